What follows belongs to an exercise in optimizing a design on an open flow for small area, a short achievable clock period and few clock cycles; a production flow would make more cautious choices.
At most, simulation tests tie the RTL to the original design; equivalence was not proved.
Order is by start time. A run may have started before the one above it ended, and the first run may already hold edits.
Not every run is shown, and edits may drop behaviour that the tests do not exercise.
The RTL of runs 2 to 8 and 11 was laid out without a check of its function.

### flow/config.mk
export PLATFORM = sky130hd
export DESIGN_NAME = milestone1
export DESIGN_NICKNAME = milestone1
export VERILOG_FILES = /design/flow/design.v
export SDC_FILE = /design/flow/constraint.sdc
export NUM_CORES = 4
export LEC_CHECK = 0
export CAP_MARGIN = 20
export CORE_MARGIN = 2
export CORE_UTILIZATION = 40
export SLEW_MARGIN = 20
### flow/constraint.sdc
create_clock -name core_clock -period 12.0 [get_ports {CLOCK_50_I}]
set_input_delay 2.4000 -clock core_clock [delete_from_list [all_inputs] [get_ports {CLOCK_50_I}]]
set_output_delay 2.4000 -clock core_clock [all_outputs]
set_load 0.01 [all_outputs]
### flow/design.v
module milestone1 (
		input logic CLOCK_50_I,                    
		input logic resetn,                        
		input logic ena,                           
		output logic done,
		output logic [17:0] SRAM_address,
		output logic [15:0] SRAM_write_data,
		output logic SRAM_we_n,
		input  logic [15:0] SRAM_read_data
);
parameter [17:0] U_OFFSET = 18'd38400;
parameter [17:0] V_OFFSET = 18'd57600;
parameter [17:0] RGB_OFFSET = 18'd146944;
logic [17:0] even_pixel_counter;
logic [7:0] col_counter;
logic [17:0] write_address_counter;
logic [15:0] SRAM_Y;
logic [15:0] SRAM_U [1:0];
logic [15:0] SRAM_V [1:0];
logic [7:0] FIR_U [5:0];
logic [7:0] FIR_V [5:0];
logic [31:0] U_prime;
logic [31:0] V_prime;
logic [31:0] Y_CSC [1:0];
logic [31:0] red [1:0];
logic [31:0] green [1:0];
logic [31:0] blue [1:0];
logic [31:0] op1 [1:0];
logic [31:0] op2 [1:0];
logic [31:0] op3 [1:0];
logic [31:0] result1;
logic [31:0] result2;
logic [31:0] result3;
logic toggle; 
typedef enum logic [4:0] {
	S_IDLE,
	S_LI1,
	S_LI2, 
	S_LI3, 
	S_LI4, 
	S_LI5, 
	S_LI6, 
	S_LI7, 
	S_LI8, 
	S_LI9, 
	S_LI10, 
	S_LI11, 
	S_LI12, 
	S_LI13,
	S_LI14, 
	S_LI15,
	S_CC1, 
	S_CC2, 
	S_CC3, 
	S_CC4, 
	S_CC5, 
	S_CC6, 
	S_LO1,
	S_LO2, 
	S_LO3, 
	S_LO4, 
	S_LO5,
	S_LO6, 
	S_LO7, 
	S_LO8, 
	S_LO9,
	S_DONE
} state_type;
state_type state;
always_ff @ (posedge CLOCK_50_I or negedge resetn) begin
	if (~resetn) begin 
        state <= S_IDLE;                           
        even_pixel_counter <= 18'd0;                
		  col_counter <= 8'd0;
		  write_address_counter <= 18'd0;
        SRAM_address <= 18'd0;                      
        SRAM_write_data <= 16'd0;                   
        SRAM_we_n <= 1'b1;                          
        SRAM_Y <= 16'd0;
        SRAM_U[0] <= 16'd0;                        
        SRAM_U[1] <= 16'd0;                        
        SRAM_V[0] <= 16'd0;                        
        SRAM_V[1] <= 16'd0;                        
        FIR_U[0] <= 8'd0;
        FIR_U[1] <= 8'd0;
        FIR_U[2] <= 8'd0;
        FIR_U[3] <= 8'd0;
        FIR_U[4] <= 8'd0;
        FIR_U[5] <= 8'd0;
        FIR_V[0] <= 8'd0;
        FIR_V[1] <= 8'd0;
        FIR_V[2] <= 8'd0;
        FIR_V[3] <= 8'd0;
        FIR_V[4] <= 8'd0;
        FIR_V[5] <= 8'd0;
        U_prime <= 32'd0;
        V_prime <= 32'd0;
        Y_CSC[0] <= 32'd0;                         
        Y_CSC[1] <= 32'd0;                         
        red[0] <= 32'd0;                           
        red[1] <= 32'd0;                           
        green[0] <= 32'd0;                         
        green[1] <= 32'd0;                         
        blue[0] <= 32'd0;                          
        blue[1] <= 32'd0;                          
        op1[0] <= 32'd0;
        op1[1] <= 32'd0;
        op2[0] <= 32'd0;
        op2[1] <= 32'd0;
        op3[0] <= 32'd0;
        op3[1] <= 32'd0;
		  toggle <= 1'b0;
		  done <= 1'b0;
    end else begin
		SRAM_we_n <= 1'b1;  
		case(state) 
			S_IDLE: begin
				done <= 1'b0;
				state <= S_IDLE;
				if(ena == 1'b1) begin 
					state <= S_LI1;
				end
         end
			S_LI1: begin 
				state <= S_LI2;
				SRAM_address <= {1'b0, even_pixel_counter[17:1]};
				SRAM_we_n <= 1'b1;
			end
			S_LI2: begin 
				state <= S_LI3;
				SRAM_address <= {2'b00, even_pixel_counter[17:2]} + U_OFFSET;
				SRAM_we_n <= 1'b1;
			end
			S_LI3: begin 
				state <= S_LI4;
				SRAM_address <= {2'b00, even_pixel_counter[17:2]} + V_OFFSET;
				SRAM_we_n <= 1'b1;
			end
			S_LI4: begin
				state <= S_LI5;	
				SRAM_address <= {2'b00, even_pixel_counter[17:2]} + U_OFFSET + 18'd1;
				SRAM_we_n <= 1'b1;
				SRAM_Y <= SRAM_read_data;
			end
			S_LI5: begin 
				state <= S_LI6;
				SRAM_address <= {2'b00, even_pixel_counter[17:2]} + V_OFFSET + 18'd1;
				SRAM_we_n <= 1'b1;
				SRAM_U[0] <= SRAM_read_data;
			end
			S_LI6: begin
				state <= S_LI7;
				SRAM_V [0] <= SRAM_read_data;
			end
			S_LI7: begin 
				state <= S_LI8;
				SRAM_U [1] <= SRAM_read_data;
			end
			S_LI8: begin 
				state <= S_LI9;
				SRAM_V [1] <= SRAM_read_data;
			end
			S_LI9: begin
				state <= S_LI10;
				SRAM_address <= (even_pixel_counter + 18'd2) >> 1;
				SRAM_we_n <= 1'b1;
				FIR_U[0] <= SRAM_U[1][7:0];
				FIR_U[1] <= SRAM_U[1][15:8];
				FIR_U[2] <= SRAM_U[0][7:0];
				FIR_U[3] <= SRAM_U[0][15:8];
				FIR_U[4] <= SRAM_U[0][15:8];
				FIR_U[5] <= SRAM_U[0][15:8];
				FIR_V[0] <= SRAM_V[1][7:0];
				FIR_V[1] <= SRAM_V[1][15:8];
				FIR_V[2] <= SRAM_V[0][7:0];
				FIR_V[3] <= SRAM_V[0][15:8];
				FIR_V[4] <= SRAM_V[0][15:8];
				FIR_V[5] <= SRAM_V[0][15:8];
				op1[0] <= {{24{1'b0}}, SRAM_Y[15:8]} - 32'd16; 
				op1[1] <= 32'd76284;
			end
			S_LI10: begin 
				state <= S_LI11;
				if(toggle == 1'b0) begin 
					SRAM_address <= ((even_pixel_counter + 18'd8) >> 2) + U_OFFSET;
					SRAM_we_n <= 1'b1;
				end else begin 
					SRAM_address <= ((even_pixel_counter + 18'd2) >> 2) + U_OFFSET;
					SRAM_we_n <= 1'b1;
				end
				Y_CSC[0] <= result1; 
				op1[0] <= {{24{1'b0}}, SRAM_Y[7:0]} - 32'd16; 
				op1[1] <= 23'd76284;
				green[1] <= green[1] - result2; 
				op2[0] <= {{23{1'b0}}, {1'b0, FIR_U[0]} + {1'b0, FIR_U[5]}};  
				op2[1] <= 32'd21;
				op3[0] <= {{23{1'b0}}, {1'b0, FIR_V[0]} + {1'b0, FIR_V[5]}};  
				op3[1] <= 32'd21;
			end
			S_LI11: begin 
				state <= S_LI12;
				if(toggle == 1'b0) begin 
					SRAM_address <= ((even_pixel_counter + 18'd8) >> 2) + V_OFFSET;
					SRAM_we_n <= 1'b1;
				end else begin 
					SRAM_address <=  ((even_pixel_counter + 18'd2) >> 2) + V_OFFSET;
					SRAM_we_n <= 1'b1;
				end
				op1[0] <= {{24{1'b0}}, SRAM_V[0][15:8]} - 32'd128;
				op1[1] <= 32'd104595;
				Y_CSC[1] <= result1; 
				op2[0] <= {{23{1'b0}}, {1'b0, FIR_U[1]} + {1'b0, FIR_U[4]}};  
				op2[1] <= 32'd52;
				U_prime <= 32'd128 + result2;
				op3[0] <= {{23{1'b0}}, {1'b0, FIR_V[1]} + {1'b0, FIR_V[4]}};  
				op3[1] <= 32'd52;
				V_prime <= 32'd128 + result3;
			end
			S_LI12: begin 
				state <= S_LI13;
				SRAM_Y <= SRAM_read_data;
				op1[0] <= {{24{1'b0}}, {SRAM_U[0][15:8]}} - 32'd128;
				op1[1] <= 32'd25624;
				red[0] <= Y_CSC[0] + result1;
				op2[0] <= {{23{1'b0}}, {1'b0, FIR_U[2]} + {1'b0, FIR_U[3]}};  
				op2[1] <= 32'd159;
				U_prime <= U_prime - result2;
				op3[0] <= {{23{1'b0}}, {1'b0, FIR_V[2]} + {1'b0, FIR_V[3]}};  
				op3[1] <= 32'd159;
				V_prime <= V_prime - result3;
			end
			S_LI13: begin
				state <= S_LI14;
				if(toggle == 1'b0) begin 
					SRAM_U[1] <= SRAM_read_data;
				end else begin 
					SRAM_U[0] <= SRAM_read_data;
				end
				op1[0] <= {{24{1'b0}}, SRAM_V[0][15:8]} - 32'd128;
				op1[1] <= 32'd53281;
				op2[0] <= {{24{1'b0}}, SRAM_U[0][15:8]} - 32'd128;
				op2[1] <= 32'd132251;
				green[0] <= Y_CSC[0] - result1;
				U_prime <= U_prime + result2;
				V_prime <= V_prime + result3;
			end
			S_LI14: begin
				state <= S_LI15;
				if(toggle == 1'b0) begin 
					SRAM_V[1] <= SRAM_read_data;
				end else begin 
					SRAM_V[0] <= SRAM_read_data;
				end
				green[0] <= green[0] - result1;
				blue[0] <= Y_CSC[0] + result2;
				op1[0] <= {{8{V_prime[31]}}, V_prime[31:8]} - 32'd128;
				op1[1] <= 32'd104595;
				op2[0] <= {{8{U_prime[31]}}, U_prime[31:8]} - 32'd128;
				op2[1] <= 32'd25624;
				op3[0] <= {{8{U_prime[31]}}, U_prime[31:8]} - 32'd128;
				op3[1] <= 32'd132251;
				if(toggle == 1'b0) begin 
					SRAM_U[0] <= {SRAM_U[0][7:0], 8'b0};
					SRAM_V[0] <= {SRAM_V[0][7:0], 8'b0};
				end else begin 
					SRAM_U[1] <= {SRAM_U[1][7:0], 8'b0};
					SRAM_V[1] <= {SRAM_V[1][7:0], 8'b0};
				end
			end
			S_LI15: begin 
				state <= S_CC1;
				SRAM_address <= (even_pixel_counter + 18'd4) >> 1;
				SRAM_we_n <= 1'b1;
				op1[0] <= {{24{1'b0}}, SRAM_Y[15:8]} - 32'd16; 
				op1[1] <= 32'd76284;
				op2[0] <= {{8{V_prime[31]}}, V_prime[31:8]} - 32'd128;
				op2[1] <= 32'd53281;
				red[1] <= Y_CSC[1] +  result1;
				green [1] <= Y_CSC[1] - result2;
				blue[1] <= Y_CSC[1] + result3;
				FIR_U[0] <= SRAM_U[1][15:8];     
           	FIR_U[1] <= FIR_U[0];        
   			FIR_U[2] <= FIR_U[1];        
				FIR_U[3] <= FIR_U[2];        
				FIR_U[4] <= FIR_U[3];        
            FIR_U[5] <= FIR_U[4];        
				FIR_V[0] <= SRAM_V[1][15:8];     
            FIR_V[1] <= FIR_V[0];        
            FIR_V[2] <= FIR_V[1];        
            FIR_V[3] <= FIR_V[2];        
         	FIR_V[4] <= FIR_V[3];        
         	FIR_V[5] <= FIR_V[4];        
				toggle <= ~toggle;
				even_pixel_counter <= even_pixel_counter + 18'd2;
				col_counter <= col_counter + 8'd1;
			end
			S_CC1: begin 
				state <= S_CC2;
				if(toggle == 1'b0) begin 
					SRAM_address <= ((even_pixel_counter + 18'd8) >> 2) + U_OFFSET;
					SRAM_we_n <= 1'b1;
				end else begin 
					SRAM_address <= ((even_pixel_counter + 18'd2) >> 2) + U_OFFSET;
					SRAM_we_n <= 1'b1;
				end
				Y_CSC[0] <= result1;  
				op1[0] <= {{24{1'b0}}, SRAM_Y[7:0]} - 32'd16;  
				op1[1] <= 23'd76284;
				green[1] <= green[1] - result2;  
				op2[0] <= {{23{1'b0}}, {1'b0, FIR_U[0]} + {1'b0, FIR_U[5]}};  
				op2[1] <= 32'd21;
				op3[0] <= {{23{1'b0}}, {1'b0, FIR_V[0]} + {1'b0, FIR_V[5]}};  
				op3[1] <= 32'd21;
			end
			S_CC2: begin 
				state <= S_CC3;
				if(toggle == 1'b0) begin 
					SRAM_address <= ((even_pixel_counter + 18'd8) >> 2) + V_OFFSET;
					SRAM_we_n <= 1'b1;
				end else begin 
					SRAM_address <=  ((even_pixel_counter + 18'd2) >> 2) + V_OFFSET;
					SRAM_we_n <= 1'b1;
				end
				op1[0] <= {{24{1'b0}}, SRAM_V[0][15:8]} - 32'd128;
				op1[1] <= 32'd104595;
				Y_CSC[1] <= result1;  
				op2[0] <= {{23{1'b0}}, {1'b0, FIR_U[1]} + {1'b0, FIR_U[4]}};  
				op2[1] <= 32'd52;
				U_prime <= 32'd128 + result2;
				op3[0] <= {{23{1'b0}}, {1'b0, FIR_V[1]} + {1'b0, FIR_V[4]}};  
				op3[1] <= 32'd52;
				V_prime <= 32'd128 + result3;
			end
			S_CC3: begin 
				state <= S_CC4;
				SRAM_address <= write_address_counter + RGB_OFFSET;
				SRAM_write_data <= { 
					 (red[0][31] == 1) ? 8'd0 :             
					 (red[0][31:24] != 8'd0) ? 8'd255 :     
					  red[0][23:16],                        
					 (green[0][31] == 1) ? 8'd0 :              
					 (green[0][31:24] != 8'd0) ? 8'd255 :      
					  green[0][23:16]                          
				};
				SRAM_we_n <= 1'b0;
				SRAM_Y <= SRAM_read_data;
				op1[0] <= {{24{1'b0}}, {SRAM_U[0][15:8]}} - 32'd128;
				op1[1] <= 32'd25624;
				red[0] <= Y_CSC[0] + result1;
				op2[0] <= {{23{1'b0}}, {1'b0, FIR_U[2]} + {1'b0, FIR_U[3]}};  
				op2[1] <= 32'd159;
				U_prime <= U_prime - result2;
				op3[0] <= {{23{1'b0}}, {1'b0, FIR_V[2]} + {1'b0, FIR_V[3]}};  
				op3[1] <= 32'd159;
				V_prime <= V_prime - result3;
			end
			S_CC4: begin
				state <= S_CC5;
				SRAM_address <= write_address_counter + RGB_OFFSET + 18'd1;
				SRAM_write_data <= { 
					 (blue[0][31] == 1) ? 8'd0 :            
					 (blue[0][31:24] != 8'd0) ? 8'd255 :    
					  blue[0][23:16],                       
					 (red[1][31] == 1) ? 8'd0 :             
					 (red[1][31:24] != 8'd0) ? 8'd255 :     
					  red[1][23:16]                         
				};
				SRAM_we_n <= 1'b0;
				if(toggle == 1'b0) begin 
					SRAM_U[1] <= SRAM_read_data;
				end else begin 
					SRAM_U[0] <= SRAM_read_data;
				end
				op1[0] <= {{24{1'b0}}, SRAM_V[0][15:8]} - 32'd128;
				op1[1] <= 32'd53281;
				op2[0] <= {{24{1'b0}}, SRAM_U[0][15:8]} - 32'd128;
				op2[1] <= 32'd132251;
				green[0] <= Y_CSC[0] - result1;
				U_prime <= U_prime + result2;
				V_prime <= V_prime + result3;
			end
			S_CC5: begin
				state <= S_CC6;
				SRAM_address <= write_address_counter + RGB_OFFSET + 18'd2;
				SRAM_write_data <= { 
					(green[1][31] == 1) ? 8'd0 :            
					(green[1][31:24] != 8'b0) ? 8'd255 :    
					 green[1][23:16],                       
					(blue[1][31] == 1) ? 8'd0 :             
					(blue[1][31:24] != 8'b0) ? 8'd255 :     
					 blue[1][23:16]                         
				};
				SRAM_we_n <= 1'b0;
				if(toggle == 1'b0) begin 
					SRAM_V[1] <= SRAM_read_data;
				end else begin 
					SRAM_V[0] <= SRAM_read_data;
				end
				green[0] <= green[0] - result1;
				blue[0] <= Y_CSC[0] + result2;
				op1[0] <= {{8{V_prime[31]}}, V_prime[31:8]} - 32'd128;
				op1[1] <= 32'd104595;
				op2[0] <= {{8{U_prime[31]}}, U_prime[31:8]} - 32'd128;
				op2[1] <= 32'd25624;
				op3[0] <= {{8{U_prime[31]}}, U_prime[31:8]} - 32'd128;
				op3[1] <= 32'd132251;
				if(toggle == 1'b0) begin 
					SRAM_U[0] <= {SRAM_U[0][7:0], 8'b0};
					SRAM_V[0] <= {SRAM_V[0][7:0], 8'b0};
				end else begin 
					SRAM_U[1] <= {SRAM_U[1][7:0], 8'b0};
					SRAM_V[1] <= {SRAM_V[1][7:0], 8'b0};
				end
			end
			S_CC6: begin 
				state <= S_CC1;
				col_counter <= col_counter + 8'd1;
				SRAM_address <= (even_pixel_counter + 18'd4) >> 1;
				SRAM_we_n <= 1'b1;
				op1[0] <= {{24{1'b0}}, SRAM_Y[15:8]} - 32'd16; 
				op1[1] <= 32'd76284;
				op2[0] <= {{8{V_prime[31]}}, V_prime[31:8]} - 32'd128;
				op2[1] <= 32'd53281;
				red[1] <= Y_CSC[1] +  result1;
				green [1] <= Y_CSC[1] - result2;
				blue[1] <= Y_CSC[1] + result3;
				FIR_U[0] <= SRAM_U[1][15:8];     
           	FIR_U[1] <= FIR_U[0];        
   			FIR_U[2] <= FIR_U[1];        
				FIR_U[3] <= FIR_U[2];        
				FIR_U[4] <= FIR_U[3];        
            FIR_U[5] <= FIR_U[4];        
				FIR_V[0] <= SRAM_V[1][15:8];     
            FIR_V[1] <= FIR_V[0];        
            FIR_V[2] <= FIR_V[1];        
            FIR_V[3] <= FIR_V[2];        
         	FIR_V[4] <= FIR_V[3];        
         	FIR_V[5] <= FIR_V[4];        
				toggle <= ~toggle;
				write_address_counter <= write_address_counter + 18'd3;
				if(col_counter == 8'd155) begin 
					state <= S_LO1; 
				end
				if(even_pixel_counter == 74240) begin 
					state <= S_DONE;
				end else begin
					even_pixel_counter <= even_pixel_counter + 18'd2;
				end
			end
			S_LO1: begin 
				state <= S_LO2;
				if(toggle == 1'b0) begin 
					SRAM_address <= ((even_pixel_counter + 18'd8) >> 2) + U_OFFSET;
					SRAM_we_n <= 1'b1;
				end else begin 
					SRAM_address <= ((even_pixel_counter + 18'd2) >> 2) + U_OFFSET;
					SRAM_we_n <= 1'b1;
				end
				Y_CSC[0] <= result1;  
				op1[0] <= {{24{1'b0}}, SRAM_Y[7:0]} - 32'd16;  
				op1[1] <= 23'd76284;
				green[1] <= green[1] - result2;  
				op2[0] <= {{23{1'b0}}, {1'b0, FIR_U[0]} + {1'b0, FIR_U[5]}};  
				op2[1] <= 32'd21;
				op3[0] <= {{23{1'b0}}, {1'b0, FIR_V[0]} + {1'b0, FIR_V[5]}};  
				op3[1] <= 32'd21;
			end
			S_LO2: begin 
				state <= S_LO3;
				if(toggle == 1'b0) begin 
					SRAM_address <= ((even_pixel_counter + 18'd8) >> 2) + V_OFFSET;
					SRAM_we_n <= 1'b1;
				end else begin 
					SRAM_address <=  ((even_pixel_counter + 18'd2) >> 2) + V_OFFSET;
					SRAM_we_n <= 1'b1;
				end
				op1[0] <= {{24{1'b0}}, SRAM_V[0][15:8]} - 32'd128;
				op1[1] <= 32'd104595;
				Y_CSC[1] <= result1;  
				op2[0] <= {{23{1'b0}}, {1'b0, FIR_U[1]} + {1'b0, FIR_U[4]}};  
				op2[1] <= 32'd52;
				U_prime <= 32'd128 + result2;
				op3[0] <= {{23{1'b0}}, {1'b0, FIR_V[1]} + {1'b0, FIR_V[4]}};  
				op3[1] <= 32'd52;
				V_prime <= 32'd128 + result3;
			end
			S_LO3: begin 
				state <= S_LO4;
				SRAM_address <= write_address_counter + RGB_OFFSET;
				SRAM_write_data <= { 
					 (red[0][31] == 1) ? 8'd0 :             
					 (red[0][31:24] != 8'd0) ? 8'd255 :     
					  red[0][23:16],                        
					 (green[0][31] == 1) ? 8'd0 :              
					 (green[0][31:24] != 8'd0) ? 8'd255 :      
					  green[0][23:16]                          
				};
				SRAM_we_n <= 1'b0;
				SRAM_Y <= SRAM_read_data;
				op1[0] <= {{24{1'b0}}, {SRAM_U[0][15:8]}} - 32'd128;
				op1[1] <= 32'd25624;
				red[0] <= Y_CSC[0] + result1;
				op2[0] <= {{23{1'b0}}, {1'b0, FIR_U[2]} + {1'b0, FIR_U[3]}};  
				op2[1] <= 32'd159;
				U_prime <= U_prime - result2;
				op3[0] <= {{23{1'b0}}, {1'b0, FIR_V[2]} + {1'b0, FIR_V[3]}};  
				op3[1] <= 32'd159;
				V_prime <= V_prime - result3;
			end
			S_LO4: begin
				state <= S_LO5;
				SRAM_address <= write_address_counter + RGB_OFFSET + 18'd1;
				SRAM_write_data <= { 
					 (blue[0][31] == 1) ? 8'd0 :            
					 (blue[0][31:24] != 8'd0) ? 8'd255 :    
					  blue[0][23:16],                       
					 (red[1][31] == 1) ? 8'd0 :             
					 (red[1][31:24] != 8'd0) ? 8'd255 :     
					  red[1][23:16]                         
				};
				SRAM_we_n <= 1'b0;
				if(toggle == 1'b0) begin 
					SRAM_U[1] <= SRAM_read_data;
				end else begin 
					SRAM_U[0] <= SRAM_read_data;
				end
				op1[0] <= {{24{1'b0}}, SRAM_V[0][15:8]} - 32'd128;
				op1[1] <= 32'd53281;
				op2[0] <= {{24{1'b0}}, SRAM_U[0][15:8]} - 32'd128;
				op2[1] <= 32'd132251;
				green[0] <= Y_CSC[0] - result1;
				U_prime <= U_prime + result2;
				V_prime <= V_prime + result3;
			end
			S_LO5: begin
				state <= S_LO6;
				SRAM_address <= write_address_counter + RGB_OFFSET + 18'd2;
				SRAM_write_data <= { 
					(green[1][31] == 1) ? 8'd0 :            
					(green[1][31:24] != 8'b0) ? 8'd255 :    
					 green[1][23:16],                       
					(blue[1][31] == 1) ? 8'd0 :             
					(blue[1][31:24] != 8'b0) ? 8'd255 :     
					 blue[1][23:16]                         
				};
				SRAM_we_n <= 1'b0;
				if(toggle == 1'b0) begin 
					SRAM_V[1] <= SRAM_read_data;
				end else begin 
					SRAM_V[0] <= SRAM_read_data;
				end
				green[0] <= green[0] - result1;
				blue[0] <= Y_CSC[0] + result2;
				op1[0] <= {{8{V_prime[31]}}, V_prime[31:8]} - 32'd128;
				op1[1] <= 32'd104595;
				op2[0] <= {{8{U_prime[31]}}, U_prime[31:8]} - 32'd128;
				op2[1] <= 32'd25624;
				op3[0] <= {{8{U_prime[31]}}, U_prime[31:8]} - 32'd128;
				op3[1] <= 32'd132251;
				if(toggle == 1'b0) begin 
					SRAM_U[0] <= {SRAM_U[0][7:0], 8'b0};
					SRAM_V[0] <= {SRAM_V[0][7:0], 8'b0};
				end else begin 
					SRAM_U[1] <= {SRAM_U[1][7:0], 8'b0};
					SRAM_V[1] <= {SRAM_V[1][7:0], 8'b0};
				end
			end
			S_LO6: begin 
				state <= S_LO1;
				SRAM_address <= (even_pixel_counter + 18'd4) >> 1;
				SRAM_we_n <= 1'b1;
				op1[0] <= {{24{1'b0}}, SRAM_Y[15:8]} - 32'd16; 
				op1[1] <= 32'd76284;
				op2[0] <= {{8{V_prime[31]}}, V_prime[31:8]} - 32'd128;
				op2[1] <= 32'd53281;
				red[1] <= Y_CSC[1] +  result1;
				green [1] <= Y_CSC[1] - result2;
				blue[1] <= Y_CSC[1] + result3;
				FIR_U[0] <= FIR_U[0];        
           	FIR_U[1] <= FIR_U[0];        
   			FIR_U[2] <= FIR_U[1];        
				FIR_U[3] <= FIR_U[2];        
				FIR_U[4] <= FIR_U[3];        
            FIR_U[5] <= FIR_U[4];        
				FIR_V[0] <= FIR_V[0];     
            FIR_V[1] <= FIR_V[0];        
            FIR_V[2] <= FIR_V[1];        
            FIR_V[3] <= FIR_V[2];        
         	FIR_V[4] <= FIR_V[3];        
         	FIR_V[5] <= FIR_V[4];        
				toggle <= ~toggle;
				write_address_counter <= write_address_counter + 18'd3;
				if(col_counter == 8'd159) begin 
					state <= S_LO7;
					col_counter <= 8'd0;
				end else begin 
					col_counter <= col_counter + 8'd1;
				end
				if(even_pixel_counter < 18'd76798) begin 
					even_pixel_counter <= even_pixel_counter + 18'd2;
				end
			end
			S_LO7: begin 
				state  <= S_LO8;
				SRAM_address <= write_address_counter + RGB_OFFSET;
				SRAM_write_data <= { 
					 (red[0][31] == 1) ? 8'd0 :             
					 (red[0][31:24] != 8'd0) ? 8'd255 :     
					  red[0][23:16],                        
					 (green[0][31] == 1) ? 8'd0 :              
					 (green[0][31:24] != 8'd0) ? 8'd255 :      
					  green[0][23:16]                          
				};
				SRAM_we_n <= 1'b0;
				green [1] <= green[1] - result2;
			end
			S_LO8: begin 
				state  <= S_LO9;
				SRAM_address <= write_address_counter + RGB_OFFSET + 18'd1;
				SRAM_write_data <= { 
					 (blue[0][31] == 1) ? 8'd0 :            
					 (blue[0][31:24] != 8'd0) ? 8'd255 :    
					  blue[0][23:16],                       
					 (red[1][31] == 1) ? 8'd0 :             
					 (red[1][31:24] != 8'd0) ? 8'd255 :     
					  red[1][23:16]                         
				};
				SRAM_we_n <= 1'b0;
			end
			S_LO9: begin 
				state  <= S_LI1;
				write_address_counter <= write_address_counter + 18'd3;
				SRAM_address <= write_address_counter + RGB_OFFSET + 18'd2;
				SRAM_write_data <= { 
					(green[1][31] == 1) ? 8'd0 :            
					(green[1][31:24] != 8'b0) ? 8'd255 :    
					 green[1][23:16],                       
					(blue[1][31] == 1) ? 8'd0 :             
					(blue[1][31:24] != 8'b0) ? 8'd255 :     
					 blue[1][23:16]                         
				};
				SRAM_we_n <= 1'b0;
				if(even_pixel_counter == 18'd76798) begin 
					state <= S_DONE;
				end
			end
			S_DONE: begin 
				done <= 1'b1;
				if(ena == 1'b0) begin 
					state <= S_IDLE;
				end
			end
		endcase 
	end
end
logic [63:0] temp_result1;
logic [63:0] temp_result2;
logic [63:0] temp_result3;
always_comb begin
	temp_result1 = 64'd0;
	temp_result2 = 64'd0;
	temp_result3 = 64'd0;
	result1 = 32'd0;	
	result2 = 32'd0;	
	result3 = 32'd0;	
	if (~resetn) begin 
      result1 = 32'd0;
      result2 = 32'd0;
      result3 = 32'd0;
   end else if (state != S_IDLE) begin 
      temp_result1 = op1[0] * op1[1];
      temp_result2 = op2[0] * op2[1];
      temp_result3 = op3[0] * op3[1];
      result1 = temp_result1[31:0];
      result2 = temp_result2[31:0];
      result3 = temp_result3[31:0];
   end
end
endmodule
### flow/run.sh
#!/bin/bash
# synth_recipe.tcl (not shown) runs the flow's synth.tcl, then flattens the netlist and writes it again
# the make line also repeats each setting of config.mk as NAME=value (left out here)
make -C /OpenROAD-flow-scripts/flow DESIGN_CONFIG=/design/flow/config.mk WORK_HOME=/design/flow/orfs CLKGATE_MAP_FILE= SYNTH_SCRIPT=/design/flow/synth_recipe.tcl finish
==> results of run 1 <==
synth_stat cells (145+ instances only):
library cell | number | area, sq um
sky130_fd_sc_hd__nand2_1 | 1050 | 3940
sky130_fd_sc_hd__a21o_1 | 145 | 1090
sky130_fd_sc_hd__fa_1 | 677 | 13600
sky130_fd_sc_hd__xor2_1 | 175 | 1530
sky130_fd_sc_hd__and2_1 | 428 | 2680
sky130_fd_sc_hd__ha_1 | 842 | 10500
sky130_fd_sc_hd__a21oi_1 | 368 | 1840
sky130_fd_sc_hd__inv_1 | 1040 | 3900
sky130_fd_sc_hd__clkbuf_1 | 307 | 1150
sky130_fd_sc_hd__nor2_1 | 467 | 1750
sky130_fd_sc_hd__xnor2_1 | 353 | 3090
sky130_fd_sc_hd__nand3_1 | 150 | 751
sky130_fd_sc_hd__o21ai_0 | 462 | 2310
sky130_fd_sc_hd__dfrtp_1 | 617 | 15400
cell type report:
class	instances	area share (%)
diodes	6	0.0187
clock buffers	107	2.76
clock inverters	31	0.714
inverters	1045	4.88
multi-input cells	6486	66.8
flip-flops and latches	618	19.2
well taps	2480	3.86
repair buffers	157	1.72
worst max path at each step:
stage	endpoint	startpoint
2_1_floorplan	V_prime[30]$_DFFE_PN0P_	op3[1][7]$_DFFE_PN0P_
3_3_place_gp	V_prime[31]$_DFFE_PN0P_	op3[1][7]$_DFFE_PN0P_
3_5_place_dp	V_prime[31]$_DFFE_PN0P_	op3[1][7]$_DFFE_PN0P_
4_1_cts	V_prime[31]$_DFFE_PN0P_	op3[1][7]$_DFFE_PN0P_
5_1_grt	V_prime[31]$_DFFE_PN0P_	op3[1][7]$_DFFE_PN0P_
6_report	V_prime[31]$_DFFE_PN0P_	op3[1][7]$_DFFE_PN0P_
routing by layer:
metal	vias up	GRT usage (%)	wire length (um)
li1	28400	-	-
met1	30300	34.1	105000
met2	1976	40.7	111000
met3	395	3.66	14800
met4	10	8.90	9180
met5	-	0	69
worst max-delay path: cells and delay by family (launching register included):
kind	cells	cell delay, ns
AOI/OAI and AO/OA	13	2.90
xor gates and xnor gates	3	0.51
and+or+nand+nor	7	1.70
adders and majority gates	10	4.01
buffers and inverters	5	0.44
DFF	1	0.85
cells by family (layout without fill, tap and decap cells):
| family | after synthesis | count (layout) | synth area share, % |
|---|---|---|---|
| compound gates | 1751 | 1751 | 15.5 |
| xor+xnor | 528 | 528 | 6.22 |
| fa+ha+maj | 1519 | 1519 | 32.4 |
| buf+inv | 1410 | 1340 | 7.17 |
| flops | 618 | 618 | 20.8 |
| mux | 88 | 88 | 1.30 |
| other cells | 0 | 6 | 0 |
| simple gates | 2600 | 2600 | 16.7 |
flip-flops by register name (all words and copies together), names as in the netlist, 17 cells and up:
| name | cells |
|---|---|
| Y_CSC | 64 |
| green | 64 |
| FIR_U | 48 |
| FIR_V | 48 |
| op2 | 36 |
| op1 | 34 |
| SRAM_U | 32 |
| SRAM_V | 32 |
| U_prime | 32 |
| V_prime | 32 |
| blue | 32 |
| red | 32 |
| op3 | 31 |
| SRAM_address | 18 |
| write_address_counter | 18 |
| even_pixel_counter | 17 |
through the flow:
step | std cells | area (sq um)
global placement | 10800 | 77600
detailed placement | 10800 | 77600
floorplan | 8514 | 74300
finish | 10900 | 80500
global route | 10900 | 80400
CTS | 10900 | 80400
==> metrics.log, run 1 <==
[metrics] H-tree depth: 3
[metrics] maximum frequency from static timing analysis: 0.0950 GHz
[metrics] worst hold slack after final layout: between 0.4 and 0.5 ns
[metrics] post-synth net total: about 10,000
[metrics] number of global-route vias before repair: 61,400
[metrics] Slowest Stage Delay on Critical Path: 0.85 ns
[metrics] number of I/O pins: 55
[metrics] Layout area overhead: 8.22%
[metrics] width of the die: 435 um
[metrics] die span in y: 435 um
[metrics] category of the worst setup path launch point: flop
[metrics] FF+latch area: 15,500 sq um
[metrics] Total Routed Length: 240,000 um
[metrics] relative slew slack: 22.5%
[metrics] share of cells above drive strength 1: 4.61%
[metrics] TritonRoute pass-1 iters: 6
[metrics] final clock period utilization by the worst path: 87.7%
[metrics] Clock Tree Root: sky130_fd_sc_hd__clkbuf_16
[metrics] flip-flop and latch count after synthesis: approximately 600
[metrics] RSZ-0062 raised after global routing: false
[metrics] worst setup margin: 1.48 ns
[metrics] global-route wire length before repair: 372,000 um
[metrics] post-synthesis sequential area ratio: a little over a fifth
[metrics] logic depth of the worst register-to-register path: 38
[metrics] routed wire length per instance: 22.0 um
[metrics] Setup Skew: 0.0584 ns
[metrics] most frequent cells in the layout: sky130_fd_sc_hd__nand2_1, sky130_fd_sc_hd__inv_1, sky130_fd_sc_hd__ha_1
[metrics] Slew @ Worst Pin: 1.15 ns
[metrics] nature of the critical path endpoint: flop
[metrics] Syn Std Cell Area: 74,300 sq um
[metrics] number of max-capacitance violations reported: 0
[metrics] count of final setup violators: 0
[metrics] worst skew pair latency: 0.71 ns
[metrics] Crit Reg-Reg Endpoint: V_prime[31]$_DFFE_PN0P_
[metrics] proportion of register bits with asynchronous set or reset after synthesis: 100%
[metrics] post-synthesis cell type count: 117
[metrics] post_cts resized: 0
[metrics] Post-CTS Setup Repair Bufs: 0
[metrics] count of input and output buffers: 54
[metrics] CTS Hold Bufs: 0
[metrics] FP Rows: 158
[metrics] accumulated negative setup slack: 0 ns
[metrics] vias per std cell: 5.59
[metrics] combined area of the multi-input logic cells: 53,800 sq um
[metrics] pre-CTS setup slack: 1.72 ns
[metrics] clock tree from TritonCTS: yes
[metrics] library cell contributing the largest single delay on the critical path: sky130_fd_sc_hd__dfrtp_1
[metrics] clock period minus final worst setup slack: 10.52 ns
[metrics] area of the core: ~190,000 sq um
[metrics] critical path fanouts, max: 27
[metrics] initial antenna violation count: 12
[metrics] DRC violations left: 0
[metrics] start point of the worst min-delay path: blue[0][18]$_DFFE_PN0N_
[metrics] count of mapped cells out of synthesis: 8,514
[metrics] count of flip-flops with a built-in enable after synthesis: 0
[metrics] final net count: approximately 9,900
[metrics] buffers from clock root to sink, at most: 3
[metrics] TritonCTS sink count: a little over 600
[metrics] required arrival time at the worst endpoint: between 10 and 15 ns
[metrics] worst setup path class: flop to flop
[metrics] DP HPWL: 191,000 um
[metrics] final standard cell utilization of the core: 43.5%
[metrics] placer congestion estimate: 0.932
[metrics] number of vias in the routed layout: 61,100
[metrics] Worst EP arrival: roughly 11 ns
[metrics] register clock-pin slew on the reported worst setup and hold paths: ~0.070 ns
[metrics] most common library cell in the layout ignoring fill and taps: sky130_fd_sc_hd__nand2_1
[metrics] run status: no timing/DRC/antenna violations
[metrics] worst reg2reg startpoint: op3[1][7]$_DFFE_PN0P_
[metrics] syn avg cell area: 8.73 sq um
[metrics] depth of the worst hold-timing path: 2
[metrics] max-slew violation count: 0
[metrics] Remaining Overflow, GRT: 0
[metrics] number of nets with antenna violations after detailed routing: 0
[metrics] clock buffer count from CTS: 77
[metrics] iteration-0 DRC count of the detailed router: 5,143
[metrics] Filler Cells Inserted: 18,300
[metrics] terminating pin of the worst hold path: blue[0][18]$_DFFE_PN0N_
[metrics] Primary FF master, synth: sky130_fd_sc_hd__dfrtp_1
[metrics] Yosys warning count: 12
[metrics] total die area: 189,000 sq um
[metrics] hold violation count in the final report: 0
[metrics] gr usage total: 25.1%
[metrics] slack of the worst reg-to-reg path: 1.48 ns
[metrics] starting density of the core: 40.2%
[metrics] worst hold path type: flop to flop
[metrics] pin count of the biggest net entering global routing: approximately 160
Testbench counts, summed over its fixed seeds: cycles 933,132.
Power of run 1 is left out: the tool's default activity adds up to more than one toggle a clock period on the data nets, which glitch-free logic cannot reach.
==> inputs of run 2 (changes only) <==
==> flow/design.v (replaced) <==
module milestone1 (
	input  logic        CLOCK_50_I,
	input  logic        resetn,
	input  logic        ena,
	output logic        done,
	output logic [17:0] SRAM_address,
	output logic [15:0] SRAM_write_data,
	output logic        SRAM_we_n,
	input  logic [15:0] SRAM_read_data
);
logic        run;          
logic        wen;          
logic [3:0]  c;            
logic [15:0] n;            
logic [6:0]  q;            
logic [16:0] waddr;        
logic start, act, finish;
assign start  = ena & ~run & ~done;
assign act    = run | start;
assign finish = run & (c == 4'd9) & (n == 16'd19200);
logic c0, c1, c2, c3, c4, c5, c6, c7, c8, c9;
assign c0 = (c == 4'd0);
assign c1 = (c == 4'd1);
assign c2 = (c == 4'd2);
assign c3 = (c == 4'd3);
assign c4 = (c == 4'd4);
assign c5 = (c == 4'd5);
assign c6 = (c == 4'd6);
assign c7 = (c == 4'd7);
assign c8 = (c == 4'd8);
assign c9 = (c == 4'd9);
logic wslot;               
assign wslot = c2 | c3 | c4 | c6 | c7 | c8;
logic [7:0]  sr [0:11];    
logic [7:0]  pend_u, pend_v;
logic signed [8:0] ureg, vreg;    
logic [15:0] yword;
logic [7:0]  pr, pg, pb;   
logic [7:0]  b0;           
logic p1, p2, k0, k1, k157, k158, k159;
assign p1   = c3 | c4;
assign p2   = c8 | c9;
assign k157 = p1 & (q == 7'd0);
assign k159 = p1 & (q == 7'd1);
assign k1   = p1 & (q == 7'd2);
assign k158 = p2 & (q == 7'd0);
assign k0   = p2 & (q == 7'd1);
logic [7:0] t0, t1, t2, t3, t4, t5;
always_comb begin
	t5 = k157 ? sr[2] : k158 ? sr[4] : k159 ? sr[6] : sr[0];
	t4 = k158 ? sr[4] : k159 ? sr[6] : sr[2];
	t3 = k159 ? sr[6] : sr[4];
	t2 = sr[6];
	t1 = k0 ? sr[6] : sr[8];
	t0 = k0 ? sr[6] : k1 ? sr[8] : sr[10];
end
logic [8:0] fa, fb, fc;
assign fa = {1'b0, t0} + {1'b0, t5};
assign fb = {1'b0, t1} + {1'b0, t4};
assign fc = {1'b0, t2} + {1'b0, t3};
logic ft_w1;
logic ft_w2;
logic ft_w3;
logic ft_w4;
logic ft_w5;
logic ft_w6;
logic ft_w7;
logic ft_w8;
logic ft_w9;
logic ft_w10;
logic ft_w11;
logic ft_w12;
logic ft_w13;
logic ft_w14;
logic ft_w15;
logic ft_w16;
logic ft_w17;
logic ft_w18;
logic ft_w19;
logic ft_w20;
logic ft_w21;
logic ft_w22;
logic ft_w23;
logic ft_w24;
logic ft_w25;
logic ft_w26;
logic ft_w27;
logic ft_w28;
logic ft_w29;
logic ft_w30;
logic ft_w31;
logic ft_w32;
logic ft_w33;
logic ft_w34;
logic ft_w35;
logic ft_w36;
logic ft_w37;
logic ft_w38;
logic ft_w39;
logic ft_w40;
logic ft_w41;
logic ft_w42;
logic ft_w43;
logic ft_w44;
logic ft_w45;
logic ft_w46;
logic ft_w47;
logic ft_w48;
logic ft_w49;
logic ft_w50;
logic ft_w51;
logic ft_w52;
logic ft_w53;
logic ft_w54;
logic ft_w55;
logic ft_w56;
logic ft_w57;
logic ft_w58;
logic ft_w59;
logic ft_w60;
logic ft_w61;
logic ft_w62;
logic ft_w63;
logic ft_w64;
logic ft_w65;
logic ft_w66;
logic ft_w67;
logic ft_w68;
logic ft_w69;
logic ft_w70;
logic ft_w71;
logic ft_w72;
logic ft_w73;
logic ft_w74;
logic ft_w75;
logic ft_w76;
logic ft_w77;
logic ft_w78;
logic ft_w79;
logic ft_w80;
logic ft_w81;
logic ft_w82;
logic ft_w83;
logic ft_w84;
logic ft_w85;
logic ft_w86;
logic ft_w87;
logic ft_w88;
logic ft_w89;
logic ft_w90;
logic ft_w91;
logic ft_w92;
logic ft_w93;
logic ft_w94;
logic ft_w95;
logic ft_w96;
logic ft_w97;
logic ft_w98;
logic ft_w99;
logic ft_w100;
logic ft_w101;
logic ft_w102;
logic ft_w103;
logic ft_w104;
logic ft_w105;
logic ft_w106;
logic ft_w107;
logic ft_w108;
logic ft_w109;
logic ft_w110;
logic ft_w111;
logic ft_w112;
logic ft_w113;
logic ft_w114;
logic ft_w115;
logic ft_w116;
logic ft_w117;
logic ft_w118;
logic ft_w119;
logic ft_w120;
logic ft_w121;
logic ft_w122;
logic ft_w123;
logic ft_w124;
logic ft_w125;
logic ft_w126;
logic ft_w127;
logic ft_w128;
logic ft_w129;
logic ft_w130;
logic ft_w131;
logic ft_w132;
logic ft_w133;
logic ft_w134;
logic ft_w135;
logic ft_w136;
logic ft_w137;
logic ft_w138;
logic ft_w139;
logic ft_w140;
logic ft_w141;
logic ft_w142;
logic ft_w143;
logic ft_w144;
assign ft_w1 = fa[7] ^ fa[5];
assign ft_w2 = fa[7] & fa[5];
assign ft_w3 = fa[8] ^ fa[6];
assign ft_w4 = fa[8] & fa[6];
assign ft_w5 = fa[5] ^ fa[3];
assign ft_w6 = fa[5] & fa[3];
assign ft_w7 = fa[6] ^ fa[4] ^ fa[2];
assign ft_w8 = (fa[6] & fa[4]) | (fa[6] & fa[2]) | (fa[4] & fa[2]);
assign ft_w9 = ~fb[4] ^ fb[2] ^ ~fb[0];
assign ft_w10 = (~fb[4] & fb[2]) | (~fb[4] & ~fb[0]) | (fb[2] & ~fb[0]);
assign ft_w11 = fa[3] ^ ~fb[5] ^ fb[3];
assign ft_w12 = (fa[3] & ~fb[5]) | (fa[3] & fb[3]) | (~fb[5] & fb[3]);
assign ft_w13 = ~fb[1] ^ ~fc[7] ^ fc[2];
assign ft_w14 = (~fb[1] & ~fc[7]) | (~fb[1] & fc[2]) | (~fc[7] & fc[2]);
assign ft_w15 = fc[0] ^ 1'b1;
assign ft_w16 = fc[0] & 1'b1;
assign ft_w17 = fa[4] ^ ~fb[6] ^ fb[4];
assign ft_w18 = (fa[4] & ~fb[6]) | (fa[4] & fb[4]) | (~fb[6] & fb[4]);
assign ft_w19 = ~fb[2] ^ ~fc[8] ^ fc[3];
assign ft_w20 = (~fb[2] & ~fc[8]) | (~fb[2] & fc[3]) | (~fc[8] & fc[3]);
assign ft_w21 = fc[1] ^ ft_w2 ^ ft_w3;
assign ft_w22 = (fc[1] & ft_w2) | (fc[1] & ft_w3) | (ft_w2 & ft_w3);
assign ft_w23 = fa[7] ^ fa[5] ^ ~fb[7];
assign ft_w24 = (fa[7] & fa[5]) | (fa[7] & ~fb[7]) | (fa[5] & ~fb[7]);
assign ft_w25 = fb[5] ^ ~fb[3] ^ fc[4];
assign ft_w26 = (fb[5] & ~fb[3]) | (fb[5] & fc[4]) | (~fb[3] & fc[4]);
assign ft_w27 = fc[2] ^ 1'b1 ^ ft_w4;
assign ft_w28 = (fc[2] & 1'b1) | (fc[2] & ft_w4) | (1'b1 & ft_w4);
assign ft_w29 = fa[8] ^ fa[6] ^ ~fb[8];
assign ft_w30 = (fa[8] & fa[6]) | (fa[8] & ~fb[8]) | (fa[6] & ~fb[8]);
assign ft_w31 = fb[6] ^ ~fb[4] ^ fc[5];
assign ft_w32 = (fb[6] & ~fb[4]) | (fb[6] & fc[5]) | (~fb[4] & fc[5]);
assign ft_w33 = fc[3] ^ 1'b1;
assign ft_w34 = fc[3] & 1'b1;
assign ft_w35 = fa[7] ^ fb[7] ^ ~fb[5];
assign ft_w36 = (fa[7] & fb[7]) | (fa[7] & ~fb[5]) | (fb[7] & ~fb[5]);
assign ft_w37 = fa[8] ^ fb[8];
assign ft_w38 = fa[8] & fb[8];
assign ft_w39 = fa[2] ^ fa[0];
assign ft_w40 = fa[2] & fa[0];
assign ft_w41 = fa[3] ^ fa[1];
assign ft_w42 = fa[3] & fa[1];
assign ft_w43 = fa[4] ^ fa[2] ^ fa[0];
assign ft_w44 = (fa[4] & fa[2]) | (fa[4] & fa[0]) | (fa[2] & fa[0]);
assign ft_w45 = ~fb[2] ^ fb[0];
assign ft_w46 = ~fb[2] & fb[0];
assign ft_w47 = fa[1] ^ ~fb[3] ^ fb[1];
assign ft_w48 = (fa[1] & ~fb[3]) | (fa[1] & fb[1]) | (~fb[3] & fb[1]);
assign ft_w49 = ~fc[5] ^ fc[0] ^ ft_w5;
assign ft_w50 = (~fc[5] & fc[0]) | (~fc[5] & ft_w5) | (fc[0] & ft_w5);
assign ft_w51 = ~fc[6] ^ fc[1] ^ 1'b1;
assign ft_w52 = (~fc[6] & fc[1]) | (~fc[6] & 1'b1) | (fc[1] & 1'b1);
assign ft_w53 = ft_w6 ^ ft_w7 ^ ft_w9;
assign ft_w54 = (ft_w6 & ft_w7) | (ft_w6 & ft_w9) | (ft_w7 & ft_w9);
assign ft_w55 = ft_w1 ^ ft_w8 ^ ft_w10;
assign ft_w56 = (ft_w1 & ft_w8) | (ft_w1 & ft_w10) | (ft_w8 & ft_w10);
assign ft_w57 = ft_w11 ^ ft_w13 ^ ft_w15;
assign ft_w58 = (ft_w11 & ft_w13) | (ft_w11 & ft_w15) | (ft_w13 & ft_w15);
assign ft_w59 = ft_w12 ^ ft_w14 ^ ft_w16;
assign ft_w60 = (ft_w12 & ft_w14) | (ft_w12 & ft_w16) | (ft_w14 & ft_w16);
assign ft_w61 = ft_w17 ^ ft_w19 ^ ft_w21;
assign ft_w62 = (ft_w17 & ft_w19) | (ft_w17 & ft_w21) | (ft_w19 & ft_w21);
assign ft_w63 = ft_w18 ^ ft_w20 ^ ft_w22;
assign ft_w64 = (ft_w18 & ft_w20) | (ft_w18 & ft_w22) | (ft_w20 & ft_w22);
assign ft_w65 = ft_w23 ^ ft_w25 ^ ft_w27;
assign ft_w66 = (ft_w23 & ft_w25) | (ft_w23 & ft_w27) | (ft_w25 & ft_w27);
assign ft_w67 = ft_w24 ^ ft_w26 ^ ft_w28;
assign ft_w68 = (ft_w24 & ft_w26) | (ft_w24 & ft_w28) | (ft_w26 & ft_w28);
assign ft_w69 = ft_w29 ^ ft_w31 ^ ft_w33;
assign ft_w70 = (ft_w29 & ft_w31) | (ft_w29 & ft_w33) | (ft_w31 & ft_w33);
assign ft_w71 = fc[6] ^ fc[4] ^ ft_w30;
assign ft_w72 = (fc[6] & fc[4]) | (fc[6] & ft_w30) | (fc[4] & ft_w30);
assign ft_w73 = ft_w32 ^ ft_w34 ^ ft_w35;
assign ft_w74 = (ft_w32 & ft_w34) | (ft_w32 & ft_w35) | (ft_w34 & ft_w35);
assign ft_w75 = ~fb[6] ^ fc[7] ^ fc[5];
assign ft_w76 = (~fb[6] & fc[7]) | (~fb[6] & fc[5]) | (fc[7] & fc[5]);
assign ft_w77 = 1'b1 ^ ft_w36 ^ ft_w37;
assign ft_w78 = (1'b1 & ft_w36) | (1'b1 & ft_w37) | (ft_w36 & ft_w37);
assign ft_w79 = ~fb[7] ^ fc[8] ^ fc[6];
assign ft_w80 = (~fb[7] & fc[8]) | (~fb[7] & fc[6]) | (fc[8] & fc[6]);
assign ft_w81 = 1'b1 ^ ft_w38;
assign ft_w82 = 1'b1 & ft_w38;
assign ft_w83 = ~fb[8] ^ fc[7];
assign ft_w84 = ~fb[8] & fc[7];
assign ft_w85 = ~fb[0] ^ ~fc[2];
assign ft_w86 = ~fb[0] & ~fc[2];
assign ft_w87 = ~fb[1] ^ ~fc[3] ^ ft_w40;
assign ft_w88 = (~fb[1] & ~fc[3]) | (~fb[1] & ft_w40) | (~fc[3] & ft_w40);
assign ft_w89 = ~fc[4] ^ ft_w42 ^ ft_w43;
assign ft_w90 = (~fc[4] & ft_w42) | (~fc[4] & ft_w43) | (ft_w42 & ft_w43);
assign ft_w91 = ft_w44 ^ ft_w46 ^ ft_w47;
assign ft_w92 = (ft_w44 & ft_w46) | (ft_w44 & ft_w47) | (ft_w46 & ft_w47);
assign ft_w93 = ft_w48 ^ ft_w50 ^ ft_w51;
assign ft_w94 = (ft_w48 & ft_w50) | (ft_w48 & ft_w51) | (ft_w50 & ft_w51);
assign ft_w95 = ft_w52 ^ ft_w54 ^ ft_w55;
assign ft_w96 = (ft_w52 & ft_w54) | (ft_w52 & ft_w55) | (ft_w54 & ft_w55);
assign ft_w97 = ft_w56 ^ ft_w58 ^ ft_w59;
assign ft_w98 = (ft_w56 & ft_w58) | (ft_w56 & ft_w59) | (ft_w58 & ft_w59);
assign ft_w99 = ft_w60 ^ ft_w62 ^ ft_w63;
assign ft_w100 = (ft_w60 & ft_w62) | (ft_w60 & ft_w63) | (ft_w62 & ft_w63);
assign ft_w101 = ft_w64 ^ ft_w66 ^ ft_w67;
assign ft_w102 = (ft_w64 & ft_w66) | (ft_w64 & ft_w67) | (ft_w66 & ft_w67);
assign ft_w103 = ft_w68 ^ ft_w70 ^ ft_w71;
assign ft_w104 = (ft_w68 & ft_w70) | (ft_w68 & ft_w71) | (ft_w70 & ft_w71);
assign ft_w105 = ft_w72 ^ ft_w74 ^ ft_w75;
assign ft_w106 = (ft_w72 & ft_w74) | (ft_w72 & ft_w75) | (ft_w74 & ft_w75);
assign ft_w107 = ft_w76 ^ ft_w78 ^ ft_w79;
assign ft_w108 = (ft_w76 & ft_w78) | (ft_w76 & ft_w79) | (ft_w78 & ft_w79);
assign ft_w109 = 1'b1 ^ ft_w80 ^ ft_w82;
assign ft_w110 = (1'b1 & ft_w80) | (1'b1 & ft_w82) | (ft_w80 & ft_w82);
assign ft_w111 = fc[8] ^ 1'b1;
assign ft_w112 = fc[8] & 1'b1;
assign ft_w113 = fa[0] ^ ~fc[0];
assign ft_w114 = fa[0] & ~fc[0];
assign ft_w115 = fa[1] ^ ~fc[1];
assign ft_w116 = fa[1] & ~fc[1];
assign ft_w117 = 1'b1 ^ ft_w39 ^ ft_w85;
assign ft_w118 = (1'b1 & ft_w39) | (1'b1 & ft_w85) | (ft_w39 & ft_w85);
assign ft_w119 = ft_w41 ^ ft_w86 ^ ft_w87;
assign ft_w120 = (ft_w41 & ft_w86) | (ft_w41 & ft_w87) | (ft_w86 & ft_w87);
assign ft_w121 = ft_w45 ^ ft_w88 ^ ft_w89;
assign ft_w122 = (ft_w45 & ft_w88) | (ft_w45 & ft_w89) | (ft_w88 & ft_w89);
assign ft_w123 = ft_w49 ^ ft_w90 ^ ft_w91;
assign ft_w124 = (ft_w49 & ft_w90) | (ft_w49 & ft_w91) | (ft_w90 & ft_w91);
assign ft_w125 = ft_w53 ^ ft_w92 ^ ft_w93;
assign ft_w126 = (ft_w53 & ft_w92) | (ft_w53 & ft_w93) | (ft_w92 & ft_w93);
assign ft_w127 = ft_w57 ^ ft_w94 ^ ft_w95;
assign ft_w128 = (ft_w57 & ft_w94) | (ft_w57 & ft_w95) | (ft_w94 & ft_w95);
assign ft_w129 = ft_w61 ^ ft_w96 ^ ft_w97;
assign ft_w130 = (ft_w61 & ft_w96) | (ft_w61 & ft_w97) | (ft_w96 & ft_w97);
assign ft_w131 = ft_w65 ^ ft_w98 ^ ft_w99;
assign ft_w132 = (ft_w65 & ft_w98) | (ft_w65 & ft_w99) | (ft_w98 & ft_w99);
assign ft_w133 = ft_w69 ^ ft_w100 ^ ft_w101;
assign ft_w134 = (ft_w69 & ft_w100) | (ft_w69 & ft_w101) | (ft_w100 & ft_w101);
assign ft_w135 = ft_w73 ^ ft_w102 ^ ft_w103;
assign ft_w136 = (ft_w73 & ft_w102) | (ft_w73 & ft_w103) | (ft_w102 & ft_w103);
assign ft_w137 = ft_w77 ^ ft_w104 ^ ft_w105;
assign ft_w138 = (ft_w77 & ft_w104) | (ft_w77 & ft_w105) | (ft_w104 & ft_w105);
assign ft_w139 = ft_w81 ^ ft_w106 ^ ft_w107;
assign ft_w140 = (ft_w81 & ft_w106) | (ft_w81 & ft_w107) | (ft_w106 & ft_w107);
assign ft_w141 = ft_w83 ^ ft_w108 ^ ft_w109;
assign ft_w142 = (ft_w83 & ft_w108) | (ft_w83 & ft_w109) | (ft_w108 & ft_w109);
assign ft_w143 = ft_w84 ^ ft_w110 ^ ft_w111;
assign ft_w144 = (ft_w84 & ft_w110) | (ft_w84 & ft_w111) | (ft_w110 & ft_w111);
logic [17:0] ft_a, ft_b;
assign ft_a = {1'b1, ft_w112, ft_w142, ft_w140, ft_w138, ft_w136, ft_w134, ft_w132, ft_w130, ft_w128, ft_w126, ft_w124, ft_w122, ft_w120, ft_w118, ft_w116, ft_w114, 1'b1};
assign ft_b = {1'b0, ft_w144, ft_w143, ft_w141, ft_w139, ft_w137, ft_w135, ft_w133, ft_w131, ft_w129, ft_w127, ft_w125, ft_w123, ft_w121, ft_w119, ft_w117, ft_w115, ft_w113};
logic [17:0] ff;
assign ff = ft_a + ft_b;
logic signed [8:0] fir;
assign fir = ff[16:8];
logic odd;
assign odd = ~(c1 | c5);
logic [7:0] yy;
logic signed [8:0] cu, cv;
assign yy = odd ? yword[7:0] : yword[15:8];
assign cu = odd ? ureg : $signed({~sr[7][7], ~sr[7][7], sr[7][6:0]});
assign cv = odd ? vreg : $signed({~sr[6][7], ~sr[6][7], sr[6][6:0]});
logic tr_w1;
logic tr_w2;
logic tr_w3;
logic tr_w4;
logic tr_w5;
logic tr_w6;
logic tr_w7;
logic tr_w8;
logic tr_w9;
logic tr_w10;
logic tr_w11;
logic tr_w12;
logic tr_w13;
logic tr_w14;
logic tr_w15;
logic tr_w16;
logic tr_w17;
logic tr_w18;
logic tr_w19;
logic tr_w20;
logic tr_w21;
logic tr_w22;
logic tr_w23;
logic tr_w24;
logic tr_w25;
logic tr_w26;
logic tr_w27;
logic tr_w28;
logic tr_w29;
logic tr_w30;
logic tr_w31;
logic tr_w32;
logic tr_w33;
logic tr_w34;
logic tr_w35;
logic tr_w36;
logic tr_w37;
logic tr_w38;
logic tr_w39;
logic tr_w40;
logic tr_w41;
logic tr_w42;
logic tr_w43;
logic tr_w44;
logic tr_w45;
logic tr_w46;
logic tr_w47;
logic tr_w48;
logic tr_w49;
logic tr_w50;
logic tr_w51;
logic tr_w52;
logic tr_w53;
logic tr_w54;
logic tr_w55;
logic tr_w56;
logic tr_w57;
logic tr_w58;
logic tr_w59;
logic tr_w60;
logic tr_w61;
logic tr_w62;
logic tr_w63;
logic tr_w64;
logic tr_w65;
logic tr_w66;
logic tr_w67;
logic tr_w68;
logic tr_w69;
logic tr_w70;
logic tr_w71;
logic tr_w72;
logic tr_w73;
logic tr_w74;
logic tr_w75;
logic tr_w76;
logic tr_w77;
logic tr_w78;
logic tr_w79;
logic tr_w80;
logic tr_w81;
logic tr_w82;
logic tr_w83;
logic tr_w84;
logic tr_w85;
logic tr_w86;
logic tr_w87;
logic tr_w88;
logic tr_w89;
logic tr_w90;
logic tr_w91;
logic tr_w92;
logic tr_w93;
logic tr_w94;
logic tr_w95;
logic tr_w96;
logic tr_w97;
logic tr_w98;
logic tr_w99;
logic tr_w100;
logic tr_w101;
logic tr_w102;
logic tr_w103;
logic tr_w104;
logic tr_w105;
logic tr_w106;
logic tr_w107;
logic tr_w108;
logic tr_w109;
logic tr_w110;
logic tr_w111;
logic tr_w112;
logic tr_w113;
logic tr_w114;
logic tr_w115;
logic tr_w116;
logic tr_w117;
logic tr_w118;
logic tr_w119;
logic tr_w120;
logic tr_w121;
logic tr_w122;
logic tr_w123;
logic tr_w124;
logic tr_w125;
logic tr_w126;
logic tr_w127;
logic tr_w128;
logic tr_w129;
logic tr_w130;
logic tr_w131;
logic tr_w132;
logic tr_w133;
logic tr_w134;
logic tr_w135;
logic tr_w136;
logic tr_w137;
logic tr_w138;
logic tr_w139;
logic tr_w140;
logic tr_w141;
logic tr_w142;
logic tr_w143;
logic tr_w144;
logic tr_w145;
logic tr_w146;
logic tr_w147;
logic tr_w148;
logic tr_w149;
logic tr_w150;
logic tr_w151;
logic tr_w152;
logic tr_w153;
logic tr_w154;
logic tr_w155;
logic tr_w156;
logic tr_w157;
logic tr_w158;
logic tr_w159;
logic tr_w160;
logic tr_w161;
logic tr_w162;
logic tr_w163;
logic tr_w164;
logic tr_w165;
logic tr_w166;
logic tr_w167;
logic tr_w168;
assign tr_w1 = yy[5] ^ yy[3];
assign tr_w2 = yy[5] & yy[3];
assign tr_w3 = yy[6] ^ yy[4] ^ yy[2];
assign tr_w4 = (yy[6] & yy[4]) | (yy[6] & yy[2]) | (yy[4] & yy[2]);
assign tr_w5 = yy[7] ^ yy[5] ^ yy[3];
assign tr_w6 = (yy[7] & yy[5]) | (yy[7] & yy[3]) | (yy[5] & yy[3]);
assign tr_w7 = yy[0] ^ ~cv[5];
assign tr_w8 = yy[0] & ~cv[5];
assign tr_w9 = yy[6] ^ yy[4] ^ yy[1];
assign tr_w10 = (yy[6] & yy[4]) | (yy[6] & yy[1]) | (yy[4] & yy[1]);
assign tr_w11 = ~cv[6] ^ cv[4];
assign tr_w12 = ~cv[6] & cv[4];
assign tr_w13 = yy[7] ^ yy[5] ^ yy[2];
assign tr_w14 = (yy[7] & yy[5]) | (yy[7] & yy[2]) | (yy[5] & yy[2]);
assign tr_w15 = ~cv[7] ^ cv[5] ^ ~cv[3];
assign tr_w16 = (~cv[7] & cv[5]) | (~cv[7] & ~cv[3]) | (cv[5] & ~cv[3]);
assign tr_w17 = yy[6] ^ yy[3] ^ cv[8];
assign tr_w18 = (yy[6] & yy[3]) | (yy[6] & cv[8]) | (yy[3] & cv[8]);
assign tr_w19 = ~yy[4] ^ ~cv[6];
assign tr_w20 = ~yy[4] & ~cv[6];
assign tr_w21 = ~yy[5] ^ ~cv[7] ^ cv[5];
assign tr_w22 = (~yy[5] & ~cv[7]) | (~yy[5] & cv[5]) | (~cv[7] & cv[5]);
assign tr_w23 = ~yy[6] ^ cv[8] ^ cv[6];
assign tr_w24 = (~yy[6] & cv[8]) | (~yy[6] & cv[6]) | (cv[8] & cv[6]);
assign tr_w25 = cv[4] ^ cv[1];
assign tr_w26 = cv[4] & cv[1];
assign tr_w27 = ~yy[7] ^ yy[0] ^ cv[7];
assign tr_w28 = (~yy[7] & yy[0]) | (~yy[7] & cv[7]) | (yy[0] & cv[7]);
assign tr_w29 = cv[5] ^ cv[2] ^ 1'b1;
assign tr_w30 = (cv[5] & cv[2]) | (cv[5] & 1'b1) | (cv[2] & 1'b1);
assign tr_w31 = yy[1] ^ ~cv[8] ^ cv[6];
assign tr_w32 = (yy[1] & ~cv[8]) | (yy[1] & cv[6]) | (~cv[8] & cv[6]);
assign tr_w33 = cv[3] ^ 1'b1;
assign tr_w34 = cv[3] & 1'b1;
assign tr_w35 = yy[2] ^ yy[0] ^ cv[7];
assign tr_w36 = (yy[2] & yy[0]) | (yy[2] & cv[7]) | (yy[0] & cv[7]);
assign tr_w37 = cv[4] ^ ~cv[0] ^ 1'b1;
assign tr_w38 = (cv[4] & ~cv[0]) | (cv[4] & 1'b1) | (~cv[0] & 1'b1);
assign tr_w39 = yy[3] ^ yy[1] ^ ~cv[8];
assign tr_w40 = (yy[3] & yy[1]) | (yy[3] & ~cv[8]) | (yy[1] & ~cv[8]);
assign tr_w41 = cv[5] ^ ~cv[1];
assign tr_w42 = cv[5] & ~cv[1];
assign tr_w43 = yy[4] ^ yy[2] ^ yy[0];
assign tr_w44 = (yy[4] & yy[2]) | (yy[4] & yy[0]) | (yy[2] & yy[0]);
assign tr_w45 = cv[6] ^ ~cv[2] ^ cv[0];
assign tr_w46 = (cv[6] & ~cv[2]) | (cv[6] & cv[0]) | (~cv[2] & cv[0]);
assign tr_w47 = yy[1] ^ cv[7] ^ ~cv[3];
assign tr_w48 = (yy[1] & cv[7]) | (yy[1] & ~cv[3]) | (cv[7] & ~cv[3]);
assign tr_w49 = cv[1] ^ 1'b1 ^ tr_w1;
assign tr_w50 = (cv[1] & 1'b1) | (cv[1] & tr_w1) | (1'b1 & tr_w1);
assign tr_w51 = ~cv[8] ^ ~cv[4] ^ cv[2];
assign tr_w52 = (~cv[8] & ~cv[4]) | (~cv[8] & cv[2]) | (~cv[4] & cv[2]);
assign tr_w53 = ~cv[0] ^ tr_w2 ^ tr_w3;
assign tr_w54 = (~cv[0] & tr_w2) | (~cv[0] & tr_w3) | (tr_w2 & tr_w3);
assign tr_w55 = cv[3] ^ ~cv[1] ^ 1'b1;
assign tr_w56 = (cv[3] & ~cv[1]) | (cv[3] & 1'b1) | (~cv[1] & 1'b1);
assign tr_w57 = tr_w4 ^ tr_w5 ^ tr_w7;
assign tr_w58 = (tr_w4 & tr_w5) | (tr_w4 & tr_w7) | (tr_w5 & tr_w7);
assign tr_w59 = ~cv[2] ^ cv[0] ^ tr_w6;
assign tr_w60 = (~cv[2] & cv[0]) | (~cv[2] & tr_w6) | (cv[0] & tr_w6);
assign tr_w61 = tr_w8 ^ tr_w9 ^ tr_w11;
assign tr_w62 = (tr_w8 & tr_w9) | (tr_w8 & tr_w11) | (tr_w9 & tr_w11);
assign tr_w63 = cv[1] ^ 1'b1 ^ tr_w10;
assign tr_w64 = (cv[1] & 1'b1) | (cv[1] & tr_w10) | (1'b1 & tr_w10);
assign tr_w65 = tr_w12 ^ tr_w13 ^ tr_w15;
assign tr_w66 = (tr_w12 & tr_w13) | (tr_w12 & tr_w15) | (tr_w13 & tr_w15);
assign tr_w67 = cv[6] ^ ~cv[4] ^ cv[2];
assign tr_w68 = (cv[6] & ~cv[4]) | (cv[6] & cv[2]) | (~cv[4] & cv[2]);
assign tr_w69 = tr_w14 ^ tr_w16 ^ tr_w17;
assign tr_w70 = (tr_w14 & tr_w16) | (tr_w14 & tr_w17) | (tr_w16 & tr_w17);
assign tr_w71 = yy[7] ^ yy[4] ^ cv[7];
assign tr_w72 = (yy[7] & yy[4]) | (yy[7] & cv[7]) | (yy[4] & cv[7]);
assign tr_w73 = ~cv[5] ^ cv[3] ^ tr_w18;
assign tr_w74 = (~cv[5] & cv[3]) | (~cv[5] & tr_w18) | (cv[3] & tr_w18);
assign tr_w75 = yy[5] ^ ~cv[8] ^ ~cv[6];
assign tr_w76 = (yy[5] & ~cv[8]) | (yy[5] & ~cv[6]) | (~cv[8] & ~cv[6]);
assign tr_w77 = yy[6] ^ ~cv[7];
assign tr_w78 = yy[6] & ~cv[7];
assign tr_w79 = ~yy[0] ^ ~cv[2];
assign tr_w80 = ~yy[0] & ~cv[2];
assign tr_w81 = ~yy[1] ^ ~cv[3];
assign tr_w82 = ~yy[1] & ~cv[3];
assign tr_w83 = ~yy[2] ^ ~cv[4] ^ cv[2];
assign tr_w84 = (~yy[2] & ~cv[4]) | (~yy[2] & cv[2]) | (~cv[4] & cv[2]);
assign tr_w85 = ~yy[3] ^ ~cv[5] ^ cv[3];
assign tr_w86 = (~yy[3] & ~cv[5]) | (~yy[3] & cv[3]) | (~cv[5] & cv[3]);
assign tr_w87 = cv[4] ^ cv[2] ^ 1'b1;
assign tr_w88 = (cv[4] & cv[2]) | (cv[4] & 1'b1) | (cv[2] & 1'b1);
assign tr_w89 = cv[3] ^ cv[0] ^ tr_w20;
assign tr_w90 = (cv[3] & cv[0]) | (cv[3] & tr_w20) | (cv[0] & tr_w20);
assign tr_w91 = 1'b1 ^ tr_w22 ^ tr_w23;
assign tr_w92 = (1'b1 & tr_w22) | (1'b1 & tr_w23) | (tr_w22 & tr_w23);
assign tr_w93 = tr_w24 ^ tr_w26 ^ tr_w27;
assign tr_w94 = (tr_w24 & tr_w26) | (tr_w24 & tr_w27) | (tr_w26 & tr_w27);
assign tr_w95 = tr_w28 ^ tr_w30 ^ tr_w31;
assign tr_w96 = (tr_w28 & tr_w30) | (tr_w28 & tr_w31) | (tr_w30 & tr_w31);
assign tr_w97 = tr_w32 ^ tr_w34 ^ tr_w35;
assign tr_w98 = (tr_w32 & tr_w34) | (tr_w32 & tr_w35) | (tr_w34 & tr_w35);
assign tr_w99 = tr_w36 ^ tr_w38 ^ tr_w39;
assign tr_w100 = (tr_w36 & tr_w38) | (tr_w36 & tr_w39) | (tr_w38 & tr_w39);
assign tr_w101 = tr_w40 ^ tr_w42 ^ tr_w43;
assign tr_w102 = (tr_w40 & tr_w42) | (tr_w40 & tr_w43) | (tr_w42 & tr_w43);
assign tr_w103 = tr_w44 ^ tr_w46 ^ tr_w47;
assign tr_w104 = (tr_w44 & tr_w46) | (tr_w44 & tr_w47) | (tr_w46 & tr_w47);
assign tr_w105 = tr_w48 ^ tr_w50 ^ tr_w51;
assign tr_w106 = (tr_w48 & tr_w50) | (tr_w48 & tr_w51) | (tr_w50 & tr_w51);
assign tr_w107 = tr_w52 ^ tr_w54 ^ tr_w55;
assign tr_w108 = (tr_w52 & tr_w54) | (tr_w52 & tr_w55) | (tr_w54 & tr_w55);
assign tr_w109 = tr_w56 ^ tr_w58 ^ tr_w59;
assign tr_w110 = (tr_w56 & tr_w58) | (tr_w56 & tr_w59) | (tr_w58 & tr_w59);
assign tr_w111 = tr_w60 ^ tr_w62 ^ tr_w63;
assign tr_w112 = (tr_w60 & tr_w62) | (tr_w60 & tr_w63) | (tr_w62 & tr_w63);
assign tr_w113 = tr_w64 ^ tr_w66 ^ tr_w67;
assign tr_w114 = (tr_w64 & tr_w66) | (tr_w64 & tr_w67) | (tr_w66 & tr_w67);
assign tr_w115 = tr_w68 ^ tr_w70 ^ tr_w71;
assign tr_w116 = (tr_w68 & tr_w70) | (tr_w68 & tr_w71) | (tr_w70 & tr_w71);
assign tr_w117 = cv[4] ^ tr_w72 ^ tr_w74;
assign tr_w118 = (cv[4] & tr_w72) | (cv[4] & tr_w74) | (tr_w72 & tr_w74);
assign tr_w119 = cv[5] ^ 1'b1 ^ tr_w76;
assign tr_w120 = (cv[5] & 1'b1) | (cv[5] & tr_w76) | (1'b1 & tr_w76);
assign tr_w121 = yy[7] ^ cv[8] ^ cv[6];
assign tr_w122 = (yy[7] & cv[8]) | (yy[7] & cv[6]) | (cv[8] & cv[6]);
assign tr_w123 = cv[0] ^ 1'b1;
assign tr_w124 = cv[0] & 1'b1;
assign tr_w125 = cv[1] ^ tr_w80 ^ tr_w81;
assign tr_w126 = (cv[1] & tr_w80) | (cv[1] & tr_w81) | (tr_w80 & tr_w81);
assign tr_w127 = cv[0] ^ tr_w82 ^ tr_w83;
assign tr_w128 = (cv[0] & tr_w82) | (cv[0] & tr_w83) | (tr_w82 & tr_w83);
assign tr_w129 = cv[1] ^ tr_w84 ^ tr_w85;
assign tr_w130 = (cv[1] & tr_w84) | (cv[1] & tr_w85) | (tr_w84 & tr_w85);
assign tr_w131 = tr_w19 ^ tr_w86 ^ tr_w87;
assign tr_w132 = (tr_w19 & tr_w86) | (tr_w19 & tr_w87) | (tr_w86 & tr_w87);
assign tr_w133 = tr_w21 ^ tr_w88 ^ tr_w89;
assign tr_w134 = (tr_w21 & tr_w88) | (tr_w21 & tr_w89) | (tr_w88 & tr_w89);
assign tr_w135 = tr_w25 ^ tr_w90 ^ tr_w91;
assign tr_w136 = (tr_w25 & tr_w90) | (tr_w25 & tr_w91) | (tr_w90 & tr_w91);
assign tr_w137 = tr_w29 ^ tr_w92 ^ tr_w93;
assign tr_w138 = (tr_w29 & tr_w92) | (tr_w29 & tr_w93) | (tr_w92 & tr_w93);
assign tr_w139 = tr_w33 ^ tr_w94 ^ tr_w95;
assign tr_w140 = (tr_w33 & tr_w94) | (tr_w33 & tr_w95) | (tr_w94 & tr_w95);
assign tr_w141 = tr_w37 ^ tr_w96 ^ tr_w97;
assign tr_w142 = (tr_w37 & tr_w96) | (tr_w37 & tr_w97) | (tr_w96 & tr_w97);
assign tr_w143 = tr_w41 ^ tr_w98 ^ tr_w99;
assign tr_w144 = (tr_w41 & tr_w98) | (tr_w41 & tr_w99) | (tr_w98 & tr_w99);
assign tr_w145 = tr_w45 ^ tr_w100 ^ tr_w101;
assign tr_w146 = (tr_w45 & tr_w100) | (tr_w45 & tr_w101) | (tr_w100 & tr_w101);
assign tr_w147 = tr_w49 ^ tr_w102 ^ tr_w103;
assign tr_w148 = (tr_w49 & tr_w102) | (tr_w49 & tr_w103) | (tr_w102 & tr_w103);
assign tr_w149 = tr_w53 ^ tr_w104 ^ tr_w105;
assign tr_w150 = (tr_w53 & tr_w104) | (tr_w53 & tr_w105) | (tr_w104 & tr_w105);
assign tr_w151 = tr_w57 ^ tr_w106 ^ tr_w107;
assign tr_w152 = (tr_w57 & tr_w106) | (tr_w57 & tr_w107) | (tr_w106 & tr_w107);
assign tr_w153 = tr_w61 ^ tr_w108 ^ tr_w109;
assign tr_w154 = (tr_w61 & tr_w108) | (tr_w61 & tr_w109) | (tr_w108 & tr_w109);
assign tr_w155 = tr_w65 ^ tr_w110 ^ tr_w111;
assign tr_w156 = (tr_w65 & tr_w110) | (tr_w65 & tr_w111) | (tr_w110 & tr_w111);
assign tr_w157 = tr_w69 ^ tr_w112 ^ tr_w113;
assign tr_w158 = (tr_w69 & tr_w112) | (tr_w69 & tr_w113) | (tr_w112 & tr_w113);
assign tr_w159 = tr_w73 ^ tr_w114 ^ tr_w115;
assign tr_w160 = (tr_w73 & tr_w114) | (tr_w73 & tr_w115) | (tr_w114 & tr_w115);
assign tr_w161 = tr_w75 ^ tr_w116 ^ tr_w117;
assign tr_w162 = (tr_w75 & tr_w116) | (tr_w75 & tr_w117) | (tr_w116 & tr_w117);
assign tr_w163 = tr_w77 ^ tr_w118 ^ tr_w119;
assign tr_w164 = (tr_w77 & tr_w118) | (tr_w77 & tr_w119) | (tr_w118 & tr_w119);
assign tr_w165 = tr_w78 ^ tr_w120 ^ tr_w121;
assign tr_w166 = (tr_w78 & tr_w120) | (tr_w78 & tr_w121) | (tr_w120 & tr_w121);
assign tr_w167 = cv[7] ^ 1'b1 ^ tr_w122;
assign tr_w168 = (cv[7] & 1'b1) | (cv[7] & tr_w122) | (1'b1 & tr_w122);
logic [27:0] tr_a, tr_b;
assign tr_a = {1'b1, 1'b1, ~cv[8], tr_w166, tr_w164, tr_w162, tr_w160, tr_w158, tr_w156, tr_w154, tr_w152, tr_w150, tr_w148, tr_w146, tr_w144, tr_w142, tr_w140, tr_w138, tr_w136, tr_w134, tr_w132, tr_w130, tr_w128, tr_w126, tr_w124, tr_w79, ~cv[1], ~cv[0]};
assign tr_b = {1'b0, 1'b0, tr_w168, tr_w167, tr_w165, tr_w163, tr_w161, tr_w159, tr_w157, tr_w155, tr_w153, tr_w151, tr_w149, tr_w147, tr_w145, tr_w143, tr_w141, tr_w139, tr_w137, tr_w135, tr_w133, tr_w131, tr_w129, tr_w127, tr_w125, tr_w123, 1'b0, 1'b1};
logic tg_w1;
logic tg_w2;
logic tg_w3;
logic tg_w4;
logic tg_w5;
logic tg_w6;
logic tg_w7;
logic tg_w8;
logic tg_w9;
logic tg_w10;
logic tg_w11;
logic tg_w12;
logic tg_w13;
logic tg_w14;
logic tg_w15;
logic tg_w16;
logic tg_w17;
logic tg_w18;
logic tg_w19;
logic tg_w20;
logic tg_w21;
logic tg_w22;
logic tg_w23;
logic tg_w24;
logic tg_w25;
logic tg_w26;
logic tg_w27;
logic tg_w28;
logic tg_w29;
logic tg_w30;
logic tg_w31;
logic tg_w32;
logic tg_w33;
logic tg_w34;
logic tg_w35;
logic tg_w36;
logic tg_w37;
logic tg_w38;
logic tg_w39;
logic tg_w40;
logic tg_w41;
logic tg_w42;
logic tg_w43;
logic tg_w44;
logic tg_w45;
logic tg_w46;
logic tg_w47;
logic tg_w48;
logic tg_w49;
logic tg_w50;
logic tg_w51;
logic tg_w52;
logic tg_w53;
logic tg_w54;
logic tg_w55;
logic tg_w56;
logic tg_w57;
logic tg_w58;
logic tg_w59;
logic tg_w60;
logic tg_w61;
logic tg_w62;
logic tg_w63;
logic tg_w64;
logic tg_w65;
logic tg_w66;
logic tg_w67;
logic tg_w68;
logic tg_w69;
logic tg_w70;
logic tg_w71;
logic tg_w72;
logic tg_w73;
logic tg_w74;
logic tg_w75;
logic tg_w76;
logic tg_w77;
logic tg_w78;
logic tg_w79;
logic tg_w80;
logic tg_w81;
logic tg_w82;
logic tg_w83;
logic tg_w84;
logic tg_w85;
logic tg_w86;
logic tg_w87;
logic tg_w88;
logic tg_w89;
logic tg_w90;
logic tg_w91;
logic tg_w92;
logic tg_w93;
logic tg_w94;
logic tg_w95;
logic tg_w96;
logic tg_w97;
logic tg_w98;
logic tg_w99;
logic tg_w100;
logic tg_w101;
logic tg_w102;
logic tg_w103;
logic tg_w104;
logic tg_w105;
logic tg_w106;
logic tg_w107;
logic tg_w108;
logic tg_w109;
logic tg_w110;
logic tg_w111;
logic tg_w112;
logic tg_w113;
logic tg_w114;
logic tg_w115;
logic tg_w116;
logic tg_w117;
logic tg_w118;
logic tg_w119;
logic tg_w120;
logic tg_w121;
logic tg_w122;
logic tg_w123;
logic tg_w124;
logic tg_w125;
logic tg_w126;
logic tg_w127;
logic tg_w128;
logic tg_w129;
logic tg_w130;
logic tg_w131;
logic tg_w132;
logic tg_w133;
logic tg_w134;
logic tg_w135;
logic tg_w136;
logic tg_w137;
logic tg_w138;
logic tg_w139;
logic tg_w140;
logic tg_w141;
logic tg_w142;
logic tg_w143;
logic tg_w144;
logic tg_w145;
logic tg_w146;
logic tg_w147;
logic tg_w148;
logic tg_w149;
logic tg_w150;
logic tg_w151;
logic tg_w152;
logic tg_w153;
logic tg_w154;
logic tg_w155;
logic tg_w156;
logic tg_w157;
logic tg_w158;
logic tg_w159;
logic tg_w160;
logic tg_w161;
logic tg_w162;
logic tg_w163;
logic tg_w164;
logic tg_w165;
logic tg_w166;
logic tg_w167;
logic tg_w168;
logic tg_w169;
logic tg_w170;
logic tg_w171;
logic tg_w172;
logic tg_w173;
logic tg_w174;
logic tg_w175;
logic tg_w176;
logic tg_w177;
logic tg_w178;
logic tg_w179;
logic tg_w180;
logic tg_w181;
logic tg_w182;
logic tg_w183;
logic tg_w184;
logic tg_w185;
logic tg_w186;
logic tg_w187;
logic tg_w188;
logic tg_w189;
logic tg_w190;
logic tg_w191;
logic tg_w192;
logic tg_w193;
logic tg_w194;
logic tg_w195;
logic tg_w196;
logic tg_w197;
logic tg_w198;
logic tg_w199;
logic tg_w200;
logic tg_w201;
logic tg_w202;
logic tg_w203;
logic tg_w204;
logic tg_w205;
logic tg_w206;
logic tg_w207;
logic tg_w208;
logic tg_w209;
logic tg_w210;
logic tg_w211;
logic tg_w212;
logic tg_w213;
logic tg_w214;
assign tg_w1 = yy[7] ^ yy[5];
assign tg_w2 = yy[7] & yy[5];
assign tg_w3 = yy[6] ^ yy[4] ^ yy[1];
assign tg_w4 = (yy[6] & yy[4]) | (yy[6] & yy[1]) | (yy[4] & yy[1]);
assign tg_w5 = yy[7] ^ yy[5];
assign tg_w6 = yy[7] & yy[5];
assign tg_w7 = yy[4] ^ yy[2] ^ yy[0];
assign tg_w8 = (yy[4] & yy[2]) | (yy[4] & yy[0]) | (yy[2] & yy[0]);
assign tg_w9 = cu[8] ^ ~cu[3];
assign tg_w10 = cu[8] & ~cu[3];
assign tg_w11 = yy[5] ^ yy[3] ^ yy[1];
assign tg_w12 = (yy[5] & yy[3]) | (yy[5] & yy[1]) | (yy[3] & yy[1]);
assign tg_w13 = ~cu[4] ^ cu[1];
assign tg_w14 = ~cu[4] & cu[1];
assign tg_w15 = yy[6] ^ yy[4] ^ yy[2];
assign tg_w16 = (yy[6] & yy[4]) | (yy[6] & yy[2]) | (yy[4] & yy[2]);
assign tg_w17 = ~cu[5] ^ cu[2] ^ ~cu[0];
assign tg_w18 = (~cu[5] & cu[2]) | (~cu[5] & ~cu[0]) | (cu[2] & ~cu[0]);
assign tg_w19 = ~cv[3] ^ cv[1];
assign tg_w20 = ~cv[3] & cv[1];
assign tg_w21 = yy[3] ^ yy[0] ^ ~cu[6];
assign tg_w22 = (yy[3] & yy[0]) | (yy[3] & ~cu[6]) | (yy[0] & ~cu[6]);
assign tg_w23 = cu[3] ^ ~cu[1] ^ ~cv[4];
assign tg_w24 = (cu[3] & ~cu[1]) | (cu[3] & ~cv[4]) | (~cu[1] & ~cv[4]);
assign tg_w25 = cv[2] ^ ~cv[0] ^ tg_w1;
assign tg_w26 = (cv[2] & ~cv[0]) | (cv[2] & tg_w1) | (~cv[0] & tg_w1);
assign tg_w27 = ~cu[7] ^ cu[4] ^ ~cu[2];
assign tg_w28 = (~cu[7] & cu[4]) | (~cu[7] & ~cu[2]) | (cu[4] & ~cu[2]);
assign tg_w29 = ~cv[5] ^ cv[3] ^ ~cv[1];
assign tg_w30 = (~cv[5] & cv[3]) | (~cv[5] & ~cv[1]) | (cv[3] & ~cv[1]);
assign tg_w31 = 1'b1 ^ tg_w2 ^ tg_w3;
assign tg_w32 = (1'b1 & tg_w2) | (1'b1 & tg_w3) | (tg_w2 & tg_w3);
assign tg_w33 = yy[2] ^ cu[8] ^ cu[5];
assign tg_w34 = (yy[2] & cu[8]) | (yy[2] & cu[5]) | (cu[8] & cu[5]);
assign tg_w35 = ~cu[3] ^ ~cv[6] ^ cv[4];
assign tg_w36 = (~cu[3] & ~cv[6]) | (~cu[3] & cv[4]) | (~cv[6] & cv[4]);
assign tg_w37 = ~cv[2] ^ tg_w4 ^ tg_w5;
assign tg_w38 = (~cv[2] & tg_w4) | (~cv[2] & tg_w5) | (tg_w4 & tg_w5);
assign tg_w39 = yy[6] ^ yy[3] ^ cu[6];
assign tg_w40 = (yy[6] & yy[3]) | (yy[6] & cu[6]) | (yy[3] & cu[6]);
assign tg_w41 = ~cu[4] ^ ~cv[7] ^ cv[5];
assign tg_w42 = (~cu[4] & ~cv[7]) | (~cu[4] & cv[5]) | (~cv[7] & cv[5]);
assign tg_w43 = ~cv[3] ^ 1'b1 ^ tg_w6;
assign tg_w44 = (~cv[3] & 1'b1) | (~cv[3] & tg_w6) | (1'b1 & tg_w6);
assign tg_w45 = yy[7] ^ yy[4] ^ cu[7];
assign tg_w46 = (yy[7] & yy[4]) | (yy[7] & cu[7]) | (yy[4] & cu[7]);
assign tg_w47 = ~cu[5] ^ cv[8] ^ cv[6];
assign tg_w48 = (~cu[5] & cv[8]) | (~cu[5] & cv[6]) | (cv[8] & cv[6]);
assign tg_w49 = ~cv[4] ^ 1'b1;
assign tg_w50 = ~cv[4] & 1'b1;
assign tg_w51 = yy[5] ^ ~cu[8] ^ ~cu[6];
assign tg_w52 = (yy[5] & ~cu[8]) | (yy[5] & ~cu[6]) | (~cu[8] & ~cu[6]);
assign tg_w53 = cv[7] ^ ~cv[5];
assign tg_w54 = cv[7] & ~cv[5];
assign tg_w55 = yy[6] ^ ~cu[7];
assign tg_w56 = yy[6] & ~cu[7];
assign tg_w57 = ~yy[3] ^ cu[2];
assign tg_w58 = ~yy[3] & cu[2];
assign tg_w59 = ~yy[4] ^ cu[3] ^ ~cu[1];
assign tg_w60 = (~yy[4] & cu[3]) | (~yy[4] & ~cu[1]) | (cu[3] & ~cu[1]);
assign tg_w61 = ~yy[5] ^ cu[4] ^ ~cu[2];
assign tg_w62 = (~yy[5] & cu[4]) | (~yy[5] & ~cu[2]) | (cu[4] & ~cu[2]);
assign tg_w63 = ~cv[7] ^ ~cv[2];
assign tg_w64 = ~cv[7] & ~cv[2];
assign tg_w65 = ~yy[6] ^ cu[5] ^ ~cu[3];
assign tg_w66 = (~yy[6] & cu[5]) | (~yy[6] & ~cu[3]) | (cu[5] & ~cu[3]);
assign tg_w67 = cv[8] ^ ~cv[3] ^ 1'b1;
assign tg_w68 = (cv[8] & ~cv[3]) | (cv[8] & 1'b1) | (~cv[3] & 1'b1);
assign tg_w69 = ~yy[7] ^ yy[0] ^ cu[6];
assign tg_w70 = (~yy[7] & yy[0]) | (~yy[7] & cu[6]) | (yy[0] & cu[6]);
assign tg_w71 = ~cu[4] ^ ~cv[4] ^ 1'b1;
assign tg_w72 = (~cu[4] & ~cv[4]) | (~cu[4] & 1'b1) | (~cv[4] & 1'b1);
assign tg_w73 = yy[1] ^ cu[7] ^ ~cu[5];
assign tg_w74 = (yy[1] & cu[7]) | (yy[1] & ~cu[5]) | (cu[7] & ~cu[5]);
assign tg_w75 = ~cu[0] ^ ~cv[5] ^ 1'b1;
assign tg_w76 = (~cu[0] & ~cv[5]) | (~cu[0] & 1'b1) | (~cv[5] & 1'b1);
assign tg_w77 = yy[2] ^ yy[0] ^ ~cu[8];
assign tg_w78 = (yy[2] & yy[0]) | (yy[2] & ~cu[8]) | (yy[0] & ~cu[8]);
assign tg_w79 = ~cu[6] ^ ~cu[1] ^ ~cv[6];
assign tg_w80 = (~cu[6] & ~cu[1]) | (~cu[6] & ~cv[6]) | (~cu[1] & ~cv[6]);
assign tg_w81 = yy[3] ^ yy[1] ^ ~cu[7];
assign tg_w82 = (yy[3] & yy[1]) | (yy[3] & ~cu[7]) | (yy[1] & ~cu[7]);
assign tg_w83 = ~cu[2] ^ ~cv[7] ^ ~cv[0];
assign tg_w84 = (~cu[2] & ~cv[7]) | (~cu[2] & ~cv[0]) | (~cv[7] & ~cv[0]);
assign tg_w85 = cu[0] ^ cv[8] ^ ~cv[1];
assign tg_w86 = (cu[0] & cv[8]) | (cu[0] & ~cv[1]) | (cv[8] & ~cv[1]);
assign tg_w87 = 1'b1 ^ tg_w7 ^ tg_w9;
assign tg_w88 = (1'b1 & tg_w7) | (1'b1 & tg_w9) | (tg_w7 & tg_w9);
assign tg_w89 = ~cv[2] ^ cv[0] ^ tg_w8;
assign tg_w90 = (~cv[2] & cv[0]) | (~cv[2] & tg_w8) | (cv[0] & tg_w8);
assign tg_w91 = tg_w10 ^ tg_w11 ^ tg_w13;
assign tg_w92 = (tg_w10 & tg_w11) | (tg_w10 & tg_w13) | (tg_w11 & tg_w13);
assign tg_w93 = 1'b1 ^ tg_w12 ^ tg_w14;
assign tg_w94 = (1'b1 & tg_w12) | (1'b1 & tg_w14) | (tg_w12 & tg_w14);
assign tg_w95 = tg_w15 ^ tg_w17 ^ tg_w19;
assign tg_w96 = (tg_w15 & tg_w17) | (tg_w15 & tg_w19) | (tg_w17 & tg_w19);
assign tg_w97 = tg_w16 ^ tg_w18 ^ tg_w20;
assign tg_w98 = (tg_w16 & tg_w18) | (tg_w16 & tg_w20) | (tg_w18 & tg_w20);
assign tg_w99 = tg_w21 ^ tg_w23 ^ tg_w25;
assign tg_w100 = (tg_w21 & tg_w23) | (tg_w21 & tg_w25) | (tg_w23 & tg_w25);
assign tg_w101 = tg_w22 ^ tg_w24 ^ tg_w26;
assign tg_w102 = (tg_w22 & tg_w24) | (tg_w22 & tg_w26) | (tg_w24 & tg_w26);
assign tg_w103 = tg_w27 ^ tg_w29 ^ tg_w31;
assign tg_w104 = (tg_w27 & tg_w29) | (tg_w27 & tg_w31) | (tg_w29 & tg_w31);
assign tg_w105 = tg_w28 ^ tg_w30 ^ tg_w32;
assign tg_w106 = (tg_w28 & tg_w30) | (tg_w28 & tg_w32) | (tg_w30 & tg_w32);
assign tg_w107 = tg_w33 ^ tg_w35 ^ tg_w37;
assign tg_w108 = (tg_w33 & tg_w35) | (tg_w33 & tg_w37) | (tg_w35 & tg_w37);
assign tg_w109 = tg_w34 ^ tg_w36 ^ tg_w38;
assign tg_w110 = (tg_w34 & tg_w36) | (tg_w34 & tg_w38) | (tg_w36 & tg_w38);
assign tg_w111 = tg_w39 ^ tg_w41 ^ tg_w43;
assign tg_w112 = (tg_w39 & tg_w41) | (tg_w39 & tg_w43) | (tg_w41 & tg_w43);
assign tg_w113 = tg_w40 ^ tg_w42 ^ tg_w44;
assign tg_w114 = (tg_w40 & tg_w42) | (tg_w40 & tg_w44) | (tg_w42 & tg_w44);
assign tg_w115 = tg_w45 ^ tg_w47 ^ tg_w49;
assign tg_w116 = (tg_w45 & tg_w47) | (tg_w45 & tg_w49) | (tg_w47 & tg_w49);
assign tg_w117 = 1'b1 ^ tg_w46 ^ tg_w48;
assign tg_w118 = (1'b1 & tg_w46) | (1'b1 & tg_w48) | (tg_w46 & tg_w48);
assign tg_w119 = tg_w50 ^ tg_w51 ^ tg_w53;
assign tg_w120 = (tg_w50 & tg_w51) | (tg_w50 & tg_w53) | (tg_w51 & tg_w53);
assign tg_w121 = ~cv[8] ^ ~cv[6] ^ 1'b1;
assign tg_w122 = (~cv[8] & ~cv[6]) | (~cv[8] & 1'b1) | (~cv[6] & 1'b1);
assign tg_w123 = tg_w52 ^ tg_w54 ^ tg_w55;
assign tg_w124 = (tg_w52 & tg_w54) | (tg_w52 & tg_w55) | (tg_w54 & tg_w55);
assign tg_w125 = yy[7] ^ cu[8] ^ ~cv[7];
assign tg_w126 = (yy[7] & cu[8]) | (yy[7] & ~cv[7]) | (cu[8] & ~cv[7]);
assign tg_w127 = 1'b1 ^ tg_w56;
assign tg_w128 = 1'b1 & tg_w56;
assign tg_w129 = ~cu[0] ^ ~cv[5];
assign tg_w130 = ~cu[0] & ~cv[5];
assign tg_w131 = ~cv[6] ^ ~cv[1] ^ tg_w58;
assign tg_w132 = (~cv[6] & ~cv[1]) | (~cv[6] & tg_w58) | (~cv[1] & tg_w58);
assign tg_w133 = 1'b1 ^ tg_w60 ^ tg_w61;
assign tg_w134 = (1'b1 & tg_w60) | (1'b1 & tg_w61) | (tg_w60 & tg_w61);
assign tg_w135 = tg_w62 ^ tg_w64 ^ tg_w65;
assign tg_w136 = (tg_w62 & tg_w64) | (tg_w62 & tg_w65) | (tg_w64 & tg_w65);
assign tg_w137 = tg_w66 ^ tg_w68 ^ tg_w69;
assign tg_w138 = (tg_w66 & tg_w68) | (tg_w66 & tg_w69) | (tg_w68 & tg_w69);
assign tg_w139 = tg_w70 ^ tg_w72 ^ tg_w73;
assign tg_w140 = (tg_w70 & tg_w72) | (tg_w70 & tg_w73) | (tg_w72 & tg_w73);
assign tg_w141 = tg_w74 ^ tg_w76 ^ tg_w77;
assign tg_w142 = (tg_w74 & tg_w76) | (tg_w74 & tg_w77) | (tg_w76 & tg_w77);
assign tg_w143 = tg_w78 ^ tg_w80 ^ tg_w81;
assign tg_w144 = (tg_w78 & tg_w80) | (tg_w78 & tg_w81) | (tg_w80 & tg_w81);
assign tg_w145 = tg_w82 ^ tg_w84 ^ tg_w85;
assign tg_w146 = (tg_w82 & tg_w84) | (tg_w82 & tg_w85) | (tg_w84 & tg_w85);
assign tg_w147 = tg_w86 ^ tg_w88 ^ tg_w89;
assign tg_w148 = (tg_w86 & tg_w88) | (tg_w86 & tg_w89) | (tg_w88 & tg_w89);
assign tg_w149 = tg_w90 ^ tg_w92 ^ tg_w93;
assign tg_w150 = (tg_w90 & tg_w92) | (tg_w90 & tg_w93) | (tg_w92 & tg_w93);
assign tg_w151 = tg_w94 ^ tg_w96 ^ tg_w97;
assign tg_w152 = (tg_w94 & tg_w96) | (tg_w94 & tg_w97) | (tg_w96 & tg_w97);
assign tg_w153 = tg_w98 ^ tg_w100 ^ tg_w101;
assign tg_w154 = (tg_w98 & tg_w100) | (tg_w98 & tg_w101) | (tg_w100 & tg_w101);
assign tg_w155 = tg_w102 ^ tg_w104 ^ tg_w105;
assign tg_w156 = (tg_w102 & tg_w104) | (tg_w102 & tg_w105) | (tg_w104 & tg_w105);
assign tg_w157 = tg_w106 ^ tg_w108 ^ tg_w109;
assign tg_w158 = (tg_w106 & tg_w108) | (tg_w106 & tg_w109) | (tg_w108 & tg_w109);
assign tg_w159 = tg_w110 ^ tg_w112 ^ tg_w113;
assign tg_w160 = (tg_w110 & tg_w112) | (tg_w110 & tg_w113) | (tg_w112 & tg_w113);
assign tg_w161 = tg_w114 ^ tg_w116 ^ tg_w117;
assign tg_w162 = (tg_w114 & tg_w116) | (tg_w114 & tg_w117) | (tg_w116 & tg_w117);
assign tg_w163 = tg_w118 ^ tg_w120 ^ tg_w121;
assign tg_w164 = (tg_w118 & tg_w120) | (tg_w118 & tg_w121) | (tg_w120 & tg_w121);
assign tg_w165 = tg_w122 ^ tg_w124 ^ tg_w125;
assign tg_w166 = (tg_w122 & tg_w124) | (tg_w122 & tg_w125) | (tg_w124 & tg_w125);
assign tg_w167 = cv[8] ^ 1'b1 ^ tg_w126;
assign tg_w168 = (cv[8] & 1'b1) | (cv[8] & tg_w126) | (1'b1 & tg_w126);
assign tg_w169 = ~yy[0] ^ ~cv[2];
assign tg_w170 = ~yy[0] & ~cv[2];
assign tg_w171 = ~yy[1] ^ cu[0] ^ ~cv[3];
assign tg_w172 = (~yy[1] & cu[0]) | (~yy[1] & ~cv[3]) | (cu[0] & ~cv[3]);
assign tg_w173 = ~yy[2] ^ cu[1] ^ ~cv[4];
assign tg_w174 = (~yy[2] & cu[1]) | (~yy[2] & ~cv[4]) | (cu[1] & ~cv[4]);
assign tg_w175 = ~cv[0] ^ tg_w57 ^ tg_w129;
assign tg_w176 = (~cv[0] & tg_w57) | (~cv[0] & tg_w129) | (tg_w57 & tg_w129);
assign tg_w177 = tg_w59 ^ tg_w130 ^ tg_w131;
assign tg_w178 = (tg_w59 & tg_w130) | (tg_w59 & tg_w131) | (tg_w130 & tg_w131);
assign tg_w179 = tg_w63 ^ tg_w132 ^ tg_w133;
assign tg_w180 = (tg_w63 & tg_w132) | (tg_w63 & tg_w133) | (tg_w132 & tg_w133);
assign tg_w181 = tg_w67 ^ tg_w134 ^ tg_w135;
assign tg_w182 = (tg_w67 & tg_w134) | (tg_w67 & tg_w135) | (tg_w134 & tg_w135);
assign tg_w183 = tg_w71 ^ tg_w136 ^ tg_w137;
assign tg_w184 = (tg_w71 & tg_w136) | (tg_w71 & tg_w137) | (tg_w136 & tg_w137);
assign tg_w185 = tg_w75 ^ tg_w138 ^ tg_w139;
assign tg_w186 = (tg_w75 & tg_w138) | (tg_w75 & tg_w139) | (tg_w138 & tg_w139);
assign tg_w187 = tg_w79 ^ tg_w140 ^ tg_w141;
assign tg_w188 = (tg_w79 & tg_w140) | (tg_w79 & tg_w141) | (tg_w140 & tg_w141);
assign tg_w189 = tg_w83 ^ tg_w142 ^ tg_w143;
assign tg_w190 = (tg_w83 & tg_w142) | (tg_w83 & tg_w143) | (tg_w142 & tg_w143);
assign tg_w191 = tg_w87 ^ tg_w144 ^ tg_w145;
assign tg_w192 = (tg_w87 & tg_w144) | (tg_w87 & tg_w145) | (tg_w144 & tg_w145);
assign tg_w193 = tg_w91 ^ tg_w146 ^ tg_w147;
assign tg_w194 = (tg_w91 & tg_w146) | (tg_w91 & tg_w147) | (tg_w146 & tg_w147);
assign tg_w195 = tg_w95 ^ tg_w148 ^ tg_w149;
assign tg_w196 = (tg_w95 & tg_w148) | (tg_w95 & tg_w149) | (tg_w148 & tg_w149);
assign tg_w197 = tg_w99 ^ tg_w150 ^ tg_w151;
assign tg_w198 = (tg_w99 & tg_w150) | (tg_w99 & tg_w151) | (tg_w150 & tg_w151);
assign tg_w199 = tg_w103 ^ tg_w152 ^ tg_w153;
assign tg_w200 = (tg_w103 & tg_w152) | (tg_w103 & tg_w153) | (tg_w152 & tg_w153);
assign tg_w201 = tg_w107 ^ tg_w154 ^ tg_w155;
assign tg_w202 = (tg_w107 & tg_w154) | (tg_w107 & tg_w155) | (tg_w154 & tg_w155);
assign tg_w203 = tg_w111 ^ tg_w156 ^ tg_w157;
assign tg_w204 = (tg_w111 & tg_w156) | (tg_w111 & tg_w157) | (tg_w156 & tg_w157);
assign tg_w205 = tg_w115 ^ tg_w158 ^ tg_w159;
assign tg_w206 = (tg_w115 & tg_w158) | (tg_w115 & tg_w159) | (tg_w158 & tg_w159);
assign tg_w207 = tg_w119 ^ tg_w160 ^ tg_w161;
assign tg_w208 = (tg_w119 & tg_w160) | (tg_w119 & tg_w161) | (tg_w160 & tg_w161);
assign tg_w209 = tg_w123 ^ tg_w162 ^ tg_w163;
assign tg_w210 = (tg_w123 & tg_w162) | (tg_w123 & tg_w163) | (tg_w162 & tg_w163);
assign tg_w211 = tg_w127 ^ tg_w164 ^ tg_w165;
assign tg_w212 = (tg_w127 & tg_w164) | (tg_w127 & tg_w165) | (tg_w164 & tg_w165);
assign tg_w213 = tg_w128 ^ tg_w166 ^ tg_w167;
assign tg_w214 = (tg_w128 & tg_w166) | (tg_w128 & tg_w167) | (tg_w166 & tg_w167);
logic [27:0] tg_a, tg_b;
assign tg_a = {1'b1, 1'b1, tg_w168, tg_w212, tg_w210, tg_w208, tg_w206, tg_w204, tg_w202, tg_w200, tg_w198, tg_w196, tg_w194, tg_w192, tg_w190, tg_w188, tg_w186, tg_w184, tg_w182, tg_w180, tg_w178, tg_w176, tg_w174, tg_w172, tg_w170, 1'b1, ~cv[1], ~cv[0]};
assign tg_b = {1'b0, 1'b0, tg_w214, tg_w213, tg_w211, tg_w209, tg_w207, tg_w205, tg_w203, tg_w201, tg_w199, tg_w197, tg_w195, tg_w193, tg_w191, tg_w189, tg_w187, tg_w185, tg_w183, tg_w181, tg_w179, tg_w177, tg_w175, tg_w173, tg_w171, tg_w169, 1'b0, 1'b1};
logic tb_w1;
logic tb_w2;
logic tb_w3;
logic tb_w4;
logic tb_w5;
logic tb_w6;
logic tb_w7;
logic tb_w8;
logic tb_w9;
logic tb_w10;
logic tb_w11;
logic tb_w12;
logic tb_w13;
logic tb_w14;
logic tb_w15;
logic tb_w16;
logic tb_w17;
logic tb_w18;
logic tb_w19;
logic tb_w20;
logic tb_w21;
logic tb_w22;
logic tb_w23;
logic tb_w24;
logic tb_w25;
logic tb_w26;
logic tb_w27;
logic tb_w28;
logic tb_w29;
logic tb_w30;
logic tb_w31;
logic tb_w32;
logic tb_w33;
logic tb_w34;
logic tb_w35;
logic tb_w36;
logic tb_w37;
logic tb_w38;
logic tb_w39;
logic tb_w40;
logic tb_w41;
logic tb_w42;
logic tb_w43;
logic tb_w44;
logic tb_w45;
logic tb_w46;
logic tb_w47;
logic tb_w48;
logic tb_w49;
logic tb_w50;
logic tb_w51;
logic tb_w52;
logic tb_w53;
logic tb_w54;
logic tb_w55;
logic tb_w56;
logic tb_w57;
logic tb_w58;
logic tb_w59;
logic tb_w60;
logic tb_w61;
logic tb_w62;
logic tb_w63;
logic tb_w64;
logic tb_w65;
logic tb_w66;
logic tb_w67;
logic tb_w68;
logic tb_w69;
logic tb_w70;
logic tb_w71;
logic tb_w72;
logic tb_w73;
logic tb_w74;
logic tb_w75;
logic tb_w76;
logic tb_w77;
logic tb_w78;
logic tb_w79;
logic tb_w80;
logic tb_w81;
logic tb_w82;
logic tb_w83;
logic tb_w84;
logic tb_w85;
logic tb_w86;
logic tb_w87;
logic tb_w88;
logic tb_w89;
logic tb_w90;
logic tb_w91;
logic tb_w92;
logic tb_w93;
logic tb_w94;
logic tb_w95;
logic tb_w96;
logic tb_w97;
logic tb_w98;
logic tb_w99;
logic tb_w100;
logic tb_w101;
logic tb_w102;
logic tb_w103;
logic tb_w104;
logic tb_w105;
logic tb_w106;
logic tb_w107;
logic tb_w108;
logic tb_w109;
logic tb_w110;
logic tb_w111;
logic tb_w112;
logic tb_w113;
logic tb_w114;
logic tb_w115;
logic tb_w116;
logic tb_w117;
logic tb_w118;
logic tb_w119;
logic tb_w120;
logic tb_w121;
logic tb_w122;
logic tb_w123;
logic tb_w124;
logic tb_w125;
logic tb_w126;
logic tb_w127;
logic tb_w128;
logic tb_w129;
logic tb_w130;
logic tb_w131;
logic tb_w132;
logic tb_w133;
logic tb_w134;
logic tb_w135;
logic tb_w136;
logic tb_w137;
logic tb_w138;
logic tb_w139;
logic tb_w140;
assign tb_w1 = yy[4] ^ yy[2];
assign tb_w2 = yy[4] & yy[2];
assign tb_w3 = ~yy[4] ^ ~cu[6];
assign tb_w4 = ~yy[4] & ~cu[6];
assign tb_w5 = ~yy[5] ^ ~cu[7] ^ ~cu[5];
assign tb_w6 = (~yy[5] & ~cu[7]) | (~yy[5] & ~cu[5]) | (~cu[7] & ~cu[5]);
assign tb_w7 = ~yy[6] ^ cu[8] ^ ~cu[6];
assign tb_w8 = (~yy[6] & cu[8]) | (~yy[6] & ~cu[6]) | (cu[8] & ~cu[6]);
assign tb_w9 = cu[3] ^ cu[1];
assign tb_w10 = cu[3] & cu[1];
assign tb_w11 = ~yy[7] ^ yy[0] ^ ~cu[7];
assign tb_w12 = (~yy[7] & yy[0]) | (~yy[7] & ~cu[7]) | (yy[0] & ~cu[7]);
assign tb_w13 = cu[4] ^ cu[2] ^ 1'b1;
assign tb_w14 = (cu[4] & cu[2]) | (cu[4] & 1'b1) | (cu[2] & 1'b1);
assign tb_w15 = yy[1] ^ cu[8] ^ cu[5];
assign tb_w16 = (yy[1] & cu[8]) | (yy[1] & cu[5]) | (cu[8] & cu[5]);
assign tb_w17 = cu[3] ^ cu[0] ^ 1'b1;
assign tb_w18 = (cu[3] & cu[0]) | (cu[3] & 1'b1) | (cu[0] & 1'b1);
assign tb_w19 = yy[2] ^ yy[0] ^ cu[6];
assign tb_w20 = (yy[2] & yy[0]) | (yy[2] & cu[6]) | (yy[0] & cu[6]);
assign tb_w21 = cu[4] ^ cu[1];
assign tb_w22 = cu[4] & cu[1];
assign tb_w23 = yy[3] ^ yy[1] ^ cu[7];
assign tb_w24 = (yy[3] & yy[1]) | (yy[3] & cu[7]) | (yy[1] & cu[7]);
assign tb_w25 = cu[5] ^ cu[2] ^ 1'b1;
assign tb_w26 = (cu[5] & cu[2]) | (cu[5] & 1'b1) | (cu[2] & 1'b1);
assign tb_w27 = yy[0] ^ ~cu[8] ^ cu[6];
assign tb_w28 = (yy[0] & ~cu[8]) | (yy[0] & cu[6]) | (~cu[8] & cu[6]);
assign tb_w29 = cu[3] ^ 1'b1 ^ tb_w1;
assign tb_w30 = (cu[3] & 1'b1) | (cu[3] & tb_w1) | (1'b1 & tb_w1);
assign tb_w31 = yy[5] ^ yy[3] ^ yy[1];
assign tb_w32 = (yy[5] & yy[3]) | (yy[5] & yy[1]) | (yy[3] & yy[1]);
assign tb_w33 = cu[7] ^ cu[4] ^ tb_w2;
assign tb_w34 = (cu[7] & cu[4]) | (cu[7] & tb_w2) | (cu[4] & tb_w2);
assign tb_w35 = yy[6] ^ yy[4] ^ yy[2];
assign tb_w36 = (yy[6] & yy[4]) | (yy[6] & yy[2]) | (yy[4] & yy[2]);
assign tb_w37 = ~cu[8] ^ cu[5] ^ 1'b1;
assign tb_w38 = (~cu[8] & cu[5]) | (~cu[8] & 1'b1) | (cu[5] & 1'b1);
assign tb_w39 = yy[7] ^ yy[5] ^ yy[3];
assign tb_w40 = (yy[7] & yy[5]) | (yy[7] & yy[3]) | (yy[5] & yy[3]);
assign tb_w41 = yy[0] ^ cu[6];
assign tb_w42 = yy[0] & cu[6];
assign tb_w43 = yy[6] ^ yy[4] ^ yy[1];
assign tb_w44 = (yy[6] & yy[4]) | (yy[6] & yy[1]) | (yy[4] & yy[1]);
assign tb_w45 = cu[7] ^ cu[0];
assign tb_w46 = cu[7] & cu[0];
assign tb_w47 = yy[7] ^ yy[5] ^ yy[2];
assign tb_w48 = (yy[7] & yy[5]) | (yy[7] & yy[2]) | (yy[5] & yy[2]);
assign tb_w49 = ~cu[8] ^ cu[1];
assign tb_w50 = ~cu[8] & cu[1];
assign tb_w51 = yy[6] ^ yy[3] ^ cu[2];
assign tb_w52 = (yy[6] & yy[3]) | (yy[6] & cu[2]) | (yy[3] & cu[2]);
assign tb_w53 = ~yy[1] ^ ~cu[3];
assign tb_w54 = ~yy[1] & ~cu[3];
assign tb_w55 = ~yy[2] ^ ~cu[4];
assign tb_w56 = ~yy[2] & ~cu[4];
assign tb_w57 = ~yy[3] ^ ~cu[5] ^ ~cu[3];
assign tb_w58 = (~yy[3] & ~cu[5]) | (~yy[3] & ~cu[3]) | (~cu[5] & ~cu[3]);
assign tb_w59 = ~cu[4] ^ cu[1] ^ 1'b1;
assign tb_w60 = (~cu[4] & cu[1]) | (~cu[4] & 1'b1) | (cu[1] & 1'b1);
assign tb_w61 = cu[2] ^ cu[0] ^ tb_w4;
assign tb_w62 = (cu[2] & cu[0]) | (cu[2] & tb_w4) | (cu[0] & tb_w4);
assign tb_w63 = 1'b1 ^ tb_w6 ^ tb_w7;
assign tb_w64 = (1'b1 & tb_w6) | (1'b1 & tb_w7) | (tb_w6 & tb_w7);
assign tb_w65 = tb_w8 ^ tb_w10 ^ tb_w11;
assign tb_w66 = (tb_w8 & tb_w10) | (tb_w8 & tb_w11) | (tb_w10 & tb_w11);
assign tb_w67 = tb_w12 ^ tb_w14 ^ tb_w15;
assign tb_w68 = (tb_w12 & tb_w14) | (tb_w12 & tb_w15) | (tb_w14 & tb_w15);
assign tb_w69 = tb_w16 ^ tb_w18 ^ tb_w19;
assign tb_w70 = (tb_w16 & tb_w18) | (tb_w16 & tb_w19) | (tb_w18 & tb_w19);
assign tb_w71 = tb_w20 ^ tb_w22 ^ tb_w23;
assign tb_w72 = (tb_w20 & tb_w22) | (tb_w20 & tb_w23) | (tb_w22 & tb_w23);
assign tb_w73 = tb_w24 ^ tb_w26 ^ tb_w27;
assign tb_w74 = (tb_w24 & tb_w26) | (tb_w24 & tb_w27) | (tb_w26 & tb_w27);
assign tb_w75 = tb_w28 ^ tb_w30 ^ tb_w31;
assign tb_w76 = (tb_w28 & tb_w30) | (tb_w28 & tb_w31) | (tb_w30 & tb_w31);
assign tb_w77 = tb_w32 ^ tb_w34 ^ tb_w35;
assign tb_w78 = (tb_w32 & tb_w34) | (tb_w32 & tb_w35) | (tb_w34 & tb_w35);
assign tb_w79 = tb_w36 ^ tb_w38 ^ tb_w39;
assign tb_w80 = (tb_w36 & tb_w38) | (tb_w36 & tb_w39) | (tb_w38 & tb_w39);
assign tb_w81 = tb_w40 ^ tb_w42 ^ tb_w43;
assign tb_w82 = (tb_w40 & tb_w42) | (tb_w40 & tb_w43) | (tb_w42 & tb_w43);
assign tb_w83 = tb_w44 ^ tb_w46 ^ tb_w47;
assign tb_w84 = (tb_w44 & tb_w46) | (tb_w44 & tb_w47) | (tb_w46 & tb_w47);
assign tb_w85 = 1'b1 ^ tb_w48 ^ tb_w50;
assign tb_w86 = (1'b1 & tb_w48) | (1'b1 & tb_w50) | (tb_w48 & tb_w50);
assign tb_w87 = yy[7] ^ yy[4] ^ cu[3];
assign tb_w88 = (yy[7] & yy[4]) | (yy[7] & cu[3]) | (yy[4] & cu[3]);
assign tb_w89 = yy[5] ^ cu[4];
assign tb_w90 = yy[5] & cu[4];
assign tb_w91 = yy[6] ^ cu[5];
assign tb_w92 = yy[6] & cu[5];
assign tb_w93 = yy[7] ^ cu[6];
assign tb_w94 = yy[7] & cu[6];
assign tb_w95 = ~yy[0] ^ ~cu[2];
assign tb_w96 = ~yy[0] & ~cu[2];
assign tb_w97 = ~cu[1] ^ 1'b1 ^ tb_w53;
assign tb_w98 = (~cu[1] & 1'b1) | (~cu[1] & tb_w53) | (1'b1 & tb_w53);
assign tb_w99 = ~cu[2] ^ tb_w54 ^ tb_w55;
assign tb_w100 = (~cu[2] & tb_w54) | (~cu[2] & tb_w55) | (tb_w54 & tb_w55);
assign tb_w101 = cu[0] ^ tb_w56 ^ tb_w57;
assign tb_w102 = (cu[0] & tb_w56) | (cu[0] & tb_w57) | (tb_w56 & tb_w57);
assign tb_w103 = tb_w3 ^ tb_w58 ^ tb_w59;
assign tb_w104 = (tb_w3 & tb_w58) | (tb_w3 & tb_w59) | (tb_w58 & tb_w59);
assign tb_w105 = tb_w5 ^ tb_w60 ^ tb_w61;
assign tb_w106 = (tb_w5 & tb_w60) | (tb_w5 & tb_w61) | (tb_w60 & tb_w61);
assign tb_w107 = tb_w9 ^ tb_w62 ^ tb_w63;
assign tb_w108 = (tb_w9 & tb_w62) | (tb_w9 & tb_w63) | (tb_w62 & tb_w63);
assign tb_w109 = tb_w13 ^ tb_w64 ^ tb_w65;
assign tb_w110 = (tb_w13 & tb_w64) | (tb_w13 & tb_w65) | (tb_w64 & tb_w65);
assign tb_w111 = tb_w17 ^ tb_w66 ^ tb_w67;
assign tb_w112 = (tb_w17 & tb_w66) | (tb_w17 & tb_w67) | (tb_w66 & tb_w67);
assign tb_w113 = tb_w21 ^ tb_w68 ^ tb_w69;
assign tb_w114 = (tb_w21 & tb_w68) | (tb_w21 & tb_w69) | (tb_w68 & tb_w69);
assign tb_w115 = tb_w25 ^ tb_w70 ^ tb_w71;
assign tb_w116 = (tb_w25 & tb_w70) | (tb_w25 & tb_w71) | (tb_w70 & tb_w71);
assign tb_w117 = tb_w29 ^ tb_w72 ^ tb_w73;
assign tb_w118 = (tb_w29 & tb_w72) | (tb_w29 & tb_w73) | (tb_w72 & tb_w73);
assign tb_w119 = tb_w33 ^ tb_w74 ^ tb_w75;
assign tb_w120 = (tb_w33 & tb_w74) | (tb_w33 & tb_w75) | (tb_w74 & tb_w75);
assign tb_w121 = tb_w37 ^ tb_w76 ^ tb_w77;
assign tb_w122 = (tb_w37 & tb_w76) | (tb_w37 & tb_w77) | (tb_w76 & tb_w77);
assign tb_w123 = tb_w41 ^ tb_w78 ^ tb_w79;
assign tb_w124 = (tb_w41 & tb_w78) | (tb_w41 & tb_w79) | (tb_w78 & tb_w79);
assign tb_w125 = tb_w45 ^ tb_w80 ^ tb_w81;
assign tb_w126 = (tb_w45 & tb_w80) | (tb_w45 & tb_w81) | (tb_w80 & tb_w81);
assign tb_w127 = tb_w49 ^ tb_w82 ^ tb_w83;
assign tb_w128 = (tb_w49 & tb_w82) | (tb_w49 & tb_w83) | (tb_w82 & tb_w83);
assign tb_w129 = tb_w51 ^ tb_w84 ^ tb_w85;
assign tb_w130 = (tb_w51 & tb_w84) | (tb_w51 & tb_w85) | (tb_w84 & tb_w85);
assign tb_w131 = tb_w52 ^ tb_w86 ^ tb_w87;
assign tb_w132 = (tb_w52 & tb_w86) | (tb_w52 & tb_w87) | (tb_w86 & tb_w87);
assign tb_w133 = 1'b1 ^ tb_w88 ^ tb_w89;
assign tb_w134 = (1'b1 & tb_w88) | (1'b1 & tb_w89) | (tb_w88 & tb_w89);
assign tb_w135 = 1'b1 ^ tb_w90 ^ tb_w91;
assign tb_w136 = (1'b1 & tb_w90) | (1'b1 & tb_w91) | (tb_w90 & tb_w91);
assign tb_w137 = 1'b1 ^ tb_w92 ^ tb_w93;
assign tb_w138 = (1'b1 & tb_w92) | (1'b1 & tb_w93) | (tb_w92 & tb_w93);
assign tb_w139 = cu[7] ^ 1'b1 ^ tb_w94;
assign tb_w140 = (cu[7] & 1'b1) | (cu[7] & tb_w94) | (1'b1 & tb_w94);
logic [27:0] tb_a, tb_b;
assign tb_a = {1'b1, 1'b1, ~cu[8], tb_w138, tb_w136, tb_w134, tb_w132, tb_w130, tb_w128, tb_w126, tb_w124, tb_w122, tb_w120, tb_w118, tb_w116, tb_w114, tb_w112, tb_w110, tb_w108, tb_w106, tb_w104, tb_w102, tb_w100, tb_w98, tb_w96, ~cu[0], ~cu[1], ~cu[0]};
assign tb_b = {1'b0, 1'b0, tb_w140, tb_w139, tb_w137, tb_w135, tb_w133, tb_w131, tb_w129, tb_w127, tb_w125, tb_w123, tb_w121, tb_w119, tb_w117, tb_w115, tb_w113, tb_w111, tb_w109, tb_w107, tb_w105, tb_w103, tb_w101, tb_w99, tb_w97, tb_w95, 1'b0, 1'b1};
logic signed [27:0] sr_r, sr_g, sr_b;
assign sr_r = tr_a + tr_b;
assign sr_g = tg_a + tg_b;
assign sr_b = tb_a + tb_b;
function automatic logic [7:0] clip(input logic signed [27:0] s);
	if (s[27])
		clip = 8'd0;
	else if (|s[26:24])
		clip = 8'd255;
	else
		clip = s[23:16];
endfunction
always_ff @(posedge CLOCK_50_I or negedge resetn) begin
	if (~resetn) begin
		run       <= 1'b0;
		wen       <= 1'b0;
		done      <= 1'b0;
		c         <= 4'd9;
		n         <= 16'hFFFE;
		q         <= 7'd79;
		waddr     <= 17'h03E00;
		SRAM_we_n <= 1'b1;
	end else if (act) begin
		c <= c9 ? 4'd0 : c + 4'd1;
		if (start)
			run <= 1'b1;
		if (c9)
			q <= (q == 7'd79) ? 7'd0 : q + 7'd1;
		if (c4)
			n <= n + 16'd1;
		if (c9 & ~n[15])
			wen <= 1'b1;
		SRAM_we_n <= ~(wen & wslot);
		if (wen & wslot)
			waddr <= waddr + 17'd1;
		if (finish) begin
			run  <= 1'b0;
			done <= 1'b1;
		end
	end
end
always_ff @(posedge CLOCK_50_I) begin
	if (act) begin
		if (c9)
			SRAM_address <= 18'd38402 + {{2{n[15]}}, n};
		else if (c0)
			SRAM_address <= 18'd57602 + {{2{n[15]}}, n};
		else if (c1)
			SRAM_address <= {1'b0, n, 1'b1};
		else if (c5)
			SRAM_address <= {1'b0, n, 1'b0};
		else
			SRAM_address <= {1'b1, waddr};
	end
	if (run & (c2 | c3 | c7 | c8)) begin
		sr[0] <= c2 | c3 ? SRAM_read_data[15:8] : c7 ? pend_u : pend_v;
		for (int i = 1; i < 12; i++)
			sr[i] <= sr[i-1];
	end
	if (c2)
		pend_u <= SRAM_read_data[7:0];
	if (c3)
		pend_v <= SRAM_read_data[7:0];
	if (c3 | c8)
		ureg <= fir;
	if (c4 | c9)
		vreg <= fir;
	if (c4 | c8)
		yword <= SRAM_read_data;
	pr <= clip(sr_r);
	pg <= clip(sr_g);
	pb <= clip(sr_b);
	if (c2 | c6)
		b0 <= pb;
	if (c2 | c6)
		SRAM_write_data <= {pr, pg};
	else if (c3 | c7)
		SRAM_write_data <= {b0, pr};
	else
		SRAM_write_data <= {pg, pb};
end
endmodule
==> run 2 against run 1 <==
Effect of this change:
- sequential cell count down 366
- first-iteration DRC count down 81%
- cell count fell by 75%
- fmax is 25% higher
- synthesized cell count down 76%
==> metrics.log, run 2 <==
[metrics] post-synth net total: 2,466 (-75%)
[metrics] Slowest Stage Delay on Critical Path: 1.10 ns (+0.25 ns)
[metrics] clock buffer count from CTS: 28 (-64%)
[metrics] most frequent cells in the layout: sky130_fd_sc_hd__inv_1, sky130_fd_sc_hd__fa_1, sky130_fd_sc_hd__ha_1
[metrics] final standard cell area without fillers: 23,800 sq um (-70%)
[metrics] final net count: 2,536 (-74%)
[metrics] maximum frequency from static timing analysis: 0.119 GHz (+25%)
[metrics] worst skew pair latency: 0.58 ns (-0.13 ns)
[metrics] leading cell type by number of instances after synthesis: sky130_fd_sc_hd__inv_1
[metrics] Clock Tree Root: sky130_fd_sc_hd__clkbuf_16
[metrics] accumulated negative setup slack: 0 ns (unchanged)
[metrics] synthesized-area fraction occupied by xor and xnor cells: 4.04% (-2.2 points)
[metrics] max-slew violation count: 0 (unchanged)
[metrics] post_cts resized: 0 (unchanged)
[metrics] total die area: 55,000 sq um (-71%)
[metrics] buffers from clock root to sink, at most: 3 (unchanged)
[metrics] number of buffers and inverters on the critical path: 2 (-3)
[metrics] Remaining Overflow, GRT: 0 (unchanged)
[metrics] number of nets with antenna violations after detailed routing: 0 (unchanged)
[metrics] number of vias in the routed layout: 14,100 (-77%)
[metrics] relative slew slack: 32.6% (+10 points)
[metrics] syn avg cell area: 10.6 sq um (+22%)
[metrics] DRC violations left: 0 (unchanged)
[metrics] clock tree from TritonCTS: yes
[metrics] Most common cell on crit path: sky130_fd_sc_hd__a21oi_1
[metrics] Post-CTS Setup Repair Bufs: 0 (unchanged)
[metrics] worst setup path class: flop to flop
[metrics] DP HPWL: 40,300 um (-79%)
[metrics] final clock period utilization by the worst path: 70.3% (-17 points)
[metrics] Worst EP arrival: 8.74 ns (-2.37 ns)
[metrics] register clock-pin slew on the reported worst setup and hold paths: 0.07 ns (about the same)
[metrics] width of the die: 235 um (-46%)
[metrics] TritonCTS sink count: 252 (-59%)
[metrics] run status: no timing/DRC/antenna violations
[metrics] hold violation count in the final report: 0 (unchanged)
[metrics] placed cell count: 2,730 (-75%)
[metrics] share of cells above drive strength 1: 6.64% (+2.0 points)
[metrics] total inserted antenna cells: 0 (-6)
[metrics] synthesized-area fraction occupied by adder cells: 34.5% (+2.1 points)
[metrics] count of non-filler cells in the finished layout: 2,782 (-75%)
[metrics] largest family of logic cells by synthesized area: adder cells
[metrics] worst setup margin: 3.57 ns (+2.09 ns)
[metrics] count of flip-flops with a built-in enable after synthesis: 164 (+164)
[metrics] critical path fanouts, max: 38 (+41%)
[metrics] post-synthesis sequential area ratio: 32.7% (+12 points)
[metrics] routed wire length per instance: 18.1 um (-18%)
[metrics] area of the core: 52,600 sq um (-72%)
[metrics] Layout area overhead: 12.0%
[metrics] count of final setup violators: 0 (unchanged)
[metrics] largest register by flop count: sr
[metrics] pre-CTS setup slack: 3.60 ns (+1.88 ns)
[metrics] die span in y: 235 um (-46%)
[metrics] post-synth top area cell: sky130_fd_sc_hd__edfxtp_1
[metrics] Syn Std Cell Area: 21,300 sq um (-71%)
[metrics] gr usage total: 18.8% (-6.3 points)
[metrics] vias per std cell: 5.07 (-9.3%)
[metrics] H-tree depth: 1 (-2)
[metrics] pin count of the biggest net entering global routing: 83 (-49%)
[metrics] clock period minus final worst setup slack: 8.43 ns (-2.09 ns)
[metrics] post-synthesis cell type count: 71 (-39%)
[metrics] Setup Skew: 0.0282 ns (-0.0302 ns)
[metrics] initial antenna violation count: 2 (-10)
[metrics] nature of the critical path endpoint: flop
[metrics] starting density of the core: 40.5% (+0.28 points)
[metrics] global-route wire length before repair: 79,500 um (-79%)
[metrics] CTS Hold Bufs: 0 (unchanged)
[metrics] Total Routed Length: 50,300 um (-79%)
[metrics] library cell contributing the largest single delay on the critical path: sky130_fd_sc_hd__dfstp_2
[metrics] count of mapped cells out of synthesis: 2,002 (-76%)
[metrics] Slew @ Worst Pin: 1.01 ns (-0.144 ns)
[metrics] fraction of synthesized area in multiplexers: 3.84% (+2.5 points)
[metrics] most common library cell in the layout ignoring fill and taps: sky130_fd_sc_hd__inv_1
[metrics] TritonRoute pass-1 iters: 5 (-1)
[metrics] FP Rows: 84 (-47%)
[metrics] iteration-0 DRC count of the detailed router: 986 (-81%)
[metrics] most frequent cells after synthesis: sky130_fd_sc_hd__inv_1, sky130_fd_sc_hd__fa_1, sky130_fd_sc_hd__ha_1, sky130_fd_sc_hd__edfxtp_1, sky130_fd_sc_hd__nand2_1
[metrics] Yosys warning count: 2 (-10)
[metrics] Primary FF master, synth: sky130_fd_sc_hd__edfxtp_1
[metrics] max reg flops: 88
[metrics] share of the synthesized area in compound gates (AO/OA/AOI/OAI): 8.58% (-6.9 points)
[metrics] number of global-route vias before repair: 14,500 (-76%)
[metrics] cell area reported after detailed placement: 22,700 sq um (-71%)
[metrics] number of I/O pins: 55 (unchanged)
[metrics] category of the worst setup path launch point: flop
[metrics] area share of and/or/nand/nor cells after synthesis: 8.04% (-8.6 points)
[metrics] number of max-capacitance violations reported: 0 (unchanged)
[metrics] Regs by FF count: sr x88, SRAM_address x18, waddr x17
[metrics] proportion of register bits with asynchronous set or reset after synthesis: 19.0% (-81 points)
[metrics] required arrival time at the worst endpoint: 12.30 ns (-0.29 ns)
[metrics] worst hold path type: flop to flop
[metrics] area share of the largest cell type after synthesis: 23.2% (+2.4 points)
[metrics] count of input and output buffers: 54 (unchanged)
[metrics] crit-path leading delay family: adder cells
[metrics] flip-flop and latch count after synthesis: 252 (-59%)
[metrics] synth top area cells: sky130_fd_sc_hd__edfxtp_1, sky130_fd_sc_hd__fa_1, sky130_fd_sc_hd__ha_1
[metrics] RSZ-0062 raised after global routing: false
[metrics] placer congestion estimate: 0.927 (-0.52%)
==> run 2: cell count changes in the layout (fill, tap and decap cells not counted), sizes merged, moves of 139 or more <==
cell    delta
ha       -631
a21oi    -259
xor2     -139
nor2     -390
dfrtp    -597
edfxtp   +164
xnor2    -291
and2     -424
nand2    -905
inv      -623
fa       -443
o21ai    -419
==> run 2: worst register-to-register path: cells and delay by family, from the launching register on <==
kind,cells,cell delay [ns]
mux,1,0.27
compound gates,9,1.38
xor+xnor,3,0.45
simple gates,9,2.34
flops,1,1.10
buf+inv,2,0.19
fa+ha+maj,7,2.43
==> run 2: final cells by class <==
class	instances	area, sq um
tap	688	861
clock buffer	31	722
timing repair buffer	85	768
sequential	252	6960
inverter	422	1580
clock inverter	21	345
fill	4886	28700
multi-input combinational	1283	12600
==> run 2: per-layer routing <==
| layer | up-vias | GRT usage, % | routed length [um] |
|---|---|---|---|
| li1 | 6681 | - | - |
| met1 | 6998 | 26.4 | 23100 |
| met2 | 329 | 30.5 | 23400 |
| met3 | 83 | 2.54 | 2460 |
| met4 | 0 | 5.27 | 1400 |
| met5 | - | 0 | 0 |
==> run 2: cells by family after synthesis <==
kind of cell    after synthesis
simple gates                366
xor+xnor                     98
buf+inv                     467
mux                          79
fa+ha+maj                   446
compound gates              294
flops                       252
==> run 2: through the flow <==
step,hold WS [ns],util [%]
after floorplan,0.400,-
after CTS,0.381,45.3
after global routing,0.396,45.3
after detailed placement,0.405,43.3
after global placement,0.400,43.3
final,0.392,45.3
==> run 2: path summary, 6_finish.rpt <==
path / end / slack, ns / cells after the start / start
worst max-delay path: vreg[6]$_DFFE_PP_ / 3.57 / 31 / c[0]$_DFFE_PN1P_
max in group asynchronous: q[5]$_DFFE_PN0P_ / 9.65 / 2 / resetn
worst min-delay path: sr[10][1]$_DFFE_PP_ / 0.39 / 0 / sr[9][1]$_DFFE_PP_
worst max register to register: vreg[6]$_DFFE_PP_ / 3.57 / 31 / c[0]$_DFFE_PN1P_
min in group asynchronous: waddr[7]$_DFFE_PN0P_ / 1.93 / 2 / resetn
worst min register to register: sr[10][1]$_DFFE_PP_ / 0.39 / 0 / sr[9][1]$_DFFE_PP_
Power of run 2 is left out for the same reason.
--- run 3: outline of the changes from run 2 ---
flow/design.v: 1497 -> 1581 lines; modules unchanged: 0
  milestone1: edited, 1497 -> 1581 lines, shown in part
==> module milestone1, changes in run 3, first 59 of 2999 lines <==
@@ -10,41 +10,26 @@
 );
 logic        run;          
 logic        wen;          
-logic [3:0]  c;            
+logic [9:0]  ph;           
 logic [15:0] n;            
 logic [6:0]  q;            
+logic        q0, q1, q2;   
 logic [16:0] waddr;        
 logic start, act, finish;
 assign start  = ena & ~run & ~done;
 assign act    = run | start;
-assign finish = run & (c == 4'd9) & (n == 16'd19200);
-logic c0, c1, c2, c3, c4, c5, c6, c7, c8, c9;
-assign c0 = (c == 4'd0);
-assign c1 = (c == 4'd1);
-assign c2 = (c == 4'd2);
-assign c3 = (c == 4'd3);
-assign c4 = (c == 4'd4);
-assign c5 = (c == 4'd5);
-assign c6 = (c == 4'd6);
-assign c7 = (c == 4'd7);
-assign c8 = (c == 4'd8);
-assign c9 = (c == 4'd9);
-logic wslot;               
-assign wslot = c2 | c3 | c4 | c6 | c7 | c8;
+assign finish = run & ph[9] & (n == 16'd19200);
+logic k157, k159, k1;      
+logic k158, k0;            
+logic odd;                 
+logic sh;                  
+logic wsel_rg, wsel_br;    
 logic [7:0]  sr [0:11];    
 logic [7:0]  pend_u, pend_v;
-logic signed [8:0] ureg, vreg;    
+logic [8:0]  fa, fb, fc;   
+logic [8:0]  ureg, vreg;   
 logic [15:0] yword;
-logic [7:0]  pr, pg, pb;   
 logic [7:0]  b0;           
-logic p1, p2, k0, k1, k157, k158, k159;
-assign p1   = c3 | c4;
-assign p2   = c8 | c9;
-assign k157 = p1 & (q == 7'd0);
-assign k159 = p1 & (q == 7'd1);
-assign k1   = p1 & (q == 7'd2);
-assign k158 = p2 & (q == 7'd0);
-assign k0   = p2 & (q == 7'd1);
 logic [7:0] t0, t1, t2, t3, t4, t5;
 always_comb begin
 	t5 = k157 ? sr[2] : k158 ? sr[4] : k159 ? sr[6] : sr[0];
@@ -54,1399 +39,1404 @@
 	t1 = k0 ? sr[6] : sr[8];
 	t0 = k0 ? sr[6] : k1 ? sr[8] : sr[10];
 end
-logic [8:0] fa, fb, fc;
-assign fa = {1'b0, t0} + {1'b0, t5};
-assign fb = {1'b0, t1} + {1'b0, t4};
==> run 3 against run 2 <==
Effect of this change:
- die area grew 8.4%
- final area grew 9.6%
- non-clock buffer count down 3
- critical path depth fell by 14
- utilization grew 0.19 points
- area after synthesis rose by 8.5%
- synthesized cell count rose by 3.0%
- sequential cell count is 108 higher
- sequential share of layout area is 5.2 points higher
- clock skew grew 0.0032 ns
- worst setup slack better by 3.7 ns
- critical endpoint is now vreg[8]$_DFFE_PP_
==> metrics.log, run 3 <==
[metrics] FF+latch area: 8990 sq um (+29%)
[metrics] number of global-route vias before repair: 15,300 (+5.2%)
[metrics] Yosys warning count: 2 (unchanged)
[metrics] Filler Cells Inserted: 5,233 (+7.1%)
[metrics] worst setup path class: flop to flop
[metrics] accumulated negative setup slack: 0 ns (unchanged)
[metrics] clock period minus final worst setup slack: 4.74 ns (-3.70 ns)
[metrics] gr usage total: 18.3% (-0.48 points)
[metrics] critical path fanouts, max: 4 (-89%)
[metrics] TritonCTS sink count: 360 (+43%)
[metrics] TritonRoute pass-1 iters: 5 (unchanged)
[metrics] Total Routed Length: 53,000 um (+5.2%)
[metrics] H-tree depth: 2 (+1)
[metrics] required arrival time at the worst endpoint: 12.30 ns (about the same)
[metrics] proportion of register bits with asynchronous set or reset after synthesis: 15.8% (-3.2 points)
[metrics] worst hold path type: flop to flop
[metrics] post-synth net total: 2,523 (+2.3%)
[metrics] Slowest Stage Delay on Critical Path: 0.50 ns (-0.60 ns)
[metrics] number of vias in the routed layout: 14,400 (+2.2%)
[metrics] DRC violations left: 0 (unchanged)
[metrics] clock buffer count from CTS: 42 (+50%)
[metrics] area of the core: 57,400 sq um (+9.2%)
[metrics] FP Rows: 88 (+4.8%)
[metrics] nature of the critical path endpoint: flop
[metrics] hold violation count in the final report: 0 (unchanged)
[metrics] starting density of the core: 40.2% (-0.24 points)
[metrics] number of max-capacitance violations reported: 0 (unchanged)
[metrics] Slew @ Worst Pin: 1.01 ns (+0.00371 ns)
[metrics] post_cts resized: 0 (unchanged)
[metrics] clock tree from TritonCTS: yes
[metrics] Setup Skew: 0.0315 ns (+0.00324 ns)
[metrics] most frequent cells in the layout: sky130_fd_sc_hd__inv_1, sky130_fd_sc_hd__fa_1, sky130_fd_sc_hd__ha_1
[metrics] buffers from clock root to sink, at most: 3 (unchanged)
[metrics] post-synth top area cell: sky130_fd_sc_hd__fa_1
[metrics] RSZ-0062 raised after global routing: false
[metrics] final net count: 2,611 (+3.0%)
[metrics] width of the die: 244 um (+4.1%)
[metrics] number of nets with antenna violations after detailed routing: 0 (unchanged)
[metrics] Regs by FF count: sr x88, SRAM_address x18, waddr x17
[metrics] total inserted antenna cells: 0 (unchanged)
[metrics] die span in y: 244 um (+4.1%)
[metrics] category of the worst setup path launch point: flop
[metrics] library cell contributing the largest single delay on the critical path: sky130_fd_sc_hd__fa_1
[metrics] largest register by flop count: sr
[metrics] placer congestion estimate: 0.858 (-7.5%)
[metrics] CTS Hold Bufs: 0 (unchanged)
[metrics] CP Cell Sequence: inv_1 -> fa_1 -> inv_1 -> fa_1 -> fa_1 -> inv_1 -> fa_1 -> inv_1 -> ha_1 -> a2111oi_0 -> o21ai_1 -> o22ai_2 -> o21ai_1 -> a41o_1 -> o41a_1 -> a21oi_2 -> xnor2_1
[metrics] combined area of the multi-input logic cells: 12,300 sq um (-1.8%)
[metrics] share of cells above drive strength 1: 7.37% (+0.73 points)
[metrics] flip-flop and latch count after synthesis: 360 (+43%)
[metrics] maximum frequency from static timing analysis: 0.211 GHz (+78%)
[metrics] global-route wire length before repair: 84,700 um (+6.5%)
[metrics] leading cell type by number of instances after synthesis: sky130_fd_sc_hd__inv_1
[metrics] routed wire length per instance: 18.0 um (-0.75%)
[metrics] synth top area cells: sky130_fd_sc_hd__fa_1, sky130_fd_sc_hd__edfxtp_1, sky130_fd_sc_hd__dfxtp_1
[metrics] Syn Std Cell Area: 23,100 sq um (+8.5%)
[metrics] count of input and output buffers: 54 (unchanged)
[metrics] run status: no timing/DRC/antenna violations
[metrics] Clock Tree Root: sky130_fd_sc_hd__clkbuf_16
[metrics] number of I/O pins: 55 (unchanged)
[metrics] Remaining Overflow, GRT: 0 (unchanged)
[metrics] count of mapped cells out of synthesis: 2,063 (+3.0%)
[metrics] syn avg cell area: 11.2 sq um (+5.3%)
[metrics] Post-CTS Setup Repair Bufs: 0 (unchanged)
[metrics] DP HPWL: 40,900 um (+1.5%)
[metrics] count of flip-flops with a built-in enable after synthesis: 146 (-11%)
[metrics] iteration-0 DRC count of the detailed router: 743 (-25%)
[metrics] register clock-pin slew on the reported worst setup and hold paths: 0.06 ns (about the same)
[metrics] worst skew pair latency: 0.58 ns (about the same)
[metrics] post-synthesis cell type count: 73 (+2.8%)
[metrics] post-synthesis sequential area ratio: 39.0% (+6.2 points)
[metrics] final clock period utilization by the worst path: 39.5% (-31 points)
[metrics] Layout area overhead: 13.1%
[metrics] initial antenna violation count: 1 (-1)
[metrics] total die area: 59,600 sq um (+8.4%)
[metrics] Primary FF master, synth: sky130_fd_sc_hd__dfxtp_1
[metrics] vias per std cell: 4.88 (-3.7%)
[metrics] area share of the largest cell type after synthesis: 20.7% (-2.5 points)
[metrics] Worst EP arrival: 5.04 ns (-3.70 ns)
[metrics] max-slew violation count: 0 (unchanged)
[metrics] pin count of the biggest net entering global routing: 84 (+1.2%)
[metrics] relative slew slack: 31.0% (-1.6 points)
[metrics] max reg flops: 88 (unchanged)
[metrics] count of final setup violators: 0 (unchanged)
[metrics] most frequent cells after synthesis: sky130_fd_sc_hd__inv_1, sky130_fd_sc_hd__fa_1, sky130_fd_sc_hd__ha_1, sky130_fd_sc_hd__dfxtp_1, sky130_fd_sc_hd__edfxtp_1
[metrics] most common library cell in the layout ignoring fill and taps: sky130_fd_sc_hd__inv_1
-- run 3: changes by cell type in the layout (fill, tap and decap cells not counted), moves of 13 or more --
cell | before | now
sky130_fd_sc_hd__nor3_1 | 15 | 33
sky130_fd_sc_hd__clkbuf_16 | 28 | 44
sky130_fd_sc_hd__nor2_1 | 79 | 103
sky130_fd_sc_hd__a21oi_1 | 113 | 100
sky130_fd_sc_hd__dfxtp_1 | 40 | 156
sky130_fd_sc_hd__edfxtp_1 | 164 | 146
sky130_fd_sc_hd__nand2_1 | 145 | 100
sky130_fd_sc_hd__nand3_1 | 32 | 19
-- run 3: worst max-delay path, delay by kind of cell (launching register included) --
family,cells,cell delay [ns]
AOI/OAI and AO/OA,7,1.70
adders and majority gates,5,2.03
buffers and inverters,4,0.26
DFF,1,0.38
xor gates and xnor gates,1,0.09
-- run 3: worst paths after layout --
path | start | depth (start not counted) | end | slack (ns)
setup / recovery | fa[2]$_DFF_P_ | 17 | vreg[8]$_DFFE_PP_ | 7.26
hold / removal | sr[5][7]$_DFFE_PP_ | 0 | sr[6][7]$_DFFE_PP_ | 0.42
setup reg to reg | fa[2]$_DFF_P_ | 17 | vreg[8]$_DFFE_PP_ | 7.26
hold reg to reg | sr[5][7]$_DFFE_PP_ | 0 | sr[6][7]$_DFFE_PP_ | 0.42
max in group asynchronous | resetn | 2 | waddr[7]$_DFFE_PN0P_ | 9.51
min in group asynchronous | resetn | 2 | ph[3]$_DFFE_PN0P_ | 1.96
-- run 3: metrics by stage --
stage | cell area, sq um | hold WS, ns | cells | utilization, % | worst slack [ns]
after floorplan | 23100 | 0.400 | 2063 | - | 7.28
after global placement | 24600 | 0.400 | 2872 | 42.9 | 7.35
after detailed placement | 24600 | 0.405 | 2872 | 42.9 | 7.27
after CTS | 26100 | 0.419 | 2950 | 45.5 | 7.26
after global routing | 26100 | 0.423 | 2950 | 45.5 | 6.92
final | 26100 | 0.418 | 2950 | 45.5 | 7.26
-- run 3: final cells by class --
class | instances | area share, %
inverter | 422 | 6.07
tap | 765 | 3.67
clock inverter | 22 | 1.17
timing repair buffer | 82 | 2.86
sequential | 360 | 34.4
clock buffer | 56 | 4.51
multi-input combinational | 1243 | 47.3
-- run 3: layer usage --
layer,track usage [%],part of all wire (%),wire length (um)
met1,24.9,46,24400
met2,30.3,47,25100
met3,2.93,4.1,2160
met4,5.33,2.5,1350
met5,0,0,0
-- run 3: cells by family (layout without fill, tap and decap cells) --
logic type	Yosys count	in the layout	synth area share [%]
buf+inv	460	582	7.58
fa+ha+maj	441	441	31.7
flops	360	360	39.0
simple gates	340	340	6.92
compound gates	298	298	8.25
xor+xnor	100	100	3.80
mux	64	64	2.84
Power of run 3 is not shown: the default activity estimate is doubtful for this run.
==> inputs of run 4 (changes only) <==
--- a/flow/config.mk
+++ b/flow/config.mk
@@ -5,6 +5,7 @@
 export SDC_FILE = /design/flow/constraint.sdc
 export NUM_CORES = 4
 export LEC_CHECK = 0
+export ABC_CLOCK_PERIOD_IN_PS = 3500
 export CAP_MARGIN = 20
 export CORE_MARGIN = 2
 export CORE_UTILIZATION = 40
==> run 4 against run 3 <==
Effect of this change:
- worst setup slack stayed put
- non-clock buffer count did not move
- global-route usage unchanged
- critical endpoint unchanged
==> metrics.log, run 4 <==
[metrics] clock tree from TritonCTS: yes
[metrics] share of the synthesized area in compound gates (AO/OA/AOI/OAI): 8.25% (unchanged)
[metrics] largest register by flop count: sr
[metrics] critical path fanouts, max: 4 (unchanged)
[metrics] starting density of the core: 40.2% (unchanged)
[metrics] Syn Std Cell Area: 23,100 sq um (unchanged)
[metrics] count of mapped cells out of synthesis: 2,063 (unchanged)
[metrics] post-synthesis sequential area ratio: 39.0% (unchanged)
[metrics] nature of the critical path endpoint: flop
[metrics] final clock period utilization by the worst path: 39.5% (unchanged)
[metrics] post-synth top area cell: sky130_fd_sc_hd__fa_1
[metrics] post-synthesis cell type count: 73 (unchanged)
[metrics] maximum frequency from static timing analysis: 0.211 GHz (unchanged)
[metrics] largest family of logic cells by synthesized area: adder cells
[metrics] buffers from clock root to sink, at most: 3 (unchanged)
[metrics] flip-flop and latch count after synthesis: 360 (unchanged)
[metrics] initial antenna violation count: 1 (unchanged)
[metrics] H-tree depth: 2 (unchanged)
[metrics] Regs by FF count: sr x88, SRAM_address x18, waddr x17
[metrics] vias per std cell: 4.88 (unchanged)
[metrics] iteration-0 DRC count of the detailed router: 743 (unchanged)
[metrics] share of cells above drive strength 1: 7.37% (unchanged)
[metrics] Layout area overhead: 13.1% (unchanged)
[metrics] worst setup path class: flop to flop
[metrics] routed wire length per instance: 18.0 um (unchanged)
[metrics] synth top area cells: sky130_fd_sc_hd__fa_1, sky130_fd_sc_hd__edfxtp_1, sky130_fd_sc_hd__dfxtp_1
[metrics] CTS Hold Bufs: 0 (unchanged)
[metrics] RSZ-0062 raised after global routing: false
[metrics] count of final setup violators: 0 (unchanged)
[metrics] number of max-capacitance violations reported: 0 (unchanged)
[metrics] Post-CTS Setup Repair Bufs: 0 (unchanged)
[metrics] count of flip-flops with a built-in enable after synthesis: 146 (unchanged)
[metrics] area share of the largest cell type after synthesis: 20.7% (unchanged)
[metrics] Total Routed Length: 53,000 um (unchanged)
[metrics] gr usage total: 18.3% (unchanged)
[metrics] FP Rows: 88 (unchanged)
[metrics] max-slew violation count: 0 (unchanged)
[metrics] register clock-pin slew on the reported worst setup and hold paths: 0.06 ns (about the same)
[metrics] fraction of synthesized area in multiplexers: 2.84% (unchanged)
[metrics] DP HPWL: 40,900 um (unchanged)
[metrics] number of global-route vias before repair: 15,300 (unchanged)
[metrics] total die area: 59,600 sq um (unchanged)
[metrics] most common library cell in the layout ignoring fill and taps: sky130_fd_sc_hd__inv_1
[metrics] clock period minus final worst setup slack: 4.74 ns (unchanged)
[metrics] number of nets with antenna violations after detailed routing: 0 (unchanged)
[metrics] Yosys warning count: 2 (unchanged)
[metrics] die span in y: 244 um (unchanged)
[metrics] leading cell type by number of instances after synthesis: sky130_fd_sc_hd__inv_1
[metrics] Setup Skew: 0.0315 ns (unchanged)
[metrics] Clock Tree Root: sky130_fd_sc_hd__clkbuf_16
[metrics] number of I/O pins: 55 (unchanged)
[metrics] relative slew slack: 31.0% (unchanged)
[metrics] final net count: 2,611 (unchanged)
[metrics] worst hold path type: flop to flop
[metrics] post-synth net total: 2,523 (unchanged)
[metrics] max reg flops: 88 (unchanged)
[metrics] count of input and output buffers: 54 (unchanged)
[metrics] pin count of the biggest net entering global routing: 84 (unchanged)
[metrics] width of the die: 244 um (unchanged)
[metrics] run status: no timing/DRC/antenna violations
[metrics] required arrival time at the worst endpoint: 12.30 ns (about the same)
[metrics] post_cts resized: 0 (unchanged)
[metrics] category of the worst setup path launch point: flop
[metrics] placer congestion estimate: 0.858 (unchanged)
[metrics] synthesized-area fraction occupied by adder cells: 31.7% (unchanged)
[metrics] TritonRoute pass-1 iters: 5 (unchanged)
[metrics] proportion of register bits with asynchronous set or reset after synthesis: 15.8% (unchanged)
[metrics] hold violation count in the final report: 0 (unchanged)
[metrics] syn avg cell area: 11.2 sq um (unchanged)
[metrics] Slew @ Worst Pin: 1.01 ns (unchanged)
[metrics] synthesized-area fraction occupied by xor and xnor cells: 3.80% (unchanged)
[metrics] total inserted antenna cells: 0 (unchanged)
[metrics] DRC violations left: 0 (unchanged)
[metrics] final standard cell utilization of the core: 45.5% (unchanged)
[metrics] area share of and/or/nand/nor cells after synthesis: 6.92% (unchanged)
[metrics] Remaining Overflow, GRT: 0 (unchanged)
[metrics] most frequent cells after synthesis: sky130_fd_sc_hd__inv_1, sky130_fd_sc_hd__fa_1, sky130_fd_sc_hd__ha_1, sky130_fd_sc_hd__dfxtp_1, sky130_fd_sc_hd__edfxtp_1
[metrics] number of vias in the routed layout: 14,400 (unchanged)
[metrics] most frequent cells in the layout: sky130_fd_sc_hd__inv_1, sky130_fd_sc_hd__fa_1, sky130_fd_sc_hd__ha_1
[metrics] clock buffer count from CTS: 42 (unchanged)
[metrics] accumulated negative setup slack: 0 ns (unchanged)
[metrics] global-route wire length before repair: 84,700 um (unchanged)
[metrics] area of the core: 57,400 sq um (unchanged)
[metrics] worst skew pair latency: 0.58 ns (about the same)
[metrics] TritonCTS sink count: 360 (unchanged)
[metrics] Worst EP arrival: 5.04 ns (about the same)
[metrics] Primary FF master, synth: sky130_fd_sc_hd__dfxtp_1
run 4: logic make-up (layout without fill, tap and decap cells):
kind of cell / after synthesis / count (layout)
buf+inv: 460 / 582
fa+ha+maj: 441 / 441
flops: 360 / 360
simple gates: 340 / 340
compound gates: 298 / 298
xor+xnor: 100 / 100
mux: 64 / 64
run 4: critical path, cell delays in order (launching register included):
cell and delay (ns):
sky130_fd_sc_hd__dfxtp_1 0.38, sky130_fd_sc_hd__inv_1 0.08, sky130_fd_sc_hd__fa_1 0.42, sky130_fd_sc_hd__inv_1 0.09, sky130_fd_sc_hd__fa_1 0.44, sky130_fd_sc_hd__fa_1 0.50, sky130_fd_sc_hd__inv_1 0.05, sky130_fd_sc_hd__fa_1 0.47
sky130_fd_sc_hd__inv_1 0.04, sky130_fd_sc_hd__ha_1 0.20, sky130_fd_sc_hd__a2111oi_0 0.33, sky130_fd_sc_hd__o21ai_1 0.15, sky130_fd_sc_hd__o22ai_2 0.19, sky130_fd_sc_hd__o21ai_1 0.19, sky130_fd_sc_hd__a41o_1 0.32, sky130_fd_sc_hd__o41a_1 0.36
sky130_fd_sc_hd__a21oi_2 0.16, sky130_fd_sc_hd__xnor2_1 0.09
run 4: per-layer routing:
| metal | global-route usage (%) | wire (um) | vias up | part of all wire [%] |
|---|---|---|---|---|
| met5 | 0 | 0 | - | 0 |
| met4 | 5.33 | 1350 | 0 | 2.5 |
| met3 | 2.93 | 2160 | 79 | 4.1 |
| met2 | 30.3 | 25100 | 272 | 47 |
| met1 | 24.9 | 24400 | 7171 | 46 |
| li1 | - | - | 6872 | - |
run 4: final cells by class:
cell class	count	area, sq um
clock inverters	22	307
clock buffers	56	1180
repair buffers	82	746
multi-input cells	1243	12300
fillers	5233	31300
flip-flops and latches	360	8990
inverters	422	1580
well taps	765	957
run 4: worst paths after layout:
| path | startpoint | depth (start not counted) | slack (ns) | to |
|---|---|---|---|---|
| max | fa[2]$_DFF_P_ | 17 | 7.26 | vreg[8]$_DFFE_PP_ |
| max in group asynchronous | resetn | 2 | 9.51 | waddr[7]$_DFFE_PN0P_ |
| min | sr[5][7]$_DFFE_PP_ | 0 | 0.42 | sr[6][7]$_DFFE_PP_ |
| max reg2reg | fa[2]$_DFF_P_ | 17 | 7.26 | vreg[8]$_DFFE_PP_ |
| min reg2reg | sr[5][7]$_DFFE_PP_ | 0 | 0.42 | sr[6][7]$_DFFE_PP_ |
| min in group asynchronous | resetn | 2 | 1.96 | ph[3]$_DFFE_PN0P_ |
run 4: stage by stage:
stage          worst slack, ns  hold WS [ns]  std cells  area [sq um]
2_1_floorplan             7.28         0.400       2063         23100
3_3_place_gp              7.35         0.400       2872         24600
3_5_place_dp              7.27         0.405       2872         24600
4_1_cts                   7.26         0.419       2950         26100
5_1_grt                   6.92         0.423       2950         26100
6_report                  7.26         0.418       2950         26100
Power of run 4 is not shown: the default activity estimate is doubtful for this run.
==> run 5: too many edits to list; what changed since run 4 <==
flow/design.v: 1581 -> 1587 lines; modules unchanged: 0
  milestone1: edited, 1581 -> 1587 lines, shown in part
==> module milestone1, changes in run 5, first 105 of 2953 lines <==
@@ -21,14 +21,15 @@
 assign finish = run & ph[9] & (n == 16'd19200);
 logic k157, k159, k1;      
 logic k158, k0;            
-logic odd;                 
 logic sh;                  
 logic wsel_rg, wsel_br;    
 logic [7:0]  sr [0:11];    
 logic [7:0]  pend_u, pend_v;
 logic [8:0]  fa, fb, fc;   
-logic [8:0]  ureg, vreg;   
-logic [15:0] yword;
+logic [8:0]  ureg;         
+logic [7:0]  ylo;          
+logic [7:0]  cy;           
+logic [8:0]  cu, cv;       
 logic [7:0]  b0;           
 logic [7:0] t0, t1, t2, t3, t4, t5;
 always_comb begin
@@ -39,1370 +40,1377 @@
 	t1 = k0 ? sr[6] : sr[8];
 	t0 = k0 ? sr[6] : k1 ? sr[8] : sr[10];
 end
-logic ft_0;
-logic ft_1;
-logic ft_2;
-logic ft_3;
-logic ft_4;
-logic ft_5;
-logic ft_6;
-logic ft_7;
-logic ft_8;
-logic ft_9;
-logic ft_10;
-logic ft_11;
-logic ft_12;
-logic ft_13;
-logic ft_14;
-logic ft_15;
-logic ft_16;
-logic ft_17;
-logic ft_18;
-logic ft_19;
-logic ft_20;
-logic ft_21;
-logic ft_22;
-logic ft_23;
-logic ft_24;
-logic ft_25;
-logic ft_26;
-logic ft_27;
-logic ft_28;
-logic ft_29;
-logic ft_30;
-logic ft_31;
-logic ft_32;
-logic ft_33;
-logic ft_34;
-logic ft_35;
-logic ft_36;
-logic ft_37;
-logic ft_38;
-logic ft_39;
-logic ft_40;
-logic ft_41;
-logic ft_42;
-logic ft_43;
-logic ft_44;
-logic ft_45;
-logic ft_46;
-logic ft_47;
-logic ft_48;
-logic ft_49;
-logic ft_50;
-logic ft_51;
-logic ft_52;
-logic ft_53;
-logic ft_54;
-logic ft_55;
-logic ft_56;
-logic ft_57;
-logic ft_58;
-logic ft_59;
-logic ft_60;
-logic ft_61;
-logic ft_62;
-logic ft_63;
-logic ft_64;
-logic ft_65;
-logic ft_66;
-logic ft_67;
-logic ft_68;
-logic ft_69;
-logic ft_70;
-logic ft_71;
-logic ft_72;
-logic ft_73;
-logic ft_74;
-logic ft_75;
-logic ft_76;
-logic ft_77;
-logic ft_78;
-logic ft_79;
-logic ft_80;
-logic ft_81;
--- a/flow/config.mk
+++ b/flow/config.mk
@@ -5,7 +5,6 @@
 export SDC_FILE = /design/flow/constraint.sdc
 export NUM_CORES = 4
 export LEC_CHECK = 0
-export ABC_CLOCK_PERIOD_IN_PS = 3500
 export CAP_MARGIN = 20
 export CORE_MARGIN = 2
 export CORE_UTILIZATION = 40
==> run 5 against run 4 <==
Effect of this change:
- register-to-register slack worse by 0.06 ns
- via count shrank 0.79%
- synthesized cell count down 0.97%
- worst hold slack lost 0.029 ns
- wire length down 2.8%
- worst setup slack got worse by 0.059 ns
- area after synthesis down 0.20%
- clock skew grew 0.017 ns
- final area down 1.3%
- largest cell class unchanged
- critical path depth unchanged
- sequential cell count fell by 2
==> metrics.log, run 5 <==
[metrics] Regs by FF count: sr x88, SRAM_address x18, waddr x17
[metrics] number of I/O pins: 55 (unchanged)
[metrics] pre-CTS setup slack: 7.19 ns (-0.0786 ns)
[metrics] share of cells above drive strength 1: 7.01% (-0.36 points)
[metrics] nature of the critical path endpoint: flop
[metrics] initial antenna violation count: 0 (-1)
[metrics] number of vias in the routed layout: 14,300 (-0.79%)
[metrics] run status: no timing/DRC/antenna violations
[metrics] leading cell type by number of instances after synthesis: sky130_fd_sc_hd__inv_1
[metrics] clock tree from TritonCTS: yes
[metrics] RSZ-0062 raised after global routing: false
[metrics] CTS Hold Bufs: 0 (unchanged)
[metrics] worst skew pair latency: 0.59 ns (about the same)
[metrics] Slew @ Worst Pin: 1.01 ns (-0.00920 ns)
[metrics] category of the worst setup path launch point: flop
[metrics] number of global-route vias before repair: 14,900 (-2.1%)
[metrics] count of mapped cells out of synthesis: 2,043 (-0.97%)
[metrics] worst hold path type: flop to flop
[metrics] pin count of the biggest net entering global routing: 89 (+6.0%)
[metrics] worst hold slack after final layout: 0.389 ns (-0.0294 ns)
[metrics] required arrival time at the worst endpoint: 12.33 ns (+0.03 ns)
[metrics] met2 WL post-DR: 24,300 um (-3.1%)
[metrics] synth top area cells: sky130_fd_sc_hd__fa_1, sky130_fd_sc_hd__edfxtp_1, sky130_fd_sc_hd__dfxtp_1
[metrics] final net count: 2,574 (-1.4%)
[metrics] clock buffer count from CTS: 40 (-4.8%)
[metrics] vias per std cell: 4.93 (+1.0%)
[metrics] most frequent cells after synthesis: sky130_fd_sc_hd__inv_1, sky130_fd_sc_hd__fa_1, sky130_fd_sc_hd__ha_1, sky130_fd_sc_hd__edfxtp_1, sky130_fd_sc_hd__dfxtp_1
[metrics] largest register by flop count: sr
[metrics] count of final setup violators: 0 (unchanged)
[metrics] hold violation count in the final report: 0 (unchanged)
[metrics] clock period minus final worst setup slack: 4.79 ns (+0.0587 ns)
[metrics] sum of met3 wire segment lengths after detailed routing: 2320 um (+7.6%)
[metrics] maximum frequency from static timing analysis: 0.209 GHz (-1.2%)
[metrics] starting density of the core: 40.7% (+0.46 points)
[metrics] relative slew slack: 31.1% (+0.034 points)
[metrics] Primary FF master, synth: sky130_fd_sc_hd__edfxtp_1
[metrics] Total Routed Length: 51,500 um (-2.8%)
[metrics] count of input and output buffers: 54 (unchanged)
[metrics] width of the die: 244 um (about the same)
[metrics] Worst EP arrival: 5.12 ns (+0.08 ns)
[metrics] max-slew violation count: 0 (unchanged)
[metrics] Syn Std Cell Area: 23,000 sq um (-0.20%)
[metrics] DP HPWL: 40,000 um (-2.3%)
[metrics] syn avg cell area: 11.3 sq um (+0.78%)
[metrics] buffers from clock root to sink, at most: 3 (unchanged)
[metrics] DRC violations left: 0 (unchanged)
[metrics] final standard cell utilization of the core: 45.5% (about the same)
[metrics] TritonRoute pass-1 iters: 5 (unchanged)
[metrics] iteration-0 DRC count of the detailed router: 915 (+23%)
[metrics] post-synthesis cell type count: 70 (-4.1%)
[metrics] accumulated negative setup slack: 0 ns (unchanged)
[metrics] proportion of register bits with asynchronous set or reset after synthesis: 15.9% (+0.088 points)
[metrics] flip-flop and latch count after synthesis: 358 (-0.56%)
[metrics] most common library cell in the layout ignoring fill and taps: sky130_fd_sc_hd__inv_1
[metrics] area share of the largest cell type after synthesis: 20.3% (-0.39 points)
[metrics] routed wire length per instance: 17.8 um (-1.0%)
[metrics] number of max-capacitance violations reported: 0 (unchanged)
[metrics] number of nets with antenna violations after detailed routing: 0 (unchanged)
[metrics] critical path fanouts, max: 4 (unchanged)
[metrics] placer congestion estimate: 0.871 (+1.5%)
[metrics] post-synth net total: 2,508 (-0.59%)
[metrics] post-synth top area cell: sky130_fd_sc_hd__fa_1
[metrics] die span in y: 244 um (about the same)
[metrics] Clock Tree Root: sky130_fd_sc_hd__clkbuf_16
[metrics] most frequent cells in the layout: sky130_fd_sc_hd__inv_1, sky130_fd_sc_hd__fa_1, sky130_fd_sc_hd__ha_1
[metrics] count of flip-flops with a built-in enable after synthesis: 155 (+6.2%)
[metrics] worst setup path class: flop to flop
[metrics] worst setup margin: 7.21 ns (-0.0587 ns)
[metrics] post-synthesis sequential area ratio: 39.3% (+0.29 points)
[metrics] area of the core: 56,600 sq um (-1.3%)
[metrics] max reg flops: 88 (unchanged)
[metrics] total inserted antenna cells: 0 (unchanged)
[metrics] Layout area overhead: 11.9%
[metrics] gr usage total: 17.8% (-0.51 points)
[metrics] Yosys warning count: 2 (unchanged)
[metrics] Filler Cells Inserted: 5,243 (+0.19%)
[metrics] global-route wire length before repair: 82,900 um (-2.2%)
[metrics] TritonCTS sink count: 358 (-0.56%)
[metrics] met1 layer wirelength in the final routing: 23,700 um (-2.9%)
[metrics] register clock-pin slew on the reported worst setup and hold paths: 0.06 ns (about the same)
[metrics] final clock period utilization by the worst path: 40.0% (+0.49 points)
[metrics] H-tree depth: 2 (unchanged)
[metrics] Post-CTS Setup Repair Bufs: 0 (unchanged)
[metrics] highest signal layer in the routed design: met4
[metrics] FP Rows: 87 (-1.1%)
[metrics] total die area: 59,500 sq um (-0.19%)
[metrics] Setup Skew: 0.0482 ns (+0.0167 ns)
[metrics] Remaining Overflow, GRT: 0 (unchanged)
[metrics] post_cts resized: 0 (unchanged)
-- run 5: stage by stage --
stage	instance area [sq um]	cells
after floorplan	23000	2043
after global placement	24400	2823
after detailed placement	24400	2823
after CTS	25800	2897
after global routing	25800	2897
final	25800	2897
-- run 5: final timing paths --
| path | slack, ns | cells past startpoint | to | startpoint |
|---|---|---|---|---|
| worst min-delay path | 0.39 | 0 | sr[10][1]$_DFFE_PP_ | sr[9][1]$_DFFE_PP_ |
| max in group asynchronous | 9.57 | 2 | q1$_DFFE_PN0P_ | resetn |
| worst min register to register | 0.39 | 0 | sr[10][1]$_DFFE_PP_ | sr[9][1]$_DFFE_PP_ |
| worst max-delay path | 7.21 | 17 | cv[7]$_DFFE_PP_ | fb[1]$_DFF_P_ |
| worst max register to register | 7.21 | 17 | cv[7]$_DFFE_PP_ | fb[1]$_DFF_P_ |
| min in group asynchronous | 1.96 | 2 | ph[2]$_DFFE_PN0P_ | resetn |
-- run 5: layer usage --
layer  global-route usage, %  vias up
li1                        -     6843
met1                    24.5     7064
met2                    29.2      302
met3                    2.73       72
met4                    5.25        0
met5                       0        -
-- run 5: worst max-delay path: stages, from the launching register on --
cell	delay, ns
sky130_fd_sc_hd__dfxtp_1	0.35
sky130_fd_sc_hd__inv_1	0.09
sky130_fd_sc_hd__fa_1	0.46
sky130_fd_sc_hd__fa_1	0.54
sky130_fd_sc_hd__inv_1	0.05
sky130_fd_sc_hd__fa_1	0.46
sky130_fd_sc_hd__fa_1	0.42
sky130_fd_sc_hd__inv_1	0.06
sky130_fd_sc_hd__ha_1	0.22
sky130_fd_sc_hd__ha_1	0.33
sky130_fd_sc_hd__nand3_1	0.16
sky130_fd_sc_hd__a21o_1	0.16
sky130_fd_sc_hd__o311ai_4	0.14
sky130_fd_sc_hd__o41ai_4	0.39
sky130_fd_sc_hd__o21ai_2	0.17
sky130_fd_sc_hd__a21oi_4	0.20
sky130_fd_sc_hd__xnor2_1	0.10
sky130_fd_sc_hd__o31a_1	0.25
-- run 5: final cells by class --
| type | instances | area, sq um | area share, % |
|---|---|---|---|
| multi-input combinational | 1258 | 12400 | 48.1 |
| tap | 756 | 946 | 3.67 |
| sequential | 358 | 9040 | 35.1 |
| timing repair buffer | 62 | 599 | 2.33 |
| clock inverter | 13 | 193 | 0.748 |
| clock buffer | 61 | 1140 | 4.42 |
| inverter | 389 | 1460 | 5.67 |
-- run 5: kinds of logic after synthesis --
| logic type | synth area share (%) |
|---|---|
| simple gates | 7.50 |
| fa+ha+maj | 31.8 |
| mux | 2.52 |
| compound gates | 8.54 |
| flops | 39.3 |
| xor+xnor | 3.38 |
| buf+inv | 6.98 |
Power of run 5 is not shown: default switching activity piles up to over one toggle a cycle in this logic, so the estimate is an artifact.
==> inputs of run 6 (changes only) <==
--- a/flow/design.v
+++ b/flow/design.v
@@ -8,6 +8,8 @@
 	output logic        SRAM_we_n,
 	input  logic [15:0] SRAM_read_data
 );
+logic        ena_q;        
+logic        we;           
 logic        run;          
 logic        wen;          
 logic [9:0]  ph;           
@@ -16,7 +18,8 @@
 logic        q0, q1, q2;   
 logic [16:0] waddr;        
 logic start, act, finish;
-assign start  = ena & ~run & ~done;
+assign start  = ena_q & ~run & ~done;
+assign SRAM_we_n = ~we;
 assign act    = run | start;
 assign finish = run & ph[9] & (n == 16'd19200);
 logic k157, k159, k1;      
@@ -25,7 +28,8 @@
 logic wsel_rg, wsel_br;    
 logic [7:0]  sr [0:11];    
 logic [7:0]  pend_u, pend_v;
-logic [8:0]  fa, fb, fc;   
+logic [9:0]  w1, w2, w3;   
+logic [12:0] w4;
 logic [8:0]  ureg;         
 logic [7:0]  ylo;          
 logic [7:0]  cy;           
@@ -40,6 +44,314 @@
 	t1 = k0 ? sr[6] : sr[8];
 	t0 = k0 ? sr[6] : k1 ? sr[8] : sr[10];
 end
+logic w1_s1;
+logic w1_c2;
+logic w1_s3;
+logic w1_c4;
+logic w1_s5;
+logic w1_c6;
+logic w1_s7;
+logic w1_c8;
+logic w1_s9;
+logic w1_c10;
+logic w1_s11;
+logic w1_c12;
+logic w1_s13;
+logic w1_c14;
+logic w1_s15;
+logic w1_c16;
+logic w1_s17;
+logic w1_c18;
+logic w1_s19;
+logic w1_c20;
+logic w1_s21;
+logic w1_c22;
+logic w1_s23;
+logic w1_c24;
+logic w1_s25;
+logic w1_c26;
+logic w1_s27;
+logic w1_c28;
+logic w1_s29;
+logic w1_c30;
+logic w2_s31;
+logic w2_c32;
+logic w2_s33;
+logic w2_c34;
+logic w2_s35;
+logic w2_c36;
+logic w2_s37;
+logic w2_c38;
+logic w2_s39;
+logic w2_c40;
+logic w2_s41;
+logic w2_c42;
+logic w2_s43;
+logic w2_c44;
+logic w2_s45;
+logic w2_c46;
+logic w2_s47;
+logic w2_c48;
+logic w2_s49;
+logic w2_c50;
+logic w2_s51;
+logic w2_c52;
+logic w2_s53;
+logic w2_c54;
+logic w2_s55;
+logic w2_c56;
+logic w2_s57;
+logic w2_c58;
+logic w2_s59;
+logic w2_c60;
+logic w3_s61;
+logic w3_c62;
+logic w3_s63;
+logic w3_c64;
+logic w3_s65;
+logic w3_c66;
+logic w3_s67;
+logic w3_c68;
+logic w3_s69;
+logic w3_c70;
+logic w3_s71;
+logic w3_c72;
+logic w3_s73;
+logic w3_c74;
+logic w3_s75;
+logic w3_c76;
+logic w3_s77;
+logic w3_c78;
+logic w3_s79;
+logic w3_c80;
+logic w3_s81;
+logic w3_c82;
+logic w3_s83;
+logic w3_c84;
+logic w3_s85;
+logic w3_c86;
+logic w3_s87;
+logic w3_c88;
+logic w3_s89;
+logic w3_c90;
+logic w4_s91;
+logic w4_c92;
+logic w4_s93;
+logic w4_c94;
+logic w4_s95;
+logic w4_c96;
+logic w4_s97;
+logic w4_c98;
+logic w4_s99;
+logic w4_c100;
+logic w4_s101;
+logic w4_c102;
+logic w4_s103;
+logic w4_c104;
+logic w4_s105;
+logic w4_c106;
+logic w4_s107;
+logic w4_c108;
+logic w4_s109;
+logic w4_c110;
+logic w4_s111;
+logic w4_c112;
+logic w4_s113;
+logic w4_c114;
+logic w4_s115;
+logic w4_c116;
+logic w4_s117;
+logic w4_c118;
+logic w4_s119;
+logic w4_c120;
+logic w4_s121;
+logic w4_c122;
+logic w4_s123;
+logic w4_c124;
+logic w4_s125;
+logic w4_c126;
+logic w4_s127;
+logic w4_c128;
+logic w4_s129;
+logic w4_c130;
+logic w4_s131;
+logic w4_c132;
+logic w4_s133;
+logic w4_c134;
+logic w4_s135;
+logic w4_c136;
+logic w4_s137;
+logic w4_c138;
+logic w4_s139;
+logic w4_c140;
+logic w4_s141;
+logic w4_c142;
+logic w4_s143;
+logic w4_c144;
+logic w4_s145;
+logic w4_c146;
+logic w4_s147;
+logic w4_c148;
+logic w4_s149;
+logic w4_c150;
+assign w1_s1 = t0[0] ^ t5[0] ^ ~t2[0];
+assign w1_c2 = (t0[0] & t5[0]) | (t0[0] & ~t2[0]) | (t5[0] & ~t2[0]);
+assign w1_s3 = 1'b1 ^ t0[1] ^ t5[1];
+assign w1_c4 = (1'b1 & t0[1]) | (1'b1 & t5[1]) | (t0[1] & t5[1]);
+assign w1_s5 = ~t2[1] ^ ~t3[1] ^ w1_c2;
+assign w1_c6 = (~t2[1] & ~t3[1]) | (~t2[1] & w1_c2) | (~t3[1] & w1_c2);
+assign w1_s7 = t0[2] ^ t5[2] ^ ~t2[2];
+assign w1_c8 = (t0[2] & t5[2]) | (t0[2] & ~t2[2]) | (t5[2] & ~t2[2]);
+assign w1_s9 = ~t3[2] ^ w1_c4 ^ w1_s7;
+assign w1_c10 = (~t3[2] & w1_c4) | (~t3[2] & w1_s7) | (w1_c4 & w1_s7);
+assign w1_s11 = t0[3] ^ t5[3] ^ ~t2[3];
+assign w1_c12 = (t0[3] & t5[3]) | (t0[3] & ~t2[3]) | (t5[3] & ~t2[3]);
+assign w1_s13 = ~t3[3] ^ w1_c8 ^ w1_s11;
+assign w1_c14 = (~t3[3] & w1_c8) | (~t3[3] & w1_s11) | (w1_c8 & w1_s11);
+assign w1_s15 = t0[4] ^ t5[4] ^ ~t2[4];
+assign w1_c16 = (t0[4] & t5[4]) | (t0[4] & ~t2[4]) | (t5[4] & ~t2[4]);
+assign w1_s17 = ~t3[4] ^ w1_c12 ^ w1_s15;
+assign w1_c18 = (~t3[4] & w1_c12) | (~t3[4] & w1_s15) | (w1_c12 & w1_s15);
+assign w1_s19 = t0[5] ^ t5[5] ^ ~t2[5];
+assign w1_c20 = (t0[5] & t5[5]) | (t0[5] & ~t2[5]) | (t5[5] & ~t2[5]);
+assign w1_s21 = ~t3[5] ^ w1_c16 ^ w1_s19;
+assign w1_c22 = (~t3[5] & w1_c16) | (~t3[5] & w1_s19) | (w1_c16 & w1_s19);
+assign w1_s23 = t0[6] ^ t5[6] ^ ~t2[6];
+assign w1_c24 = (t0[6] & t5[6]) | (t0[6] & ~t2[6]) | (t5[6] & ~t2[6]);
+assign w1_s25 = ~t3[6] ^ w1_c20 ^ w1_s23;
+assign w1_c26 = (~t3[6] & w1_c20) | (~t3[6] & w1_s23) | (w1_c20 & w1_s23);
+assign w1_s27 = t0[7] ^ t5[7] ^ ~t2[7];
+assign w1_c28 = (t0[7] & t5[7]) | (t0[7] & ~t2[7]) | (t5[7] & ~t2[7]);
+assign w1_s29 = ~t3[7] ^ w1_c24 ^ w1_s27;
+assign w1_c30 = (~t3[7] & w1_c24) | (~t3[7] & w1_s27) | (w1_c24 & w1_s27);
+logic [9:0] w1_n;
+assign w1_n = {1'b1, w1_c28, w1_c26, w1_c22, w1_c18, w1_c14, w1_c10, w1_c6, w1_s3, ~t3[0]} + {1'b0, w1_c30, w1_s29, w1_s25, w1_s21, w1_s17, w1_s13, w1_s9, w1_s5, w1_s1};
+assign w2_s31 = t0[0] ^ t5[0] ^ ~t1[0];
+assign w2_c32 = (t0[0] & t5[0]) | (t0[0] & ~t1[0]) | (t5[0] & ~t1[0]);
+assign w2_s33 = 1'b1 ^ t0[1] ^ t5[1];
+assign w2_c34 = (1'b1 & t0[1]) | (1'b1 & t5[1]) | (t0[1] & t5[1]);
+assign w2_s35 = ~t1[1] ^ ~t4[1] ^ w2_c32;
+assign w2_c36 = (~t1[1] & ~t4[1]) | (~t1[1] & w2_c32) | (~t4[1] & w2_c32);
+assign w2_s37 = t0[2] ^ t5[2] ^ ~t1[2];
+assign w2_c38 = (t0[2] & t5[2]) | (t0[2] & ~t1[2]) | (t5[2] & ~t1[2]);
+assign w2_s39 = ~t4[2] ^ w2_c34 ^ w2_s37;
+assign w2_c40 = (~t4[2] & w2_c34) | (~t4[2] & w2_s37) | (w2_c34 & w2_s37);
+assign w2_s41 = t0[3] ^ t5[3] ^ ~t1[3];
+assign w2_c42 = (t0[3] & t5[3]) | (t0[3] & ~t1[3]) | (t5[3] & ~t1[3]);
+assign w2_s43 = ~t4[3] ^ w2_c38 ^ w2_s41;
+assign w2_c44 = (~t4[3] & w2_c38) | (~t4[3] & w2_s41) | (w2_c38 & w2_s41);
+assign w2_s45 = t0[4] ^ t5[4] ^ ~t1[4];
+assign w2_c46 = (t0[4] & t5[4]) | (t0[4] & ~t1[4]) | (t5[4] & ~t1[4]);
+assign w2_s47 = ~t4[4] ^ w2_c42 ^ w2_s45;
+assign w2_c48 = (~t4[4] & w2_c42) | (~t4[4] & w2_s45) | (w2_c42 & w2_s45);
+assign w2_s49 = t0[5] ^ t5[5] ^ ~t1[5];
+assign w2_c50 = (t0[5] & t5[5]) | (t0[5] & ~t1[5]) | (t5[5] & ~t1[5]);
+assign w2_s51 = ~t4[5] ^ w2_c46 ^ w2_s49;
+assign w2_c52 = (~t4[5] & w2_c46) | (~t4[5] & w2_s49) | (w2_c46 & w2_s49);
+assign w2_s53 = t0[6] ^ t5[6] ^ ~t1[6];
+assign w2_c54 = (t0[6] & t5[6]) | (t0[6] & ~t1[6]) | (t5[6] & ~t1[6]);
+assign w2_s55 = ~t4[6] ^ w2_c50 ^ w2_s53;
+assign w2_c56 = (~t4[6] & w2_c50) | (~t4[6] & w2_s53) | (w2_c50 & w2_s53);
+assign w2_s57 = t0[7] ^ t5[7] ^ ~t1[7];
+assign w2_c58 = (t0[7] & t5[7]) | (t0[7] & ~t1[7]) | (t5[7] & ~t1[7]);
+assign w2_s59 = ~t4[7] ^ w2_c54 ^ w2_s57;
+assign w2_c60 = (~t4[7] & w2_c54) | (~t4[7] & w2_s57) | (w2_c54 & w2_s57);
+logic [9:0] w2_n;
+assign w2_n = {1'b1, w2_c58, w2_c56, w2_c52, w2_c48, w2_c44, w2_c40, w2_c36, w2_s33, ~t4[0]} + {1'b0, w2_c60, w2_s59, w2_s55, w2_s51, w2_s47, w2_s43, w2_s39, w2_s35, w2_s31};
+assign w3_s61 = t0[0] ^ t5[0] ^ t1[0];
+assign w3_c62 = (t0[0] & t5[0]) | (t0[0] & t1[0]) | (t5[0] & t1[0]);
+assign w3_s63 = t0[1] ^ t5[1] ^ t1[1];
+assign w3_c64 = (t0[1] & t5[1]) | (t0[1] & t1[1]) | (t5[1] & t1[1]);
+assign w3_s65 = t4[1] ^ w3_c62;
+assign w3_c66 = t4[1] & w3_c62;
+assign w3_s67 = t0[2] ^ t5[2] ^ t1[2];
+assign w3_c68 = (t0[2] & t5[2]) | (t0[2] & t1[2]) | (t5[2] & t1[2]);
+assign w3_s69 = t4[2] ^ w3_c64 ^ w3_s67;
+assign w3_c70 = (t4[2] & w3_c64) | (t4[2] & w3_s67) | (w3_c64 & w3_s67);
+assign w3_s71 = t0[3] ^ t5[3] ^ t1[3];
+assign w3_c72 = (t0[3] & t5[3]) | (t0[3] & t1[3]) | (t5[3] & t1[3]);
+assign w3_s73 = t4[3] ^ w3_c68 ^ w3_s71;
+assign w3_c74 = (t4[3] & w3_c68) | (t4[3] & w3_s71) | (w3_c68 & w3_s71);
+assign w3_s75 = t0[4] ^ t5[4] ^ t1[4];
+assign w3_c76 = (t0[4] & t5[4]) | (t0[4] & t1[4]) | (t5[4] & t1[4]);
+assign w3_s77 = t4[4] ^ w3_c72 ^ w3_s75;
+assign w3_c78 = (t4[4] & w3_c72) | (t4[4] & w3_s75) | (w3_c72 & w3_s75);
+assign w3_s79 = t0[5] ^ t5[5] ^ t1[5];
+assign w3_c80 = (t0[5] & t5[5]) | (t0[5] & t1[5]) | (t5[5] & t1[5]);
+assign w3_s81 = t4[5] ^ w3_c76 ^ w3_s79;
+assign w3_c82 = (t4[5] & w3_c76) | (t4[5] & w3_s79) | (w3_c76 & w3_s79);
+assign w3_s83 = t0[6] ^ t5[6] ^ t1[6];
+assign w3_c84 = (t0[6] & t5[6]) | (t0[6] & t1[6]) | (t5[6] & t1[6]);
+assign w3_s85 = t4[6] ^ w3_c80 ^ w3_s83;
+assign w3_c86 = (t4[6] & w3_c80) | (t4[6] & w3_s83) | (w3_c80 & w3_s83);
+assign w3_s87 = t0[7] ^ t5[7] ^ t1[7];
+assign w3_c88 = (t0[7] & t5[7]) | (t0[7] & t1[7]) | (t5[7] & t1[7]);
+assign w3_s89 = t4[7] ^ w3_c84 ^ w3_s87;
+assign w3_c90 = (t4[7] & w3_c84) | (t4[7] & w3_s87) | (w3_c84 & w3_s87);
+logic [9:0] w3_n;
+assign w3_n = {1'b0, w3_c88, w3_c86, w3_c82, w3_c78, w3_c74, w3_c70, w3_c66, w3_s63, t4[0]} + {1'b0, w3_c90, w3_s89, w3_s85, w3_s81, w3_s77, w3_s73, w3_s69, w3_s65, w3_s61};
+assign w4_s91 = t2[1] ^ t3[1] ^ ~t1[0];
+assign w4_c92 = (t2[1] & t3[1]) | (t2[1] & ~t1[0]) | (t3[1] & ~t1[0]);
+assign w4_s93 = 1'b1 ^ t2[2] ^ t2[0];
+assign w4_c94 = (1'b1 & t2[2]) | (1'b1 & t2[0]) | (t2[2] & t2[0]);
+assign w4_s95 = t3[2] ^ t3[0] ^ ~t1[1];
+assign w4_c96 = (t3[2] & t3[0]) | (t3[2] & ~t1[1]) | (t3[0] & ~t1[1]);
+assign w4_s97 = ~t4[1] ^ w4_c92 ^ w4_s93;
+assign w4_c98 = (~t4[1] & w4_c92) | (~t4[1] & w4_s93) | (w4_c92 & w4_s93);
+assign w4_s99 = t2[3] ^ t2[1] ^ t3[3];
+assign w4_c100 = (t2[3] & t2[1]) | (t2[3] & t3[3]) | (t2[1] & t3[3]);
+assign w4_s101 = t3[1] ^ ~t1[2] ^ ~t4[2];
+assign w4_c102 = (t3[1] & ~t1[2]) | (t3[1] & ~t4[2]) | (~t1[2] & ~t4[2]);
+assign w4_s103 = w4_c94 ^ w4_c96 ^ w4_s99;
+assign w4_c104 = (w4_c94 & w4_c96) | (w4_c94 & w4_s99) | (w4_c96 & w4_s99);
+assign w4_s105 = w4_s101 ^ w4_c98;
+assign w4_c106 = w4_s101 & w4_c98;
+assign w4_s107 = t2[4] ^ t2[2] ^ t3[4];
+assign w4_c108 = (t2[4] & t2[2]) | (t2[4] & t3[4]) | (t2[2] & t3[4]);
+assign w4_s109 = t3[2] ^ ~t1[3] ^ ~t4[3];
+assign w4_c110 = (t3[2] & ~t1[3]) | (t3[2] & ~t4[3]) | (~t1[3] & ~t4[3]);
+assign w4_s111 = w4_c100 ^ w4_c102 ^ w4_s107;
+assign w4_c112 = (w4_c100 & w4_c102) | (w4_c100 & w4_s107) | (w4_c102 & w4_s107);
+assign w4_s113 = w4_s109 ^ w4_c104 ^ w4_s111;
+assign w4_c114 = (w4_s109 & w4_c104) | (w4_s109 & w4_s111) | (w4_c104 & w4_s111);
+assign w4_s115 = t2[5] ^ t2[3] ^ t3[5];
+assign w4_c116 = (t2[5] & t2[3]) | (t2[5] & t3[5]) | (t2[3] & t3[5]);
+assign w4_s117 = t3[3] ^ ~t1[4] ^ ~t4[4];
+assign w4_c118 = (t3[3] & ~t1[4]) | (t3[3] & ~t4[4]) | (~t1[4] & ~t4[4]);
+assign w4_s119 = w4_c108 ^ w4_c110 ^ w4_s115;
+assign w4_c120 = (w4_c108 & w4_c110) | (w4_c108 & w4_s115) | (w4_c110 & w4_s115);
+assign w4_s121 = w4_s117 ^ w4_c112 ^ w4_s119;
+assign w4_c122 = (w4_s117 & w4_c112) | (w4_s117 & w4_s119) | (w4_c112 & w4_s119);
+assign w4_s123 = t2[6] ^ t2[4] ^ t3[6];
+assign w4_c124 = (t2[6] & t2[4]) | (t2[6] & t3[6]) | (t2[4] & t3[6]);
+assign w4_s125 = t3[4] ^ ~t1[5] ^ ~t4[5];
+assign w4_c126 = (t3[4] & ~t1[5]) | (t3[4] & ~t4[5]) | (~t1[5] & ~t4[5]);
+assign w4_s127 = w4_c116 ^ w4_c118 ^ w4_s123;
+assign w4_c128 = (w4_c116 & w4_c118) | (w4_c116 & w4_s123) | (w4_c118 & w4_s123);
+assign w4_s129 = w4_s125 ^ w4_c120 ^ w4_s127;
+assign w4_c130 = (w4_s125 & w4_c120) | (w4_s125 & w4_s127) | (w4_c120 & w4_s127);
+assign w4_s131 = t2[7] ^ t2[5] ^ t3[7];
+assign w4_c132 = (t2[7] & t2[5]) | (t2[7] & t3[7]) | (t2[5] & t3[7]);
+assign w4_s133 = t3[5] ^ ~t1[6] ^ ~t4[6];
+assign w4_c134 = (t3[5] & ~t1[6]) | (t3[5] & ~t4[6]) | (~t1[6] & ~t4[6]);
+assign w4_s135 = w4_c124 ^ w4_c126 ^ w4_s131;
+assign w4_c136 = (w4_c124 & w4_c126) | (w4_c124 & w4_s131) | (w4_c126 & w4_s131);
+assign w4_s137 = w4_s133 ^ w4_c128 ^ w4_s135;
+assign w4_c138 = (w4_s133 & w4_c128) | (w4_s133 & w4_s135) | (w4_c128 & w4_s135);
+assign w4_s139 = t2[6] ^ t3[6] ^ ~t1[7];
+assign w4_c140 = (t2[6] & t3[6]) | (t2[6] & ~t1[7]) | (t3[6] & ~t1[7]);
+assign w4_s141 = ~t4[7] ^ w4_c132 ^ w4_c134;
+assign w4_c142 = (~t4[7] & w4_c132) | (~t4[7] & w4_c134) | (w4_c132 & w4_c134);
+assign w4_s143 = w4_s139 ^ w4_c136 ^ w4_s141;
+assign w4_c144 = (w4_s139 & w4_c136) | (w4_s139 & w4_s141) | (w4_c136 & w4_s141);
+assign w4_s145 = t2[7] ^ t3[7] ^ w4_c140;
+assign w4_c146 = (t2[7] & t3[7]) | (t2[7] & w4_c140) | (t3[7] & w4_c140);
+assign w4_s147 = w4_c142 ^ w4_s145;
+assign w4_c148 = w4_c142 & w4_s145;
+assign w4_s149 = 1'b1 ^ w4_c146;
+assign w4_c150 = 1'b1 & w4_c146;
+logic [12:0] w4_n;
+assign w4_n = {1'b1, 1'b1, w4_s149, w4_s147, w4_c138, w4_c130, w4_c122, w4_c114, w4_c106, w4_s103, w4_s95, ~t4[0], t2[0]} + {1'b0, w4_c150, w4_c148, w4_c144, w4_s143, w4_s137, w4_s129, w4_s121, w4_s113, w4_s105, w4_s97, w4_s91, t3[0]};
 logic fs1;
 logic fc2;
 logic fs3;
@@ -88,224 +400,56 @@
 logic fc46;
 logic fs47;
 logic fc48;
-logic fs49;
-logic fc50;
-logic fs51;
-logic fc52;
-logic fs53;
-logic fc54;
-logic fs55;
-logic fc56;
-logic fs57;
-logic fc58;
-logic fs59;
-logic fc60;
-logic fs61;
-logic fc62;
-logic fs63;
-logic fc64;
-logic fs65;
-logic fc66;
-logic fs67;
-logic fc68;
-logic fs69;
-logic fc70;
-logic fs71;
-logic fc72;
-logic fs73;
-logic fc74;
-logic fs75;
-logic fc76;
-logic fs77;
-logic fc78;
-logic fs79;
-logic fc80;
-logic fs81;
-logic fc82;
-logic fs83;
-logic fc84;
-logic fs85;
-logic fc86;
-logic fs87;
-logic fc88;
-logic fs89;
-logic fc90;
-logic fs91;
-logic fc92;
-logic fs93;
-logic fc94;
-logic fs95;
-logic fc96;
-logic fs97;
-logic fc98;
-logic fs99;
-logic fc100;
-logic fs101;
-logic fc102;
-logic fs103;
-logic fc104;
-logic fs105;
-logic fc106;
-logic fs107;
-logic fc108;
-logic fs109;
-logic fc110;
-logic fs111;
-logic fc112;
-logic fs113;
-logic fc114;
-logic fs115;
-logic fc116;
-logic fs117;
-logic fc118;
-logic fs119;
-logic fc120;
-logic fs121;
-logic fc122;
-logic fs123;
-logic fc124;
-logic fs125;
-logic fc126;
-logic fs127;
-logic fc128;
-logic fs129;
-logic fc130;
-logic fs131;
-logic fc132;
-assign fs1 = 1'b1 ^ fa[0];
-assign fc2 = 1'b1 & fa[0];
-assign fs3 = fa[1] ^ ~fc[1];
-assign fc4 = fa[1] & ~fc[1];
-assign fs5 = 1'b1 ^ fa[2] ^ fa[0];
-assign fc6 = (1'b1 & fa[2]) | (1'b1 & fa[0]) | (fa[2] & fa[0]);
-assign fs7 = ~fb[0] ^ ~fc[2] ^ fc4;
-assign fc8 = (~fb[0] & ~fc[2]) | (~fb[0] & fc4) | (~fc[2] & fc4);
-assign fs9 = fa[3] ^ fa[1] ^ ~fb[1];
-assign fc10 = (fa[3] & fa[1]) | (fa[3] & ~fb[1]) | (fa[1] & ~fb[1]);
-assign fs11 = ~fc[3] ^ fc6 ^ fs9;
-assign fc12 = (~fc[3] & fc6) | (~fc[3] & fs9) | (fc6 & fs9);
-assign fs13 = fa[4] ^ fa[2] ^ fa[0];
-assign fc14 = (fa[4] & fa[2]) | (fa[4] & fa[0]) | (fa[2] & fa[0]);
-assign fs15 = ~fb[2] ^ fb[0] ^ ~fc[4];
-assign fc16 = (~fb[2] & fb[0]) | (~fb[2] & ~fc[4]) | (fb[0] & ~fc[4]);
-assign fs17 = fc10 ^ fs13 ^ fs15;
-assign fc18 = (fc10 & fs13) | (fc10 & fs15) | (fs13 & fs15);
-assign fs19 = fa[5] ^ fa[3] ^ fa[1];
-assign fc20 = (fa[5] & fa[3]) | (fa[5] & fa[1]) | (fa[3] & fa[1]);
-assign fs21 = ~fb[3] ^ fb[1] ^ ~fc[5];
-assign fc22 = (~fb[3] & fb[1]) | (~fb[3] & ~fc[5]) | (fb[1] & ~fc[5]);
-assign fs23 = fc[0] ^ fc14 ^ fc16;
-assign fc24 = (fc[0] & fc14) | (fc[0] & fc16) | (fc14 & fc16);
-assign fs25 = fs19 ^ fs21 ^ fc18;
-assign fc26 = (fs19 & fs21) | (fs19 & fc18) | (fs21 & fc18);
-assign fs27 = 1'b1 ^ fa[6] ^ fa[4];
-assign fc28 = (1'b1 & fa[6]) | (1'b1 & fa[4]) | (fa[6] & fa[4]);
-assign fs29 = fa[2] ^ ~fb[4] ^ fb[2];
-assign fc30 = (fa[2] & ~fb[4]) | (fa[2] & fb[2]) | (~fb[4] & fb[2]);
-assign fs31 = ~fb[0] ^ ~fc[6] ^ fc[1];
-assign fc32 = (~fb[0] & ~fc[6]) | (~fb[0] & fc[1]) | (~fc[6] & fc[1]);
-assign fs33 = fc20 ^ fc22 ^ fs27;
-assign fc34 = (fc20 & fc22) | (fc20 & fs27) | (fc22 & fs27);
-assign fs35 = fs29 ^ fs31 ^ fc24;
-assign fc36 = (fs29 & fs31) | (fs29 & fc24) | (fs31 & fc24);
-assign fs37 = fs33 ^ fc26;
-assign fc38 = fs33 & fc26;
-assign fs39 = 1'b1 ^ fa[7] ^ fa[5];
-assign fc40 = (1'b1 & fa[7]) | (1'b1 & fa[5]) | (fa[7] & fa[5]);
-assign fs41 = fa[3] ^ ~fb[5] ^ fb[3];
-assign fc42 = (fa[3] & ~fb[5]) | (fa[3] & fb[3]) | (~fb[5] & fb[3]);
-assign fs43 = ~fb[1] ^ ~fc[7] ^ fc[2];
-assign fc44 = (~fb[1] & ~fc[7]) | (~fb[1] & fc[2]) | (~fc[7] & fc[2]);
-assign fs45 = fc[0] ^ fc28 ^ fc30;
-assign fc46 = (fc[0] & fc28) | (fc[0] & fc30) | (fc28 & fc30);
-assign fs47 = fc32 ^ fs39 ^ fs41;
-assign fc48 = (fc32 & fs39) | (fc32 & fs41) | (fs39 & fs41);
-assign fs49 = fs43 ^ fc34 ^ fs45;
-assign fc50 = (fs43 & fc34) | (fs43 & fs45) | (fc34 & fs45);
-assign fs51 = fs47 ^ fc36 ^ fs49;
-assign fc52 = (fs47 & fc36) | (fs47 & fs49) | (fc36 & fs49);
-assign fs53 = fa[8] ^ fa[6] ^ fa[4];
-assign fc54 = (fa[8] & fa[6]) | (fa[8] & fa[4]) | (fa[6] & fa[4]);
-assign fs55 = ~fb[6] ^ fb[4] ^ ~fb[2];
-assign fc56 = (~fb[6] & fb[4]) | (~fb[6] & ~fb[2]) | (fb[4] & ~fb[2]);
-assign fs57 = ~fc[8] ^ fc[3] ^ fc[1];
-assign fc58 = (~fc[8] & fc[3]) | (~fc[8] & fc[1]) | (fc[3] & fc[1]);
-assign fs59 = fc40 ^ fc42 ^ fc44;
-assign fc60 = (fc40 & fc42) | (fc40 & fc44) | (fc42 & fc44);
-assign fs61 = fs53 ^ fs55 ^ fs57;
-assign fc62 = (fs53 & fs55) | (fs53 & fs57) | (fs55 & fs57);
-assign fs63 = fc46 ^ fc48 ^ fs59;
-assign fc64 = (fc46 & fc48) | (fc46 & fs59) | (fc48 & fs59);
-assign fs65 = fs61 ^ fc50 ^ fs63;
-assign fc66 = (fs61 & fc50) | (fs61 & fs63) | (fc50 & fs63);
-assign fs67 = 1'b1 ^ fa[7] ^ fa[5];
-assign fc68 = (1'b1 & fa[7]) | (1'b1 & fa[5]) | (fa[7] & fa[5]);
-assign fs69 = ~fb[7] ^ fb[5] ^ ~fb[3];
-assign fc70 = (~fb[7] & fb[5]) | (~fb[7] & ~fb[3]) | (fb[5] & ~fb[3]);
-assign fs71 = fc[4] ^ fc[2] ^ fc54;
-assign fc72 = (fc[4] & fc[2]) | (fc[4] & fc54) | (fc[2] & fc54);
-assign fs73 = fc56 ^ fc58 ^ fs67;
-assign fc74 = (fc56 & fc58) | (fc56 & fs67) | (fc58 & fs67);
-assign fs75 = fs69 ^ fc60 ^ fc62;
-assign fc76 = (fs69 & fc60) | (fs69 & fc62) | (fc60 & fc62);
-assign fs77 = fs71 ^ fs73 ^ fc64;
-assign fc78 = (fs71 & fs73) | (fs71 & fc64) | (fs73 & fc64);
-assign fs79 = fs75 ^ fc66;
-assign fc80 = fs75 & fc66;
-assign fs81 = 1'b1 ^ fa[8] ^ fa[6];
-assign fc82 = (1'b1 & fa[8]) | (1'b1 & fa[6]) | (fa[8] & fa[6]);
-assign fs83 = ~fb[8] ^ fb[6] ^ ~fb[4];
-assign fc84 = (~fb[8] & fb[6]) | (~fb[8] & ~fb[4]) | (fb[6] & ~fb[4]);
-assign fs85 = fc[5] ^ fc[3] ^ fc68;
-assign fc86 = (fc[5] & fc[3]) | (fc[5] & fc68) | (fc[3] & fc68);
-assign fs87 = fc70 ^ fs81 ^ fs83;
-assign fc88 = (fc70 & fs81) | (fc70 & fs83) | (fs81 & fs83);
-assign fs89 = fc72 ^ fc74 ^ fs85;
-assign fc90 = (fc72 & fc74) | (fc72 & fs85) | (fc74 & fs85);
-assign fs91 = fs87 ^ fc76 ^ fs89;
-assign fc92 = (fs87 & fc76) | (fs87 & fs89) | (fc76 & fs89);
-assign fs93 = fc78 ^ fs91;
-assign fc94 = fc78 & fs91;
-assign fs95 = fa[7] ^ fb[7] ^ ~fb[5];
-assign fc96 = (fa[7] & fb[7]) | (fa[7] & ~fb[5]) | (fb[7] & ~fb[5]);
-assign fs97 = fc[6] ^ fc[4] ^ fc82;
-assign fc98 = (fc[6] & fc[4]) | (fc[6] & fc82) | (fc[4] & fc82);
-assign fs99 = fc84 ^ fs95 ^ fc86;
-assign fc100 = (fc84 & fs95) | (fc84 & fc86) | (fs95 & fc86);
-assign fs101 = fc88 ^ fs97 ^ fc90;
-assign fc102 = (fc88 & fs97) | (fc88 & fc90) | (fs97 & fc90);
-assign fs103 = fs99 ^ fc92 ^ fs101;
-assign fc104 = (fs99 & fc92) | (fs99 & fs101) | (fc92 & fs101);
-assign fs105 = 1'b1 ^ fa[8] ^ fb[8];
-assign fc106 = (1'b1 & fa[8]) | (1'b1 & fb[8]) | (fa[8] & fb[8]);
-assign fs107 = ~fb[6] ^ fc[7] ^ fc[5];
-assign fc108 = (~fb[6] & fc[7]) | (~fb[6] & fc[5]) | (fc[7] & fc[5]);
-assign fs109 = fc96 ^ fs105 ^ fs107;
-assign fc110 = (fc96 & fs105) | (fc96 & fs107) | (fs105 & fs107);
-assign fs111 = fc98 ^ fs109 ^ fc100;
-assign fc112 = (fc98 & fs109) | (fc98 & fc100) | (fs109 & fc100);
-assign fs113 = fs111 ^ fc102;
-assign fc114 = fs111 & fc102;
-assign fs115 = 1'b1 ^ ~fb[7] ^ fc[8];
-assign fc116 = (1'b1 & ~fb[7]) | (1'b1 & fc[8]) | (~fb[7] & fc[8]);
-assign fs117 = fc[6] ^ fc106 ^ fc108;
-assign fc118 = (fc[6] & fc106) | (fc[6] & fc108) | (fc106 & fc108);
-assign fs119 = fs115 ^ fc110 ^ fs117;
-assign fc120 = (fs115 & fc110) | (fs115 & fs117) | (fc110 & fs117);
-assign fs121 = fs119 ^ fc112;
-assign fc122 = fs119 & fc112;
-assign fs123 = 1'b1 ^ ~fb[8] ^ fc[7];
-assign fc124 = (1'b1 & ~fb[8]) | (1'b1 & fc[7]) | (~fb[8] & fc[7]);
-assign fs125 = fc116 ^ fs123 ^ fc118;
-assign fc126 = (fc116 & fs123) | (fc116 & fc118) | (fs123 & fc118);
-assign fs127 = fc120 ^ fs125;
-assign fc128 = fc120 & fs125;
-assign fs129 = 1'b1 ^ fc[8] ^ fc124;
-assign fc130 = (1'b1 & fc[8]) | (1'b1 & fc124) | (fc[8] & fc124);
-assign fs131 = fs129 ^ fc126;
-assign fc132 = fs129 & fc126;
+assign fs1 = w1[4] ^ w2[2];
+assign fc2 = w1[4] & w2[2];
+assign fs3 = w1[5] ^ w2[3] ^ w3[1];
+assign fc4 = (w1[5] & w2[3]) | (w1[5] & w3[1]) | (w2[3] & w3[1]);
+assign fs5 = w4[0] ^ fc2;
+assign fc6 = w4[0] & fc2;
+assign fs7 = w1[6] ^ w2[4] ^ w3[2];
+assign fc8 = (w1[6] & w2[4]) | (w1[6] & w3[2]) | (w2[4] & w3[2]);
+assign fs9 = w4[1] ^ fc4 ^ fc6;
+assign fc10 = (w4[1] & fc4) | (w4[1] & fc6) | (fc4 & fc6);
+assign fs11 = 1'b1 ^ w1[7] ^ w2[5];
+assign fc12 = (1'b1 & w1[7]) | (1'b1 & w2[5]) | (w1[7] & w2[5]);
+assign fs13 = w3[3] ^ w4[2] ^ fc8;
+assign fc14 = (w3[3] & w4[2]) | (w3[3] & fc8) | (w4[2] & fc8);
+assign fs15 = fs11 ^ fc10;
+assign fc16 = fs11 & fc10;
+assign fs17 = w1[8] ^ w2[6] ^ w3[4];
+assign fc18 = (w1[8] & w2[6]) | (w1[8] & w3[4]) | (w2[6] & w3[4]);
+assign fs19 = w4[3] ^ fc12 ^ fs17;
+assign fc20 = (w4[3] & fc12) | (w4[3] & fs17) | (fc12 & fs17);
+assign fs21 = fc14 ^ fs19;
+assign fc22 = fc14 & fs19;
+assign fs23 = 1'b1 ^ ~w1[9] ^ w2[7];
+assign fc24 = (1'b1 & ~w1[9]) | (1'b1 & w2[7]) | (~w1[9] & w2[7]);
+assign fs25 = w3[5] ^ w4[4] ^ fc18;
+assign fc26 = (w3[5] & w4[4]) | (w3[5] & fc18) | (w4[4] & fc18);
+assign fs27 = fs23 ^ fc20 ^ fs25;
+assign fc28 = (fs23 & fc20) | (fs23 & fs25) | (fc20 & fs25);
+assign fs29 = 1'b1 ^ w2[8] ^ w3[6];
+assign fc30 = (1'b1 & w2[8]) | (1'b1 & w3[6]) | (w2[8] & w3[6]);
+assign fs31 = w4[5] ^ fc24 ^ fs29;
+assign fc32 = (w4[5] & fc24) | (w4[5] & fs29) | (fc24 & fs29);
+assign fs33 = fc26 ^ fs31;
+assign fc34 = fc26 & fs31;
+assign fs35 = ~w2[9] ^ w3[7] ^ w4[6];
+assign fc36 = (~w2[9] & w3[7]) | (~w2[9] & w4[6]) | (w3[7] & w4[6]);
+assign fs37 = fc30 ^ fs35 ^ fc32;
+assign fc38 = (fc30 & fs35) | (fc30 & fc32) | (fs35 & fc32);
+assign fs39 = 1'b1 ^ w3[8] ^ w4[7];
+assign fc40 = (1'b1 & w3[8]) | (1'b1 & w4[7]) | (w3[8] & w4[7]);
+assign fs41 = fc36 ^ fs39;
+assign fc42 = fc36 & fs39;
+assign fs43 = 1'b1 ^ w3[9] ^ w4[8];
+assign fc44 = (1'b1 & w3[9]) | (1'b1 & w4[8]) | (w3[9] & w4[8]);
+assign fs45 = fc40 ^ fs43;
+assign fc46 = fc40 & fs43;
+assign fs47 = 1'b1 ^ w4[9] ^ fc44;
+assign fc48 = (1'b1 & w4[9]) | (1'b1 & fc44) | (w4[9] & fc44);
 logic [16:0] fsum;
-assign fsum = {fc130, fs131, fs127, fs121, fs113, fc94, fc80, fs77, fc52, fc38, fs35, fs23, fc12, fc8, fs5, fc2, ~fc[0]} + {fc132, fc128, fc122, fc114, fc104, fs103, fs93, fs79, fs65, fs51, fs37, fs25, fs17, fs11, fs7, fs3, fs1};
+assign fsum = {1'b1, w4[10], fc46, fc42, fs41, fc34, fs33, fc22, fc16, fs13, fs7, fs3, w3[0], w1[3], w1[2], w1[1], w1[0]} + {w4[11], fc48, fs47, fs45, fc38, fs37, fc28, fs27, fs21, fs15, fs9, fs5, fs1, w2[1], w2[0], 1'b0, 1'b0};
 logic ys1;
 logic yc2;
 logic ys3;
@@ -1428,8 +1572,11 @@
 		q1        <= 1'b0;
 		q2        <= 1'b0;
 		waddr     <= 17'h03E00;
-		SRAM_we_n <= 1'b1;
-	end else if (act) begin
+		we        <= 1'b0;
+		ena_q     <= 1'b0;
+	end else begin
+		ena_q <= ena;
+		if (act) begin
 		ph <= {ph[8:0], ph[9]};
 		if (start)
 			run <= 1'b1;
@@ -1443,13 +1590,14 @@
 			n <= n + 16'd1;
 		if (ph[9] & ~n[15])
 			wen <= 1'b1;
-		SRAM_we_n <= ~(wen & (ph[2] | ph[3] | ph[4] | ph[6] | ph[7] | ph[8]));
+		we <= wen & (ph[2] | ph[3] | ph[4] | ph[6] | ph[7] | ph[8]);
 		if (wen & (ph[2] | ph[3] | ph[4] | ph[6] | ph[7] | ph[8]))
 			waddr <= waddr + 17'd1;
 		if (finish) begin
 			run  <= 1'b0;
 			done <= 1'b1;
 		end
+		end
 	end
 end
 always_ff @(posedge CLOCK_50_I) begin
@@ -1480,9 +1628,10 @@
 		pend_u <= SRAM_read_data[7:0];
 	if (ph[3])
 		pend_v <= SRAM_read_data[7:0];
-	fa <= {1'b0, t0} + {1'b0, t5};
-	fb <= {1'b0, t1} + {1'b0, t4};
-	fc <= {1'b0, t2} + {1'b0, t3};
+	w1 <= w1_n;
+	w2 <= w2_n;
+	w3 <= w3_n;
+	w4 <= w4_n;
 	if (ph[4] | ph[9])
 		ureg <= fsum[16:8];
 	if (ph[4] | ph[8])
==> run 6 against run 5 <==
Effect of this change:
- still clean on timing, DRC and antenna
- synthesized cell count rose by 10%
- final area rose by 8.1%
- via count rose by 8.9%
- die area rose by 7.9%
- register-to-register slack improved by 0.49 ns
- sequential share of layout area fell by 1.6 points
- area after synthesis rose by 8.0%
- critical path type unchanged
- critical endpoint is now w4[10]$_DFF_P_
==> metrics.log, run 6 <==
[metrics] Setup Skew: 0.0216 ns (-0.0266 ns)
[metrics] post-synthesis sequential area ratio: 37.5% (-1.8 points)
[metrics] placer congestion estimate: 0.899 (+3.2%)
[metrics] most frequent cells in the layout: sky130_fd_sc_hd__inv_1, sky130_fd_sc_hd__fa_1, sky130_fd_sc_hd__ha_1
[metrics] clock tree from TritonCTS: yes
[metrics] post_cts resized: 0 (unchanged)
[metrics] largest register by flop count: sr
[metrics] area of the core: 61,600 sq um (+8.8%)
[metrics] area share of the largest cell type after synthesis: 21.7% (+1.5 points)
[metrics] max reg flops: 88 (unchanged)
[metrics] gr usage total: 18.1% (+0.24 points)
[metrics] H-tree depth: 2 (unchanged)
[metrics] total inserted antenna cells: 0 (unchanged)
[metrics] share of the synthesized area in compound gates (AO/OA/AOI/OAI): 8.55% (+0.013 points)
[metrics] proportion of register bits with asynchronous set or reset after synthesis: 15.6% (-0.33 points)
[metrics] DP HPWL: 44,400 um (+11%)
[metrics] count of input and output buffers: 54 (unchanged)
[metrics] max-slew violation count: 0 (unchanged)
[metrics] buffers from clock root to sink, at most: 3 (unchanged)
[metrics] DRC violations left: 0 (unchanged)
[metrics] clock buffer count from CTS: 44 (+10%)
[metrics] iteration-0 DRC count of the detailed router: 856 (-6.4%)
[metrics] starting density of the core: 40.4% (-0.31 points)
[metrics] synthesized-area fraction occupied by adder cells: 33.1% (+1.3 points)
[metrics] number of max-capacitance violations reported: 0 (unchanged)
[metrics] Syn Std Cell Area: 24,900 sq um (+8.0%)
[metrics] Worst EP arrival: 4.73 ns (-0.39 ns)
[metrics] final clock period utilization by the worst path: 35.9% (-4.0 points)
[metrics] accumulated negative setup slack: 0 ns (unchanged)
[metrics] TritonRoute pass-1 iters: 5 (unchanged)
[metrics] flip-flop and latch count after synthesis: 372 (+3.9%)
[metrics] Layout area overhead: 12.0%
[metrics] run status: no timing/DRC/antenna violations
[metrics] largest family of logic cells by synthesized area: adder cells
[metrics] global-route wire length before repair: 89,700 um (+8.3%)
[metrics] area share of and/or/nand/nor cells after synthesis: 7.50% (about the same)
[metrics] RSZ-0062 raised after global routing: false
[metrics] number of I/O pins: 55 (unchanged)
[metrics] number of nets with antenna violations after detailed routing: 0 (unchanged)
[metrics] relative slew slack: 30.1% (-1.0 points)
[metrics] share of cells above drive strength 1: 7.02% (+0.0092 points)
[metrics] total die area: 64,200 sq um (+7.9%)
[metrics] count of final setup violators: 0 (unchanged)
[metrics] post-synthesis cell type count: 71 (+1.4%)
[metrics] CTS Hold Bufs: 0 (unchanged)
[metrics] most frequent cells after synthesis: sky130_fd_sc_hd__inv_1, sky130_fd_sc_hd__fa_1, sky130_fd_sc_hd__ha_1, sky130_fd_sc_hd__dfxtp_1, sky130_fd_sc_hd__edfxtp_1
[metrics] routed wire length per instance: 17.5 um (-1.5%)
[metrics] Total Routed Length: 55,900 um (+8.5%)
[metrics] most common library cell in the layout ignoring fill and taps: sky130_fd_sc_hd__inv_1
[metrics] pin count of the biggest net entering global routing: 89 (unchanged)
[metrics] count of flip-flops with a built-in enable after synthesis: 155 (unchanged)
[metrics] Regs by FF count: sr x88, SRAM_address x18, waddr x17
[metrics] worst hold path type: flop to flop
[metrics] width of the die: 253 um (+3.9%)
[metrics] synthesized-area fraction occupied by xor and xnor cells: 3.17% (-0.21 points)
[metrics] Remaining Overflow, GRT: 0 (unchanged)
[metrics] Yosys warning count: 2 (unchanged)
[metrics] worst skew pair latency: 0.57 ns (-0.02 ns)
[metrics] Post-CTS Setup Repair Bufs: 0 (unchanged)
[metrics] final net count: 2,831 (+10%)
[metrics] vias per std cell: 4.88 (-1.1%)
[metrics] maximum frequency from static timing analysis: 0.232 GHz (+11%)
[metrics] category of the worst setup path launch point: flop
[metrics] nature of the critical path endpoint: flop
[metrics] critical path fanouts, max: 24 (+20)
[metrics] worst setup path class: flop to flop
[metrics] number of global-route vias before repair: 16,500 (+10%)
[metrics] clock period minus final worst setup slack: 4.31 ns (-0.485 ns)
[metrics] post-synth net total: 2,766 (+10%)
[metrics] hold violation count in the final report: 0 (unchanged)
[metrics] leading cell type by number of instances after synthesis: sky130_fd_sc_hd__inv_1
[metrics] register clock-pin slew on the reported worst setup and hold paths: 0.06 ns (about the same)
[metrics] syn avg cell area: 11.0 sq um (-2.0%)
[metrics] die span in y: 253 um (+3.9%)
[metrics] fraction of synthesized area in multiplexers: 2.44% (-0.075 points)
[metrics] post-synth top area cell: sky130_fd_sc_hd__fa_1
[metrics] Slew @ Worst Pin: 1.05 ns (+0.0426 ns)
[metrics] Clock Tree Root: sky130_fd_sc_hd__clkbuf_16
[metrics] count of mapped cells out of synthesis: 2,251 (+10%)
[metrics] TritonCTS sink count: 372 (+3.9%)
[metrics] FP Rows: 91 (+4.6%)
[metrics] initial antenna violation count: 0 (unchanged)
[metrics] Filler Cells Inserted: 5,696 (+8.6%)
[metrics] number of vias in the routed layout: 15,500 (+8.9%)
[metrics] required arrival time at the worst endpoint: 12.42 ns (+0.09 ns)
[metrics] synth top area cells: sky130_fd_sc_hd__fa_1, sky130_fd_sc_hd__edfxtp_1, sky130_fd_sc_hd__dfxtp_1
[metrics] Primary FF master, synth: sky130_fd_sc_hd__dfxtp_1
[run 6: changes by cell type in the layout (fill, tap and decap cells not counted), sizes merged, moves of 8 or more]
cell,before,now
dfxtp,146,159
o221ai,13,5
o21ai,83,95
nor2,117,127
nor2b,12,22
o211ai,9,21
inv,391,476
ha,213,226
fa,233,270
[run 6: cell families (layout without fill, tap and decap cells)]
family          after synthesis  count (layout)
compound gates              328             328
xor+xnor                     90              90
fa+ha+maj                   496             496
buf+inv                     511             612
flops                       372             372
mux                          57              57
simple gates                397             397
[run 6: critical path, cell delays in order (launching register included)]
cell                       delay (ns)
sky130_fd_sc_hd__dfxtp_1         0.82
sky130_fd_sc_hd__mux2i_1         0.35
sky130_fd_sc_hd__inv_1           0.14
sky130_fd_sc_hd__fa_1            0.47
sky130_fd_sc_hd__fa_1            0.41
sky130_fd_sc_hd__inv_1           0.08
sky130_fd_sc_hd__fa_1            0.46
sky130_fd_sc_hd__ha_1            0.34
sky130_fd_sc_hd__a21boi_1        0.14
sky130_fd_sc_hd__o21ai_0         0.24
sky130_fd_sc_hd__a21boi_1        0.12
sky130_fd_sc_hd__o21ai_0         0.23
sky130_fd_sc_hd__nor2b_1         0.24
sky130_fd_sc_hd__o311ai_1        0.12
[run 6: per-stage QoR]
step           setup WS (ns)  instance area (sq um)  hold slack, ns  cells  utilization [%]
2_1_floorplan           7.92                  24900           0.400   2251                -
4_1_cts                 7.36                  27800           0.418   3188             45.2
6_report                7.69                  27900           0.417   3189             45.2
3_3_place_gp            7.36                  26300           0.402   3106             42.7
5_1_grt                 7.28                  27900           0.427   3189             45.2
3_5_place_dp            7.39                  26300           0.405   3106             42.7
[run 6: worst paths after layout]
kind | from | to | slack, ns | depth (start not counted)
worst max register to register | k0$_DFF_P_ | w4[10]$_DFF_P_ | 7.69 | 13
min in group asynchronous | resetn | q1$_DFFE_PN0P_ | 1.97 | 2
worst min register to register | sr[3][5]$_DFFE_PP_ | sr[4][5]$_DFFE_PP_ | 0.42 | 0
worst min-delay path | sr[3][5]$_DFFE_PP_ | sr[4][5]$_DFFE_PP_ | 0.42 | 0
worst max-delay path | k0$_DFF_P_ | w4[10]$_DFF_P_ | 7.69 | 13
max in group asynchronous | resetn | ph[4]$_DFFE_PN0N_ | 9.51 | 2
[run 6: final cells by class]
type,instances,area [sq um],area share [%]
clock buffer,61,1290,4.62
clock inverter,21,206,0.741
inverter,471,1770,6.35
multi-input combinational,1368,13600,48.9
sequential,372,9330,33.5
tap,837,1050,3.76
timing repair buffer,59,593,2.13
[run 6: layer usage]
layer / share of wire, % / track usage [%] / vias up
li1: - / - / 7427
met1: 45 / 23.9 / 7752
met2: 48 / 30.4 / 296
met3: 4.6 / 3.10 / 74
met4: 2.4 / 5.24 / 0
met5: 0 / 0 / -
Power of run 6 is not shown: the default activity estimate is doubtful for this run.
==> inputs of run 7 (changes only) <==
==> flow/design.v (replaced) <==
module milestone1 (
	input  logic        CLOCK_50_I,
	input  logic        resetn,
	input  logic        ena,
	output logic        done,
	output logic [17:0] SRAM_address,
	output logic [15:0] SRAM_write_data,
	output logic        SRAM_we_n,
	input  logic [15:0] SRAM_read_data
);
logic        run;          
logic        wen;          
logic [9:0]  ph;           
logic [15:0] n;            
logic [6:0]  q;            
logic        q0, q1, q2;   
logic [16:0] waddr;        
logic start, act, finish;
assign start  = ena & ~run & ~done;
assign act    = run | start;
assign finish = run & ph[9] & (n == 16'd19200);
logic k157, k159, k1;      
logic k158, k0;            
logic sh;                  
logic wsel_rg, wsel_br;    
logic [7:0]  sr [0:11];    
logic [7:0]  pend_u, pend_v;
logic [8:0]  fa, fb, fc;   
logic [8:0]  ureg;         
logic [7:0]  ylo;          
logic [7:0]  cy;           
logic [8:0]  cu, cv;       
logic [7:0]  b0;           
logic [7:0] ins;           
logic [7:0] win [0:10];
assign ins = (ph[2] | ph[3]) ? SRAM_read_data[15:8] : ph[8] ? pend_u : pend_v;
always_comb begin
	win[0] = ins;
	for (int i = 1; i < 11; i++)
		win[i] = sr[i-1];
end
logic [7:0] t0, t1, t2, t3, t4, t5;
always_comb begin
	t5 = k157 ? win[2] : k158 ? win[4] : k159 ? win[6] : win[0];
	t4 = k158 ? win[4] : k159 ? win[6] : win[2];
	t3 = k159 ? win[6] : win[4];
	t2 = win[6];
	t1 = k0 ? win[6] : win[8];
	t0 = k0 ? win[6] : k1 ? win[8] : win[10];
end
logic fs1;
logic fc2;
logic fs3;
logic fc4;
logic fs5;
logic fc6;
logic fs7;
logic fc8;
logic fs9;
logic fc10;
logic fs11;
logic fc12;
logic fs13;
logic fc14;
logic fs15;
logic fc16;
logic fs17;
logic fc18;
logic fs19;
logic fc20;
logic fs21;
logic fc22;
logic fs23;
logic fc24;
logic fs25;
logic fc26;
logic fs27;
logic fc28;
logic fs29;
logic fc30;
logic fs31;
logic fc32;
logic fs33;
logic fc34;
logic fs35;
logic fc36;
logic fs37;
logic fc38;
logic fs39;
logic fc40;
logic fs41;
logic fc42;
logic fs43;
logic fc44;
logic fs45;
logic fc46;
logic fs47;
logic fc48;
logic fs49;
logic fc50;
logic fs51;
logic fc52;
logic fs53;
logic fc54;
logic fs55;
logic fc56;
logic fs57;
logic fc58;
logic fs59;
logic fc60;
logic fs61;
logic fc62;
logic fs63;
logic fc64;
logic fs65;
logic fc66;
logic fs67;
logic fc68;
logic fs69;
logic fc70;
logic fs71;
logic fc72;
logic fs73;
logic fc74;
logic fs75;
logic fc76;
logic fs77;
logic fc78;
logic fs79;
logic fc80;
logic fs81;
logic fc82;
logic fs83;
logic fc84;
logic fs85;
logic fc86;
logic fs87;
logic fc88;
logic fs89;
logic fc90;
logic fs91;
logic fc92;
logic fs93;
logic fc94;
logic fs95;
logic fc96;
logic fs97;
logic fc98;
logic fs99;
logic fc100;
logic fs101;
logic fc102;
logic fs103;
logic fc104;
logic fs105;
logic fc106;
logic fs107;
logic fc108;
logic fs109;
logic fc110;
logic fs111;
logic fc112;
logic fs113;
logic fc114;
logic fs115;
logic fc116;
logic fs117;
logic fc118;
logic fs119;
logic fc120;
logic fs121;
logic fc122;
logic fs123;
logic fc124;
logic fs125;
logic fc126;
logic fs127;
logic fc128;
logic fs129;
logic fc130;
logic fs131;
logic fc132;
assign fs1 = ~fa[0];
assign fc2 = fa[0];
ha_cell u_fs3 (.a(fa[1]), .b(~fc[1]), .s(fs3), .co(fc4));
assign fs5 = ~(fa[2] ^ fa[0]);
assign fc6 = fa[2] | fa[0];
fa_cell u_fs7 (.a(~fb[0]), .b(~fc[2]), .c(fc4), .s(fs7), .co(fc8));
fa_cell u_fs9 (.a(fa[3]), .b(fa[1]), .c(~fb[1]), .s(fs9), .co(fc10));
fa_cell u_fs11 (.a(~fc[3]), .b(fc6), .c(fs9), .s(fs11), .co(fc12));
fa_cell u_fs13 (.a(fa[4]), .b(fa[2]), .c(fa[0]), .s(fs13), .co(fc14));
fa_cell u_fs15 (.a(~fb[2]), .b(fb[0]), .c(~fc[4]), .s(fs15), .co(fc16));
fa_cell u_fs17 (.a(fc10), .b(fs13), .c(fs15), .s(fs17), .co(fc18));
fa_cell u_fs19 (.a(fa[5]), .b(fa[3]), .c(fa[1]), .s(fs19), .co(fc20));
fa_cell u_fs21 (.a(~fb[3]), .b(fb[1]), .c(~fc[5]), .s(fs21), .co(fc22));
fa_cell u_fs23 (.a(fc[0]), .b(fc14), .c(fc16), .s(fs23), .co(fc24));
fa_cell u_fs25 (.a(fs19), .b(fs21), .c(fc18), .s(fs25), .co(fc26));
assign fs27 = ~(fa[6] ^ fa[4]);
assign fc28 = fa[6] | fa[4];
fa_cell u_fs29 (.a(fa[2]), .b(~fb[4]), .c(fb[2]), .s(fs29), .co(fc30));
fa_cell u_fs31 (.a(~fb[0]), .b(~fc[6]), .c(fc[1]), .s(fs31), .co(fc32));
fa_cell u_fs33 (.a(fc20), .b(fc22), .c(fs27), .s(fs33), .co(fc34));
fa_cell u_fs35 (.a(fs29), .b(fs31), .c(fc24), .s(fs35), .co(fc36));
ha_cell u_fs37 (.a(fs33), .b(fc26), .s(fs37), .co(fc38));
assign fs39 = ~(fa[7] ^ fa[5]);
assign fc40 = fa[7] | fa[5];
fa_cell u_fs41 (.a(fa[3]), .b(~fb[5]), .c(fb[3]), .s(fs41), .co(fc42));
fa_cell u_fs43 (.a(~fb[1]), .b(~fc[7]), .c(fc[2]), .s(fs43), .co(fc44));
fa_cell u_fs45 (.a(fc[0]), .b(fc28), .c(fc30), .s(fs45), .co(fc46));
fa_cell u_fs47 (.a(fc32), .b(fs39), .c(fs41), .s(fs47), .co(fc48));
fa_cell u_fs49 (.a(fs43), .b(fc34), .c(fs45), .s(fs49), .co(fc50));
fa_cell u_fs51 (.a(fs47), .b(fc36), .c(fs49), .s(fs51), .co(fc52));
fa_cell u_fs53 (.a(fa[8]), .b(fa[6]), .c(fa[4]), .s(fs53), .co(fc54));
fa_cell u_fs55 (.a(~fb[6]), .b(fb[4]), .c(~fb[2]), .s(fs55), .co(fc56));
fa_cell u_fs57 (.a(~fc[8]), .b(fc[3]), .c(fc[1]), .s(fs57), .co(fc58));
fa_cell u_fs59 (.a(fc40), .b(fc42), .c(fc44), .s(fs59), .co(fc60));
fa_cell u_fs61 (.a(fs53), .b(fs55), .c(fs57), .s(fs61), .co(fc62));
fa_cell u_fs63 (.a(fc46), .b(fc48), .c(fs59), .s(fs63), .co(fc64));
fa_cell u_fs65 (.a(fs61), .b(fc50), .c(fs63), .s(fs65), .co(fc66));
assign fs67 = ~(fa[7] ^ fa[5]);
assign fc68 = fa[7] | fa[5];
fa_cell u_fs69 (.a(~fb[7]), .b(fb[5]), .c(~fb[3]), .s(fs69), .co(fc70));
fa_cell u_fs71 (.a(fc[4]), .b(fc[2]), .c(fc54), .s(fs71), .co(fc72));
fa_cell u_fs73 (.a(fc56), .b(fc58), .c(fs67), .s(fs73), .co(fc74));
fa_cell u_fs75 (.a(fs69), .b(fc60), .c(fc62), .s(fs75), .co(fc76));
fa_cell u_fs77 (.a(fs71), .b(fs73), .c(fc64), .s(fs77), .co(fc78));
ha_cell u_fs79 (.a(fs75), .b(fc66), .s(fs79), .co(fc80));
assign fs81 = ~(fa[8] ^ fa[6]);
assign fc82 = fa[8] | fa[6];
fa_cell u_fs83 (.a(~fb[8]), .b(fb[6]), .c(~fb[4]), .s(fs83), .co(fc84));
fa_cell u_fs85 (.a(fc[5]), .b(fc[3]), .c(fc68), .s(fs85), .co(fc86));
fa_cell u_fs87 (.a(fc70), .b(fs81), .c(fs83), .s(fs87), .co(fc88));
fa_cell u_fs89 (.a(fc72), .b(fc74), .c(fs85), .s(fs89), .co(fc90));
fa_cell u_fs91 (.a(fs87), .b(fc76), .c(fs89), .s(fs91), .co(fc92));
ha_cell u_fs93 (.a(fc78), .b(fs91), .s(fs93), .co(fc94));
fa_cell u_fs95 (.a(fa[7]), .b(fb[7]), .c(~fb[5]), .s(fs95), .co(fc96));
fa_cell u_fs97 (.a(fc[6]), .b(fc[4]), .c(fc82), .s(fs97), .co(fc98));
fa_cell u_fs99 (.a(fc84), .b(fs95), .c(fc86), .s(fs99), .co(fc100));
fa_cell u_fs101 (.a(fc88), .b(fs97), .c(fc90), .s(fs101), .co(fc102));
fa_cell u_fs103 (.a(fs99), .b(fc92), .c(fs101), .s(fs103), .co(fc104));
assign fs105 = ~(fa[8] ^ fb[8]);
assign fc106 = fa[8] | fb[8];
fa_cell u_fs107 (.a(~fb[6]), .b(fc[7]), .c(fc[5]), .s(fs107), .co(fc108));
fa_cell u_fs109 (.a(fc96), .b(fs105), .c(fs107), .s(fs109), .co(fc110));
fa_cell u_fs111 (.a(fc98), .b(fs109), .c(fc100), .s(fs111), .co(fc112));
ha_cell u_fs113 (.a(fs111), .b(fc102), .s(fs113), .co(fc114));
assign fs115 = ~(~fb[7] ^ fc[8]);
assign fc116 = ~fb[7] | fc[8];
fa_cell u_fs117 (.a(fc[6]), .b(fc106), .c(fc108), .s(fs117), .co(fc118));
fa_cell u_fs119 (.a(fs115), .b(fc110), .c(fs117), .s(fs119), .co(fc120));
ha_cell u_fs121 (.a(fs119), .b(fc112), .s(fs121), .co(fc122));
assign fs123 = ~(~fb[8] ^ fc[7]);
assign fc124 = ~fb[8] | fc[7];
fa_cell u_fs125 (.a(fc116), .b(fs123), .c(fc118), .s(fs125), .co(fc126));
ha_cell u_fs127 (.a(fc120), .b(fs125), .s(fs127), .co(fc128));
assign fs129 = ~(fc[8] ^ fc124);
assign fc130 = fc[8] | fc124;
ha_cell u_fs131 (.a(fs129), .b(fc126), .s(fs131), .co(fc132));
logic [8:0] f_lo;
assign f_lo = {fc38, fs35, fs23, fc12, fc8, fs5, fc2, ~fc[0]} + {fs51, fs37, fs25, fs17, fs11, fs7, fs3, fs1};
logic [8:0] fra, frb;
logic frc;
logic [8:0] fsum;
assign fsum = {fra[8], fra[7], fra[6], fra[5], fra[4], fra[3], fra[2], fra[1], fra[0]} + {frb[8], frb[7], frb[6], frb[5], frb[4], frb[3], frb[2], frb[1], frb[0]} + {8'd0, frc};
logic ys1;
logic yc2;
logic ys3;
logic yc4;
logic ys5;
logic yc6;
logic ys7;
logic yc8;
logic ys9;
logic yc10;
logic ys11;
logic yc12;
logic ys13;
logic yc14;
logic ys15;
logic yc16;
logic ys17;
logic yc18;
logic ys19;
logic yc20;
logic ys21;
logic yc22;
logic ys23;
logic yc24;
logic ys25;
logic yc26;
logic ys27;
logic yc28;
logic ys29;
logic yc30;
logic ys31;
logic yc32;
logic ys33;
logic yc34;
logic ys35;
logic yc36;
logic ys37;
logic yc38;
logic ys39;
logic yc40;
logic rs41;
logic rc42;
logic rs43;
logic rc44;
logic rs45;
logic rc46;
logic rs47;
logic rc48;
logic rs49;
logic rc50;
logic rs51;
logic rc52;
logic rs53;
logic rc54;
logic rs55;
logic rc56;
logic rs57;
logic rc58;
logic rs59;
logic rc60;
logic rs61;
logic rc62;
logic rs63;
logic rc64;
logic rs65;
logic rc66;
logic rs67;
logic rc68;
logic rs69;
logic rc70;
logic rs71;
logic rc72;
logic rs73;
logic rc74;
logic rs75;
logic rc76;
logic rs77;
logic rc78;
logic rs79;
logic rc80;
logic rs81;
logic rc82;
logic rs83;
logic rc84;
logic rs85;
logic rc86;
logic rs87;
logic rc88;
logic rs89;
logic rc90;
logic rs91;
logic rc92;
logic rs93;
logic rc94;
logic rs95;
logic rc96;
logic rs97;
logic rc98;
logic rs99;
logic rc100;
logic rs101;
logic rc102;
logic rs103;
logic rc104;
logic rs105;
logic rc106;
logic rs107;
logic rc108;
logic rs109;
logic rc110;
logic rs111;
logic rc112;
logic rs113;
logic rc114;
logic rs115;
logic rc116;
logic rs117;
logic rc118;
logic rs119;
logic rc120;
logic rs121;
logic rc122;
logic rs123;
logic rc124;
logic rs125;
logic rc126;
logic rs127;
logic rc128;
logic rs129;
logic rc130;
logic rs131;
logic rc132;
logic rs133;
logic rc134;
logic rs135;
logic rc136;
logic rs137;
logic rc138;
logic rs139;
logic rc140;
logic rs141;
logic rc142;
logic rs143;
logic rc144;
logic rs145;
logic rc146;
logic rs147;
logic rc148;
logic rs149;
logic rc150;
logic rs151;
logic rc152;
logic rs153;
logic rc154;
logic rs155;
logic rc156;
logic rs157;
logic rc158;
logic rs159;
logic rc160;
logic rs161;
logic rc162;
logic rs163;
logic rc164;
logic rs165;
logic rc166;
logic rs167;
logic rc168;
logic rs169;
logic rc170;
logic rs171;
logic rc172;
logic rs173;
logic rc174;
logic rs175;
logic rc176;
logic rs177;
logic rc178;
logic rs179;
logic rc180;
logic rs181;
logic rc182;
logic rs183;
logic rc184;
logic rs185;
logic rc186;
logic rs187;
logic rc188;
logic rs189;
logic rc190;
logic rs191;
logic rc192;
logic rs193;
logic rc194;
logic rs195;
logic rc196;
logic rs197;
logic rc198;
logic rs199;
logic rc200;
logic rs201;
logic rc202;
logic rs203;
logic rc204;
logic rs205;
logic rc206;
logic rs207;
logic rc208;
logic gs209;
logic gc210;
logic gs211;
logic gc212;
logic gs213;
logic gc214;
logic gs215;
logic gc216;
logic gs217;
logic gc218;
logic gs219;
logic gc220;
logic gs221;
logic gc222;
logic gs223;
logic gc224;
logic gs225;
logic gc226;
logic gs227;
logic gc228;
logic gs229;
logic gc230;
logic gs231;
logic gc232;
logic gs233;
logic gc234;
logic gs235;
logic gc236;
logic gs237;
logic gc238;
logic gs239;
logic gc240;
logic gs241;
logic gc242;
logic gs243;
logic gc244;
logic gs245;
logic gc246;
logic gs247;
logic gc248;
logic gs249;
logic gc250;
logic gs251;
logic gc252;
logic gs253;
logic gc254;
logic gs255;
logic gc256;
logic gs257;
logic gc258;
logic gs259;
logic gc260;
logic gs261;
logic gc262;
logic gs263;
logic gc264;
logic gs265;
logic gc266;
logic gs267;
logic gc268;
logic gs269;
logic gc270;
logic gs271;
logic gc272;
logic gs273;
logic gc274;
logic gs275;
logic gc276;
logic gs277;
logic gc278;
logic gs279;
logic gc280;
logic gs281;
logic gc282;
logic gs283;
logic gc284;
logic gs285;
logic gc286;
logic gs287;
logic gc288;
logic gs289;
logic gc290;
logic gs291;
logic gc292;
logic gs293;
logic gc294;
logic gs295;
logic gc296;
logic gs297;
logic gc298;
logic gs299;
logic gc300;
logic gs301;
logic gc302;
logic gs303;
logic gc304;
logic gs305;
logic gc306;
logic gs307;
logic gc308;
logic gs309;
logic gc310;
logic gs311;
logic gc312;
logic gs313;
logic gc314;
logic gs315;
logic gc316;
logic gs317;
logic gc318;
logic gs319;
logic gc320;
logic gs321;
logic gc322;
logic gs323;
logic gc324;
logic gs325;
logic gc326;
logic gs327;
logic gc328;
logic gs329;
logic gc330;
logic gs331;
logic gc332;
logic gs333;
logic gc334;
logic gs335;
logic gc336;
logic gs337;
logic gc338;
logic gs339;
logic gc340;
logic gs341;
logic gc342;
logic gs343;
logic gc344;
logic gs345;
logic gc346;
logic gs347;
logic gc348;
logic gs349;
logic gc350;
logic gs351;
logic gc352;
logic gs353;
logic gc354;
logic gs355;
logic gc356;
logic gs357;
logic gc358;
logic gs359;
logic gc360;
logic gs361;
logic gc362;
logic gs363;
logic gc364;
logic gs365;
logic gc366;
logic gs367;
logic gc368;
logic gs369;
logic gc370;
logic gs371;
logic gc372;
logic gs373;
logic gc374;
logic gs375;
logic gc376;
logic gs377;
logic gc378;
logic gs379;
logic gc380;
logic gs381;
logic gc382;
logic gs383;
logic gc384;
logic gs385;
logic gc386;
logic gs387;
logic gc388;
logic gs389;
logic gc390;
logic gs391;
logic gc392;
logic gs393;
logic gc394;
logic gs395;
logic gc396;
logic gs397;
logic gc398;
logic bs399;
logic bc400;
logic bs401;
logic bc402;
logic bs403;
logic bc404;
logic bs405;
logic bc406;
logic bs407;
logic bc408;
logic bs409;
logic bc410;
logic bs411;
logic bc412;
logic bs413;
logic bc414;
logic bs415;
logic bc416;
logic bs417;
logic bc418;
logic bs419;
logic bc420;
logic bs421;
logic bc422;
logic bs423;
logic bc424;
logic bs425;
logic bc426;
logic bs427;
logic bc428;
logic bs429;
logic bc430;
logic bs431;
logic bc432;
logic bs433;
logic bc434;
logic bs435;
logic bc436;
logic bs437;
logic bc438;
logic bs439;
logic bc440;
logic bs441;
logic bc442;
logic bs443;
logic bc444;
logic bs445;
logic bc446;
logic bs447;
logic bc448;
logic bs449;
logic bc450;
logic bs451;
logic bc452;
logic bs453;
logic bc454;
logic bs455;
logic bc456;
logic bs457;
logic bc458;
logic bs459;
logic bc460;
logic bs461;
logic bc462;
logic bs463;
logic bc464;
logic bs465;
logic bc466;
logic bs467;
logic bc468;
logic bs469;
logic bc470;
logic bs471;
logic bc472;
logic bs473;
logic bc474;
logic bs475;
logic bc476;
logic bs477;
logic bc478;
logic bs479;
logic bc480;
logic bs481;
logic bc482;
logic bs483;
logic bc484;
logic bs485;
logic bc486;
logic bs487;
logic bc488;
logic bs489;
logic bc490;
logic bs491;
logic bc492;
logic bs493;
logic bc494;
logic bs495;
logic bc496;
logic bs497;
logic bc498;
logic bs499;
logic bc500;
logic bs501;
logic bc502;
logic bs503;
logic bc504;
logic bs505;
logic bc506;
logic bs507;
logic bc508;
logic bs509;
logic bc510;
logic bs511;
logic bc512;
logic bs513;
logic bc514;
logic bs515;
logic bc516;
logic bs517;
logic bc518;
logic bs519;
logic bc520;
logic bs521;
logic bc522;
logic bs523;
logic bc524;
logic bs525;
logic bc526;
logic bs527;
logic bc528;
logic bs529;
logic bc530;
logic bs531;
logic bc532;
logic bs533;
logic bc534;
logic bs535;
logic bc536;
logic bs537;
logic bc538;
logic bs539;
logic bc540;
assign ys1 = ~cy[2];
assign yc2 = cy[2];
assign ys3 = ~(cy[3] ^ cy[1]);
assign yc4 = cy[3] | cy[1];
fa_cell u_ys5 (.a(cy[4]), .b(cy[2]), .c(cy[0]), .s(ys5), .co(yc6));
assign ys7 = ~(cy[5] ^ cy[3]);
assign yc8 = cy[5] | cy[3];
ha_cell u_ys9 (.a(cy[1]), .b(yc6), .s(ys9), .co(yc10));
fa_cell u_ys11 (.a(cy[6]), .b(cy[4]), .c(cy[2]), .s(ys11), .co(yc12));
ha_cell u_ys13 (.a(yc8), .b(ys11), .s(ys13), .co(yc14));
assign ys15 = ~(cy[7] ^ cy[5]);
assign yc16 = cy[7] | cy[5];
fa_cell u_ys17 (.a(cy[3]), .b(cy[0]), .c(yc12), .s(ys17), .co(yc18));
ha_cell u_ys19 (.a(ys15), .b(yc14), .s(ys19), .co(yc20));
fa_cell u_ys21 (.a(cy[6]), .b(cy[4]), .c(cy[1]), .s(ys21), .co(yc22));
fa_cell u_ys23 (.a(yc16), .b(ys21), .c(yc18), .s(ys23), .co(yc24));
assign ys25 = ~(cy[7] ^ cy[5]);
assign yc26 = cy[7] | cy[5];
fa_cell u_ys27 (.a(cy[2]), .b(yc22), .c(ys25), .s(ys27), .co(yc28));
assign ys29 = ~(cy[6] ^ cy[3]);
assign yc30 = cy[6] | cy[3];
ha_cell u_ys31 (.a(yc26), .b(ys29), .s(ys31), .co(yc32));
fa_cell u_ys33 (.a(cy[7]), .b(cy[4]), .c(yc30), .s(ys33), .co(yc34));
assign ys35 = ~cy[5];
assign yc36 = cy[5];
assign ys37 = ~cy[6];
assign yc38 = cy[6];
assign ys39 = ~cy[7];
assign yc40 = cy[7];
assign rs41 = ~(~cy[0] ^ ~cv[2]);
assign rc42 = ~cy[0] | ~cv[2];
fa_cell u_rs43 (.a(~cy[1]), .b(~cv[3]), .c(cv[1]), .s(rs43), .co(rc44));
fa_cell u_rs45 (.a(~cy[2]), .b(~cv[4]), .c(cv[2]), .s(rs45), .co(rc46));
ha_cell u_rs47 (.a(cv[0]), .b(rc44), .s(rs47), .co(rc48));
fa_cell u_rs49 (.a(~cy[3]), .b(~cv[5]), .c(cv[3]), .s(rs49), .co(rc50));
fa_cell u_rs51 (.a(cv[1]), .b(rc46), .c(rs49), .s(rs51), .co(rc52));
assign rs53 = ~(~cy[4] ^ ~cv[6]);
assign rc54 = ~cy[4] | ~cv[6];
fa_cell u_rs55 (.a(cv[4]), .b(cv[2]), .c(rc50), .s(rs55), .co(rc56));
ha_cell u_rs57 (.a(rs53), .b(rc52), .s(rs57), .co(rc58));
fa_cell u_rs59 (.a(~cy[5]), .b(~cv[7]), .c(cv[5]), .s(rs59), .co(rc60));
fa_cell u_rs61 (.a(cv[3]), .b(cv[0]), .c(rc54), .s(rs61), .co(rc62));
fa_cell u_rs63 (.a(rs59), .b(rc56), .c(rs61), .s(rs63), .co(rc64));
assign rs65 = ~(~cy[6] ^ cv[8]);
assign rc66 = ~cy[6] | cv[8];
fa_cell u_rs67 (.a(cv[6]), .b(cv[4]), .c(cv[1]), .s(rs67), .co(rc68));
fa_cell u_rs69 (.a(rc60), .b(rs65), .c(rs67), .s(rs69), .co(rc70));
ha_cell u_rs71 (.a(rc62), .b(rs69), .s(rs71), .co(rc72));
assign rs73 = ~(~cy[7] ^ cy[0]);
assign rc74 = ~cy[7] | cy[0];
fa_cell u_rs75 (.a(cv[7]), .b(cv[5]), .c(cv[2]), .s(rs75), .co(rc76));
fa_cell u_rs77 (.a(rc66), .b(rc68), .c(rs73), .s(rs77), .co(rc78));
fa_cell u_rs79 (.a(rs75), .b(rc70), .c(rs77), .s(rs79), .co(rc80));
assign rs81 = ~(cy[1] ^ ~cv[8]);
assign rc82 = cy[1] | ~cv[8];
fa_cell u_rs83 (.a(cv[6]), .b(cv[3]), .c(rc74), .s(rs83), .co(rc84));
fa_cell u_rs85 (.a(rc76), .b(rs81), .c(rc78), .s(rs85), .co(rc86));
ha_cell u_rs87 (.a(rs83), .b(rc80), .s(rs87), .co(rc88));
fa_cell u_rs89 (.a(cy[0]), .b(cv[7]), .c(cv[4]), .s(rs89), .co(rc90));
fa_cell u_rs91 (.a(~cv[0]), .b(ys1), .c(rc82), .s(rs91), .co(rc92));
fa_cell u_rs93 (.a(rs89), .b(rc84), .c(rs91), .s(rs93), .co(rc94));
ha_cell u_rs95 (.a(rc86), .b(rs93), .s(rs95), .co(rc96));
assign rs97 = ~(~cv[8] ^ cv[5]);
assign rc98 = ~cv[8] | cv[5];
fa_cell u_rs99 (.a(~cv[1]), .b(yc2), .c(rc90), .s(rs99), .co(rc100));
fa_cell u_rs101 (.a(ys3), .b(rs97), .c(rc92), .s(rs101), .co(rc102));
fa_cell u_rs103 (.a(rs99), .b(rc94), .c(rs101), .s(rs103), .co(rc104));
assign rs105 = ~(cv[6] ^ ~cv[2]);
assign rc106 = cv[6] | ~cv[2];
fa_cell u_rs107 (.a(cv[0]), .b(yc4), .c(rc98), .s(rs107), .co(rc108));
fa_cell u_rs109 (.a(ys5), .b(rs105), .c(rc100), .s(rs109), .co(rc110));
fa_cell u_rs111 (.a(rs107), .b(rc102), .c(rs109), .s(rs111), .co(rc112));
assign rs113 = ~(cv[7] ^ ~cv[3]);
assign rc114 = cv[7] | ~cv[3];
fa_cell u_rs115 (.a(cv[1]), .b(rc106), .c(ys7), .s(rs115), .co(rc116));
fa_cell u_rs117 (.a(rs113), .b(ys9), .c(rc108), .s(rs117), .co(rc118));
fa_cell u_rs119 (.a(rs115), .b(rc110), .c(rs117), .s(rs119), .co(rc120));
assign rs121 = ~(~cv[8] ^ ~cv[4]);
assign rc122 = ~cv[8] | ~cv[4];
fa_cell u_rs123 (.a(cv[2]), .b(~cv[0]), .c(rc114), .s(rs123), .co(rc124));
fa_cell u_rs125 (.a(rs121), .b(yc10), .c(ys13), .s(rs125), .co(rc126));
fa_cell u_rs127 (.a(rc116), .b(rs123), .c(rc118), .s(rs127), .co(rc128));
ha_cell u_rs129 (.a(rs125), .b(rs127), .s(rs129), .co(rc130));
assign rs131 = ~(~cv[5] ^ cv[3]);
assign rc132 = ~cv[5] | cv[3];
fa_cell u_rs133 (.a(~cv[1]), .b(rc122), .c(rs131), .s(rs133), .co(rc134));
fa_cell u_rs135 (.a(rc124), .b(ys17), .c(rs133), .s(rs135), .co(rc136));
fa_cell u_rs137 (.a(ys19), .b(rc126), .c(rs135), .s(rs137), .co(rc138));
ha_cell u_rs139 (.a(rc128), .b(rs137), .s(rs139), .co(rc140));
assign rs141 = ~(~cv[6] ^ cv[4]);
assign rc142 = ~cv[6] | cv[4];
fa_cell u_rs143 (.a(~cv[2]), .b(cv[0]), .c(rc132), .s(rs143), .co(rc144));
fa_cell u_rs145 (.a(rs141), .b(rc134), .c(rs143), .s(rs145), .co(rc146));
fa_cell u_rs147 (.a(yc20), .b(ys23), .c(rc136), .s(rs147), .co(rc148));
fa_cell u_rs149 (.a(rs145), .b(rc138), .c(rs147), .s(rs149), .co(rc150));
assign rs151 = ~(~cv[7] ^ cv[5]);
assign rc152 = ~cv[7] | cv[5];
fa_cell u_rs153 (.a(~cv[3]), .b(cv[1]), .c(rc142), .s(rs153), .co(rc154));
fa_cell u_rs155 (.a(rs151), .b(rc144), .c(rs153), .s(rs155), .co(rc156));
fa_cell u_rs157 (.a(ys27), .b(yc24), .c(rc146), .s(rs157), .co(rc158));
fa_cell u_rs159 (.a(rs155), .b(rc148), .c(rs157), .s(rs159), .co(rc160));
fa_cell u_rs161 (.a(cv[8]), .b(cv[6]), .c(~cv[4]), .s(rs161), .co(rc162));
fa_cell u_rs163 (.a(cv[2]), .b(rc152), .c(rs161), .s(rs163), .co(rc164));
fa_cell u_rs165 (.a(ys31), .b(rc154), .c(yc28), .s(rs165), .co(rc166));
fa_cell u_rs167 (.a(rs163), .b(rc156), .c(rs165), .s(rs167), .co(rc168));
ha_cell u_rs169 (.a(rc158), .b(rs167), .s(rs169), .co(rc170));
assign rs171 = ~(cv[7] ^ ~cv[5]);
assign rc172 = cv[7] | ~cv[5];
fa_cell u_rs173 (.a(cv[3]), .b(rc162), .c(rs171), .s(rs173), .co(rc174));
fa_cell u_rs175 (.a(yc32), .b(ys33), .c(rc164), .s(rs175), .co(rc176));
fa_cell u_rs177 (.a(rs173), .b(rc166), .c(rs175), .s(rs177), .co(rc178));
ha_cell u_rs179 (.a(rc168), .b(rs177), .s(rs179), .co(rc180));
fa_cell u_rs181 (.a(~cv[8]), .b(~cv[6]), .c(cv[4]), .s(rs181), .co(rc182));
fa_cell u_rs183 (.a(ys35), .b(rc172), .c(rs181), .s(rs183), .co(rc184));
fa_cell u_rs185 (.a(yc34), .b(rc174), .c(rs183), .s(rs185), .co(rc186));
fa_cell u_rs187 (.a(rc176), .b(rs185), .c(rc178), .s(rs187), .co(rc188));
assign rs189 = ~(~cv[7] ^ cv[5]);
assign rc190 = ~cv[7] | cv[5];
fa_cell u_rs191 (.a(yc36), .b(ys37), .c(rc182), .s(rs191), .co(rc192));
fa_cell u_rs193 (.a(rs189), .b(rc184), .c(rs191), .s(rs193), .co(rc194));
ha_cell u_rs195 (.a(rc186), .b(rs193), .s(rs195), .co(rc196));
fa_cell u_rs197 (.a(cv[8]), .b(cv[6]), .c(yc38), .s(rs197), .co(rc198));
fa_cell u_rs199 (.a(ys39), .b(rc190), .c(rs197), .s(rs199), .co(rc200));
fa_cell u_rs201 (.a(rc192), .b(rs199), .c(rc194), .s(rs201), .co(rc202));
fa_cell u_rs203 (.a(cv[7]), .b(yc40), .c(rc198), .s(rs203), .co(rc204));
ha_cell u_rs205 (.a(rc200), .b(rs203), .s(rs205), .co(rc206));
ha_cell u_rs207 (.a(~cv[8]), .b(rc204), .s(rs207), .co(rc208));
logic [14:0] r_lo;
assign r_lo = {rc104, rc96, rc88, rs85, rc72, rs71, rc58, rs55, rc48, rs45, rc42, cv[0], ~cv[1], 1'b1} + {rs111, rs103, rs95, rs87, rs79, rc64, rs63, rs57, rs51, rs47, rs43, rs41, 1'b0, ~cv[0]};
logic [12:0] ra_q, rb_q;
logic rc_q;
assign gs209 = cy[0];
assign gc210 = ~cy[0];
fa_cell u_gs211 (.a(~cy[1]), .b(cu[0]), .c(~cv[3]), .s(gs211), .co(gc212));
fa_cell u_gs213 (.a(~cy[2]), .b(cu[1]), .c(~cv[4]), .s(gs213), .co(gc214));
fa_cell u_gs215 (.a(~cy[3]), .b(cu[2]), .c(~cu[0]), .s(gs215), .co(gc216));
fa_cell u_gs217 (.a(~cv[5]), .b(~cv[0]), .c(gc214), .s(gs217), .co(gc218));
fa_cell u_gs219 (.a(~cy[4]), .b(cu[3]), .c(~cu[1]), .s(gs219), .co(gc220));
fa_cell u_gs221 (.a(~cv[6]), .b(~cv[1]), .c(gc216), .s(gs221), .co(gc222));
ha_cell u_gs223 (.a(gs219), .b(gc218), .s(gs223), .co(gc224));
assign gs225 = ~(~cy[5] ^ cu[4]);
assign gc226 = ~cy[5] | cu[4];
fa_cell u_gs227 (.a(~cu[2]), .b(~cv[7]), .c(~cv[2]), .s(gs227), .co(gc228));
fa_cell u_gs229 (.a(gc220), .b(gs225), .c(gs227), .s(gs229), .co(gc230));
ha_cell u_gs231 (.a(gc222), .b(gs229), .s(gs231), .co(gc232));
assign gs233 = ~(~cy[6] ^ cu[5]);
assign gc234 = ~cy[6] | cu[5];
fa_cell u_gs235 (.a(~cu[3]), .b(cv[8]), .c(~cv[3]), .s(gs235), .co(gc236));
fa_cell u_gs237 (.a(gc226), .b(gc228), .c(gs233), .s(gs237), .co(gc238));
fa_cell u_gs239 (.a(gs235), .b(gc230), .c(gs237), .s(gs239), .co(gc240));
assign gs241 = ~(~cy[7] ^ cy[0]);
assign gc242 = ~cy[7] | cy[0];
fa_cell u_gs243 (.a(cu[6]), .b(~cu[4]), .c(~cv[4]), .s(gs243), .co(gc244));
fa_cell u_gs245 (.a(gc234), .b(gc236), .c(gs241), .s(gs245), .co(gc246));
fa_cell u_gs247 (.a(gs243), .b(gc238), .c(gs245), .s(gs247), .co(gc248));
assign gs249 = ~(cy[1] ^ cu[7]);
assign gc250 = cy[1] | cu[7];
fa_cell u_gs251 (.a(~cu[5]), .b(~cu[0]), .c(~cv[5]), .s(gs251), .co(gc252));
fa_cell u_gs253 (.a(gc242), .b(gc244), .c(gs249), .s(gs253), .co(gc254));
fa_cell u_gs255 (.a(gs251), .b(gc246), .c(gs253), .s(gs255), .co(gc256));
assign gs257 = ~(cy[0] ^ ~cu[8]);
assign gc258 = cy[0] | ~cu[8];
fa_cell u_gs259 (.a(~cu[6]), .b(~cu[1]), .c(~cv[6]), .s(gs259), .co(gc260));
fa_cell u_gs261 (.a(ys1), .b(gc250), .c(gc252), .s(gs261), .co(gc262));
fa_cell u_gs263 (.a(gs257), .b(gs259), .c(gc254), .s(gs263), .co(gc264));
ha_cell u_gs265 (.a(gs261), .b(gc256), .s(gs265), .co(gc266));
fa_cell u_gs267 (.a(~cu[7]), .b(~cu[2]), .c(~cv[7]), .s(gs267), .co(gc268));
fa_cell u_gs269 (.a(~cv[0]), .b(yc2), .c(gc258), .s(gs269), .co(gc270));
fa_cell u_gs271 (.a(gc260), .b(ys3), .c(gs267), .s(gs271), .co(gc272));
fa_cell u_gs273 (.a(gc262), .b(gs269), .c(gs271), .s(gs273), .co(gc274));
ha_cell u_gs275 (.a(gc264), .b(gs273), .s(gs275), .co(gc276));
fa_cell u_gs277 (.a(cu[8]), .b(~cu[3]), .c(cu[0]), .s(gs277), .co(gc278));
fa_cell u_gs279 (.a(cv[8]), .b(~cv[1]), .c(yc4), .s(gs279), .co(gc280));
fa_cell u_gs281 (.a(gc268), .b(ys5), .c(gs277), .s(gs281), .co(gc282));
fa_cell u_gs283 (.a(gc270), .b(gc272), .c(gs279), .s(gs283), .co(gc284));
fa_cell u_gs285 (.a(gs281), .b(gc274), .c(gs283), .s(gs285), .co(gc286));
assign gs287 = ~(~cu[4] ^ cu[1]);
assign gc288 = ~cu[4] | cu[1];
fa_cell u_gs289 (.a(~cv[2]), .b(cv[0]), .c(gc278), .s(gs289), .co(gc290));
fa_cell u_gs291 (.a(ys7), .b(gs287), .c(ys9), .s(gs291), .co(gc292));
fa_cell u_gs293 (.a(gc280), .b(gc282), .c(gs289), .s(gs293), .co(gc294));
fa_cell u_gs295 (.a(gs291), .b(gc284), .c(gs293), .s(gs295), .co(gc296));
fa_cell u_gs297 (.a(~cu[5]), .b(cu[2]), .c(~cu[0]), .s(gs297), .co(gc298));
fa_cell u_gs299 (.a(~cv[3]), .b(cv[1]), .c(gc288), .s(gs299), .co(gc300));
fa_cell u_gs301 (.a(gs297), .b(yc10), .c(ys13), .s(gs301), .co(gc302));
fa_cell u_gs303 (.a(gc290), .b(gs299), .c(gc292), .s(gs303), .co(gc304));
fa_cell u_gs305 (.a(gs301), .b(gc294), .c(gs303), .s(gs305), .co(gc306));
assign gs307 = ~(~cu[6] ^ cu[3]);
assign gc308 = ~cu[6] | cu[3];
fa_cell u_gs309 (.a(~cu[1]), .b(~cv[4]), .c(cv[2]), .s(gs309), .co(gc310));
fa_cell u_gs311 (.a(~cv[0]), .b(gc298), .c(gs307), .s(gs311), .co(gc312));
fa_cell u_gs313 (.a(gs309), .b(gc300), .c(ys17), .s(gs313), .co(gc314));
fa_cell u_gs315 (.a(gs311), .b(ys19), .c(gc302), .s(gs315), .co(gc316));
fa_cell u_gs317 (.a(gs313), .b(gc304), .c(gs315), .s(gs317), .co(gc318));
fa_cell u_gs319 (.a(~cu[7]), .b(cu[4]), .c(~cu[2]), .s(gs319), .co(gc320));
fa_cell u_gs321 (.a(~cv[5]), .b(cv[3]), .c(~cv[1]), .s(gs321), .co(gc322));
fa_cell u_gs323 (.a(gc308), .b(gc310), .c(gs319), .s(gs323), .co(gc324));
fa_cell u_gs325 (.a(gs321), .b(gc312), .c(yc20), .s(gs325), .co(gc326));
fa_cell u_gs327 (.a(gs323), .b(ys23), .c(gc314), .s(gs327), .co(gc328));
fa_cell u_gs329 (.a(gs325), .b(gc316), .c(gs327), .s(gs329), .co(gc330));
assign gs331 = ~(cu[8] ^ cu[5]);
assign gc332 = cu[8] | cu[5];
fa_cell u_gs333 (.a(~cu[3]), .b(~cv[6]), .c(cv[4]), .s(gs333), .co(gc334));
fa_cell u_gs335 (.a(~cv[2]), .b(gc320), .c(gc322), .s(gs335), .co(gc336));
fa_cell u_gs337 (.a(gs331), .b(gs333), .c(gc324), .s(gs337), .co(gc338));
fa_cell u_gs339 (.a(gs335), .b(ys27), .c(yc24), .s(gs339), .co(gc340));
fa_cell u_gs341 (.a(gc326), .b(gs337), .c(gs339), .s(gs341), .co(gc342));
ha_cell u_gs343 (.a(gc328), .b(gc330), .s(gs343), .co(gc344));
assign gs345 = ~(cu[6] ^ ~cu[4]);
assign gc346 = cu[6] | ~cu[4];
fa_cell u_gs347 (.a(~cv[7]), .b(cv[5]), .c(~cv[3]), .s(gs347), .co(gc348));
fa_cell u_gs349 (.a(gc332), .b(gc334), .c(gs345), .s(gs349), .co(gc350));
fa_cell u_gs351 (.a(gs347), .b(ys31), .c(gc336), .s(gs351), .co(gc352));
fa_cell u_gs353 (.a(yc28), .b(gs349), .c(gc338), .s(gs353), .co(gc354));
fa_cell u_gs355 (.a(gs351), .b(gc340), .c(gs353), .s(gs355), .co(gc356));
ha_cell u_gs357 (.a(gc342), .b(gs355), .s(gs357), .co(gc358));
fa_cell u_gs359 (.a(cu[7]), .b(~cu[5]), .c(cv[8]), .s(gs359), .co(gc360));
fa_cell u_gs361 (.a(cv[6]), .b(~cv[4]), .c(gc346), .s(gs361), .co(gc362));
fa_cell u_gs363 (.a(gc348), .b(gs359), .c(yc32), .s(gs363), .co(gc364));
fa_cell u_gs365 (.a(ys33), .b(gc350), .c(gs361), .s(gs365), .co(gc366));
fa_cell u_gs367 (.a(gs363), .b(gc352), .c(gs365), .s(gs367), .co(gc368));
fa_cell u_gs369 (.a(gc354), .b(gs367), .c(gc356), .s(gs369), .co(gc370));
fa_cell u_gs371 (.a(~cu[8]), .b(~cu[6]), .c(cv[7]), .s(gs371), .co(gc372));
fa_cell u_gs373 (.a(~cv[5]), .b(ys35), .c(gc360), .s(gs373), .co(gc374));
fa_cell u_gs375 (.a(gs371), .b(yc34), .c(gc362), .s(gs375), .co(gc376));
fa_cell u_gs377 (.a(gs373), .b(gc364), .c(gc366), .s(gs377), .co(gc378));
fa_cell u_gs379 (.a(gs375), .b(gc368), .c(gs377), .s(gs379), .co(gc380));
fa_cell u_gs381 (.a(~cu[7]), .b(~cv[8]), .c(~cv[6]), .s(gs381), .co(gc382));
fa_cell u_gs383 (.a(yc36), .b(ys37), .c(gc372), .s(gs383), .co(gc384));
fa_cell u_gs385 (.a(gs381), .b(gc374), .c(gs383), .s(gs385), .co(gc386));
fa_cell u_gs387 (.a(gc376), .b(gs385), .c(gc378), .s(gs387), .co(gc388));
fa_cell u_gs389 (.a(cu[8]), .b(~cv[7]), .c(yc38), .s(gs389), .co(gc390));
fa_cell u_gs391 (.a(ys39), .b(gc382), .c(gs389), .s(gs391), .co(gc392));
fa_cell u_gs393 (.a(gc384), .b(gs391), .c(gc386), .s(gs393), .co(gc394));
assign gs395 = ~(cv[8] ^ yc40);
assign gc396 = cv[8] | yc40;
fa_cell u_gs397 (.a(gc390), .b(gs395), .c(gc392), .s(gs397), .co(gc398));
logic [14:0] g_lo;
assign g_lo = {gc276, gc266, gs263, gc248, gc240, gc232, gc224, gs221, gs215, gc212, gc210, ~cv[2], ~cv[1], 1'b1} + {gs285, gs275, gs265, gs255, gs247, gs239, gs231, gs223, gs217, gs213, gs211, gs209, 1'b0, ~cv[0]};
logic [12:0] ga_q, gb_q;
logic gc_q;
ha_cell u_bs399 (.a(~cy[0]), .b(~cu[2]), .s(bs399), .co(bc400));
assign bs401 = ~(~cy[1] ^ ~cu[3]);
assign bc402 = ~cy[1] | ~cu[3];
ha_cell u_bs403 (.a(~cu[1]), .b(bc400), .s(bs403), .co(bc404));
fa_cell u_bs405 (.a(~cy[2]), .b(~cu[4]), .c(~cu[2]), .s(bs405), .co(bc406));
ha_cell u_bs407 (.a(bc402), .b(bc404), .s(bs407), .co(bc408));
fa_cell u_bs409 (.a(~cy[3]), .b(~cu[5]), .c(~cu[3]), .s(bs409), .co(bc410));
fa_cell u_bs411 (.a(cu[0]), .b(bc406), .c(bs409), .s(bs411), .co(bc412));
assign bs413 = ~(~cy[4] ^ ~cu[6]);
assign bc414 = ~cy[4] | ~cu[6];
fa_cell u_bs415 (.a(~cu[4]), .b(cu[1]), .c(bc410), .s(bs415), .co(bc416));
ha_cell u_bs417 (.a(bs413), .b(bc412), .s(bs417), .co(bc418));
fa_cell u_bs419 (.a(~cy[5]), .b(~cu[7]), .c(~cu[5]), .s(bs419), .co(bc420));
fa_cell u_bs421 (.a(cu[2]), .b(cu[0]), .c(bc414), .s(bs421), .co(bc422));
fa_cell u_bs423 (.a(bs419), .b(bc416), .c(bs421), .s(bs423), .co(bc424));
assign bs425 = ~(~cy[6] ^ cu[8]);
assign bc426 = ~cy[6] | cu[8];
fa_cell u_bs427 (.a(~cu[6]), .b(cu[3]), .c(cu[1]), .s(bs427), .co(bc428));
fa_cell u_bs429 (.a(bc420), .b(bs425), .c(bs427), .s(bs429), .co(bc430));
ha_cell u_bs431 (.a(bc422), .b(bs429), .s(bs431), .co(bc432));
assign bs433 = ~(~cy[7] ^ cy[0]);
assign bc434 = ~cy[7] | cy[0];
fa_cell u_bs435 (.a(~cu[7]), .b(cu[4]), .c(cu[2]), .s(bs435), .co(bc436));
fa_cell u_bs437 (.a(bc426), .b(bc428), .c(bs433), .s(bs437), .co(bc438));
fa_cell u_bs439 (.a(bs435), .b(bc430), .c(bs437), .s(bs439), .co(bc440));
assign bs441 = ~(cy[1] ^ cu[8]);
assign bc442 = cy[1] | cu[8];
fa_cell u_bs443 (.a(cu[5]), .b(cu[3]), .c(cu[0]), .s(bs443), .co(bc444));
fa_cell u_bs445 (.a(bc434), .b(bc436), .c(bs441), .s(bs445), .co(bc446));
fa_cell u_bs447 (.a(bs443), .b(bc438), .c(bs445), .s(bs447), .co(bc448));
assign bs449 = ~(cy[0] ^ cu[6]);
assign bc450 = cy[0] | cu[6];
fa_cell u_bs451 (.a(cu[4]), .b(cu[1]), .c(ys1), .s(bs451), .co(bc452));
fa_cell u_bs453 (.a(bc442), .b(bc444), .c(bs449), .s(bs453), .co(bc454));
fa_cell u_bs455 (.a(bs451), .b(bc446), .c(bs453), .s(bs455), .co(bc456));
assign bs457 = ~(cu[7] ^ cu[5]);
assign bc458 = cu[7] | cu[5];
fa_cell u_bs459 (.a(cu[2]), .b(yc2), .c(bc450), .s(bs459), .co(bc460));
fa_cell u_bs461 (.a(ys3), .b(bs457), .c(bc452), .s(bs461), .co(bc462));
fa_cell u_bs463 (.a(bc454), .b(bs459), .c(bs461), .s(bs463), .co(bc464));
fa_cell u_bs465 (.a(~cu[8]), .b(cu[6]), .c(cu[3]), .s(bs465), .co(bc466));
fa_cell u_bs467 (.a(yc4), .b(bc458), .c(ys5), .s(bs467), .co(bc468));
fa_cell u_bs469 (.a(bs465), .b(bc460), .c(bs467), .s(bs469), .co(bc470));
ha_cell u_bs471 (.a(bc462), .b(bs469), .s(bs471), .co(bc472));
assign bs473 = ~(cu[7] ^ cu[4]);
assign bc474 = cu[7] | cu[4];
fa_cell u_bs475 (.a(bc466), .b(ys7), .c(bs473), .s(bs475), .co(bc476));
fa_cell u_bs477 (.a(ys9), .b(bc468), .c(bs475), .s(bs477), .co(bc478));
ha_cell u_bs479 (.a(bc470), .b(bs477), .s(bs479), .co(bc480));
fa_cell u_bs481 (.a(~cu[8]), .b(cu[5]), .c(bc474), .s(bs481), .co(bc482));
fa_cell u_bs483 (.a(yc10), .b(ys13), .c(bc476), .s(bs483), .co(bc484));
fa_cell u_bs485 (.a(bs481), .b(bc478), .c(bs483), .s(bs485), .co(bc486));
assign bs487 = ~(cu[6] ^ bc482);
assign bc488 = cu[6] | bc482;
fa_cell u_bs489 (.a(ys17), .b(ys19), .c(bc484), .s(bs489), .co(bc490));
ha_cell u_bs491 (.a(bs487), .b(bc486), .s(bs491), .co(bc492));
assign bs493 = ~(cu[7] ^ cu[0]);
assign bc494 = cu[7] | cu[0];
fa_cell u_bs495 (.a(bs493), .b(yc20), .c(bc488), .s(bs495), .co(bc496));
fa_cell u_bs497 (.a(ys23), .b(bs495), .c(bc490), .s(bs497), .co(bc498));
fa_cell u_bs499 (.a(~cu[8]), .b(cu[1]), .c(bc494), .s(bs499), .co(bc500));
fa_cell u_bs501 (.a(bs499), .b(ys27), .c(yc24), .s(bs501), .co(bc502));
ha_cell u_bs503 (.a(bc496), .b(bs501), .s(bs503), .co(bc504));
assign bs505 = ~(cu[2] ^ ys31);
assign bc506 = cu[2] | ys31;
fa_cell u_bs507 (.a(bc500), .b(yc28), .c(bs505), .s(bs507), .co(bc508));
ha_cell u_bs509 (.a(bc502), .b(bs507), .s(bs509), .co(bc510));
assign bs511 = ~(cu[3] ^ yc32);
assign bc512 = cu[3] | yc32;
fa_cell u_bs513 (.a(ys33), .b(bc506), .c(bs511), .s(bs513), .co(bc514));
ha_cell u_bs515 (.a(bc508), .b(bs513), .s(bs515), .co(bc516));
assign bs517 = ~(cu[4] ^ ys35);
assign bc518 = cu[4] | ys35;
fa_cell u_bs519 (.a(bs517), .b(yc34), .c(bc512), .s(bs519), .co(bc520));
ha_cell u_bs521 (.a(bc514), .b(bs519), .s(bs521), .co(bc522));
assign bs523 = ~(cu[5] ^ yc36);
assign bc524 = cu[5] | yc36;
fa_cell u_bs525 (.a(ys37), .b(bc518), .c(bs523), .s(bs525), .co(bc526));
ha_cell u_bs527 (.a(bs525), .b(bc520), .s(bs527), .co(bc528));
assign bs529 = ~(cu[6] ^ yc38);
assign bc530 = cu[6] | yc38;
fa_cell u_bs531 (.a(ys39), .b(bc524), .c(bs529), .s(bs531), .co(bc532));
ha_cell u_bs533 (.a(bc526), .b(bs531), .s(bs533), .co(bc534));
fa_cell u_bs535 (.a(cu[7]), .b(yc40), .c(bc530), .s(bs535), .co(bc536));
ha_cell u_bs537 (.a(bc532), .b(bs535), .s(bs537), .co(bc538));
ha_cell u_bs539 (.a(~cu[8]), .b(bc536), .s(bs539), .co(bc540));
logic [14:0] b_lo;
assign b_lo = {bc464, bc456, bc448, bc440, bc432, bs431, bc418, bs415, bc408, bs405, bs401, ~cu[0], ~cu[1], 1'b1} + {bs471, bs463, bs455, bs447, bs439, bc424, bs423, bs417, bs411, bs407, bs403, bs399, 1'b0, ~cu[0]};
logic [12:0] ba_q, bb_q;
logic bc_q;
logic [12:0] r_hi;
assign r_hi = {1'b1, ra_q[11], ra_q[10], ra_q[9], ra_q[8], ra_q[7], ra_q[6], ra_q[5], ra_q[4], ra_q[3], ra_q[2], ra_q[1], ra_q[0]} + {rb_q[12], rb_q[11], rb_q[10], rb_q[9], rb_q[8], rb_q[7], rb_q[6], rb_q[5], rb_q[4], rb_q[3], rb_q[2], rb_q[1], rb_q[0]} + {12'd0, rc_q};
logic [12:0] g_hi;
assign g_hi = {1'b1, ga_q[11], ga_q[10], ga_q[9], ga_q[8], ga_q[7], ga_q[6], ga_q[5], ga_q[4], ga_q[3], ga_q[2], ga_q[1], ga_q[0]} + {1'b0, gb_q[11], gb_q[10], gb_q[9], gb_q[8], gb_q[7], gb_q[6], gb_q[5], gb_q[4], gb_q[3], gb_q[2], gb_q[1], gb_q[0]} + {12'd0, gc_q};
logic [12:0] b_hi;
assign b_hi = {1'b1, ba_q[11], ba_q[10], ba_q[9], ba_q[8], ba_q[7], ba_q[6], ba_q[5], ba_q[4], ba_q[3], ba_q[2], ba_q[1], ba_q[0]} + {bb_q[12], bb_q[11], bb_q[10], bb_q[9], bb_q[8], bb_q[7], bb_q[6], bb_q[5], bb_q[4], bb_q[3], bb_q[2], bb_q[1], bb_q[0]} + {12'd0, bc_q};
function automatic logic [7:0] clip(input logic [12:0] s);
	if (s[12])
		clip = 8'd0;
	else if (|s[11:10])
		clip = 8'd255;
	else
		clip = s[9:2];
endfunction
logic [7:0] cr, cg, cb;
assign cr = clip(r_hi);
assign cg = clip(g_hi);
assign cb = clip(b_hi);
always_ff @(posedge CLOCK_50_I or negedge resetn) begin
	if (~resetn) begin
		run       <= 1'b0;
		wen       <= 1'b0;
		done      <= 1'b0;
		ph        <= 10'b1000000000;
		n         <= 16'hFFFE;
		q         <= 7'd79;
		q0        <= 1'b0;
		q1        <= 1'b0;
		q2        <= 1'b0;
		waddr     <= 17'h03E00;
		SRAM_we_n <= 1'b1;
	end else if (act) begin
		ph <= {ph[8:0], ph[9]};
		if (start)
			run <= 1'b1;
		if (ph[9]) begin
			q  <= (q == 7'd79) ? 7'd0 : q + 7'd1;
			q0 <= (q == 7'd79);
			q1 <= q0;
			q2 <= q1;
		end
		if (ph[4])
			n <= n + 16'd1;
		if (ph[9] & ~n[15])
			wen <= 1'b1;
		SRAM_we_n <= ~(wen & (ph[2] | ph[3] | ph[4] | ph[6] | ph[7] | ph[8]));
		if (wen & (ph[2] | ph[3] | ph[4] | ph[6] | ph[7] | ph[8]))
			waddr <= waddr + 17'd1;
		if (finish) begin
			run  <= 1'b0;
			done <= 1'b1;
		end
	end
end
always_ff @(posedge CLOCK_50_I) begin
	k157    <= (ph[1] | ph[2]) & q0;
	k159    <= (ph[1] | ph[2]) & q1;
	k1      <= (ph[1] | ph[2]) & q2;
	k158    <= (ph[7] | ph[8]) & q0;
	k0      <= (ph[7] | ph[8]) & q1;
	sh      <= run & (ph[1] | ph[2] | ph[7] | ph[8]);
	wsel_rg <= ph[5] | ph[1];
	wsel_br <= ph[6] | ph[2];
	if (ph[9])
		SRAM_address <= 18'd38402 + {{2{n[15]}}, n};
	else if (ph[0])
		SRAM_address <= 18'd57602 + {{2{n[15]}}, n};
	else if (ph[1])
		SRAM_address <= {1'b0, n, 1'b1};
	else if (ph[5])
		SRAM_address <= {1'b0, n, 1'b0};
	else
		SRAM_address <= {1'b1, waddr};
	if (sh) begin
		sr[0] <= ins;
		for (int i = 1; i < 12; i++)
			sr[i] <= sr[i-1];
	end
	if (ph[2])
		pend_u <= SRAM_read_data[7:0];
	if (ph[3])
		pend_v <= SRAM_read_data[7:0];
	fa <= {1'b0, t0} + {1'b0, t5};
	fb <= {1'b0, t1} + {1'b0, t4};
	fc <= {1'b0, t2} + {1'b0, t3};
	if (ph[4] | ph[0])
		ureg <= fsum;
	if (ph[4] | ph[8])
		ylo <= SRAM_read_data[7:0];
	if (ph[4] | ph[8])
		cy <= SRAM_read_data[15:8];
	else if (ph[5] | ph[1])
		cy <= ylo;
	if (ph[4] | ph[0]) begin
		cu <= {~sr[7][7], ~sr[7][7], sr[7][6:0]};
		cv <= {~sr[6][7], ~sr[6][7], sr[6][6:0]};
	end else if (ph[5] | ph[1]) begin
		cu <= ureg;
		cv <= fsum;
	end
	fra[0] <= fc52;
	frb[0] <= fs65;
	fra[1] <= fs77;
	frb[1] <= fs79;
	fra[2] <= fc80;
	frb[2] <= fs93;
	fra[3] <= fc94;
	frb[3] <= fs103;
	fra[4] <= fs113;
	frb[4] <= fc104;
	fra[5] <= fs121;
	frb[5] <= fc114;
	fra[6] <= fs127;
	frb[6] <= fc122;
	fra[7] <= fs131;
	frb[7] <= fc128;
	fra[8] <= fc130;
	frb[8] <= fc132;
	frc <= f_lo[8];
	ra_q[0] <= rc112;
	rb_q[0] <= rs119;
	ra_q[1] <= rc120;
	rb_q[1] <= rs129;
	ra_q[2] <= rc130;
	rb_q[2] <= rs139;
	ra_q[3] <= rc140;
	rb_q[3] <= rs149;
	ra_q[4] <= rc150;
	rb_q[4] <= rs159;
	ra_q[5] <= rs169;
	rb_q[5] <= rc160;
	ra_q[6] <= rc170;
	rb_q[6] <= rs179;
	ra_q[7] <= rc180;
	rb_q[7] <= rs187;
	ra_q[8] <= rs195;
	rb_q[8] <= rc188;
	ra_q[9] <= rc196;
	rb_q[9] <= rs201;
	ra_q[10] <= rs205;
	rb_q[10] <= rc202;
	ra_q[11] <= rs207;
	rb_q[11] <= rc206;
	rb_q[12] <= rc208;
	rc_q <= r_lo[14];
	ga_q[0] <= gc286;
	gb_q[0] <= gs295;
	ga_q[1] <= gc296;
	gb_q[1] <= gs305;
	ga_q[2] <= gc306;
	gb_q[2] <= gs317;
	ga_q[3] <= gc318;
	gb_q[3] <= gs329;
	ga_q[4] <= gs341;
	gb_q[4] <= gs343;
	ga_q[5] <= gc344;
	gb_q[5] <= gs357;
	ga_q[6] <= gc358;
	gb_q[6] <= gs369;
	ga_q[7] <= gs379;
	gb_q[7] <= gc370;
	ga_q[8] <= gc380;
	gb_q[8] <= gs387;
	ga_q[9] <= gs393;
	gb_q[9] <= gc388;
	ga_q[10] <= gs397;
	gb_q[10] <= gc394;
	ga_q[11] <= gc396;
	gb_q[11] <= gc398;
	gc_q <= g_lo[14];
	ba_q[0] <= bc472;
	bb_q[0] <= bs479;
	ba_q[1] <= bc480;
	bb_q[1] <= bs485;
	ba_q[2] <= bs489;
	bb_q[2] <= bs491;
	ba_q[3] <= bc492;
	bb_q[3] <= bs497;
	ba_q[4] <= bs503;
	bb_q[4] <= bc498;
	ba_q[5] <= bc504;
	bb_q[5] <= bs509;
	ba_q[6] <= bc510;
	bb_q[6] <= bs515;
	ba_q[7] <= bs521;
	bb_q[7] <= bc516;
	ba_q[8] <= bs527;
	bb_q[8] <= bc522;
	ba_q[9] <= bs533;
	bb_q[9] <= bc528;
	ba_q[10] <= bs537;
	bb_q[10] <= bc534;
	ba_q[11] <= bs539;
	bb_q[11] <= bc538;
	bb_q[12] <= bc540;
	bc_q <= b_lo[14];
	if (wsel_rg)
		b0 <= cb;
	if (wsel_rg)
		SRAM_write_data <= {cr, cg};
	else if (wsel_br)
		SRAM_write_data <= {b0, cr};
	else
		SRAM_write_data <= {cg, cb};
end
endmodule
module fa_cell (
	input  logic a,
	input  logic b,
	input  logic c,
	output logic s,
	output logic co
);
assign s  = a ^ b ^ c;
assign co = (a & b) | (a & c) | (b & c);
endmodule
module ha_cell (
	input  logic a,
	input  logic b,
	output logic s,
	output logic co
);
assign s  = a ^ b;
assign co = a & b;
endmodule
--- a/flow/config.mk
+++ b/flow/config.mk
@@ -9,3 +9,5 @@
 export CORE_MARGIN = 2
 export CORE_UTILIZATION = 40
 export SLEW_MARGIN = 20
+export SYNTH_HIERARCHICAL = 1
+export SYNTH_MINIMUM_KEEP_SIZE = 0
==> run 7 against run 6 <==
Effect of this change:
- still clean
- global-route usage up 0.15 points
- die area down 9.7%
- critical path depth is 2 higher
- synthesized cell count is 16% lower
- count of clock-buffer cells in the layout grew 1
- worst hold slack got worse by 0.00077 ns
- register-to-register slack improved by 0.41 ns
- area after synthesis decreased by 9.8%
- sequential cell count shrank 3
- fmax fell by 4.4%
- wire length down 9.0%
- first-iteration DRC count is 6.1% lower
==> metrics.log, run 7 <==
[metrics] share of cells above drive strength 1: 6.87% (-0.15 points)
[metrics] proportion of register bits with asynchronous set or reset after synthesis: 15.4% (-0.14 points)
[metrics] number of nets with antenna violations after detailed routing: 0 (unchanged)
[metrics] max reg flops: 80 (-9.1%)
[metrics] clock buffer count from CTS: 42 (-4.5%)
[metrics] most frequent cells after synthesis: sky130_fd_sc_hd__fa_1, sky130_fd_sc_hd__ha_1, sky130_fd_sc_hd__inv_1, sky130_fd_sc_hd__nand2_1, sky130_fd_sc_hd__dfxtp_1
[metrics] DP HPWL: 39,600 um (-11%)
[metrics] Layout area overhead: 12.4%
[metrics] clock tree from TritonCTS: yes
[metrics] FP Rows: 86 (-5.5%)
[metrics] placer congestion estimate: 0.891 (-0.86%)
[metrics] most common library cell in the layout ignoring fill and taps: sky130_fd_sc_hd__fa_1
[metrics] number of global-route vias before repair: 14,600 (-11%)
[metrics] Setup Skew: 0.0187 ns (-0.00296 ns)
[metrics] Clock Tree Root: sky130_fd_sc_hd__clkbuf_16
[metrics] Post-CTS Setup Repair Bufs: 0 (unchanged)
[metrics] iteration-0 DRC count of the detailed router: 804 (-6.1%)
[metrics] post-synthesis sequential area ratio: 40.9% (+3.4 points)
[metrics] pin count of the biggest net entering global routing: 81 (-9.0%)
[metrics] post-synth top area cell: sky130_fd_sc_hd__fa_1
[metrics] count of mapped cells out of synthesis: 1,886 (-16%)
[metrics] combined area of the multi-input logic cells: 12,300 sq um (-9.4%)
[metrics] count of final setup violators: 0 (unchanged)
[metrics] RSZ-0062 raised after global routing: false
[metrics] TritonCTS sink count: 369 (-0.81%)
[metrics] buffers from clock root to sink, at most: 3 (unchanged)
[metrics] number of I/O pins: 55 (unchanged)
[metrics] maximum frequency from static timing analysis: 0.222 GHz (-4.4%)
[metrics] H-tree depth: 2 (unchanged)
[metrics] worst hold path type: flop to flop
[metrics] final clock period utilization by the worst path: 37.5% (+1.6 points)
[metrics] CTS Hold Bufs: 0 (unchanged)
[metrics] Total Routed Length: 50,900 um (-9.0%)
[metrics] final net count: 2,410 (-15%)
[metrics] largest register by flop count: sr
[metrics] post_cts resized: 0 (unchanged)
[metrics] Worst EP arrival: 4.99 ns (+0.26 ns)
[metrics] post-synth net total: 2,349 (-15%)
[metrics] initial antenna violation count: 0 (unchanged)
[metrics] global-route wire length before repair: 81,300 um (-9.4%)
[metrics] leading cell type by number of instances after synthesis: sky130_fd_sc_hd__fa_1
[metrics] clock period minus final worst setup slack: 4.51 ns (+0.197 ns)
[metrics] accumulated negative setup slack: 0 ns (unchanged)
[metrics] Filler Cells Inserted: 5,103 (-10%)
[metrics] total inserted antenna cells: 0 (unchanged)
[metrics] count of flip-flops with a built-in enable after synthesis: 147 (-5.2%)
[metrics] routed wire length per instance: 18.6 um (+6.4%)
[metrics] syn avg cell area: 11.9 sq um (+7.6%)
[metrics] count of input and output buffers: 54 (unchanged)
[metrics] number of max-capacitance violations reported: 0 (unchanged)
[metrics] category of the worst setup path launch point: primary input
[metrics] DRC violations left: 0 (unchanged)
[metrics] starting density of the core: 40.5% (+0.18 points)
[metrics] run status: no timing/DRC/antenna violations
[metrics] hold violation count in the final report: 0 (unchanged)
[metrics] area of the core: 55,300 sq um (-10%)
[metrics] total die area: 58,000 sq um (-9.7%)
[metrics] nature of the critical path endpoint: flop
[metrics] worst setup path class: primary input to flop
[metrics] max-slew violation count: 0 (unchanged)
[metrics] FF+latch area: 9180 sq um (-1.6%)
[metrics] die span in y: 241 um (-5.0%)
[metrics] required arrival time at the worst endpoint: 12.48 ns (+0.06 ns)
[metrics] final standard cell utilization of the core: 45.6% (+0.35 points)
[metrics] synth top area cells: sky130_fd_sc_hd__fa_1, sky130_fd_sc_hd__edfxtp_1, sky130_fd_sc_hd__dfxtp_1
[metrics] flip-flop and latch count after synthesis: 369 (-0.81%)
[metrics] register clock-pin slew on the reported worst setup and hold paths: 0.06 ns (about the same)
[metrics] number of vias in the routed layout: 13,900 (-11%)
[metrics] Syn Std Cell Area: 22,400 sq um (-9.8%)
[metrics] Primary FF master, synth: sky130_fd_sc_hd__dfxtp_1
[metrics] vias per std cell: 5.09 (+4.4%)
[metrics] Regs by FF count: sr x80, SRAM_address x18, waddr x17
[metrics] critical path fanouts, max: 2 (-92%)
[metrics] post-synthesis cell type count: 63 (-11%)
[metrics] width of the die: 241 um (-5.0%)
[metrics] TritonRoute pass-1 iters: 5 (unchanged)
[metrics] Remaining Overflow, GRT: 0 (unchanged)
[metrics] Yosys warning count: 9 (+7)
[metrics] gr usage total: 18.2% (+0.15 points)
[metrics] most frequent cells in the layout: sky130_fd_sc_hd__fa_1, sky130_fd_sc_hd__ha_1, sky130_fd_sc_hd__inv_1
[metrics] Slew @ Worst Pin: 1.05 ns (-0.000414 ns)
[metrics] relative slew slack: 30.2% (+0.10 points)
[metrics] area share of the largest cell type after synthesis: 21.1% (-0.67 points)
[metrics] worst skew pair latency: 0.56 ns (about the same)
## run 7: cell count changes in the layout (fill, tap and decap cells not counted), sizes merged, moves of 9 or more
cell / delta
inv: -273
o21a: -15
ha: -18
o221ai: +9
fa: -34
nand2: +43
o211ai: -11
nand2b: +10
nor2: -34
nor3: -9
nand3: -9
a31oi: -13
## run 7: final timing paths
check                                   start              endpoint  slack [ns]  cells past startpoint
min in group asynchronous              resetn      q[4]$_DFFE_PN0P_        1.99                      2
min reg2reg                sr[4][3]$_DFFE_PP_    sr[5][3]$_DFFE_PP_        0.42                      0
max in group asynchronous              resetn  waddr[8]$_DFFE_PN0P_        9.54                      2
max                         SRAM_read_data[9]         fa[7]$_DFF_P_        7.49                     15
min                        sr[4][3]$_DFFE_PP_    sr[5][3]$_DFFE_PP_        0.42                      0
max reg2reg                   cv[4]$_DFFE_PP_       gb_q[6]$_DFF_P_        8.10                      7
## run 7: layer usage
metal | routed length [um] | vias to the layer above | global-route usage (%)
li1 | - | 6484 | -
met1 | 23200 | 7035 | 25.0
met2 | 24100 | 291 | 29.9
met3 | 2420 | 80 | 3.02
met4 | 1210 | 0 | 5.11
met5 | 0 | - | 0
## run 7: final cells by class
class,count,area share (%)
tap,748,3.71
multi-input combinational,1276,49.0
sequential,369,36.4
inverter,200,2.98
clock inverter,15,0.864
clock buffer,62,4.79
timing repair buffer,58,2.24
## run 7: critical path, stage by stage
cell and delay [ns]:
sky130_fd_sc_hd__clkdlybuf4s50_1 0.47, sky130_fd_sc_hd__nor2_1 0.05, sky130_fd_sc_hd__a21oi_1 0.19, sky130_fd_sc_hd__nand2b_1 0.07
sky130_fd_sc_hd__nand2_1 0.06, sky130_fd_sc_hd__a21oi_1 0.06, sky130_fd_sc_hd__a21oi_1 0.27, sky130_fd_sc_hd__ha_1 0.30
sky130_fd_sc_hd__a21o_1 0.16, sky130_fd_sc_hd__a21oi_1 0.21, sky130_fd_sc_hd__o21bai_1 0.09, sky130_fd_sc_hd__a21oi_1 0.24
sky130_fd_sc_hd__o21bai_1 0.10, sky130_fd_sc_hd__a21oi_1 0.18, sky130_fd_sc_hd__xnor2_1 0.13
## run 7: Yosys stat by module, one instance, submodules excluded
module,flops+latches,times used,cells
milestone1,369,1,1609
fa_cell,0,231,1
ha_cell,0,46,1
## run 7: kinds of logic (layout without fill, tap and decap cells)
family / Yosys count / after routing / share of synthesized area, %
simple gates: 389 / 389 / 7.92
flops: 369 / 369 / 40.9
fa+ha+maj: 444 / 444 / 32.7
buf+inv: 241 / 335 / 4.05
xor+xnor: 97 / 97 / 3.82
compound gates: 298 / 298 / 8.35
mux: 48 / 48 / 2.26
## run 7: through the flow
step	hold WS (ns)	cell area [sq um]	setup slack, ns	cells
4_1_cts	0.413	25200	7.50	2728
3_3_place_gp	0.402	23800	6.94	2651
6_report	0.416	25200	7.49	2728
2_1_floorplan	0.400	22400	7.66	1886
5_1_grt	0.411	25200	7.22	2728
3_5_place_dp	0.405	23800	6.92	2651
Power of run 7 is not shown: the default activity estimate is doubtful for this run.
==> inputs of run 8 (changes only) <==
--- a/flow/design.v
+++ b/flow/design.v
@@ -8,6 +8,7 @@
 	output logic        SRAM_we_n,
 	input  logic [15:0] SRAM_read_data
 );
+logic        we;           
 logic        run;          
 logic        wen;          
 logic [9:0]  ph;           
@@ -19,13 +20,16 @@
 assign start  = ena & ~run & ~done;
 assign act    = run | start;
 assign finish = run & ph[9] & (n == 16'd19200);
+assign SRAM_we_n = ~we;
 logic k157, k159, k1;      
 logic k158, k0;            
 logic sh;                  
+logic fresh;               
 logic wsel_rg, wsel_br;    
 logic [7:0]  sr [0:11];    
 logic [7:0]  pend_u, pend_v;
-logic [8:0]  fa, fb, fc;   
+logic [7:0]  ft0, ft5;     
+logic [8:0]  fb, fc;       
 logic [8:0]  ureg;         
 logic [7:0]  ylo;          
 logic [7:0]  cy;           
@@ -39,9 +43,10 @@
 	for (int i = 1; i < 11; i++)
 		win[i] = sr[i-1];
 end
-logic [7:0] t0, t1, t2, t3, t4, t5;
+logic [7:0] t0, t1, t2, t3, t4, t5, t5_old;
 always_comb begin
-	t5 = k157 ? win[2] : k158 ? win[4] : k159 ? win[6] : win[0];
+	t5_old = k157 ? win[2] : k158 ? win[4] : k159 ? win[6] : ph[8] ? pend_u : pend_v;
+	t5 = fresh ? SRAM_read_data[15:8] : t5_old;
 	t4 = k158 ? win[4] : k159 ? win[6] : win[2];
 	t3 = k159 ? win[6] : win[4];
 	t2 = win[6];
@@ -180,84 +185,147 @@
 logic fc130;
 logic fs131;
 logic fc132;
-assign fs1 = ~fa[0];
-assign fc2 = fa[0];
-ha_cell u_fs3 (.a(fa[1]), .b(~fc[1]), .s(fs3), .co(fc4));
-assign fs5 = ~(fa[2] ^ fa[0]);
-assign fc6 = fa[2] | fa[0];
-fa_cell u_fs7 (.a(~fb[0]), .b(~fc[2]), .c(fc4), .s(fs7), .co(fc8));
-fa_cell u_fs9 (.a(fa[3]), .b(fa[1]), .c(~fb[1]), .s(fs9), .co(fc10));
-fa_cell u_fs11 (.a(~fc[3]), .b(fc6), .c(fs9), .s(fs11), .co(fc12));
-fa_cell u_fs13 (.a(fa[4]), .b(fa[2]), .c(fa[0]), .s(fs13), .co(fc14));
-fa_cell u_fs15 (.a(~fb[2]), .b(fb[0]), .c(~fc[4]), .s(fs15), .co(fc16));
-fa_cell u_fs17 (.a(fc10), .b(fs13), .c(fs15), .s(fs17), .co(fc18));
-fa_cell u_fs19 (.a(fa[5]), .b(fa[3]), .c(fa[1]), .s(fs19), .co(fc20));
-fa_cell u_fs21 (.a(~fb[3]), .b(fb[1]), .c(~fc[5]), .s(fs21), .co(fc22));
-fa_cell u_fs23 (.a(fc[0]), .b(fc14), .c(fc16), .s(fs23), .co(fc24));
-fa_cell u_fs25 (.a(fs19), .b(fs21), .c(fc18), .s(fs25), .co(fc26));
-assign fs27 = ~(fa[6] ^ fa[4]);
-assign fc28 = fa[6] | fa[4];
-fa_cell u_fs29 (.a(fa[2]), .b(~fb[4]), .c(fb[2]), .s(fs29), .co(fc30));
-fa_cell u_fs31 (.a(~fb[0]), .b(~fc[6]), .c(fc[1]), .s(fs31), .co(fc32));
-fa_cell u_fs33 (.a(fc20), .b(fc22), .c(fs27), .s(fs33), .co(fc34));
-fa_cell u_fs35 (.a(fs29), .b(fs31), .c(fc24), .s(fs35), .co(fc36));
-ha_cell u_fs37 (.a(fs33), .b(fc26), .s(fs37), .co(fc38));
-assign fs39 = ~(fa[7] ^ fa[5]);
-assign fc40 = fa[7] | fa[5];
-fa_cell u_fs41 (.a(fa[3]), .b(~fb[5]), .c(fb[3]), .s(fs41), .co(fc42));
-fa_cell u_fs43 (.a(~fb[1]), .b(~fc[7]), .c(fc[2]), .s(fs43), .co(fc44));
-fa_cell u_fs45 (.a(fc[0]), .b(fc28), .c(fc30), .s(fs45), .co(fc46));
-fa_cell u_fs47 (.a(fc32), .b(fs39), .c(fs41), .s(fs47), .co(fc48));
-fa_cell u_fs49 (.a(fs43), .b(fc34), .c(fs45), .s(fs49), .co(fc50));
-fa_cell u_fs51 (.a(fs47), .b(fc36), .c(fs49), .s(fs51), .co(fc52));
-fa_cell u_fs53 (.a(fa[8]), .b(fa[6]), .c(fa[4]), .s(fs53), .co(fc54));
-fa_cell u_fs55 (.a(~fb[6]), .b(fb[4]), .c(~fb[2]), .s(fs55), .co(fc56));
-fa_cell u_fs57 (.a(~fc[8]), .b(fc[3]), .c(fc[1]), .s(fs57), .co(fc58));
-fa_cell u_fs59 (.a(fc40), .b(fc42), .c(fc44), .s(fs59), .co(fc60));
-fa_cell u_fs61 (.a(fs53), .b(fs55), .c(fs57), .s(fs61), .co(fc62));
-fa_cell u_fs63 (.a(fc46), .b(fc48), .c(fs59), .s(fs63), .co(fc64));
-fa_cell u_fs65 (.a(fs61), .b(fc50), .c(fs63), .s(fs65), .co(fc66));
-assign fs67 = ~(fa[7] ^ fa[5]);
-assign fc68 = fa[7] | fa[5];
-fa_cell u_fs69 (.a(~fb[7]), .b(fb[5]), .c(~fb[3]), .s(fs69), .co(fc70));
-fa_cell u_fs71 (.a(fc[4]), .b(fc[2]), .c(fc54), .s(fs71), .co(fc72));
-fa_cell u_fs73 (.a(fc56), .b(fc58), .c(fs67), .s(fs73), .co(fc74));
-fa_cell u_fs75 (.a(fs69), .b(fc60), .c(fc62), .s(fs75), .co(fc76));
-fa_cell u_fs77 (.a(fs71), .b(fs73), .c(fc64), .s(fs77), .co(fc78));
-ha_cell u_fs79 (.a(fs75), .b(fc66), .s(fs79), .co(fc80));
-assign fs81 = ~(fa[8] ^ fa[6]);
-assign fc82 = fa[8] | fa[6];
-fa_cell u_fs83 (.a(~fb[8]), .b(fb[6]), .c(~fb[4]), .s(fs83), .co(fc84));
-fa_cell u_fs85 (.a(fc[5]), .b(fc[3]), .c(fc68), .s(fs85), .co(fc86));
-fa_cell u_fs87 (.a(fc70), .b(fs81), .c(fs83), .s(fs87), .co(fc88));
-fa_cell u_fs89 (.a(fc72), .b(fc74), .c(fs85), .s(fs89), .co(fc90));
-fa_cell u_fs91 (.a(fs87), .b(fc76), .c(fs89), .s(fs91), .co(fc92));
-ha_cell u_fs93 (.a(fc78), .b(fs91), .s(fs93), .co(fc94));
-fa_cell u_fs95 (.a(fa[7]), .b(fb[7]), .c(~fb[5]), .s(fs95), .co(fc96));
-fa_cell u_fs97 (.a(fc[6]), .b(fc[4]), .c(fc82), .s(fs97), .co(fc98));
-fa_cell u_fs99 (.a(fc84), .b(fs95), .c(fc86), .s(fs99), .co(fc100));
-fa_cell u_fs101 (.a(fc88), .b(fs97), .c(fc90), .s(fs101), .co(fc102));
-fa_cell u_fs103 (.a(fs99), .b(fc92), .c(fs101), .s(fs103), .co(fc104));
-assign fs105 = ~(fa[8] ^ fb[8]);
-assign fc106 = fa[8] | fb[8];
-fa_cell u_fs107 (.a(~fb[6]), .b(fc[7]), .c(fc[5]), .s(fs107), .co(fc108));
-fa_cell u_fs109 (.a(fc96), .b(fs105), .c(fs107), .s(fs109), .co(fc110));
-fa_cell u_fs111 (.a(fc98), .b(fs109), .c(fc100), .s(fs111), .co(fc112));
-ha_cell u_fs113 (.a(fs111), .b(fc102), .s(fs113), .co(fc114));
-assign fs115 = ~(~fb[7] ^ fc[8]);
-assign fc116 = ~fb[7] | fc[8];
-fa_cell u_fs117 (.a(fc[6]), .b(fc106), .c(fc108), .s(fs117), .co(fc118));
-fa_cell u_fs119 (.a(fs115), .b(fc110), .c(fs117), .s(fs119), .co(fc120));
-ha_cell u_fs121 (.a(fs119), .b(fc112), .s(fs121), .co(fc122));
-assign fs123 = ~(~fb[8] ^ fc[7]);
-assign fc124 = ~fb[8] | fc[7];
-fa_cell u_fs125 (.a(fc116), .b(fs123), .c(fc118), .s(fs125), .co(fc126));
-ha_cell u_fs127 (.a(fc120), .b(fs125), .s(fs127), .co(fc128));
-assign fs129 = ~(fc[8] ^ fc124);
-assign fc130 = fc[8] | fc124;
-ha_cell u_fs131 (.a(fs129), .b(fc126), .s(fs131), .co(fc132));
+logic fs133;
+logic fc134;
+logic fs135;
+logic fc136;
+logic fs137;
+logic fc138;
+logic fs139;
+logic fc140;
+logic fs141;
+logic fc142;
+logic fs143;
+logic fc144;
+logic fs145;
+logic fc146;
+logic fs147;
+logic fc148;
+logic fs149;
+logic fc150;
+logic fs151;
+logic fc152;
+logic fs153;
+logic fc154;
+logic fs155;
+logic fc156;
+logic fs157;
+logic fc158;
+logic fs159;
+logic fc160;
+logic fs161;
+logic fc162;
+logic fs163;
+logic fc164;
+logic fs165;
+logic fc166;
+logic fs167;
+logic fc168;
+logic fs169;
+logic fc170;
+logic fs171;
+logic fc172;
+logic fs173;
+logic fc174;
+assign fs1 = ~(ft0[0] ^ ft5[0]);
+assign fc2 = ft0[0] | ft5[0];
+fa_cell u_fs3 (.a(ft0[1]), .b(ft5[1]), .c(~fc[1]), .s(fs3), .co(fc4));
+assign fs5 = ~(ft0[2] ^ ft0[0]);
+assign fc6 = ft0[2] | ft0[0];
+fa_cell u_fs7 (.a(ft5[2]), .b(ft5[0]), .c(~fb[0]), .s(fs7), .co(fc8));
+fa_cell u_fs9 (.a(~fc[2]), .b(fc4), .c(fs5), .s(fs9), .co(fc10));
+fa_cell u_fs11 (.a(ft0[3]), .b(ft0[1]), .c(ft5[3]), .s(fs11), .co(fc12));
+fa_cell u_fs13 (.a(ft5[1]), .b(~fb[1]), .c(~fc[3]), .s(fs13), .co(fc14));
+fa_cell u_fs15 (.a(fc6), .b(fc8), .c(fs11), .s(fs15), .co(fc16));
+ha_cell u_fs17 (.a(fs13), .b(fc10), .s(fs17), .co(fc18));
+fa_cell u_fs19 (.a(ft0[4]), .b(ft0[2]), .c(ft0[0]), .s(fs19), .co(fc20));
+fa_cell u_fs21 (.a(ft5[4]), .b(ft5[2]), .c(ft5[0]), .s(fs21), .co(fc22));
+fa_cell u_fs23 (.a(~fb[2]), .b(fb[0]), .c(~fc[4]), .s(fs23), .co(fc24));
+fa_cell u_fs25 (.a(fc12), .b(fc14), .c(fs19), .s(fs25), .co(fc26));
+fa_cell u_fs27 (.a(fs21), .b(fs23), .c(fc16), .s(fs27), .co(fc28));
+ha_cell u_fs29 (.a(fs25), .b(fc18), .s(fs29), .co(fc30));
+fa_cell u_fs31 (.a(ft0[5]), .b(ft0[3]), .c(ft0[1]), .s(fs31), .co(fc32));
+fa_cell u_fs33 (.a(ft5[5]), .b(ft5[3]), .c(ft5[1]), .s(fs33), .co(fc34));
+fa_cell u_fs35 (.a(~fb[3]), .b(fb[1]), .c(~fc[5]), .s(fs35), .co(fc36));
+fa_cell u_fs37 (.a(fc[0]), .b(fc20), .c(fc22), .s(fs37), .co(fc38));
+fa_cell u_fs39 (.a(fc24), .b(fs31), .c(fs33), .s(fs39), .co(fc40));
+fa_cell u_fs41 (.a(fs35), .b(fc26), .c(fs37), .s(fs41), .co(fc42));
+fa_cell u_fs43 (.a(fs39), .b(fc28), .c(fc30), .s(fs43), .co(fc44));
+assign fs45 = ~(ft0[6] ^ ft0[4]);
+assign fc46 = ft0[6] | ft0[4];
+fa_cell u_fs47 (.a(ft0[2]), .b(ft5[6]), .c(ft5[4]), .s(fs47), .co(fc48));
+fa_cell u_fs49 (.a(ft5[2]), .b(~fb[4]), .c(fb[2]), .s(fs49), .co(fc50));
+fa_cell u_fs51 (.a(~fb[0]), .b(~fc[6]), .c(fc[1]), .s(fs51), .co(fc52));
+fa_cell u_fs53 (.a(fc32), .b(fc34), .c(fc36), .s(fs53), .co(fc54));
+fa_cell u_fs55 (.a(fs45), .b(fs47), .c(fs49), .s(fs55), .co(fc56));
+fa_cell u_fs57 (.a(fs51), .b(fc38), .c(fc40), .s(fs57), .co(fc58));
+fa_cell u_fs59 (.a(fs53), .b(fs55), .c(fc42), .s(fs59), .co(fc60));
+ha_cell u_fs61 (.a(fs57), .b(fc44), .s(fs61), .co(fc62));
+assign fs63 = ~(ft0[7] ^ ft0[5]);
+assign fc64 = ft0[7] | ft0[5];
+fa_cell u_fs65 (.a(ft0[3]), .b(ft5[7]), .c(ft5[5]), .s(fs65), .co(fc66));
+fa_cell u_fs67 (.a(ft5[3]), .b(~fb[5]), .c(fb[3]), .s(fs67), .co(fc68));
+fa_cell u_fs69 (.a(~fb[1]), .b(~fc[7]), .c(fc[2]), .s(fs69), .co(fc70));
+fa_cell u_fs71 (.a(fc[0]), .b(fc46), .c(fc48), .s(fs71), .co(fc72));
+fa_cell u_fs73 (.a(fc50), .b(fc52), .c(fs63), .s(fs73), .co(fc74));
+fa_cell u_fs75 (.a(fs65), .b(fs67), .c(fs69), .s(fs75), .co(fc76));
+fa_cell u_fs77 (.a(fc54), .b(fc56), .c(fs71), .s(fs77), .co(fc78));
+fa_cell u_fs79 (.a(fs73), .b(fs75), .c(fc58), .s(fs79), .co(fc80));
+fa_cell u_fs81 (.a(fs77), .b(fc60), .c(fs79), .s(fs81), .co(fc82));
+fa_cell u_fs83 (.a(ft0[6]), .b(ft0[4]), .c(ft5[6]), .s(fs83), .co(fc84));
+fa_cell u_fs85 (.a(ft5[4]), .b(~fb[6]), .c(fb[4]), .s(fs85), .co(fc86));
+fa_cell u_fs87 (.a(~fb[2]), .b(~fc[8]), .c(fc[3]), .s(fs87), .co(fc88));
+fa_cell u_fs89 (.a(fc[1]), .b(fc64), .c(fc66), .s(fs89), .co(fc90));
+fa_cell u_fs91 (.a(fc68), .b(fc70), .c(fs83), .s(fs91), .co(fc92));
+fa_cell u_fs93 (.a(fs85), .b(fs87), .c(fc72), .s(fs93), .co(fc94));
+fa_cell u_fs95 (.a(fc74), .b(fc76), .c(fs89), .s(fs95), .co(fc96));
+fa_cell u_fs97 (.a(fs91), .b(fc78), .c(fs93), .s(fs97), .co(fc98));
+fa_cell u_fs99 (.a(fs95), .b(fc80), .c(fs97), .s(fs99), .co(fc100));
+assign fs101 = ~(ft0[7] ^ ft0[5]);
+assign fc102 = ft0[7] | ft0[5];
+fa_cell u_fs103 (.a(ft5[7]), .b(ft5[5]), .c(~fb[7]), .s(fs103), .co(fc104));
+fa_cell u_fs105 (.a(fb[5]), .b(~fb[3]), .c(fc[4]), .s(fs105), .co(fc106));
+fa_cell u_fs107 (.a(fc[2]), .b(fc84), .c(fc86), .s(fs107), .co(fc108));
+fa_cell u_fs109 (.a(fc88), .b(fs101), .c(fs103), .s(fs109), .co(fc110));
+fa_cell u_fs111 (.a(fs105), .b(fc90), .c(fc92), .s(fs111), .co(fc112));
+fa_cell u_fs113 (.a(fs107), .b(fs109), .c(fc94), .s(fs113), .co(fc114));
+fa_cell u_fs115 (.a(fc96), .b(fs111), .c(fs113), .s(fs115), .co(fc116));
+ha_cell u_fs117 (.a(fc98), .b(fc100), .s(fs117), .co(fc118));
+assign fs119 = ~(ft0[6] ^ ft5[6]);
+assign fc120 = ft0[6] | ft5[6];
+fa_cell u_fs121 (.a(~fb[8]), .b(fb[6]), .c(~fb[4]), .s(fs121), .co(fc122));
+fa_cell u_fs123 (.a(fc[5]), .b(fc[3]), .c(fc102), .s(fs123), .co(fc124));
+fa_cell u_fs125 (.a(fc104), .b(fc106), .c(fs119), .s(fs125), .co(fc126));
+fa_cell u_fs127 (.a(fs121), .b(fc108), .c(fc110), .s(fs127), .co(fc128));
+fa_cell u_fs129 (.a(fs123), .b(fs125), .c(fc112), .s(fs129), .co(fc130));
+fa_cell u_fs131 (.a(fs127), .b(fc114), .c(fs129), .s(fs131), .co(fc132));
+ha_cell u_fs133 (.a(fc116), .b(fs131), .s(fs133), .co(fc134));
+fa_cell u_fs135 (.a(ft0[7]), .b(ft5[7]), .c(fb[7]), .s(fs135), .co(fc136));
+fa_cell u_fs137 (.a(~fb[5]), .b(fc[6]), .c(fc[4]), .s(fs137), .co(fc138));
+fa_cell u_fs139 (.a(fc120), .b(fc122), .c(fs135), .s(fs139), .co(fc140));
+fa_cell u_fs141 (.a(fs137), .b(fc124), .c(fc126), .s(fs141), .co(fc142));
+fa_cell u_fs143 (.a(fs139), .b(fc128), .c(fs141), .s(fs143), .co(fc144));
+fa_cell u_fs145 (.a(fc130), .b(fs143), .c(fc132), .s(fs145), .co(fc146));
+assign fs147 = ~(fb[8] ^ ~fb[6]);
+assign fc148 = fb[8] | ~fb[6];
+fa_cell u_fs149 (.a(fc[7]), .b(fc[5]), .c(fc136), .s(fs149), .co(fc150));
+fa_cell u_fs151 (.a(fc138), .b(fs147), .c(fc140), .s(fs151), .co(fc152));
+fa_cell u_fs153 (.a(fs149), .b(fc142), .c(fs151), .s(fs153), .co(fc154));
+ha_cell u_fs155 (.a(fc144), .b(fs153), .s(fs155), .co(fc156));
+assign fs157 = ~(~fb[7] ^ fc[8]);
+assign fc158 = ~fb[7] | fc[8];
+fa_cell u_fs159 (.a(fc[6]), .b(fc148), .c(fs157), .s(fs159), .co(fc160));
+fa_cell u_fs161 (.a(fc150), .b(fs159), .c(fc152), .s(fs161), .co(fc162));
+ha_cell u_fs163 (.a(fc154), .b(fs161), .s(fs163), .co(fc164));
+assign fs165 = ~(~fb[8] ^ fc[7]);
+assign fc166 = ~fb[8] | fc[7];
+fa_cell u_fs167 (.a(fc158), .b(fs165), .c(fc160), .s(fs167), .co(fc168));
+ha_cell u_fs169 (.a(fs167), .b(fc162), .s(fs169), .co(fc170));
+assign fs171 = ~(fc[8] ^ fc166);
+assign fc172 = fc[8] | fc166;
+ha_cell u_fs173 (.a(fs171), .b(fc168), .s(fs173), .co(fc174));
 logic [8:0] f_lo;
-assign f_lo = {fc38, fs35, fs23, fc12, fc8, fs5, fc2, ~fc[0]} + {fs51, fs37, fs25, fs17, fs11, fs7, fs3, fs1};
+assign f_lo = {fc62, fs59, fs41, fs27, fs15, fs7, fc2, ~fc[0]} + {fs81, fs61, fs43, fs29, fs17, fs9, fs3, fs1};
 logic [8:0] fra, frb;
 logic frc;
 logic [8:0] fsum;
@@ -1163,7 +1231,7 @@
 		q1        <= 1'b0;
 		q2        <= 1'b0;
 		waddr     <= 17'h03E00;
-		SRAM_we_n <= 1'b1;
+		we        <= 1'b0;
 	end else if (act) begin
 		ph <= {ph[8:0], ph[9]};
 		if (start)
@@ -1178,7 +1246,7 @@
 			n <= n + 16'd1;
 		if (ph[9] & ~n[15])
 			wen <= 1'b1;
-		SRAM_we_n <= ~(wen & (ph[2] | ph[3] | ph[4] | ph[6] | ph[7] | ph[8]));
+		we <= wen & (ph[2] | ph[3] | ph[4] | ph[6] | ph[7] | ph[8]);
 		if (wen & (ph[2] | ph[3] | ph[4] | ph[6] | ph[7] | ph[8]))
 			waddr <= waddr + 17'd1;
 		if (finish) begin
@@ -1194,6 +1262,7 @@
 	k158    <= (ph[7] | ph[8]) & q0;
 	k0      <= (ph[7] | ph[8]) & q1;
 	sh      <= run & (ph[1] | ph[2] | ph[7] | ph[8]);
+	fresh   <= (ph[1] | ph[2]) & ~q0 & ~q1;
 	wsel_rg <= ph[5] | ph[1];
 	wsel_br <= ph[6] | ph[2];
 	if (ph[9])
@@ -1215,7 +1284,8 @@
 		pend_u <= SRAM_read_data[7:0];
 	if (ph[3])
 		pend_v <= SRAM_read_data[7:0];
-	fa <= {1'b0, t0} + {1'b0, t5};
+	ft0 <= t0;
+	ft5 <= t5;
 	fb <= {1'b0, t1} + {1'b0, t4};
 	fc <= {1'b0, t2} + {1'b0, t3};
 	if (ph[4] | ph[0])
@@ -1233,24 +1303,24 @@
 		cu <= ureg;
 		cv <= fsum;
 	end
-	fra[0] <= fc52;
-	frb[0] <= fs65;
-	fra[1] <= fs77;
-	frb[1] <= fs79;
-	fra[2] <= fc80;
-	frb[2] <= fs93;
-	fra[3] <= fc94;
-	frb[3] <= fs103;
-	fra[4] <= fs113;
-	frb[4] <= fc104;
-	fra[5] <= fs121;
-	frb[5] <= fc114;
-	fra[6] <= fs127;
-	frb[6] <= fc122;
-	fra[7] <= fs131;
-	frb[7] <= fc128;
-	fra[8] <= fc130;
-	frb[8] <= fc132;
+	fra[0] <= fc82;
+	frb[0] <= fs99;
+	fra[1] <= fs115;
+	frb[1] <= fs117;
+	fra[2] <= fc118;
+	frb[2] <= fs133;
+	fra[3] <= fc134;
+	frb[3] <= fs145;
+	fra[4] <= fs155;
+	frb[4] <= fc146;
+	fra[5] <= fs163;
+	frb[5] <= fc156;
+	fra[6] <= fs169;
+	frb[6] <= fc164;
+	fra[7] <= fs173;
+	frb[7] <= fc170;
+	fra[8] <= fc172;
+	frb[8] <= fc174;
 	frc <= f_lo[8];
 	ra_q[0] <= rc112;
 	rb_q[0] <= rs119;
==> run 8 against run 7 <==
Effect of this change:
- sequential cell count grew 8
- synthesized cell count is the same
- final area grew 2.0%
- cell count grew 0.48%
- utilization shrank 0.13 points
- global-route usage shrank 0.37 points
- register-to-register slack lost 0.04 ns
- clock skew grew 0.021 ns
- area after synthesis grew 2.4%
- critical path depth shrank 7
- worst setup slack gained 0.34 ns
==> metrics.log, run 8 <==
[metrics] count of input and output buffers: 54 (unchanged)
[metrics] largest family of logic cells by synthesized area: adder cells
[metrics] nature of the critical path endpoint: flop
[metrics] category of the worst setup path launch point: primary input
[metrics] clock tree from TritonCTS: yes
[metrics] synthesized-area fraction occupied by adder cells: 33.2% (+0.57 points)
[metrics] total inserted antenna cells: 0 (unchanged)
[metrics] most frequent cells after synthesis: sky130_fd_sc_hd__fa_1, sky130_fd_sc_hd__ha_1, sky130_fd_sc_hd__inv_1, sky130_fd_sc_hd__dfxtp_1, sky130_fd_sc_hd__nand2_1
[metrics] max reg flops: 80 (unchanged)
[metrics] Post-CTS Setup Repair Bufs: 0 (unchanged)
[metrics] post-synth net total: 2,362 (+0.55%)
[metrics] synthesized-area fraction occupied by xor and xnor cells: 3.20% (-0.62 points)
[metrics] post-synth top area cell: sky130_fd_sc_hd__fa_1
[metrics] worst setup margin: 7.83 ns (+0.335 ns)
[metrics] number of vias in the routed layout: 13,700 (-1.5%)
[metrics] global-route wire length before repair: 82,600 um (+1.6%)
[metrics] buffers from clock root to sink, at most: 3 (unchanged)
[metrics] Syn Std Cell Area: 23,000 sq um (+2.4%)
[metrics] Yosys warning count: 9 (unchanged)
[metrics] largest register by flop count: sr
[metrics] area of the core: 56,600 sq um (+2.3%)
[metrics] TritonRoute pass-1 iters: 5 (unchanged)
[metrics] Primary FF master, synth: sky130_fd_sc_hd__dfxtp_1
[metrics] maximum frequency from static timing analysis: 0.240 GHz (+8.0%)
[metrics] Filler Cells Inserted: 5,238 (+2.6%)
[metrics] run status: no timing/DRC/antenna violations
[metrics] DP HPWL: 40,500 um (+2.3%)
[metrics] most frequent cells in the layout: sky130_fd_sc_hd__fa_1, sky130_fd_sc_hd__ha_1, sky130_fd_sc_hd__inv_1
[metrics] pre-CTS setup slack: 7.21 ns (+0.290 ns)
[metrics] number of global-route vias before repair: 14,600 (-0.64%)
[metrics] clock period minus final worst setup slack: 4.17 ns (-0.335 ns)
[metrics] iteration-0 DRC count of the detailed router: 773 (-3.9%)
[metrics] worst skew pair latency: 0.59 ns (+0.03 ns)
[metrics] max-slew violation count: 0 (unchanged)
[metrics] area share of the largest cell type after synthesis: 22.2% (+1.2 points)
[metrics] Remaining Overflow, GRT: 0 (unchanged)
[metrics] vias per std cell: 4.99 (-1.9%)
[metrics] share of cells above drive strength 1: 8.16% (+1.3 points)
[metrics] accumulated negative setup slack: 0 ns (unchanged)
[metrics] Layout area overhead: 12.0%
[metrics] Regs by FF count: sr x80, SRAM_address x18, waddr x17
[metrics] final net count: 2,427 (+0.71%)
[metrics] post-synthesis sequential area ratio: 40.7% (-0.26 points)
[metrics] Slew @ Worst Pin: 1.04 ns (-0.00547 ns)
[metrics] initial antenna violation count: 0 (unchanged)
[metrics] leading cell type by number of instances after synthesis: sky130_fd_sc_hd__fa_1
[metrics] Setup Skew: 0.0395 ns (+0.0209 ns)
[metrics] area share of and/or/nand/nor cells after synthesis: 7.39% (-0.53 points)
[metrics] share of the synthesized area in compound gates (AO/OA/AOI/OAI): 8.32% (-0.030 points)
[metrics] RSZ-0062 raised after global routing: false
[metrics] gr usage total: 17.8% (-0.37 points)
[metrics] H-tree depth: 2 (unchanged)
[metrics] synth top area cells: sky130_fd_sc_hd__fa_1, sky130_fd_sc_hd__edfxtp_1, sky130_fd_sc_hd__dfxtp_1
[metrics] routed wire length per instance: 18.7 um (+0.53%)
[metrics] Worst EP arrival: 4.62 ns (-0.37 ns)
[metrics] relative slew slack: 30.6% (+0.36 points)
[metrics] Clock Tree Root: sky130_fd_sc_hd__clkbuf_16
[metrics] flip-flop and latch count after synthesis: 377 (+2.2%)
[metrics] number of I/O pins: 55 (unchanged)
[metrics] number of max-capacitance violations reported: 0 (unchanged)
[metrics] total die area: 59,300 sq um (+2.3%)
[metrics] Total Routed Length: 51,400 um (+1.0%)
[metrics] number of nets with antenna violations after detailed routing: 0 (unchanged)
[metrics] proportion of register bits with asynchronous set or reset after synthesis: 15.1% (-0.33 points)
[metrics] placer congestion estimate: 0.946 (+6.1%)
[metrics] TritonCTS sink count: 377 (+2.2%)
[metrics] worst hold path type: flop to flop
[metrics] count of mapped cells out of synthesis: 1,886 (unchanged)
[metrics] syn avg cell area: 12.2 sq um (+2.4%)
[metrics] hold violation count in the final report: 0 (unchanged)
[metrics] post_cts resized: 0 (unchanged)
[metrics] FF+latch area: 9340 sq um (+1.7%)
[metrics] post-synthesis cell type count: 79 (+25%)
[metrics] pin count of the biggest net entering global routing: 81 (unchanged)
[metrics] die span in y: 244 um (+1.2%)
[metrics] FP Rows: 87 (+1.2%)
[metrics] width of the die: 244 um (+1.2%)
[metrics] CTS Hold Bufs: 0 (unchanged)
[metrics] most common library cell in the layout ignoring fill and taps: sky130_fd_sc_hd__fa_1
[metrics] final clock period utilization by the worst path: 34.8% (-2.8 points)
[metrics] DRC violations left: 0 (unchanged)
[metrics] fraction of synthesized area in multiplexers: 3.15% (+0.89 points)
[metrics] count of flip-flops with a built-in enable after synthesis: 147 (unchanged)
[metrics] combined area of the multi-input logic cells: 12,700 sq um (+2.9%)
[metrics] critical path fanouts, max: 15 (+13)
[metrics] count of final setup violators: 0 (unchanged)
[metrics] clock buffer count from CTS: 43 (+2.4%)
[metrics] required arrival time at the worst endpoint: 12.45 ns (-0.03 ns)
[metrics] worst setup path class: primary input to flop
[metrics] starting density of the core: 40.6% (about the same)
[metrics] register clock-pin slew on the reported worst setup and hold paths: 0.06 ns (about the same)
[run 8: routing by layer]
layer  up-vias  track usage (%)  wire length, um
met5         -                0                0
met1      6809             24.5            23600
li1       6520                -                -
met3        73             2.76             2120
met4         0             5.77             1350
met2       286             29.0            24300
[run 8: final timing paths]
path                                     from               endpoint  slack [ns]  cells past startpoint
max reg2reg                   cv[4]$_DFFE_PP_        gb_q[6]$_DFF_P_        8.06                      7
min                        sr[0][5]$_DFFE_PP_     sr[1][5]$_DFFE_PP_        0.42                      0
max in group asynchronous              resetn   waddr[8]$_DFFE_PN0P_        9.55                      2
min reg2reg                sr[0][5]$_DFFE_PP_     sr[1][5]$_DFFE_PP_        0.42                      0
min in group asynchronous              resetn      ph[5]$_DFFE_PN0P_        1.96                      2
max                                       ena  waddr[15]$_DFFE_PN0P_        7.83                      8
[run 8: cells by family after synthesis]
kind of cell / count (synthesis)
DFF: 377
and+or+nand+nor: 367
muxes: 68
adders and majority gates: 457
xor gates and xnor gates: 84
AOI/OAI and AO/OA: 296
buffers and inverters: 237
[run 8: final cells by class]
cell class | instances | area share, %
Sequential cell | 377 | 36.3
Tap cell | 756 | 3.68
Clock buffer | 62 | 4.87
Multi-Input combinational cell | 1272 | 49.4
Timing Repair Buffer | 59 | 2.23
Clock inverter | 17 | 0.632
Inverter | 198 | 2.89
[run 8: metrics by stage]
stage	area [sq um]	instances	utilization [%]	hold WS [ns]
6_report	25700	2741	45.4	0.415
2_1_floorplan	23000	1886	-	0.400
3_3_place_gp	24300	2662	42.9	0.400
5_1_grt	25700	2741	45.4	0.423
4_1_cts	25700	2741	45.4	0.418
3_5_place_dp	24300	2662	42.9	0.405
[run 8: per-module statistics from Yosys, one instance, submodules excluded]
module      cells inside  area [sq um]  copies in the design  flops+latches
fa_cell                1          20.0                   251              0
ha_cell                1          12.5                    47              0
milestone1          1588         17300                     1            377
[run 8: worst max-delay path, cell delays in order]
cell and delay, ns:
sky130_fd_sc_hd__clkdlybuf4s50_1 0.48, sky130_fd_sc_hd__a21o_1 0.39, sky130_fd_sc_hd__nand2_1 0.12, sky130_fd_sc_hd__a21oi_2 0.27, sky130_fd_sc_hd__nand4_1 0.23, sky130_fd_sc_hd__nor3_1 0.39, sky130_fd_sc_hd__nand4_1 0.17, sky130_fd_sc_hd__xnor2_1 0.15
Power of run 8 is not shown: the default activity estimate is doubtful for this run.
==> inputs of run 9 (changes only) <==
--- a/flow/design.v
+++ b/flow/design.v
@@ -8,6 +8,7 @@
 	output logic        SRAM_we_n,
 	input  logic [15:0] SRAM_read_data
 );
+logic        ena_q;        
 logic        we;           
 logic        run;          
 logic        wen;          
@@ -17,7 +18,7 @@
 logic        q0, q1, q2;   
 logic [16:0] waddr;        
 logic start, act, finish;
-assign start  = ena & ~run & ~done;
+assign start  = ena_q & ~run & ~done;
 assign act    = run | start;
 assign finish = run & ph[9] & (n == 16'd19200);
 assign SRAM_we_n = ~we;
@@ -1232,7 +1233,10 @@
 		q2        <= 1'b0;
 		waddr     <= 17'h03E00;
 		we        <= 1'b0;
-	end else if (act) begin
+		ena_q     <= 1'b0;
+	end else begin
+		ena_q <= ena;
+		if (act) begin
 		ph <= {ph[8:0], ph[9]};
 		if (start)
 			run <= 1'b1;
@@ -1253,6 +1257,7 @@
 			run  <= 1'b0;
 			done <= 1'b1;
 		end
+		end
 	end
 end
 always_ff @(posedge CLOCK_50_I) begin
==> run 9 against run 8 <==
Effect of this change:
- still clean on timing, DRC and antenna
- sequential cell count grew 1
- clock skew shrank 0.0014 ns
- wire length grew 4.9%
- via count grew 1.5%
- cell count grew 0.99%
- critical path type is now flop to primary output
- critical endpoint is now SRAM_we_n
- highest routed layer unchanged
==> metrics.log, run 9 <==
[metrics] clock tree from TritonCTS: yes
[metrics] relative slew slack: 28.7% (-1.8 points)
[metrics] Clock Tree Root: sky130_fd_sc_hd__clkbuf_16
[metrics] worst setup path class: flop to primary output
[metrics] max-slew violation count: 0 (unchanged)
[metrics] critical path fanouts, max: 2 (-13)
[metrics] post-synthesis cell type count: 69 (-13%)
[metrics] worst skew pair latency: 0.59 ns (about the same)
[metrics] Post-CTS Setup Repair Bufs: 0 (unchanged)
[metrics] iteration-0 DRC count of the detailed router: 867 (+12%)
[metrics] count of input and output buffers: 54 (unchanged)
[metrics] width of the die: 244 um (+0.34%)
[metrics] syn avg cell area: 12.1 sq um (-0.58%)
[metrics] clock buffer count from CTS: 42 (-2.3%)
[metrics] leading cell type by number of instances after synthesis: sky130_fd_sc_hd__fa_1
[metrics] placer congestion estimate: 0.901 (-4.7%)
[metrics] number of I/O pins: 55 (unchanged)
[metrics] area share of the largest cell type after synthesis: 22.1% (-0.15 points)
[metrics] flip-flop and latch count after synthesis: 378 (+0.27%)
[metrics] Yosys warning count: 9 (unchanged)
[metrics] number of global-route vias before repair: 14,900 (+2.5%)
[metrics] post-synthesis sequential area ratio: 40.5% (-0.17 points)
[metrics] CTS Hold Bufs: 0 (unchanged)
[metrics] post_cts resized: 0 (unchanged)
[metrics] Syn Std Cell Area: 23,100 sq um (+0.69%)
[metrics] Layout area overhead: 12.0% (about the same)
[metrics] most frequent cells in the layout: sky130_fd_sc_hd__fa_1, sky130_fd_sc_hd__ha_1, sky130_fd_sc_hd__inv_1
[metrics] Primary FF master, synth: sky130_fd_sc_hd__dfxtp_1
[metrics] depth of the worst hold-timing path: 0 (unchanged)
[metrics] worst hold path type: flop to flop
[metrics] post-synth top area cell: sky130_fd_sc_hd__fa_1
[metrics] proportion of register bits with asynchronous set or reset after synthesis: 15.3% (+0.22 points)
[metrics] TritonCTS sink count: 378 (+0.27%)
[metrics] largest register by flop count: sr
[metrics] Slew @ Worst Pin: 1.07 ns (+0.0273 ns)
[metrics] global-route wire length before repair: 84,900 um (+2.8%)
[metrics] number of vias in the routed layout: 13,900 (+1.5%)
[metrics] slack of the worst reg-to-reg path: 8.22 ns (+0.16 ns)
[metrics] vias per std cell: 5.02 (+0.46%)
[metrics] accumulated negative setup slack: 0 ns (unchanged)
[metrics] max reg flops: 80 (unchanged)
[metrics] DRC violations left: 0 (unchanged)
[metrics] maximum frequency from static timing analysis: 0.253 GHz (+5.7%)
[metrics] category of the worst setup path launch point: flop
[metrics] hold violation count in the final report: 0 (unchanged)
[metrics] total die area: 59,700 sq um (+0.67%)
[metrics] H-tree depth: 2 (unchanged)
[metrics] TritonRoute pass-1 iters: 4 (-1)
[metrics] run status: no timing/DRC/antenna violations
[metrics] clock period minus final worst setup slack: 3.95 ns (-0.225 ns)
[metrics] Remaining Overflow, GRT: 0 (unchanged)
[metrics] final net count: 2,444 (+0.70%)
[metrics] routed wire length per instance: 19.5 um (+3.8%)
[metrics] area of the core: 57,400 sq um (+1.3%)
[metrics] count of final setup violators: 0 (unchanged)
[metrics] gr usage total: 18.5% (+0.70 points)
[metrics] most common library cell in the layout ignoring fill and taps: sky130_fd_sc_hd__fa_1
[metrics] RSZ-0062 raised after global routing: false
[metrics] Regs by FF count: sr x80, SRAM_address x18, waddr x17
[metrics] share of cells above drive strength 1: 7.34% (-0.82 points)
[metrics] pin count of the biggest net entering global routing: 81 (unchanged)
[metrics] starting density of the core: 40.3% (-0.26 points)
[metrics] Setup Skew: 0.0381 ns (-0.00144 ns)
[metrics] required arrival time at the worst endpoint: 9.60 ns (-2.85 ns)
[metrics] logic depth of the worst register-to-register path: 7 (unchanged)
[metrics] die span in y: 244 um (+0.34%)
[metrics] count of mapped cells out of synthesis: 1,910 (+1.3%)
[metrics] most frequent cells after synthesis: sky130_fd_sc_hd__fa_1, sky130_fd_sc_hd__ha_1, sky130_fd_sc_hd__inv_1, sky130_fd_sc_hd__dfxtp_1, sky130_fd_sc_hd__nand2_1
[metrics] buffers from clock root to sink, at most: 3 (unchanged)
[metrics] number of max-capacitance violations reported: 0 (unchanged)
[metrics] post-synth net total: 2,386 (+1.0%)
[metrics] Total Routed Length: 53,900 um (+4.9%)
[metrics] final clock period utilization by the worst path: 32.9% (-1.9 points)
[metrics] DP HPWL: 42,800 um (+5.7%)
[metrics] initial antenna violation count: 3 (+3)
[metrics] register clock-pin slew on the reported worst setup and hold paths: 0.07 ns (about the same)
[metrics] nature of the critical path endpoint: primary output
[metrics] number of nets with antenna violations after detailed routing: 0 (unchanged)
[metrics] count of flip-flops with a built-in enable after synthesis: 147 (unchanged)
[metrics] FP Rows: 88 (+1.1%)
[metrics] Worst EP arrival: 1.55 ns (-3.07 ns)
[metrics] synth top area cells: sky130_fd_sc_hd__fa_1, sky130_fd_sc_hd__edfxtp_1, sky130_fd_sc_hd__dfxtp_1
-- run 9: cell types whose count changed in the layout (fill, tap and decap cells not counted), moves of 9 or more --
cell / before / now
sky130_fd_sc_hd__mux2i_1: 36 / 46
sky130_fd_sc_hd__a31oi_1: 11 / 2
sky130_fd_sc_hd__nand2_1: 166 / 149
sky130_fd_sc_hd__a21o_1: 15 / 39
sky130_fd_sc_hd__a21oi_1: 66 / 79
-- run 9: final cells by class --
type	instances	area (sq um)
flip-flops and latches	378	9370
inverters	195	732
clock buffers	62	1250
well taps	765	957
diodes	1	2.50
repair buffers	61	588
fillers	5194	31500
multi-input cells	1290	12800
clock inverters	16	141
-- run 9: kinds of logic (layout without fill, tap and decap cells) --
group	after synthesis	after routing	share of synthesized area, %
muxes	78	78	3.55
xor gates and xnor gates	93	93	3.52
buffers and inverters	242	334	3.95
other	0	1	0
AOI/OAI and AO/OA	302	302	8.27
adders and majority gates	457	457	33.0
and+or+nand+nor	360	360	7.18
DFF	378	378	40.5
-- run 9: per-module statistics from Yosys (local to each module, per instance) --
module	times used	flip-flops and latches	area, sq um
milestone1	1	378	17500
ha_cell	47	0	12.5
fa_cell	251	0	20.0
-- run 9: worst max-delay path, cell delays in order (launching register included) --
cell and delay [ns]:
sky130_fd_sc_hd__dfrtp_1 0.37, sky130_fd_sc_hd__inv_1 0.06, sky130_fd_sc_hd__clkdlybuf4s50_1 0.53
-- run 9: path summary, 6_finish.rpt --
| path | startpoint | to |
|---|---|---|
| max | we$_DFFE_PN0P_ | SRAM_we_n |
| min | sr[8][0]$_DFFE_PP_ | sr[9][0]$_DFFE_PP_ |
| max reg2reg | cv[4]$_DFFE_PP_ | gb_q[6]$_DFF_P_ |
| min reg2reg | sr[8][0]$_DFFE_PP_ | sr[9][0]$_DFFE_PP_ |
| max in group asynchronous | resetn | waddr[3]$_DFFE_PN0P_ |
| min in group asynchronous | resetn | we$_DFFE_PN0P_ |
-- run 9: metrics by stage --
stage	instances	instance area [sq um]	util, %	worst slack (ns)	hold WS [ns]
6_report	2768	25900	45.1	8.05	0.408
5_1_grt	2767	25900	45.1	7.97	0.421
4_1_cts	2767	25900	45.1	8.00	0.419
3_5_place_dp	2689	24500	42.7	8.26	0.405
3_3_place_gp	2689	24500	42.7	8.28	0.401
2_1_floorplan	1910	23100	-	8.63	0.400
-- run 9: per-layer routing --
| metal | wire length [um] | global-route usage [%] |
|---|---|---|
| met1 | 23700 | 23.8 |
| met2 | 26200 | 31.6 |
| met3 | 2000 | 2.75 |
| met4 | 1930 | 7.14 |
| met5 | 0 | 0 |
Testbench counts for the RTL of run 9, summed over its fixed seeds: cycles 768,092.
Power of run 9 is not shown: the default activity estimate is doubtful for this run.
==> inputs of run 10 (changes only) <==
--- a/flow/config.mk
+++ b/flow/config.mk
@@ -7,7 +7,10 @@
 export LEC_CHECK = 0
 export CAP_MARGIN = 20
 export CORE_MARGIN = 2
-export CORE_UTILIZATION = 40
+export CORE_UTILIZATION = 60
+export CTS_CLUSTER_DIAMETER = 100
+export CTS_CLUSTER_SIZE = 25
+export PLACE_DENSITY = 0.7
 export SLEW_MARGIN = 20
 export SYNTH_HIERARCHICAL = 1
 export SYNTH_MINIMUM_KEEP_SIZE = 0
==> run 10 against run 9 <==
Effect of this change:
- still clean on timing, DRC and antenna
- sequential share of layout area rose by 1.6 points
- worst hold slack improved by 0.018 ns
- area after synthesis did not move
- worst setup slack improved by 0.032 ns
- fmax rose by 0.81%
==> metrics.log, run 10 <==
[metrics] run status: no timing/DRC/antenna violations
[metrics] flip-flop and latch count after synthesis: 378 (unchanged)
[metrics] share of cells above drive strength 1: 5.67% (-1.7 points)
[metrics] area of the core: 37,800 sq um (-34%)
[metrics] Primary FF master, synth: sky130_fd_sc_hd__dfxtp_1
[metrics] DRC violations left: 0 (unchanged)
[metrics] placer congestion estimate: 0.960 (+6.5%)
[metrics] worst hold path type: flop to flop
[metrics] count of mapped cells out of synthesis: 1,910 (unchanged)
[metrics] max-slew violation count: 0 (unchanged)
[metrics] TritonRoute pass-1 iters: 5 (+1)
[metrics] post-synthesis sequential area ratio: 40.5% (unchanged)
[metrics] Layout area overhead: 7.30%
[metrics] Setup Skew: 0.0362 ns (-0.00195 ns)
[metrics] initial antenna violation count: 0 (-3)
[metrics] accumulated negative setup slack: 0 ns (unchanged)
[metrics] TritonCTS sink count: 378 (unchanged)
[metrics] final standard cell utilization of the core: 65.5% (+20 points)
[metrics] total inserted antenna cells: 0 (-1)
[metrics] vias per std cell: 5.63 (+12%)
[metrics] category of the worst setup path launch point: flop
[metrics] critical path fanouts, max: 2 (unchanged)
[metrics] Syn Std Cell Area: 23,100 sq um (unchanged)
[metrics] required arrival time at the worst endpoint: 9.60 ns (about the same)
[metrics] starting density of the core: 61.1% (+21 points)
[metrics] number of I/O pins: 55 (unchanged)
[metrics] final clock period utilization by the worst path: 32.6% (-0.26 points)
[metrics] number of global-route vias before repair: 14,900 (-0.32%)
[metrics] CTS Hold Bufs: 0 (unchanged)
[metrics] total die area: 40,100 sq um (-33%)
[metrics] area share of and/or/nand/nor cells after synthesis: 7.18% (unchanged)
[metrics] number of nets with antenna violations after detailed routing: 0 (unchanged)
[metrics] clock period minus final worst setup slack: 3.91 ns (-0.0316 ns)
[metrics] synth top area cells: sky130_fd_sc_hd__fa_1, sky130_fd_sc_hd__edfxtp_1, sky130_fd_sc_hd__dfxtp_1
[metrics] leading cell type by number of instances after synthesis: sky130_fd_sc_hd__fa_1
[metrics] fraction of synthesized area in multiplexers: 3.55% (unchanged)
[metrics] post_cts resized: 0 (unchanged)
[metrics] routed wire length per instance: 20.9 um (+7.3%)
[metrics] post-synth net total: 2,386 (unchanged)
[metrics] number of max-capacitance violations reported: 0 (unchanged)
[metrics] most frequent cells in the layout: sky130_fd_sc_hd__fa_1, sky130_fd_sc_hd__ha_1, sky130_fd_sc_hd__inv_1
[metrics] FP Rows: 71 (-19%)
[metrics] library cell contributing the largest single delay on the critical path: sky130_fd_sc_hd__clkdlybuf4s50_1
[metrics] syn avg cell area: 12.1 sq um (unchanged)
[metrics] Remaining Overflow, GRT: 0 (unchanged)
[metrics] gr usage total: 26.8% (+8.2 points)
[metrics] number of vias in the routed layout: 13,900 (+0.15%)
[metrics] clock tree from TritonCTS: yes
[metrics] count of final setup violators: 0 (unchanged)
[metrics] Yosys warning count: 9 (unchanged)
[metrics] nature of the critical path endpoint: primary output
[metrics] post-synthesis cell type count: 69 (unchanged)
[metrics] worst hold slack after final layout: 0.425 ns (+0.0179 ns)
[metrics] count of flip-flops with a built-in enable after synthesis: 147 (unchanged)
[metrics] Clock Tree Root: sky130_fd_sc_hd__clkbuf_16
[metrics] worst setup path class: flop to primary output
[metrics] clock buffer count from CTS: 20 (-52%)
[metrics] die span in y: 200 um (-18%)
[metrics] area share of the largest cell type after synthesis: 22.1% (unchanged)
[metrics] most frequent cells after synthesis: sky130_fd_sc_hd__fa_1, sky130_fd_sc_hd__ha_1, sky130_fd_sc_hd__inv_1, sky130_fd_sc_hd__dfxtp_1, sky130_fd_sc_hd__nand2_1
[metrics] register clock-pin slew on the reported worst setup and hold paths: 0.09 ns (+0.02 ns)
[metrics] crit-path leading delay family: buffers and inverters
[metrics] Slew @ Worst Pin: 1.02 ns (-0.0480 ns)
[metrics] iteration-0 DRC count of the detailed router: 879 (+1.4%)
[metrics] RSZ-0062 raised after global routing: false
[metrics] worst skew pair latency: 0.57 ns (-0.02 ns)
[metrics] number of buffers and inverters on the critical path: 2 (unchanged)
[metrics] largest family of logic cells by synthesized area: adder cells
[metrics] hold violation count in the final report: 0 (unchanged)
[metrics] final net count: 2,421 (-0.94%)
[metrics] count of input and output buffers: 54 (unchanged)
[metrics] share of the synthesized area in compound gates (AO/OA/AOI/OAI): 8.27% (unchanged)
[metrics] largest register by flop count: sr
[metrics] Total Routed Length: 51,600 um (-4.2%)
[metrics] Worst EP arrival: 1.51 ns (-0.04 ns)
[metrics] width of the die: 200 um (-18%)
[metrics] synthesized-area fraction occupied by xor and xnor cells: 3.52% (unchanged)
[metrics] max reg flops: 80 (unchanged)
[metrics] DP HPWL: 41,600 um (-2.9%)
[metrics] maximum frequency from static timing analysis: 0.255 GHz (+0.81%)
[metrics] CP Cell Sequence: inv_1 -> clkdlybuf4s50_1
[metrics] post-synth top area cell: sky130_fd_sc_hd__fa_1
[metrics] proportion of register bits with asynchronous set or reset after synthesis: 15.3% (unchanged)
[metrics] synthesized-area fraction occupied by adder cells: 33.0% (unchanged)
[metrics] Regs by FF count: sr x80, SRAM_address x18, waddr x17
[metrics] relative slew slack: 31.9% (+3.2 points)
[metrics] global-route wire length before repair: 83,600 um (-1.6%)
[metrics] pin count of the biggest net entering global routing: 81 (unchanged)
[metrics] H-tree depth: 1 (-1)
[metrics] buffers from clock root to sink, at most: 3 (unchanged)
[metrics] Post-CTS Setup Repair Bufs: 0 (unchanged)
[metrics] Slowest Stage Delay on Critical Path: 0.52 ns (about the same)
[metrics] most common library cell in the layout ignoring fill and taps: sky130_fd_sc_hd__fa_1
run 10: cell counts after synthesis:
No cell type changed its count.
run 10: path summary, 6_finish.rpt:
check / startpoint / endpoint / slack [ns] / cells after the start
worst max register to register: cu[7]$_DFFE_PP_ / gb_q[6]$_DFF_P_ / 8.31 / 7
worst min-delay path: sr[4][7]$_DFFE_PP_ / sr[5][7]$_DFFE_PP_ / 0.43 / 0
worst min register to register: sr[4][7]$_DFFE_PP_ / sr[5][7]$_DFFE_PP_ / 0.43 / 0
min in group asynchronous: resetn / waddr[1]$_DFFE_PN0P_ / 1.98 / 2
max in group asynchronous: resetn / q1$_DFFE_PN0P_ / 9.53 / 2
worst max-delay path: we$_DFFE_PN0P_ / SRAM_we_n / 8.09 / 2
run 10: worst reg2reg max path, delay by kind of cell (launching register included):
family     cells  cell delay, ns
fa+ha+maj      6            2.63
buf+inv        1            0.45
flops          1            0.49
run 10: per-module statistics from Yosys (local to each module, per instance):
module	cells	copies in the design	area, sq um
milestone1	1612	1	17500
ha_cell	1	47	12.5
fa_cell	1	251	20.0
run 10: metal layers:
layer / GRT usage [%] / vias to the layer above / share of wire (%)
li1: - / 6520 / -
met1: 36.1 / 6999 / 43
met2: 46.1 / 317 / 50
met3: 2.86 / 72 / 3.8
met4: 7.96 / 0 / 3.3
met5: 0 / - / 0
run 10: cell families (layout without fill, tap and decap cells):
| kind of cell | Yosys count | in the layout |
|---|---|---|
| adder cells (fa/ha/maj) | 457 | 457 |
| flip-flops | 378 | 378 |
| AND/OR/NAND/NOR | 360 | 360 |
| AO/OA/AOI/OAI | 302 | 302 |
| buffers and inverters | 242 | 291 |
| XOR/XNOR | 93 | 93 |
| multiplexers | 78 | 78 |
run 10: layout make-up:
| type | instances | area [sq um] |
|---|---|---|
| clock buffers | 31 | 542 |
| clock inverters | 5 | 91.3 |
| well taps | 511 | 639 |
| multi-input cells | 1290 | 12800 |
| inverters | 195 | 732 |
| repair buffers | 60 | 581 |
| flip-flops and latches | 378 | 9370 |
| fillers | 2957 | 13000 |
run 10: stage by stage:
step	cell area [sq um]	setup slack [ns]	std cells
after detailed placement	24200	8.34	2434
after CTS	24800	8.05	2470
after global routing	24800	7.99	2470
after floorplan	23100	8.63	1910
after global placement	24200	8.40	2434
final	24800	8.09	2470
Power of run 10 is not shown: the default activity estimate is doubtful for this run.
==> inputs of run 11 (changes only) <==
--- a/flow/design.v
+++ b/flow/design.v
@@ -29,8 +29,7 @@
 logic wsel_rg, wsel_br;    
 logic [7:0]  sr [0:11];    
 logic [7:0]  pend_u, pend_v;
-logic [7:0]  ft0, ft5;     
-logic [8:0]  fb, fc;       
+logic [8:0]  fa, fb, fc;   
 logic [8:0]  ureg;         
 logic [7:0]  ylo;          
 logic [7:0]  cy;           
@@ -186,147 +185,84 @@
 logic fc130;
 logic fs131;
 logic fc132;
-logic fs133;
-logic fc134;
-logic fs135;
-logic fc136;
-logic fs137;
-logic fc138;
-logic fs139;
-logic fc140;
-logic fs141;
-logic fc142;
-logic fs143;
-logic fc144;
-logic fs145;
-logic fc146;
-logic fs147;
-logic fc148;
-logic fs149;
-logic fc150;
-logic fs151;
-logic fc152;
-logic fs153;
-logic fc154;
-logic fs155;
-logic fc156;
-logic fs157;
-logic fc158;
-logic fs159;
-logic fc160;
-logic fs161;
-logic fc162;
-logic fs163;
-logic fc164;
-logic fs165;
-logic fc166;
-logic fs167;
-logic fc168;
-logic fs169;
-logic fc170;
-logic fs171;
-logic fc172;
-logic fs173;
-logic fc174;
-assign fs1 = ~(ft0[0] ^ ft5[0]);
-assign fc2 = ft0[0] | ft5[0];
-fa_cell u_fs3 (.a(ft0[1]), .b(ft5[1]), .c(~fc[1]), .s(fs3), .co(fc4));
-assign fs5 = ~(ft0[2] ^ ft0[0]);
-assign fc6 = ft0[2] | ft0[0];
-fa_cell u_fs7 (.a(ft5[2]), .b(ft5[0]), .c(~fb[0]), .s(fs7), .co(fc8));
-fa_cell u_fs9 (.a(~fc[2]), .b(fc4), .c(fs5), .s(fs9), .co(fc10));
-fa_cell u_fs11 (.a(ft0[3]), .b(ft0[1]), .c(ft5[3]), .s(fs11), .co(fc12));
-fa_cell u_fs13 (.a(ft5[1]), .b(~fb[1]), .c(~fc[3]), .s(fs13), .co(fc14));
-fa_cell u_fs15 (.a(fc6), .b(fc8), .c(fs11), .s(fs15), .co(fc16));
-ha_cell u_fs17 (.a(fs13), .b(fc10), .s(fs17), .co(fc18));
-fa_cell u_fs19 (.a(ft0[4]), .b(ft0[2]), .c(ft0[0]), .s(fs19), .co(fc20));
-fa_cell u_fs21 (.a(ft5[4]), .b(ft5[2]), .c(ft5[0]), .s(fs21), .co(fc22));
-fa_cell u_fs23 (.a(~fb[2]), .b(fb[0]), .c(~fc[4]), .s(fs23), .co(fc24));
-fa_cell u_fs25 (.a(fc12), .b(fc14), .c(fs19), .s(fs25), .co(fc26));
-fa_cell u_fs27 (.a(fs21), .b(fs23), .c(fc16), .s(fs27), .co(fc28));
-ha_cell u_fs29 (.a(fs25), .b(fc18), .s(fs29), .co(fc30));
-fa_cell u_fs31 (.a(ft0[5]), .b(ft0[3]), .c(ft0[1]), .s(fs31), .co(fc32));
-fa_cell u_fs33 (.a(ft5[5]), .b(ft5[3]), .c(ft5[1]), .s(fs33), .co(fc34));
-fa_cell u_fs35 (.a(~fb[3]), .b(fb[1]), .c(~fc[5]), .s(fs35), .co(fc36));
-fa_cell u_fs37 (.a(fc[0]), .b(fc20), .c(fc22), .s(fs37), .co(fc38));
-fa_cell u_fs39 (.a(fc24), .b(fs31), .c(fs33), .s(fs39), .co(fc40));
-fa_cell u_fs41 (.a(fs35), .b(fc26), .c(fs37), .s(fs41), .co(fc42));
-fa_cell u_fs43 (.a(fs39), .b(fc28), .c(fc30), .s(fs43), .co(fc44));
-assign fs45 = ~(ft0[6] ^ ft0[4]);
-assign fc46 = ft0[6] | ft0[4];
-fa_cell u_fs47 (.a(ft0[2]), .b(ft5[6]), .c(ft5[4]), .s(fs47), .co(fc48));
-fa_cell u_fs49 (.a(ft5[2]), .b(~fb[4]), .c(fb[2]), .s(fs49), .co(fc50));
-fa_cell u_fs51 (.a(~fb[0]), .b(~fc[6]), .c(fc[1]), .s(fs51), .co(fc52));
-fa_cell u_fs53 (.a(fc32), .b(fc34), .c(fc36), .s(fs53), .co(fc54));
-fa_cell u_fs55 (.a(fs45), .b(fs47), .c(fs49), .s(fs55), .co(fc56));
-fa_cell u_fs57 (.a(fs51), .b(fc38), .c(fc40), .s(fs57), .co(fc58));
-fa_cell u_fs59 (.a(fs53), .b(fs55), .c(fc42), .s(fs59), .co(fc60));
-ha_cell u_fs61 (.a(fs57), .b(fc44), .s(fs61), .co(fc62));
-assign fs63 = ~(ft0[7] ^ ft0[5]);
-assign fc64 = ft0[7] | ft0[5];
-fa_cell u_fs65 (.a(ft0[3]), .b(ft5[7]), .c(ft5[5]), .s(fs65), .co(fc66));
-fa_cell u_fs67 (.a(ft5[3]), .b(~fb[5]), .c(fb[3]), .s(fs67), .co(fc68));
-fa_cell u_fs69 (.a(~fb[1]), .b(~fc[7]), .c(fc[2]), .s(fs69), .co(fc70));
-fa_cell u_fs71 (.a(fc[0]), .b(fc46), .c(fc48), .s(fs71), .co(fc72));
-fa_cell u_fs73 (.a(fc50), .b(fc52), .c(fs63), .s(fs73), .co(fc74));
-fa_cell u_fs75 (.a(fs65), .b(fs67), .c(fs69), .s(fs75), .co(fc76));
-fa_cell u_fs77 (.a(fc54), .b(fc56), .c(fs71), .s(fs77), .co(fc78));
-fa_cell u_fs79 (.a(fs73), .b(fs75), .c(fc58), .s(fs79), .co(fc80));
-fa_cell u_fs81 (.a(fs77), .b(fc60), .c(fs79), .s(fs81), .co(fc82));
-fa_cell u_fs83 (.a(ft0[6]), .b(ft0[4]), .c(ft5[6]), .s(fs83), .co(fc84));
-fa_cell u_fs85 (.a(ft5[4]), .b(~fb[6]), .c(fb[4]), .s(fs85), .co(fc86));
-fa_cell u_fs87 (.a(~fb[2]), .b(~fc[8]), .c(fc[3]), .s(fs87), .co(fc88));
-fa_cell u_fs89 (.a(fc[1]), .b(fc64), .c(fc66), .s(fs89), .co(fc90));
-fa_cell u_fs91 (.a(fc68), .b(fc70), .c(fs83), .s(fs91), .co(fc92));
-fa_cell u_fs93 (.a(fs85), .b(fs87), .c(fc72), .s(fs93), .co(fc94));
-fa_cell u_fs95 (.a(fc74), .b(fc76), .c(fs89), .s(fs95), .co(fc96));
-fa_cell u_fs97 (.a(fs91), .b(fc78), .c(fs93), .s(fs97), .co(fc98));
-fa_cell u_fs99 (.a(fs95), .b(fc80), .c(fs97), .s(fs99), .co(fc100));
-assign fs101 = ~(ft0[7] ^ ft0[5]);
-assign fc102 = ft0[7] | ft0[5];
-fa_cell u_fs103 (.a(ft5[7]), .b(ft5[5]), .c(~fb[7]), .s(fs103), .co(fc104));
-fa_cell u_fs105 (.a(fb[5]), .b(~fb[3]), .c(fc[4]), .s(fs105), .co(fc106));
-fa_cell u_fs107 (.a(fc[2]), .b(fc84), .c(fc86), .s(fs107), .co(fc108));
-fa_cell u_fs109 (.a(fc88), .b(fs101), .c(fs103), .s(fs109), .co(fc110));
-fa_cell u_fs111 (.a(fs105), .b(fc90), .c(fc92), .s(fs111), .co(fc112));
-fa_cell u_fs113 (.a(fs107), .b(fs109), .c(fc94), .s(fs113), .co(fc114));
-fa_cell u_fs115 (.a(fc96), .b(fs111), .c(fs113), .s(fs115), .co(fc116));
-ha_cell u_fs117 (.a(fc98), .b(fc100), .s(fs117), .co(fc118));
-assign fs119 = ~(ft0[6] ^ ft5[6]);
-assign fc120 = ft0[6] | ft5[6];
-fa_cell u_fs121 (.a(~fb[8]), .b(fb[6]), .c(~fb[4]), .s(fs121), .co(fc122));
-fa_cell u_fs123 (.a(fc[5]), .b(fc[3]), .c(fc102), .s(fs123), .co(fc124));
-fa_cell u_fs125 (.a(fc104), .b(fc106), .c(fs119), .s(fs125), .co(fc126));
-fa_cell u_fs127 (.a(fs121), .b(fc108), .c(fc110), .s(fs127), .co(fc128));
-fa_cell u_fs129 (.a(fs123), .b(fs125), .c(fc112), .s(fs129), .co(fc130));
-fa_cell u_fs131 (.a(fs127), .b(fc114), .c(fs129), .s(fs131), .co(fc132));
-ha_cell u_fs133 (.a(fc116), .b(fs131), .s(fs133), .co(fc134));
-fa_cell u_fs135 (.a(ft0[7]), .b(ft5[7]), .c(fb[7]), .s(fs135), .co(fc136));
-fa_cell u_fs137 (.a(~fb[5]), .b(fc[6]), .c(fc[4]), .s(fs137), .co(fc138));
-fa_cell u_fs139 (.a(fc120), .b(fc122), .c(fs135), .s(fs139), .co(fc140));
-fa_cell u_fs141 (.a(fs137), .b(fc124), .c(fc126), .s(fs141), .co(fc142));
-fa_cell u_fs143 (.a(fs139), .b(fc128), .c(fs141), .s(fs143), .co(fc144));
-fa_cell u_fs145 (.a(fc130), .b(fs143), .c(fc132), .s(fs145), .co(fc146));
-assign fs147 = ~(fb[8] ^ ~fb[6]);
-assign fc148 = fb[8] | ~fb[6];
-fa_cell u_fs149 (.a(fc[7]), .b(fc[5]), .c(fc136), .s(fs149), .co(fc150));
-fa_cell u_fs151 (.a(fc138), .b(fs147), .c(fc140), .s(fs151), .co(fc152));
-fa_cell u_fs153 (.a(fs149), .b(fc142), .c(fs151), .s(fs153), .co(fc154));
-ha_cell u_fs155 (.a(fc144), .b(fs153), .s(fs155), .co(fc156));
-assign fs157 = ~(~fb[7] ^ fc[8]);
-assign fc158 = ~fb[7] | fc[8];
-fa_cell u_fs159 (.a(fc[6]), .b(fc148), .c(fs157), .s(fs159), .co(fc160));
-fa_cell u_fs161 (.a(fc150), .b(fs159), .c(fc152), .s(fs161), .co(fc162));
-ha_cell u_fs163 (.a(fc154), .b(fs161), .s(fs163), .co(fc164));
-assign fs165 = ~(~fb[8] ^ fc[7]);
-assign fc166 = ~fb[8] | fc[7];
-fa_cell u_fs167 (.a(fc158), .b(fs165), .c(fc160), .s(fs167), .co(fc168));
-ha_cell u_fs169 (.a(fs167), .b(fc162), .s(fs169), .co(fc170));
-assign fs171 = ~(fc[8] ^ fc166);
-assign fc172 = fc[8] | fc166;
-ha_cell u_fs173 (.a(fs171), .b(fc168), .s(fs173), .co(fc174));
+assign fs1 = ~fa[0];
+assign fc2 = fa[0];
+ha_cell u_fs3 (.a(fa[1]), .b(~fc[1]), .s(fs3), .co(fc4));
+assign fs5 = ~(fa[2] ^ fa[0]);
+assign fc6 = fa[2] | fa[0];
+fa_cell u_fs7 (.a(~fb[0]), .b(~fc[2]), .c(fc4), .s(fs7), .co(fc8));
+fa_cell u_fs9 (.a(fa[3]), .b(fa[1]), .c(~fb[1]), .s(fs9), .co(fc10));
+fa_cell u_fs11 (.a(~fc[3]), .b(fc6), .c(fs9), .s(fs11), .co(fc12));
+fa_cell u_fs13 (.a(fa[4]), .b(fa[2]), .c(fa[0]), .s(fs13), .co(fc14));
+fa_cell u_fs15 (.a(~fb[2]), .b(fb[0]), .c(~fc[4]), .s(fs15), .co(fc16));
+fa_cell u_fs17 (.a(fc10), .b(fs13), .c(fs15), .s(fs17), .co(fc18));
+fa_cell u_fs19 (.a(fa[5]), .b(fa[3]), .c(fa[1]), .s(fs19), .co(fc20));
+fa_cell u_fs21 (.a(~fb[3]), .b(fb[1]), .c(~fc[5]), .s(fs21), .co(fc22));
+fa_cell u_fs23 (.a(fc[0]), .b(fc14), .c(fc16), .s(fs23), .co(fc24));
+fa_cell u_fs25 (.a(fs19), .b(fs21), .c(fc18), .s(fs25), .co(fc26));
+assign fs27 = ~(fa[6] ^ fa[4]);
+assign fc28 = fa[6] | fa[4];
+fa_cell u_fs29 (.a(fa[2]), .b(~fb[4]), .c(fb[2]), .s(fs29), .co(fc30));
+fa_cell u_fs31 (.a(~fb[0]), .b(~fc[6]), .c(fc[1]), .s(fs31), .co(fc32));
+fa_cell u_fs33 (.a(fc20), .b(fc22), .c(fs27), .s(fs33), .co(fc34));
+fa_cell u_fs35 (.a(fs29), .b(fs31), .c(fc24), .s(fs35), .co(fc36));
+ha_cell u_fs37 (.a(fs33), .b(fc26), .s(fs37), .co(fc38));
+assign fs39 = ~(fa[7] ^ fa[5]);
+assign fc40 = fa[7] | fa[5];
+fa_cell u_fs41 (.a(fa[3]), .b(~fb[5]), .c(fb[3]), .s(fs41), .co(fc42));
+fa_cell u_fs43 (.a(~fb[1]), .b(~fc[7]), .c(fc[2]), .s(fs43), .co(fc44));
+fa_cell u_fs45 (.a(fc[0]), .b(fc28), .c(fc30), .s(fs45), .co(fc46));
+fa_cell u_fs47 (.a(fc32), .b(fs39), .c(fs41), .s(fs47), .co(fc48));
+fa_cell u_fs49 (.a(fs43), .b(fc34), .c(fs45), .s(fs49), .co(fc50));
+fa_cell u_fs51 (.a(fs47), .b(fc36), .c(fs49), .s(fs51), .co(fc52));
+fa_cell u_fs53 (.a(fa[8]), .b(fa[6]), .c(fa[4]), .s(fs53), .co(fc54));
+fa_cell u_fs55 (.a(~fb[6]), .b(fb[4]), .c(~fb[2]), .s(fs55), .co(fc56));
+fa_cell u_fs57 (.a(~fc[8]), .b(fc[3]), .c(fc[1]), .s(fs57), .co(fc58));
+fa_cell u_fs59 (.a(fc40), .b(fc42), .c(fc44), .s(fs59), .co(fc60));
+fa_cell u_fs61 (.a(fs53), .b(fs55), .c(fs57), .s(fs61), .co(fc62));
+fa_cell u_fs63 (.a(fc46), .b(fc48), .c(fs59), .s(fs63), .co(fc64));
+fa_cell u_fs65 (.a(fs61), .b(fc50), .c(fs63), .s(fs65), .co(fc66));
+assign fs67 = ~(fa[7] ^ fa[5]);
+assign fc68 = fa[7] | fa[5];
+fa_cell u_fs69 (.a(~fb[7]), .b(fb[5]), .c(~fb[3]), .s(fs69), .co(fc70));
+fa_cell u_fs71 (.a(fc[4]), .b(fc[2]), .c(fc54), .s(fs71), .co(fc72));
+fa_cell u_fs73 (.a(fc56), .b(fc58), .c(fs67), .s(fs73), .co(fc74));
+fa_cell u_fs75 (.a(fs69), .b(fc60), .c(fc62), .s(fs75), .co(fc76));
+fa_cell u_fs77 (.a(fs71), .b(fs73), .c(fc64), .s(fs77), .co(fc78));
+ha_cell u_fs79 (.a(fs75), .b(fc66), .s(fs79), .co(fc80));
+assign fs81 = ~(fa[8] ^ fa[6]);
+assign fc82 = fa[8] | fa[6];
+fa_cell u_fs83 (.a(~fb[8]), .b(fb[6]), .c(~fb[4]), .s(fs83), .co(fc84));
+fa_cell u_fs85 (.a(fc[5]), .b(fc[3]), .c(fc68), .s(fs85), .co(fc86));
+fa_cell u_fs87 (.a(fc70), .b(fs81), .c(fs83), .s(fs87), .co(fc88));
+fa_cell u_fs89 (.a(fc72), .b(fc74), .c(fs85), .s(fs89), .co(fc90));
+fa_cell u_fs91 (.a(fs87), .b(fc76), .c(fs89), .s(fs91), .co(fc92));
+ha_cell u_fs93 (.a(fc78), .b(fs91), .s(fs93), .co(fc94));
+fa_cell u_fs95 (.a(fa[7]), .b(fb[7]), .c(~fb[5]), .s(fs95), .co(fc96));
+fa_cell u_fs97 (.a(fc[6]), .b(fc[4]), .c(fc82), .s(fs97), .co(fc98));
+fa_cell u_fs99 (.a(fc84), .b(fs95), .c(fc86), .s(fs99), .co(fc100));
+fa_cell u_fs101 (.a(fc88), .b(fs97), .c(fc90), .s(fs101), .co(fc102));
+fa_cell u_fs103 (.a(fs99), .b(fc92), .c(fs101), .s(fs103), .co(fc104));
+assign fs105 = ~(fa[8] ^ fb[8]);
+assign fc106 = fa[8] | fb[8];
+fa_cell u_fs107 (.a(~fb[6]), .b(fc[7]), .c(fc[5]), .s(fs107), .co(fc108));
+fa_cell u_fs109 (.a(fc96), .b(fs105), .c(fs107), .s(fs109), .co(fc110));
+fa_cell u_fs111 (.a(fc98), .b(fs109), .c(fc100), .s(fs111), .co(fc112));
+ha_cell u_fs113 (.a(fs111), .b(fc102), .s(fs113), .co(fc114));
+assign fs115 = ~(~fb[7] ^ fc[8]);
+assign fc116 = ~fb[7] | fc[8];
+fa_cell u_fs117 (.a(fc[6]), .b(fc106), .c(fc108), .s(fs117), .co(fc118));
+fa_cell u_fs119 (.a(fs115), .b(fc110), .c(fs117), .s(fs119), .co(fc120));
+ha_cell u_fs121 (.a(fs119), .b(fc112), .s(fs121), .co(fc122));
+assign fs123 = ~(~fb[8] ^ fc[7]);
+assign fc124 = ~fb[8] | fc[7];
+fa_cell u_fs125 (.a(fc116), .b(fs123), .c(fc118), .s(fs125), .co(fc126));
+ha_cell u_fs127 (.a(fc120), .b(fs125), .s(fs127), .co(fc128));
+assign fs129 = ~(fc[8] ^ fc124);
+assign fc130 = fc[8] | fc124;
+ha_cell u_fs131 (.a(fs129), .b(fc126), .s(fs131), .co(fc132));
 logic [8:0] f_lo;
-assign f_lo = {fc62, fs59, fs41, fs27, fs15, fs7, fc2, ~fc[0]} + {fs81, fs61, fs43, fs29, fs17, fs9, fs3, fs1};
+assign f_lo = {fc38, fs35, fs23, fc12, fc8, fs5, fc2, ~fc[0]} + {fs51, fs37, fs25, fs17, fs11, fs7, fs3, fs1};
 logic [8:0] fra, frb;
 logic frc;
 logic [8:0] fsum;
@@ -1289,8 +1225,7 @@
 		pend_u <= SRAM_read_data[7:0];
 	if (ph[3])
 		pend_v <= SRAM_read_data[7:0];
-	ft0 <= t0;
-	ft5 <= t5;
+	fa <= {1'b0, t0} + {1'b0, t5};
 	fb <= {1'b0, t1} + {1'b0, t4};
 	fc <= {1'b0, t2} + {1'b0, t3};
 	if (ph[4] | ph[0])
@@ -1308,24 +1243,24 @@
 		cu <= ureg;
 		cv <= fsum;
 	end
-	fra[0] <= fc82;
-	frb[0] <= fs99;
-	fra[1] <= fs115;
-	frb[1] <= fs117;
-	fra[2] <= fc118;
-	frb[2] <= fs133;
-	fra[3] <= fc134;
-	frb[3] <= fs145;
-	fra[4] <= fs155;
-	frb[4] <= fc146;
-	fra[5] <= fs163;
-	frb[5] <= fc156;
-	fra[6] <= fs169;
-	frb[6] <= fc164;
-	fra[7] <= fs173;
-	frb[7] <= fc170;
-	fra[8] <= fc172;
-	frb[8] <= fc174;
+	fra[0] <= fc52;
+	frb[0] <= fs65;
+	fra[1] <= fs77;
+	frb[1] <= fs79;
+	fra[2] <= fc80;
+	frb[2] <= fs93;
+	fra[3] <= fc94;
+	frb[3] <= fs103;
+	fra[4] <= fs113;
+	frb[4] <= fc104;
+	fra[5] <= fs121;
+	frb[5] <= fc114;
+	fra[6] <= fs127;
+	frb[6] <= fc122;
+	fra[7] <= fs131;
+	frb[7] <= fc128;
+	fra[8] <= fc130;
+	frb[8] <= fc132;
 	frc <= f_lo[8];
 	ra_q[0] <= rc112;
 	rb_q[0] <= rs119;
==> flow/flow/run.sh (new file) <==
#!/bin/bash
# Layout flow: the standard layout (standard.sh, with config.mk's settings),
# asking its timing repairs for a larger setup margin so that they also speed up
# paths that already meet the 12 ns clock.  make's output goes to flow.log; each
# ORFS step keeps its own log under orfs/logs/.
set -euo pipefail
bash standard.sh SETUP_SLACK_MARGIN=8.7 finish > flow.log 2>&1
==> flow/standard.sh (new file) <==
#!/bin/bash
# synth_recipe.tcl (not shown) runs the flow's synth.tcl, then flattens the netlist and writes it again
# the make line also repeats each setting of config.mk as NAME=value (left out here)
make -C /OpenROAD-flow-scripts/flow DESIGN_CONFIG=/design/flow/config.mk WORK_HOME=/design/flow/orfs CLKGATE_MAP_FILE= SYNTH_SCRIPT=/design/flow/synth_recipe.tcl "${@:-finish}"
removed: flow/run.sh
==> run 11 against run 10 <==
Effect of this change:
- die area down 2.0%
- register-to-register slack better by 0.37 ns
- count of clock-buffer cells in the layout down 2
- critical path type is now primary input to flop
==> metrics.log, run 11 <==
[metrics] run status: no timing/DRC/antenna violations
[metrics] routed wire length per instance: 20.3 um (-2.7%)
[metrics] final standard cell utilization of the core: 67.4% (+1.9 points)
[metrics] clock tree from TritonCTS: yes
[metrics] TritonCTS sink count: 371 (-1.9%)
[metrics] nature of the critical path endpoint: flop
[metrics] most frequent cells after synthesis: sky130_fd_sc_hd__fa_1, sky130_fd_sc_hd__ha_1, sky130_fd_sc_hd__inv_1, sky130_fd_sc_hd__dfxtp_1, sky130_fd_sc_hd__nand2_1
[metrics] worst hold path type: flop to flop
[metrics] starting density of the core: 60.6% (-0.51 points)
[metrics] clock buffer count from CTS: 19 (-5.0%)
[metrics] count of flip-flops with a built-in enable after synthesis: 147 (unchanged)
[metrics] share of cells above drive strength 1: 15.5% (+9.8 points)
[metrics] count of final setup violators: 0 (unchanged)
[metrics] initial antenna violation count: 0 (unchanged)
[metrics] Syn Std Cell Area: 22,700 sq um (-2.0%)
[metrics] TritonRoute pass-1 iters: 5 (unchanged)
[metrics] Regs by FF count: sr x80, SRAM_address x18, waddr x17
[metrics] Primary FF master, synth: sky130_fd_sc_hd__dfxtp_1
[metrics] Filler Cells Inserted: 2,806 (-5.1%)
[metrics] number of I/O pins: 55 (unchanged)
[metrics] number of max-capacitance violations reported: 0 (unchanged)
[metrics] pin count of the biggest net entering global routing: 81 (unchanged)
[metrics] post-synth top area cell: sky130_fd_sc_hd__fa_1
[metrics] Worst EP arrival: 3.99 ns (+2.48 ns)
[metrics] Total Routed Length: 52,200 um (+1.2%)
[metrics] FP Rows: 71 (unchanged)
[metrics] max-slew violation count: 0 (unchanged)
[metrics] H-tree depth: 1 (unchanged)
[metrics] iteration-0 DRC count of the detailed router: 873 (-0.68%)
[metrics] hold violation count in the final report: 0 (unchanged)
[metrics] Setup Skew: 0.0190 ns (-0.0172 ns)
[metrics] post-synth net total: 2,366 (-0.84%)
[metrics] Layout area overhead: 11.3%
[metrics] largest register by flop count: sr
[metrics] total die area: 39,300 sq um (-2.0%)
[metrics] width of the die: 198 um (-0.98%)
[metrics] area share of the largest cell type after synthesis: 20.9% (-1.2 points)
[metrics] Slew @ Worst Pin: 1.04 ns (+0.0216 ns)
[metrics] final net count: 2,511 (+3.7%)
[metrics] total inserted antenna cells: 0 (unchanged)
[metrics] number of global-route vias before repair: 15,200 (+2.3%)
[metrics] final clock period utilization by the worst path: 29.5% (-3.1 points)
[metrics] number of vias in the routed layout: 14,500 (+3.9%)
[metrics] proportion of register bits with asynchronous set or reset after synthesis: 15.6% (+0.29 points)
[metrics] area of the core: 37,400 sq um (-1.2%)
[metrics] accumulated negative setup slack: 0 ns (unchanged)
[metrics] synth top area cells: sky130_fd_sc_hd__fa_1, sky130_fd_sc_hd__edfxtp_1, sky130_fd_sc_hd__dfxtp_1
[metrics] max reg flops: 80 (unchanged)
[metrics] RSZ-0062 raised after global routing: true
[metrics] category of the worst setup path launch point: primary input
[metrics] global-route wire length before repair: 81,700 um (-2.2%)
[metrics] placer congestion estimate: 0.916 (-4.6%)
[metrics] critical path fanouts, max: 2 (unchanged)
[metrics] register clock-pin slew on the reported worst setup and hold paths: 0.10 ns (about the same)
[metrics] most common library cell in the layout ignoring fill and taps: sky130_fd_sc_hd__fa_1
[metrics] worst skew pair latency: 0.55 ns (-0.02 ns)
[metrics] DP HPWL: 39,300 um (-5.4%)
[metrics] flip-flop and latch count after synthesis: 371 (-1.9%)
[metrics] syn avg cell area: 11.9 sq um (-1.6%)
[metrics] count of input and output buffers: 54 (unchanged)
[metrics] post-synthesis cell type count: 70 (+1.4%)
[metrics] gr usage total: 27.4% (+0.64 points)
[metrics] vias per std cell: 5.62 (-0.16%)
[metrics] Remaining Overflow, GRT: 0 (unchanged)
[metrics] required arrival time at the worst endpoint: 12.45 ns (+2.85 ns)
[metrics] leading cell type by number of instances after synthesis: sky130_fd_sc_hd__fa_1
[metrics] worst setup path class: primary input to flop
[metrics] Clock Tree Root: sky130_fd_sc_hd__clkbuf_16
[metrics] relative slew slack: 30.5% (-1.4 points)
[metrics] clock period minus final worst setup slack: 3.54 ns (-0.375 ns)
[metrics] CTS Hold Bufs: 0 (unchanged)
[metrics] die span in y: 198 um (-0.98%)
[metrics] post-synthesis sequential area ratio: 40.7% (+0.20 points)
[metrics] buffers from clock root to sink, at most: 3 (unchanged)
[metrics] count of mapped cells out of synthesis: 1,903 (-0.37%)
[metrics] Yosys warning count: 9 (unchanged)
[metrics] DRC violations left: 0 (unchanged)
[metrics] number of nets with antenna violations after detailed routing: 0 (unchanged)
[metrics] most frequent cells in the layout: sky130_fd_sc_hd__fa_1, sky130_fd_sc_hd__ha_1, sky130_fd_sc_hd__inv_1
[metrics] maximum frequency from static timing analysis: 0.283 GHz (+11%)
==> run 11: layer usage <==
metal  vias up  share of wire (%)  GRT usage, %
li1       6744                  -             -
met1      7177                 41          35.5
met2       398                 49          46.6
met3       134                4.4          3.25
met4         0                5.3          12.3
met5         -                  0             0
==> run 11: cell families after synthesis <==
group	count (synthesis)	synth area share, %
compound gates	300	8.19
xor+xnor	91	3.60
fa+ha+maj	444	32.3
buf+inv	243	4.06
flops	371	40.7
mux	75	3.54
simple gates	379	7.56
==> run 11: timing repair <==
item | CTS | global route
pin swaps | 19 | 27
hold endpoints to repair | 0 | 0
cloned | 0 | 0
gates resized for setup | 188 | 39
setup endpoints to repair | 69 | 57
setup buffers | 79 | 28
==> run 11: metrics by stage <==
stage | setup WS, ns | instances | instance area (sq um) | hold WS [ns]
final | 8.46 | 2571 | 25200 | 0.424
after global routing | 8.35 | 2571 | 25200 | 0.436
after CTS | 8.45 | 2543 | 24800 | 0.423
after detailed placement | 7.43 | 2431 | 23800 | 0.405
after global placement | 7.48 | 2431 | 23800 | 0.401
after floorplan | 8.11 | 1903 | 22700 | 0.400
==> run 11: final cells by class <==
| cell class | instances | area, sq um | area share [%] |
|---|---|---|---|
| multi-input cells | 1289 | 12700 | 50.3 |
| flip-flops and latches | 371 | 9240 | 36.6 |
| repair buffers | 167 | 1300 | 5.15 |
| inverters | 200 | 805 | 3.19 |
| well taps | 511 | 639 | 2.54 |
| clock buffers | 29 | 513 | 2.04 |
| clock inverters | 4 | 45.0 | 0.179 |
==> run 11: critical path: stages <==
cell and delay [ns]:
sky130_fd_sc_hd__buf_8 0.10, sky130_fd_sc_hd__nand2_4 0.04, sky130_fd_sc_hd__o21ai_2 0.06, sky130_fd_sc_hd__ha_2 0.22, sky130_fd_sc_hd__fa_2 0.35, sky130_fd_sc_hd__a21oi_2 0.13
sky130_fd_sc_hd__nor2_1 0.05, sky130_fd_sc_hd__nor2_1 0.15, sky130_fd_sc_hd__o21bai_1 0.11, sky130_fd_sc_hd__a21oi_2 0.15, sky130_fd_sc_hd__nor2b_1 0.06, sky130_fd_sc_hd__o21ai_1 0.11
sky130_fd_sc_hd__nand2b_1 0.06
==> run 11: worst paths after layout <==
| kind | from | end | slack (ns) | cells past startpoint |
|---|---|---|---|---|
| min reg2reg | sr[4][2]$_DFFE_PP_ | sr[5][2]$_DFFE_PP_ | 0.42 | 0 |
| max reg2reg | cy[3]$_DFFE_PP_ | gb_q[6]$_DFF_P_ | 8.68 | 8 |
| min in group asynchronous | resetn | run$_DFFE_PN0P_ | 1.98 | 2 |
| max | SRAM_read_data[8] | fa[8]$_DFF_P_ | 8.46 | 13 |
| max in group asynchronous | resetn | waddr[15]$_DFFE_PN0P_ | 9.54 | 2 |
| min | sr[4][2]$_DFFE_PP_ | sr[5][2]$_DFFE_PP_ | 0.42 | 0 |
==> run 11: modules after synthesis (local to each module, per instance) <==
module	area (sq um)	flip-flops and latches
milestone1	17500	371
fa_cell	20.0	0
ha_cell	12.5	0
Power of run 11 is not shown: the default activity estimate is doubtful for this run.
==> inputs of run 12 (changes only) <==
==> flow/design.v: back to that of run 9 <==
==> run 12 against run 11 <==
Effect of this change:
- worst setup slack better by 0.045 ns
- critical endpoint is now SRAM_we_n
- count of clock-buffer cells in the layout up 3
- global-route usage down 0.22 points
- fmax up 1.3%
- register-to-register slack better by 0.05 ns
- clock skew up 0.00092 ns
- synthesized cell count up 0.37%
- still clean
- wire length up 2.4%
- die area up 2.0%
- cell count down 0.89%
- largest cell class unchanged
==> metrics.log, run 12 <==
[metrics] Slew @ Worst Pin: 1.12 ns (+0.0823 ns)
[metrics] count of input and output buffers: 54 (unchanged)
[metrics] Filler Cells Inserted: 2,893 (+3.1%)
[metrics] accumulated negative setup slack: 0 ns (unchanged)
[metrics] worst skew pair latency: 0.55 ns (about the same)
[metrics] Remaining Overflow, GRT: 0 (unchanged)
[metrics] category of the worst setup path launch point: flop
[metrics] Clock Tree Root: sky130_fd_sc_hd__clkbuf_16
[metrics] routed wire length per instance: 21.0 um (+3.3%)
[metrics] required arrival time at the worst endpoint: 9.60 ns (-2.85 ns)
[metrics] Yosys warning count: 9 (unchanged)
[metrics] post-synthesis sequential area ratio: 40.5% (-0.20 points)
[metrics] die span in y: 200 um (+0.99%)
[metrics] leading cell type by number of instances after synthesis: sky130_fd_sc_hd__fa_1
[metrics] initial antenna violation count: 2 (+2)
[metrics] number of nets with antenna violations after detailed routing: 0 (unchanged)
[metrics] Worst EP arrival: 1.09 ns (-2.90 ns)
[metrics] clock period minus final worst setup slack: 3.49 ns (-0.0445 ns)
[metrics] nature of the critical path endpoint: primary output
[metrics] critical path fanouts, max: 2 (unchanged)
[metrics] most common library cell in the layout ignoring fill and taps: sky130_fd_sc_hd__fa_1
[metrics] post-synth net total: 2,386 (+0.85%)
[metrics] vias per std cell: 5.62 (about the same)
[metrics] most frequent cells after synthesis: sky130_fd_sc_hd__fa_1, sky130_fd_sc_hd__ha_1, sky130_fd_sc_hd__inv_1, sky130_fd_sc_hd__dfxtp_1, sky130_fd_sc_hd__nand2_1
[metrics] count of final setup violators: 0 (unchanged)
[metrics] H-tree depth: 1 (unchanged)
[metrics] width of the die: 200 um (+0.99%)
[metrics] worst setup path class: flop to primary output
[metrics] max reg flops: 80 (unchanged)
[metrics] count of mapped cells out of synthesis: 1,910 (+0.37%)
[metrics] hold violation count in the final report: 0 (unchanged)
[metrics] maximum frequency from static timing analysis: 0.286 GHz (+1.3%)
[metrics] synth top area cells: sky130_fd_sc_hd__fa_1, sky130_fd_sc_hd__edfxtp_1, sky130_fd_sc_hd__dfxtp_1
[metrics] pin count of the biggest net entering global routing: 81 (unchanged)
[metrics] FP Rows: 71 (unchanged)
[metrics] DRC violations left: 0 (unchanged)
[metrics] number of max-capacitance violations reported: 0 (unchanged)
[metrics] Layout area overhead: 9.81%
[metrics] run status: no timing/DRC/antenna violations
[metrics] most frequent cells in the layout: sky130_fd_sc_hd__fa_1, sky130_fd_sc_hd__ha_1, sky130_fd_sc_hd__inv_1
[metrics] Total Routed Length: 53,500 um (+2.4%)
[metrics] starting density of the core: 61.1% (+0.51 points)
[metrics] Setup Skew: 0.0199 ns (+0.000917 ns)
[metrics] total inserted antenna cells: 0 (unchanged)
[metrics] share of cells above drive strength 1: 14.1% (-1.3 points)
[metrics] relative slew slack: 25.0% (-5.5 points)
[metrics] post-synth top area cell: sky130_fd_sc_hd__fa_1
[metrics] total die area: 40,100 sq um (+2.0%)
[metrics] gr usage total: 27.2% (-0.22 points)
[metrics] max-slew violation count: 0 (unchanged)
[metrics] number of vias in the routed layout: 14,300 (-0.91%)
[metrics] placer congestion estimate: 0.934 (+2.0%)
[metrics] proportion of register bits with asynchronous set or reset after synthesis: 15.3% (-0.29 points)
[metrics] Syn Std Cell Area: 23,100 sq um (+2.0%)
[metrics] buffers from clock root to sink, at most: 3 (unchanged)
[metrics] clock buffer count from CTS: 19 (unchanged)
[metrics] TritonCTS sink count: 378 (+1.9%)
[metrics] worst hold path type: flop to flop
[metrics] register clock-pin slew on the reported worst setup and hold paths: 0.10 ns (about the same)
[metrics] RSZ-0062 raised after global routing: true
[metrics] Primary FF master, synth: sky130_fd_sc_hd__dfxtp_1
[metrics] area of the core: 37,800 sq um (+1.2%)
[metrics] DP HPWL: 41,200 um (+4.8%)
[metrics] largest register by flop count: sr
[metrics] final standard cell utilization of the core: 67.1% (-0.32 points)
[metrics] post-synthesis cell type count: 69 (-1.4%)
[metrics] iteration-0 DRC count of the detailed router: 1,126 (+29%)
[metrics] number of global-route vias before repair: 14,800 (-2.5%)
[metrics] count of flip-flops with a built-in enable after synthesis: 147 (unchanged)
[metrics] flip-flop and latch count after synthesis: 378 (+1.9%)
[metrics] syn avg cell area: 12.1 sq um (+1.7%)
[metrics] area share of the largest cell type after synthesis: 22.1% (+1.2 points)
[metrics] Regs by FF count: sr x80, SRAM_address x18, waddr x17
[metrics] final clock period utilization by the worst path: 29.1% (-0.37 points)
[metrics] number of I/O pins: 55 (unchanged)
[metrics] global-route wire length before repair: 84,000 um (+2.8%)
[metrics] TritonRoute pass-1 iters: 5 (unchanged)
[metrics] clock tree from TritonCTS: yes
[metrics] final net count: 2,500 (-0.44%)
[run 12: what timing repair did]
action | 4_1_cts | 5_1_grt
pin swaps | 2 | 6
hold buffers | 0 | 0
setup endpoints to repair | 60 | 49
gates resized for setup | 167 | 56
setup buffers | 46 | 34
[run 12: Yosys stat by module (local to each module, per instance)]
module	cell area, sq um	cells	times used	flip-flops and latches
ha_cell	12.5	1	47	0
milestone1	17500	1612	1	378
fa_cell	20.0	1	251	0
[run 12: critical path, stage by stage (launching register included)]
cell and delay (ns):
sky130_fd_sc_hd__dfrtp_1 0.39, sky130_fd_sc_hd__inv_1 0.05, sky130_fd_sc_hd__buf_2 0.12
[run 12: cells by family (layout without fill, tap and decap cells)]
logic type                 count (synthesis)  count (layout)  share of synthesized area, %
adders and majority gates                457             457                          33.0
DFF                                      378             378                          40.5
and+or+nand+nor                          360             360                          7.18
AOI/OAI and AO/OA                        302             302                          8.27
buffers and inverters                    242             369                          3.95
xor gates and xnor gates                  93              93                          3.52
muxes                                     78              78                          3.55
[run 12: worst paths after layout]
path | from | end | slack (ns) | depth (start not counted)
max in group asynchronous | resetn | q1$_DFFE_PN0P_ | 9.53 | 2
setup / recovery | we$_DFFE_PN0P_ | SRAM_we_n | 8.51 | 2
setup reg to reg | cy[6]$_DFFE_PP_ | gb_q[6]$_DFF_P_ | 8.73 | 7
hold / removal | sr[0][4]$_DFFE_PP_ | sr[1][4]$_DFFE_PP_ | 0.43 | 0
hold reg to reg | sr[0][4]$_DFFE_PP_ | sr[1][4]$_DFFE_PP_ | 0.43 | 0
min in group asynchronous | resetn | waddr[16]$_DFFE_PN0P_ | 1.99 | 2
[run 12: layer usage]
layer	wire length [um]	GRT usage, %
met2	26600	46.8
met3	2260	2.91
met1	22700	36.7
met5	0	0
met4	1910	8.10
[run 12: layout make-up]
type | instances | area (sq um) | share of cell area (%)
Clock buffer | 32 | 534 | 2.11
Clock inverter | 2 | 28.8 | 0.113
Inverter | 195 | 777 | 3.06
Multi-Input combinational cell | 1290 | 12900 | 50.9
Sequential cell | 378 | 9400 | 37.0
Tap cell | 511 | 639 | 2.52
Timing Repair Buffer | 140 | 1090 | 4.29
[run 12: per-stage QoR]
stage	area [sq um]	setup slack, ns	hold WS, ns	std cells
global placement	24200	8.38	0.401	2434
CTS	25000	8.49	0.430	2514
detailed placement	24200	8.32	0.406	2434
global route	25400	8.46	0.433	2548
floorplan	23100	8.74	0.400	1910
finish	25400	8.51	0.427	2548
Testbench counts for the RTL of run 12, summed over its fixed seeds: cycles 768,092.
Power of run 12 is not shown: the default activity estimate is doubtful for this run.
==> inputs of run 13 (changes only) <==
--- a/flow/flow/run.sh
+++ b/flow/flow/run.sh
@@ -4,4 +4,4 @@
 # paths that already meet the 12 ns clock.  make's output goes to flow.log; each
 # ORFS step keeps its own log under orfs/logs/.
 set -euo pipefail
-bash standard.sh SETUP_SLACK_MARGIN=8.7 finish > flow.log 2>&1
+bash standard.sh SETUP_SLACK_MARGIN=8.5 finish > flow.log 2>&1
==> run 13 against run 12 <==
Effect of this change:
- still clean on timing, DRC and antenna
- critical path depth rose by 4
- final area down 1.2%
- via count down 1.2%
- cell count fell by 0.90%
- utilization fell by 0.80 points
- worst setup slack worse by 0.021 ns
- sequential cell count unchanged
- register-to-register slack got worse by 0.25 ns
- area after synthesis did not move
- highest routed layer unchanged
==> metrics.log, run 13 <==
[metrics] run status: no timing/DRC/antenna violations
[metrics] number of max-capacitance violations reported: 0 (unchanged)
[metrics] critical path fanouts, max: 8 (+6)
[metrics] syn avg cell area: 12.1 sq um (unchanged)
[metrics] buffers from clock root to sink, at most: 3 (unchanged)
[metrics] count of flip-flops with a built-in enable after synthesis: 147 (unchanged)
[metrics] routed wire length per instance: 20.9 um (-0.48%)
[metrics] clock period minus final worst setup slack: 3.52 ns (+0.0208 ns)
[metrics] Worst EP arrival: 3.94 ns (+2.85 ns)
[metrics] area of the core: 37,800 sq um (unchanged)
[metrics] FF+latch area: 9380 sq um (-0.23%)
[metrics] total inserted antenna cells: 0 (unchanged)
[metrics] library cell contributing the largest single delay on the critical path: sky130_fd_sc_hd__edfxtp_1
[metrics] combined area of the multi-input logic cells: 12,900 sq um (-0.46%)
[metrics] worst setup path class: flop to flop
[metrics] hold violation count in the final report: 0 (unchanged)
[metrics] die span in y: 200 um (unchanged)
[metrics] worst skew pair latency: 0.57 ns (+0.02 ns)
[metrics] final net count: 2,476 (-0.96%)
[metrics] number of vias in the routed layout: 14,100 (-1.2%)
[metrics] number of I/O pins: 55 (unchanged)
[metrics] CP Launch Point: cu[8]$_DFFE_PP_
[metrics] largest register by flop count: sr
[metrics] slack of the worst reg-to-reg path: 8.48 ns (-0.25 ns)
[metrics] H-tree depth: 1 (unchanged)
[metrics] Setup Skew: 0.0375 ns (+0.0176 ns)
[metrics] count of final setup violators: 0 (unchanged)
[metrics] placed cell count: 2,434 (unchanged)
[metrics] post-synth net total: 2,386 (unchanged)
[metrics] depth of the worst hold-timing path: 0 (unchanged)
[metrics] synth top area cells: sky130_fd_sc_hd__fa_1, sky130_fd_sc_hd__edfxtp_1, sky130_fd_sc_hd__dfxtp_1
[metrics] final clock period utilization by the worst path: 29.3% (+0.17 points)
[metrics] Regs by FF count: sr x80, SRAM_address x18, waddr x17
[metrics] count of input and output buffers: 54 (unchanged)
[metrics] most common library cell in the layout ignoring fill and taps: sky130_fd_sc_hd__fa_1
[metrics] post-synthesis cell type count: 69 (unchanged)
[metrics] worst reg2reg startpoint: cu[8]$_DFFE_PP_
[metrics] post-synth top area cell: sky130_fd_sc_hd__fa_1
[metrics] total die area: 40,100 sq um (unchanged)
[metrics] number of nets with antenna violations after detailed routing: 0 (unchanged)
[metrics] CP Cell Sequence: clkinvlp_4 -> fa_1 -> fa_1 -> fa_1 -> fa_1 -> fa_1
[metrics] Slew @ Worst Pin: 1.02 ns (-0.101 ns)
[metrics] accumulated negative setup slack: 0 ns (unchanged)
[metrics] FP Rows: 71 (unchanged)
[metrics] starting density of the core: 61.1% (unchanged)
[metrics] clock tree from TritonCTS: yes
[metrics] proportion of register bits with asynchronous set or reset after synthesis: 15.3% (unchanged)
[metrics] Remaining Overflow, GRT: 0 (unchanged)
[metrics] TritonRoute pass-1 iters: 5 (unchanged)
[metrics] number of buffers and inverters on the critical path: 1 (-1)
[metrics] relative slew slack: 31.5% (+6.5 points)
[metrics] iteration-0 DRC count of the detailed router: 918 (-18%)
[metrics] width of the die: 200 um (unchanged)
[metrics] flip-flop and latch count after synthesis: 378 (unchanged)
[metrics] DRC violations left: 0 (unchanged)
[metrics] share of cells above drive strength 1: 11.1% (-3.1 points)
[metrics] start point of the worst min-delay path: sr[8][4]$_DFFE_PP_
[metrics] area share of the largest cell type after synthesis: 22.1% (unchanged)
[metrics] category of the worst setup path launch point: flop
[metrics] post-synthesis sequential area ratio: 40.5% (unchanged)
[metrics] crit-path leading delay family: adder cells
[metrics] required arrival time at the worst endpoint: 12.42 ns (+2.82 ns)
[metrics] count of non-filler cells in the finished layout: 2,525 (-0.90%)
[metrics] initial antenna violation count: 0 (-2)
[metrics] Yosys warning count: 9 (unchanged)
[metrics] maximum frequency from static timing analysis: 0.284 GHz (-0.59%)
[metrics] nature of the critical path endpoint: flop
[metrics] gr usage total: 27.1% (-0.12 points)
[metrics] final standard cell utilization of the core: 66.3% (-0.80 points)
[metrics] max-slew violation count: 0 (unchanged)
[metrics] DP HPWL: 41,600 um (+0.81%)
[metrics] pin count of the biggest net entering global routing: 81 (unchanged)
[metrics] most frequent cells in the layout: sky130_fd_sc_hd__fa_1, sky130_fd_sc_hd__ha_1, sky130_fd_sc_hd__inv_1
[metrics] vias per std cell: 5.60 (-0.35%)
[metrics] CTS Hold Bufs: 0 (unchanged)
[metrics] Syn Std Cell Area: 23,100 sq um (unchanged)
[metrics] Crit Reg-Reg Endpoint: bb_q[3]$_DFF_P_
[metrics] Layout area overhead: 8.50%
[metrics] Most common cell on crit path: sky130_fd_sc_hd__fa_1
[metrics] logic depth of the worst register-to-register path: 6 (-1)
[metrics] most frequent cells after synthesis: sky130_fd_sc_hd__fa_1, sky130_fd_sc_hd__ha_1, sky130_fd_sc_hd__inv_1, sky130_fd_sc_hd__dfxtp_1, sky130_fd_sc_hd__nand2_1
[metrics] Primary FF master, synth: sky130_fd_sc_hd__dfxtp_1
[metrics] Slowest Stage Delay on Critical Path: 0.63 ns (+0.24 ns)
[metrics] clock buffer count from CTS: 20 (+1)
[metrics] number of global-route vias before repair: 14,900 (+0.80%)
[metrics] stages on the worst setup path: 6 (+4)
[metrics] max reg flops: 80 (unchanged)
[metrics] global-route wire length before repair: 84,400 um (+0.50%)
[metrics] count of mapped cells out of synthesis: 1,910 (unchanged)
[metrics] TritonCTS sink count: 378 (unchanged)
[metrics] Clock Tree Root: sky130_fd_sc_hd__clkbuf_16
[metrics] leading cell type by number of instances after synthesis: sky130_fd_sc_hd__fa_1
[metrics] placer congestion estimate: 0.960 (+2.8%)
[metrics] RSZ-0062 raised after global routing: true
[metrics] Total Routed Length: 52,700 um (-1.4%)
[metrics] worst hold path type: flop to flop
[metrics] register clock-pin slew on the reported worst setup and hold paths: 0.11 ns (about the same)
[metrics] Filler Cells Inserted: 2,947 (+1.9%)
[metrics] terminating pin of the worst hold path: sr[9][4]$_DFFE_PP_
-- run 13: cell types whose count changed in the layout (fill, tap and decap cells not counted), sizes merged --
| cell | delta |
|---|---|
| buf | -26 |
| clkinvlp | -4 |
| inv | +4 |
| clkinv | +2 |
| bufinv | +1 |
-- run 13: layout make-up --
class | count | area share (%)
tap | 511 | 2.55
timing repair buffer | 115 | 3.24
multi-input combinational | 1290 | 51.2
clock buffer | 31 | 2.16
inverter | 195 | 3.04
sequential | 378 | 37.4
clock inverter | 5 | 0.364
-- run 13: what timing repair did --
| action | 4_1_cts | 5_1_grt |
|---|---|---|
| resized for setup | 143 | 21 |
| setup buffers | 16 | 39 |
| setup endpoints to repair | 45 | 16 |
| pin swaps | 0 | 1 |
-- run 13: worst max path at each step --
stage	slack, ns	endpoint
global route	8.40	SRAM_we_n
CTS	8.47	SRAM_we_n
finish	8.48	bb_q[3]$_DFF_P_
global placement	8.40	gb_q[6]$_DFF_P_
floorplan	8.63	gb_q[6]$_DFF_P_
detailed placement	8.34	gb_q[6]$_DFF_P_
-- run 13: logic make-up after synthesis --
group                      after synthesis  share of synthesized area, %
buffers and inverters                  242                          3.95
and+or+nand+nor                        360                          7.18
xor gates and xnor gates                93                          3.52
DFF                                    378                          40.5
AOI/OAI and AO/OA                      302                          8.27
adders and majority gates              457                          33.0
muxes                                   78                          3.55
-- run 13: layer usage --
metal / wire [um] / global-route usage [%]
met1: 22600 / 36.6
met2: 26000 / 46.3
met3: 2210 / 2.99
met4: 1860 / 8.31
met5: 0 / 0
-- run 13: worst reg2reg max path: stages (launching register included) --
cell,delay (ns)
sky130_fd_sc_hd__edfxtp_1,0.63
sky130_fd_sc_hd__clkinvlp_4,0.46
sky130_fd_sc_hd__fa_1,0.59
sky130_fd_sc_hd__fa_1,0.47
sky130_fd_sc_hd__fa_1,0.41
sky130_fd_sc_hd__fa_1,0.40
sky130_fd_sc_hd__fa_1,0.43
-- run 13: metrics by stage --
step,setup WS (ns),hold WS [ns],cell area [sq um]
final,8.48,0.422,25100
after global routing,8.40,0.433,25100
after CTS,8.47,0.428,24800
after detailed placement,8.34,0.405,24200
after global placement,8.40,0.400,24200
after floorplan,8.63,0.400,23100
-- run 13: modules after synthesis (local to each module, per instance) --
module      flip-flops and latches  cells
milestone1                     378   1612
ha_cell                          0      1
fa_cell                          0      1
Power of run 13 is not shown: the default activity estimate is doubtful for this run.
==> inputs of run 14 (changes only) <==
==> flow/flow/run.sh (replaced) <==
#!/bin/bash
# Layout flow: the standard layout (standard.sh, with config.mk's settings),
# with buf_2 cells as the port buffers and a larger setup margin for the timing
# repairs, so that they also speed up paths that already meet the 12 ns clock.
# make's output goes to flow.log; each ORFS step keeps its own log under orfs/logs/.
set -euo pipefail
bash standard.sh "BUFFER_PORTS_ARGS=-buffer_cell sky130_fd_sc_hd__buf_2" SETUP_SLACK_MARGIN=8.55 finish > flow.log 2>&1
==> run 14 against run 13 <==
Effect of this change:
- still clean on timing, DRC and antenna
- cell count increased by 0.16%
- synthesized cell count unchanged
- area after synthesis stayed put
- wire length rose by 0.40%
- worst setup slack worse by 0.024 ns
- sequential share of layout area grew 0.097 points
- final area is 0.36% lower
- register-to-register slack gained 0.13 ns
- worst hold slack lost 0.0019 ns
==> metrics.log, run 14 <==
[metrics] largest register by flop count: sr
[metrics] number of global-route vias before repair: 15,100 (+1.0%)
[metrics] cell area reported after detailed placement: 23,900 sq um (-1.2%)
[metrics] count of mapped cells out of synthesis: 1,910 (unchanged)
[metrics] vias per std cell: 5.62 (+0.26%)
[metrics] category of the worst setup path launch point: flop
[metrics] FP Rows: 71 (unchanged)
[metrics] max-slew violation count: 0 (unchanged)
[metrics] max reg flops: 80 (unchanged)
[metrics] critical path fanouts, max: 2 (-6)
[metrics] final clock period utilization by the worst path: 29.5% (+0.20 points)
[metrics] synth top area cells: sky130_fd_sc_hd__fa_1, sky130_fd_sc_hd__edfxtp_1, sky130_fd_sc_hd__dfxtp_1
[metrics] starting density of the core: 61.1% (unchanged)
[metrics] most common library cell in the layout ignoring fill and taps: sky130_fd_sc_hd__fa_1
[metrics] area of the core: 37,800 sq um (unchanged)
[metrics] number of buffers and inverters on the critical path: 2 (+1)
[metrics] clock tree from TritonCTS: yes
[metrics] DP HPWL: 42,100 um (+1.3%)
[metrics] Layout area overhead: 8.11%
[metrics] Regs by FF count: sr x80, SRAM_address x18, waddr x17
[metrics] crit-path leading delay family: flip-flops
[metrics] initial antenna violation count: 1 (+1)
[metrics] final standard cell area without fillers: 25,000 sq um (-0.36%)
[metrics] required arrival time at the worst endpoint: 9.60 ns (-2.82 ns)
[metrics] hold violation count in the final report: 0 (unchanged)
[metrics] maximum frequency from static timing analysis: 0.283 GHz (-0.68%)
[metrics] global-route wire length before repair: 84,000 um (-0.45%)
[metrics] count of flip-flops with a built-in enable after synthesis: 147 (unchanged)
[metrics] area share of the largest cell type after synthesis: 22.1% (unchanged)
[metrics] slack of the worst reg-to-reg path: 8.61 ns (+0.13 ns)
[metrics] post-synthesis cell type count: 69 (unchanged)
[metrics] Primary FF master, synth: sky130_fd_sc_hd__dfxtp_1
[metrics] most frequent cells in the layout: sky130_fd_sc_hd__fa_1, sky130_fd_sc_hd__ha_1, sky130_fd_sc_hd__inv_1
[metrics] worst hold path type: flop to flop
[metrics] flip-flop and latch count after synthesis: 378 (unchanged)
[metrics] register clock-pin slew on the reported worst setup and hold paths: 0.10 ns (about the same)
[metrics] nature of the critical path endpoint: primary output
[metrics] syn avg cell area: 12.1 sq um (unchanged)
[metrics] count of input and output buffers: 54 (unchanged)
[metrics] Worst EP arrival: 1.14 ns (-2.80 ns)
[metrics] routed wire length per instance: 20.9 um (+0.24%)
[metrics] post-synth top area cell: sky130_fd_sc_hd__fa_1
[metrics] post-synthesis sequential area ratio: 40.5% (unchanged)
[metrics] TritonCTS sink count: 378 (unchanged)
[metrics] library cell contributing the largest single delay on the critical path: sky130_fd_sc_hd__dfrtp_1
[metrics] number of I/O pins: 55 (unchanged)
[metrics] Remaining Overflow, GRT: 0 (unchanged)
[metrics] Syn Std Cell Area: 23,100 sq um (unchanged)
[metrics] clock buffer count from CTS: 19 (-5.0%)
[metrics] share of cells above drive strength 1: 11.9% (+0.87 points)
[metrics] final standard cell utilization of the core: 66.0% (-0.24 points)
[metrics] H-tree depth: 1 (unchanged)
[metrics] Yosys warning count: 9 (unchanged)
[metrics] buffers from clock root to sink, at most: 3 (unchanged)
[metrics] RSZ-0062 raised after global routing: true
[metrics] leading cell type by number of instances after synthesis: sky130_fd_sc_hd__fa_1
[metrics] total inserted antenna cells: 0 (unchanged)
[metrics] TritonRoute pass-1 iters: 5 (unchanged)
[metrics] count of final setup violators: 0 (unchanged)
[metrics] Slowest Stage Delay on Critical Path: 0.41 ns (-0.22 ns)
[metrics] number of nets with antenna violations after detailed routing: 0 (unchanged)
[metrics] Filler Cells Inserted: 2,926 (-0.71%)
[metrics] worst setup path class: flop to primary output
[metrics] CTS Hold Bufs: 0 (unchanged)
[metrics] worst skew pair latency: 0.55 ns (-0.02 ns)
[metrics] number of max-capacitance violations reported: 0 (unchanged)
[metrics] proportion of register bits with asynchronous set or reset after synthesis: 15.3% (unchanged)
[metrics] pin count of the biggest net entering global routing: 81 (unchanged)
[metrics] accumulated negative setup slack: 0 ns (unchanged)
[metrics] Clock Tree Root: sky130_fd_sc_hd__clkbuf_16
[metrics] CP Cell Sequence: inv_2 -> buf_6
[metrics] DRC violations left: 0 (unchanged)
[metrics] most frequent cells after synthesis: sky130_fd_sc_hd__fa_1, sky130_fd_sc_hd__ha_1, sky130_fd_sc_hd__inv_1, sky130_fd_sc_hd__dfxtp_1, sky130_fd_sc_hd__nand2_1
[metrics] Total Routed Length: 52,900 um (+0.40%)
[metrics] die span in y: 200 um (unchanged)
[metrics] clock period minus final worst setup slack: 3.54 ns (+0.0242 ns)
[metrics] relative slew slack: 29.1% (-2.4 points)
[metrics] Setup Skew: 0.0253 ns (-0.0123 ns)
[metrics] placer congestion estimate: 0.954 (-0.64%)
[metrics] number of vias in the routed layout: 14,200 (+0.42%)
[metrics] iteration-0 DRC count of the detailed router: 798 (-13%)
[metrics] final net count: 2,481 (+0.20%)
[metrics] post-synth net total: 2,386 (unchanged)
[metrics] total die area: 40,100 sq um (unchanged)
[metrics] run status: no timing/DRC/antenna violations
[metrics] Slew @ Worst Pin: 1.06 ns (+0.0398 ns)
[metrics] gr usage total: 27.2% (+0.15 points)
[metrics] width of the die: 200 um (unchanged)
run 14: changes by cell type in the layout (fill, tap and decap cells not counted), sizes merged:
cell / previous run / this run
bufinv: 1 / 0
clkdlybuf4s50: 17 / 0
clkbuf: 32 / 31
buf: 97 / 121
clkinvlp: 8 / 11
inv: 188 / 186
clkinv: 3 / 1
run 14: area by class of cell:
| cell class | count | area [sq um] | share of cell area (%) |
|---|---|---|---|
| Clock buffer | 31 | 531 | 2.12 |
| Clock inverter | 3 | 31.3 | 0.125 |
| Inverter | 195 | 773 | 3.09 |
| Multi-Input combinational cell | 1290 | 12900 | 51.4 |
| Sequential cell | 378 | 9370 | 37.5 |
| Tap cell | 511 | 639 | 2.56 |
| Timing Repair Buffer | 121 | 792 | 3.17 |
run 14: per-layer routing:
layer | part of all wire, % | wire (um) | vias up | GRT usage [%]
met1 | 42 | 22200 | 7092 | 35.3
met4 | 4.2 | 2200 | 2 | 10.2
met2 | 49 | 25900 | 356 | 46.1
met5 | 0.023 | 12 | - | 0
met3 | 4.9 | 2570 | 106 | 4.67
li1 | - | - | 6646 | -
run 14: repair_timing:
item                                    CTS  global route
endpoints found under the setup margin   13            13
buffers inserted                         26            37
resized for setup                         8            13
pin swaps                                 0             1
run 14: stage by stage:
stage          setup slack [ns]  hold WS [ns]  std cells
2_1_floorplan              8.63         0.400       1910
3_3_place_gp               8.37         0.400       2432
4_1_cts                    8.44         0.421       2492
5_1_grt                    8.43         0.434       2529
3_5_place_dp               8.30         0.405       2432
6_report                   8.46         0.420       2529
run 14: worst paths after layout:
check	start	endpoint	cells past startpoint
min in group asynchronous	resetn	waddr[16]$_DFFE_PN0P_	2
min reg2reg	sr[8][4]$_DFFE_PP_	sr[9][4]$_DFFE_PP_	0
max reg2reg	cu[8]$_DFFE_PP_	bb_q[3]$_DFF_P_	6
max	we$_DFFE_PN0P_	SRAM_we_n	2
min	sr[8][4]$_DFFE_PP_	sr[9][4]$_DFFE_PP_	0
max in group asynchronous	resetn	run$_DFFE_PN0P_	2
run 14: Yosys stat by module, one instance, submodules excluded:
| module | cell area (sq um) | flops+latches | cells inside |
|---|---|---|---|
| ha_cell | 12.5 | 0 | 1 |
| fa_cell | 20.0 | 0 | 1 |
| milestone1 | 17500 | 378 | 1612 |
run 14: kinds of logic (layout without fill, tap and decap cells):
kind of cell / Yosys count / after routing / synth area share (%)
compound gates: 302 / 302 / 8.27
flops: 378 / 378 / 40.5
buf+inv: 242 / 350 / 3.95
xor+xnor: 93 / 93 / 3.52
mux: 78 / 78 / 3.55
fa+ha+maj: 457 / 457 / 33.0
simple gates: 360 / 360 / 7.18
Power of run 14 is not shown: the default activity estimate is doubtful for this run.

## afterwards: timing with drivers on the ports
How much do the figures lean on ideal ports? The routed layouts below were timed once more, with nothing changed but the port constraints.
Step 1 assumes that a clkbuf_16 drives the clock port and a buf_2 every other input.
Step 2, shift: input delay + t, output delay - t, t = (earliest + latest rising clock arrival at the registers) / 2. This alone moves slack from input paths to output paths.
Three values: no drivers, after step 1, after step 2; two values: the first two.
run	t, ns	setup slack, ns	hold slack, ns	latest minus earliest clock arrival (ns)
run 1	0.762	1.478 / 1.478 / 1.478	0.467 / 0.467 / 0.467	0.061 / 0.061
run 2	0.617	3.566 / 3.566 / 3.566	0.392 / 0.392 / 0.392	0.032 / 0.033
run 3	0.625	7.264 / 7.264 / 7.257	0.418 / 0.418 / 0.418	0.031 / 0.031
run 4	0.625	7.264 / 7.264 / 7.257	0.418 / 0.418 / 0.418	0.031 / 0.031
run 5	0.622	7.206 / 7.206 / 7.206	0.389 / 0.389 / 0.389	0.048 / 0.048
run 6	0.625	7.691 / 7.691 / 7.691	0.417 / 0.417 / 0.417	0.023 / 0.023
run 7	0.609	7.494 / 7.525 / 6.915	0.416 / 0.416 / 0.416	0.019 / 0.019
run 8	0.629	7.829 / 7.870 / 7.241	0.415 / 0.415 / 0.415	0.039 / 0.039
run 9	0.635	8.054 / 7.995 / 8.218	0.408 / 0.408 / 0.408	0.044 / 0.043
run 10	0.607	8.086 / 8.027 / 8.313	0.425 / 0.425 / 0.425	0.037 / 0.037
run 11	0.595	8.461 / 8.429 / 7.879	0.424 / 0.424 / 0.424	0.027 / 0.027
run 12	0.594	8.506 / 8.450 / 8.436	0.427 / 0.427 / 0.427	0.019 / 0.020
run 13	0.607	8.485 / 8.444 / 8.428	0.422 / 0.422 / 0.422	0.038 / 0.037
run 14	0.592	8.461 / 8.405 / 8.611	0.420 / 0.420 / 0.420	0.028 / 0.028
After both steps every run listed still meets setup and hold. For run 8, which loses most, drivers alone change the setup slack by +0.041 ns; drivers and shift together by -0.588 ns.
